What follows belongs to an exercise in optimizing a design on an open flow for small area; a production flow would make more cautious choices. Function was checked by simulation only, so behaviour that the tests miss may differ from the original. Runs are listed by start time; runs that overlapped did not see each other's results, and the first one shown may already differ from the original design. The series may have gaps, and a smaller design here may also do less where the tests do not look.

==> design.v <==
module hamming_window #(
    parameter DATA_WIDTH = 16,
    parameter WINDOW_SIZE = 1024
)(
    input wire clk,
    input wire rst_n,
    input wire [DATA_WIDTH-1:0] data_in,
    input wire data_valid,
    output wire [DATA_WIDTH-1:0] data_out,
    output wire data_out_valid
);
reg [DATA_WIDTH-1:0] window_coeff [0:WINDOW_SIZE-1];
reg [$clog2(WINDOW_SIZE)-1:0] window_index;
reg [DATA_WIDTH*2-1:0] multiplied_result;
reg result_valid;
initial begin
    $readmemh("hamming_coeff.hex", window_coeff);
end
always @(posedge clk or negedge rst_n) begin
    if (!rst_n) begin
        window_index <= 0;
        multiplied_result <= 0;
        result_valid <= 0;
    end else if (data_valid) begin
        multiplied_result <= data_in * window_coeff[window_index];
        result_valid <= 1;
        if (window_index == WINDOW_SIZE - 1) begin
            window_index <= 0;
        end else begin
            window_index <= window_index + 1;
        end
    end else begin
        result_valid <= 0;
    end
end
assign data_out = multiplied_result[DATA_WIDTH*2-1:DATA_WIDTH];
assign data_out_valid = result_valid;
endmodule
==> hamming_coeff.hex <==
0a3d
0a3d
0a3e
0a3f
0a41
0a44
0a47
0a4b
0a4f
0a54
0a59
0a5f
0a66
0a6d
0a75
0a7d
0a86
0a8f
0a99
0aa3
0aae
0aba
0ac6
0ad3
0ae0
0aee
0afd
0b0c
0b1b
0b2b
0b3c
0b4d
0b5f
0b71
0b84
0b98
0bac
0bc0
0bd6
0beb
0c01
0c18
0c30
0c47
0c60
0c79
0c92
0cad
0cc7
0ce2
0cfe
0d1a
0d37
0d54
0d72
0d91
0db0
0dcf
0def
0e10
0e31
0e52
0e75
0e97
0eba
0ede
0f02
0f27
0f4c
0f72
0f99
0fbf
0fe7
100f
1037
1060
1089
10b3
10de
1109
1134
1160
118c
11b9
11e7
1215
1243
1272
12a1
12d1
1302
1332
1364
1396
13c8
13fb
142e
1462
1496
14ca
1500
1535
156b
15a2
15d9
1610
1648
1680
16b9
16f2
172c
1766
17a1
17dc
1817
1853
188f
18cc
1909
1947
1985
19c3
1a02
1a41
1a81
1ac1
1b02
1b42
1b84
1bc5
1c08
1c4a
1c8d
1cd0
1d14
1d58
1d9c
1de1
1e27
1e6c
1eb2
1ef8
1f3f
1f86
1fce
2015
205e
20a6
20ef
2138
2182
21cc
2216
2260
22ab
22f7
2342
238e
23da
2427
2474
24c1
250e
255c
25aa
25f9
2647
2696
26e6
2735
2785
27d5
2826
2877
28c8
2919
296a
29bc
2a0e
2a61
2ab3
2b06
2b59
2bad
2c00
2c54
2ca8
2cfd
2d51
2da6
2dfb
2e50
2ea6
2efb
2f51
2fa7
2ffe
3054
30ab
3102
3159
31b0
3208
325f
32b7
330f
3367
33c0
3418
3471
34ca
3523
357c
35d5
362f
3688
36e2
373c
3796
37f0
384b
38a5
3900
395a
39b5
3a10
3a6b
3ac6
3b21
3b7c
3bd8
3c33
3c8f
3cea
3d46
3da2
3dfe
3e5a
3eb6
3f12
3f6e
3fca
4026
4083
40df
413b
4198
41f4
4250
42ad
4309
4366
43c3
441f
447c
44d8
4535
4591
45ee
464b
46a7
4704
4760
47bd
4819
4876
48d2
492e
498b
49e7
4a43
4a9f
4afc
4b58
4bb4
4c10
4c6b
4cc7
4d23
4d7f
4dda
4e36
4e91
4eed
4f48
4fa3
4ffe
5059
50b4
510e
5169
51c4
521e
5278
52d2
532c
5386
53e0
5439
5493
54ec
5545
559e
55f7
564f
56a8
5700
5758
57b0
5808
585f
58b7
590e
5965
59bc
5a13
5a69
5abf
5b15
5b6b
5bc0
5c16
5c6b
5cc0
5d15
5d69
5dbd
5e11
5e65
5eb8
5f0c
5f5f
5fb1
6004
6056
60a8
60fa
614b
619c
61ed
623e
628e
62de
632e
637d
63cc
641b
646a
64b8
6506
6554
65a1
65ee
663b
6687
66d3
671f
676a
67b5
6800
684b
6895
68de
6928
6971
69ba
6a02
6a4a
6a91
6ad9
6b20
6b66
6bac
6bf2
6c37
6c7c
6cc1
6d05
6d49
6d8d
6dd0
6e13
6e55
6e97
6ed8
6f19
6f5a
6f9a
6fda
701a
7059
7097
70d6
7113
7151
718e
71ca
7206
7242
727d
72b8
72f2
732c
7366
739f
73d7
740f
7447
747e
74b5
74eb
7521
7556
758b
75c0
75f4
7627
765a
768d
76bf
76f0
7721
7752
7782
77b2
77e1
7810
783e
786b
7899
78c5
78f1
791d
7948
7973
799d
79c7
79f0
7a19
7a41
7a68
7a8f
7ab6
7adc
7b02
7b27
7b4b
7b6f
7b93
7bb6
7bd8
7bfa
7c1b
7c3c
7c5c
7c7c
7c9b
7cba
7cd8
7cf6
7d13
7d2f
7d4b
7d67
7d82
7d9c
7db6
7dcf
7de8
7e00
7e18
7e2f
7e45
7e5b
7e70
7e85
7e9a
7ead
7ec1
7ed3
7ee5
7ef7
7f08
7f18
7f28
7f37
7f46
7f54
7f62
7f6f
7f7b
7f87
7f93
7f9d
7fa8
7fb1
7fba
7fc3
7fcb
7fd2
7fd9
7fdf
7fe5
7fea
7fef
7ff2
7ff6
7ff9
7ffb
7ffd
7ffe
7ffe
7ffe
7ffe
7ffd
7ffb
7ff9
7ff6
7ff2
7fef
7fea
7fe5
7fdf
7fd9
7fd2
7fcb
7fc3
7fba
7fb1
7fa8
7f9d
7f93
7f87
7f7b
7f6f
7f62
7f54
7f46
7f37
7f28
7f18
7f08
7ef7
7ee5
7ed3
7ec1
7ead
7e9a
7e85
7e70
7e5b
7e45
7e2f
7e18
7e00
7de8
7dcf
7db6
7d9c
7d82
7d67
7d4b
7d2f
7d13
7cf6
7cd8
7cba
7c9b
7c7c
7c5c
7c3c
7c1b
7bfa
7bd8
7bb6
7b93
7b6f
7b4b
7b27
7b02
7adc
7ab6
7a8f
7a68
7a41
7a19
79f0
79c7
799d
7973
7948
791d
78f1
78c5
7899
786b
783e
7810
77e1
77b2
7782
7752
7721
76f0
76bf
768d
765a
7627
75f4
75c0
758b
7556
7521
74eb
74b5
747e
7447
740f
73d7
739f
7366
732c
72f2
72b8
727d
7242
7206
71ca
718e
7151
7114
70d6
7097
7059
701a
6fda
6f9a
6f5a
6f19
6ed8
6e97
6e55
6e13
6dd0
6d8d
6d49
6d05
6cc1
6c7d
6c37
6bf2
6bac
6b66
6b20
6ad9
6a92
6a4a
6a02
69ba
6971
6928
68df
6895
684b
6800
67b6
676a
671f
66d3
6687
663b
65ee
65a1
6554
6506
64b8
646a
641b
63cd
637d
632e
62de
628e
623e
61ed
619c
614b
60fa
60a8
6056
6004
5fb1
5f5f
5f0c
5eb8
5e65
5e11
5dbd
5d69
5d15
5cc0
5c6b
5c16
5bc1
5b6b
5b15
5abf
5a69
5a13
59bc
5965
590e
58b7
5860
5808
57b0
5758
5700
56a8
564f
55f7
559e
5545
54ec
5493
5439
53e0
5386
532c
52d2
5278
521e
51c4
5169
510f
50b4
5059
4ffe
4fa3
4f48
4eed
4e91
4e36
4dda
4d7f
4d23
4cc7
4c6c
4c10
4bb4
4b58
4afc
4a9f
4a43
49e7
498b
492e
48d2
4876
4819
47bd
4760
4704
46a7
464b
45ee
4591
4535
44d8
447c
441f
43c3
4366
430a
42ad
4251
41f4
4198
413b
40df
4083
4026
3fca
3f6e
3f12
3eb6
3e5a
3dfe
3da2
3d46
3cea
3c8f
3c33
3bd8
3b7c
3b21
3ac6
3a6b
3a10
39b5
395a
3900
38a5
384b
37f0
3796
373c
36e2
3689
362f
35d5
357c
3523
34ca
3471
3418
33c0
3367
330f
32b7
325f
3208
31b0
3159
3102
30ab
3054
2ffe
2fa7
2f51
2efb
2ea6
2e50
2dfb
2da6
2d51
2cfd
2ca8
2c54
2c00
2bad
2b59
2b06
2ab3
2a61
2a0e
29bc
296a
2919
28c8
2877
2826
27d5
2785
2735
26e6
2696
2647
25f9
25aa
255c
250e
24c1
2474
2427
23da
238e
2342
22f7
22ab
2260
2216
21cc
2182
2138
20ef
20a6
205e
2015
1fce
1f86
1f3f
1ef8
1eb2
1e6c
1e27
1de1
1d9d
1d58
1d14
1cd0
1c8d
1c4a
1c08
1bc6
1b84
1b43
1b02
1ac1
1a81
1a41
1a02
19c3
1985
1947
1909
18cc
188f
1853
1817
17dc
17a1
1766
172c
16f2
16b9
1680
1648
1610
15d9
15a2
156b
1535
1500
14cb
1496
1462
142e
13fb
13c8
1396
1364
1333
1302
12d1
12a1
1272
1243
1215
11e7
11b9
118c
1160
1134
1109
10de
10b3
1089
1060
1037
100f
0fe7
0fbf
0f99
0f72
0f4c
0f27
0f02
0ede
0eba
0e97
0e75
0e52
0e31
0e10
0def
0dcf
0db0
0d91
0d72
0d54
0d37
0d1a
0cfe
0ce2
0cc7
0cad
0c92
0c79
0c60
0c47
0c30
0c18
0c01
0beb
0bd6
0bc0
0bac
0b98
0b84
0b71
0b5f
0b4d
0b3c
0b2b
0b1b
0b0c
0afd
0aee
0ae0
0ad3
0ac6
0aba
0aae
0aa3
0a99
0a8f
0a86
0a7d
0a75
0a6d
0a66
0a5f
0a59
0a54
0a4f
0a4b
0a47
0a44
0a41
0a3f
0a3e
0a3d
0a3d
==> run.sh <==
#!/bin/bash
# synth_recipe.tcl (not shown) runs the flow's synth.tcl, then flattens the netlist and writes it again
# the make line also repeats each setting of config.mk as NAME=value (left out here)
make -C /OpenROAD-flow-scripts/flow DESIGN_CONFIG=/design/flow/config.mk WORK_HOME=/design/flow/orfs CLKGATE_MAP_FILE= SYNTH_SCRIPT=/design/flow/synth_recipe.tcl finish
==> config.mk <==
export PLATFORM = sky130hd
export DESIGN_NAME = hamming_window
export DESIGN_NICKNAME = hamming_window
export VERILOG_FILES = /design/flow/design.v
export SDC_FILE = /design/flow/constraint.sdc
export NUM_CORES = 4
export LEC_CHECK = 0
export CAP_MARGIN = 20
export CORE_MARGIN = 2
export CORE_UTILIZATION = 25
export PLACE_DENSITY = 0.5
export SLEW_MARGIN = 20
export SYNTH_MEMORY_MAX_BITS = 32768
==> constraint.sdc <==
create_clock -name core_clock -period 10.0 [get_ports {clk}]
set_input_delay 2.0000 -clock core_clock [delete_from_list [all_inputs] [get_ports {clk}]]
set_output_delay 2.0000 -clock core_clock [all_outputs]
set_load 0.01 [all_outputs]
==> flow_metrics.tcl, run 1 <==
set metrics [dict create \
    status "no timing/DRC/antenna violations" \
    die_w_um 292.9 \
    cp.required_ns 10.15 \
    ff_latch_area_um2 695.7 \
    clk_pin_slew_worst_paths_ns 0.08 \
    fin_crit_sh_pct 97.60 \
    synth_edf_count 0 \
    max_stage_delay_ns 0.82 \
    routabilityCongestion 1.121 \
    drtAntennaViolNets 0 \
    hpwl_um 123200 \
    grt_use_total_pct 36.50 \
    grt_overflow_total 0 \
    ys_ff_latch 27 \
    synthFlopType "dfrtp_1" \
    synth_cells 3068 \
    rsz0062_at_grt "false" \
    die_area_um2 85800 \
    cts_root_buf "clkbuf_16" \
    initial_core_util_pct 25.33 \
    hold_class "flip-flop to flip-flop" \
    drive_above_1_share_pct 13.37 \
    async_flop_share_pct 100.0 \
    worstPathArrival_ns 9.91 \
    grt_max_degree 109 \
    finalCriticalPeriod_ns 9.760 \
    crit_type "flip-flop to flip-flop" \
    cts_tree "yes" \
    wl_um 161000 \
    via_per_inst 6.592 \
    dr.first_iter.drc_count 5078 \
    vias 27810 \
    maxSlewViolCount 0 \
    ys_types 92 \
    max_freq_mhz 102.5 \
    die_h_um 292.9 \
    core_um2 82370 \
    cts_buffer_depth 2 \
    ioPinCount 36 \
    postCtsSetupBuffers 0 \
    worstMarginPinSlew_ns 1.277 \
    final_common_cell "nand2_1" \
    critPathMostFrequentCell "fa_1" \
    synth_warnings 1 \
    nFillCells 9113 \
    port_buffers 35 \
    seq_area_frac_synth_pct 3.238 \
    drt_pass1_iterations 8 \
    grt_pass1_wl_um 220700 \
    crit_fanout 29 \
    grt_pass1_vias 26570 \
    finalNetCount 3484 \
    cts.sinks 27 \
    layout_common_cells "nand2_1, buf_4, inv_1, a21oi_1, nor2_1" \
    slowest_stage "and2_1" \
    setup_viol 0 \
    holdWs_ns 0.5258 \
    row_count 105 \
    hold_buffers 0 \
    crit_path_start_kind "flip-flop" \
    syn_area_per_cell_um2 6.802 \
    fin_util_pct 29.41 \
    cts_made_buffers 3 \
    cap_violations 0 \
    route.detailed.drc 0 \
    area_growth_pct 16.09 \
    critPathCaptureType "flip-flop" \
    antenna_found_initial 13 \
    setup_tns_ns 0 \
    netlist_area_um2 20870 \
    clock_latency_ns 0.28 \
    hold_viol_final 0 \
    relSlewSlack_pct 14.62 \
    htreeDepth 1 \
    clock_skew_ns 0.006249 \
    multiInputGateArea_um2 17890 \
    wl_per_cell_um 38.16 \
]
[registers in the layout (all words and copies together) (netlist names)]
| name | flops |
|---|---|
| result_valid | 1 |
| multiplied_result | 16 |
| window_index | 10 |
[metal layers]
| layer | GRT usage (%) | vias to the layer above | part of all wire (%) |
|---|---|---|---|
| li1 | - | 11100 | - |
| met5 | 0 | - | 0.093 |
| met1 | 48.93 | 13540 | 41 |
| met2 | 47.87 | 2450 | 37 |
| met3 | 15.03 | 712 | 14 |
| met4 | 22.19 | 14 | 7.7 |
[worst max-delay path: cells and delay by family, from the launching register on]
family | cells | cell delay [ns]
buf+inv | 8 | 1.26
compound gates | 9 | 2.04
simple gates | 7 | 1.70
flops | 1 | 0.34
xor+xnor | 1 | 0.29
fa+ha+maj | 8 | 3.92
[cell families after synthesis]
kind of cell	count (synthesis)	share of synthesized area [%]
AND/OR/NAND/NOR	1093	25.07
AO/OA/AOI/OAI	1011	32.49
buffers and inverters	579	11.29
adder cells (fa/ha/maj)	323	25.84
flip-flops	27	3.238
multiplexers	20	1.439
XOR/XNOR	15	0.6296
[worst paths after layout]
check | to | depth (start not counted) | startpoint | slack, ns
min in group asynchronous | multiplied_result[19] | 2 | rst_n | 2.12
max in group asynchronous | window_index[2] | 2 | rst_n | 7.51
setup reg to reg | multiplied_result[17] | 33 | window_index[0] | 0.24
hold reg to reg | multiplied_result[19] | 2 | multiplied_result[19] | 0.53
setup / recovery | multiplied_result[17] | 33 | window_index[0] | 0.24
hold / removal | multiplied_result[19] | 2 | multiplied_result[19] | 0.53
[final cells by class]
| class | instances | area share, % |
|---|---|---|
| Tap cell | 1070 | 5.526 |
| Clock inverter | 1 | 0.03099 |
| Antenna cell | 8 | 0.08264 |
| Timing Repair Buffer | 380 | 13.17 |
| Sequential cell | 27 | 2.872 |
| Inverter | 268 | 4.158 |
| Multi-Input combinational cell | 2462 | 73.85 |
| Clock buffer | 3 | 0.3099 |
[repair_timing]
action                                  4_1_cts  5_1_grt
resized for setup                             0        7
hold endpoints to repair                      0        0
endpoints found under the setup margin        0       13
[cell usage after synthesis (15+ instances only)]
master / count / area, µm²
a2111oi_0: 15 / 131.4
a211oi_1: 54 / 405.4
a21o_1: 36 / 270.3
a21oi_1: 234 / 1171
a221oi_1: 25 / 219.0
a311oi_1: 32 / 280.3
a31oi_1: 60 / 375.4
and2_1: 144 / 900.9
buf_1: 31 / 116.4
buf_2: 104 / 520.5
clkbuf_1: 167 / 626.9
dfrtp_1: 27 / 675.7
fa_1: 180 / 3603
ha_1: 143 / 1789
inv_1: 267 / 1002
nand2_1: 344 / 1291
nand2b_1: 45 / 281.5
nand3_1: 103 / 515.5
nand4_1: 23 / 143.9
nor2_1: 234 / 878.3
nor2b_1: 31 / 193.9
nor3_1: 88 / 440.4
o2111ai_1: 19 / 166.4
o211ai_1: 61 / 457.9
o21ai_0: 209 / 1046
o221ai_1: 27 / 236.5
o22ai_1: 31 / 193.9
o311ai_0: 36 / 315.3
o31ai_1: 22 / 165.2
[metrics by stage]
| stage | setup slack [ns] | instance area [µm²] | cells |
|---|---|---|---|
| floorplan | 0.6669 | 20870 | 3068 |
| global placement | 0.2443 | 24090 | 4207 |
| detailed placement | 0.3360 | 24090 | 4207 |
| CTS | 0.2249 | 24170 | 4211 |
| global route | 0.04763 | 24210 | 4211 |
| finish | 0.2398 | 24230 | 4219 |
Power of run 1 is left out: the tool's default activity adds up to more than one toggle a clock period on the data nets, which glitch-free logic cannot reach.
==> run 2: changes to the inputs <==
==> design.v (replaced) <==
module hamming_window #(
    parameter DATA_WIDTH = 16,
    parameter WINDOW_SIZE = 1024
)(
    input wire clk,
    input wire rst_n,
    input wire [DATA_WIDTH-1:0] data_in,
    input wire data_valid,
    output wire [DATA_WIDTH-1:0] data_out,
    output wire data_out_valid
);
reg [9:0]  window_index;
reg [14:0] coeff;
reg [7:0]  slope;
reg [14:0] result_hi;
reg        result_valid;
function [2:0] dd_rom(input [9:0] a);
    case (a)
    10'd0: dd_rom = 3'b001;
    10'd2: dd_rom = 3'b001;
    10'd3: dd_rom = 3'b001;
    10'd5: dd_rom = 3'b001;
    10'd7: dd_rom = 3'b001;
    10'd9: dd_rom = 3'b001;
    10'd10: dd_rom = 3'b001;
    10'd12: dd_rom = 3'b001;
    10'd14: dd_rom = 3'b001;
    10'd16: dd_rom = 3'b001;
    10'd18: dd_rom = 3'b001;
    10'd19: dd_rom = 3'b001;
    10'd21: dd_rom = 3'b001;
    10'd23: dd_rom = 3'b001;
    10'd24: dd_rom = 3'b001;
    10'd27: dd_rom = 3'b001;
    10'd28: dd_rom = 3'b001;
    10'd30: dd_rom = 3'b001;
    10'd32: dd_rom = 3'b001;
    10'd33: dd_rom = 3'b001;
    10'd36: dd_rom = 3'b010;
    10'd37: dd_rom = 3'b111;
    10'd38: dd_rom = 3'b001;
    10'd39: dd_rom = 3'b001;
    10'd40: dd_rom = 3'b001;
    10'd41: dd_rom = 3'b111;
    10'd42: dd_rom = 3'b010;
    10'd45: dd_rom = 3'b010;
    10'd46: dd_rom = 3'b111;
    10'd47: dd_rom = 3'b001;
    10'd48: dd_rom = 3'b001;
    10'd50: dd_rom = 3'b001;
    10'd52: dd_rom = 3'b001;
    10'd53: dd_rom = 3'b001;
    10'd56: dd_rom = 3'b001;
    10'd57: dd_rom = 3'b001;
    10'd60: dd_rom = 3'b010;
    10'd61: dd_rom = 3'b111;
    10'd62: dd_rom = 3'b001;
    10'd63: dd_rom = 3'b001;
    10'd65: dd_rom = 3'b001;
    10'd67: dd_rom = 3'b001;
    10'd68: dd_rom = 3'b001;
    10'd69: dd_rom = 3'b111;
    10'd70: dd_rom = 3'b010;
    10'd73: dd_rom = 3'b001;
    10'd75: dd_rom = 3'b001;
    10'd76: dd_rom = 3'b001;
    10'd79: dd_rom = 3'b001;
    10'd81: dd_rom = 3'b001;
    10'd82: dd_rom = 3'b001;
    10'd85: dd_rom = 3'b001;
    10'd87: dd_rom = 3'b001;
    10'd88: dd_rom = 3'b001;
    10'd89: dd_rom = 3'b111;
    10'd90: dd_rom = 3'b010;
    10'd93: dd_rom = 3'b001;
    10'd95: dd_rom = 3'b001;
    10'd98: dd_rom = 3'b010;
    10'd99: dd_rom = 3'b111;
    10'd100: dd_rom = 3'b001;
    10'd101: dd_rom = 3'b001;
    10'd104: dd_rom = 3'b001;
    10'd106: dd_rom = 3'b001;
    10'd108: dd_rom = 3'b001;
    10'd110: dd_rom = 3'b001;
    10'd113: dd_rom = 3'b001;
    10'd115: dd_rom = 3'b001;
    10'd117: dd_rom = 3'b001;
    10'd120: dd_rom = 3'b001;
    10'd122: dd_rom = 3'b001;
    10'd124: dd_rom = 3'b001;
    10'd125: dd_rom = 3'b111;
    10'd126: dd_rom = 3'b010;
    10'd127: dd_rom = 3'b111;
    10'd128: dd_rom = 3'b010;
    10'd129: dd_rom = 3'b111;
    10'd130: dd_rom = 3'b001;
    10'd132: dd_rom = 3'b001;
    10'd135: dd_rom = 3'b001;
    10'd136: dd_rom = 3'b001;
    10'd137: dd_rom = 3'b111;
    10'd138: dd_rom = 3'b001;
    10'd140: dd_rom = 3'b001;
    10'd142: dd_rom = 3'b001;
    10'd143: dd_rom = 3'b111;
    10'd144: dd_rom = 3'b010;
    10'd145: dd_rom = 3'b111;
    10'd146: dd_rom = 3'b001;
    10'd148: dd_rom = 3'b001;
    10'd152: dd_rom = 3'b001;
    10'd153: dd_rom = 3'b001;
    10'd154: dd_rom = 3'b111;
    10'd155: dd_rom = 3'b001;
    10'd157: dd_rom = 3'b001;
    10'd161: dd_rom = 3'b001;
    10'd163: dd_rom = 3'b001;
    10'd164: dd_rom = 3'b111;
    10'd165: dd_rom = 3'b001;
    10'd166: dd_rom = 3'b001;
    10'd167: dd_rom = 3'b111;
    10'd168: dd_rom = 3'b001;
    10'd170: dd_rom = 3'b001;
    10'd175: dd_rom = 3'b001;
    10'd177: dd_rom = 3'b001;
    10'd178: dd_rom = 3'b111;
    10'd179: dd_rom = 3'b001;
    10'd181: dd_rom = 3'b001;
    10'd182: dd_rom = 3'b111;
    10'd183: dd_rom = 3'b001;
    10'd185: dd_rom = 3'b001;
    10'd186: dd_rom = 3'b111;
    10'd187: dd_rom = 3'b001;
    10'd190: dd_rom = 3'b001;
    10'd191: dd_rom = 3'b111;
    10'd192: dd_rom = 3'b001;
    10'd194: dd_rom = 3'b001;
    10'd195: dd_rom = 3'b111;
    10'd196: dd_rom = 3'b001;
    10'd200: dd_rom = 3'b001;
    10'd201: dd_rom = 3'b111;
    10'd202: dd_rom = 3'b001;
    10'd205: dd_rom = 3'b001;
    10'd206: dd_rom = 3'b111;
    10'd207: dd_rom = 3'b001;
    10'd212: dd_rom = 3'b001;
    10'd213: dd_rom = 3'b111;
    10'd214: dd_rom = 3'b001;
    10'd218: dd_rom = 3'b001;
    10'd219: dd_rom = 3'b111;
    10'd220: dd_rom = 3'b001;
    10'd221: dd_rom = 3'b111;
    10'd222: dd_rom = 3'b001;
    10'd228: dd_rom = 3'b001;
    10'd229: dd_rom = 3'b111;
    10'd230: dd_rom = 3'b001;
    10'd231: dd_rom = 3'b111;
    10'd232: dd_rom = 3'b001;
    10'd241: dd_rom = 3'b001;
    10'd242: dd_rom = 3'b111;
    10'd244: dd_rom = 3'b001;
    10'd245: dd_rom = 3'b111;
    10'd247: dd_rom = 3'b001;
    10'd248: dd_rom = 3'b111;
    10'd249: dd_rom = 3'b001;
    10'd251: dd_rom = 3'b111;
    10'd252: dd_rom = 3'b001;
    10'd253: dd_rom = 3'b111;
    10'd254: dd_rom = 3'b001;
    10'd255: dd_rom = 3'b111;
    10'd256: dd_rom = 3'b001;
    10'd258: dd_rom = 3'b111;
    10'd259: dd_rom = 3'b001;
    10'd260: dd_rom = 3'b111;
    10'd261: dd_rom = 3'b001;
    10'd262: dd_rom = 3'b111;
    10'd263: dd_rom = 3'b001;
    10'd264: dd_rom = 3'b111;
    10'd266: dd_rom = 3'b001;
    10'd267: dd_rom = 3'b111;
    10'd270: dd_rom = 3'b001;
    10'd271: dd_rom = 3'b111;
    10'd274: dd_rom = 3'b111;
    10'd275: dd_rom = 3'b001;
    10'd278: dd_rom = 3'b111;
    10'd279: dd_rom = 3'b001;
    10'd280: dd_rom = 3'b111;
    10'd281: dd_rom = 3'b001;
    10'd282: dd_rom = 3'b111;
    10'd287: dd_rom = 3'b111;
    10'd288: dd_rom = 3'b001;
    10'd290: dd_rom = 3'b111;
    10'd296: dd_rom = 3'b111;
    10'd297: dd_rom = 3'b001;
    10'd298: dd_rom = 3'b111;
    10'd302: dd_rom = 3'b111;
    10'd303: dd_rom = 3'b001;
    10'd304: dd_rom = 3'b111;
    10'd308: dd_rom = 3'b111;
    10'd309: dd_rom = 3'b001;
    10'd310: dd_rom = 3'b111;
    10'd314: dd_rom = 3'b111;
    10'd318: dd_rom = 3'b111;
    10'd319: dd_rom = 3'b001;
    10'd320: dd_rom = 3'b111;
    10'd323: dd_rom = 3'b111;
    10'd327: dd_rom = 3'b111;
    10'd328: dd_rom = 3'b001;
    10'd329: dd_rom = 3'b111;
    10'd330: dd_rom = 3'b111;
    10'd331: dd_rom = 3'b001;
    10'd332: dd_rom = 3'b111;
    10'd335: dd_rom = 3'b111;
    10'd339: dd_rom = 3'b111;
    10'd342: dd_rom = 3'b111;
    10'd346: dd_rom = 3'b111;
    10'd349: dd_rom = 3'b111;
    10'd352: dd_rom = 3'b111;
    10'd355: dd_rom = 3'b111;
    10'd359: dd_rom = 3'b111;
    10'd360: dd_rom = 3'b111;
    10'd361: dd_rom = 3'b001;
    10'd362: dd_rom = 3'b111;
    10'd364: dd_rom = 3'b111;
    10'd366: dd_rom = 3'b111;
    10'd367: dd_rom = 3'b001;
    10'd368: dd_rom = 3'b111;
    10'd369: dd_rom = 3'b111;
    10'd372: dd_rom = 3'b111;
    10'd375: dd_rom = 3'b111;
    10'd378: dd_rom = 3'b111;
    10'd380: dd_rom = 3'b111;
    10'd382: dd_rom = 3'b111;
    10'd385: dd_rom = 3'b111;
    10'd388: dd_rom = 3'b111;
    10'd389: dd_rom = 3'b111;
    10'd390: dd_rom = 3'b001;
    10'd391: dd_rom = 3'b110;
    10'd392: dd_rom = 3'b001;
    10'd393: dd_rom = 3'b111;
    10'd394: dd_rom = 3'b111;
    10'd397: dd_rom = 3'b111;
    10'd399: dd_rom = 3'b111;
    10'd402: dd_rom = 3'b111;
    10'd403: dd_rom = 3'b111;
    10'd406: dd_rom = 3'b111;
    10'd408: dd_rom = 3'b111;
    10'd410: dd_rom = 3'b111;
    10'd413: dd_rom = 3'b111;
    10'd414: dd_rom = 3'b111;
    10'd417: dd_rom = 3'b111;
    10'd418: dd_rom = 3'b111;
    10'd421: dd_rom = 3'b111;
    10'd423: dd_rom = 3'b111;
    10'd425: dd_rom = 3'b111;
    10'd426: dd_rom = 3'b111;
    10'd427: dd_rom = 3'b001;
    10'd428: dd_rom = 3'b110;
    10'd431: dd_rom = 3'b111;
    10'd433: dd_rom = 3'b111;
    10'd435: dd_rom = 3'b111;
    10'd437: dd_rom = 3'b111;
    10'd438: dd_rom = 3'b111;
    10'd441: dd_rom = 3'b111;
    10'd443: dd_rom = 3'b111;
    10'd444: dd_rom = 3'b111;
    10'd447: dd_rom = 3'b111;
    10'd448: dd_rom = 3'b111;
    10'd450: dd_rom = 3'b111;
    10'd452: dd_rom = 3'b111;
    10'd454: dd_rom = 3'b111;
    10'd456: dd_rom = 3'b111;
    10'd458: dd_rom = 3'b111;
    10'd459: dd_rom = 3'b111;
    10'd462: dd_rom = 3'b111;
    10'd463: dd_rom = 3'b111;
    10'd465: dd_rom = 3'b111;
    10'd467: dd_rom = 3'b111;
    10'd469: dd_rom = 3'b111;
    10'd470: dd_rom = 3'b111;
    10'd472: dd_rom = 3'b111;
    10'd475: dd_rom = 3'b110;
    10'd476: dd_rom = 3'b001;
    10'd477: dd_rom = 3'b110;
    10'd480: dd_rom = 3'b111;
    10'd481: dd_rom = 3'b111;
    10'd483: dd_rom = 3'b111;
    10'd485: dd_rom = 3'b111;
    10'd487: dd_rom = 3'b111;
    10'd488: dd_rom = 3'b111;
    10'd491: dd_rom = 3'b110;
    10'd492: dd_rom = 3'b001;
    10'd493: dd_rom = 3'b110;
    10'd496: dd_rom = 3'b111;
    10'd497: dd_rom = 3'b111;
    10'd499: dd_rom = 3'b111;
    10'd501: dd_rom = 3'b111;
    10'd503: dd_rom = 3'b110;
    10'd504: dd_rom = 3'b001;
    10'd505: dd_rom = 3'b111;
    10'd506: dd_rom = 3'b111;
    10'd508: dd_rom = 3'b111;
    10'd509: dd_rom = 3'b111;
    10'd512: dd_rom = 3'b111;
    10'd513: dd_rom = 3'b111;
    10'd515: dd_rom = 3'b111;
    10'd516: dd_rom = 3'b111;
    10'd517: dd_rom = 3'b001;
    10'd518: dd_rom = 3'b110;
    10'd520: dd_rom = 3'b111;
    10'd522: dd_rom = 3'b111;
    10'd524: dd_rom = 3'b111;
    10'd525: dd_rom = 3'b111;
    10'd528: dd_rom = 3'b110;
    10'd529: dd_rom = 3'b001;
    10'd530: dd_rom = 3'b110;
    10'd533: dd_rom = 3'b111;
    10'd534: dd_rom = 3'b111;
    10'd536: dd_rom = 3'b111;
    10'd538: dd_rom = 3'b111;
    10'd540: dd_rom = 3'b111;
    10'd541: dd_rom = 3'b111;
    10'd544: dd_rom = 3'b110;
    10'd545: dd_rom = 3'b001;
    10'd546: dd_rom = 3'b110;
    10'd549: dd_rom = 3'b111;
    10'd551: dd_rom = 3'b111;
    10'd552: dd_rom = 3'b111;
    10'd554: dd_rom = 3'b111;
    10'd556: dd_rom = 3'b111;
    10'd558: dd_rom = 3'b111;
    10'd559: dd_rom = 3'b111;
    10'd562: dd_rom = 3'b111;
    10'd563: dd_rom = 3'b111;
    10'd565: dd_rom = 3'b111;
    10'd567: dd_rom = 3'b111;
    10'd569: dd_rom = 3'b111;
    10'd571: dd_rom = 3'b111;
    10'd573: dd_rom = 3'b111;
    10'd574: dd_rom = 3'b111;
    10'd577: dd_rom = 3'b111;
    10'd578: dd_rom = 3'b111;
    10'd580: dd_rom = 3'b111;
    10'd583: dd_rom = 3'b111;
    10'd584: dd_rom = 3'b111;
    10'd586: dd_rom = 3'b111;
    10'd588: dd_rom = 3'b111;
    10'd590: dd_rom = 3'b111;
    10'd593: dd_rom = 3'b110;
    10'd594: dd_rom = 3'b001;
    10'd595: dd_rom = 3'b111;
    10'd596: dd_rom = 3'b111;
    10'd598: dd_rom = 3'b111;
    10'd600: dd_rom = 3'b111;
    10'd603: dd_rom = 3'b111;
    10'd604: dd_rom = 3'b111;
    10'd607: dd_rom = 3'b111;
    10'd608: dd_rom = 3'b111;
    10'd611: dd_rom = 3'b111;
    10'd613: dd_rom = 3'b111;
    10'd615: dd_rom = 3'b111;
    10'd618: dd_rom = 3'b111;
    10'd619: dd_rom = 3'b111;
    10'd622: dd_rom = 3'b111;
    10'd624: dd_rom = 3'b111;
    10'd627: dd_rom = 3'b111;
    10'd629: dd_rom = 3'b111;
    10'd630: dd_rom = 3'b111;
    10'd631: dd_rom = 3'b001;
    10'd632: dd_rom = 3'b111;
    10'd633: dd_rom = 3'b111;
    10'd636: dd_rom = 3'b111;
    10'd639: dd_rom = 3'b111;
    10'd641: dd_rom = 3'b111;
    10'd643: dd_rom = 3'b111;
    10'd647: dd_rom = 3'b110;
    10'd648: dd_rom = 3'b001;
    10'd649: dd_rom = 3'b111;
    10'd652: dd_rom = 3'b111;
    10'd654: dd_rom = 3'b111;
    10'd657: dd_rom = 3'b111;
    10'd660: dd_rom = 3'b111;
    10'd662: dd_rom = 3'b111;
    10'd663: dd_rom = 3'b001;
    10'd664: dd_rom = 3'b110;
    10'd665: dd_rom = 3'b001;
    10'd666: dd_rom = 3'b111;
    10'd669: dd_rom = 3'b111;
    10'd672: dd_rom = 3'b111;
    10'd675: dd_rom = 3'b111;
    10'd676: dd_rom = 3'b001;
    10'd677: dd_rom = 3'b110;
    10'd678: dd_rom = 3'b001;
    10'd679: dd_rom = 3'b111;
    10'd682: dd_rom = 3'b111;
    10'd686: dd_rom = 3'b111;
    10'd689: dd_rom = 3'b111;
    10'd690: dd_rom = 3'b001;
    10'd691: dd_rom = 3'b111;
    10'd692: dd_rom = 3'b111;
    10'd693: dd_rom = 3'b001;
    10'd694: dd_rom = 3'b111;
    10'd698: dd_rom = 3'b111;
    10'd702: dd_rom = 3'b111;
    10'd707: dd_rom = 3'b111;
    10'd712: dd_rom = 3'b111;
    10'd717: dd_rom = 3'b111;
    10'd718: dd_rom = 3'b001;
    10'd719: dd_rom = 3'b111;
    10'd723: dd_rom = 3'b111;
    10'd724: dd_rom = 3'b001;
    10'd725: dd_rom = 3'b111;
    10'd731: dd_rom = 3'b111;
    10'd732: dd_rom = 3'b001;
    10'd733: dd_rom = 3'b111;
    10'd739: dd_rom = 3'b111;
    10'd740: dd_rom = 3'b001;
    10'd741: dd_rom = 3'b111;
    10'd742: dd_rom = 3'b001;
    10'd743: dd_rom = 3'b111;
    10'd745: dd_rom = 3'b001;
    10'd746: dd_rom = 3'b111;
    10'd750: dd_rom = 3'b111;
    10'd751: dd_rom = 3'b001;
    10'd754: dd_rom = 3'b111;
    10'd755: dd_rom = 3'b001;
    10'd757: dd_rom = 3'b111;
    10'd758: dd_rom = 3'b001;
    10'd759: dd_rom = 3'b111;
    10'd760: dd_rom = 3'b001;
    10'd761: dd_rom = 3'b111;
    10'd762: dd_rom = 3'b001;
    10'd763: dd_rom = 3'b111;
    10'd765: dd_rom = 3'b001;
    10'd766: dd_rom = 3'b111;
    10'd767: dd_rom = 3'b001;
    10'd768: dd_rom = 3'b111;
    10'd769: dd_rom = 3'b001;
    10'd770: dd_rom = 3'b111;
    10'd771: dd_rom = 3'b001;
    10'd772: dd_rom = 3'b111;
    10'd773: dd_rom = 3'b001;
    10'd774: dd_rom = 3'b111;
    10'd775: dd_rom = 3'b001;
    10'd776: dd_rom = 3'b111;
    10'd777: dd_rom = 3'b001;
    10'd779: dd_rom = 3'b111;
    10'd780: dd_rom = 3'b001;
    10'd789: dd_rom = 3'b001;
    10'd790: dd_rom = 3'b111;
    10'd791: dd_rom = 3'b001;
    10'd792: dd_rom = 3'b111;
    10'd793: dd_rom = 3'b001;
    10'd799: dd_rom = 3'b001;
    10'd800: dd_rom = 3'b111;
    10'd801: dd_rom = 3'b001;
    10'd802: dd_rom = 3'b111;
    10'd803: dd_rom = 3'b001;
    10'd806: dd_rom = 3'b001;
    10'd807: dd_rom = 3'b111;
    10'd809: dd_rom = 3'b001;
    10'd814: dd_rom = 3'b001;
    10'd815: dd_rom = 3'b111;
    10'd816: dd_rom = 3'b001;
    10'd819: dd_rom = 3'b001;
    10'd820: dd_rom = 3'b111;
    10'd821: dd_rom = 3'b001;
    10'd825: dd_rom = 3'b001;
    10'd826: dd_rom = 3'b111;
    10'd827: dd_rom = 3'b001;
    10'd829: dd_rom = 3'b001;
    10'd830: dd_rom = 3'b111;
    10'd831: dd_rom = 3'b001;
    10'd834: dd_rom = 3'b001;
    10'd835: dd_rom = 3'b111;
    10'd836: dd_rom = 3'b001;
    10'd838: dd_rom = 3'b001;
    10'd839: dd_rom = 3'b111;
    10'd840: dd_rom = 3'b001;
    10'd842: dd_rom = 3'b001;
    10'd843: dd_rom = 3'b111;
    10'd844: dd_rom = 3'b001;
    10'd846: dd_rom = 3'b001;
    10'd851: dd_rom = 3'b001;
    10'd853: dd_rom = 3'b001;
    10'd854: dd_rom = 3'b111;
    10'd855: dd_rom = 3'b001;
    10'd856: dd_rom = 3'b001;
    10'd857: dd_rom = 3'b111;
    10'd858: dd_rom = 3'b001;
    10'd860: dd_rom = 3'b001;
    10'd864: dd_rom = 3'b001;
    10'd866: dd_rom = 3'b001;
    10'd867: dd_rom = 3'b111;
    10'd868: dd_rom = 3'b001;
    10'd869: dd_rom = 3'b001;
    10'd873: dd_rom = 3'b001;
    10'd875: dd_rom = 3'b001;
    10'd876: dd_rom = 3'b111;
    10'd877: dd_rom = 3'b010;
    10'd878: dd_rom = 3'b111;
    10'd879: dd_rom = 3'b001;
    10'd881: dd_rom = 3'b001;
    10'd883: dd_rom = 3'b001;
    10'd884: dd_rom = 3'b111;
    10'd885: dd_rom = 3'b010;
    10'd886: dd_rom = 3'b111;
    10'd887: dd_rom = 3'b001;
    10'd889: dd_rom = 3'b001;
    10'd891: dd_rom = 3'b001;
    10'd894: dd_rom = 3'b001;
    10'd897: dd_rom = 3'b001;
    10'd899: dd_rom = 3'b001;
    10'd901: dd_rom = 3'b001;
    10'd904: dd_rom = 3'b001;
    10'd906: dd_rom = 3'b001;
    10'd908: dd_rom = 3'b001;
    10'd911: dd_rom = 3'b001;
    10'd913: dd_rom = 3'b001;
    10'd915: dd_rom = 3'b001;
    10'd917: dd_rom = 3'b001;
    10'd920: dd_rom = 3'b001;
    10'd921: dd_rom = 3'b001;
    10'd924: dd_rom = 3'b001;
    10'd926: dd_rom = 3'b001;
    10'd928: dd_rom = 3'b001;
    10'd930: dd_rom = 3'b001;
    10'd933: dd_rom = 3'b001;
    10'd934: dd_rom = 3'b001;
    10'd936: dd_rom = 3'b001;
    10'd939: dd_rom = 3'b001;
    10'd940: dd_rom = 3'b001;
    10'd942: dd_rom = 3'b001;
    10'd945: dd_rom = 3'b001;
    10'd946: dd_rom = 3'b001;
    10'd948: dd_rom = 3'b001;
    10'd951: dd_rom = 3'b010;
    10'd952: dd_rom = 3'b111;
    10'd953: dd_rom = 3'b001;
    10'd954: dd_rom = 3'b001;
    10'd956: dd_rom = 3'b001;
    10'd958: dd_rom = 3'b001;
    10'd959: dd_rom = 3'b001;
    10'd960: dd_rom = 3'b111;
    10'd961: dd_rom = 3'b010;
    10'd964: dd_rom = 3'b001;
    10'd965: dd_rom = 3'b001;
    10'd968: dd_rom = 3'b001;
    10'd969: dd_rom = 3'b001;
    10'd971: dd_rom = 3'b001;
    10'd973: dd_rom = 3'b001;
    10'd974: dd_rom = 3'b001;
    10'd975: dd_rom = 3'b111;
    10'd976: dd_rom = 3'b010;
    10'd979: dd_rom = 3'b010;
    10'd980: dd_rom = 3'b111;
    10'd981: dd_rom = 3'b001;
    10'd982: dd_rom = 3'b001;
    10'd983: dd_rom = 3'b001;
    10'd984: dd_rom = 3'b111;
    10'd985: dd_rom = 3'b010;
    10'd988: dd_rom = 3'b001;
    10'd989: dd_rom = 3'b001;
    10'd991: dd_rom = 3'b001;
    10'd993: dd_rom = 3'b001;
    10'd994: dd_rom = 3'b001;
    10'd997: dd_rom = 3'b001;
    10'd998: dd_rom = 3'b001;
    10'd1000: dd_rom = 3'b001;
    10'd1002: dd_rom = 3'b001;
    10'd1003: dd_rom = 3'b001;
    10'd1005: dd_rom = 3'b001;
    10'd1007: dd_rom = 3'b001;
    10'd1009: dd_rom = 3'b001;
    10'd1011: dd_rom = 3'b001;
    10'd1012: dd_rom = 3'b001;
    10'd1014: dd_rom = 3'b001;
    10'd1016: dd_rom = 3'b001;
    10'd1018: dd_rom = 3'b001;
    10'd1019: dd_rom = 3'b001;
    10'd1021: dd_rom = 3'b001;
    default: dd_rom = 3'b000;
    endcase
endfunction
wire [2:0] dd = dd_rom(window_index);
wire [14:0] prod_hi;
wire pp1 = ~(data_in[0] & coeff[0]);
wire pp2 = ~(data_in[0] & coeff[1]);
wire pp3 = ~(data_in[0] & coeff[2]);
wire pp4 = ~(data_in[0] & coeff[3]);
wire pp5 = ~(data_in[0] & coeff[4]);
wire pp6 = ~(data_in[0] & coeff[5]);
wire pp7 = ~(data_in[0] & coeff[6]);
wire pp8 = ~(data_in[0] & coeff[7]);
wire pp9 = ~(data_in[0] & coeff[8]);
wire pp10 = ~(data_in[0] & coeff[9]);
wire pp11 = ~(data_in[0] & coeff[10]);
wire pp12 = ~(data_in[0] & coeff[11]);
wire pp13 = ~(data_in[0] & coeff[12]);
wire pp14 = ~(data_in[0] & coeff[13]);
wire pp15 = ~(data_in[0] & coeff[14]);
wire pp16 = ~(data_in[1] & coeff[0]);
wire pp17 = ~(data_in[1] & coeff[1]);
wire pp18 = ~(data_in[1] & coeff[2]);
wire pp19 = ~(data_in[1] & coeff[3]);
wire pp20 = ~(data_in[1] & coeff[4]);
wire pp21 = ~(data_in[1] & coeff[5]);
wire pp22 = ~(data_in[1] & coeff[6]);
wire pp23 = ~(data_in[1] & coeff[7]);
wire pp24 = ~(data_in[1] & coeff[8]);
wire pp25 = ~(data_in[1] & coeff[9]);
wire pp26 = ~(data_in[1] & coeff[10]);
wire pp27 = ~(data_in[1] & coeff[11]);
wire pp28 = ~(data_in[1] & coeff[12]);
wire pp29 = ~(data_in[1] & coeff[13]);
wire pp30 = ~(data_in[1] & coeff[14]);
wire pp31 = ~(data_in[2] & coeff[0]);
wire pp32 = ~(data_in[2] & coeff[1]);
wire pp33 = ~(data_in[2] & coeff[2]);
wire pp34 = ~(data_in[2] & coeff[3]);
wire pp35 = ~(data_in[2] & coeff[4]);
wire pp36 = ~(data_in[2] & coeff[5]);
wire pp37 = ~(data_in[2] & coeff[6]);
wire pp38 = ~(data_in[2] & coeff[7]);
wire pp39 = ~(data_in[2] & coeff[8]);
wire pp40 = ~(data_in[2] & coeff[9]);
wire pp41 = ~(data_in[2] & coeff[10]);
wire pp42 = ~(data_in[2] & coeff[11]);
wire pp43 = ~(data_in[2] & coeff[12]);
wire pp44 = ~(data_in[2] & coeff[13]);
wire pp45 = ~(data_in[2] & coeff[14]);
wire pp46 = ~(data_in[3] & coeff[0]);
wire pp47 = ~(data_in[3] & coeff[1]);
wire pp48 = ~(data_in[3] & coeff[2]);
wire pp49 = ~(data_in[3] & coeff[3]);
wire pp50 = ~(data_in[3] & coeff[4]);
wire pp51 = ~(data_in[3] & coeff[5]);
wire pp52 = ~(data_in[3] & coeff[6]);
wire pp53 = ~(data_in[3] & coeff[7]);
wire pp54 = ~(data_in[3] & coeff[8]);
wire pp55 = ~(data_in[3] & coeff[9]);
wire pp56 = ~(data_in[3] & coeff[10]);
wire pp57 = ~(data_in[3] & coeff[11]);
wire pp58 = ~(data_in[3] & coeff[12]);
wire pp59 = ~(data_in[3] & coeff[13]);
wire pp60 = ~(data_in[3] & coeff[14]);
wire pp61 = ~(data_in[4] & coeff[0]);
wire pp62 = ~(data_in[4] & coeff[1]);
wire pp63 = ~(data_in[4] & coeff[2]);
wire pp64 = ~(data_in[4] & coeff[3]);
wire pp65 = ~(data_in[4] & coeff[4]);
wire pp66 = ~(data_in[4] & coeff[5]);
wire pp67 = ~(data_in[4] & coeff[6]);
wire pp68 = ~(data_in[4] & coeff[7]);
wire pp69 = ~(data_in[4] & coeff[8]);
wire pp70 = ~(data_in[4] & coeff[9]);
wire pp71 = ~(data_in[4] & coeff[10]);
wire pp72 = ~(data_in[4] & coeff[11]);
wire pp73 = ~(data_in[4] & coeff[12]);
wire pp74 = ~(data_in[4] & coeff[13]);
wire pp75 = ~(data_in[4] & coeff[14]);
wire pp76 = ~(data_in[5] & coeff[0]);
wire pp77 = ~(data_in[5] & coeff[1]);
wire pp78 = ~(data_in[5] & coeff[2]);
wire pp79 = ~(data_in[5] & coeff[3]);
wire pp80 = ~(data_in[5] & coeff[4]);
wire pp81 = ~(data_in[5] & coeff[5]);
wire pp82 = ~(data_in[5] & coeff[6]);
wire pp83 = ~(data_in[5] & coeff[7]);
wire pp84 = ~(data_in[5] & coeff[8]);
wire pp85 = ~(data_in[5] & coeff[9]);
wire pp86 = ~(data_in[5] & coeff[10]);
wire pp87 = ~(data_in[5] & coeff[11]);
wire pp88 = ~(data_in[5] & coeff[12]);
wire pp89 = ~(data_in[5] & coeff[13]);
wire pp90 = ~(data_in[5] & coeff[14]);
wire pp91 = ~(data_in[6] & coeff[0]);
wire pp92 = ~(data_in[6] & coeff[1]);
wire pp93 = ~(data_in[6] & coeff[2]);
wire pp94 = ~(data_in[6] & coeff[3]);
wire pp95 = ~(data_in[6] & coeff[4]);
wire pp96 = ~(data_in[6] & coeff[5]);
wire pp97 = ~(data_in[6] & coeff[6]);
wire pp98 = ~(data_in[6] & coeff[7]);
wire pp99 = ~(data_in[6] & coeff[8]);
wire pp100 = ~(data_in[6] & coeff[9]);
wire pp101 = ~(data_in[6] & coeff[10]);
wire pp102 = ~(data_in[6] & coeff[11]);
wire pp103 = ~(data_in[6] & coeff[12]);
wire pp104 = ~(data_in[6] & coeff[13]);
wire pp105 = ~(data_in[6] & coeff[14]);
wire pp106 = ~(data_in[7] & coeff[0]);
wire pp107 = ~(data_in[7] & coeff[1]);
wire pp108 = ~(data_in[7] & coeff[2]);
wire pp109 = ~(data_in[7] & coeff[3]);
wire pp110 = ~(data_in[7] & coeff[4]);
wire pp111 = ~(data_in[7] & coeff[5]);
wire pp112 = ~(data_in[7] & coeff[6]);
wire pp113 = ~(data_in[7] & coeff[7]);
wire pp114 = ~(data_in[7] & coeff[8]);
wire pp115 = ~(data_in[7] & coeff[9]);
wire pp116 = ~(data_in[7] & coeff[10]);
wire pp117 = ~(data_in[7] & coeff[11]);
wire pp118 = ~(data_in[7] & coeff[12]);
wire pp119 = ~(data_in[7] & coeff[13]);
wire pp120 = ~(data_in[7] & coeff[14]);
wire pp121 = ~(data_in[8] & coeff[0]);
wire pp122 = ~(data_in[8] & coeff[1]);
wire pp123 = ~(data_in[8] & coeff[2]);
wire pp124 = ~(data_in[8] & coeff[3]);
wire pp125 = ~(data_in[8] & coeff[4]);
wire pp126 = ~(data_in[8] & coeff[5]);
wire pp127 = ~(data_in[8] & coeff[6]);
wire pp128 = ~(data_in[8] & coeff[7]);
wire pp129 = ~(data_in[8] & coeff[8]);
wire pp130 = ~(data_in[8] & coeff[9]);
wire pp131 = ~(data_in[8] & coeff[10]);
wire pp132 = ~(data_in[8] & coeff[11]);
wire pp133 = ~(data_in[8] & coeff[12]);
wire pp134 = ~(data_in[8] & coeff[13]);
wire pp135 = ~(data_in[8] & coeff[14]);
wire pp136 = ~(data_in[9] & coeff[0]);
wire pp137 = ~(data_in[9] & coeff[1]);
wire pp138 = ~(data_in[9] & coeff[2]);
wire pp139 = ~(data_in[9] & coeff[3]);
wire pp140 = ~(data_in[9] & coeff[4]);
wire pp141 = ~(data_in[9] & coeff[5]);
wire pp142 = ~(data_in[9] & coeff[6]);
wire pp143 = ~(data_in[9] & coeff[7]);
wire pp144 = ~(data_in[9] & coeff[8]);
wire pp145 = ~(data_in[9] & coeff[9]);
wire pp146 = ~(data_in[9] & coeff[10]);
wire pp147 = ~(data_in[9] & coeff[11]);
wire pp148 = ~(data_in[9] & coeff[12]);
wire pp149 = ~(data_in[9] & coeff[13]);
wire pp150 = ~(data_in[9] & coeff[14]);
wire pp151 = ~(data_in[10] & coeff[0]);
wire pp152 = ~(data_in[10] & coeff[1]);
wire pp153 = ~(data_in[10] & coeff[2]);
wire pp154 = ~(data_in[10] & coeff[3]);
wire pp155 = ~(data_in[10] & coeff[4]);
wire pp156 = ~(data_in[10] & coeff[5]);
wire pp157 = ~(data_in[10] & coeff[6]);
wire pp158 = ~(data_in[10] & coeff[7]);
wire pp159 = ~(data_in[10] & coeff[8]);
wire pp160 = ~(data_in[10] & coeff[9]);
wire pp161 = ~(data_in[10] & coeff[10]);
wire pp162 = ~(data_in[10] & coeff[11]);
wire pp163 = ~(data_in[10] & coeff[12]);
wire pp164 = ~(data_in[10] & coeff[13]);
wire pp165 = ~(data_in[10] & coeff[14]);
wire pp166 = ~(data_in[11] & coeff[0]);
wire pp167 = ~(data_in[11] & coeff[1]);
wire pp168 = ~(data_in[11] & coeff[2]);
wire pp169 = ~(data_in[11] & coeff[3]);
wire pp170 = ~(data_in[11] & coeff[4]);
wire pp171 = ~(data_in[11] & coeff[5]);
wire pp172 = ~(data_in[11] & coeff[6]);
wire pp173 = ~(data_in[11] & coeff[7]);
wire pp174 = ~(data_in[11] & coeff[8]);
wire pp175 = ~(data_in[11] & coeff[9]);
wire pp176 = ~(data_in[11] & coeff[10]);
wire pp177 = ~(data_in[11] & coeff[11]);
wire pp178 = ~(data_in[11] & coeff[12]);
wire pp179 = ~(data_in[11] & coeff[13]);
wire pp180 = ~(data_in[11] & coeff[14]);
wire pp181 = ~(data_in[12] & coeff[0]);
wire pp182 = ~(data_in[12] & coeff[1]);
wire pp183 = ~(data_in[12] & coeff[2]);
wire pp184 = ~(data_in[12] & coeff[3]);
wire pp185 = ~(data_in[12] & coeff[4]);
wire pp186 = ~(data_in[12] & coeff[5]);
wire pp187 = ~(data_in[12] & coeff[6]);
wire pp188 = ~(data_in[12] & coeff[7]);
wire pp189 = ~(data_in[12] & coeff[8]);
wire pp190 = ~(data_in[12] & coeff[9]);
wire pp191 = ~(data_in[12] & coeff[10]);
wire pp192 = ~(data_in[12] & coeff[11]);
wire pp193 = ~(data_in[12] & coeff[12]);
wire pp194 = ~(data_in[12] & coeff[13]);
wire pp195 = ~(data_in[12] & coeff[14]);
wire pp196 = ~(data_in[13] & coeff[0]);
wire pp197 = ~(data_in[13] & coeff[1]);
wire pp198 = ~(data_in[13] & coeff[2]);
wire pp199 = ~(data_in[13] & coeff[3]);
wire pp200 = ~(data_in[13] & coeff[4]);
wire pp201 = ~(data_in[13] & coeff[5]);
wire pp202 = ~(data_in[13] & coeff[6]);
wire pp203 = ~(data_in[13] & coeff[7]);
wire pp204 = ~(data_in[13] & coeff[8]);
wire pp205 = ~(data_in[13] & coeff[9]);
wire pp206 = ~(data_in[13] & coeff[10]);
wire pp207 = ~(data_in[13] & coeff[11]);
wire pp208 = ~(data_in[13] & coeff[12]);
wire pp209 = ~(data_in[13] & coeff[13]);
wire pp210 = ~(data_in[13] & coeff[14]);
wire pp211 = ~(data_in[14] & coeff[0]);
wire pp212 = ~(data_in[14] & coeff[1]);
wire pp213 = ~(data_in[14] & coeff[2]);
wire pp214 = ~(data_in[14] & coeff[3]);
wire pp215 = ~(data_in[14] & coeff[4]);
wire pp216 = ~(data_in[14] & coeff[5]);
wire pp217 = ~(data_in[14] & coeff[6]);
wire pp218 = ~(data_in[14] & coeff[7]);
wire pp219 = ~(data_in[14] & coeff[8]);
wire pp220 = ~(data_in[14] & coeff[9]);
wire pp221 = ~(data_in[14] & coeff[10]);
wire pp222 = ~(data_in[14] & coeff[11]);
wire pp223 = ~(data_in[14] & coeff[12]);
wire pp224 = ~(data_in[14] & coeff[13]);
wire pp225 = ~(data_in[14] & coeff[14]);
wire pp226 = ~(data_in[15] & coeff[0]);
wire pp227 = ~(data_in[15] & coeff[1]);
wire pp228 = ~(data_in[15] & coeff[2]);
wire pp229 = ~(data_in[15] & coeff[3]);
wire pp230 = ~(data_in[15] & coeff[4]);
wire pp231 = ~(data_in[15] & coeff[5]);
wire pp232 = ~(data_in[15] & coeff[6]);
wire pp233 = ~(data_in[15] & coeff[7]);
wire pp234 = ~(data_in[15] & coeff[8]);
wire pp235 = ~(data_in[15] & coeff[9]);
wire pp236 = ~(data_in[15] & coeff[10]);
wire pp237 = ~(data_in[15] & coeff[11]);
wire pp238 = ~(data_in[15] & coeff[12]);
wire pp239 = ~(data_in[15] & coeff[13]);
wire pp240 = ~(data_in[15] & coeff[14]);
wire s241, c242;
mul_ha_n us241 (.a(pp14), .b(pp28), .s(s241), .co(c242));
wire s243, c244;
mul_fa us243 (.a(pp15), .b(pp29), .c(pp43), .s(s243), .co(c244));
wire s245, c246;
mul_ha_n us245 (.a(pp57), .b(pp71), .s(s245), .co(c246));
wire s247, c248;
mul_fa us247 (.a(pp30), .b(pp44), .c(pp58), .s(s247), .co(c248));
wire s249, c250;
mul_fa us249 (.a(pp72), .b(pp86), .c(pp100), .s(s249), .co(c250));
wire s251, c252;
mul_fa us251 (.a(pp45), .b(pp59), .c(pp73), .s(s251), .co(c252));
wire s253, c254;
mul_ha_n us253 (.a(pp87), .b(pp101), .s(s253), .co(c254));
wire s255, c256;
mul_fa us255 (.a(pp60), .b(pp74), .c(pp88), .s(s255), .co(c256));
wire s257, c258;
mul_ha_n us257 (.a(pp10), .b(pp24), .s(s257), .co(c258));
wire s259, c260;
mul_fa us259 (.a(pp11), .b(pp25), .c(pp39), .s(s259), .co(c260));
wire s261, c262;
mul_ha_n us261 (.a(pp53), .b(pp67), .s(s261), .co(c262));
wire s263, c264;
mul_fa us263 (.a(pp12), .b(pp26), .c(pp40), .s(s263), .co(c264));
wire s265, c266;
mul_fa us265 (.a(pp54), .b(pp68), .c(pp82), .s(s265), .co(c266));
wire s267, c268;
mul_ha_n us267 (.a(pp96), .b(pp110), .s(s267), .co(c268));
wire s269, c270;
mul_fa us269 (.a(pp13), .b(pp27), .c(pp41), .s(s269), .co(c270));
wire s271, c272;
mul_fa us271 (.a(pp55), .b(pp69), .c(pp83), .s(s271), .co(c272));
wire s273, c274;
mul_fa us273 (.a(pp97), .b(pp111), .c(pp125), .s(s273), .co(c274));
wire s275, c276;
mul_ha_n us275 (.a(pp139), .b(pp153), .s(s275), .co(c276));
wire s277, c278;
mul_fa us277 (.a(s241), .b(pp42), .c(pp56), .s(s277), .co(c278));
wire s279, c280;
mul_fa us279 (.a(pp70), .b(pp84), .c(pp98), .s(s279), .co(c280));
wire s281, c282;
mul_fa us281 (.a(pp112), .b(pp126), .c(pp140), .s(s281), .co(c282));
wire s283, c284;
mul_fa us283 (.a(pp154), .b(pp168), .c(pp182), .s(s283), .co(c284));
wire s285, c286;
mul_fa us285 (.a(c242), .b(s243), .c(s245), .s(s285), .co(c286));
wire s287, c288;
mul_fa us287 (.a(pp85), .b(pp99), .c(pp113), .s(s287), .co(c288));
wire s289, c290;
mul_fa us289 (.a(pp127), .b(pp141), .c(pp155), .s(s289), .co(c290));
wire s291, c292;
mul_fa us291 (.a(pp169), .b(pp183), .c(pp197), .s(s291), .co(c292));
wire s293, c294;
mul_fa us293 (.a(c244), .b(c246), .c(s247), .s(s293), .co(c294));
wire s295, c296;
mul_fa us295 (.a(s249), .b(pp114), .c(pp128), .s(s295), .co(c296));
wire s297, c298;
mul_fa us297 (.a(pp142), .b(pp156), .c(pp170), .s(s297), .co(c298));
wire s299, c300;
mul_fa us299 (.a(pp184), .b(pp198), .c(pp212), .s(s299), .co(c300));
wire s301, c302;
mul_fa us301 (.a(c248), .b(c250), .c(s251), .s(s301), .co(c302));
wire s303, c304;
mul_fa us303 (.a(s253), .b(pp115), .c(pp129), .s(s303), .co(c304));
wire s305, c306;
mul_fa us305 (.a(pp143), .b(pp157), .c(pp171), .s(s305), .co(c306));
wire s307, c308;
mul_fa us307 (.a(pp185), .b(pp199), .c(pp213), .s(s307), .co(c308));
wire s309, c310;
mul_fa us309 (.a(c252), .b(c254), .c(s255), .s(s309), .co(c310));
wire s311, c312;
mul_fa us311 (.a(pp102), .b(pp116), .c(pp130), .s(s311), .co(c312));
wire s313, c314;
mul_fa us313 (.a(pp144), .b(pp158), .c(pp172), .s(s313), .co(c314));
wire s315, c316;
mul_fa us315 (.a(pp186), .b(pp200), .c(pp214), .s(s315), .co(c316));
wire s317, c318;
mul_fa us317 (.a(c256), .b(pp75), .c(pp89), .s(s317), .co(c318));
wire s319, c320;
mul_fa us319 (.a(pp103), .b(pp117), .c(pp131), .s(s319), .co(c320));
wire s321, c322;
mul_fa us321 (.a(pp145), .b(pp159), .c(pp173), .s(s321), .co(c322));
wire s323, c324;
mul_fa us323 (.a(pp187), .b(pp201), .c(pp215), .s(s323), .co(c324));
wire s325, c326;
mul_fa us325 (.a(pp90), .b(pp104), .c(pp118), .s(s325), .co(c326));
wire s327, c328;
mul_fa us327 (.a(pp132), .b(pp146), .c(pp160), .s(s327), .co(c328));
wire s329, c330;
mul_fa us329 (.a(pp174), .b(pp188), .c(pp202), .s(s329), .co(c330));
wire s331, c332;
mul_fa us331 (.a(pp105), .b(pp119), .c(pp133), .s(s331), .co(c332));
wire s333, c334;
mul_fa us333 (.a(pp147), .b(pp161), .c(pp175), .s(s333), .co(c334));
wire s335, c336;
mul_fa us335 (.a(pp120), .b(pp134), .c(pp148), .s(s335), .co(c336));
wire s337, c338;
mul_ha_n us337 (.a(pp7), .b(pp21), .s(s337), .co(c338));
wire s339, c340;
mul_fa us339 (.a(pp8), .b(pp22), .c(pp36), .s(s339), .co(c340));
wire s341, c342;
mul_ha_n us341 (.a(pp50), .b(pp64), .s(s341), .co(c342));
wire s343, c344;
mul_fa us343 (.a(pp9), .b(pp23), .c(pp37), .s(s343), .co(c344));
wire s345, c346;
mul_fa us345 (.a(pp51), .b(pp65), .c(pp79), .s(s345), .co(c346));
wire s347, c348;
mul_ha_n us347 (.a(pp93), .b(pp107), .s(s347), .co(c348));
wire s349, c350;
mul_fa us349 (.a(s257), .b(pp38), .c(pp52), .s(s349), .co(c350));
wire s351, c352;
mul_fa us351 (.a(pp66), .b(pp80), .c(pp94), .s(s351), .co(c352));
wire s353, c354;
mul_fa us353 (.a(pp108), .b(pp122), .c(pp136), .s(s353), .co(c354));
wire s355, c356;
mul_fa us355 (.a(c258), .b(s259), .c(s261), .s(s355), .co(c356));
wire s357, c358;
mul_fa us357 (.a(pp81), .b(pp95), .c(pp109), .s(s357), .co(c358));
wire s359, c360;
mul_fa us359 (.a(pp123), .b(pp137), .c(pp151), .s(s359), .co(c360));
wire s361, c362;
mul_fa us361 (.a(c260), .b(c262), .c(s263), .s(s361), .co(c362));
wire s363, c364;
mul_fa us363 (.a(s265), .b(s267), .c(pp124), .s(s363), .co(c364));
wire s365, c366;
mul_fa us365 (.a(pp138), .b(pp152), .c(pp166), .s(s365), .co(c366));
wire s367, c368;
mul_fa us367 (.a(c264), .b(c266), .c(c268), .s(s367), .co(c368));
wire s369, c370;
mul_fa us369 (.a(s269), .b(s271), .c(s273), .s(s369), .co(c370));
wire s371, c372;
mul_fa us371 (.a(s275), .b(pp167), .c(pp181), .s(s371), .co(c372));
wire s373, c374;
mul_fa us373 (.a(c270), .b(c272), .c(c274), .s(s373), .co(c374));
wire s375, c376;
mul_fa us375 (.a(c276), .b(s277), .c(s279), .s(s375), .co(c376));
wire s377, c378;
mul_fa us377 (.a(s281), .b(s283), .c(pp196), .s(s377), .co(c378));
wire s379, c380;
mul_fa us379 (.a(c278), .b(c280), .c(c282), .s(s379), .co(c380));
wire s381, c382;
mul_fa us381 (.a(c284), .b(s285), .c(s287), .s(s381), .co(c382));
wire s383, c384;
mul_fa us383 (.a(s289), .b(s291), .c(pp211), .s(s383), .co(c384));
wire s385, c386;
mul_fa us385 (.a(c286), .b(c288), .c(c290), .s(s385), .co(c386));
wire s387, c388;
mul_fa us387 (.a(c292), .b(s293), .c(s295), .s(s387), .co(c388));
wire s389, c390;
mul_fa us389 (.a(s297), .b(s299), .c(pp226), .s(s389), .co(c390));
wire s391, c392;
mul_fa us391 (.a(c294), .b(c296), .c(c298), .s(s391), .co(c392));
wire s393, c394;
mul_fa us393 (.a(c300), .b(s301), .c(s303), .s(s393), .co(c394));
wire s395, c396;
mul_fa us395 (.a(s305), .b(s307), .c(pp227), .s(s395), .co(c396));
wire s397, c398;
mul_fa us397 (.a(c302), .b(c304), .c(c306), .s(s397), .co(c398));
wire s399, c400;
mul_fa us399 (.a(c308), .b(s309), .c(s311), .s(s399), .co(c400));
wire s401, c402;
mul_fa us401 (.a(s313), .b(s315), .c(pp228), .s(s401), .co(c402));
wire s403, c404;
mul_fa us403 (.a(c310), .b(c312), .c(c314), .s(s403), .co(c404));
wire s405, c406;
mul_fa us405 (.a(c316), .b(s317), .c(s319), .s(s405), .co(c406));
wire s407, c408;
mul_fa us407 (.a(s321), .b(s323), .c(pp229), .s(s407), .co(c408));
wire s409, c410;
mul_fa us409 (.a(c318), .b(c320), .c(c322), .s(s409), .co(c410));
wire s411, c412;
mul_fa us411 (.a(c324), .b(s325), .c(s327), .s(s411), .co(c412));
wire s413, c414;
mul_fa us413 (.a(s329), .b(pp216), .c(pp230), .s(s413), .co(c414));
wire s415, c416;
mul_fa us415 (.a(c326), .b(c328), .c(c330), .s(s415), .co(c416));
wire s417, c418;
mul_fa us417 (.a(s331), .b(s333), .c(pp189), .s(s417), .co(c418));
wire s419, c420;
mul_fa us419 (.a(pp203), .b(pp217), .c(pp231), .s(s419), .co(c420));
wire s421, c422;
mul_fa us421 (.a(c332), .b(c334), .c(s335), .s(s421), .co(c422));
wire s423, c424;
mul_fa us423 (.a(pp162), .b(pp176), .c(pp190), .s(s423), .co(c424));
wire s425, c426;
mul_fa us425 (.a(pp204), .b(pp218), .c(pp232), .s(s425), .co(c426));
wire s427, c428;
mul_fa us427 (.a(c336), .b(pp135), .c(pp149), .s(s427), .co(c428));
wire s429, c430;
mul_fa us429 (.a(pp163), .b(pp177), .c(pp191), .s(s429), .co(c430));
wire s431, c432;
mul_fa us431 (.a(pp205), .b(pp219), .c(pp233), .s(s431), .co(c432));
wire s433, c434;
mul_fa us433 (.a(pp150), .b(pp164), .c(pp178), .s(s433), .co(c434));
wire s435, c436;
mul_fa us435 (.a(pp192), .b(pp206), .c(pp220), .s(s435), .co(c436));
wire s437, c438;
mul_fa us437 (.a(pp165), .b(pp179), .c(pp193), .s(s437), .co(c438));
wire s439, c440;
mul_ha_n us439 (.a(pp5), .b(pp19), .s(s439), .co(c440));
wire s441, c442;
mul_fa us441 (.a(pp6), .b(pp20), .c(pp34), .s(s441), .co(c442));
wire s443, c444;
mul_ha_n us443 (.a(pp48), .b(pp62), .s(s443), .co(c444));
wire s445, c446;
mul_fa us445 (.a(s337), .b(pp35), .c(pp49), .s(s445), .co(c446));
wire s447, c448;
mul_fa us447 (.a(pp63), .b(pp77), .c(pp91), .s(s447), .co(c448));
wire s449, c450;
mul_fa us449 (.a(c338), .b(s339), .c(s341), .s(s449), .co(c450));
wire s451, c452;
mul_fa us451 (.a(pp78), .b(pp92), .c(pp106), .s(s451), .co(c452));
wire s453, c454;
mul_fa us453 (.a(c340), .b(c342), .c(s343), .s(s453), .co(c454));
wire s455, c456;
mul_fa us455 (.a(s345), .b(s347), .c(pp121), .s(s455), .co(c456));
wire s457, c458;
mul_fa us457 (.a(c344), .b(c346), .c(c348), .s(s457), .co(c458));
wire s459, c460;
mul_fa us459 (.a(s349), .b(s351), .c(s353), .s(s459), .co(c460));
wire s461, c462;
mul_fa us461 (.a(c350), .b(c352), .c(c354), .s(s461), .co(c462));
wire s463, c464;
mul_fa us463 (.a(s355), .b(s357), .c(s359), .s(s463), .co(c464));
wire s465, c466;
mul_fa us465 (.a(c356), .b(c358), .c(c360), .s(s465), .co(c466));
wire s467, c468;
mul_fa us467 (.a(s361), .b(s363), .c(s365), .s(s467), .co(c468));
wire s469, c470;
mul_fa us469 (.a(c362), .b(c364), .c(c366), .s(s469), .co(c470));
wire s471, c472;
mul_fa us471 (.a(s367), .b(s369), .c(s371), .s(s471), .co(c472));
wire s473, c474;
mul_fa us473 (.a(c368), .b(c370), .c(c372), .s(s473), .co(c474));
wire s475, c476;
mul_fa us475 (.a(s373), .b(s375), .c(s377), .s(s475), .co(c476));
wire s477, c478;
mul_fa us477 (.a(c374), .b(c376), .c(c378), .s(s477), .co(c478));
wire s479, c480;
mul_fa us479 (.a(s379), .b(s381), .c(s383), .s(s479), .co(c480));
wire s481, c482;
mul_fa us481 (.a(c380), .b(c382), .c(c384), .s(s481), .co(c482));
wire s483, c484;
mul_fa us483 (.a(s385), .b(s387), .c(s389), .s(s483), .co(c484));
wire s485, c486;
mul_fa us485 (.a(c386), .b(c388), .c(c390), .s(s485), .co(c486));
wire s487, c488;
mul_fa us487 (.a(s391), .b(s393), .c(s395), .s(s487), .co(c488));
wire s489, c490;
mul_fa us489 (.a(c392), .b(c394), .c(c396), .s(s489), .co(c490));
wire s491, c492;
mul_fa us491 (.a(s397), .b(s399), .c(s401), .s(s491), .co(c492));
wire s493, c494;
mul_fa us493 (.a(c398), .b(c400), .c(c402), .s(s493), .co(c494));
wire s495, c496;
mul_fa us495 (.a(s403), .b(s405), .c(s407), .s(s495), .co(c496));
wire s497, c498;
mul_fa us497 (.a(c404), .b(c406), .c(c408), .s(s497), .co(c498));
wire s499, c500;
mul_fa us499 (.a(s409), .b(s411), .c(s413), .s(s499), .co(c500));
wire s501, c502;
mul_fa us501 (.a(c410), .b(c412), .c(c414), .s(s501), .co(c502));
wire s503, c504;
mul_fa us503 (.a(s415), .b(s417), .c(s419), .s(s503), .co(c504));
wire s505, c506;
mul_fa us505 (.a(c416), .b(c418), .c(c420), .s(s505), .co(c506));
wire s507, c508;
mul_fa us507 (.a(s421), .b(s423), .c(s425), .s(s507), .co(c508));
wire s509, c510;
mul_fa us509 (.a(c422), .b(c424), .c(c426), .s(s509), .co(c510));
wire s511, c512;
mul_fa us511 (.a(s427), .b(s429), .c(s431), .s(s511), .co(c512));
wire s513, c514;
mul_fa us513 (.a(c428), .b(c430), .c(c432), .s(s513), .co(c514));
wire s515, c516;
mul_fa us515 (.a(s433), .b(s435), .c(pp234), .s(s515), .co(c516));
wire s517, c518;
mul_fa us517 (.a(c434), .b(c436), .c(s437), .s(s517), .co(c518));
wire s519, c520;
mul_fa us519 (.a(pp207), .b(pp221), .c(pp235), .s(s519), .co(c520));
wire s521, c522;
mul_fa us521 (.a(c438), .b(pp180), .c(pp194), .s(s521), .co(c522));
wire s523, c524;
mul_fa us523 (.a(pp208), .b(pp222), .c(pp236), .s(s523), .co(c524));
wire s525, c526;
mul_fa us525 (.a(pp195), .b(pp209), .c(pp223), .s(s525), .co(c526));
wire s527, c528;
mul_ha_n us527 (.a(pp4), .b(pp18), .s(s527), .co(c528));
wire s529, c530;
mul_fa us529 (.a(s439), .b(pp33), .c(pp47), .s(s529), .co(c530));
wire s531, c532;
mul_fa us531 (.a(c440), .b(s441), .c(s443), .s(s531), .co(c532));
wire s533, c534;
mul_fa us533 (.a(c442), .b(c444), .c(s445), .s(s533), .co(c534));
wire s535, c536;
mul_fa us535 (.a(c446), .b(c448), .c(s449), .s(s535), .co(c536));
wire s537, c538;
mul_fa us537 (.a(c450), .b(c452), .c(s453), .s(s537), .co(c538));
wire s539, c540;
mul_fa us539 (.a(c454), .b(c456), .c(s457), .s(s539), .co(c540));
wire s541, c542;
mul_fa us541 (.a(c458), .b(c460), .c(s461), .s(s541), .co(c542));
wire s543, c544;
mul_fa us543 (.a(c462), .b(c464), .c(s465), .s(s543), .co(c544));
wire s545, c546;
mul_fa us545 (.a(c466), .b(c468), .c(s469), .s(s545), .co(c546));
wire s547, c548;
mul_fa us547 (.a(c470), .b(c472), .c(s473), .s(s547), .co(c548));
wire s549, c550;
mul_fa us549 (.a(c474), .b(c476), .c(s477), .s(s549), .co(c550));
wire s551, c552;
mul_fa us551 (.a(c478), .b(c480), .c(s481), .s(s551), .co(c552));
wire s553, c554;
mul_fa us553 (.a(c482), .b(c484), .c(s485), .s(s553), .co(c554));
wire s555, c556;
mul_fa us555 (.a(c486), .b(c488), .c(s489), .s(s555), .co(c556));
wire s557, c558;
mul_fa us557 (.a(c490), .b(c492), .c(s493), .s(s557), .co(c558));
wire s559, c560;
mul_fa us559 (.a(c494), .b(c496), .c(s497), .s(s559), .co(c560));
wire s561, c562;
mul_fa us561 (.a(c498), .b(c500), .c(s501), .s(s561), .co(c562));
wire s563, c564;
mul_fa us563 (.a(c502), .b(c504), .c(s505), .s(s563), .co(c564));
wire s565, c566;
mul_fa us565 (.a(c506), .b(c508), .c(s509), .s(s565), .co(c566));
wire s567, c568;
mul_fa us567 (.a(c510), .b(c512), .c(s513), .s(s567), .co(c568));
wire s569, c570;
mul_fa us569 (.a(c514), .b(c516), .c(s517), .s(s569), .co(c570));
wire s571, c572;
mul_fa us571 (.a(c518), .b(c520), .c(s521), .s(s571), .co(c572));
wire s573, c574;
mul_fa us573 (.a(c522), .b(c524), .c(s525), .s(s573), .co(c574));
wire s575, c576;
mul_fa us575 (.a(c526), .b(pp210), .c(pp224), .s(s575), .co(c576));
wire s577, c578;
mul_ha_n us577 (.a(pp3), .b(pp17), .s(s577), .co(c578));
wire s579, c580;
mul_fa us579 (.a(s527), .b(pp32), .c(pp46), .s(s579), .co(c580));
wire s581, c582;
mul_fa us581 (.a(c528), .b(s529), .c(pp61), .s(s581), .co(c582));
wire s583, c584;
mul_fa us583 (.a(c530), .b(s531), .c(pp76), .s(s583), .co(c584));
wire s585, c586;
mul_fa us585 (.a(c532), .b(s533), .c(s447), .s(s585), .co(c586));
wire s587, c588;
mul_fa us587 (.a(c534), .b(s535), .c(s451), .s(s587), .co(c588));
wire s589, c590;
mul_fa us589 (.a(c536), .b(s537), .c(s455), .s(s589), .co(c590));
wire s591, c592;
mul_fa us591 (.a(c538), .b(s539), .c(s459), .s(s591), .co(c592));
wire s593, c594;
mul_fa us593 (.a(c540), .b(s541), .c(s463), .s(s593), .co(c594));
wire s595, c596;
mul_fa us595 (.a(c542), .b(s543), .c(s467), .s(s595), .co(c596));
wire s597, c598;
mul_fa us597 (.a(c544), .b(s545), .c(s471), .s(s597), .co(c598));
wire s599, c600;
mul_fa us599 (.a(c546), .b(s547), .c(s475), .s(s599), .co(c600));
wire s601, c602;
mul_fa us601 (.a(c548), .b(s549), .c(s479), .s(s601), .co(c602));
wire s603, c604;
mul_fa us603 (.a(c550), .b(s551), .c(s483), .s(s603), .co(c604));
wire s605, c606;
mul_fa us605 (.a(c552), .b(s553), .c(s487), .s(s605), .co(c606));
wire s607, c608;
mul_fa us607 (.a(c554), .b(s555), .c(s491), .s(s607), .co(c608));
wire s609, c610;
mul_fa us609 (.a(c556), .b(s557), .c(s495), .s(s609), .co(c610));
wire s611, c612;
mul_fa us611 (.a(c558), .b(s559), .c(s499), .s(s611), .co(c612));
wire s613, c614;
mul_fa us613 (.a(c560), .b(s561), .c(s503), .s(s613), .co(c614));
wire s615, c616;
mul_fa us615 (.a(c562), .b(s563), .c(s507), .s(s615), .co(c616));
wire s617, c618;
mul_fa us617 (.a(c564), .b(s565), .c(s511), .s(s617), .co(c618));
wire s619, c620;
mul_fa us619 (.a(c566), .b(s567), .c(s515), .s(s619), .co(c620));
wire s621, c622;
mul_fa us621 (.a(c568), .b(s569), .c(s519), .s(s621), .co(c622));
wire s623, c624;
mul_fa us623 (.a(c570), .b(s571), .c(s523), .s(s623), .co(c624));
wire s625, c626;
mul_fa us625 (.a(c572), .b(s573), .c(pp237), .s(s625), .co(c626));
wire s627, c628;
mul_fa us627 (.a(c574), .b(s575), .c(pp238), .s(s627), .co(c628));
wire s629, c630;
mul_fa us629 (.a(c576), .b(pp225), .c(pp239), .s(s629), .co(c630));
wire c631 = pp2 | pp16;
wire c632 = (s577 & pp31) | (s577 & c631) | (pp31 & c631);
wire c633 = (c578 & s579) | (c578 & c632) | (s579 & c632);
wire c634 = (c580 & s581) | (c580 & c633) | (s581 & c633);
wire c635 = (c582 & s583) | (c582 & c634) | (s583 & c634);
wire c636 = (c584 & s585) | (c584 & c635) | (s585 & c635);
wire c637 = (c586 & s587) | (c586 & c636) | (s587 & c636);
wire c638 = (c588 & s589) | (c588 & c637) | (s589 & c637);
wire c639 = (c590 & s591) | (c590 & c638) | (s591 & c638);
wire c640 = (c592 & s593) | (c592 & c639) | (s593 & c639);
wire c641 = (c594 & s595) | (c594 & c640) | (s595 & c640);
wire c642 = (c596 & s597) | (c596 & c641) | (s597 & c641);
wire c643 = (c598 & s599) | (c598 & c642) | (s599 & c642);
wire c644 = (c600 & s601) | (c600 & c643) | (s601 & c643);
wire c645 = (c602 & s603) | (c602 & c644) | (s603 & c644);
wire s646, c647;
mul_fa us646 (.a(c604), .b(s605), .c(c645), .s(s646), .co(c647));
wire s648, c649;
mul_fa us648 (.a(c606), .b(s607), .c(c647), .s(s648), .co(c649));
wire s650, c651;
mul_fa us650 (.a(c608), .b(s609), .c(c649), .s(s650), .co(c651));
wire s652, c653;
mul_fa us652 (.a(c610), .b(s611), .c(c651), .s(s652), .co(c653));
wire s654, c655;
mul_fa us654 (.a(c612), .b(s613), .c(c653), .s(s654), .co(c655));
wire s656, c657;
mul_fa us656 (.a(c614), .b(s615), .c(c655), .s(s656), .co(c657));
wire s658, c659;
mul_fa us658 (.a(c616), .b(s617), .c(c657), .s(s658), .co(c659));
wire s660, c661;
mul_fa us660 (.a(c618), .b(s619), .c(c659), .s(s660), .co(c661));
wire s662, c663;
mul_fa us662 (.a(c620), .b(s621), .c(c661), .s(s662), .co(c663));
wire s664, c665;
mul_fa us664 (.a(c622), .b(s623), .c(c663), .s(s664), .co(c665));
wire s666, c667;
mul_fa us666 (.a(c624), .b(s625), .c(c665), .s(s666), .co(c667));
wire s668, c669;
mul_fa us668 (.a(c626), .b(s627), .c(c667), .s(s668), .co(c669));
wire s670, c671;
mul_fa us670 (.a(c628), .b(s629), .c(c669), .s(s670), .co(c671));
wire s672, c673;
mul_fa us672 (.a(c630), .b(pp240), .c(c671), .s(s672), .co(c673));
assign prod_hi = ~{c673, s672, s670, s668, s666, s664, s662, s660, s658, s656, s654, s652, s650, s648, s646};
always @(posedge clk or negedge rst_n) begin
    if (!rst_n) begin
        window_index <= 10'd0;
        coeff        <= 15'd2621;
        slope        <= 8'd0;
        result_valid <= 1'b0;
    end else begin
        result_valid <= data_valid;
        if (data_valid) begin
            window_index <= window_index + 10'd1;
            coeff        <= coeff + {{7{slope[7]}}, slope};
            slope        <= slope + {{5{dd[2]}}, dd};
        end
    end
end
always @(posedge clk) begin
    result_hi <= prod_hi;
end
assign data_out = {1'b0, result_hi};
assign data_out_valid = result_valid;
endmodule
module mul_fa(input wire a, input wire b, input wire c, output wire s, output wire co);
assign s = a ^ b ^ c;
assign co = (a & b) | (a & c) | (b & c);
endmodule
module mul_ha_n(input wire a, input wire b, output wire s, output wire co);
assign s = ~(a ^ b);
assign co = a | b;
endmodule
--- a/config.mk
+++ b/config.mk
@@ -6,8 +6,11 @@
 export NUM_CORES = 4
 export LEC_CHECK = 0
+export ABC_AREA = 1
 export CAP_MARGIN = 20
 export CORE_MARGIN = 2
-export CORE_UTILIZATION = 25
-export PLACE_DENSITY = 0.5
+export CORE_UTILIZATION = 60
+export PLACE_DENSITY = 0.7
 export SLEW_MARGIN = 20
+export SYNTH_HIERARCHICAL = 1
 export SYNTH_MEMORY_MAX_BITS = 32768
+export SYNTH_MINIMUM_KEEP_SIZE = 0
removed: hamming_coeff.hex
==> flow_metrics.tcl, run 2 <==
set metrics [dict create \
    status "finished with violations" \
    failed_checks "setup timing" \
    relSlewSlack_pct 39.42 \
    reg2reg_to "result_hi[13]" \
    cts.sinks 49 \
    setup_viol 1 \
    cts_made_buffers 5 \
    crit_cells 23 \
    cts_buffer_depth 2 \
    synth_top_cell_by_area "fa_1" \
    maxSlewViolCount 0 \
    slowest_stage "fa_2" \
    cap_violations 0 \
    via_per_inst 6.157 \
    hold_class "flip-flop to flip-flop" \
    port_buffers 34 \
    die_w_um 139.2 \
    wl_um 33980 \
    cp.required_ns 10.20 \
    layout_common_cells "nand2_1, fa_1, inv_1, nand3_1, ha_1" \
    vias 10290 \
    cts_tree "yes" \
    worstRegToRegCells 26 \
    critPathCaptureType "flip-flop" \
    rr_startpoint "coeff[13]" \
    drtAntennaViolNets 0 \
    area_growth_pct 7.657 \
    netlist_top_cells_count "nand2_1, fa_1, inv_1" \
    synthMostInstantiatedCell "nand2_1" \
    route.detailed.drc 0 \
    worstPathArrival_ns 10.34 \
    critPathMostFrequentCell "fa_2" \
    max_stage_delay_ns 0.54 \
    setup_tns_ns -0.1342 \
    finalCriticalPeriod_ns 10.13 \
    max_freq_mhz 98.68 \
    drt_pass1_iterations 6 \
    crit_chain "clkdlybuf4s50_1 > buf_4 > nand2_1 > fa_1 > fa_1 > fa_1 > fa_1 > fa_1 > fa_2 > fa_2 > fa_2 > fa_2 > fa_2 > fa_2 > fa_2 > fa_2 > fa_2 > fa_2 > fa_2 > fa_2 > fa_2 > fa_2 > inv_2" \
    ys_ff_latch 49 \
    worstMarginPinSlew_ns 0.9058 \
    crit_type "primary input to flip-flop" \
    grt_pass1_vias 10380 \
    ff_latch_area_um2 1160 \
    reg_top3 "coeff: 15 flops, result_hi: 15 flops, window_index: 10 flops" \
    rsz0062_at_grt "true" \
    synth_top_area_share_pct 35.97 \
    reg2reg_slack_ns 0.78 \
    die_h_um 139.2 \
    clk_pin_slew_worst_paths_ns 0.07 \
    critPathBufInv 3 \
    synth_warnings 7 \
    nFillCells 1595 \
    htreeDepth 2 \
    crit_fanout 14 \
    finalNetCount 1722 \
    grt_use_total_pct 35.55 \
    netlist_area_um2 10960 \
    hpwl_um 25670 \
    ioPinCount 36 \
    cp_top_family "adder cells" \
    fin_ws_ns -0.1342 \
    drive_above_1_share_pct 9.425 \
    hold_end "slope[3]" \
    multiInputGateArea_um2 8821 \
    whs_path_depth 2 \
    fin_crit_sh_pct 101.3 \
    grt_overflow_total 0 \
    core_um2 17960 \
    wl_per_cell_um 20.32 \
    synthTopCellsByArea "fa_1, nand2_1, ha_1" \
    n_antenna_cell 0 \
    synth_edf_count 0 \
    syn_area_per_cell_um2 7.662 \
    seq_area_frac_synth_pct 10.58 \
    grt_max_degree 36 \
    die_area_um2 19370 \
    hold_viol_final 0 \
    clock_latency_ns 0.30 \
    final_common_cell "nand2_1" \
    synthFlopType "dfrtp_1" \
    async_flop_share_pct 69.39 \
    row_count 49 \
    grt_pass1_wl_um 54320 \
    cts_root_buf "clkbuf_16" \
    clock_skew_ns 0.01023 \
    ys_types 52 \
    crit_path_start_kind "primary input" \
    synth_cells 1431 \
    initial_core_util_pct 61.04 \
    dr.first_iter.drc_count 1231 \
    hold_buffers 0 \
    antenna_found_initial 0 \
    routabilityCongestion 1.063 \
    worstHoldStart "slope[3]" \
]
## run 2: cell families (layout without fill, tap and decap cells)
group                      count (synthesis)  after routing  synth area share [%]
adders and majority gates                261            261                 43.27
xor gates and xnor gates                  16             16                 1.278
buffers and inverters                    256            268                 9.757
and+or+nand+nor                          667            667                 25.25
other                                      1              1               0.03420
AOI/OAI and AO/OA                        181            181                 9.825
DFF                                       49             49                 10.58
## run 2: tightest hold or removal path, delay by kind of cell (launching register included)
family	cells	cell delay, ns
flops	1	0.38
compound gates	1	0.06
simple gates	1	0.06
## run 2: how the worst max path moves through the flow
stage,start,to,slack (ns)
2_1_floorplan,data_in[2],result_hi[13],-0.04
3_3_place_gp,data_in[0],result_hi[13],-0.79
3_5_place_dp,data_in[0],result_hi[13],-0.87
4_1_cts,data_in[4],result_hi[13],-0.23
5_1_grt,data_in[2],result_hi[13],-0.34
6_report,data_in[13],result_hi[13],-0.13
## run 2: repair_timing
action                     CTS  global route
pin swaps                   10             3
gates resized for setup     35            27
gates cloned                 0             0
buffers inserted             1             1
setup endpoints to repair    3             3
## run 2: modules after synthesis, one instance, submodules excluded
module | area, µm² | times used | cells inside | flip-flops and latches
hamming_window | 6675 | 1 | 1166 | 49
mul_fa | 20.02 | 195 | 1 | 0
mul_ha_n | 27.53 | 14 | 5 | 0
## run 2: per-layer routing
layer,vias up,part of all wire [%],GRT usage [%]
met5,-,0,0
met1,4913,38,48.38
met2,731,46,57.87
li1,4518,-,-
met4,0,3.5,11.11
met3,132,12,7.182
## run 2: final cells by class
class / count / area share, %
multi-input combinational: 1126 / 74.73
inverter: 178 / 5.745
clock buffer: 5 / 1.060
clock inverter: 3 / 0.2438
sequential: 49 / 9.826
timing repair buffer: 82 / 5.968
tap: 229 / 2.427
## run 2: stage by stage
| step | hold slack, ns | setup slack [ns] | utilization (%) | std cells | instance area [µm²] |
|---|---|---|---|---|---|
| 6_report | 0.5290 | -0.1342 | 65.71 | 1672 | 11800 |
| 5_1_grt | 0.5707 | -0.3387 | 65.71 | 1672 | 11800 |
| 4_1_cts | 0.5358 | -0.2318 | 65.50 | 1671 | 11770 |
| 3_5_place_dp | 0.5176 | -0.8706 | 64.57 | 1662 | 11600 |
| 3_3_place_gp | 0.5101 | -0.7895 | 64.57 | 1662 | 11600 |
| 2_1_floorplan | 0.4739 | -0.04364 | - | 1431 | 11030 |
Power of run 2 is left out for the same reason.
==> run 3: changes to the inputs <==
==> design.v (replaced) <==
module hamming_window #(
    parameter DATA_WIDTH = 16,
    parameter WINDOW_SIZE = 1024
)(
    input wire clk,
    input wire rst_n,
    input wire [DATA_WIDTH-1:0] data_in,
    input wire data_valid,
    output wire [DATA_WIDTH-1:0] data_out,
    output wire data_out_valid
);
reg [9:0]  window_index;
reg [14:0] coeff;
reg [7:0]  slope;
reg [14:0] result_hi;
reg        result_valid;
function [2:0] dd_rom(input [9:0] a);
    case (a)
    10'd0: dd_rom = 3'b001;
    10'd2: dd_rom = 3'b001;
    10'd3: dd_rom = 3'b001;
    10'd5: dd_rom = 3'b001;
    10'd7: dd_rom = 3'b001;
    10'd9: dd_rom = 3'b001;
    10'd10: dd_rom = 3'b001;
    10'd12: dd_rom = 3'b001;
    10'd14: dd_rom = 3'b001;
    10'd16: dd_rom = 3'b001;
    10'd18: dd_rom = 3'b001;
    10'd19: dd_rom = 3'b001;
    10'd21: dd_rom = 3'b001;
    10'd23: dd_rom = 3'b001;
    10'd24: dd_rom = 3'b001;
    10'd27: dd_rom = 3'b001;
    10'd28: dd_rom = 3'b001;
    10'd30: dd_rom = 3'b001;
    10'd32: dd_rom = 3'b001;
    10'd33: dd_rom = 3'b001;
    10'd36: dd_rom = 3'b010;
    10'd37: dd_rom = 3'b111;
    10'd38: dd_rom = 3'b001;
    10'd39: dd_rom = 3'b001;
    10'd40: dd_rom = 3'b001;
    10'd41: dd_rom = 3'b111;
    10'd42: dd_rom = 3'b010;
    10'd45: dd_rom = 3'b010;
    10'd46: dd_rom = 3'b111;
    10'd47: dd_rom = 3'b001;
    10'd48: dd_rom = 3'b001;
    10'd50: dd_rom = 3'b001;
    10'd52: dd_rom = 3'b001;
    10'd53: dd_rom = 3'b001;
    10'd56: dd_rom = 3'b001;
    10'd57: dd_rom = 3'b001;
    10'd60: dd_rom = 3'b010;
    10'd61: dd_rom = 3'b111;
    10'd62: dd_rom = 3'b001;
    10'd63: dd_rom = 3'b001;
    10'd65: dd_rom = 3'b001;
    10'd67: dd_rom = 3'b001;
    10'd68: dd_rom = 3'b001;
    10'd69: dd_rom = 3'b111;
    10'd70: dd_rom = 3'b010;
    10'd73: dd_rom = 3'b001;
    10'd75: dd_rom = 3'b001;
    10'd76: dd_rom = 3'b001;
    10'd79: dd_rom = 3'b001;
    10'd81: dd_rom = 3'b001;
    10'd82: dd_rom = 3'b001;
    10'd85: dd_rom = 3'b001;
    10'd87: dd_rom = 3'b001;
    10'd88: dd_rom = 3'b001;
    10'd89: dd_rom = 3'b111;
    10'd90: dd_rom = 3'b010;
    10'd93: dd_rom = 3'b001;
    10'd95: dd_rom = 3'b001;
    10'd98: dd_rom = 3'b010;
    10'd99: dd_rom = 3'b111;
    10'd100: dd_rom = 3'b001;
    10'd101: dd_rom = 3'b001;
    10'd104: dd_rom = 3'b001;
    10'd106: dd_rom = 3'b001;
    10'd108: dd_rom = 3'b001;
    10'd110: dd_rom = 3'b001;
    10'd113: dd_rom = 3'b001;
    10'd115: dd_rom = 3'b001;
    10'd117: dd_rom = 3'b001;
    10'd120: dd_rom = 3'b001;
    10'd122: dd_rom = 3'b001;
    10'd124: dd_rom = 3'b001;
    10'd125: dd_rom = 3'b111;
    10'd126: dd_rom = 3'b010;
    10'd127: dd_rom = 3'b111;
    10'd128: dd_rom = 3'b010;
    10'd129: dd_rom = 3'b111;
    10'd130: dd_rom = 3'b001;
    10'd132: dd_rom = 3'b001;
    10'd135: dd_rom = 3'b001;
    10'd136: dd_rom = 3'b001;
    10'd137: dd_rom = 3'b111;
    10'd138: dd_rom = 3'b001;
    10'd140: dd_rom = 3'b001;
    10'd142: dd_rom = 3'b001;
    10'd143: dd_rom = 3'b111;
    10'd144: dd_rom = 3'b010;
    10'd145: dd_rom = 3'b111;
    10'd146: dd_rom = 3'b001;
    10'd148: dd_rom = 3'b001;
    10'd152: dd_rom = 3'b001;
    10'd153: dd_rom = 3'b001;
    10'd154: dd_rom = 3'b111;
    10'd155: dd_rom = 3'b001;
    10'd157: dd_rom = 3'b001;
    10'd161: dd_rom = 3'b001;
    10'd163: dd_rom = 3'b001;
    10'd164: dd_rom = 3'b111;
    10'd165: dd_rom = 3'b001;
    10'd166: dd_rom = 3'b001;
    10'd167: dd_rom = 3'b111;
    10'd168: dd_rom = 3'b001;
    10'd170: dd_rom = 3'b001;
    10'd175: dd_rom = 3'b001;
    10'd177: dd_rom = 3'b001;
    10'd178: dd_rom = 3'b111;
    10'd179: dd_rom = 3'b001;
    10'd181: dd_rom = 3'b001;
    10'd182: dd_rom = 3'b111;
    10'd183: dd_rom = 3'b001;
    10'd185: dd_rom = 3'b001;
    10'd186: dd_rom = 3'b111;
    10'd187: dd_rom = 3'b001;
    10'd190: dd_rom = 3'b001;
    10'd191: dd_rom = 3'b111;
    10'd192: dd_rom = 3'b001;
    10'd194: dd_rom = 3'b001;
    10'd195: dd_rom = 3'b111;
    10'd196: dd_rom = 3'b001;
    10'd200: dd_rom = 3'b001;
    10'd201: dd_rom = 3'b111;
    10'd202: dd_rom = 3'b001;
    10'd205: dd_rom = 3'b001;
    10'd206: dd_rom = 3'b111;
    10'd207: dd_rom = 3'b001;
    10'd212: dd_rom = 3'b001;
    10'd213: dd_rom = 3'b111;
    10'd214: dd_rom = 3'b001;
    10'd218: dd_rom = 3'b001;
    10'd219: dd_rom = 3'b111;
    10'd220: dd_rom = 3'b001;
    10'd221: dd_rom = 3'b111;
    10'd222: dd_rom = 3'b001;
    10'd228: dd_rom = 3'b001;
    10'd229: dd_rom = 3'b111;
    10'd230: dd_rom = 3'b001;
    10'd231: dd_rom = 3'b111;
    10'd232: dd_rom = 3'b001;
    10'd241: dd_rom = 3'b001;
    10'd242: dd_rom = 3'b111;
    10'd244: dd_rom = 3'b001;
    10'd245: dd_rom = 3'b111;
    10'd247: dd_rom = 3'b001;
    10'd248: dd_rom = 3'b111;
    10'd249: dd_rom = 3'b001;
    10'd251: dd_rom = 3'b111;
    10'd252: dd_rom = 3'b001;
    10'd253: dd_rom = 3'b111;
    10'd254: dd_rom = 3'b001;
    10'd255: dd_rom = 3'b111;
    10'd256: dd_rom = 3'b001;
    10'd258: dd_rom = 3'b111;
    10'd259: dd_rom = 3'b001;
    10'd260: dd_rom = 3'b111;
    10'd261: dd_rom = 3'b001;
    10'd262: dd_rom = 3'b111;
    10'd263: dd_rom = 3'b001;
    10'd264: dd_rom = 3'b111;
    10'd266: dd_rom = 3'b001;
    10'd267: dd_rom = 3'b111;
    10'd270: dd_rom = 3'b001;
    10'd271: dd_rom = 3'b111;
    10'd274: dd_rom = 3'b111;
    10'd275: dd_rom = 3'b001;
    10'd278: dd_rom = 3'b111;
    10'd279: dd_rom = 3'b001;
    10'd280: dd_rom = 3'b111;
    10'd281: dd_rom = 3'b001;
    10'd282: dd_rom = 3'b111;
    10'd287: dd_rom = 3'b111;
    10'd288: dd_rom = 3'b001;
    10'd290: dd_rom = 3'b111;
    10'd296: dd_rom = 3'b111;
    10'd297: dd_rom = 3'b001;
    10'd298: dd_rom = 3'b111;
    10'd302: dd_rom = 3'b111;
    10'd303: dd_rom = 3'b001;
    10'd304: dd_rom = 3'b111;
    10'd308: dd_rom = 3'b111;
    10'd309: dd_rom = 3'b001;
    10'd310: dd_rom = 3'b111;
    10'd314: dd_rom = 3'b111;
    10'd318: dd_rom = 3'b111;
    10'd319: dd_rom = 3'b001;
    10'd320: dd_rom = 3'b111;
    10'd323: dd_rom = 3'b111;
    10'd327: dd_rom = 3'b111;
    10'd328: dd_rom = 3'b001;
    10'd329: dd_rom = 3'b111;
    10'd330: dd_rom = 3'b111;
    10'd331: dd_rom = 3'b001;
    10'd332: dd_rom = 3'b111;
    10'd335: dd_rom = 3'b111;
    10'd339: dd_rom = 3'b111;
    10'd342: dd_rom = 3'b111;
    10'd346: dd_rom = 3'b111;
    10'd349: dd_rom = 3'b111;
    10'd352: dd_rom = 3'b111;
    10'd355: dd_rom = 3'b111;
    10'd359: dd_rom = 3'b111;
    10'd360: dd_rom = 3'b111;
    10'd361: dd_rom = 3'b001;
    10'd362: dd_rom = 3'b111;
    10'd364: dd_rom = 3'b111;
    10'd366: dd_rom = 3'b111;
    10'd367: dd_rom = 3'b001;
    10'd368: dd_rom = 3'b111;
    10'd369: dd_rom = 3'b111;
    10'd372: dd_rom = 3'b111;
    10'd375: dd_rom = 3'b111;
    10'd378: dd_rom = 3'b111;
    10'd380: dd_rom = 3'b111;
    10'd382: dd_rom = 3'b111;
    10'd385: dd_rom = 3'b111;
    10'd388: dd_rom = 3'b111;
    10'd389: dd_rom = 3'b111;
    10'd390: dd_rom = 3'b001;
    10'd391: dd_rom = 3'b110;
    10'd392: dd_rom = 3'b001;
    10'd393: dd_rom = 3'b111;
    10'd394: dd_rom = 3'b111;
    10'd397: dd_rom = 3'b111;
    10'd399: dd_rom = 3'b111;
    10'd402: dd_rom = 3'b111;
    10'd403: dd_rom = 3'b111;
    10'd406: dd_rom = 3'b111;
    10'd408: dd_rom = 3'b111;
    10'd410: dd_rom = 3'b111;
    10'd413: dd_rom = 3'b111;
    10'd414: dd_rom = 3'b111;
    10'd417: dd_rom = 3'b111;
    10'd418: dd_rom = 3'b111;
    10'd421: dd_rom = 3'b111;
    10'd423: dd_rom = 3'b111;
    10'd425: dd_rom = 3'b111;
    10'd426: dd_rom = 3'b111;
    10'd427: dd_rom = 3'b001;
    10'd428: dd_rom = 3'b110;
    10'd431: dd_rom = 3'b111;
    10'd433: dd_rom = 3'b111;
    10'd435: dd_rom = 3'b111;
    10'd437: dd_rom = 3'b111;
    10'd438: dd_rom = 3'b111;
    10'd441: dd_rom = 3'b111;
    10'd443: dd_rom = 3'b111;
    10'd444: dd_rom = 3'b111;
    10'd447: dd_rom = 3'b111;
    10'd448: dd_rom = 3'b111;
    10'd450: dd_rom = 3'b111;
    10'd452: dd_rom = 3'b111;
    10'd454: dd_rom = 3'b111;
    10'd456: dd_rom = 3'b111;
    10'd458: dd_rom = 3'b111;
    10'd459: dd_rom = 3'b111;
    10'd462: dd_rom = 3'b111;
    10'd463: dd_rom = 3'b111;
    10'd465: dd_rom = 3'b111;
    10'd467: dd_rom = 3'b111;
    10'd469: dd_rom = 3'b111;
    10'd470: dd_rom = 3'b111;
    10'd472: dd_rom = 3'b111;
    10'd475: dd_rom = 3'b110;
    10'd476: dd_rom = 3'b001;
    10'd477: dd_rom = 3'b110;
    10'd480: dd_rom = 3'b111;
    10'd481: dd_rom = 3'b111;
    10'd483: dd_rom = 3'b111;
    10'd485: dd_rom = 3'b111;
    10'd487: dd_rom = 3'b111;
    10'd488: dd_rom = 3'b111;
    10'd491: dd_rom = 3'b110;
    10'd492: dd_rom = 3'b001;
    10'd493: dd_rom = 3'b110;
    10'd496: dd_rom = 3'b111;
    10'd497: dd_rom = 3'b111;
    10'd499: dd_rom = 3'b111;
    10'd501: dd_rom = 3'b111;
    10'd503: dd_rom = 3'b110;
    10'd504: dd_rom = 3'b001;
    10'd505: dd_rom = 3'b111;
    10'd506: dd_rom = 3'b111;
    10'd508: dd_rom = 3'b111;
    10'd509: dd_rom = 3'b111;
    10'd512: dd_rom = 3'b111;
    10'd513: dd_rom = 3'b111;
    10'd515: dd_rom = 3'b111;
    10'd516: dd_rom = 3'b111;
    10'd517: dd_rom = 3'b001;
    10'd518: dd_rom = 3'b110;
    10'd520: dd_rom = 3'b111;
    10'd522: dd_rom = 3'b111;
    10'd524: dd_rom = 3'b111;
    10'd525: dd_rom = 3'b111;
    10'd528: dd_rom = 3'b110;
    10'd529: dd_rom = 3'b001;
    10'd530: dd_rom = 3'b110;
    10'd533: dd_rom = 3'b111;
    10'd534: dd_rom = 3'b111;
    10'd536: dd_rom = 3'b111;
    10'd538: dd_rom = 3'b111;
    10'd540: dd_rom = 3'b111;
    10'd541: dd_rom = 3'b111;
    10'd544: dd_rom = 3'b110;
    10'd545: dd_rom = 3'b001;
    10'd546: dd_rom = 3'b110;
    10'd549: dd_rom = 3'b111;
    10'd551: dd_rom = 3'b111;
    10'd552: dd_rom = 3'b111;
    10'd554: dd_rom = 3'b111;
    10'd556: dd_rom = 3'b111;
    10'd558: dd_rom = 3'b111;
    10'd559: dd_rom = 3'b111;
    10'd562: dd_rom = 3'b111;
    10'd563: dd_rom = 3'b111;
    10'd565: dd_rom = 3'b111;
    10'd567: dd_rom = 3'b111;
    10'd569: dd_rom = 3'b111;
    10'd571: dd_rom = 3'b111;
    10'd573: dd_rom = 3'b111;
    10'd574: dd_rom = 3'b111;
    10'd577: dd_rom = 3'b111;
    10'd578: dd_rom = 3'b111;
    10'd580: dd_rom = 3'b111;
    10'd583: dd_rom = 3'b111;
    10'd584: dd_rom = 3'b111;
    10'd586: dd_rom = 3'b111;
    10'd588: dd_rom = 3'b111;
    10'd590: dd_rom = 3'b111;
    10'd593: dd_rom = 3'b110;
    10'd594: dd_rom = 3'b001;
    10'd595: dd_rom = 3'b111;
    10'd596: dd_rom = 3'b111;
    10'd598: dd_rom = 3'b111;
    10'd600: dd_rom = 3'b111;
    10'd603: dd_rom = 3'b111;
    10'd604: dd_rom = 3'b111;
    10'd607: dd_rom = 3'b111;
    10'd608: dd_rom = 3'b111;
    10'd611: dd_rom = 3'b111;
    10'd613: dd_rom = 3'b111;
    10'd615: dd_rom = 3'b111;
    10'd618: dd_rom = 3'b111;
    10'd619: dd_rom = 3'b111;
    10'd622: dd_rom = 3'b111;
    10'd624: dd_rom = 3'b111;
    10'd627: dd_rom = 3'b111;
    10'd629: dd_rom = 3'b111;
    10'd630: dd_rom = 3'b111;
    10'd631: dd_rom = 3'b001;
    10'd632: dd_rom = 3'b111;
    10'd633: dd_rom = 3'b111;
    10'd636: dd_rom = 3'b111;
    10'd639: dd_rom = 3'b111;
    10'd641: dd_rom = 3'b111;
    10'd643: dd_rom = 3'b111;
    10'd647: dd_rom = 3'b110;
    10'd648: dd_rom = 3'b001;
    10'd649: dd_rom = 3'b111;
    10'd652: dd_rom = 3'b111;
    10'd654: dd_rom = 3'b111;
    10'd657: dd_rom = 3'b111;
    10'd660: dd_rom = 3'b111;
    10'd662: dd_rom = 3'b111;
    10'd663: dd_rom = 3'b001;
    10'd664: dd_rom = 3'b110;
    10'd665: dd_rom = 3'b001;
    10'd666: dd_rom = 3'b111;
    10'd669: dd_rom = 3'b111;
    10'd672: dd_rom = 3'b111;
    10'd675: dd_rom = 3'b111;
    10'd676: dd_rom = 3'b001;
    10'd677: dd_rom = 3'b110;
    10'd678: dd_rom = 3'b001;
    10'd679: dd_rom = 3'b111;
    10'd682: dd_rom = 3'b111;
    10'd686: dd_rom = 3'b111;
    10'd689: dd_rom = 3'b111;
    10'd690: dd_rom = 3'b001;
    10'd691: dd_rom = 3'b111;
    10'd692: dd_rom = 3'b111;
    10'd693: dd_rom = 3'b001;
    10'd694: dd_rom = 3'b111;
    10'd698: dd_rom = 3'b111;
    10'd702: dd_rom = 3'b111;
    10'd707: dd_rom = 3'b111;
    10'd712: dd_rom = 3'b111;
    10'd717: dd_rom = 3'b111;
    10'd718: dd_rom = 3'b001;
    10'd719: dd_rom = 3'b111;
    10'd723: dd_rom = 3'b111;
    10'd724: dd_rom = 3'b001;
    10'd725: dd_rom = 3'b111;
    10'd731: dd_rom = 3'b111;
    10'd732: dd_rom = 3'b001;
    10'd733: dd_rom = 3'b111;
    10'd739: dd_rom = 3'b111;
    10'd740: dd_rom = 3'b001;
    10'd741: dd_rom = 3'b111;
    10'd742: dd_rom = 3'b001;
    10'd743: dd_rom = 3'b111;
    10'd745: dd_rom = 3'b001;
    10'd746: dd_rom = 3'b111;
    10'd750: dd_rom = 3'b111;
    10'd751: dd_rom = 3'b001;
    10'd754: dd_rom = 3'b111;
    10'd755: dd_rom = 3'b001;
    10'd757: dd_rom = 3'b111;
    10'd758: dd_rom = 3'b001;
    10'd759: dd_rom = 3'b111;
    10'd760: dd_rom = 3'b001;
    10'd761: dd_rom = 3'b111;
    10'd762: dd_rom = 3'b001;
    10'd763: dd_rom = 3'b111;
    10'd765: dd_rom = 3'b001;
    10'd766: dd_rom = 3'b111;
    10'd767: dd_rom = 3'b001;
    10'd768: dd_rom = 3'b111;
    10'd769: dd_rom = 3'b001;
    10'd770: dd_rom = 3'b111;
    10'd771: dd_rom = 3'b001;
    10'd772: dd_rom = 3'b111;
    10'd773: dd_rom = 3'b001;
    10'd774: dd_rom = 3'b111;
    10'd775: dd_rom = 3'b001;
    10'd776: dd_rom = 3'b111;
    10'd777: dd_rom = 3'b001;
    10'd779: dd_rom = 3'b111;
    10'd780: dd_rom = 3'b001;
    10'd789: dd_rom = 3'b001;
    10'd790: dd_rom = 3'b111;
    10'd791: dd_rom = 3'b001;
    10'd792: dd_rom = 3'b111;
    10'd793: dd_rom = 3'b001;
    10'd799: dd_rom = 3'b001;
    10'd800: dd_rom = 3'b111;
    10'd801: dd_rom = 3'b001;
    10'd802: dd_rom = 3'b111;
    10'd803: dd_rom = 3'b001;
    10'd806: dd_rom = 3'b001;
    10'd807: dd_rom = 3'b111;
    10'd809: dd_rom = 3'b001;
    10'd814: dd_rom = 3'b001;
    10'd815: dd_rom = 3'b111;
    10'd816: dd_rom = 3'b001;
    10'd819: dd_rom = 3'b001;
    10'd820: dd_rom = 3'b111;
    10'd821: dd_rom = 3'b001;
    10'd825: dd_rom = 3'b001;
    10'd826: dd_rom = 3'b111;
    10'd827: dd_rom = 3'b001;
    10'd829: dd_rom = 3'b001;
    10'd830: dd_rom = 3'b111;
    10'd831: dd_rom = 3'b001;
    10'd834: dd_rom = 3'b001;
    10'd835: dd_rom = 3'b111;
    10'd836: dd_rom = 3'b001;
    10'd838: dd_rom = 3'b001;
    10'd839: dd_rom = 3'b111;
    10'd840: dd_rom = 3'b001;
    10'd842: dd_rom = 3'b001;
    10'd843: dd_rom = 3'b111;
    10'd844: dd_rom = 3'b001;
    10'd846: dd_rom = 3'b001;
    10'd851: dd_rom = 3'b001;
    10'd853: dd_rom = 3'b001;
    10'd854: dd_rom = 3'b111;
    10'd855: dd_rom = 3'b001;
    10'd856: dd_rom = 3'b001;
    10'd857: dd_rom = 3'b111;
    10'd858: dd_rom = 3'b001;
    10'd860: dd_rom = 3'b001;
    10'd864: dd_rom = 3'b001;
    10'd866: dd_rom = 3'b001;
    10'd867: dd_rom = 3'b111;
    10'd868: dd_rom = 3'b001;
    10'd869: dd_rom = 3'b001;
    10'd873: dd_rom = 3'b001;
    10'd875: dd_rom = 3'b001;
    10'd876: dd_rom = 3'b111;
    10'd877: dd_rom = 3'b010;
    10'd878: dd_rom = 3'b111;
    10'd879: dd_rom = 3'b001;
    10'd881: dd_rom = 3'b001;
    10'd883: dd_rom = 3'b001;
    10'd884: dd_rom = 3'b111;
    10'd885: dd_rom = 3'b010;
    10'd886: dd_rom = 3'b111;
    10'd887: dd_rom = 3'b001;
    10'd889: dd_rom = 3'b001;
    10'd891: dd_rom = 3'b001;
    10'd894: dd_rom = 3'b001;
    10'd897: dd_rom = 3'b001;
    10'd899: dd_rom = 3'b001;
    10'd901: dd_rom = 3'b001;
    10'd904: dd_rom = 3'b001;
    10'd906: dd_rom = 3'b001;
    10'd908: dd_rom = 3'b001;
    10'd911: dd_rom = 3'b001;
    10'd913: dd_rom = 3'b001;
    10'd915: dd_rom = 3'b001;
    10'd917: dd_rom = 3'b001;
    10'd920: dd_rom = 3'b001;
    10'd921: dd_rom = 3'b001;
    10'd924: dd_rom = 3'b001;
    10'd926: dd_rom = 3'b001;
    10'd928: dd_rom = 3'b001;
    10'd930: dd_rom = 3'b001;
    10'd933: dd_rom = 3'b001;
    10'd934: dd_rom = 3'b001;
    10'd936: dd_rom = 3'b001;
    10'd939: dd_rom = 3'b001;
    10'd940: dd_rom = 3'b001;
    10'd942: dd_rom = 3'b001;
    10'd945: dd_rom = 3'b001;
    10'd946: dd_rom = 3'b001;
    10'd948: dd_rom = 3'b001;
    10'd951: dd_rom = 3'b010;
    10'd952: dd_rom = 3'b111;
    10'd953: dd_rom = 3'b001;
    10'd954: dd_rom = 3'b001;
    10'd956: dd_rom = 3'b001;
    10'd958: dd_rom = 3'b001;
    10'd959: dd_rom = 3'b001;
    10'd960: dd_rom = 3'b111;
    10'd961: dd_rom = 3'b010;
    10'd964: dd_rom = 3'b001;
    10'd965: dd_rom = 3'b001;
    10'd968: dd_rom = 3'b001;
    10'd969: dd_rom = 3'b001;
    10'd971: dd_rom = 3'b001;
    10'd973: dd_rom = 3'b001;
    10'd974: dd_rom = 3'b001;
    10'd975: dd_rom = 3'b111;
    10'd976: dd_rom = 3'b010;
    10'd979: dd_rom = 3'b010;
    10'd980: dd_rom = 3'b111;
    10'd981: dd_rom = 3'b001;
    10'd982: dd_rom = 3'b001;
    10'd983: dd_rom = 3'b001;
    10'd984: dd_rom = 3'b111;
    10'd985: dd_rom = 3'b010;
    10'd988: dd_rom = 3'b001;
    10'd989: dd_rom = 3'b001;
    10'd991: dd_rom = 3'b001;
    10'd993: dd_rom = 3'b001;
    10'd994: dd_rom = 3'b001;
    10'd997: dd_rom = 3'b001;
    10'd998: dd_rom = 3'b001;
    10'd1000: dd_rom = 3'b001;
    10'd1002: dd_rom = 3'b001;
    10'd1003: dd_rom = 3'b001;
    10'd1005: dd_rom = 3'b001;
    10'd1007: dd_rom = 3'b001;
    10'd1009: dd_rom = 3'b001;
    10'd1011: dd_rom = 3'b001;
    10'd1012: dd_rom = 3'b001;
    10'd1014: dd_rom = 3'b001;
    10'd1016: dd_rom = 3'b001;
    10'd1018: dd_rom = 3'b001;
    10'd1019: dd_rom = 3'b001;
    10'd1021: dd_rom = 3'b001;
    default: dd_rom = 3'b000;
    endcase
endfunction
wire [2:0] dd = dd_rom(window_index);
wire [14:0] prod_hi;
wire [15:0] data_in_n;
wire y1;
inv_m uy1 (.a(data_in[0]), .y(y1));
assign data_in_n[0] = y1;
wire y2;
inv_m uy2 (.a(data_in[1]), .y(y2));
assign data_in_n[1] = y2;
wire y3;
inv_m uy3 (.a(data_in[2]), .y(y3));
assign data_in_n[2] = y3;
wire y4;
inv_m uy4 (.a(data_in[3]), .y(y4));
assign data_in_n[3] = y4;
wire y5;
inv_m uy5 (.a(data_in[4]), .y(y5));
assign data_in_n[4] = y5;
wire y6;
inv_m uy6 (.a(data_in[5]), .y(y6));
assign data_in_n[5] = y6;
wire y7;
inv_m uy7 (.a(data_in[6]), .y(y7));
assign data_in_n[6] = y7;
wire y8;
inv_m uy8 (.a(data_in[7]), .y(y8));
assign data_in_n[7] = y8;
wire y9;
inv_m uy9 (.a(data_in[8]), .y(y9));
assign data_in_n[8] = y9;
wire y10;
inv_m uy10 (.a(data_in[9]), .y(y10));
assign data_in_n[9] = y10;
wire y11;
inv_m uy11 (.a(data_in[10]), .y(y11));
assign data_in_n[10] = y11;
wire y12;
inv_m uy12 (.a(data_in[11]), .y(y12));
assign data_in_n[11] = y12;
wire y13;
inv_m uy13 (.a(data_in[12]), .y(y13));
assign data_in_n[12] = y13;
wire y14;
inv_m uy14 (.a(data_in[13]), .y(y14));
assign data_in_n[13] = y14;
wire y15;
inv_m uy15 (.a(data_in[14]), .y(y15));
assign data_in_n[14] = y15;
wire y16;
inv_m uy16 (.a(data_in[15]), .y(y16));
assign data_in_n[15] = y16;
wire one_n17, two_n18, neg19, nneg20;
booth_enc uone_n17 (.b2(coeff[1]), .b1(coeff[0]), .b0(1'b0), .one_n(one_n17), .two_n(two_n18), .neg(neg19), .nneg(nneg20));
wire y21;
nor2m uy21 (.a(one_n17), .b(data_in_n[0]), .y(y21));
wire s22;
xor2m us22 (.a(y21), .b(neg19), .s(s22));
wire y23;
oai22m uy23 (.a(one_n17), .b(data_in_n[1]), .c(two_n18), .d(data_in_n[0]), .y(y23));
wire s24;
xor2m us24 (.a(y23), .b(neg19), .s(s24));
wire y25;
oai22m uy25 (.a(one_n17), .b(data_in_n[2]), .c(two_n18), .d(data_in_n[1]), .y(y25));
wire s26;
xor2m us26 (.a(y25), .b(neg19), .s(s26));
wire y27;
oai22m uy27 (.a(one_n17), .b(data_in_n[3]), .c(two_n18), .d(data_in_n[2]), .y(y27));
wire s28;
xor2m us28 (.a(y27), .b(neg19), .s(s28));
wire y29;
oai22m uy29 (.a(one_n17), .b(data_in_n[4]), .c(two_n18), .d(data_in_n[3]), .y(y29));
wire s30;
xor2m us30 (.a(y29), .b(neg19), .s(s30));
wire y31;
oai22m uy31 (.a(one_n17), .b(data_in_n[5]), .c(two_n18), .d(data_in_n[4]), .y(y31));
wire s32;
xor2m us32 (.a(y31), .b(neg19), .s(s32));
wire y33;
oai22m uy33 (.a(one_n17), .b(data_in_n[6]), .c(two_n18), .d(data_in_n[5]), .y(y33));
wire s34;
xor2m us34 (.a(y33), .b(neg19), .s(s34));
wire y35;
oai22m uy35 (.a(one_n17), .b(data_in_n[7]), .c(two_n18), .d(data_in_n[6]), .y(y35));
wire s36;
xor2m us36 (.a(y35), .b(neg19), .s(s36));
wire y37;
oai22m uy37 (.a(one_n17), .b(data_in_n[8]), .c(two_n18), .d(data_in_n[7]), .y(y37));
wire s38;
xor2m us38 (.a(y37), .b(neg19), .s(s38));
wire y39;
oai22m uy39 (.a(one_n17), .b(data_in_n[9]), .c(two_n18), .d(data_in_n[8]), .y(y39));
wire s40;
xor2m us40 (.a(y39), .b(neg19), .s(s40));
wire y41;
oai22m uy41 (.a(one_n17), .b(data_in_n[10]), .c(two_n18), .d(data_in_n[9]), .y(y41));
wire s42;
xor2m us42 (.a(y41), .b(neg19), .s(s42));
wire y43;
oai22m uy43 (.a(one_n17), .b(data_in_n[11]), .c(two_n18), .d(data_in_n[10]), .y(y43));
wire s44;
xor2m us44 (.a(y43), .b(neg19), .s(s44));
wire y45;
oai22m uy45 (.a(one_n17), .b(data_in_n[12]), .c(two_n18), .d(data_in_n[11]), .y(y45));
wire s46;
xor2m us46 (.a(y45), .b(neg19), .s(s46));
wire y47;
oai22m uy47 (.a(one_n17), .b(data_in_n[13]), .c(two_n18), .d(data_in_n[12]), .y(y47));
wire s48;
xor2m us48 (.a(y47), .b(neg19), .s(s48));
wire y49;
oai22m uy49 (.a(one_n17), .b(data_in_n[14]), .c(two_n18), .d(data_in_n[13]), .y(y49));
wire s50;
xor2m us50 (.a(y49), .b(neg19), .s(s50));
wire y51;
oai22m uy51 (.a(one_n17), .b(data_in_n[15]), .c(two_n18), .d(data_in_n[14]), .y(y51));
wire s52;
xor2m us52 (.a(y51), .b(neg19), .s(s52));
wire y53;
nor2m uy53 (.a(two_n18), .b(data_in_n[15]), .y(y53));
wire s54;
xor2m us54 (.a(y53), .b(neg19), .s(s54));
wire one_n55, two_n56, neg57, nneg58;
booth_enc uone_n55 (.b2(coeff[3]), .b1(coeff[2]), .b0(coeff[1]), .one_n(one_n55), .two_n(two_n56), .neg(neg57), .nneg(nneg58));
wire y59;
nor2m uy59 (.a(one_n55), .b(data_in_n[0]), .y(y59));
wire s60;
xor2m us60 (.a(y59), .b(neg57), .s(s60));
wire y61;
oai22m uy61 (.a(one_n55), .b(data_in_n[1]), .c(two_n56), .d(data_in_n[0]), .y(y61));
wire s62;
xor2m us62 (.a(y61), .b(neg57), .s(s62));
wire y63;
oai22m uy63 (.a(one_n55), .b(data_in_n[2]), .c(two_n56), .d(data_in_n[1]), .y(y63));
wire s64;
xor2m us64 (.a(y63), .b(neg57), .s(s64));
wire y65;
oai22m uy65 (.a(one_n55), .b(data_in_n[3]), .c(two_n56), .d(data_in_n[2]), .y(y65));
wire s66;
xor2m us66 (.a(y65), .b(neg57), .s(s66));
wire y67;
oai22m uy67 (.a(one_n55), .b(data_in_n[4]), .c(two_n56), .d(data_in_n[3]), .y(y67));
wire s68;
xor2m us68 (.a(y67), .b(neg57), .s(s68));
wire y69;
oai22m uy69 (.a(one_n55), .b(data_in_n[5]), .c(two_n56), .d(data_in_n[4]), .y(y69));
wire s70;
xor2m us70 (.a(y69), .b(neg57), .s(s70));
wire y71;
oai22m uy71 (.a(one_n55), .b(data_in_n[6]), .c(two_n56), .d(data_in_n[5]), .y(y71));
wire s72;
xor2m us72 (.a(y71), .b(neg57), .s(s72));
wire y73;
oai22m uy73 (.a(one_n55), .b(data_in_n[7]), .c(two_n56), .d(data_in_n[6]), .y(y73));
wire s74;
xor2m us74 (.a(y73), .b(neg57), .s(s74));
wire y75;
oai22m uy75 (.a(one_n55), .b(data_in_n[8]), .c(two_n56), .d(data_in_n[7]), .y(y75));
wire s76;
xor2m us76 (.a(y75), .b(neg57), .s(s76));
wire y77;
oai22m uy77 (.a(one_n55), .b(data_in_n[9]), .c(two_n56), .d(data_in_n[8]), .y(y77));
wire s78;
xor2m us78 (.a(y77), .b(neg57), .s(s78));
wire y79;
oai22m uy79 (.a(one_n55), .b(data_in_n[10]), .c(two_n56), .d(data_in_n[9]), .y(y79));
wire s80;
xor2m us80 (.a(y79), .b(neg57), .s(s80));
wire y81;
oai22m uy81 (.a(one_n55), .b(data_in_n[11]), .c(two_n56), .d(data_in_n[10]), .y(y81));
wire s82;
xor2m us82 (.a(y81), .b(neg57), .s(s82));
wire y83;
oai22m uy83 (.a(one_n55), .b(data_in_n[12]), .c(two_n56), .d(data_in_n[11]), .y(y83));
wire s84;
xor2m us84 (.a(y83), .b(neg57), .s(s84));
wire y85;
oai22m uy85 (.a(one_n55), .b(data_in_n[13]), .c(two_n56), .d(data_in_n[12]), .y(y85));
wire s86;
xor2m us86 (.a(y85), .b(neg57), .s(s86));
wire y87;
oai22m uy87 (.a(one_n55), .b(data_in_n[14]), .c(two_n56), .d(data_in_n[13]), .y(y87));
wire s88;
xor2m us88 (.a(y87), .b(neg57), .s(s88));
wire y89;
oai22m uy89 (.a(one_n55), .b(data_in_n[15]), .c(two_n56), .d(data_in_n[14]), .y(y89));
wire s90;
xor2m us90 (.a(y89), .b(neg57), .s(s90));
wire y91;
nor2m uy91 (.a(two_n56), .b(data_in_n[15]), .y(y91));
wire s92;
xor2m us92 (.a(y91), .b(neg57), .s(s92));
wire one_n93, two_n94, neg95, nneg96;
booth_enc uone_n93 (.b2(coeff[5]), .b1(coeff[4]), .b0(coeff[3]), .one_n(one_n93), .two_n(two_n94), .neg(neg95), .nneg(nneg96));
wire y97;
nor2m uy97 (.a(one_n93), .b(data_in_n[0]), .y(y97));
wire s98;
xor2m us98 (.a(y97), .b(neg95), .s(s98));
wire y99;
oai22m uy99 (.a(one_n93), .b(data_in_n[1]), .c(two_n94), .d(data_in_n[0]), .y(y99));
wire s100;
xor2m us100 (.a(y99), .b(neg95), .s(s100));
wire y101;
oai22m uy101 (.a(one_n93), .b(data_in_n[2]), .c(two_n94), .d(data_in_n[1]), .y(y101));
wire s102;
xor2m us102 (.a(y101), .b(neg95), .s(s102));
wire y103;
oai22m uy103 (.a(one_n93), .b(data_in_n[3]), .c(two_n94), .d(data_in_n[2]), .y(y103));
wire s104;
xor2m us104 (.a(y103), .b(neg95), .s(s104));
wire y105;
oai22m uy105 (.a(one_n93), .b(data_in_n[4]), .c(two_n94), .d(data_in_n[3]), .y(y105));
wire s106;
xor2m us106 (.a(y105), .b(neg95), .s(s106));
wire y107;
oai22m uy107 (.a(one_n93), .b(data_in_n[5]), .c(two_n94), .d(data_in_n[4]), .y(y107));
wire s108;
xor2m us108 (.a(y107), .b(neg95), .s(s108));
wire y109;
oai22m uy109 (.a(one_n93), .b(data_in_n[6]), .c(two_n94), .d(data_in_n[5]), .y(y109));
wire s110;
xor2m us110 (.a(y109), .b(neg95), .s(s110));
wire y111;
oai22m uy111 (.a(one_n93), .b(data_in_n[7]), .c(two_n94), .d(data_in_n[6]), .y(y111));
wire s112;
xor2m us112 (.a(y111), .b(neg95), .s(s112));
wire y113;
oai22m uy113 (.a(one_n93), .b(data_in_n[8]), .c(two_n94), .d(data_in_n[7]), .y(y113));
wire s114;
xor2m us114 (.a(y113), .b(neg95), .s(s114));
wire y115;
oai22m uy115 (.a(one_n93), .b(data_in_n[9]), .c(two_n94), .d(data_in_n[8]), .y(y115));
wire s116;
xor2m us116 (.a(y115), .b(neg95), .s(s116));
wire y117;
oai22m uy117 (.a(one_n93), .b(data_in_n[10]), .c(two_n94), .d(data_in_n[9]), .y(y117));
wire s118;
xor2m us118 (.a(y117), .b(neg95), .s(s118));
wire y119;
oai22m uy119 (.a(one_n93), .b(data_in_n[11]), .c(two_n94), .d(data_in_n[10]), .y(y119));
wire s120;
xor2m us120 (.a(y119), .b(neg95), .s(s120));
wire y121;
oai22m uy121 (.a(one_n93), .b(data_in_n[12]), .c(two_n94), .d(data_in_n[11]), .y(y121));
wire s122;
xor2m us122 (.a(y121), .b(neg95), .s(s122));
wire y123;
oai22m uy123 (.a(one_n93), .b(data_in_n[13]), .c(two_n94), .d(data_in_n[12]), .y(y123));
wire s124;
xor2m us124 (.a(y123), .b(neg95), .s(s124));
wire y125;
oai22m uy125 (.a(one_n93), .b(data_in_n[14]), .c(two_n94), .d(data_in_n[13]), .y(y125));
wire s126;
xor2m us126 (.a(y125), .b(neg95), .s(s126));
wire y127;
oai22m uy127 (.a(one_n93), .b(data_in_n[15]), .c(two_n94), .d(data_in_n[14]), .y(y127));
wire s128;
xor2m us128 (.a(y127), .b(neg95), .s(s128));
wire y129;
nor2m uy129 (.a(two_n94), .b(data_in_n[15]), .y(y129));
wire s130;
xor2m us130 (.a(y129), .b(neg95), .s(s130));
wire one_n131, two_n132, neg133, nneg134;
booth_enc uone_n131 (.b2(coeff[7]), .b1(coeff[6]), .b0(coeff[5]), .one_n(one_n131), .two_n(two_n132), .neg(neg133), .nneg(nneg134));
wire y135;
nor2m uy135 (.a(one_n131), .b(data_in_n[0]), .y(y135));
wire s136;
xor2m us136 (.a(y135), .b(neg133), .s(s136));
wire y137;
oai22m uy137 (.a(one_n131), .b(data_in_n[1]), .c(two_n132), .d(data_in_n[0]), .y(y137));
wire s138;
xor2m us138 (.a(y137), .b(neg133), .s(s138));
wire y139;
oai22m uy139 (.a(one_n131), .b(data_in_n[2]), .c(two_n132), .d(data_in_n[1]), .y(y139));
wire s140;
xor2m us140 (.a(y139), .b(neg133), .s(s140));
wire y141;
oai22m uy141 (.a(one_n131), .b(data_in_n[3]), .c(two_n132), .d(data_in_n[2]), .y(y141));
wire s142;
xor2m us142 (.a(y141), .b(neg133), .s(s142));
wire y143;
oai22m uy143 (.a(one_n131), .b(data_in_n[4]), .c(two_n132), .d(data_in_n[3]), .y(y143));
wire s144;
xor2m us144 (.a(y143), .b(neg133), .s(s144));
wire y145;
oai22m uy145 (.a(one_n131), .b(data_in_n[5]), .c(two_n132), .d(data_in_n[4]), .y(y145));
wire s146;
xor2m us146 (.a(y145), .b(neg133), .s(s146));
wire y147;
oai22m uy147 (.a(one_n131), .b(data_in_n[6]), .c(two_n132), .d(data_in_n[5]), .y(y147));
wire s148;
xor2m us148 (.a(y147), .b(neg133), .s(s148));
wire y149;
oai22m uy149 (.a(one_n131), .b(data_in_n[7]), .c(two_n132), .d(data_in_n[6]), .y(y149));
wire s150;
xor2m us150 (.a(y149), .b(neg133), .s(s150));
wire y151;
oai22m uy151 (.a(one_n131), .b(data_in_n[8]), .c(two_n132), .d(data_in_n[7]), .y(y151));
wire s152;
xor2m us152 (.a(y151), .b(neg133), .s(s152));
wire y153;
oai22m uy153 (.a(one_n131), .b(data_in_n[9]), .c(two_n132), .d(data_in_n[8]), .y(y153));
wire s154;
xor2m us154 (.a(y153), .b(neg133), .s(s154));
wire y155;
oai22m uy155 (.a(one_n131), .b(data_in_n[10]), .c(two_n132), .d(data_in_n[9]), .y(y155));
wire s156;
xor2m us156 (.a(y155), .b(neg133), .s(s156));
wire y157;
oai22m uy157 (.a(one_n131), .b(data_in_n[11]), .c(two_n132), .d(data_in_n[10]), .y(y157));
wire s158;
xor2m us158 (.a(y157), .b(neg133), .s(s158));
wire y159;
oai22m uy159 (.a(one_n131), .b(data_in_n[12]), .c(two_n132), .d(data_in_n[11]), .y(y159));
wire s160;
xor2m us160 (.a(y159), .b(neg133), .s(s160));
wire y161;
oai22m uy161 (.a(one_n131), .b(data_in_n[13]), .c(two_n132), .d(data_in_n[12]), .y(y161));
wire s162;
xor2m us162 (.a(y161), .b(neg133), .s(s162));
wire y163;
oai22m uy163 (.a(one_n131), .b(data_in_n[14]), .c(two_n132), .d(data_in_n[13]), .y(y163));
wire s164;
xor2m us164 (.a(y163), .b(neg133), .s(s164));
wire y165;
oai22m uy165 (.a(one_n131), .b(data_in_n[15]), .c(two_n132), .d(data_in_n[14]), .y(y165));
wire s166;
xor2m us166 (.a(y165), .b(neg133), .s(s166));
wire y167;
nor2m uy167 (.a(two_n132), .b(data_in_n[15]), .y(y167));
wire s168;
xor2m us168 (.a(y167), .b(neg133), .s(s168));
wire one_n169, two_n170, neg171, nneg172;
booth_enc uone_n169 (.b2(coeff[9]), .b1(coeff[8]), .b0(coeff[7]), .one_n(one_n169), .two_n(two_n170), .neg(neg171), .nneg(nneg172));
wire y173;
nor2m uy173 (.a(one_n169), .b(data_in_n[0]), .y(y173));
wire s174;
xor2m us174 (.a(y173), .b(neg171), .s(s174));
wire y175;
oai22m uy175 (.a(one_n169), .b(data_in_n[1]), .c(two_n170), .d(data_in_n[0]), .y(y175));
wire s176;
xor2m us176 (.a(y175), .b(neg171), .s(s176));
wire y177;
oai22m uy177 (.a(one_n169), .b(data_in_n[2]), .c(two_n170), .d(data_in_n[1]), .y(y177));
wire s178;
xor2m us178 (.a(y177), .b(neg171), .s(s178));
wire y179;
oai22m uy179 (.a(one_n169), .b(data_in_n[3]), .c(two_n170), .d(data_in_n[2]), .y(y179));
wire s180;
xor2m us180 (.a(y179), .b(neg171), .s(s180));
wire y181;
oai22m uy181 (.a(one_n169), .b(data_in_n[4]), .c(two_n170), .d(data_in_n[3]), .y(y181));
wire s182;
xor2m us182 (.a(y181), .b(neg171), .s(s182));
wire y183;
oai22m uy183 (.a(one_n169), .b(data_in_n[5]), .c(two_n170), .d(data_in_n[4]), .y(y183));
wire s184;
xor2m us184 (.a(y183), .b(neg171), .s(s184));
wire y185;
oai22m uy185 (.a(one_n169), .b(data_in_n[6]), .c(two_n170), .d(data_in_n[5]), .y(y185));
wire s186;
xor2m us186 (.a(y185), .b(neg171), .s(s186));
wire y187;
oai22m uy187 (.a(one_n169), .b(data_in_n[7]), .c(two_n170), .d(data_in_n[6]), .y(y187));
wire s188;
xor2m us188 (.a(y187), .b(neg171), .s(s188));
wire y189;
oai22m uy189 (.a(one_n169), .b(data_in_n[8]), .c(two_n170), .d(data_in_n[7]), .y(y189));
wire s190;
xor2m us190 (.a(y189), .b(neg171), .s(s190));
wire y191;
oai22m uy191 (.a(one_n169), .b(data_in_n[9]), .c(two_n170), .d(data_in_n[8]), .y(y191));
wire s192;
xor2m us192 (.a(y191), .b(neg171), .s(s192));
wire y193;
oai22m uy193 (.a(one_n169), .b(data_in_n[10]), .c(two_n170), .d(data_in_n[9]), .y(y193));
wire s194;
xor2m us194 (.a(y193), .b(neg171), .s(s194));
wire y195;
oai22m uy195 (.a(one_n169), .b(data_in_n[11]), .c(two_n170), .d(data_in_n[10]), .y(y195));
wire s196;
xor2m us196 (.a(y195), .b(neg171), .s(s196));
wire y197;
oai22m uy197 (.a(one_n169), .b(data_in_n[12]), .c(two_n170), .d(data_in_n[11]), .y(y197));
wire s198;
xor2m us198 (.a(y197), .b(neg171), .s(s198));
wire y199;
oai22m uy199 (.a(one_n169), .b(data_in_n[13]), .c(two_n170), .d(data_in_n[12]), .y(y199));
wire s200;
xor2m us200 (.a(y199), .b(neg171), .s(s200));
wire y201;
oai22m uy201 (.a(one_n169), .b(data_in_n[14]), .c(two_n170), .d(data_in_n[13]), .y(y201));
wire s202;
xor2m us202 (.a(y201), .b(neg171), .s(s202));
wire y203;
oai22m uy203 (.a(one_n169), .b(data_in_n[15]), .c(two_n170), .d(data_in_n[14]), .y(y203));
wire s204;
xor2m us204 (.a(y203), .b(neg171), .s(s204));
wire y205;
nor2m uy205 (.a(two_n170), .b(data_in_n[15]), .y(y205));
wire s206;
xor2m us206 (.a(y205), .b(neg171), .s(s206));
wire one_n207, two_n208, neg209, nneg210;
booth_enc uone_n207 (.b2(coeff[11]), .b1(coeff[10]), .b0(coeff[9]), .one_n(one_n207), .two_n(two_n208), .neg(neg209), .nneg(nneg210));
wire y211;
nor2m uy211 (.a(one_n207), .b(data_in_n[0]), .y(y211));
wire s212;
xor2m us212 (.a(y211), .b(neg209), .s(s212));
wire y213;
oai22m uy213 (.a(one_n207), .b(data_in_n[1]), .c(two_n208), .d(data_in_n[0]), .y(y213));
wire s214;
xor2m us214 (.a(y213), .b(neg209), .s(s214));
wire y215;
oai22m uy215 (.a(one_n207), .b(data_in_n[2]), .c(two_n208), .d(data_in_n[1]), .y(y215));
wire s216;
xor2m us216 (.a(y215), .b(neg209), .s(s216));
wire y217;
oai22m uy217 (.a(one_n207), .b(data_in_n[3]), .c(two_n208), .d(data_in_n[2]), .y(y217));
wire s218;
xor2m us218 (.a(y217), .b(neg209), .s(s218));
wire y219;
oai22m uy219 (.a(one_n207), .b(data_in_n[4]), .c(two_n208), .d(data_in_n[3]), .y(y219));
wire s220;
xor2m us220 (.a(y219), .b(neg209), .s(s220));
wire y221;
oai22m uy221 (.a(one_n207), .b(data_in_n[5]), .c(two_n208), .d(data_in_n[4]), .y(y221));
wire s222;
xor2m us222 (.a(y221), .b(neg209), .s(s222));
wire y223;
oai22m uy223 (.a(one_n207), .b(data_in_n[6]), .c(two_n208), .d(data_in_n[5]), .y(y223));
wire s224;
xor2m us224 (.a(y223), .b(neg209), .s(s224));
wire y225;
oai22m uy225 (.a(one_n207), .b(data_in_n[7]), .c(two_n208), .d(data_in_n[6]), .y(y225));
wire s226;
xor2m us226 (.a(y225), .b(neg209), .s(s226));
wire y227;
oai22m uy227 (.a(one_n207), .b(data_in_n[8]), .c(two_n208), .d(data_in_n[7]), .y(y227));
wire s228;
xor2m us228 (.a(y227), .b(neg209), .s(s228));
wire y229;
oai22m uy229 (.a(one_n207), .b(data_in_n[9]), .c(two_n208), .d(data_in_n[8]), .y(y229));
wire s230;
xor2m us230 (.a(y229), .b(neg209), .s(s230));
wire y231;
oai22m uy231 (.a(one_n207), .b(data_in_n[10]), .c(two_n208), .d(data_in_n[9]), .y(y231));
wire s232;
xor2m us232 (.a(y231), .b(neg209), .s(s232));
wire y233;
oai22m uy233 (.a(one_n207), .b(data_in_n[11]), .c(two_n208), .d(data_in_n[10]), .y(y233));
wire s234;
xor2m us234 (.a(y233), .b(neg209), .s(s234));
wire y235;
oai22m uy235 (.a(one_n207), .b(data_in_n[12]), .c(two_n208), .d(data_in_n[11]), .y(y235));
wire s236;
xor2m us236 (.a(y235), .b(neg209), .s(s236));
wire y237;
oai22m uy237 (.a(one_n207), .b(data_in_n[13]), .c(two_n208), .d(data_in_n[12]), .y(y237));
wire s238;
xor2m us238 (.a(y237), .b(neg209), .s(s238));
wire y239;
oai22m uy239 (.a(one_n207), .b(data_in_n[14]), .c(two_n208), .d(data_in_n[13]), .y(y239));
wire s240;
xor2m us240 (.a(y239), .b(neg209), .s(s240));
wire y241;
oai22m uy241 (.a(one_n207), .b(data_in_n[15]), .c(two_n208), .d(data_in_n[14]), .y(y241));
wire s242;
xor2m us242 (.a(y241), .b(neg209), .s(s242));
wire y243;
nor2m uy243 (.a(two_n208), .b(data_in_n[15]), .y(y243));
wire s244;
xor2m us244 (.a(y243), .b(neg209), .s(s244));
wire one_n245, two_n246, neg247, nneg248;
booth_enc uone_n245 (.b2(coeff[13]), .b1(coeff[12]), .b0(coeff[11]), .one_n(one_n245), .two_n(two_n246), .neg(neg247), .nneg(nneg248));
wire y249;
nor2m uy249 (.a(one_n245), .b(data_in_n[0]), .y(y249));
wire s250;
xor2m us250 (.a(y249), .b(neg247), .s(s250));
wire y251;
oai22m uy251 (.a(one_n245), .b(data_in_n[1]), .c(two_n246), .d(data_in_n[0]), .y(y251));
wire s252;
xor2m us252 (.a(y251), .b(neg247), .s(s252));
wire y253;
oai22m uy253 (.a(one_n245), .b(data_in_n[2]), .c(two_n246), .d(data_in_n[1]), .y(y253));
wire s254;
xor2m us254 (.a(y253), .b(neg247), .s(s254));
wire y255;
oai22m uy255 (.a(one_n245), .b(data_in_n[3]), .c(two_n246), .d(data_in_n[2]), .y(y255));
wire s256;
xor2m us256 (.a(y255), .b(neg247), .s(s256));
wire y257;
oai22m uy257 (.a(one_n245), .b(data_in_n[4]), .c(two_n246), .d(data_in_n[3]), .y(y257));
wire s258;
xor2m us258 (.a(y257), .b(neg247), .s(s258));
wire y259;
oai22m uy259 (.a(one_n245), .b(data_in_n[5]), .c(two_n246), .d(data_in_n[4]), .y(y259));
wire s260;
xor2m us260 (.a(y259), .b(neg247), .s(s260));
wire y261;
oai22m uy261 (.a(one_n245), .b(data_in_n[6]), .c(two_n246), .d(data_in_n[5]), .y(y261));
wire s262;
xor2m us262 (.a(y261), .b(neg247), .s(s262));
wire y263;
oai22m uy263 (.a(one_n245), .b(data_in_n[7]), .c(two_n246), .d(data_in_n[6]), .y(y263));
wire s264;
xor2m us264 (.a(y263), .b(neg247), .s(s264));
wire y265;
oai22m uy265 (.a(one_n245), .b(data_in_n[8]), .c(two_n246), .d(data_in_n[7]), .y(y265));
wire s266;
xor2m us266 (.a(y265), .b(neg247), .s(s266));
wire y267;
oai22m uy267 (.a(one_n245), .b(data_in_n[9]), .c(two_n246), .d(data_in_n[8]), .y(y267));
wire s268;
xor2m us268 (.a(y267), .b(neg247), .s(s268));
wire y269;
oai22m uy269 (.a(one_n245), .b(data_in_n[10]), .c(two_n246), .d(data_in_n[9]), .y(y269));
wire s270;
xor2m us270 (.a(y269), .b(neg247), .s(s270));
wire y271;
oai22m uy271 (.a(one_n245), .b(data_in_n[11]), .c(two_n246), .d(data_in_n[10]), .y(y271));
wire s272;
xor2m us272 (.a(y271), .b(neg247), .s(s272));
wire y273;
oai22m uy273 (.a(one_n245), .b(data_in_n[12]), .c(two_n246), .d(data_in_n[11]), .y(y273));
wire s274;
xor2m us274 (.a(y273), .b(neg247), .s(s274));
wire y275;
oai22m uy275 (.a(one_n245), .b(data_in_n[13]), .c(two_n246), .d(data_in_n[12]), .y(y275));
wire s276;
xor2m us276 (.a(y275), .b(neg247), .s(s276));
wire y277;
oai22m uy277 (.a(one_n245), .b(data_in_n[14]), .c(two_n246), .d(data_in_n[13]), .y(y277));
wire s278;
xor2m us278 (.a(y277), .b(neg247), .s(s278));
wire y279;
oai22m uy279 (.a(one_n245), .b(data_in_n[15]), .c(two_n246), .d(data_in_n[14]), .y(y279));
wire s280;
xor2m us280 (.a(y279), .b(neg247), .s(s280));
wire y281;
nor2m uy281 (.a(two_n246), .b(data_in_n[15]), .y(y281));
wire s282;
xor2m us282 (.a(y281), .b(neg247), .s(s282));
wire one_n283, two_n284, neg285, nneg286;
booth_enc uone_n283 (.b2(1'b0), .b1(coeff[14]), .b0(coeff[13]), .one_n(one_n283), .two_n(two_n284), .neg(neg285), .nneg(nneg286));
wire y287;
nor2m uy287 (.a(one_n283), .b(data_in_n[0]), .y(y287));
wire y288;
oai22m uy288 (.a(one_n283), .b(data_in_n[1]), .c(two_n284), .d(data_in_n[0]), .y(y288));
wire y289;
oai22m uy289 (.a(one_n283), .b(data_in_n[2]), .c(two_n284), .d(data_in_n[1]), .y(y289));
wire y290;
oai22m uy290 (.a(one_n283), .b(data_in_n[3]), .c(two_n284), .d(data_in_n[2]), .y(y290));
wire y291;
oai22m uy291 (.a(one_n283), .b(data_in_n[4]), .c(two_n284), .d(data_in_n[3]), .y(y291));
wire y292;
oai22m uy292 (.a(one_n283), .b(data_in_n[5]), .c(two_n284), .d(data_in_n[4]), .y(y292));
wire y293;
oai22m uy293 (.a(one_n283), .b(data_in_n[6]), .c(two_n284), .d(data_in_n[5]), .y(y293));
wire y294;
oai22m uy294 (.a(one_n283), .b(data_in_n[7]), .c(two_n284), .d(data_in_n[6]), .y(y294));
wire y295;
oai22m uy295 (.a(one_n283), .b(data_in_n[8]), .c(two_n284), .d(data_in_n[7]), .y(y295));
wire y296;
oai22m uy296 (.a(one_n283), .b(data_in_n[9]), .c(two_n284), .d(data_in_n[8]), .y(y296));
wire y297;
oai22m uy297 (.a(one_n283), .b(data_in_n[10]), .c(two_n284), .d(data_in_n[9]), .y(y297));
wire y298;
oai22m uy298 (.a(one_n283), .b(data_in_n[11]), .c(two_n284), .d(data_in_n[10]), .y(y298));
wire y299;
oai22m uy299 (.a(one_n283), .b(data_in_n[12]), .c(two_n284), .d(data_in_n[11]), .y(y299));
wire y300;
oai22m uy300 (.a(one_n283), .b(data_in_n[13]), .c(two_n284), .d(data_in_n[12]), .y(y300));
wire y301;
oai22m uy301 (.a(one_n283), .b(data_in_n[14]), .c(two_n284), .d(data_in_n[13]), .y(y301));
wire y302;
oai22m uy302 (.a(one_n283), .b(data_in_n[15]), .c(two_n284), .d(data_in_n[14]), .y(y302));
wire y303;
nor2m uy303 (.a(two_n284), .b(data_in_n[15]), .y(y303));
wire s304, co305;
ha_m us304 (.a(neg209), .b(s42), .s(s304), .co(co305));
wire s306, co307;
ha_m us306 (.a(s44), .b(s78), .s(s306), .co(co307));
wire s308, co309;
mul_fa us308 (.a(neg247), .b(s46), .c(s80), .s(s308), .co(co309));
wire s310, co311;
ha_m us310 (.a(s114), .b(s148), .s(s310), .co(co311));
wire s312, co313;
mul_fa us312 (.a(s48), .b(s82), .c(s116), .s(s312), .co(co313));
wire s314, co315;
ha_m us314 (.a(s150), .b(s184), .s(s314), .co(co315));
wire s316, co317;
mul_fa us316 (.a(s50), .b(s84), .c(s118), .s(s316), .co(co317));
wire s318, co319;
mul_fa us318 (.a(s152), .b(s186), .c(s220), .s(s318), .co(co319));
wire s320, co321;
mul_fa us320 (.a(s52), .b(s86), .c(s120), .s(s320), .co(co321));
wire s322, co323;
mul_fa us322 (.a(s154), .b(s188), .c(s222), .s(s322), .co(co323));
wire s324, co325;
mul_fa us324 (.a(s54), .b(s88), .c(s122), .s(s324), .co(co325));
wire s326, co327;
mul_fa us326 (.a(s156), .b(s190), .c(s224), .s(s326), .co(co327));
wire s328, co329;
mul_fa us328 (.a(1'b1), .b(nneg20), .c(s90), .s(s328), .co(co329));
wire s330, co331;
mul_fa us330 (.a(s124), .b(s158), .c(s192), .s(s330), .co(co331));
wire s332, co333;
ha_m us332 (.a(s226), .b(s260), .s(s332), .co(co333));
wire s334, co335;
mul_fa us334 (.a(1'b1), .b(s92), .c(s126), .s(s334), .co(co335));
wire s336, co337;
mul_fa us336 (.a(s160), .b(s194), .c(s228), .s(s336), .co(co337));
wire s338, co339;
ha_m us338 (.a(s262), .b(y291), .s(s338), .co(co339));
wire s340, co341;
mul_fa us340 (.a(nneg58), .b(s128), .c(s162), .s(s340), .co(co341));
wire s342, co343;
mul_fa us342 (.a(s196), .b(s230), .c(s264), .s(s342), .co(co343));
wire s344, co345;
mul_fa us344 (.a(1'b1), .b(s130), .c(s164), .s(s344), .co(co345));
wire s346, co347;
ha_m us346 (.a(s198), .b(s232), .s(s346), .co(co347));
wire s348, co349;
mul_fa us348 (.a(nneg96), .b(s166), .c(s200), .s(s348), .co(co349));
wire y350;
inv_m uy350 (.a(s168), .y(y350));
wire s351, co352;
ha_m us351 (.a(neg133), .b(s34), .s(s351), .co(co352));
wire s353, co354;
ha_m us353 (.a(s36), .b(s70), .s(s353), .co(co354));
wire s355, co356;
mul_fa us355 (.a(neg171), .b(s38), .c(s72), .s(s355), .co(co356));
wire s357, co358;
ha_m us357 (.a(s106), .b(s140), .s(s357), .co(co358));
wire s359, co360;
mul_fa us359 (.a(s40), .b(s74), .c(s108), .s(s359), .co(co360));
wire s361, co362;
ha_m us361 (.a(s142), .b(s176), .s(s361), .co(co362));
wire s363, co364;
mul_fa us363 (.a(s76), .b(s110), .c(s144), .s(s363), .co(co364));
wire s365, co366;
mul_fa us365 (.a(s178), .b(s212), .c(s304), .s(s365), .co(co366));
wire s367, co368;
mul_fa us367 (.a(s112), .b(s146), .c(s180), .s(s367), .co(co368));
wire s369, co370;
mul_fa us369 (.a(s214), .b(co305), .c(s306), .s(s369), .co(co370));
wire s371, co372;
mul_fa us371 (.a(s182), .b(s216), .c(s250), .s(s371), .co(co372));
wire s373, co374;
mul_fa us373 (.a(co307), .b(s310), .c(s308), .s(s373), .co(co374));
wire s375, co376;
mul_fa us375 (.a(s218), .b(s252), .c(co311), .s(s375), .co(co376));
wire s377, co378;
mul_fa us377 (.a(s314), .b(co309), .c(s312), .s(s377), .co(co378));
wire s379, co380;
mul_fa us379 (.a(s254), .b(y287), .c(co315), .s(s379), .co(co380));
wire s381, co382;
mul_fa us381 (.a(co313), .b(s316), .c(s318), .s(s381), .co(co382));
wire s383, co384;
mul_fa us383 (.a(s256), .b(y288), .c(co317), .s(s383), .co(co384));
wire s385, co386;
mul_fa us385 (.a(co319), .b(s320), .c(s322), .s(s385), .co(co386));
wire s387, co388;
mul_fa us387 (.a(s258), .b(y289), .c(co321), .s(s387), .co(co388));
wire s389, co390;
mul_fa us389 (.a(co323), .b(s324), .c(s326), .s(s389), .co(co390));
wire s391, co392;
mul_fa us391 (.a(y290), .b(s332), .c(co325), .s(s391), .co(co392));
wire s393, co394;
mul_fa us393 (.a(co327), .b(s328), .c(s330), .s(s393), .co(co394));
wire s395, co396;
mul_fa us395 (.a(co333), .b(s338), .c(co329), .s(s395), .co(co396));
wire s397, co398;
mul_fa us397 (.a(co331), .b(s334), .c(s336), .s(s397), .co(co398));
wire s399, co400;
mul_fa us399 (.a(y292), .b(co339), .c(co335), .s(s399), .co(co400));
wire s401, co402;
mul_fa us401 (.a(co337), .b(s340), .c(s342), .s(s401), .co(co402));
wire s403, co404;
mul_fa us403 (.a(s266), .b(y293), .c(s346), .s(s403), .co(co404));
wire s405, co406;
mul_fa us405 (.a(co341), .b(co343), .c(s344), .s(s405), .co(co406));
wire s407, co408;
mul_fa us407 (.a(s234), .b(s268), .c(y294), .s(s407), .co(co408));
wire s409, co410;
mul_fa us409 (.a(co347), .b(co345), .c(s348), .s(s409), .co(co410));
wire s411, co412;
mul_fa us411 (.a(s202), .b(s236), .c(s270), .s(s411), .co(co412));
wire s413, co414;
mul_fa us413 (.a(y295), .b(y350), .c(co349), .s(s413), .co(co414));
wire s415, co416;
mul_fa us415 (.a(nneg134), .b(s168), .c(s204), .s(s415), .co(co416));
wire s417, co418;
mul_fa us417 (.a(s238), .b(s272), .c(y296), .s(s417), .co(co418));
wire s419, co420;
mul_fa us419 (.a(1'b1), .b(s206), .c(s240), .s(s419), .co(co420));
wire s421, co422;
ha_m us421 (.a(s274), .b(y297), .s(s421), .co(co422));
wire s423, co424;
mul_fa us423 (.a(nneg172), .b(s242), .c(s276), .s(s423), .co(co424));
wire y425;
inv_m uy425 (.a(s244), .y(y425));
wire s426, co427;
ha_m us426 (.a(neg95), .b(s30), .s(s426), .co(co427));
wire s428, co429;
ha_m us428 (.a(s32), .b(s66), .s(s428), .co(co429));
wire s430, co431;
mul_fa us430 (.a(s68), .b(s102), .c(s136), .s(s430), .co(co431));
wire s432, co433;
mul_fa us432 (.a(s104), .b(s138), .c(co352), .s(s432), .co(co433));
wire s434, co435;
mul_fa us434 (.a(s174), .b(co354), .c(s357), .s(s434), .co(co435));
wire s436, co437;
mul_fa us436 (.a(co358), .b(s361), .c(co356), .s(s436), .co(co437));
wire s438, co439;
mul_fa us438 (.a(co362), .b(co360), .c(s363), .s(s438), .co(co439));
wire s440, co441;
mul_fa us440 (.a(co364), .b(s367), .c(co366), .s(s440), .co(co441));
wire s442, co443;
mul_fa us442 (.a(co368), .b(s371), .c(co370), .s(s442), .co(co443));
wire s444, co445;
mul_fa us444 (.a(co372), .b(s375), .c(co374), .s(s444), .co(co445));
wire s446, co447;
mul_fa us446 (.a(co376), .b(s379), .c(co378), .s(s446), .co(co447));
wire s448, co449;
mul_fa us448 (.a(co380), .b(s383), .c(co382), .s(s448), .co(co449));
wire s450, co451;
mul_fa us450 (.a(co384), .b(s387), .c(co386), .s(s450), .co(co451));
wire s452, co453;
mul_fa us452 (.a(co388), .b(s391), .c(co390), .s(s452), .co(co453));
wire s454, co455;
mul_fa us454 (.a(co392), .b(s395), .c(co394), .s(s454), .co(co455));
wire s456, co457;
mul_fa us456 (.a(co396), .b(s399), .c(co398), .s(s456), .co(co457));
wire s458, co459;
mul_fa us458 (.a(s403), .b(co400), .c(co402), .s(s458), .co(co459));
wire s460, co461;
mul_fa us460 (.a(s407), .b(co404), .c(co406), .s(s460), .co(co461));
wire s462, co463;
mul_fa us462 (.a(co408), .b(s411), .c(s413), .s(s462), .co(co463));
wire s464, co465;
mul_fa us464 (.a(co412), .b(s415), .c(s417), .s(s464), .co(co465));
wire s466, co467;
mul_fa us466 (.a(s421), .b(co416), .c(co418), .s(s466), .co(co467));
wire s468, co469;
mul_fa us468 (.a(y298), .b(co422), .c(co420), .s(s468), .co(co469));
wire s470, co471;
mul_fa us470 (.a(s278), .b(y299), .c(y425), .s(s470), .co(co471));
wire s472, co473;
mul_fa us472 (.a(nneg210), .b(s244), .c(s280), .s(s472), .co(co473));
wire y474;
inv_m uy474 (.a(s282), .y(y474));
wire s475, co476;
ha_m us475 (.a(neg57), .b(s26), .s(s475), .co(co476));
wire s477, co478;
ha_m us477 (.a(s28), .b(s62), .s(s477), .co(co478));
wire s479, co480;
mul_fa us479 (.a(s64), .b(s98), .c(s426), .s(s479), .co(co480));
wire s481, co482;
mul_fa us481 (.a(s100), .b(co427), .c(s428), .s(s481), .co(co482));
wire s483, co484;
mul_fa us483 (.a(co429), .b(s351), .c(s430), .s(s483), .co(co484));
wire s485, co486;
mul_fa us485 (.a(s353), .b(co431), .c(s432), .s(s485), .co(co486));
wire s487, co488;
mul_fa us487 (.a(s355), .b(co433), .c(s434), .s(s487), .co(co488));
wire s489, co490;
mul_fa us489 (.a(s359), .b(co435), .c(s436), .s(s489), .co(co490));
wire s491, co492;
mul_fa us491 (.a(s365), .b(co437), .c(s438), .s(s491), .co(co492));
wire s493, co494;
mul_fa us493 (.a(s369), .b(co439), .c(s440), .s(s493), .co(co494));
wire s495, co496;
mul_fa us495 (.a(s373), .b(co441), .c(s442), .s(s495), .co(co496));
wire s497, co498;
mul_fa us497 (.a(s377), .b(co443), .c(s444), .s(s497), .co(co498));
wire s499, co500;
mul_fa us499 (.a(s381), .b(co445), .c(s446), .s(s499), .co(co500));
wire s501, co502;
mul_fa us501 (.a(s385), .b(co447), .c(s448), .s(s501), .co(co502));
wire s503, co504;
mul_fa us503 (.a(s389), .b(co449), .c(s450), .s(s503), .co(co504));
wire s505, co506;
mul_fa us505 (.a(s393), .b(co451), .c(s452), .s(s505), .co(co506));
wire s507, co508;
mul_fa us507 (.a(s397), .b(co453), .c(s454), .s(s507), .co(co508));
wire s509, co510;
mul_fa us509 (.a(s401), .b(co455), .c(s456), .s(s509), .co(co510));
wire s511, co512;
mul_fa us511 (.a(s405), .b(co457), .c(s458), .s(s511), .co(co512));
wire s513, co514;
mul_fa us513 (.a(s409), .b(co459), .c(s460), .s(s513), .co(co514));
wire s515, co516;
mul_fa us515 (.a(co410), .b(s462), .c(co461), .s(s515), .co(co516));
wire s517, co518;
mul_fa us517 (.a(co414), .b(s464), .c(co463), .s(s517), .co(co518));
wire s519, co520;
mul_fa us519 (.a(s419), .b(co465), .c(s466), .s(s519), .co(co520));
wire s521, co522;
mul_fa us521 (.a(s423), .b(co467), .c(s468), .s(s521), .co(co522));
wire s523, co524;
mul_fa us523 (.a(co424), .b(s470), .c(co469), .s(s523), .co(co524));
wire s525, co526;
mul_fa us525 (.a(y300), .b(co471), .c(s472), .s(s525), .co(co526));
wire s527, co528;
mul_fa us527 (.a(y301), .b(y474), .c(co473), .s(s527), .co(co528));
wire s529, co530;
mul_fa us529 (.a(nneg248), .b(s282), .c(y302), .s(s529), .co(co530));
wire y531;
inv_m uy531 (.a(y303), .y(y531));
wire co532;
carry2 uco532 (.a(neg19), .b(s22), .co(co532));
wire co533;
and2m uco533 (.a(co532), .b(s24), .co(co533));
wire g534, p535;
gp_t ug534 (.a(s60), .b(s475), .g(g534), .p(p535));
wire cn536;
chain_aoi ucn536 (.g(g534), .p(p535), .c(co533), .cn(cn536));
wire gn537, pn538;
gp_n ugn537 (.a(co476), .b(s477), .gn(gn537), .pn(pn538));
wire c539;
chain_oai uc539 (.gn(gn537), .pn(pn538), .cn(cn536), .c(c539));
wire g540, p541;
gp_t ug540 (.a(co478), .b(s479), .g(g540), .p(p541));
wire cn542;
chain_aoi ucn542 (.g(g540), .p(p541), .c(c539), .cn(cn542));
wire gn543, pn544;
gp_n ugn543 (.a(co480), .b(s481), .gn(gn543), .pn(pn544));
wire c545;
chain_oai uc545 (.gn(gn543), .pn(pn544), .cn(cn542), .c(c545));
wire g546, p547;
gp_t ug546 (.a(co482), .b(s483), .g(g546), .p(p547));
wire cn548;
chain_aoi ucn548 (.g(g546), .p(p547), .c(c545), .cn(cn548));
wire gn549, pn550;
gp_n ugn549 (.a(co484), .b(s485), .gn(gn549), .pn(pn550));
wire c551;
chain_oai uc551 (.gn(gn549), .pn(pn550), .cn(cn548), .c(c551));
wire g552, p553;
gp_t ug552 (.a(co486), .b(s487), .g(g552), .p(p553));
wire cn554;
chain_aoi ucn554 (.g(g552), .p(p553), .c(c551), .cn(cn554));
wire gn555, pn556;
gp_n ugn555 (.a(co488), .b(s489), .gn(gn555), .pn(pn556));
wire c557;
chain_oai uc557 (.gn(gn555), .pn(pn556), .cn(cn554), .c(c557));
wire g558, p559;
gp_t ug558 (.a(co490), .b(s491), .g(g558), .p(p559));
wire cn560;
chain_aoi ucn560 (.g(g558), .p(p559), .c(c557), .cn(cn560));
wire gn561, pn562;
gp_n ugn561 (.a(co492), .b(s493), .gn(gn561), .pn(pn562));
wire c563;
chain_oai uc563 (.gn(gn561), .pn(pn562), .cn(cn560), .c(c563));
wire g564, p565;
gp_t ug564 (.a(co494), .b(s495), .g(g564), .p(p565));
wire cn566;
chain_aoi ucn566 (.g(g564), .p(p565), .c(c563), .cn(cn566));
wire gn567, pn568;
gp_n ugn567 (.a(co496), .b(s497), .gn(gn567), .pn(pn568));
wire c569;
chain_oai uc569 (.gn(gn567), .pn(pn568), .cn(cn566), .c(c569));
wire g570, p571;
gp_t ug570 (.a(co498), .b(s499), .g(g570), .p(p571));
wire cn572;
chain_aoi ucn572 (.g(g570), .p(p571), .c(c569), .cn(cn572));
wire gn573, pn574;
gp_n ugn573 (.a(co500), .b(s501), .gn(gn573), .pn(pn574));
wire c575;
chain_oai uc575 (.gn(gn573), .pn(pn574), .cn(cn572), .c(c575));
wire s576, co577;
ha_m us576 (.a(co502), .b(s503), .s(s576), .co(co577));
wire s578;
xor2m us578 (.a(s576), .b(c575), .s(s578));
wire cn579;
chain_aoi ucn579 (.g(co577), .p(s576), .c(c575), .cn(cn579));
wire gn580, pn581;
gp_n ugn580 (.a(co504), .b(s505), .gn(gn580), .pn(pn581));
wire s582;
xor2m us582 (.a(co504), .b(s505), .s(s582));
wire s583;
xnor2m us583 (.a(s582), .b(cn579), .s(s583));
wire c584;
chain_oai uc584 (.gn(gn580), .pn(pn581), .cn(cn579), .c(c584));
wire s585, co586;
ha_m us585 (.a(co506), .b(s507), .s(s585), .co(co586));
wire s587;
xor2m us587 (.a(s585), .b(c584), .s(s587));
wire cn588;
chain_aoi ucn588 (.g(co586), .p(s585), .c(c584), .cn(cn588));
wire gn589, pn590;
gp_n ugn589 (.a(co508), .b(s509), .gn(gn589), .pn(pn590));
wire s591;
xor2m us591 (.a(co508), .b(s509), .s(s591));
wire s592;
xnor2m us592 (.a(s591), .b(cn588), .s(s592));
wire c593;
chain_oai uc593 (.gn(gn589), .pn(pn590), .cn(cn588), .c(c593));
wire s594, co595;
ha_m us594 (.a(co510), .b(s511), .s(s594), .co(co595));
wire s596;
xor2m us596 (.a(s594), .b(c593), .s(s596));
wire cn597;
chain_aoi ucn597 (.g(co595), .p(s594), .c(c593), .cn(cn597));
wire gn598, pn599;
gp_n ugn598 (.a(co512), .b(s513), .gn(gn598), .pn(pn599));
wire s600;
xor2m us600 (.a(co512), .b(s513), .s(s600));
wire s601;
xnor2m us601 (.a(s600), .b(cn597), .s(s601));
wire c602;
chain_oai uc602 (.gn(gn598), .pn(pn599), .cn(cn597), .c(c602));
wire s603, co604;
ha_m us603 (.a(co514), .b(s515), .s(s603), .co(co604));
wire s605;
xor2m us605 (.a(s603), .b(c602), .s(s605));
wire cn606;
chain_aoi ucn606 (.g(co604), .p(s603), .c(c602), .cn(cn606));
wire gn607, pn608;
gp_n ugn607 (.a(co516), .b(s517), .gn(gn607), .pn(pn608));
wire s609;
xor2m us609 (.a(co516), .b(s517), .s(s609));
wire s610;
xnor2m us610 (.a(s609), .b(cn606), .s(s610));
wire c611;
chain_oai uc611 (.gn(gn607), .pn(pn608), .cn(cn606), .c(c611));
wire s612, co613;
ha_m us612 (.a(s519), .b(co518), .s(s612), .co(co613));
wire s614;
xor2m us614 (.a(s612), .b(c611), .s(s614));
wire cn615;
chain_aoi ucn615 (.g(co613), .p(s612), .c(c611), .cn(cn615));
wire gn616, pn617;
gp_n ugn616 (.a(co520), .b(s521), .gn(gn616), .pn(pn617));
wire s618;
xor2m us618 (.a(co520), .b(s521), .s(s618));
wire s619;
xnor2m us619 (.a(s618), .b(cn615), .s(s619));
wire c620;
chain_oai uc620 (.gn(gn616), .pn(pn617), .cn(cn615), .c(c620));
wire s621, co622;
ha_m us621 (.a(co522), .b(s523), .s(s621), .co(co622));
wire s623;
xor2m us623 (.a(s621), .b(c620), .s(s623));
wire cn624;
chain_aoi ucn624 (.g(co622), .p(s621), .c(c620), .cn(cn624));
wire gn625, pn626;
gp_n ugn625 (.a(s525), .b(co524), .gn(gn625), .pn(pn626));
wire s627;
xor2m us627 (.a(s525), .b(co524), .s(s627));
wire s628;
xnor2m us628 (.a(s627), .b(cn624), .s(s628));
wire c629;
chain_oai uc629 (.gn(gn625), .pn(pn626), .cn(cn624), .c(c629));
wire s630, co631;
ha_m us630 (.a(s527), .b(co526), .s(s630), .co(co631));
wire s632;
xor2m us632 (.a(s630), .b(c629), .s(s632));
wire cn633;
chain_aoi ucn633 (.g(co631), .p(s630), .c(c629), .cn(cn633));
wire gn634, pn635;
gp_n ugn634 (.a(s529), .b(co528), .gn(gn634), .pn(pn635));
wire s636;
xor2m us636 (.a(s529), .b(co528), .s(s636));
wire s637;
xnor2m us637 (.a(s636), .b(cn633), .s(s637));
wire c638;
chain_oai uc638 (.gn(gn634), .pn(pn635), .cn(cn633), .c(c638));
wire s639, co640;
ha_m us639 (.a(y531), .b(co530), .s(s639), .co(co640));
wire s641;
xor2m us641 (.a(s639), .b(c638), .s(s641));
assign prod_hi = {s641, s637, s632, s628, s623, s619, s614, s610, s605, s601, s596, s592, s587, s583, s578};
always @(posedge clk or negedge rst_n) begin
    if (!rst_n) begin
        window_index <= 10'd0;
        coeff        <= 15'd2621;
        slope        <= 8'd0;
        result_valid <= 1'b0;
    end else begin
        result_valid <= data_valid;
        if (data_valid) begin
            window_index <= window_index + 10'd1;
            coeff        <= coeff + {{7{slope[7]}}, slope};
            slope        <= slope + {{5{dd[2]}}, dd};
        end
    end
end
always @(posedge clk) begin
    result_hi <= prod_hi;
end
assign data_out = {1'b0, result_hi};
assign data_out_valid = result_valid;
endmodule
module booth_enc(input wire b2, input wire b1, input wire b0,
                 output wire one_n, output wire two_n, output wire neg, output wire nneg);
assign one_n = ~(b1 ^ b0);
assign two_n = ~((b2 & ~b1 & ~b0) | (~b2 & b1 & b0));
assign neg  = b2 & ~(b1 & b0);
assign nneg = ~neg;
endmodule
module oai22m(input wire a, input wire b, input wire c, input wire d, output wire y);
assign y = ~((a | b) & (c | d));
endmodule
module nor2m(input wire a, input wire b, output wire y);
assign y = ~(a | b);
endmodule
module nand2m(input wire a, input wire b, output wire y);
assign y = ~(a & b);
endmodule
module aoi22m(input wire a, input wire b, input wire c, input wire d, output wire y);
assign y = ~((a & b) | (c & d));
endmodule
module booth_sel(input wire one, input wire two, input wire neg, input wire xa, input wire xb,
                 output wire p);
assign p = ((one & xa) | (two & xb)) ^ neg;
endmodule
module booth_sel_pos(input wire one, input wire two, input wire xa, input wire xb, output wire p);
assign p = (one & xa) | (two & xb);
endmodule
module mul_fa(input wire a, input wire b, input wire c, output wire s, output wire co);
assign s  = a ^ b ^ c;
assign co = (a & b) | (a & c) | (b & c);
endmodule
module add_1(input wire a, input wire b, output wire s, output wire co);
assign s  = ~(a ^ b);
assign co = a | b;
endmodule
module ha_m(input wire a, input wire b, output wire s, output wire co);
assign s  = a ^ b;
assign co = a & b;
endmodule
module carry2(input wire a, input wire b, output wire co);
assign co = a & b;
endmodule
module carry3(input wire a, input wire b, input wire c, output wire co);
assign co = (a & b) | (a & c) | (b & c);
endmodule
module gp_m(input wire a, input wire b, output wire g, output wire x);
assign g = a & b;
assign x = a ^ b;
endmodule
module chain_m(input wire g, input wire p, input wire c, output wire co);
assign co = g | (p & c);
endmodule
module gp_t(input wire a, input wire b, output wire g, output wire p);
assign g = a & b;
assign p = a | b;
endmodule
module gp_n(input wire a, input wire b, output wire gn, output wire pn);
assign gn = ~(a & b);
assign pn = ~(a | b);
endmodule
module chain_aoi(input wire g, input wire p, input wire c, output wire cn);
assign cn = ~(g | (p & c));
endmodule
module chain_oai(input wire gn, input wire pn, input wire cn, output wire c);
assign c = ~(gn & (pn | cn));
endmodule
module xnor2m(input wire a, input wire b, output wire s);
assign s = ~(a ^ b);
endmodule
module and2m(input wire a, input wire b, output wire co);
assign co = a & b;
endmodule
module nor2bm(input wire a, input wire b, output wire co);
assign co = a | ~b;
endmodule
module inv_m(input wire a, output wire y);
assign y = ~a;
endmodule
module xor2m(input wire a, input wire b, output wire s);
assign s = a ^ b;
endmodule
module xor3m(input wire a, input wire b, input wire c, output wire s);
assign s = a ^ b ^ c;
endmodule
--- a/config.mk
+++ b/config.mk
@@ -6,9 +6,8 @@
 export NUM_CORES = 4
 export LEC_CHECK = 0
-export ABC_AREA = 1
 export CAP_MARGIN = 20
 export CORE_MARGIN = 2
-export CORE_UTILIZATION = 60
-export PLACE_DENSITY = 0.7
+export CORE_UTILIZATION = 65
+export PLACE_DENSITY = 0.75
 export SLEW_MARGIN = 20
 export SYNTH_HIERARCHICAL = 1
==> flow_metrics.tcl, run 3 <==
set metrics [dict create \
    status "no timing/DRC/antenna violations" \
    holdWs_ns 0.5770 \
    finalNetCount 1426 \
    layout_common_cells "xor2_1, o22ai_1, fa_1, nor2_1, ha_1" \
    antenna_found_initial 0 \
    syn_area_per_cell_um2 8.709 \
    n_antenna_cell 0 \
    cp.required_ns 10.23 \
    critPathMostFrequentCell "o21ai_1" \
    grt_pass1_wl_um 52300 \
    core_um2 16000 \
    worstMarginPinSlew_ns 1.159 \
    initial_core_util_pct 66.89 \
    die_h_um 132.3 \
    fin_crit_sh_pct 80.84 \
    hold_viol_final 0 \
    drive_above_1_share_pct 8.367 \
    setup_tns_ns 0 \
    grt_use_total_pct 36.86 \
    grt_pass1_vias 9767 \
    via_per_inst 7.006 \
    clk_pin_slew_worst_paths_ns 0.08 \
    area_growth_pct 5.436 \
    cts_tree "yes" \
    hold_class "flip-flop to flip-flop" \
    maxSlewViolCount 0 \
    postCtsSetupBuffers 0 \
    row_count 46 \
    finalCriticalPeriod_ns 8.084 \
    reg_top3 "coeff: 15 flops, result_hi: 15 flops, window_index: 10 flops" \
    crit_fanout 16 \
    setup_viol 0 \
    vias 10140 \
    netlist_area_um2 10700 \
    worstPathArrival_ns 8.32 \
    cts_root_buf "clkbuf_16" \
    die_area_um2 17510 \
    drtAntennaViolNets 0 \
    wl_per_cell_um 22.43 \
    rsz0062_at_grt "false" \
    fin_ws_ns 1.916 \
    grt_overflow_total 0 \
    crit_type "primary input to flip-flop" \
    route.detailed.drc 0 \
    grt_max_degree 82 \
    max_freq_mhz 123.7 \
    ioPinCount 36 \
    pre_cts_ws_ns 1.642 \
    drt_pass1_iterations 8 \
    cts_made_buffers 5 \
    relSlewSlack_pct 22.71 \
    dr.first_iter.drc_count 1535 \
    port_buffers 34 \
    routabilityCongestion 1.083 \
    nFillCells 1332 \
    max_stage_delay_ns 0.54 \
    slowest_stage "fa_1" \
    hold_buffers 0 \
    clock_latency_ns 0.31 \
    wl_um 32460 \
    htreeDepth 2 \
    cts_buffer_depth 2 \
    clock_skew_ns 0.004438 \
    final_common_cell "xor2_1" \
    synth_warnings 7 \
    cap_violations 0 \
    critPathCaptureType "flip-flop" \
    crit_path_start_kind "primary input" \
    cts.sinks 49 \
    synth_cells 1229 \
    hpwl_um 22590 \
    post_cts_resize_count 0 \
    die_w_um 132.3 \
]
==> run 3: critical path, delay by kind of cell <==
kind / cells / cell delay [ns]
AO/OA/AOI/OAI: 18 / 3.05
XOR/XNOR: 2 / 0.38
adder cells (fa/ha/maj): 4 / 1.95
buffers and inverters: 2 / 0.88
AND/OR/NAND/NOR: 1 / 0.05
==> run 3: metrics by stage <==
stage / instance area [µm²] / cells / util, %
final: 11280 / 1447 / 70.53
after global routing: 11280 / 1447 / 70.53
after CTS: 11280 / 1447 / 70.52
after detailed placement: 11120 / 1439 / 69.53
after global placement: 11120 / 1439 / 69.53
after floorplan: 10730 / 1237 / -
==> run 3: final timing paths <==
kind                       cells after the start               to  slack [ns]        start
max in group asynchronous                      1  window_index[3]        7.71        rst_n
min in group asynchronous                      1         slope[3]        1.75        rst_n
min                                            1         slope[0]        0.58     slope[0]
min reg2reg                                    1         slope[0]        0.58     slope[0]
max reg2reg                                   30    result_hi[14]        3.09     coeff[6]
max                                           27    result_hi[14]        1.92  data_in[11]
==> run 3: metal layers <==
metal	part of all wire, %	track usage (%)	routed length, µm
met5	0	0	0
met4	5.1	16.55	1653
met3	11	6.151	3604
met1	39	49.89	12540
met2	45	58.20	14660
==> run 3: layout make-up <==
type | count | area [µm²] | share of cell area [%]
Clock buffer | 5 | 125.1 | 1.109
Clock inverter | 3 | 33.78 | 0.2994
Inverter | 55 | 206.4 | 1.829
Multi-Input combinational cell | 1076 | 9082 | 80.49
Sequential cell | 49 | 1164 | 10.31
Tap cell | 216 | 270.3 | 2.395
Timing Repair Buffer | 43 | 402.9 | 3.570
Power of run 3 is left out for the same reason.
==> run 4: changes to the inputs <==
--- a/design.v
+++ b/design.v
@@ -15,571 +15,4 @@
 reg [14:0] result_hi;
 reg        result_valid;
-function [2:0] dd_rom(input [9:0] a);
-    case (a)
-    10'd0: dd_rom = 3'b001;
-    10'd2: dd_rom = 3'b001;
-    10'd3: dd_rom = 3'b001;
-    10'd5: dd_rom = 3'b001;
-    10'd7: dd_rom = 3'b001;
-    10'd9: dd_rom = 3'b001;
-    10'd10: dd_rom = 3'b001;
-    10'd12: dd_rom = 3'b001;
-    10'd14: dd_rom = 3'b001;
-    10'd16: dd_rom = 3'b001;
-    10'd18: dd_rom = 3'b001;
-    10'd19: dd_rom = 3'b001;
-    10'd21: dd_rom = 3'b001;
-    10'd23: dd_rom = 3'b001;
-    10'd24: dd_rom = 3'b001;
-    10'd27: dd_rom = 3'b001;
-    10'd28: dd_rom = 3'b001;
-    10'd30: dd_rom = 3'b001;
-    10'd32: dd_rom = 3'b001;
-    10'd33: dd_rom = 3'b001;
-    10'd36: dd_rom = 3'b010;
-    10'd37: dd_rom = 3'b111;
-    10'd38: dd_rom = 3'b001;
-    10'd39: dd_rom = 3'b001;
-    10'd40: dd_rom = 3'b001;
-    10'd41: dd_rom = 3'b111;
-    10'd42: dd_rom = 3'b010;
-    10'd45: dd_rom = 3'b010;
-    10'd46: dd_rom = 3'b111;
-    10'd47: dd_rom = 3'b001;
-    10'd48: dd_rom = 3'b001;
-    10'd50: dd_rom = 3'b001;
-    10'd52: dd_rom = 3'b001;
-    10'd53: dd_rom = 3'b001;
-    10'd56: dd_rom = 3'b001;
-    10'd57: dd_rom = 3'b001;
-    10'd60: dd_rom = 3'b010;
-    10'd61: dd_rom = 3'b111;
-    10'd62: dd_rom = 3'b001;
-    10'd63: dd_rom = 3'b001;
-    10'd65: dd_rom = 3'b001;
-    10'd67: dd_rom = 3'b001;
-    10'd68: dd_rom = 3'b001;
-    10'd69: dd_rom = 3'b111;
-    10'd70: dd_rom = 3'b010;
-    10'd73: dd_rom = 3'b001;
-    10'd75: dd_rom = 3'b001;
-    10'd76: dd_rom = 3'b001;
-    10'd79: dd_rom = 3'b001;
-    10'd81: dd_rom = 3'b001;
-    10'd82: dd_rom = 3'b001;
-    10'd85: dd_rom = 3'b001;
-    10'd87: dd_rom = 3'b001;
-    10'd88: dd_rom = 3'b001;
-    10'd89: dd_rom = 3'b111;
-    10'd90: dd_rom = 3'b010;
-    10'd93: dd_rom = 3'b001;
-    10'd95: dd_rom = 3'b001;
-    10'd98: dd_rom = 3'b010;
-    10'd99: dd_rom = 3'b111;
-    10'd100: dd_rom = 3'b001;
-    10'd101: dd_rom = 3'b001;
-    10'd104: dd_rom = 3'b001;
-    10'd106: dd_rom = 3'b001;
-    10'd108: dd_rom = 3'b001;
-    10'd110: dd_rom = 3'b001;
-    10'd113: dd_rom = 3'b001;
-    10'd115: dd_rom = 3'b001;
-    10'd117: dd_rom = 3'b001;
-    10'd120: dd_rom = 3'b001;
-    10'd122: dd_rom = 3'b001;
-    10'd124: dd_rom = 3'b001;
-    10'd125: dd_rom = 3'b111;
-    10'd126: dd_rom = 3'b010;
-    10'd127: dd_rom = 3'b111;
-    10'd128: dd_rom = 3'b010;
-    10'd129: dd_rom = 3'b111;
-    10'd130: dd_rom = 3'b001;
-    10'd132: dd_rom = 3'b001;
-    10'd135: dd_rom = 3'b001;
-    10'd136: dd_rom = 3'b001;
-    10'd137: dd_rom = 3'b111;
-    10'd138: dd_rom = 3'b001;
-    10'd140: dd_rom = 3'b001;
-    10'd142: dd_rom = 3'b001;
-    10'd143: dd_rom = 3'b111;
-    10'd144: dd_rom = 3'b010;
-    10'd145: dd_rom = 3'b111;
-    10'd146: dd_rom = 3'b001;
-    10'd148: dd_rom = 3'b001;
-    10'd152: dd_rom = 3'b001;
-    10'd153: dd_rom = 3'b001;
-    10'd154: dd_rom = 3'b111;
-    10'd155: dd_rom = 3'b001;
-    10'd157: dd_rom = 3'b001;
-    10'd161: dd_rom = 3'b001;
-    10'd163: dd_rom = 3'b001;
-    10'd164: dd_rom = 3'b111;
-    10'd165: dd_rom = 3'b001;
-    10'd166: dd_rom = 3'b001;
-    10'd167: dd_rom = 3'b111;
-    10'd168: dd_rom = 3'b001;
-    10'd170: dd_rom = 3'b001;
-    10'd175: dd_rom = 3'b001;
-    10'd177: dd_rom = 3'b001;
-    10'd178: dd_rom = 3'b111;
-    10'd179: dd_rom = 3'b001;
-    10'd181: dd_rom = 3'b001;
-    10'd182: dd_rom = 3'b111;
-    10'd183: dd_rom = 3'b001;
-    10'd185: dd_rom = 3'b001;
-    10'd186: dd_rom = 3'b111;
-    10'd187: dd_rom = 3'b001;
-    10'd190: dd_rom = 3'b001;
-    10'd191: dd_rom = 3'b111;
-    10'd192: dd_rom = 3'b001;
-    10'd194: dd_rom = 3'b001;
-    10'd195: dd_rom = 3'b111;
-    10'd196: dd_rom = 3'b001;
-    10'd200: dd_rom = 3'b001;
-    10'd201: dd_rom = 3'b111;
-    10'd202: dd_rom = 3'b001;
-    10'd205: dd_rom = 3'b001;
-    10'd206: dd_rom = 3'b111;
-    10'd207: dd_rom = 3'b001;
-    10'd212: dd_rom = 3'b001;
-    10'd213: dd_rom = 3'b111;
-    10'd214: dd_rom = 3'b001;
-    10'd218: dd_rom = 3'b001;
-    10'd219: dd_rom = 3'b111;
-    10'd220: dd_rom = 3'b001;
-    10'd221: dd_rom = 3'b111;
-    10'd222: dd_rom = 3'b001;
-    10'd228: dd_rom = 3'b001;
-    10'd229: dd_rom = 3'b111;
-    10'd230: dd_rom = 3'b001;
-    10'd231: dd_rom = 3'b111;
-    10'd232: dd_rom = 3'b001;
-    10'd241: dd_rom = 3'b001;
-    10'd242: dd_rom = 3'b111;
-    10'd244: dd_rom = 3'b001;
-    10'd245: dd_rom = 3'b111;
-    10'd247: dd_rom = 3'b001;
-    10'd248: dd_rom = 3'b111;
-    10'd249: dd_rom = 3'b001;
-    10'd251: dd_rom = 3'b111;
-    10'd252: dd_rom = 3'b001;
-    10'd253: dd_rom = 3'b111;
-    10'd254: dd_rom = 3'b001;
-    10'd255: dd_rom = 3'b111;
-    10'd256: dd_rom = 3'b001;
-    10'd258: dd_rom = 3'b111;
-    10'd259: dd_rom = 3'b001;
-    10'd260: dd_rom = 3'b111;
-    10'd261: dd_rom = 3'b001;
-    10'd262: dd_rom = 3'b111;
-    10'd263: dd_rom = 3'b001;
-    10'd264: dd_rom = 3'b111;
-    10'd266: dd_rom = 3'b001;
-    10'd267: dd_rom = 3'b111;
-    10'd270: dd_rom = 3'b001;
-    10'd271: dd_rom = 3'b111;
-    10'd274: dd_rom = 3'b111;
-    10'd275: dd_rom = 3'b001;
-    10'd278: dd_rom = 3'b111;
-    10'd279: dd_rom = 3'b001;
-    10'd280: dd_rom = 3'b111;
-    10'd281: dd_rom = 3'b001;
-    10'd282: dd_rom = 3'b111;
-    10'd287: dd_rom = 3'b111;
-    10'd288: dd_rom = 3'b001;
-    10'd290: dd_rom = 3'b111;
-    10'd296: dd_rom = 3'b111;
-    10'd297: dd_rom = 3'b001;
-    10'd298: dd_rom = 3'b111;
-    10'd302: dd_rom = 3'b111;
-    10'd303: dd_rom = 3'b001;
-    10'd304: dd_rom = 3'b111;
-    10'd308: dd_rom = 3'b111;
-    10'd309: dd_rom = 3'b001;
-    10'd310: dd_rom = 3'b111;
-    10'd314: dd_rom = 3'b111;
-    10'd318: dd_rom = 3'b111;
-    10'd319: dd_rom = 3'b001;
-    10'd320: dd_rom = 3'b111;
-    10'd323: dd_rom = 3'b111;
-    10'd327: dd_rom = 3'b111;
-    10'd328: dd_rom = 3'b001;
-    10'd329: dd_rom = 3'b111;
-    10'd330: dd_rom = 3'b111;
-    10'd331: dd_rom = 3'b001;
-    10'd332: dd_rom = 3'b111;
-    10'd335: dd_rom = 3'b111;
-    10'd339: dd_rom = 3'b111;
-    10'd342: dd_rom = 3'b111;
-    10'd346: dd_rom = 3'b111;
-    10'd349: dd_rom = 3'b111;
-    10'd352: dd_rom = 3'b111;
-    10'd355: dd_rom = 3'b111;
-    10'd359: dd_rom = 3'b111;
-    10'd360: dd_rom = 3'b111;
-    10'd361: dd_rom = 3'b001;
-    10'd362: dd_rom = 3'b111;
-    10'd364: dd_rom = 3'b111;
-    10'd366: dd_rom = 3'b111;
-    10'd367: dd_rom = 3'b001;
-    10'd368: dd_rom = 3'b111;
-    10'd369: dd_rom = 3'b111;
-    10'd372: dd_rom = 3'b111;
-    10'd375: dd_rom = 3'b111;
-    10'd378: dd_rom = 3'b111;
-    10'd380: dd_rom = 3'b111;
-    10'd382: dd_rom = 3'b111;
-    10'd385: dd_rom = 3'b111;
-    10'd388: dd_rom = 3'b111;
-    10'd389: dd_rom = 3'b111;
-    10'd390: dd_rom = 3'b001;
-    10'd391: dd_rom = 3'b110;
-    10'd392: dd_rom = 3'b001;
-    10'd393: dd_rom = 3'b111;
-    10'd394: dd_rom = 3'b111;
-    10'd397: dd_rom = 3'b111;
-    10'd399: dd_rom = 3'b111;
-    10'd402: dd_rom = 3'b111;
-    10'd403: dd_rom = 3'b111;
-    10'd406: dd_rom = 3'b111;
-    10'd408: dd_rom = 3'b111;
-    10'd410: dd_rom = 3'b111;
-    10'd413: dd_rom = 3'b111;
-    10'd414: dd_rom = 3'b111;
-    10'd417: dd_rom = 3'b111;
-    10'd418: dd_rom = 3'b111;
-    10'd421: dd_rom = 3'b111;
-    10'd423: dd_rom = 3'b111;
-    10'd425: dd_rom = 3'b111;
-    10'd426: dd_rom = 3'b111;
-    10'd427: dd_rom = 3'b001;
-    10'd428: dd_rom = 3'b110;
-    10'd431: dd_rom = 3'b111;
-    10'd433: dd_rom = 3'b111;
-    10'd435: dd_rom = 3'b111;
-    10'd437: dd_rom = 3'b111;
-    10'd438: dd_rom = 3'b111;
-    10'd441: dd_rom = 3'b111;
-    10'd443: dd_rom = 3'b111;
-    10'd444: dd_rom = 3'b111;
-    10'd447: dd_rom = 3'b111;
-    10'd448: dd_rom = 3'b111;
-    10'd450: dd_rom = 3'b111;
-    10'd452: dd_rom = 3'b111;
-    10'd454: dd_rom = 3'b111;
-    10'd456: dd_rom = 3'b111;
-    10'd458: dd_rom = 3'b111;
-    10'd459: dd_rom = 3'b111;
-    10'd462: dd_rom = 3'b111;
-    10'd463: dd_rom = 3'b111;
-    10'd465: dd_rom = 3'b111;
-    10'd467: dd_rom = 3'b111;
-    10'd469: dd_rom = 3'b111;
-    10'd470: dd_rom = 3'b111;
-    10'd472: dd_rom = 3'b111;
-    10'd475: dd_rom = 3'b110;
-    10'd476: dd_rom = 3'b001;
-    10'd477: dd_rom = 3'b110;
-    10'd480: dd_rom = 3'b111;
-    10'd481: dd_rom = 3'b111;
-    10'd483: dd_rom = 3'b111;
-    10'd485: dd_rom = 3'b111;
-    10'd487: dd_rom = 3'b111;
-    10'd488: dd_rom = 3'b111;
-    10'd491: dd_rom = 3'b110;
-    10'd492: dd_rom = 3'b001;
-    10'd493: dd_rom = 3'b110;
-    10'd496: dd_rom = 3'b111;
-    10'd497: dd_rom = 3'b111;
-    10'd499: dd_rom = 3'b111;
-    10'd501: dd_rom = 3'b111;
-    10'd503: dd_rom = 3'b110;
-    10'd504: dd_rom = 3'b001;
-    10'd505: dd_rom = 3'b111;
-    10'd506: dd_rom = 3'b111;
-    10'd508: dd_rom = 3'b111;
-    10'd509: dd_rom = 3'b111;
-    10'd512: dd_rom = 3'b111;
-    10'd513: dd_rom = 3'b111;
-    10'd515: dd_rom = 3'b111;
-    10'd516: dd_rom = 3'b111;
-    10'd517: dd_rom = 3'b001;
-    10'd518: dd_rom = 3'b110;
-    10'd520: dd_rom = 3'b111;
-    10'd522: dd_rom = 3'b111;
-    10'd524: dd_rom = 3'b111;
-    10'd525: dd_rom = 3'b111;
-    10'd528: dd_rom = 3'b110;
-    10'd529: dd_rom = 3'b001;
-    10'd530: dd_rom = 3'b110;
-    10'd533: dd_rom = 3'b111;
-    10'd534: dd_rom = 3'b111;
-    10'd536: dd_rom = 3'b111;
-    10'd538: dd_rom = 3'b111;
-    10'd540: dd_rom = 3'b111;
-    10'd541: dd_rom = 3'b111;
-    10'd544: dd_rom = 3'b110;
-    10'd545: dd_rom = 3'b001;
-    10'd546: dd_rom = 3'b110;
-    10'd549: dd_rom = 3'b111;
-    10'd551: dd_rom = 3'b111;
-    10'd552: dd_rom = 3'b111;
-    10'd554: dd_rom = 3'b111;
-    10'd556: dd_rom = 3'b111;
-    10'd558: dd_rom = 3'b111;
-    10'd559: dd_rom = 3'b111;
-    10'd562: dd_rom = 3'b111;
-    10'd563: dd_rom = 3'b111;
-    10'd565: dd_rom = 3'b111;
-    10'd567: dd_rom = 3'b111;
-    10'd569: dd_rom = 3'b111;
-    10'd571: dd_rom = 3'b111;
-    10'd573: dd_rom = 3'b111;
-    10'd574: dd_rom = 3'b111;
-    10'd577: dd_rom = 3'b111;
-    10'd578: dd_rom = 3'b111;
-    10'd580: dd_rom = 3'b111;
-    10'd583: dd_rom = 3'b111;
-    10'd584: dd_rom = 3'b111;
-    10'd586: dd_rom = 3'b111;
-    10'd588: dd_rom = 3'b111;
-    10'd590: dd_rom = 3'b111;
-    10'd593: dd_rom = 3'b110;
-    10'd594: dd_rom = 3'b001;
-    10'd595: dd_rom = 3'b111;
-    10'd596: dd_rom = 3'b111;
-    10'd598: dd_rom = 3'b111;
-    10'd600: dd_rom = 3'b111;
-    10'd603: dd_rom = 3'b111;
-    10'd604: dd_rom = 3'b111;
-    10'd607: dd_rom = 3'b111;
-    10'd608: dd_rom = 3'b111;
-    10'd611: dd_rom = 3'b111;
-    10'd613: dd_rom = 3'b111;
-    10'd615: dd_rom = 3'b111;
-    10'd618: dd_rom = 3'b111;
-    10'd619: dd_rom = 3'b111;
-    10'd622: dd_rom = 3'b111;
-    10'd624: dd_rom = 3'b111;
-    10'd627: dd_rom = 3'b111;
-    10'd629: dd_rom = 3'b111;
-    10'd630: dd_rom = 3'b111;
-    10'd631: dd_rom = 3'b001;
-    10'd632: dd_rom = 3'b111;
-    10'd633: dd_rom = 3'b111;
-    10'd636: dd_rom = 3'b111;
-    10'd639: dd_rom = 3'b111;
-    10'd641: dd_rom = 3'b111;
-    10'd643: dd_rom = 3'b111;
-    10'd647: dd_rom = 3'b110;
-    10'd648: dd_rom = 3'b001;
-    10'd649: dd_rom = 3'b111;
-    10'd652: dd_rom = 3'b111;
-    10'd654: dd_rom = 3'b111;
-    10'd657: dd_rom = 3'b111;
-    10'd660: dd_rom = 3'b111;
-    10'd662: dd_rom = 3'b111;
-    10'd663: dd_rom = 3'b001;
-    10'd664: dd_rom = 3'b110;
-    10'd665: dd_rom = 3'b001;
-    10'd666: dd_rom = 3'b111;
-    10'd669: dd_rom = 3'b111;
-    10'd672: dd_rom = 3'b111;
-    10'd675: dd_rom = 3'b111;
-    10'd676: dd_rom = 3'b001;
-    10'd677: dd_rom = 3'b110;
-    10'd678: dd_rom = 3'b001;
-    10'd679: dd_rom = 3'b111;
-    10'd682: dd_rom = 3'b111;
-    10'd686: dd_rom = 3'b111;
-    10'd689: dd_rom = 3'b111;
-    10'd690: dd_rom = 3'b001;
-    10'd691: dd_rom = 3'b111;
-    10'd692: dd_rom = 3'b111;
-    10'd693: dd_rom = 3'b001;
-    10'd694: dd_rom = 3'b111;
-    10'd698: dd_rom = 3'b111;
-    10'd702: dd_rom = 3'b111;
-    10'd707: dd_rom = 3'b111;
-    10'd712: dd_rom = 3'b111;
-    10'd717: dd_rom = 3'b111;
-    10'd718: dd_rom = 3'b001;
-    10'd719: dd_rom = 3'b111;
-    10'd723: dd_rom = 3'b111;
-    10'd724: dd_rom = 3'b001;
-    10'd725: dd_rom = 3'b111;
-    10'd731: dd_rom = 3'b111;
-    10'd732: dd_rom = 3'b001;
-    10'd733: dd_rom = 3'b111;
-    10'd739: dd_rom = 3'b111;
-    10'd740: dd_rom = 3'b001;
-    10'd741: dd_rom = 3'b111;
-    10'd742: dd_rom = 3'b001;
-    10'd743: dd_rom = 3'b111;
-    10'd745: dd_rom = 3'b001;
-    10'd746: dd_rom = 3'b111;
-    10'd750: dd_rom = 3'b111;
-    10'd751: dd_rom = 3'b001;
-    10'd754: dd_rom = 3'b111;
-    10'd755: dd_rom = 3'b001;
-    10'd757: dd_rom = 3'b111;
-    10'd758: dd_rom = 3'b001;
-    10'd759: dd_rom = 3'b111;
-    10'd760: dd_rom = 3'b001;
-    10'd761: dd_rom = 3'b111;
-    10'd762: dd_rom = 3'b001;
-    10'd763: dd_rom = 3'b111;
-    10'd765: dd_rom = 3'b001;
-    10'd766: dd_rom = 3'b111;
-    10'd767: dd_rom = 3'b001;
-    10'd768: dd_rom = 3'b111;
-    10'd769: dd_rom = 3'b001;
-    10'd770: dd_rom = 3'b111;
-    10'd771: dd_rom = 3'b001;
-    10'd772: dd_rom = 3'b111;
-    10'd773: dd_rom = 3'b001;
-    10'd774: dd_rom = 3'b111;
-    10'd775: dd_rom = 3'b001;
-    10'd776: dd_rom = 3'b111;
-    10'd777: dd_rom = 3'b001;
-    10'd779: dd_rom = 3'b111;
-    10'd780: dd_rom = 3'b001;
-    10'd789: dd_rom = 3'b001;
-    10'd790: dd_rom = 3'b111;
-    10'd791: dd_rom = 3'b001;
-    10'd792: dd_rom = 3'b111;
-    10'd793: dd_rom = 3'b001;
-    10'd799: dd_rom = 3'b001;
-    10'd800: dd_rom = 3'b111;
-    10'd801: dd_rom = 3'b001;
-    10'd802: dd_rom = 3'b111;
-    10'd803: dd_rom = 3'b001;
-    10'd806: dd_rom = 3'b001;
-    10'd807: dd_rom = 3'b111;
-    10'd809: dd_rom = 3'b001;
-    10'd814: dd_rom = 3'b001;
-    10'd815: dd_rom = 3'b111;
-    10'd816: dd_rom = 3'b001;
-    10'd819: dd_rom = 3'b001;
-    10'd820: dd_rom = 3'b111;
-    10'd821: dd_rom = 3'b001;
-    10'd825: dd_rom = 3'b001;
-    10'd826: dd_rom = 3'b111;
-    10'd827: dd_rom = 3'b001;
-    10'd829: dd_rom = 3'b001;
-    10'd830: dd_rom = 3'b111;
-    10'd831: dd_rom = 3'b001;
-    10'd834: dd_rom = 3'b001;
-    10'd835: dd_rom = 3'b111;
-    10'd836: dd_rom = 3'b001;
-    10'd838: dd_rom = 3'b001;
-    10'd839: dd_rom = 3'b111;
-    10'd840: dd_rom = 3'b001;
-    10'd842: dd_rom = 3'b001;
-    10'd843: dd_rom = 3'b111;
-    10'd844: dd_rom = 3'b001;
-    10'd846: dd_rom = 3'b001;
-    10'd851: dd_rom = 3'b001;
-    10'd853: dd_rom = 3'b001;
-    10'd854: dd_rom = 3'b111;
-    10'd855: dd_rom = 3'b001;
-    10'd856: dd_rom = 3'b001;
-    10'd857: dd_rom = 3'b111;
-    10'd858: dd_rom = 3'b001;
-    10'd860: dd_rom = 3'b001;
-    10'd864: dd_rom = 3'b001;
-    10'd866: dd_rom = 3'b001;
-    10'd867: dd_rom = 3'b111;
-    10'd868: dd_rom = 3'b001;
-    10'd869: dd_rom = 3'b001;
-    10'd873: dd_rom = 3'b001;
-    10'd875: dd_rom = 3'b001;
-    10'd876: dd_rom = 3'b111;
-    10'd877: dd_rom = 3'b010;
-    10'd878: dd_rom = 3'b111;
-    10'd879: dd_rom = 3'b001;
-    10'd881: dd_rom = 3'b001;
-    10'd883: dd_rom = 3'b001;
-    10'd884: dd_rom = 3'b111;
-    10'd885: dd_rom = 3'b010;
-    10'd886: dd_rom = 3'b111;
-    10'd887: dd_rom = 3'b001;
-    10'd889: dd_rom = 3'b001;
-    10'd891: dd_rom = 3'b001;
-    10'd894: dd_rom = 3'b001;
-    10'd897: dd_rom = 3'b001;
-    10'd899: dd_rom = 3'b001;
-    10'd901: dd_rom = 3'b001;
-    10'd904: dd_rom = 3'b001;
-    10'd906: dd_rom = 3'b001;
-    10'd908: dd_rom = 3'b001;
-    10'd911: dd_rom = 3'b001;
-    10'd913: dd_rom = 3'b001;
-    10'd915: dd_rom = 3'b001;
-    10'd917: dd_rom = 3'b001;
-    10'd920: dd_rom = 3'b001;
-    10'd921: dd_rom = 3'b001;
-    10'd924: dd_rom = 3'b001;
-    10'd926: dd_rom = 3'b001;
-    10'd928: dd_rom = 3'b001;
-    10'd930: dd_rom = 3'b001;
-    10'd933: dd_rom = 3'b001;
-    10'd934: dd_rom = 3'b001;
-    10'd936: dd_rom = 3'b001;
-    10'd939: dd_rom = 3'b001;
-    10'd940: dd_rom = 3'b001;
-    10'd942: dd_rom = 3'b001;
-    10'd945: dd_rom = 3'b001;
-    10'd946: dd_rom = 3'b001;
-    10'd948: dd_rom = 3'b001;
-    10'd951: dd_rom = 3'b010;
-    10'd952: dd_rom = 3'b111;
-    10'd953: dd_rom = 3'b001;
-    10'd954: dd_rom = 3'b001;
-    10'd956: dd_rom = 3'b001;
-    10'd958: dd_rom = 3'b001;
-    10'd959: dd_rom = 3'b001;
-    10'd960: dd_rom = 3'b111;
-    10'd961: dd_rom = 3'b010;
-    10'd964: dd_rom = 3'b001;
-    10'd965: dd_rom = 3'b001;
-    10'd968: dd_rom = 3'b001;
-    10'd969: dd_rom = 3'b001;
-    10'd971: dd_rom = 3'b001;
-    10'd973: dd_rom = 3'b001;
-    10'd974: dd_rom = 3'b001;
-    10'd975: dd_rom = 3'b111;
-    10'd976: dd_rom = 3'b010;
-    10'd979: dd_rom = 3'b010;
-    10'd980: dd_rom = 3'b111;
-    10'd981: dd_rom = 3'b001;
-    10'd982: dd_rom = 3'b001;
-    10'd983: dd_rom = 3'b001;
-    10'd984: dd_rom = 3'b111;
-    10'd985: dd_rom = 3'b010;
-    10'd988: dd_rom = 3'b001;
-    10'd989: dd_rom = 3'b001;
-    10'd991: dd_rom = 3'b001;
-    10'd993: dd_rom = 3'b001;
-    10'd994: dd_rom = 3'b001;
-    10'd997: dd_rom = 3'b001;
-    10'd998: dd_rom = 3'b001;
-    10'd1000: dd_rom = 3'b001;
-    10'd1002: dd_rom = 3'b001;
-    10'd1003: dd_rom = 3'b001;
-    10'd1005: dd_rom = 3'b001;
-    10'd1007: dd_rom = 3'b001;
-    10'd1009: dd_rom = 3'b001;
-    10'd1011: dd_rom = 3'b001;
-    10'd1012: dd_rom = 3'b001;
-    10'd1014: dd_rom = 3'b001;
-    10'd1016: dd_rom = 3'b001;
-    10'd1018: dd_rom = 3'b001;
-    10'd1019: dd_rom = 3'b001;
-    10'd1021: dd_rom = 3'b001;
-    default: dd_rom = 3'b000;
-    endcase
-endfunction
-wire [2:0] dd = dd_rom(window_index);
 wire [14:0] prod_hi;
 wire [15:0] data_in_n;
@@ -1553,7 +986,126 @@
 xor2m us641 (.a(s639), .b(c638), .s(s641));
 assign prod_hi = {s641, s637, s632, s628, s623, s619, s614, s610, s605, s601, s596, s592, s587, s583, s578};
+wire s642, co643;
+ha_m us642 (.a(window_index[0]), .b(data_valid), .s(s642), .co(co643));
+wire s644, co645;
+ha_m us644 (.a(window_index[1]), .b(co643), .s(s644), .co(co645));
+wire s646, co647;
+ha_m us646 (.a(window_index[2]), .b(co645), .s(s646), .co(co647));
+wire s648, co649;
+ha_m us648 (.a(window_index[3]), .b(co647), .s(s648), .co(co649));
+wire s650, co651;
+ha_m us650 (.a(window_index[4]), .b(co649), .s(s650), .co(co651));
+wire s652, co653;
+ha_m us652 (.a(window_index[5]), .b(co651), .s(s652), .co(co653));
+wire s654, co655;
+ha_m us654 (.a(window_index[6]), .b(co653), .s(s654), .co(co655));
+wire s656, co657;
+ha_m us656 (.a(window_index[7]), .b(co655), .s(s656), .co(co657));
+wire s658, co659;
+ha_m us658 (.a(window_index[8]), .b(co657), .s(s658), .co(co659));
+wire s660;
+xor2m us660 (.a(window_index[9]), .b(co659), .s(s660));
+wire s661;
+xor2m us661 (.a(window_index[0]), .b(window_index[9]), .s(s661));
+wire s662;
+xor2m us662 (.a(window_index[1]), .b(window_index[9]), .s(s662));
+wire s663;
+xor2m us663 (.a(window_index[2]), .b(window_index[9]), .s(s663));
+wire s664;
+xor2m us664 (.a(window_index[3]), .b(window_index[9]), .s(s664));
+wire s665;
+xor2m us665 (.a(window_index[4]), .b(window_index[9]), .s(s665));
+wire s666;
+xor2m us666 (.a(window_index[5]), .b(window_index[9]), .s(s666));
+wire s667;
+xor2m us667 (.a(window_index[6]), .b(window_index[9]), .s(s667));
+wire s668;
+xor2m us668 (.a(window_index[7]), .b(window_index[9]), .s(s668));
+wire s669;
+xor2m us669 (.a(window_index[8]), .b(window_index[9]), .s(s669));
+wire [8:0] mirror_index = {s669, s668, s667, s666, s665, s664, s663, s662, s661};
+wire [2:0] dd_sym, dd_fix;
+rom_dd u_rom_dd (.m(mirror_index), .dd(dd_sym));
+rom_fix u_rom_fix (.j(window_index), .c(dd_fix));
+wire s670, co671;
+ha_m us670 (.a(dd_sym[0]), .b(dd_fix[0]), .s(s670), .co(co671));
+wire s672, co673;
+mul_fa us672 (.a(dd_sym[1]), .b(dd_fix[1]), .c(co671), .s(s672), .co(co673));
+wire s674;
+xor3m us674 (.a(dd_sym[2]), .b(dd_fix[2]), .c(co673), .s(s674));
+wire co675;
+and2m uco675 (.a(s670), .b(data_valid), .co(co675));
+wire co676;
+and2m uco676 (.a(s672), .b(data_valid), .co(co676));
+wire co677;
+and2m uco677 (.a(s674), .b(data_valid), .co(co677));
+wire s678, co679;
+ha_m us678 (.a(slope[0]), .b(co675), .s(s678), .co(co679));
+wire s680, co681;
+mul_fa us680 (.a(slope[1]), .b(co676), .c(co679), .s(s680), .co(co681));
+wire s682, co683;
+mul_fa us682 (.a(slope[2]), .b(co677), .c(co681), .s(s682), .co(co683));
+wire s684, co685;
+mul_fa us684 (.a(slope[3]), .b(co677), .c(co683), .s(s684), .co(co685));
+wire s686, co687;
+mul_fa us686 (.a(slope[4]), .b(co677), .c(co685), .s(s686), .co(co687));
+wire s688, co689;
+mul_fa us688 (.a(slope[5]), .b(co677), .c(co687), .s(s688), .co(co689));
+wire s690, co691;
+mul_fa us690 (.a(slope[6]), .b(co677), .c(co689), .s(s690), .co(co691));
+wire s692;
+xor3m us692 (.a(slope[7]), .b(co677), .c(co691), .s(s692));
+wire co693;
+and2m uco693 (.a(slope[0]), .b(data_valid), .co(co693));
+wire co694;
+and2m uco694 (.a(slope[1]), .b(data_valid), .co(co694));
+wire co695;
+and2m uco695 (.a(slope[2]), .b(data_valid), .co(co695));
+wire co696;
+and2m uco696 (.a(slope[3]), .b(data_valid), .co(co696));
+wire co697;
+and2m uco697 (.a(slope[4]), .b(data_valid), .co(co697));
+wire co698;
+and2m uco698 (.a(slope[5]), .b(data_valid), .co(co698));
+wire co699;
+and2m uco699 (.a(slope[6]), .b(data_valid), .co(co699));
+wire co700;
+and2m uco700 (.a(slope[7]), .b(data_valid), .co(co700));
+wire s701, co702;
+ha_m us701 (.a(coeff[0]), .b(co693), .s(s701), .co(co702));
+wire s703, co704;
+mul_fa us703 (.a(coeff[1]), .b(co694), .c(co702), .s(s703), .co(co704));
+wire s705, co706;
+mul_fa us705 (.a(coeff[2]), .b(co695), .c(co704), .s(s705), .co(co706));
+wire s707, co708;
+mul_fa us707 (.a(coeff[3]), .b(co696), .c(co706), .s(s707), .co(co708));
+wire s709, co710;
+mul_fa us709 (.a(coeff[4]), .b(co697), .c(co708), .s(s709), .co(co710));
+wire s711, co712;
+mul_fa us711 (.a(coeff[5]), .b(co698), .c(co710), .s(s711), .co(co712));
+wire s713, co714;
+mul_fa us713 (.a(coeff[6]), .b(co699), .c(co712), .s(s713), .co(co714));
+wire s715, co716;
+mul_fa us715 (.a(coeff[7]), .b(co700), .c(co714), .s(s715), .co(co716));
+wire s717, co718;
+mul_fa us717 (.a(coeff[8]), .b(co700), .c(co716), .s(s717), .co(co718));
+wire s719, co720;
+mul_fa us719 (.a(coeff[9]), .b(co700), .c(co718), .s(s719), .co(co720));
+wire s721, co722;
+mul_fa us721 (.a(coeff[10]), .b(co700), .c(co720), .s(s721), .co(co722));
+wire s723, co724;
+mul_fa us723 (.a(coeff[11]), .b(co700), .c(co722), .s(s723), .co(co724));
+wire s725, co726;
+mul_fa us725 (.a(coeff[12]), .b(co700), .c(co724), .s(s725), .co(co726));
+wire s727, co728;
+mul_fa us727 (.a(coeff[13]), .b(co700), .c(co726), .s(s727), .co(co728));
+wire s729;
+xor3m us729 (.a(coeff[14]), .b(co700), .c(co728), .s(s729));
+wire [9:0] window_index_next = {s660, s658, s656, s654, s652, s650, s648, s646, s644, s642};
+wire [7:0] slope_next = {s692, s690, s688, s686, s684, s682, s680, s678};
+wire [14:0] coeff_next = {s729, s727, s725, s723, s721, s719, s717, s715, s713, s711, s709, s707, s705, s703, s701};
 always @(posedge clk or negedge rst_n) begin
     if (!rst_n) begin
-        window_index <= 10'd0;
+        window_index <= 10'd1;
         coeff        <= 15'd2621;
         slope        <= 8'd0;
@@ -1561,9 +1113,7 @@
     end else begin
         result_valid <= data_valid;
-        if (data_valid) begin
-            window_index <= window_index + 10'd1;
-            coeff        <= coeff + {{7{slope[7]}}, slope};
-            slope        <= slope + {{5{dd[2]}}, dd};
-        end
+        window_index <= window_index_next;
+        coeff        <= coeff_next;
+        slope        <= slope_next;
     end
 end
@@ -1657,2 +1207,595 @@
 assign s = a ^ b ^ c;
 endmodule
+module rom_dd(m, dd);
+  input [8:0] m;
+  wire [8:0] m;
+  output [2:0] dd;
+  wire [2:0] dd;
+  wire _000_;
+  wire _001_;
+  wire _002_;
+  wire _003_;
+  wire _004_;
+  wire _005_;
+  wire _006_;
+  wire _007_;
+  wire _008_;
+  wire _009_;
+  wire _010_;
+  wire _011_;
+  wire _012_;
+  wire _013_;
+  wire _014_;
+  wire _015_;
+  wire _016_;
+  wire _017_;
+  wire _018_;
+  wire _019_;
+  wire _020_;
+  wire _021_;
+  wire _022_;
+  wire _023_;
+  wire _024_;
+  wire _025_;
+  wire _026_;
+  wire _027_;
+  wire _028_;
+  wire _029_;
+  wire _030_;
+  wire _031_;
+  wire _032_;
+  wire _033_;
+  wire _034_;
+  wire _035_;
+  wire _036_;
+  wire _037_;
+  wire _038_;
+  wire _039_;
+  wire _040_;
+  wire _041_;
+  wire _042_;
+  wire _043_;
+  wire _044_;
+  wire _045_;
+  wire _046_;
+  wire _047_;
+  wire _048_;
+  wire _049_;
+  wire _050_;
+  wire _051_;
+  wire _052_;
+  wire _053_;
+  wire _054_;
+  wire _055_;
+  wire _056_;
+  wire _057_;
+  wire _058_;
+  wire _059_;
+  wire _060_;
+  wire _061_;
+  wire _062_;
+  wire _063_;
+  wire _064_;
+  wire _065_;
+  wire _066_;
+  wire _067_;
+  wire _068_;
+  wire _069_;
+  wire _070_;
+  wire _071_;
+  wire _072_;
+  wire _073_;
+  wire _074_;
+  wire _075_;
+  wire _076_;
+  wire _077_;
+  wire _078_;
+  wire _079_;
+  wire _080_;
+  wire _081_;
+  wire _082_;
+  wire _083_;
+  wire _084_;
+  wire _085_;
+  wire _086_;
+  wire _087_;
+  wire _088_;
+  wire _089_;
+  wire _090_;
+  wire _091_;
+  wire _092_;
+  wire _093_;
+  wire _094_;
+  wire _095_;
+  wire _096_;
+  wire _097_;
+  wire _098_;
+  wire _099_;
+  wire _100_;
+  wire _101_;
+  wire _102_;
+  wire _103_;
+  wire _104_;
+  wire _105_;
+  wire _106_;
+  wire _107_;
+  wire _108_;
+  wire _109_;
+  wire _110_;
+  wire _111_;
+  wire _112_;
+  wire _113_;
+  wire _114_;
+  wire _115_;
+  wire _116_;
+  wire _117_;
+  wire _118_;
+  wire _119_;
+  wire _120_;
+  wire _121_;
+  wire _122_;
+  wire _123_;
+  wire _124_;
+  wire _125_;
+  wire _126_;
+  wire _127_;
+  wire _128_;
+  wire _129_;
+  wire _130_;
+  wire _131_;
+  wire _132_;
+  wire _133_;
+  wire _134_;
+  wire _135_;
+  wire _136_;
+  wire _137_;
+  wire _138_;
+  wire _139_;
+  wire _140_;
+  wire _141_;
+  wire _142_;
+  wire _143_;
+  wire _144_;
+  wire _145_;
+  wire _146_;
+  wire _147_;
+  wire _148_;
+  wire _149_;
+  wire _150_;
+  wire _151_;
+  wire _152_;
+  wire _153_;
+  wire _154_;
+  wire _155_;
+  wire _156_;
+  wire _157_;
+  wire _158_;
+  wire _159_;
+  wire _160_;
+  wire _161_;
+  wire _162_;
+  wire _163_;
+  wire _164_;
+  wire _165_;
+  wire _166_;
+  wire _167_;
+  wire _168_;
+  wire _169_;
+  wire _170_;
+  wire _171_;
+  wire _172_;
+  wire _173_;
+  wire _174_;
+  wire _175_;
+  wire _176_;
+  wire _177_;
+  wire _178_;
+  wire _179_;
+  wire _180_;
+  wire _181_;
+  wire _182_;
+  wire _183_;
+  wire _184_;
+  wire _185_;
+  wire _186_;
+  wire _187_;
+  wire _188_;
+  wire _189_;
+  wire _190_;
+  wire _191_;
+  wire _192_;
+  wire _193_;
+  wire [8:0] n_0 ;
+  k_inv _194_ (.A(m[4]), .Y(_030_));
+  k_nor2 _195_ (.A(m[0]), .B(_030_), .Y(_041_));
+  k_inv _196_ (.A(m[0]), .Y(_051_));
+  k_nor2 _197_ (.A(m[4]), .B(_051_), .Y(_062_));
+  k_nor2 _198_ (.A(m[4]), .B(m[1]), .Y(_073_));
+  k_nor2 _199_ (.A(m[5]), .B(_030_), .Y(_084_));
+  k_inv _200_ (.A(m[2]), .Y(_095_));
+  k_nor2 _201_ (.A(m[3]), .B(_095_), .Y(_106_));
+  k_o21ai _202_ (.A1(_073_), .A2(_084_), .B1(_106_), .Y(_115_));
+  k_nor2 _203_ (.A(m[3]), .B(m[1]), .Y(_116_));
+  k_nand2 _204_ (.A(_116_), .B(m[4]), .Y(_117_));
+  k_inv _205_ (.A(_117_), .Y(_118_));
+  k_inv _206_ (.A(m[3]), .Y(_119_));
+  k_nor2 _207_ (.A(_095_), .B(_119_), .Y(_120_));
+  k_nor2 _208_ (.A(m[1]), .B(m[0]), .Y(_121_));
+  k_inv _209_ (.A(_121_), .Y(_122_));
+  k_o311a _210_ (.A1(m[5]), .A2(_073_), .A3(_041_), .B1(_120_), .C1(_122_), .X(_123_));
+  k_inv _211_ (.A(m[5]), .Y(_124_));
+  k_nor2 _212_ (.A(m[0]), .B(_124_), .Y(_125_));
+  k_inv _213_ (.A(_125_), .Y(_126_));
+  k_o21ai _214_ (.A1(_118_), .A2(_123_), .B1(_126_), .Y(_127_));
+  k_nor2 _215_ (.A(m[1]), .B(_124_), .Y(_128_));
+  k_inv _216_ (.A(_128_), .Y(_129_));
+  k_nor2 _217_ (.A(m[0]), .B(_129_), .Y(_130_));
+  k_inv _218_ (.A(m[1]), .Y(_131_));
+  k_nor2 _219_ (.A(_131_), .B(_051_), .Y(_132_));
+  k_nor2 _220_ (.A(_119_), .B(_030_), .Y(_133_));
+  k_nor2 _221_ (.A(m[5]), .B(m[0]), .Y(_134_));
+  k_nor2 _222_ (.A(_119_), .B(_134_), .Y(_135_));
+  k_inv _223_ (.A(_135_), .Y(_136_));
+  k_nor2 _224_ (.A(_128_), .B(_136_), .Y(_137_));
+  k_nor2 _225_ (.A(_133_), .B(_137_), .Y(_138_));
+  k_nor2 _226_ (.A(_030_), .B(_131_), .Y(_139_));
+  k_inv _227_ (.A(_139_), .Y(_140_));
+  k_nor2 _228_ (.A(m[1]), .B(_051_), .Y(_141_));
+  k_nor2 _229_ (.A(m[3]), .B(_141_), .Y(_142_));
+  k_o21ai _230_ (.A1(_126_), .A2(_140_), .B1(_142_), .Y(_143_));
+  k_o311ai _231_ (.A1(_130_), .A2(_132_), .A3(_138_), .B1(_095_), .C1(_143_), .Y(_144_));
+  k_o311ai _232_ (.A1(_041_), .A2(_062_), .A3(_115_), .B1(_127_), .C1(_144_), .Y(_145_));
+  k_nor2 _233_ (.A(m[5]), .B(_051_), .Y(_146_));
+  k_nand2 _234_ (.A(_118_), .B(_146_), .Y(_147_));
+  k_a31oi _235_ (.A1(_145_), .A2(m[6]), .A3(_147_), .B1(m[7]), .Y(_148_));
+  k_nor2 _236_ (.A(_073_), .B(_139_), .Y(_149_));
+  k_a311oi _237_ (.A1(_030_), .A2(m[2]), .A3(m[5]), .B1(m[3]), .C1(_051_), .Y(_150_));
+  k_o311ai _238_ (.A1(m[2]), .A2(_084_), .A3(_149_), .B1(_147_), .C1(_150_), .Y(_151_));
+  k_inv _239_ (.A(_120_), .Y(_152_));
+  k_nor2 _240_ (.A(m[2]), .B(m[3]), .Y(_153_));
+  k_inv _241_ (.A(_153_), .Y(_154_));
+  k_nand2 _242_ (.A(_152_), .B(_154_), .Y(_155_));
+  k_nor2 _243_ (.A(_122_), .B(_133_), .Y(_156_));
+  k_o21ai _244_ (.A1(m[3]), .A2(m[4]), .B1(m[5]), .Y(_157_));
+  k_nand3 _245_ (.A(_155_), .B(_156_), .C(_157_), .Y(_158_));
+  k_nor2 _246_ (.A(_073_), .B(_084_), .Y(_159_));
+  k_o22ai _247_ (.A1(_124_), .A2(_131_), .B1(m[2]), .B2(_159_), .Y(_160_));
+  k_nor2 _248_ (.A(_119_), .B(_051_), .Y(_161_));
+  k_nand2 _249_ (.A(_160_), .B(_161_), .Y(_162_));
+  k_nand3 _250_ (.A(_151_), .B(_158_), .C(_162_), .Y(_163_));
+  k_inv _251_ (.A(m[6]), .Y(_164_));
+  k_nand2 _252_ (.A(_163_), .B(_164_), .Y(_165_));
+  k_nor2 _253_ (.A(m[4]), .B(_119_), .Y(_166_));
+  k_inv _254_ (.A(_166_), .Y(_167_));
+  k_nor2 _255_ (.A(_131_), .B(_167_), .Y(_168_));
+  k_inv _256_ (.A(_168_), .Y(_169_));
+  k_nand3 _257_ (.A(_169_), .B(m[3]), .C(_124_), .Y(_170_));
+  k_nand2 _258_ (.A(_139_), .B(_120_), .Y(_171_));
+  k_nand2 _259_ (.A(_170_), .B(_171_), .Y(_172_));
+  k_nor2 _260_ (.A(_095_), .B(_051_), .Y(_173_));
+  k_nor2 _261_ (.A(m[4]), .B(_095_), .Y(_174_));
+  k_nand2 _262_ (.A(_030_), .B(m[5]), .Y(_175_));
+  k_o21ai _263_ (.A1(_174_), .A2(_120_), .B1(_175_), .Y(_176_));
+  k_o21ai _264_ (.A1(_116_), .A2(_168_), .B1(m[5]), .Y(_177_));
+  k_nand2 _265_ (.A(_170_), .B(_177_), .Y(_178_));
+  k_nand2 _266_ (.A(_178_), .B(_095_), .Y(_179_));
+  k_o21ai _267_ (.A1(_172_), .A2(_176_), .B1(_179_), .Y(_180_));
+  k_inv _268_ (.A(_133_), .Y(_181_));
+  k_nor2 _269_ (.A(m[2]), .B(m[1]), .Y(_182_));
+  k_nand2 _270_ (.A(_181_), .B(_182_), .Y(_183_));
+  k_nor2 _271_ (.A(_124_), .B(_051_), .Y(_184_));
+  k_o21ai _272_ (.A1(m[2]), .A2(m[1]), .B1(_133_), .Y(_185_));
+  k_nand3 _273_ (.A(_183_), .B(_184_), .C(_185_), .Y(_186_));
+  k_nor2 _274_ (.A(_041_), .B(_062_), .Y(_187_));
+  k_inv _275_ (.A(_173_), .Y(_188_));
+  k_nor2 _276_ (.A(m[5]), .B(_131_), .Y(_189_));
+  k_nand3 _277_ (.A(_187_), .B(_188_), .C(_189_), .Y(_190_));
+  k_nand4 _278_ (.A(_186_), .B(m[6]), .C(_147_), .D(_190_), .Y(_191_));
+  k_a221o _279_ (.A1(_172_), .A2(_173_), .B1(_180_), .B2(_051_), .C1(_191_), .X(_192_));
+  k_nor2 _280_ (.A(m[0]), .B(_131_), .Y(_193_));
+  k_inv _281_ (.A(_193_), .Y(_000_));
+  k_nor2 _282_ (.A(m[3]), .B(m[0]), .Y(_001_));
+  k_inv _283_ (.A(_001_), .Y(_002_));
+  k_nor2 _284_ (.A(m[2]), .B(_030_), .Y(_003_));
+  k_a32oi _285_ (.A1(_000_), .A2(_002_), .A3(_003_), .B1(_119_), .B2(_073_), .Y(_004_));
+  k_o221a _286_ (.A1(_051_), .A2(_117_), .B1(_146_), .B2(_004_), .C1(_164_), .X(_005_));
+  k_nand2 _287_ (.A(_095_), .B(_051_), .Y(_006_));
+  k_nand2 _288_ (.A(_188_), .B(_006_), .Y(_007_));
+  k_nand2 _289_ (.A(_007_), .B(_131_), .Y(_008_));
+  k_nor2 _290_ (.A(_073_), .B(_062_), .Y(_009_));
+  k_inv _291_ (.A(_009_), .Y(_010_));
+  k_nand2 _292_ (.A(_095_), .B(m[1]), .Y(_011_));
+  k_nand3 _293_ (.A(_008_), .B(_010_), .C(_011_), .Y(_012_));
+  k_nor2 _294_ (.A(_128_), .B(_189_), .Y(_013_));
+  k_o21ai _295_ (.A1(_119_), .A2(_051_), .B1(_189_), .Y(_014_));
+  k_o21ai _296_ (.A1(_014_), .A2(_187_), .B1(_152_), .Y(_015_));
+  k_o21ai _297_ (.A1(_152_), .A2(_013_), .B1(_015_), .Y(_016_));
+  k_inv _298_ (.A(m[7]), .Y(_017_));
+  k_a31oi _299_ (.A1(_005_), .A2(_012_), .A3(_016_), .B1(_017_), .Y(_018_));
+  k_inv _300_ (.A(m[8]), .Y(_019_));
+  k_a221o _301_ (.A1(_148_), .A2(_165_), .B1(_192_), .B2(_018_), .C1(_019_), .X(_020_));
+  k_nor2 _302_ (.A(m[5]), .B(_132_), .Y(_021_));
+  k_nor2 _303_ (.A(_149_), .B(_186_), .Y(_022_));
+  k_nor2 _304_ (.A(_051_), .B(_181_), .Y(_023_));
+  k_inv _305_ (.A(_023_), .Y(_024_));
+  k_o21ai _306_ (.A1(_011_), .A2(_024_), .B1(_164_), .Y(_025_));
+  k_a221o _307_ (.A1(_153_), .A2(_021_), .B1(_022_), .B2(_119_), .C1(_025_), .X(_026_));
+  k_or3 _308_ (.A(_152_), .B(_187_), .C(_123_), .X(_027_));
+  k_a31oi _309_ (.A1(_193_), .A2(m[2]), .A3(m[4]), .B1(_164_), .Y(_028_));
+  k_nor2 _310_ (.A(_095_), .B(_124_), .Y(_029_));
+  k_o31a _311_ (.A1(_073_), .A2(_139_), .A3(_029_), .B1(_001_), .X(_031_));
+  k_inv _312_ (.A(_003_), .Y(_032_));
+  k_nand3 _313_ (.A(_031_), .B(_032_), .C(_013_), .Y(_033_));
+  k_nand4 _314_ (.A(_183_), .B(_184_), .C(_185_), .D(_003_), .Y(_034_));
+  k_nand4 _315_ (.A(_027_), .B(_028_), .C(_033_), .D(_034_), .Y(_035_));
+  k_nand2 _316_ (.A(_026_), .B(_035_), .Y(_036_));
+  k_o311ai _317_ (.A1(_167_), .A2(_013_), .A3(_006_), .B1(m[7]), .C1(_036_), .Y(_037_));
+  k_o22ai _318_ (.A1(_051_), .A2(_011_), .B1(_095_), .B2(_122_), .Y(_038_));
+  k_inv _319_ (.A(_038_), .Y(_039_));
+  k_o311ai _320_ (.A1(m[3]), .A2(m[4]), .A3(_039_), .B1(m[6]), .C1(_171_), .Y(_040_));
+  k_o21ai _321_ (.A1(m[3]), .A2(m[4]), .B1(_032_), .Y(_042_));
+  k_nand3 _322_ (.A(_042_), .B(_154_), .C(_189_), .Y(_043_));
+  k_inv _323_ (.A(_141_), .Y(_044_));
+  k_o21ai _324_ (.A1(_166_), .A2(_044_), .B1(_000_), .Y(_045_));
+  k_o21ai _325_ (.A1(_120_), .A2(_174_), .B1(_045_), .Y(_046_));
+  k_nand3 _326_ (.A(_046_), .B(_164_), .C(_169_), .Y(_047_));
+  k_a31oi _327_ (.A1(_040_), .A2(m[5]), .A3(_047_), .B1(m[7]), .Y(_048_));
+  k_o21ai _328_ (.A1(_040_), .A2(_043_), .B1(_048_), .Y(_049_));
+  k_nand3 _329_ (.A(_037_), .B(_019_), .C(_049_), .Y(_050_));
+  k_nand2 _330_ (.A(_020_), .B(_050_), .Y(dd[1]));
+  k_nand2 _331_ (.A(_156_), .B(_124_), .Y(_052_));
+  k_nor2 _332_ (.A(_030_), .B(_189_), .Y(_053_));
+  k_nor2 _333_ (.A(_062_), .B(_135_), .Y(_054_));
+  k_a22o _334_ (.A1(_161_), .A2(_053_), .B1(_054_), .B2(_189_), .X(_055_));
+  k_nand2 _335_ (.A(_055_), .B(_095_), .Y(_056_));
+  k_a31oi _336_ (.A1(m[5]), .A2(_140_), .A3(_161_), .B1(_031_), .Y(_057_));
+  k_a32oi _337_ (.A1(_126_), .A2(m[2]), .A3(_073_), .B1(_042_), .B2(_134_), .Y(_058_));
+  k_nand4 _338_ (.A(_056_), .B(_057_), .C(_028_), .D(_058_), .Y(_059_));
+  k_o21ai _339_ (.A1(_132_), .A2(_059_), .B1(m[6]), .Y(_060_));
+  k_inv _340_ (.A(_053_), .Y(_061_));
+  k_nor2 _341_ (.A(_131_), .B(_084_), .Y(_063_));
+  k_a32oi _342_ (.A1(_061_), .A2(_095_), .A3(m[0]), .B1(_063_), .B2(_161_), .Y(_064_));
+  k_o21ai _343_ (.A1(_121_), .A2(_021_), .B1(m[4]), .Y(_065_));
+  k_nand3 _344_ (.A(_065_), .B(_175_), .C(_106_), .Y(_066_));
+  k_nand3 _345_ (.A(_179_), .B(_064_), .C(_066_), .Y(_067_));
+  k_nand2 _346_ (.A(_060_), .B(_067_), .Y(_068_));
+  k_nand2 _347_ (.A(_192_), .B(_054_), .Y(_069_));
+  k_o21ai _348_ (.A1(m[5]), .A2(_044_), .B1(_126_), .Y(_070_));
+  k_nand2 _349_ (.A(_070_), .B(m[2]), .Y(_071_));
+  k_a221o _350_ (.A1(_122_), .A2(_053_), .B1(_071_), .B2(_010_), .C1(_119_), .X(_072_));
+  k_nor2 _351_ (.A(_131_), .B(_003_), .Y(_074_));
+  k_o21ai _352_ (.A1(_106_), .A2(_074_), .B1(_184_), .Y(_075_));
+  k_o21ai _353_ (.A1(_184_), .A2(_155_), .B1(_164_), .Y(_076_));
+  k_nand4 _354_ (.A(_069_), .B(_072_), .C(_075_), .D(_076_), .Y(_077_));
+  k_nand2 _355_ (.A(_039_), .B(_010_), .Y(_078_));
+  k_a31oi _356_ (.A1(_005_), .A2(_078_), .A3(_016_), .B1(_017_), .Y(_079_));
+  k_a32oi _357_ (.A1(_052_), .A2(_148_), .A3(_068_), .B1(_077_), .B2(_079_), .Y(_080_));
+  k_nand2 _358_ (.A(_163_), .B(_153_), .Y(_081_));
+  k_nor2 _359_ (.A(_119_), .B(_003_), .Y(_082_));
+  k_o21ai _360_ (.A1(_174_), .A2(_193_), .B1(_082_), .Y(_083_));
+  k_nand2 _361_ (.A(_081_), .B(_083_), .Y(_085_));
+  k_nand2 _362_ (.A(_085_), .B(m[5]), .Y(_086_));
+  k_nor2 _363_ (.A(m[5]), .B(_095_), .Y(_087_));
+  k_o21ai _364_ (.A1(_142_), .A2(_023_), .B1(_087_), .Y(_088_));
+  k_nor2 _365_ (.A(_001_), .B(_166_), .Y(_089_));
+  k_inv _366_ (.A(_174_), .Y(_090_));
+  k_o22ai _367_ (.A1(_119_), .A2(_090_), .B1(_124_), .B2(_044_), .Y(_091_));
+  k_a32oi _368_ (.A1(_136_), .A2(_182_), .A3(_089_), .B1(_091_), .B2(_187_), .Y(_092_));
+  k_a31oi _369_ (.A1(_086_), .A2(_088_), .A3(_092_), .B1(m[6]), .Y(_093_));
+  k_nor2 _370_ (.A(m[0]), .B(_061_), .Y(_094_));
+  k_a32oi _371_ (.A1(_170_), .A2(_177_), .A3(_094_), .B1(_124_), .B2(_062_), .Y(_096_));
+  k_nor2 _372_ (.A(m[2]), .B(_096_), .Y(_097_));
+  k_o21ai _373_ (.A1(m[2]), .A2(_128_), .B1(_090_), .Y(_098_));
+  k_nand2 _374_ (.A(_190_), .B(_098_), .Y(_099_));
+  k_nand2 _375_ (.A(_063_), .B(_175_), .Y(_100_));
+  k_nor2 _376_ (.A(_166_), .B(_188_), .Y(_101_));
+  k_a221o _377_ (.A1(m[3]), .A2(_099_), .B1(_100_), .B2(_101_), .C1(_035_), .X(_102_));
+  k_o21ai _378_ (.A1(_097_), .A2(_102_), .B1(m[7]), .Y(_103_));
+  k_nand3 _379_ (.A(_038_), .B(m[5]), .C(_140_), .Y(_104_));
+  k_nand2 _380_ (.A(_149_), .B(m[5]), .Y(_105_));
+  k_o21ai _381_ (.A1(m[5]), .A2(_044_), .B1(_095_), .Y(_107_));
+  k_o22ai _382_ (.A1(_125_), .A2(_011_), .B1(m[0]), .B2(_129_), .Y(_108_));
+  k_a32o _383_ (.A1(_107_), .A2(_166_), .A3(_188_), .B1(_133_), .B2(_108_), .X(_109_));
+  k_a31oi _384_ (.A1(_119_), .A2(_007_), .A3(_105_), .B1(_109_), .Y(_110_));
+  k_o311ai _385_ (.A1(_152_), .A2(_132_), .A3(_013_), .B1(_104_), .C1(_110_), .Y(_111_));
+  k_nand2 _386_ (.A(_111_), .B(_164_), .Y(_112_));
+  k_a31oi _387_ (.A1(_112_), .A2(_017_), .A3(_059_), .B1(m[8]), .Y(_113_));
+  k_o21ai _388_ (.A1(_093_), .A2(_103_), .B1(_113_), .Y(_114_));
+  k_o21a _389_ (.A1(_019_), .A2(_080_), .B1(_114_), .X(dd[0]));
+  k_and2 _390_ (.A(dd[1]), .B(_114_), .X(dd[2]));
+  assign n_0  = 9'hxxx;
+endmodule
+module rom_fix(j, c);
+  input [9:0] j;
+  wire [9:0] j;
+  output [2:0] c;
+  wire [2:0] c;
+  wire _000_;
+  wire _001_;
+  wire _002_;
+  wire _003_;
+  wire _004_;
+  wire _005_;
+  wire _006_;
+  wire _007_;
+  wire _008_;
+  wire _009_;
+  wire _010_;
+  wire _011_;
+  wire _012_;
+  wire _013_;
+  wire _014_;
+  wire _015_;
+  wire _016_;
+  wire _017_;
+  wire _018_;
+  wire _019_;
+  wire _020_;
+  wire _021_;
+  wire _022_;
+  wire _023_;
+  wire _024_;
+  wire _025_;
+  wire _026_;
+  wire _027_;
+  wire _028_;
+  wire _029_;
+  wire _030_;
+  wire _031_;
+  wire _032_;
+  wire _033_;
+  wire _034_;
+  wire _035_;
+  wire _036_;
+  wire _037_;
+  wire _038_;
+  wire _039_;
+  wire _040_;
+  wire _041_;
+  wire _042_;
+  wire _043_;
+  wire _044_;
+  wire _045_;
+  wire _046_;
+  wire _047_;
+  wire _048_;
+  wire _049_;
+  wire _050_;
+  wire _051_;
+  wire _052_;
+  wire _053_;
+  wire _054_;
+  wire _055_;
+  wire _056_;
+  wire _057_;
+  wire _058_;
+  wire _059_;
+  wire [9:0] n_0 ;
+  k_inv _060_ (.A(j[5]), .Y(_000_));
+  k_inv _061_ (.A(j[8]), .Y(_001_));
+  k_nor2 _062_ (.A(j[7]), .B(_001_), .Y(_002_));
+  k_nand2 _063_ (.A(_001_), .B(j[7]), .Y(_003_));
+  k_nand2 _064_ (.A(_003_), .B(_000_), .Y(_004_));
+  k_o21ai _065_ (.A1(_000_), .A2(_002_), .B1(_004_), .Y(_005_));
+  k_inv _066_ (.A(j[1]), .Y(_006_));
+  k_inv _067_ (.A(j[2]), .Y(_007_));
+  k_nor2 _068_ (.A(_006_), .B(_007_), .Y(_008_));
+  k_inv _069_ (.A(_008_), .Y(_009_));
+  k_a31oi _070_ (.A1(_005_), .A2(_006_), .A3(j[2]), .B1(j[3]), .Y(_010_));
+  k_o21ai _071_ (.A1(_005_), .A2(_009_), .B1(_010_), .Y(_011_));
+  k_o21ai _072_ (.A1(j[1]), .A2(j[2]), .B1(j[3]), .Y(_012_));
+  k_nand2 _073_ (.A(_011_), .B(_012_), .Y(_013_));
+  k_nor2 _074_ (.A(_005_), .B(_013_), .Y(_014_));
+  k_inv _075_ (.A(j[4]), .Y(_015_));
+  k_inv _076_ (.A(j[6]), .Y(_016_));
+  k_nor2 _077_ (.A(j[6]), .B(_008_), .Y(_017_));
+  k_and3 _078_ (.A(_017_), .B(j[7]), .C(j[8]), .X(_018_));
+  k_inv _079_ (.A(j[3]), .Y(_019_));
+  k_o21ai _080_ (.A1(j[1]), .A2(j[2]), .B1(_000_), .Y(_020_));
+  k_nand2 _081_ (.A(_020_), .B(_015_), .Y(_021_));
+  k_o21ai _082_ (.A1(_019_), .A2(_015_), .B1(_021_), .Y(_022_));
+  k_nand2 _083_ (.A(_020_), .B(j[3]), .Y(_023_));
+  k_nand3 _084_ (.A(_018_), .B(_022_), .C(_023_), .Y(_024_));
+  k_a31oi _085_ (.A1(_006_), .A2(_007_), .A3(j[5]), .B1(_024_), .Y(_025_));
+  k_a31oi _086_ (.A1(_014_), .A2(_015_), .A3(_016_), .B1(_025_), .Y(_026_));
+  k_nand2 _087_ (.A(_026_), .B(_006_), .Y(_027_));
+  k_inv _088_ (.A(j[9]), .Y(_028_));
+  k_nor2 _089_ (.A(j[0]), .B(_028_), .Y(_029_));
+  k_nor2 _090_ (.A(_015_), .B(_016_), .Y(_030_));
+  k_inv _091_ (.A(_030_), .Y(_031_));
+  k_o21ai _092_ (.A1(_031_), .A2(_005_), .B1(j[3]), .Y(_032_));
+  k_o21ai _093_ (.A1(j[4]), .A2(j[6]), .B1(j[7]), .Y(_033_));
+  k_nand3 _094_ (.A(_033_), .B(j[5]), .C(_001_), .Y(_034_));
+  k_nor2 _095_ (.A(j[7]), .B(_030_), .Y(_035_));
+  k_o21ai _096_ (.A1(_034_), .A2(_035_), .B1(_019_), .Y(_036_));
+  k_nand3 _097_ (.A(_032_), .B(j[2]), .C(_036_), .Y(_037_));
+  k_nand2 _098_ (.A(_037_), .B(j[1]), .Y(_038_));
+  k_nand3 _099_ (.A(_027_), .B(_029_), .C(_038_), .Y(_039_));
+  k_nand2 _100_ (.A(_031_), .B(j[5]), .Y(_040_));
+  k_o21ai _101_ (.A1(j[4]), .A2(j[6]), .B1(_000_), .Y(_041_));
+  k_nand3 _102_ (.A(_040_), .B(_002_), .C(_041_), .Y(_042_));
+  k_nor2 _103_ (.A(j[3]), .B(_006_), .Y(_043_));
+  k_o21ai _104_ (.A1(_019_), .A2(_015_), .B1(_016_), .Y(_044_));
+  k_nand2 _105_ (.A(_044_), .B(_000_), .Y(_045_));
+  k_o21ai _106_ (.A1(_006_), .A2(_021_), .B1(_045_), .Y(_046_));
+  k_nand2 _107_ (.A(_046_), .B(j[2]), .Y(_047_));
+  k_o21ai _108_ (.A1(_012_), .A2(_017_), .B1(_041_), .Y(_048_));
+  k_a311oi _109_ (.A1(j[1]), .A2(_019_), .A3(_007_), .B1(_003_), .C1(_030_), .Y(_049_));
+  k_nand3 _110_ (.A(_047_), .B(_048_), .C(_049_), .Y(_050_));
+  k_o22ai _111_ (.A1(j[3]), .A2(_042_), .B1(_043_), .B2(_050_), .Y(_051_));
+  k_nand2 _112_ (.A(_023_), .B(_007_), .Y(_052_));
+  k_nand2 _113_ (.A(_006_), .B(j[5]), .Y(_053_));
+  k_and2 _114_ (.A(j[0]), .B(j[9]), .X(_054_));
+  k_nand4 _115_ (.A(_051_), .B(_052_), .C(_053_), .D(_054_), .Y(_055_));
+  k_nand2 _116_ (.A(_039_), .B(_055_), .Y(c[2]));
+  k_o21ai _117_ (.A1(_042_), .A2(_013_), .B1(_050_), .Y(_056_));
+  k_nor2 _118_ (.A(_009_), .B(_042_), .Y(_057_));
+  k_o21ai _119_ (.A1(_037_), .A2(_057_), .B1(_026_), .Y(_058_));
+  k_a22o _120_ (.A1(_029_), .A2(_056_), .B1(_058_), .B2(_054_), .X(c[0]));
+  k_nand2 _121_ (.A(_057_), .B(_032_), .Y(_059_));
+  k_o311ai _122_ (.A1(_028_), .A2(_014_), .A3(_059_), .B1(_055_), .C1(_039_), .Y(c[1]));
+  assign n_0  = 10'hxxx;
+endmodule
+module k_a221o(input wire A1, input wire A2, input wire B1, input wire B2, input wire C1, output wire X);
+assign X = (B1&B2) | (A1&A2) | (C1);
+endmodule
+module k_a22o(input wire A1, input wire A2, input wire B1, input wire B2, output wire X);
+assign X = (B1&B2) | (A1&A2);
+endmodule
+module k_a311oi(input wire A1, input wire A2, input wire A3, input wire B1, input wire C1, output wire Y);
+assign Y = (~A1&~B1&~C1) | (~A2&~B1&~C1) | (~A3&~B1&~C1);
+endmodule
+module k_a31oi(input wire A1, input wire A2, input wire A3, input wire B1, output wire Y);
+assign Y = (~A1&~B1) | (~A2&~B1) | (~A3&~B1);
+endmodule
+module k_a32o(input wire A1, input wire A2, input wire A3, input wire B1, input wire B2, output wire X);
+assign X = (A1&A2&A3) | (B1&B2);
+endmodule
+module k_a32oi(input wire A1, input wire A2, input wire A3, input wire B1, input wire B2, output wire Y);
+assign Y = (~A1&~B1) | (~A1&~B2) | (~A2&~B1) | (~A3&~B1) | (~A2&~B2) | (~A3&~B2);
+endmodule
+module k_and2(input wire A, input wire B, output wire X);
+assign X = (A&B);
+endmodule
+module k_and3(input wire A, input wire B, input wire C, output wire X);
+assign X = (A&B&C);
+endmodule
+module k_inv(input wire A, output wire Y);
+assign Y = (~A);
+endmodule
+module k_nand2(input wire A, input wire B, output wire Y);
+assign Y = (~A) | (~B);
+endmodule
+module k_nand3(input wire A, input wire B, input wire C, output wire Y);
+assign Y = (~A) | (~B) | (~C);
+endmodule
+module k_nand4(input wire A, input wire B, input wire C, input wire D, output wire Y);
+assign Y = (~A) | (~B) | (~C) | (~D);
+endmodule
+module k_nor2(input wire A, input wire B, output wire Y);
+assign Y = (~A&~B);
+endmodule
+module k_o21a(input wire A1, input wire A2, input wire B1, output wire X);
+assign X = (A1&B1) | (A2&B1);
+endmodule
+module k_o21ai(input wire A1, input wire A2, input wire B1, output wire Y);
+assign Y = (~A1&~A2) | (~B1);
+endmodule
+module k_o221a(input wire A1, input wire A2, input wire B1, input wire B2, input wire C1, output wire X);
+assign X = (A1&B1&C1) | (A2&B1&C1) | (A1&B2&C1) | (A2&B2&C1);
+endmodule
+module k_o22ai(input wire A1, input wire A2, input wire B1, input wire B2, output wire Y);
+assign Y = (~B1&~B2) | (~A1&~A2);
+endmodule
+module k_o311a(input wire A1, input wire A2, input wire A3, input wire B1, input wire C1, output wire X);
+assign X = (A1&B1&C1) | (A2&B1&C1) | (A3&B1&C1);
+endmodule
+module k_o311ai(input wire A1, input wire A2, input wire A3, input wire B1, input wire C1, output wire Y);
+assign Y = (~A1&~A2&~A3) | (~B1) | (~C1);
+endmodule
+module k_o31a(input wire A1, input wire A2, input wire A3, input wire B1, output wire X);
+assign X = (A1&B1) | (A2&B1) | (A3&B1);
+endmodule
+module k_or3(input wire A, input wire B, input wire C, output wire X);
+assign X = (A) | (B) | (C);
+endmodule
==> flow_metrics.tcl, run 4 <==
set metrics [dict create \
    drive_above_1_share_pct 6.797 \
    port_buffers 34 \
    reg2reg_slack_ns 2.93 \
    clk_pin_slew_worst_paths_ns 0.08 \
    initial_core_util_pct 66.54 \
    hpwl_um 17530 \
    worstMarginPinSlew_ns 1.131 \
    die_w_um 117.7 \
    crit_end "result_hi[14]" \
    cp.required_ns 10.24 \
    drtAntennaViolNets 0 \
    layout.cells.non_filler 1143 \
    grt_use_met3_pct 5.184 \
    crit_fanout 16 \
    drt_pass1_iterations 9 \
    layout_common_cells "xor2_1, o22ai_1, fa_1, nor2_1, inv_1" \
    max_stage_delay_ns 0.50 \
    synth_cells 911 \
    top_usage_layer "met2" \
    antenna_found_initial 0 \
    via_per_inst 6.814 \
    finalNetCount 1149 \
    netlist_area_um2 8397 \
    cts_tree "yes" \
    critPathCaptureType "flip-flop" \
    critPathBufInv 2 \
    syn_area_per_cell_um2 9.217 \
    cts_buffer_depth 2 \
    synth_warnings 7 \
    setup_tns_ns 0 \
    grt_pass1_wl_um 40420 \
    slowest_stage "inv_1" \
    worstPathArrival_ns 8.56 \
    routabilityCongestion 0.9725 \
    worstRegToRegCells 31 \
    clock_skew_ns 0.006319 \
    cts_root_buf "clkbuf_16" \
    rsz0062_at_grt "false" \
    core_um2 12620 \
    ioPinCount 36 \
    wl_per_cell_um 21.37 \
    reg_top3 "coeff: 15 flops, result_hi: 15 flops, window_index: 10 flops" \
    grt_use_total_pct 36.18 \
    crit_cells 31 \
    grt_overflow_total 0 \
    hold_buffers 0 \
    rr_startpoint "coeff[5]" \
    die_area_um2 13840 \
    grt_pass1_vias 8156 \
    hold_class "flip-flop to flip-flop" \
    row_count 41 \
    clock_latency_ns 0.30 \
    cap_violations 0 \
    maxSlewViolCount 0 \
    route.detailed.drc 0 \
    status "no timing/DRC/antenna violations" \
    fin_crit_sh_pct 83.29 \
    grt_max_degree 35 \
    vias 7788 \
    post_cts_resize_count 0 \
    htreeDepth 2 \
    grt_util_met2_pct 58.72 \
    postCtsSetupBuffers 0 \
    relSlewSlack_pct 24.60 \
    wl_um 24420 \
    area_growth_pct 9.805 \
    dr.first_iter.drc_count 1246 \
    setup_viol 0 \
    reg2reg_to "result_hi[14]" \
    crit_path_start_kind "primary input" \
    cts.sinks 49 \
    use_met1_pct 48.43 \
    crit_type "primary input to flip-flop" \
    cp_top_family "compound AO/OA/AOI/OAI gates" \
    max_freq_mhz 120.1 \
    final_common_cell "xor2_1" \
    finalCriticalPeriod_ns 8.329 \
    cts_made_buffers 5 \
    placed_cells 1135 \
    critPathLaunch "data_in[4]" \
    n_antenna_cell 0 \
    hold_viol_final 0 \
    die_h_um 117.7 \
]
==> run 4: how the worst min path moves through the flow <==
stage	start	endpoint	slack (ns)	depth (start not counted)
global route	slope[0]	slope[0]	0.54	1
floorplan	slope[0]	slope[0]	0.47	1
finish	slope[0]	slope[0]	0.54	1
CTS	slope[0]	slope[0]	0.55	1
detailed placement	slope[0]	slope[0]	0.53	1
global placement	slope[0]	slope[0]	0.50	1
==> run 4: per-layer routing <==
layer  vias up  share of wire (%)  wire, µm
li1       3304                  -         -
met1      3685                 37      8936
met2       639                 47     11580
met3       160                 11      2653
met4         0                5.1      1254
met5         -                  0         0
==> run 4: stage by stage <==
stage,hold slack (ns),utilization [%],worst slack (ns),instance area [µm²]
3_5_place_dp,0.5306,71.83,1.387,9065
3_3_place_gp,0.5033,71.83,1.763,9065
5_1_grt,0.5436,73.06,1.196,9220
4_1_cts,0.5471,73.05,1.669,9219
6_report,0.5421,73.06,1.671,9220
2_1_floorplan,0.4708,-,2.478,8427
==> run 4: worst register-to-register path: cells and delay by family (launching register included) <==
kind | cells | cell delay, ns
and+or+nand+nor | 2 | 0.23
DFF | 1 | 0.61
AOI/OAI and AO/OA | 24 | 4.50
xor gates and xnor gates | 2 | 0.34
adders and majority gates | 3 | 1.31
==> run 4: final cells by class <==
cell class	count	area, µm²
multi-input cells	794	6985
fillers	892	3400
flip-flops and latches	49	1161
repair buffers	45	422.9
inverters	75	281.5
well taps	172	215.2
clock buffers	5	125.1
clock inverters	3	28.78
Power of run 4 is left out for the same reason.
--- run 5: outline of the changes from run 4 ---
design.v: 1801 -> 1696 lines; modules unchanged: 33
  hamming_window: edited, 1125 -> 1009 lines, shown in part
  aoi222m: new, 4 lines
  oa22m: new, 3 lines
  oa21m: new, 3 lines
  aoi221m: new, 3 lines
  aoi21m: new, 3 lines
  mux2im: new, 3 lines
  or2m: new, 3 lines
  rom_dd: edited, 399 -> 401 lines
  rom_fix: edited, 131 -> 137 lines
  k_a2111o: new, 3 lines
  k_a211o: new, 3 lines
  k_a21o: new, 3 lines
  k_nand2b: new, 3 lines
  k_o2111a: new, 3 lines
  k_o211a: new, 3 lines
  k_o41a: new, 3 lines
  k_xnor2: new, 3 lines
  removed: booth_enc, aoi22m, booth_sel, booth_sel_pos, add_1, carry3, gp_m, chain_m, nor2bm, k_a22o, k_o21a, k_o221a
==> module hamming_window, changes in run 5, first 44 of 1833 lines <==
@@ -65,1044 +65,928 @@
 inv_m uy16 (.a(data_in[15]), .y(y16));
 assign data_in_n[15] = y16;
-wire one_n17, two_n18, neg19, nneg20;
-booth_enc uone_n17 (.b2(coeff[1]), .b1(coeff[0]), .b0(1'b0), .one_n(one_n17), .two_n(two_n18), .neg(neg19), .nneg(nneg20));
+wire y17;
+inv_m uy17 (.a(coeff[0]), .y(y17));
+wire co18;
+and2m uco18 (.a(coeff[1]), .b(coeff[0]), .co(co18));
+wire y19;
+inv_m uy19 (.a(coeff[1]), .y(y19));
+wire y20;
+nor2m uy20 (.a(coeff[1]), .b(y17), .y(y20));
 wire y21;
-nor2m uy21 (.a(one_n17), .b(data_in_n[0]), .y(y21));
+nor2m uy21 (.a(y19), .b(y17), .y(y21));
 wire s22;
-xor2m us22 (.a(y21), .b(neg19), .s(s22));
+xnor2m us22 (.a(coeff[1]), .b(coeff[0]), .s(s22));
 wire y23;
-oai22m uy23 (.a(one_n17), .b(data_in_n[1]), .c(two_n18), .d(data_in_n[0]), .y(y23));
-wire s24;
-xor2m us24 (.a(y23), .b(neg19), .s(s24));
+nor2m uy23 (.a(coeff[0]), .b(s22), .y(y23));
+wire y24;
+mux2im uy24 (.s(coeff[0]), .a0(s22), .a1(coeff[1]), .y(y24));
 wire y25;
-oai22m uy25 (.a(one_n17), .b(data_in_n[2]), .c(two_n18), .d(data_in_n[1]), .y(y25));
-wire s26;
-xor2m us26 (.a(y25), .b(neg19), .s(s26));
+inv_m uy25 (.a(y24), .y(y25));
+wire y26;
+aoi221m uy26 (.a1(y20), .a2(data_in_n[0]), .b1(y21), .b2(data_in[0]), .c(y23), .y(y26));
 wire y27;
-oai22m uy27 (.a(one_n17), .b(data_in_n[3]), .c(two_n18), .d(data_in_n[2]), .y(y27));
-wire s28;
-xor2m us28 (.a(y27), .b(neg19), .s(s28));
+aoi222m uy27 (.a1(y20), .a2(data_in_n[1]), .b1(y21), .b2(data_in[1]), .c1(y23), .c2(data_in_n[0]), .y(y27));
+wire y28;
+aoi222m uy28 (.a1(y20), .a2(data_in_n[2]), .b1(y21), .b2(data_in[2]), .c1(y23), .c2(data_in_n[1]), .y(y28));
 wire y29;
-oai22m uy29 (.a(one_n17), .b(data_in_n[4]), .c(two_n18), .d(data_in_n[3]), .y(y29));
-wire s30;
-xor2m us30 (.a(y29), .b(neg19), .s(s30));
==> module aoi222m as of run 5 <==
module aoi222m(input wire a1, input wire a2, input wire b1, input wire b2, input wire c1, input wire c2,
               output wire y);
assign y = ~((a1 & a2) | (b1 & b2) | (c1 & c2));
endmodule
==> module oa22m as of run 5 <==
module oa22m(input wire a, input wire b, input wire c, input wire d, output wire y);
assign y = (a | b) & (c | d);
endmodule
==> module oa21m as of run 5 <==
module oa21m(input wire a, input wire b, input wire c, output wire y);
assign y = (a | b) & c;
endmodule
==> module aoi221m as of run 5 <==
module aoi221m(input wire a1, input wire a2, input wire b1, input wire b2, input wire c, output wire y);
assign y = ~((a1 & a2) | (b1 & b2) | c);
endmodule
==> module aoi21m as of run 5 <==
module aoi21m(input wire a1, input wire a2, input wire b, output wire y);
assign y = ~((a1 & a2) | b);
endmodule
==> module mux2im as of run 5 <==
module mux2im(input wire s, input wire a0, input wire a1, output wire y);
assign y = ~(s ? a1 : a0);
endmodule
==> module or2m as of run 5 <==
module or2m(input wire a, input wire b, output wire y);
assign y = a | b;
endmodule
==> module rom_dd as of run 5 <==
module rom_dd(m, dd);
  input [8:0] m;
  wire [8:0] m;
  output [2:0] dd;
  wire [2:0] dd;
  wire _000_;
  wire _001_;
  wire _002_;
  wire _003_;
  wire _004_;
  wire _005_;
  wire _006_;
  wire _007_;
  wire _008_;
  wire _009_;
  wire _010_;
  wire _011_;
  wire _012_;
  wire _013_;
  wire _014_;
  wire _015_;
  wire _016_;
  wire _017_;
  wire _018_;
  wire _019_;
  wire _020_;
  wire _021_;
  wire _022_;
  wire _023_;
  wire _024_;
  wire _025_;
  wire _026_;
  wire _027_;
  wire _028_;
  wire _029_;
  wire _030_;
  wire _031_;
  wire _032_;
  wire _033_;
  wire _034_;
  wire _035_;
  wire _036_;
  wire _037_;
  wire _038_;
  wire _039_;
  wire _040_;
  wire _041_;
  wire _042_;
  wire _043_;
  wire _044_;
  wire _045_;
  wire _046_;
  wire _047_;
  wire _048_;
  wire _049_;
  wire _050_;
  wire _051_;
  wire _052_;
  wire _053_;
  wire _054_;
  wire _055_;
  wire _056_;
  wire _057_;
  wire _058_;
  wire _059_;
  wire _060_;
  wire _061_;
  wire _062_;
  wire _063_;
  wire _064_;
  wire _065_;
  wire _066_;
  wire _067_;
  wire _068_;
  wire _069_;
  wire _070_;
  wire _071_;
  wire _072_;
  wire _073_;
  wire _074_;
  wire _075_;
  wire _076_;
  wire _077_;
  wire _078_;
  wire _079_;
  wire _080_;
  wire _081_;
  wire _082_;
  wire _083_;
  wire _084_;
  wire _085_;
  wire _086_;
  wire _087_;
  wire _088_;
  wire _089_;
  wire _090_;
  wire _091_;
  wire _092_;
  wire _093_;
  wire _094_;
  wire _095_;
  wire _096_;
  wire _097_;
  wire _098_;
  wire _099_;
  wire _100_;
  wire _101_;
  wire _102_;
  wire _103_;
  wire _104_;
  wire _105_;
  wire _106_;
  wire _107_;
  wire _108_;
  wire _109_;
  wire _110_;
  wire _111_;
  wire _112_;
  wire _113_;
  wire _114_;
  wire _115_;
  wire _116_;
  wire _117_;
  wire _118_;
  wire _119_;
  wire _120_;
  wire _121_;
  wire _122_;
  wire _123_;
  wire _124_;
  wire _125_;
  wire _126_;
  wire _127_;
  wire _128_;
  wire _129_;
  wire _130_;
  wire _131_;
  wire _132_;
  wire _133_;
  wire _134_;
  wire _135_;
  wire _136_;
  wire _137_;
  wire _138_;
  wire _139_;
  wire _140_;
  wire _141_;
  wire _142_;
  wire _143_;
  wire _144_;
  wire _145_;
  wire _146_;
  wire _147_;
  wire _148_;
  wire _149_;
  wire _150_;
  wire _151_;
  wire _152_;
  wire _153_;
  wire _154_;
  wire _155_;
  wire _156_;
  wire _157_;
  wire _158_;
  wire _159_;
  wire _160_;
  wire _161_;
  wire _162_;
  wire _163_;
  wire _164_;
  wire _165_;
  wire _166_;
  wire _167_;
  wire _168_;
  wire _169_;
  wire _170_;
  wire _171_;
  wire _172_;
  wire _173_;
  wire _174_;
  wire _175_;
  wire _176_;
  wire _177_;
  wire _178_;
  wire _179_;
  wire _180_;
  wire _181_;
  wire _182_;
  wire _183_;
  wire _184_;
  wire _185_;
  wire _186_;
  wire _187_;
  wire _188_;
  wire _189_;
  wire _190_;
  wire _191_;
  wire _192_;
  wire _193_;
  wire _194_;
  wire [8:0] n_0 ;
  k_inv _195_ (.A(m[4]), .Y(_030_));
  k_nor2 _196_ (.A(m[1]), .B(m[0]), .Y(_041_));
  k_inv _197_ (.A(m[1]), .Y(_052_));
  k_inv _198_ (.A(m[0]), .Y(_063_));
  k_nor2 _199_ (.A(_052_), .B(_063_), .Y(_073_));
  k_nor2 _200_ (.A(_041_), .B(_073_), .Y(_084_));
  k_nor2 _201_ (.A(m[2]), .B(m[1]), .Y(_095_));
  k_inv _202_ (.A(_095_), .Y(_106_));
  k_nand2 _203_ (.A(_084_), .B(_106_), .Y(_116_));
  k_nor2 _204_ (.A(m[1]), .B(_063_), .Y(_117_));
  k_inv _205_ (.A(_117_), .Y(_118_));
  k_nor2 _206_ (.A(m[3]), .B(m[0]), .Y(_119_));
  k_nor2 _207_ (.A(m[2]), .B(_119_), .Y(_120_));
  k_nand2 _208_ (.A(_118_), .B(_120_), .Y(_121_));
  k_inv _209_ (.A(m[3]), .Y(_122_));
  k_nor2 _210_ (.A(m[4]), .B(m[5]), .Y(_123_));
  k_nand2 _211_ (.A(_063_), .B(m[3]), .Y(_124_));
  k_inv _212_ (.A(m[5]), .Y(_125_));
  k_nor2 _213_ (.A(_125_), .B(_052_), .Y(_126_));
  k_nor2 _214_ (.A(_125_), .B(_063_), .Y(_127_));
  k_inv _215_ (.A(_127_), .Y(_128_));
  k_o21ai _216_ (.A1(_124_), .A2(_126_), .B1(_128_), .Y(_129_));
  k_a32oi _217_ (.A1(_122_), .A2(m[0]), .A3(_123_), .B1(_129_), .B2(m[4]), .Y(_130_));
  k_nor2 _218_ (.A(_030_), .B(_126_), .Y(_131_));
  k_inv _219_ (.A(_131_), .Y(_132_));
  k_nand2 _220_ (.A(_084_), .B(_122_), .Y(_133_));
  k_inv _221_ (.A(m[6]), .Y(_134_));
  k_nor2 _222_ (.A(m[1]), .B(_125_), .Y(_135_));
  k_nor2 _223_ (.A(m[3]), .B(m[4]), .Y(_136_));
  k_nand2 _224_ (.A(_135_), .B(_136_), .Y(_137_));
  k_nor2 _225_ (.A(m[5]), .B(m[1]), .Y(_138_));
  k_nor2 _226_ (.A(_138_), .B(_126_), .Y(_139_));
  k_inv _227_ (.A(_139_), .Y(_140_));
  k_inv _228_ (.A(m[2]), .Y(_141_));
  k_nor2 _229_ (.A(_141_), .B(_122_), .Y(_142_));
  k_nand2 _230_ (.A(_140_), .B(_142_), .Y(_143_));
  k_o2111a _231_ (.A1(_132_), .A2(_133_), .B1(_134_), .C1(_137_), .D1(_143_), .X(_144_));
  k_o21ai _232_ (.A1(m[2]), .A2(_130_), .B1(_144_), .Y(_145_));
  k_a31oi _233_ (.A1(_030_), .A2(_116_), .A3(_121_), .B1(_145_), .Y(_146_));
  k_nand2 _234_ (.A(_118_), .B(_141_), .Y(_147_));
  k_nor2 _235_ (.A(_030_), .B(_138_), .Y(_148_));
  k_nor2 _236_ (.A(_030_), .B(_125_), .Y(_149_));
  k_nor2 _237_ (.A(_123_), .B(_149_), .Y(_150_));
  k_nor2 _238_ (.A(m[0]), .B(_141_), .Y(_151_));
  k_nor2 _239_ (.A(_095_), .B(_151_), .Y(_152_));
  k_a32oi _240_ (.A1(_116_), .A2(_147_), .A3(_148_), .B1(_150_), .B2(_152_), .Y(_153_));
  k_nor2 _241_ (.A(_122_), .B(_153_), .Y(_154_));
  k_nor2 _242_ (.A(m[2]), .B(m[3]), .Y(_155_));
  k_nand2 _243_ (.A(_125_), .B(_063_), .Y(_156_));
  k_nand2 _244_ (.A(_125_), .B(m[4]), .Y(_157_));
  k_o21ai _245_ (.A1(m[1]), .A2(m[0]), .B1(_157_), .Y(_158_));
  k_nor2 _246_ (.A(m[2]), .B(m[5]), .Y(_159_));
  k_inv _247_ (.A(_159_), .Y(_160_));
  k_o21ai _248_ (.A1(_124_), .A2(_160_), .B1(m[6]), .Y(_161_));
  k_a31oi _249_ (.A1(_155_), .A2(_156_), .A3(_158_), .B1(_161_), .Y(_162_));
  k_inv _250_ (.A(_138_), .Y(_163_));
  k_o21ai _251_ (.A1(_030_), .A2(_163_), .B1(_128_), .Y(_164_));
  k_inv _252_ (.A(_164_), .Y(_165_));
  k_nor2 _253_ (.A(_155_), .B(_142_), .Y(_166_));
  k_nor2 _254_ (.A(m[2]), .B(_122_), .Y(_167_));
  k_inv _255_ (.A(_167_), .Y(_168_));
  k_o21ai _256_ (.A1(m[1]), .A2(_166_), .B1(_168_), .Y(_169_));
  k_a221o _257_ (.A1(_118_), .A2(_131_), .B1(_165_), .B2(_156_), .C1(_169_), .X(_170_));
  k_o311ai _258_ (.A1(m[4]), .A2(_118_), .A3(_143_), .B1(_162_), .C1(_170_), .Y(_171_));
  k_nor2 _259_ (.A(_154_), .B(_171_), .Y(_172_));
  k_nand2 _260_ (.A(m[7]), .B(m[8]), .Y(_173_));
  k_nor2 _261_ (.A(m[4]), .B(_125_), .Y(_174_));
  k_nand2 _262_ (.A(_166_), .B(m[0]), .Y(_175_));
  k_o21ai _263_ (.A1(_174_), .A2(_175_), .B1(_120_), .Y(_176_));
  k_o22ai _264_ (.A1(m[0]), .A2(_136_), .B1(_151_), .B2(_142_), .Y(_177_));
  k_nand2 _265_ (.A(_176_), .B(_177_), .Y(_178_));
  k_nand2 _266_ (.A(_178_), .B(_052_), .Y(_179_));
  k_nor2 _267_ (.A(m[5]), .B(m[6]), .Y(_180_));
  k_inv _268_ (.A(_180_), .Y(_181_));
  k_inv _269_ (.A(_135_), .Y(_182_));
  k_nand4 _270_ (.A(_169_), .B(_030_), .C(_181_), .D(_182_), .Y(_183_));
  k_nor2 _271_ (.A(m[0]), .B(_052_), .Y(_184_));
  k_nand2 _272_ (.A(_175_), .B(m[4]), .Y(_185_));
  k_nand2 _273_ (.A(_030_), .B(m[2]), .Y(_186_));
  k_inv _274_ (.A(_119_), .Y(_187_));
  k_nor2 _275_ (.A(m[1]), .B(_187_), .Y(_188_));
  k_a31oi _276_ (.A1(_185_), .A2(m[1]), .A3(_186_), .B1(_188_), .Y(_189_));
  k_o22ai _277_ (.A1(m[6]), .A2(_184_), .B1(_155_), .B2(_189_), .Y(_190_));
  k_nor2 _278_ (.A(m[4]), .B(m[1]), .Y(_191_));
  k_nor2 _279_ (.A(_030_), .B(_052_), .Y(_192_));
  k_nor2 _280_ (.A(_191_), .B(_192_), .Y(_193_));
  k_inv _281_ (.A(_193_), .Y(_194_));
  k_nand2 _282_ (.A(_194_), .B(_106_), .Y(_000_));
  k_o21ai _283_ (.A1(_175_), .A2(_000_), .B1(_134_), .Y(_001_));
  k_a31oi _284_ (.A1(m[4]), .A2(_184_), .A3(_129_), .B1(_001_), .Y(_002_));
  k_and3 _285_ (.A(_122_), .B(_125_), .C(m[0]), .X(_003_));
  k_nor2 _286_ (.A(m[4]), .B(_124_), .Y(_004_));
  k_o21ai _287_ (.A1(_003_), .A2(_004_), .B1(m[2]), .Y(_005_));
  k_nand2 _288_ (.A(_002_), .B(_005_), .Y(_006_));
  k_inv _289_ (.A(_084_), .Y(_007_));
  k_nor2 _290_ (.A(_030_), .B(_007_), .Y(_008_));
  k_nor2 _291_ (.A(m[5]), .B(_008_), .Y(_009_));
  k_nand2 _292_ (.A(_151_), .B(m[6]), .Y(_010_));
  k_o21ai _293_ (.A1(_157_), .A2(_010_), .B1(_128_), .Y(_011_));
  k_nor2 _294_ (.A(_122_), .B(_052_), .Y(_012_));
  k_nand2 _295_ (.A(_011_), .B(_012_), .Y(_013_));
  k_inv _296_ (.A(m[7]), .Y(_014_));
  k_nand3 _297_ (.A(_013_), .B(_014_), .C(m[8]), .Y(_015_));
  k_inv _298_ (.A(_149_), .Y(_016_));
  k_nand2 _299_ (.A(_118_), .B(m[3]), .Y(_017_));
  k_nand4 _300_ (.A(_133_), .B(_141_), .C(_016_), .D(_017_), .Y(_018_));
  k_nor2 _301_ (.A(m[3]), .B(_063_), .Y(_019_));
  k_nand3 _302_ (.A(_147_), .B(_149_), .C(_019_), .Y(_020_));
  k_nand2 _303_ (.A(m[5]), .B(m[6]), .Y(_021_));
  k_inv _304_ (.A(_179_), .Y(_022_));
  k_inv _305_ (.A(_174_), .Y(_023_));
  k_o21ai _306_ (.A1(_187_), .A2(_135_), .B1(_023_), .Y(_024_));
  k_o211a _307_ (.A1(_073_), .A2(_023_), .B1(_141_), .C1(_024_), .X(_025_));
  k_a31oi _308_ (.A1(m[2]), .A2(_052_), .A3(m[0]), .B1(_025_), .Y(_026_));
  k_o21ai _309_ (.A1(_030_), .A2(_026_), .B1(m[6]), .Y(_027_));
  k_nor2 _310_ (.A(_022_), .B(_027_), .Y(_028_));
  k_a31oi _311_ (.A1(_018_), .A2(_020_), .A3(_021_), .B1(_028_), .Y(_029_));
  k_a311oi _312_ (.A1(_190_), .A2(_006_), .A3(_009_), .B1(_015_), .C1(_029_), .Y(_031_));
  k_o21ai _313_ (.A1(_179_), .A2(_183_), .B1(_031_), .Y(_032_));
  k_o31a _314_ (.A1(_146_), .A2(_172_), .A3(_173_), .B1(_032_), .X(_033_));
  k_or3 _315_ (.A(_141_), .B(_004_), .C(_188_), .X(_034_));
  k_nor2 _316_ (.A(_180_), .B(_034_), .Y(_035_));
  k_a211o _317_ (.A1(_134_), .A2(_034_), .B1(_035_), .C1(_154_), .X(_036_));
  k_o21ai _318_ (.A1(_122_), .A2(_052_), .B1(_123_), .Y(_037_));
  k_a2111o _319_ (.A1(_149_), .A2(_141_), .B1(_134_), .C1(_123_), .D1(_151_), .X(_038_));
  k_nand4 _320_ (.A(_036_), .B(_001_), .C(_037_), .D(_038_), .Y(_039_));
  k_nand3 _321_ (.A(_138_), .B(_122_), .C(m[6]), .Y(_040_));
  k_o21ai _322_ (.A1(_168_), .A2(_140_), .B1(_040_), .Y(_042_));
  k_nand3 _323_ (.A(_042_), .B(_030_), .C(_063_), .Y(_043_));
  k_nor2 _324_ (.A(_180_), .B(_073_), .Y(_044_));
  k_inv _325_ (.A(_044_), .Y(_045_));
  k_nand2 _326_ (.A(_016_), .B(_073_), .Y(_046_));
  k_a31oi _327_ (.A1(_045_), .A2(_155_), .A3(_046_), .B1(_014_), .Y(_047_));
  k_nor2 _328_ (.A(_122_), .B(_030_), .Y(_048_));
  k_o21ai _329_ (.A1(_117_), .A2(_193_), .B1(m[6]), .Y(_049_));
  k_nand2 _330_ (.A(_049_), .B(m[5]), .Y(_050_));
  k_nand2 _331_ (.A(_050_), .B(m[2]), .Y(_051_));
  k_o21ai _332_ (.A1(_136_), .A2(_048_), .B1(_051_), .Y(_053_));
  k_nand4 _333_ (.A(_123_), .B(_122_), .C(m[1]), .D(m[6]), .Y(_054_));
  k_nor2 _334_ (.A(_041_), .B(_132_), .Y(_055_));
  k_nand2 _335_ (.A(_055_), .B(_181_), .Y(_056_));
  k_o21ai _336_ (.A1(_052_), .A2(m[0]), .B1(_174_), .Y(_057_));
  k_nand2 _337_ (.A(_056_), .B(_057_), .Y(_058_));
  k_nand2 _338_ (.A(_007_), .B(_134_), .Y(_059_));
  k_a32oi _339_ (.A1(_058_), .A2(m[1]), .A3(m[6]), .B1(m[2]), .B2(_059_), .Y(_060_));
  k_a21o _340_ (.A1(_053_), .A2(_054_), .B1(_060_), .X(_061_));
  k_a31oi _341_ (.A1(_012_), .A2(_134_), .A3(_174_), .B1(m[7]), .Y(_062_));
  k_a32o _342_ (.A1(_039_), .A2(_043_), .A3(_047_), .B1(_061_), .B2(_062_), .X(_064_));
  k_inv _343_ (.A(m[8]), .Y(_065_));
  k_nand2 _344_ (.A(_064_), .B(_065_), .Y(_066_));
  k_and2 _345_ (.A(_033_), .B(_066_), .X(dd[1]));
  k_nor2 _346_ (.A(m[4]), .B(_003_), .Y(_067_));
  k_nand3 _347_ (.A(_182_), .B(_141_), .C(m[0]), .Y(_068_));
  k_nand2 _348_ (.A(_163_), .B(_063_), .Y(_069_));
  k_a31oi _349_ (.A1(_067_), .A2(_068_), .A3(_069_), .B1(_145_), .Y(_070_));
  k_o21ai _350_ (.A1(_095_), .A2(_023_), .B1(_132_), .Y(_071_));
  k_a31oi _351_ (.A1(m[3]), .A2(_118_), .A3(_071_), .B1(_171_), .Y(_072_));
  k_nor2 _352_ (.A(m[6]), .B(_150_), .Y(_074_));
  k_nor2 _353_ (.A(_052_), .B(_074_), .Y(_075_));
  k_nand3 _354_ (.A(_071_), .B(m[3]), .C(_118_), .Y(_076_));
  k_o21ai _355_ (.A1(_141_), .A2(_019_), .B1(_076_), .Y(_077_));
  k_nand2 _356_ (.A(_077_), .B(_135_), .Y(_078_));
  k_a31oi _357_ (.A1(_176_), .A2(_030_), .A3(_095_), .B1(_025_), .Y(_079_));
  k_nand2 _358_ (.A(_078_), .B(_079_), .Y(_080_));
  k_nand2 _359_ (.A(_048_), .B(_180_), .Y(_081_));
  k_o21ai _360_ (.A1(m[4]), .A2(_118_), .B1(_081_), .Y(_082_));
  k_a32oi _361_ (.A1(_007_), .A2(_134_), .A3(_123_), .B1(_141_), .B2(_082_), .Y(_083_));
  k_o311a _362_ (.A1(_187_), .A2(_075_), .A3(_080_), .B1(_183_), .C1(_083_), .X(_085_));
  k_nand2 _363_ (.A(_031_), .B(_085_), .Y(_086_));
  k_nor2 _364_ (.A(m[1]), .B(_186_), .Y(_087_));
  k_and3 _365_ (.A(_181_), .B(m[3]), .C(_030_), .X(_088_));
  k_o21ai _366_ (.A1(_126_), .A2(_087_), .B1(_088_), .Y(_089_));
  k_o311ai _367_ (.A1(_163_), .A2(_168_), .A3(_074_), .B1(_054_), .C1(_089_), .Y(_090_));
  k_o21ai _368_ (.A1(m[2]), .A2(_063_), .B1(_090_), .Y(_091_));
  k_nand2 _369_ (.A(_160_), .B(m[6]), .Y(_092_));
  k_nand3 _370_ (.A(_055_), .B(_044_), .C(_092_), .Y(_093_));
  k_nand2 _371_ (.A(_044_), .B(_092_), .Y(_094_));
  k_and3 _372_ (.A(_178_), .B(_052_), .C(_094_), .X(_096_));
  k_o21ai _373_ (.A1(_058_), .A2(_096_), .B1(_155_), .Y(_097_));
  k_o2111a _374_ (.A1(_189_), .A2(_021_), .B1(_091_), .C1(_093_), .D1(_097_), .X(_098_));
  k_nor2 _375_ (.A(_141_), .B(_164_), .Y(_099_));
  k_nor2 _376_ (.A(_159_), .B(_087_), .Y(_100_));
  k_o21ai _377_ (.A1(_100_), .A2(_000_), .B1(m[0]), .Y(_101_));
  k_o311ai _378_ (.A1(_194_), .A2(_159_), .A3(_099_), .B1(_122_), .C1(_101_), .Y(_102_));
  k_nand2 _379_ (.A(_184_), .B(_159_), .Y(_103_));
  k_o21ai _380_ (.A1(_192_), .A2(_128_), .B1(m[2]), .Y(_104_));
  k_o21ai _381_ (.A1(_030_), .A2(_007_), .B1(_163_), .Y(_105_));
  k_a32oi _382_ (.A1(m[3]), .A2(_164_), .A3(_104_), .B1(_105_), .B2(_099_), .Y(_107_));
  k_a31oi _383_ (.A1(_102_), .A2(_103_), .A3(_107_), .B1(_134_), .Y(_108_));
  k_o22ai _384_ (.A1(m[3]), .A2(_052_), .B1(_180_), .B2(_184_), .Y(_109_));
  k_nor2 _385_ (.A(_109_), .B(_036_), .Y(_110_));
  k_and2 _386_ (.A(_036_), .B(_109_), .X(_111_));
  k_o21ai _387_ (.A1(_006_), .A2(_080_), .B1(_014_), .Y(_112_));
  k_o41a _388_ (.A1(_141_), .A2(_014_), .A3(_110_), .A4(_111_), .B1(_112_), .X(_113_));
  k_o22ai _389_ (.A1(_014_), .A2(_098_), .B1(_108_), .B2(_113_), .Y(_114_));
  k_nand2 _390_ (.A(_114_), .B(_065_), .Y(_115_));
  k_o311a _391_ (.A1(_173_), .A2(_070_), .A3(_072_), .B1(_086_), .C1(_115_), .X(dd[0]));
  k_and3 _392_ (.A(_115_), .B(_033_), .C(_066_), .X(dd[2]));
  assign n_0  = 9'hxxx;
endmodule
==> module rom_fix as of run 5 <==
module rom_fix(j, c);
  input [9:0] j;
  wire [9:0] j;
  output [2:0] c;
  wire [2:0] c;
  wire _000_;
  wire _001_;
  wire _002_;
  wire _003_;
  wire _004_;
  wire _005_;
  wire _006_;
  wire _007_;
  wire _008_;
  wire _009_;
  wire _010_;
  wire _011_;
  wire _012_;
  wire _013_;
  wire _014_;
  wire _015_;
  wire _016_;
  wire _017_;
  wire _018_;
  wire _019_;
  wire _020_;
  wire _021_;
  wire _022_;
  wire _023_;
  wire _024_;
  wire _025_;
  wire _026_;
  wire _027_;
  wire _028_;
  wire _029_;
  wire _030_;
  wire _031_;
  wire _032_;
  wire _033_;
  wire _034_;
  wire _035_;
  wire _036_;
  wire _037_;
  wire _038_;
  wire _039_;
  wire _040_;
  wire _041_;
  wire _042_;
  wire _043_;
  wire _044_;
  wire _045_;
  wire _046_;
  wire _047_;
  wire _048_;
  wire _049_;
  wire _050_;
  wire _051_;
  wire _052_;
  wire _053_;
  wire _054_;
  wire _055_;
  wire _056_;
  wire _057_;
  wire _058_;
  wire _059_;
  wire _060_;
  wire _061_;
  wire _062_;
  wire [9:0] n_0 ;
  k_nor2 _063_ (.A(j[4]), .B(j[6]), .Y(_000_));
  k_inv _064_ (.A(j[7]), .Y(_001_));
  k_nor2 _065_ (.A(j[3]), .B(_001_), .Y(_002_));
  k_nor2 _066_ (.A(j[1]), .B(j[2]), .Y(_003_));
  k_inv _067_ (.A(j[5]), .Y(_004_));
  k_nand2 _068_ (.A(_002_), .B(_000_), .Y(_005_));
  k_nor2 _069_ (.A(j[5]), .B(_000_), .Y(_006_));
  k_nor2 _070_ (.A(j[6]), .B(_001_), .Y(_007_));
  k_nand3 _071_ (.A(_006_), .B(j[3]), .C(_007_), .Y(_008_));
  k_o21ai _072_ (.A1(_004_), .A2(_005_), .B1(_008_), .Y(_009_));
  k_a31oi _073_ (.A1(_000_), .A2(_002_), .A3(_003_), .B1(_009_), .Y(_010_));
  k_inv _074_ (.A(j[1]), .Y(_011_));
  k_inv _075_ (.A(j[2]), .Y(_012_));
  k_nor2 _076_ (.A(_011_), .B(_012_), .Y(_013_));
  k_o21ai _077_ (.A1(_003_), .A2(_013_), .B1(_009_), .Y(_014_));
  k_nand3 _078_ (.A(_014_), .B(j[9]), .C(j[8]), .Y(_015_));
  k_nand3 _079_ (.A(_001_), .B(j[9]), .C(j[8]), .Y(_016_));
  k_inv _080_ (.A(j[8]), .Y(_017_));
  k_nand3 _081_ (.A(_017_), .B(j[7]), .C(j[9]), .Y(_018_));
  k_inv _082_ (.A(_018_), .Y(_019_));
  k_nand2 _083_ (.A(_019_), .B(_004_), .Y(_020_));
  k_o21ai _084_ (.A1(_004_), .A2(_016_), .B1(_020_), .Y(_021_));
  k_xnor2 _085_ (.A(j[3]), .B(j[2]), .Y(_022_));
  k_nor2 _086_ (.A(_003_), .B(_013_), .Y(_023_));
  k_nor2 _087_ (.A(_022_), .B(_023_), .Y(_024_));
  k_nand3 _088_ (.A(_021_), .B(_024_), .C(_000_), .Y(_025_));
  k_o21ai _089_ (.A1(_010_), .A2(_015_), .B1(_025_), .Y(_026_));
  k_nand3 _090_ (.A(_017_), .B(j[5]), .C(j[9]), .Y(_027_));
  k_nand2b _091_ (.A_N(j[3]), .B(j[2]), .Y(_028_));
  k_nand3 _092_ (.A(_021_), .B(j[3]), .C(j[2]), .Y(_029_));
  k_o21ai _093_ (.A1(_027_), .A2(_028_), .B1(_029_), .Y(_030_));
  k_nand2 _094_ (.A(j[4]), .B(j[6]), .Y(_031_));
  k_o21ai _095_ (.A1(_031_), .A2(_002_), .B1(_005_), .Y(_032_));
  k_nand2 _096_ (.A(_030_), .B(_032_), .Y(_033_));
  k_nand2 _097_ (.A(_033_), .B(j[1]), .Y(_034_));
  k_o21ai _098_ (.A1(j[1]), .A2(_026_), .B1(_034_), .Y(_035_));
  k_inv _099_ (.A(j[0]), .Y(_036_));
  k_and2 _100_ (.A(_035_), .B(_036_), .X(_037_));
  k_nand3 _101_ (.A(_013_), .B(j[4]), .C(j[6]), .Y(_038_));
  k_o21ai _102_ (.A1(j[5]), .A2(_028_), .B1(_038_), .Y(_039_));
  k_nor2 _103_ (.A(_016_), .B(_006_), .Y(_040_));
  k_o21ai _104_ (.A1(j[5]), .A2(_022_), .B1(j[1]), .Y(_041_));
  k_nor2 _105_ (.A(j[5]), .B(_022_), .Y(_042_));
  k_nand2 _106_ (.A(_042_), .B(_011_), .Y(_043_));
  k_o21ai _107_ (.A1(j[4]), .A2(_004_), .B1(_013_), .Y(_044_));
  k_nand2 _108_ (.A(_011_), .B(_004_), .Y(_045_));
  k_nand3 _109_ (.A(_023_), .B(j[6]), .C(_045_), .Y(_046_));
  k_o21ai _110_ (.A1(_006_), .A2(_044_), .B1(_046_), .Y(_047_));
  k_nand2 _111_ (.A(_047_), .B(j[3]), .Y(_048_));
  k_nand2 _112_ (.A(_042_), .B(j[4]), .Y(_049_));
  k_nand2 _113_ (.A(_006_), .B(_003_), .Y(_050_));
  k_nand3 _114_ (.A(_048_), .B(_049_), .C(_050_), .Y(_051_));
  k_nand3 _115_ (.A(_051_), .B(_019_), .C(_031_), .Y(_052_));
  k_a21o _116_ (.A1(_041_), .A2(_043_), .B1(_052_), .X(_053_));
  k_nand2 _117_ (.A(_053_), .B(j[0]), .Y(_054_));
  k_a31oi _118_ (.A1(_035_), .A2(_039_), .A3(_040_), .B1(_054_), .Y(_055_));
  k_nor2 _119_ (.A(_037_), .B(_055_), .Y(c[2]));
  k_nand2 _120_ (.A(_039_), .B(_040_), .Y(_056_));
  k_a31oi _121_ (.A1(_032_), .A2(_030_), .A3(_056_), .B1(_026_), .Y(_057_));
  k_nand3 _122_ (.A(_024_), .B(j[4]), .C(j[6]), .Y(_058_));
  k_nand2 _123_ (.A(_058_), .B(_043_), .Y(_059_));
  k_nand2 _124_ (.A(_059_), .B(_040_), .Y(_060_));
  k_nand2 _125_ (.A(_052_), .B(_060_), .Y(_061_));
  k_nand2 _126_ (.A(_061_), .B(_036_), .Y(_062_));
  k_o21ai _127_ (.A1(_036_), .A2(_057_), .B1(_062_), .Y(c[0]));
  k_o22ai _128_ (.A1(_056_), .A2(_059_), .B1(_037_), .B2(_055_), .Y(c[1]));
  assign n_0  = 10'hxxx;
endmodule
==> module k_a2111o as of run 5 <==
module k_a2111o(input wire A1, input wire A2, input wire B1, input wire C1, input wire D1, output wire X);
assign X = (A1&A2) | (B1) | (C1) | (D1);
endmodule
==> module k_a211o as of run 5 <==
module k_a211o(input wire A1, input wire A2, input wire B1, input wire C1, output wire X);
assign X = (A1&A2) | (B1) | (C1);
endmodule
==> module k_a21o as of run 5 <==
module k_a21o(input wire A1, input wire A2, input wire B1, output wire X);
assign X = (A1&A2) | (B1);
endmodule
==> module k_nand2b as of run 5 <==
module k_nand2b(input wire A_N, input wire B, output wire Y);
assign Y = (A_N) | (~B);
endmodule
==> module k_o2111a as of run 5 <==
module k_o2111a(input wire A1, input wire A2, input wire B1, input wire C1, input wire D1, output wire X);
assign X = (A1&B1&C1&D1) | (A2&B1&C1&D1);
endmodule
==> module k_o211a as of run 5 <==
module k_o211a(input wire A1, input wire A2, input wire B1, input wire C1, output wire X);
assign X = (A1&B1&C1) | (A2&B1&C1);
endmodule
==> module k_o41a as of run 5 <==
module k_o41a(input wire A1, input wire A2, input wire A3, input wire A4, input wire B1, output wire X);
assign X = (A1&B1) | (A2&B1) | (A3&B1) | (A4&B1);
endmodule
==> module k_xnor2 as of run 5 <==
module k_xnor2(input wire A, input wire B, output wire Y);
assign Y = (~A&~B) | (A&B);
endmodule
--- a/config.mk
+++ b/config.mk
@@ -8,6 +8,6 @@
 export CAP_MARGIN = 20
 export CORE_MARGIN = 2
-export CORE_UTILIZATION = 65
-export PLACE_DENSITY = 0.75
+export CORE_UTILIZATION = 60
+export PLACE_DENSITY = 0.7
 export SLEW_MARGIN = 20
 export SYNTH_HIERARCHICAL = 1
==> flow_metrics.tcl, run 5 <==
set metrics [dict create \
    drt_pass1_iterations 33 \
    cp.required_ns 10.22 \
    row_count 41 \
    setup_viol 0 \
    core_um2 12670 \
    drive_above_1_share_pct 9.194 \
    vias 7798 \
    via_per_inst 7.406 \
    die_area_um2 13940 \
    grt_overflow_total 0 \
    clock_skew_ns 0.01030 \
    htreeDepth 2 \
    hpwl_um 18590 \
    clk_pin_slew_worst_paths_ns 0.07 \
    synthFlopType "dfrtp_1" \
    crit_path_start_kind "primary input" \
    grt_use_total_pct 36.27 \
    finalNetCount 1047 \
    grt_max_degree 35 \
    clock_latency_ns 0.30 \
    ys_types 42 \
    wl_um 25120 \
    netlist_top_cells_count "fa_1, a222oi_1, nor2_1" \
    wl_per_cell_um 23.85 \
    route.detailed.drc 0 \
    pre_cts_ws_ns 1.229 \
    postCtsSetupBuffers 0 \
    rr_startpoint "coeff[1]" \
    status "no timing/DRC/antenna violations" \
    final_common_cell "fa_1" \
    async_flop_share_pct 69.39 \
    worstMarginPinSlew_ns 0.7334 \
    layout_common_cells "fa_1, a222oi_1, nor2_1, inv_1, nand2_1" \
    cts.sinks 49 \
    fin_util_pct 68.95 \
    reg_top3 "coeff: 15 flops, result_hi: 15 flops, window_index: 10 flops" \
    netlist_area_um2 7805 \
    ioPinCount 36 \
    synthTopCellsByArea "fa_1, a222oi_1, dfrtp_1" \
    cts_made_buffers 5 \
    hold_viol_final 0 \
    cts_tree "yes" \
    multiInputGateArea_um2 6347 \
    grt_pass1_vias 7621 \
    relSlewSlack_pct 50.99 \
    synthMostInstantiatedCell "fa_1" \
    fin_ws_ns 1.316 \
    worstPathArrival_ns 8.90 \
    ff_latch_area_um2 1161 \
    die_h_um 118.1 \
    max_freq_mhz 115.2 \
    holdWs_ns 0.5056 \
    crit_fanout 16 \
    setup_tns_ns 0 \
    area_growth_pct 11.94 \
    cts_buffer_depth 2 \
    rsz0062_at_grt "false" \
    synth_edf_count 0 \
    seq_area_frac_synth_pct 14.88 \
    maxSlewViolCount 0 \
    hold_class "flip-flop to flip-flop" \
    finalCriticalPeriod_ns 8.684 \
    port_buffers 34 \
    cts_root_buf "clkbuf_16" \
    syn_area_per_cell_um2 9.636 \
    synth_top_area_share_pct 29.75 \
    synth_warnings 7 \
    dr.first_iter.drc_count 2404 \
    initial_core_util_pct 61.60 \
    hold_buffers 0 \
    nFillCells 970 \
    synth_top_cell_by_area "fa_1" \
    fin_crit_sh_pct 86.84 \
    synth_cells 810 \
    routabilityCongestion 0.9818 \
    critPathLaunch "data_in[13]" \
    cap_violations 0 \
    n_antenna_cell 0 \
    crit_type "primary input to flip-flop" \
    critPathCaptureType "flip-flop" \
    drtAntennaViolNets 0 \
    post_cts_resize_count 0 \
    antenna_found_initial 0 \
    grt_pass1_wl_um 40560 \
    worstHoldStart "slope[0]" \
    die_w_um 118.1 \
    ys_ff_latch 49 \
]
-- run 5: kinds of logic (layout without fill, tap and decap cells) --
kind of cell	after synthesis	count (layout)	synth area share, %
compound gates	250	250	26.66
xor+xnor	50	50	6.188
fa+ha+maj	148	148	34.88
buf+inv	78	149	3.799
flops	49	49	14.88
mux	7	7	0.8978
other cells	1	1	0.04805
simple gates	227	227	12.65
-- run 5: area by class of cell --
class / count / share of cell area [%]
tap: 172 / 2.463
multi-input combinational: 683 / 72.65
clock inverter: 3 / 0.3867
clock buffer: 5 / 1.432
timing repair buffer: 64 / 6.473
sequential: 49 / 13.29
inverter: 77 / 3.308
-- run 5: routing by layer --
metal	wire, µm	global-route usage [%]
met4	1424	14.16
met2	11070	54.03
met1	9116	50.53
met5	0	1.838
met3	3513	9.787
-- run 5: critical path, stage by stage --
cell	delay, ns
clkdlybuf4s50_1	0.72
inv_1	0.38
a222oi_1	0.61
fa_1	0.50
fa_1	0.42
fa_1	0.49
fa_1	0.52
and2_2	0.15
a21oi_2	0.04
o21ai_1	0.34
a21oi_2	0.12
o21ai_1	0.25
a21oi_2	0.11
o21ai_1	0.25
a21oi_2	0.11
o21ai_1	0.28
a21oi_2	0.12
o21ai_1	0.27
a21oi_2	0.11
o21ai_1	0.27
a21oi_2	0.11
o21ai_1	0.27
a21oi_2	0.12
o21ai_1	0.18
xor2_1	0.16
-- run 5: final timing paths --
check	to	cells after the start	slack, ns
worst max-delay path	result_hi[14]	25	1.32
worst min-delay path	slope[0]	1	0.51
worst max register to register	result_hi[14]	33	1.99
worst min register to register	slope[0]	1	0.51
max in group asynchronous	window_index[0]	2	7.57
min in group asynchronous	coeff[8]	2	2.10
-- run 5: Yosys stat by module, one instance, submodules excluded, excerpt --
module    flip-flops and latches  cells inside  times used  cell area, µm²
inv_m                          0             1          43           3.754
k_and3                         0             1           4           6.256
k_nand2b                       0             1           1           6.256
k_o211a                        0             1           1           10.01
mux2im                         0             1           7           10.01
oa21m                          0             1           6           7.507
xnor2m                         0             1          21           8.758
-- run 5: through the flow --
stage,instances,area (µm²)
after CTS,1053,8737
final,1053,8737
after detailed placement,1045,8578
after global routing,1053,8737
after floorplan,810,7805
after global placement,1045,8578
Power of run 5 is left out for the same reason.
--- run 6: outline of the changes from run 5 ---
design.v: 1696 -> 1900 lines; modules unchanged: 44
  hamming_window: edited, 1009 -> 1205 lines, shown in part
  rom_dd: edited, 401 -> 415 lines
  k_a31o: new, 3 lines
  k_o21a: new, 3 lines
  k_o221a: new, 3 lines
  removed: k_a2111o, k_a311oi, k_o211a, k_o41a, k_or3
==> module hamming_window, changes in run 6, first 48 of 1871 lines <==
@@ -65,928 +65,1124 @@
 inv_m uy16 (.a(data_in[15]), .y(y16));
 assign data_in_n[15] = y16;
-wire y17;
-inv_m uy17 (.a(coeff[0]), .y(y17));
-wire co18;
-and2m uco18 (.a(coeff[1]), .b(coeff[0]), .co(co18));
+wire s17;
+xnor2m us17 (.a(coeff[0]), .b(1'b0), .s(s17));
+wire s18;
+xor2m us18 (.a(coeff[1]), .b(coeff[0]), .s(s18));
 wire y19;
-inv_m uy19 (.a(coeff[1]), .y(y19));
+nand2m uy19 (.a(s17), .b(s18), .y(y19));
 wire y20;
-nor2m uy20 (.a(coeff[1]), .b(y17), .y(y20));
+nand2m uy20 (.a(coeff[0]), .b(1'b0), .y(y20));
 wire y21;
-nor2m uy21 (.a(y19), .b(y17), .y(y21));
-wire s22;
-xnor2m us22 (.a(coeff[1]), .b(coeff[0]), .s(s22));
+nand2m uy21 (.a(coeff[1]), .b(y20), .y(y21));
+wire y22;
+inv_m uy22 (.a(y21), .y(y22));
 wire y23;
-nor2m uy23 (.a(coeff[0]), .b(s22), .y(y23));
-wire y24;
-mux2im uy24 (.s(coeff[0]), .a0(s22), .a1(coeff[1]), .y(y24));
+nor2m uy23 (.a(s17), .b(data_in_n[0]), .y(y23));
+wire s24;
+xor2m us24 (.a(y23), .b(y22), .s(s24));
 wire y25;
-inv_m uy25 (.a(y24), .y(y25));
-wire y26;
-aoi221m uy26 (.a1(y20), .a2(data_in_n[0]), .b1(y21), .b2(data_in[0]), .c(y23), .y(y26));
+oai22m uy25 (.a(s17), .b(data_in_n[1]), .c(y19), .d(data_in_n[0]), .y(y25));
+wire s26;
+xor2m us26 (.a(y25), .b(y22), .s(s26));
 wire y27;
-aoi222m uy27 (.a1(y20), .a2(data_in_n[1]), .b1(y21), .b2(data_in[1]), .c1(y23), .c2(data_in_n[0]), .y(y27));
-wire y28;
-aoi222m uy28 (.a1(y20), .a2(data_in_n[2]), .b1(y21), .b2(data_in[2]), .c1(y23), .c2(data_in_n[1]), .y(y28));
+oai22m uy27 (.a(s17), .b(data_in_n[2]), .c(y19), .d(data_in_n[1]), .y(y27));
+wire s28;
+xor2m us28 (.a(y27), .b(y22), .s(s28));
 wire y29;
-aoi222m uy29 (.a1(y20), .a2(data_in_n[3]), .b1(y21), .b2(data_in[3]), .c1(y23), .c2(data_in_n[2]), .y(y29));
-wire y30;
==> module rom_dd as of run 6 <==
module rom_dd(m, dd);
  input [8:0] m;
  wire [8:0] m;
  output [2:0] dd;
  wire [2:0] dd;
  wire _000_;
  wire _001_;
  wire _002_;
  wire _003_;
  wire _004_;
  wire _005_;
  wire _006_;
  wire _007_;
  wire _008_;
  wire _009_;
  wire _010_;
  wire _011_;
  wire _012_;
  wire _013_;
  wire _014_;
  wire _015_;
  wire _016_;
  wire _017_;
  wire _018_;
  wire _019_;
  wire _020_;
  wire _021_;
  wire _022_;
  wire _023_;
  wire _024_;
  wire _025_;
  wire _026_;
  wire _027_;
  wire _028_;
  wire _029_;
  wire _030_;
  wire _031_;
  wire _032_;
  wire _033_;
  wire _034_;
  wire _035_;
  wire _036_;
  wire _037_;
  wire _038_;
  wire _039_;
  wire _040_;
  wire _041_;
  wire _042_;
  wire _043_;
  wire _044_;
  wire _045_;
  wire _046_;
  wire _047_;
  wire _048_;
  wire _049_;
  wire _050_;
  wire _051_;
  wire _052_;
  wire _053_;
  wire _054_;
  wire _055_;
  wire _056_;
  wire _057_;
  wire _058_;
  wire _059_;
  wire _060_;
  wire _061_;
  wire _062_;
  wire _063_;
  wire _064_;
  wire _065_;
  wire _066_;
  wire _067_;
  wire _068_;
  wire _069_;
  wire _070_;
  wire _071_;
  wire _072_;
  wire _073_;
  wire _074_;
  wire _075_;
  wire _076_;
  wire _077_;
  wire _078_;
  wire _079_;
  wire _080_;
  wire _081_;
  wire _082_;
  wire _083_;
  wire _084_;
  wire _085_;
  wire _086_;
  wire _087_;
  wire _088_;
  wire _089_;
  wire _090_;
  wire _091_;
  wire _092_;
  wire _093_;
  wire _094_;
  wire _095_;
  wire _096_;
  wire _097_;
  wire _098_;
  wire _099_;
  wire _100_;
  wire _101_;
  wire _102_;
  wire _103_;
  wire _104_;
  wire _105_;
  wire _106_;
  wire _107_;
  wire _108_;
  wire _109_;
  wire _110_;
  wire _111_;
  wire _112_;
  wire _113_;
  wire _114_;
  wire _115_;
  wire _116_;
  wire _117_;
  wire _118_;
  wire _119_;
  wire _120_;
  wire _121_;
  wire _122_;
  wire _123_;
  wire _124_;
  wire _125_;
  wire _126_;
  wire _127_;
  wire _128_;
  wire _129_;
  wire _130_;
  wire _131_;
  wire _132_;
  wire _133_;
  wire _134_;
  wire _135_;
  wire _136_;
  wire _137_;
  wire _138_;
  wire _139_;
  wire _140_;
  wire _141_;
  wire _142_;
  wire _143_;
  wire _144_;
  wire _145_;
  wire _146_;
  wire _147_;
  wire _148_;
  wire _149_;
  wire _150_;
  wire _151_;
  wire _152_;
  wire _153_;
  wire _154_;
  wire _155_;
  wire _156_;
  wire _157_;
  wire _158_;
  wire _159_;
  wire _160_;
  wire _161_;
  wire _162_;
  wire _163_;
  wire _164_;
  wire _165_;
  wire _166_;
  wire _167_;
  wire _168_;
  wire _169_;
  wire _170_;
  wire _171_;
  wire _172_;
  wire _173_;
  wire _174_;
  wire _175_;
  wire _176_;
  wire _177_;
  wire _178_;
  wire _179_;
  wire _180_;
  wire _181_;
  wire _182_;
  wire _183_;
  wire _184_;
  wire _185_;
  wire _186_;
  wire _187_;
  wire _188_;
  wire _189_;
  wire _190_;
  wire _191_;
  wire _192_;
  wire _193_;
  wire _194_;
  wire _195_;
  wire _196_;
  wire _197_;
  wire _198_;
  wire _199_;
  wire _200_;
  wire _201_;
  wire [8:0] n_0 ;
  k_nand2 _202_ (.A(m[7]), .B(m[8]), .Y(_030_));
  k_inv _203_ (.A(m[3]), .Y(_041_));
  k_nor2 _204_ (.A(m[4]), .B(_041_), .Y(_052_));
  k_inv _205_ (.A(m[2]), .Y(_063_));
  k_nor2 _206_ (.A(m[0]), .B(_063_), .Y(_074_));
  k_inv _207_ (.A(m[5]), .Y(_085_));
  k_nor2 _208_ (.A(m[1]), .B(_085_), .Y(_096_));
  k_inv _209_ (.A(m[1]), .Y(_106_));
  k_nor2 _210_ (.A(m[5]), .B(_106_), .Y(_117_));
  k_nor2 _211_ (.A(_096_), .B(_117_), .Y(_124_));
  k_inv _212_ (.A(_124_), .Y(_125_));
  k_nor2 _213_ (.A(m[4]), .B(m[5]), .Y(_126_));
  k_inv _214_ (.A(m[4]), .Y(_127_));
  k_nor2 _215_ (.A(_127_), .B(_085_), .Y(_128_));
  k_nor2 _216_ (.A(_126_), .B(_128_), .Y(_129_));
  k_nand2 _217_ (.A(_125_), .B(_129_), .Y(_130_));
  k_inv _218_ (.A(m[0]), .Y(_131_));
  k_nor2 _219_ (.A(m[2]), .B(_131_), .Y(_132_));
  k_nor2 _220_ (.A(_132_), .B(_074_), .Y(_133_));
  k_nor2 _221_ (.A(_041_), .B(_085_), .Y(_134_));
  k_nor2 _222_ (.A(m[1]), .B(_127_), .Y(_135_));
  k_nand2 _223_ (.A(_134_), .B(_135_), .Y(_136_));
  k_nor2 _224_ (.A(m[3]), .B(m[1]), .Y(_137_));
  k_o21ai _225_ (.A1(_127_), .A2(m[5]), .B1(_124_), .Y(_138_));
  k_nor2 _226_ (.A(m[2]), .B(_138_), .Y(_139_));
  k_o21ai _227_ (.A1(_137_), .A2(_052_), .B1(_139_), .Y(_140_));
  k_nor2 _228_ (.A(_063_), .B(_041_), .Y(_141_));
  k_inv _229_ (.A(_141_), .Y(_142_));
  k_nor2 _230_ (.A(_131_), .B(_142_), .Y(_143_));
  k_nand2 _231_ (.A(_143_), .B(_129_), .Y(_144_));
  k_o221a _232_ (.A1(_133_), .A2(_136_), .B1(_085_), .B2(_140_), .C1(_144_), .X(_145_));
  k_o21ai _233_ (.A1(_137_), .A2(_052_), .B1(_131_), .Y(_146_));
  k_nor2 _234_ (.A(m[5]), .B(m[6]), .Y(_147_));
  k_inv _235_ (.A(_147_), .Y(_148_));
  k_nand3 _236_ (.A(_146_), .B(m[2]), .C(_148_), .Y(_149_));
  k_nand2 _237_ (.A(_146_), .B(m[2]), .Y(_150_));
  k_inv _238_ (.A(m[6]), .Y(_151_));
  k_nand2 _239_ (.A(_150_), .B(_151_), .Y(_152_));
  k_nand3 _240_ (.A(_145_), .B(_149_), .C(_152_), .Y(_153_));
  k_o21ai _241_ (.A1(_127_), .A2(_106_), .B1(m[5]), .Y(_154_));
  k_a31oi _242_ (.A1(_132_), .A2(_041_), .A3(m[5]), .B1(_151_), .Y(_155_));
  k_inv _243_ (.A(_155_), .Y(_156_));
  k_o21ai _244_ (.A1(m[1]), .A2(m[0]), .B1(_156_), .Y(_157_));
  k_o21ai _245_ (.A1(_130_), .A2(_153_), .B1(_157_), .Y(_158_));
  k_a31o _246_ (.A1(_130_), .A2(_153_), .A3(_154_), .B1(_158_), .X(_159_));
  k_nor2 _247_ (.A(m[0]), .B(_106_), .Y(_160_));
  k_nand2 _248_ (.A(_160_), .B(m[4]), .Y(_161_));
  k_nor2 _249_ (.A(m[3]), .B(_106_), .Y(_162_));
  k_nand4 _250_ (.A(_159_), .B(_155_), .C(_161_), .D(_162_), .Y(_163_));
  k_nor2 _251_ (.A(m[3]), .B(_127_), .Y(_164_));
  k_inv _252_ (.A(_132_), .Y(_165_));
  k_nor2 _253_ (.A(_164_), .B(_165_), .Y(_166_));
  k_nor2 _254_ (.A(m[5]), .B(_127_), .Y(_167_));
  k_nor2 _255_ (.A(m[0]), .B(_041_), .Y(_168_));
  k_nand2 _256_ (.A(_168_), .B(m[4]), .Y(_169_));
  k_o21ai _257_ (.A1(m[3]), .A2(_131_), .B1(m[2]), .Y(_170_));
  k_nand2 _258_ (.A(_169_), .B(_170_), .Y(_171_));
  k_nand2 _259_ (.A(_171_), .B(_096_), .Y(_172_));
  k_inv _260_ (.A(_172_), .Y(_173_));
  k_o21ai _261_ (.A1(_167_), .A2(_173_), .B1(_168_), .Y(_174_));
  k_inv _262_ (.A(_174_), .Y(_175_));
  k_nor2 _263_ (.A(_127_), .B(_106_), .Y(_176_));
  k_o21ai _264_ (.A1(_166_), .A2(_175_), .B1(_176_), .Y(_177_));
  k_inv _265_ (.A(_137_), .Y(_178_));
  k_nor2 _266_ (.A(m[4]), .B(_131_), .Y(_179_));
  k_nor2 _267_ (.A(m[2]), .B(_041_), .Y(_180_));
  k_inv _268_ (.A(_180_), .Y(_181_));
  k_nor2 _269_ (.A(m[4]), .B(m[1]), .Y(_182_));
  k_and3 _270_ (.A(_165_), .B(_181_), .C(_182_), .X(_183_));
  k_o21ai _271_ (.A1(_168_), .A2(_170_), .B1(_183_), .Y(_184_));
  k_nand3 _272_ (.A(_133_), .B(_041_), .C(_154_), .Y(_185_));
  k_nand3 _273_ (.A(_184_), .B(_172_), .C(_185_), .Y(_186_));
  k_a31oi _274_ (.A1(_139_), .A2(_178_), .A3(_179_), .B1(_186_), .Y(_187_));
  k_nand2 _275_ (.A(_177_), .B(_187_), .Y(_188_));
  k_a221o _276_ (.A1(_052_), .A2(_074_), .B1(_163_), .B2(m[6]), .C1(_188_), .X(_189_));
  k_nand2 _277_ (.A(_132_), .B(_106_), .Y(_190_));
  k_nor2 _278_ (.A(m[3]), .B(_085_), .Y(_191_));
  k_nor2 _279_ (.A(_160_), .B(_074_), .Y(_192_));
  k_nand2 _280_ (.A(_127_), .B(m[1]), .Y(_193_));
  k_nor2 _281_ (.A(m[2]), .B(m[0]), .Y(_194_));
  k_nand3 _282_ (.A(_193_), .B(_085_), .C(_194_), .Y(_195_));
  k_o21ai _283_ (.A1(_041_), .A2(_195_), .B1(m[6]), .Y(_196_));
  k_a31oi _284_ (.A1(_190_), .A2(_191_), .A3(_192_), .B1(_196_), .Y(_197_));
  k_nand2 _285_ (.A(_189_), .B(_197_), .Y(_198_));
  k_inv _286_ (.A(_198_), .Y(_199_));
  k_nand3 _287_ (.A(_154_), .B(m[2]), .C(_041_), .Y(_200_));
  k_o21ai _288_ (.A1(m[5]), .A2(_106_), .B1(_200_), .Y(_201_));
  k_nand3 _289_ (.A(_201_), .B(_127_), .C(_131_), .Y(_000_));
  k_inv _290_ (.A(_160_), .Y(_001_));
  k_inv _291_ (.A(_135_), .Y(_002_));
  k_nand3 _292_ (.A(_001_), .B(_002_), .C(_085_), .Y(_003_));
  k_o21ai _293_ (.A1(m[3]), .A2(_131_), .B1(_003_), .Y(_004_));
  k_inv _294_ (.A(_162_), .Y(_005_));
  k_nand3 _295_ (.A(_004_), .B(_167_), .C(_005_), .Y(_006_));
  k_o311a _296_ (.A1(_131_), .A2(_142_), .A3(_138_), .B1(_000_), .C1(_006_), .X(_007_));
  k_nor2 _297_ (.A(m[2]), .B(m[3]), .Y(_008_));
  k_inv _298_ (.A(_128_), .Y(_009_));
  k_o21ai _299_ (.A1(_131_), .A2(_009_), .B1(_174_), .Y(_010_));
  k_nand2 _300_ (.A(_010_), .B(_063_), .Y(_011_));
  k_nor2 _301_ (.A(m[1]), .B(_131_), .Y(_012_));
  k_inv _302_ (.A(_012_), .Y(_013_));
  k_nand2 _303_ (.A(_130_), .B(_013_), .Y(_014_));
  k_o21ai _304_ (.A1(_142_), .A2(_125_), .B1(_151_), .Y(_015_));
  k_a31oi _305_ (.A1(_014_), .A2(_041_), .A3(_003_), .B1(_015_), .Y(_016_));
  k_nand2 _306_ (.A(_011_), .B(_016_), .Y(_017_));
  k_a31oi _307_ (.A1(_126_), .A2(_001_), .A3(_008_), .B1(_017_), .Y(_018_));
  k_nand3 _308_ (.A(_013_), .B(_001_), .C(m[2]), .Y(_019_));
  k_nand2 _309_ (.A(_019_), .B(_190_), .Y(_020_));
  k_nand2 _310_ (.A(_020_), .B(_127_), .Y(_021_));
  k_a32o _311_ (.A1(_199_), .A2(_145_), .A3(_007_), .B1(_018_), .B2(_021_), .X(_022_));
  k_inv _312_ (.A(m[7]), .Y(_023_));
  k_inv _313_ (.A(m[8]), .Y(_024_));
  k_inv _314_ (.A(_134_), .Y(_025_));
  k_nor2 _315_ (.A(_193_), .B(_025_), .Y(_026_));
  k_inv _316_ (.A(_164_), .Y(_027_));
  k_nand2b _317_ (.A_N(_052_), .B(_027_), .Y(_028_));
  k_nor2 _318_ (.A(_106_), .B(_131_), .Y(_029_));
  k_inv _319_ (.A(_029_), .Y(_031_));
  k_a32oi _320_ (.A1(_031_), .A2(m[2]), .A3(m[5]), .B1(m[1]), .B2(m[6]), .Y(_032_));
  k_nor2 _321_ (.A(_028_), .B(_032_), .Y(_033_));
  k_o21ai _322_ (.A1(_026_), .A2(_033_), .B1(_159_), .Y(_034_));
  k_nand2 _323_ (.A(_127_), .B(_131_), .Y(_035_));
  k_nor2 _324_ (.A(m[1]), .B(_151_), .Y(_036_));
  k_a32oi _325_ (.A1(_041_), .A2(_085_), .A3(_036_), .B1(_125_), .B2(_180_), .Y(_037_));
  k_nand2 _326_ (.A(_009_), .B(_029_), .Y(_038_));
  k_nand2 _327_ (.A(_031_), .B(_148_), .Y(_039_));
  k_nand3 _328_ (.A(_038_), .B(_039_), .C(_008_), .Y(_040_));
  k_nor2 _329_ (.A(m[8]), .B(_023_), .Y(_042_));
  k_nand2 _330_ (.A(_127_), .B(m[6]), .Y(_043_));
  k_nand3 _331_ (.A(_009_), .B(_194_), .C(_043_), .Y(_044_));
  k_o21ai _332_ (.A1(_131_), .A2(_009_), .B1(_044_), .Y(_045_));
  k_nor2 _333_ (.A(_008_), .B(_045_), .Y(_046_));
  k_nand2 _334_ (.A(_183_), .B(_025_), .Y(_047_));
  k_o31a _335_ (.A1(m[2]), .A2(m[3]), .A3(_035_), .B1(_195_), .X(_048_));
  k_a221o _336_ (.A1(_151_), .A2(_002_), .B1(_047_), .B2(_048_), .C1(_137_), .X(_049_));
  k_and3 _337_ (.A(_063_), .B(_106_), .C(m[6]), .X(_050_));
  k_nand3 _338_ (.A(_048_), .B(_164_), .C(_050_), .Y(_051_));
  k_nor2 _339_ (.A(m[2]), .B(m[1]), .Y(_053_));
  k_o22ai _340_ (.A1(m[3]), .A2(_053_), .B1(_160_), .B2(_181_), .Y(_054_));
  k_o21ai _341_ (.A1(_106_), .A2(_151_), .B1(m[3]), .Y(_055_));
  k_nand2 _342_ (.A(_166_), .B(_055_), .Y(_056_));
  k_o21ai _343_ (.A1(m[4]), .A2(_054_), .B1(_056_), .Y(_057_));
  k_nand2 _344_ (.A(_057_), .B(m[5]), .Y(_058_));
  k_nand3 _345_ (.A(_049_), .B(_051_), .C(_058_), .Y(_059_));
  k_inv _346_ (.A(_059_), .Y(_060_));
  k_o311a _347_ (.A1(_013_), .A2(_155_), .A3(_046_), .B1(_060_), .C1(_163_), .X(_061_));
  k_nor2 _348_ (.A(_131_), .B(_052_), .Y(_062_));
  k_nand2 _349_ (.A(_188_), .B(_062_), .Y(_064_));
  k_nand2 _350_ (.A(_064_), .B(_151_), .Y(_065_));
  k_nand3 _351_ (.A(_062_), .B(m[2]), .C(m[6]), .Y(_066_));
  k_nand4 _352_ (.A(_061_), .B(_153_), .C(_065_), .D(_066_), .Y(_067_));
  k_o2111a _353_ (.A1(_035_), .A2(_037_), .B1(_040_), .C1(_042_), .D1(_067_), .X(_068_));
  k_a31oi _354_ (.A1(_023_), .A2(_024_), .A3(_034_), .B1(_068_), .Y(_069_));
  k_o21ai _355_ (.A1(_030_), .A2(_022_), .B1(_069_), .Y(_070_));
  k_a31oi _356_ (.A1(_127_), .A2(_085_), .A3(_162_), .B1(_022_), .Y(_071_));
  k_a211o _357_ (.A1(_027_), .A2(_022_), .B1(_131_), .C1(_071_), .X(_072_));
  k_nand2 _358_ (.A(_085_), .B(m[0]), .Y(_073_));
  k_inv _359_ (.A(_017_), .Y(_075_));
  k_nor2 _360_ (.A(_057_), .B(_075_), .Y(_076_));
  k_nor2 _361_ (.A(_073_), .B(_076_), .Y(_077_));
  k_o21ai _362_ (.A1(_147_), .A2(_160_), .B1(_005_), .Y(_078_));
  k_nor2 _363_ (.A(_078_), .B(_153_), .Y(_079_));
  k_nand2 _364_ (.A(_153_), .B(_078_), .Y(_080_));
  k_nand2 _365_ (.A(_080_), .B(m[2]), .Y(_081_));
  k_nor2 _366_ (.A(_079_), .B(_081_), .Y(_082_));
  k_nor2 _367_ (.A(_085_), .B(_198_), .Y(_083_));
  k_a21o _368_ (.A1(_009_), .A2(_036_), .B1(_188_), .X(_084_));
  k_o21ai _369_ (.A1(_128_), .A2(_059_), .B1(_074_), .Y(_086_));
  k_o311ai _370_ (.A1(_077_), .A2(_082_), .A3(_083_), .B1(_084_), .C1(_086_), .Y(_087_));
  k_nand3 _371_ (.A(_013_), .B(m[3]), .C(_126_), .Y(_088_));
  k_nand2 _372_ (.A(_029_), .B(_134_), .Y(_089_));
  k_nand3 _373_ (.A(_089_), .B(_023_), .C(m[8]), .Y(_090_));
  k_a31oi _374_ (.A1(_045_), .A2(_041_), .A3(_106_), .B1(_090_), .Y(_091_));
  k_nand3 _375_ (.A(_018_), .B(_132_), .C(_088_), .Y(_092_));
  k_o311a _376_ (.A1(m[2]), .A2(_088_), .A3(_018_), .B1(_091_), .C1(_092_), .X(_093_));
  k_nand3 _377_ (.A(_072_), .B(_087_), .C(_093_), .Y(_094_));
  k_inv _378_ (.A(_094_), .Y(_095_));
  k_nor2 _379_ (.A(_070_), .B(_095_), .Y(dd[1]));
  k_nand2 _380_ (.A(m[2]), .B(m[4]), .Y(_097_));
  k_nand3 _381_ (.A(_035_), .B(_085_), .C(_097_), .Y(_098_));
  k_nand2 _382_ (.A(_200_), .B(_098_), .Y(_099_));
  k_nand2 _383_ (.A(_016_), .B(_099_), .Y(_100_));
  k_nand3 _384_ (.A(_036_), .B(m[3]), .C(_126_), .Y(_101_));
  k_nand3 _385_ (.A(_191_), .B(_053_), .C(_043_), .Y(_102_));
  k_and3 _386_ (.A(_140_), .B(_101_), .C(_102_), .X(_103_));
  k_a221o _387_ (.A1(m[2]), .A2(_154_), .B1(m[5]), .B2(_131_), .C1(_004_), .X(_104_));
  k_nand2 _388_ (.A(_074_), .B(_191_), .Y(_105_));
  k_nand3 _389_ (.A(_181_), .B(m[4]), .C(_160_), .Y(_107_));
  k_nand4 _390_ (.A(_104_), .B(_047_), .C(_105_), .D(_107_), .Y(_108_));
  k_nand2 _391_ (.A(_108_), .B(m[6]), .Y(_109_));
  k_a31oi _392_ (.A1(_189_), .A2(_024_), .A3(_109_), .B1(_042_), .Y(_110_));
  k_nand2 _393_ (.A(_068_), .B(_082_), .Y(_111_));
  k_a31oi _394_ (.A1(_050_), .A2(m[0]), .A3(_167_), .B1(_023_), .Y(_112_));
  k_and3 _395_ (.A(_111_), .B(_061_), .C(_112_), .X(_113_));
  k_nor2 _396_ (.A(_026_), .B(_175_), .Y(_114_));
  k_a31oi _397_ (.A1(_199_), .A2(_007_), .A3(_114_), .B1(_030_), .Y(_115_));
  k_nand2 _398_ (.A(_131_), .B(m[5]), .Y(_116_));
  k_nand3 _399_ (.A(_073_), .B(_116_), .C(_182_), .Y(_118_));
  k_nand2 _400_ (.A(_041_), .B(_085_), .Y(_119_));
  k_nand3 _401_ (.A(_179_), .B(_119_), .C(m[2]), .Y(_120_));
  k_nand3 _402_ (.A(_018_), .B(_118_), .C(_120_), .Y(_121_));
  k_nand2 _403_ (.A(_115_), .B(_121_), .Y(_122_));
  k_o21ai _404_ (.A1(_110_), .A2(_113_), .B1(_122_), .Y(_123_));
  k_a31oi _405_ (.A1(_095_), .A2(_100_), .A3(_103_), .B1(_123_), .Y(dd[0]));
  k_o21a _406_ (.A1(_113_), .A2(_110_), .B1(dd[1]), .X(dd[2]));
  assign n_0  = 9'hxxx;
endmodule
==> module k_a31o as of run 6 <==
module k_a31o(input wire A1, input wire A2, input wire A3, input wire B1, output wire X);
assign X = (A1&A2&A3) | (B1);
endmodule
==> module k_o21a as of run 6 <==
module k_o21a(input wire A1, input wire A2, input wire B1, output wire X);
assign X = (A1&B1) | (A2&B1);
endmodule
==> module k_o221a as of run 6 <==
module k_o221a(input wire A1, input wire A2, input wire B1, input wire B2, input wire C1, output wire X);
assign X = (A1&B1&C1) | (A2&B1&C1) | (A1&B2&C1) | (A2&B2&C1);
endmodule
--- a/config.mk
+++ b/config.mk
@@ -8,6 +8,6 @@
 export CAP_MARGIN = 20
 export CORE_MARGIN = 2
-export CORE_UTILIZATION = 60
-export PLACE_DENSITY = 0.7
+export CORE_UTILIZATION = 65
+export PLACE_DENSITY = 0.75
 export SLEW_MARGIN = 20
 export SYNTH_HIERARCHICAL = 1
==> flow_metrics.tcl, run 6 <==
set metrics [dict create \
    netlist_top_cells_count "xor2_1, o22ai_1, fa_1" \
    relSlewSlack_pct 29.95 \
    hold_class "flip-flop to flip-flop" \
    dr.first_iter.drc_count 1065 \
    synthMostInstantiatedCell "xor2_1" \
    finalCriticalPeriod_ns 8.395 \
    crit_type "primary input to flip-flop" \
    reg2reg_slack_ns 1.89 \
    ys_ff_latch 49 \
    post_cts_resize_count 0 \
    drive_above_1_share_pct 5.749 \
    reg_top3 "coeff: 15 flops, result_hi: 15 flops, window_index: 10 flops" \
    critPathBufInv 2 \
    top_usage_layer "met2" \
    synth_edf_count 0 \
    crit_fanout 16 \
    grt_pass1_wl_um 39300 \
    reg2reg_to "slope[7]" \
    pre_cts_ws_ns 1.429 \
    netlist_area_um2 8195 \
    fin_ws_ns 1.605 \
    core_um2 12470 \
    cts_made_buffers 5 \
    cts_root_buf "clkbuf_16" \
    grt_use_met3_pct 5.241 \
    n_antenna_cell 0 \
    grt_overflow_total 0 \
    finalNetCount 1140 \
    worstMarginPinSlew_ns 1.050 \
    seq_area_frac_synth_pct 14.17 \
    area_growth_pct 10.44 \
    drt_pass1_iterations 7 \
    synth_cells 912 \
    initial_core_util_pct 65.74 \
    ioPinCount 36 \
    worstRegToRegCells 30 \
    synth_top_area_share_pct 28.34 \
    worstHoldStart "slope[0]" \
    cp.required_ns 10.23 \
    clock_skew_ns 0.01139 \
    status "no timing/DRC/antenna violations" \
    wl_per_cell_um 21.04 \
    ys_types 36 \
    crit_path_start_kind "primary input" \
    routabilityCongestion 0.9529 \
    worstPathArrival_ns 8.63 \
    die_w_um 116.3 \
    critPathCaptureType "flip-flop" \
    nFillCells 898 \
    clock_latency_ns 0.30 \
    postCtsSetupBuffers 0 \
    layout_common_cells "xor2_1, o22ai_1, fa_1, nand2_1, nor2_1" \
    wl_um 24110 \
    fin_crit_sh_pct 83.95 \
    grt_max_degree 35 \
    cap_violations 0 \
    max_stage_delay_ns 0.51 \
    die_area_um2 13520 \
    synthFlopType "dfrtp_1" \
    async_flop_share_pct 69.39 \
    hold_buffers 0 \
    critPathMostFrequentCell "o21ai_1" \
    max_freq_mhz 119.1 \
    row_count 41 \
    rr_startpoint "window_index[9]" \
    route.detailed.drc 0 \
    cts.sinks 49 \
    synthTopCellsByArea "fa_1, xor2_1, o22ai_1" \
    setup_tns_ns 0 \
    vias 7712 \
    final_common_cell "xor2_1" \
    clk_pin_slew_worst_paths_ns 0.07 \
    grt_util_met2_pct 60.31 \
    cp_top_family "compound AO/OA/AOI/OAI gates" \
    rsz0062_at_grt "false" \
    via_per_inst 6.729 \
    antenna_found_initial 0 \
    hpwl_um 17770 \
    hold_viol_final 0 \
    port_buffers 34 \
    die_h_um 116.3 \
    synth_warnings 7 \
    htreeDepth 2 \
    hold_end "slope[0]" \
    grt_pass1_vias 7804 \
    cts_tree "yes" \
    use_met1_pct 51.26 \
    grt_use_total_pct 37.37 \
    whs_path_depth 1 \
    synth_top_cell_by_area "fa_1" \
    setup_viol 0 \
    cts_buffer_depth 2 \
    syn_area_per_cell_um2 8.986 \
    maxSlewViolCount 0 \
    slowest_stage "fa_1" \
    drtAntennaViolNets 0 \
]
run 6: worst register-to-register path, delay by kind of cell (launching register included):
family | cells | cell delay, ns
adder cells (fa/ha/maj) | 8 | 3.02
AO/OA/AOI/OAI | 8 | 1.99
flip-flops | 1 | 0.75
AND/OR/NAND/NOR | 8 | 1.24
XOR/XNOR | 2 | 0.31
buffers and inverters | 4 | 0.67
run 6: area by class of cell:
type	count	area (µm²)	area share (%)
Clock buffer	5	125.1	1.382
Clock inverter	3	28.78	0.3179
Inverter	68	255.2	2.820
Multi-Input combinational cell	797	6790	75.02
Sequential cell	49	1161	12.83
Tap cell	172	215.2	2.378
Timing Repair Buffer	52	475.5	5.253
run 6: per-module statistics from Yosys, one instance, submodules excluded, excerpt:
module | times used | flops+latches | cell area (µm²)
chain_aoi | 14 | 0 | 8.758
chain_oai | 14 | 0 | 5.005
k_inv | 37 | 0 | 3.754
k_nand2 | 57 | 0 | 3.754
k_o21ai | 35 | 0 | 5.005
k_xnor2 | 1 | 0 | 8.758
run 6: worst max-delay path by stage:
stage / startpoint / to / slack [ns] / depth (start not counted)
3_5_place_dp: data_in[6] / result_hi[14] / 1.43 / 32
5_1_grt: data_in[3] / result_hi[14] / 1.29 / 34
3_3_place_gp: data_valid / coeff[14] / 1.72 / 17
6_report: data_in[7] / result_hi[14] / 1.61 / 30
2_1_floorplan: data_valid / coeff[14] / 2.48 / 16
4_1_cts: data_in[6] / result_hi[14] / 1.71 / 32
run 6: logic make-up (layout without fill, tap and decap cells):
family	count (synthesis)	count (layout)	share of synthesized area, %
AND/OR/NAND/NOR	256	256	13.54
AO/OA/AOI/OAI	218	218	16.99
XOR/XNOR	171	171	18.82
adder cells (fa/ha/maj)	148	148	33.22
buffers and inverters	69	128	3.206
flip-flops	49	49	14.17
other	1	4	0.04576
run 6: stage by stage:
step | instances | instance area (µm²) | hold WS (ns) | utilization (%)
floorplan | 915 | 8207 | 0.4708 | -
global placement | 1138 | 8897 | 0.4865 | 71.37
detailed placement | 1138 | 8897 | 0.4975 | 71.37
CTS | 1146 | 9051 | 0.5144 | 72.61
global route | 1146 | 9051 | 0.5234 | 72.61
finish | 1146 | 9051 | 0.5088 | 72.61
run 6: per-layer routing:
metal	share of wire (%)	up-vias
met2	47	623
met3	11	125
li1	-	3276
met1	37	3688
met5	0	-
met4	4.6	0
Power of run 6 is left out for the same reason.
==> run 7: changes to the inputs <==
==> flow/run.sh (new file) <==
#!/bin/bash
# Layout flow: the standard layout (standard.sh: standard synthesis, floorplan,
# placement, CTS, routing, finish) with one change: the buffers that ORFS puts on
# every input and output port are the smallest buffer, sky130_fd_sc_hd__buf_1,
# instead of ORFS's default choice.  Each tool's full output stays in the ORFS
# log folder (orfs/logs/...); make's own output goes to flow_make.log.
set -euo pipefail
export BUFFER_PORTS_ARGS="-buffer_cell sky130_fd_sc_hd__buf_1"
bash standard.sh finish > flow_make.log 2>&1
==> standard.sh (new file) <==
#!/bin/bash
# synth_recipe.tcl (not shown) runs the flow's synth.tcl, then flattens the netlist and writes it again
# the make line also repeats each setting of config.mk as NAME=value (left out here)
make -C /OpenROAD-flow-scripts/flow DESIGN_CONFIG=/design/flow/config.mk WORK_HOME=/design/flow/orfs CLKGATE_MAP_FILE= SYNTH_SCRIPT=/design/flow/synth_recipe.tcl "${@:-finish}"
removed: run.sh
==> flow_metrics.tcl, run 7 <==
set metrics [dict create \
    wl_per_cell_um 20.90 \
    seq_area_frac_synth_pct 14.17 \
    area_growth_pct 7.954 \
    finalCriticalPeriod_ns 7.947 \
    crit_type "primary input to flip-flop" \
    fin_crit_sh_pct 79.47 \
    cts_tree "yes" \
    clk_pin_slew_worst_paths_ns 0.07 \
    port_buffers 34 \
    crit_fanout 16 \
    cts.sinks 49 \
    reg2reg_to "slope[7]" \
    post_cts_resize_count 0 \
    netlist_area_um2 8195 \
    route.detailed.drc 0 \
    worstMarginPinSlew_ns 1.034 \
    die_w_um 116.3 \
    cp.required_ns 10.23 \
    layout_common_cells "xor2_1, o22ai_1, fa_1, nand2_1, nor2_1" \
    antenna_found_initial 0 \
    synth_top_cell_by_area "fa_1" \
    htreeDepth 2 \
    die_area_um2 13520 \
    clock_skew_ns 0.007750 \
    grt_use_total_pct 37.10 \
    cts_made_buffers 5 \
    rsz0062_at_grt "false" \
    setup_tns_ns 0 \
    hold_buffers 0 \
    critPathBufInv 2 \
    grt_pass1_vias 7996 \
    die_h_um 116.3 \
    synth_cells 912 \
    hold_viol_final 0 \
    initial_core_util_pct 65.74 \
    drt_pass1_iterations 6 \
    routabilityCongestion 0.9988 \
    grt_max_degree 35 \
    grt_overflow_total 0 \
    final_common_cell "xor2_1" \
    synthMostInstantiatedCell "xor2_1" \
    synth_edf_count 0 \
    postCtsSetupBuffers 0 \
    hpwl_um 17440 \
    max_freq_mhz 125.8 \
    slowest_stage "fa_1" \
    cp_top_family "compound AO/OA/AOI/OAI gates" \
    synthFlopType "dfrtp_1" \
    vias 7530 \
    dr.first_iter.drc_count 1044 \
    ys_ff_latch 49 \
    ioPinCount 36 \
    synth_warnings 7 \
    row_count 41 \
    ff_latch_area_um2 1161 \
    hold_class "flip-flop to flip-flop" \
    critPathMostFrequentCell "o21ai_1" \
    rr_startpoint "window_index[9]" \
    async_flop_share_pct 69.39 \
    reg_top3 "coeff: 15 flops, result_hi: 15 flops, window_index: 10 flops" \
    cap_violations 0 \
    crit_end "result_hi[14]" \
    critPathLaunch "data_in[10]" \
    ys_types 36 \
    drive_above_1_share_pct 5.949 \
    maxSlewViolCount 0 \
    drtAntennaViolNets 0 \
    reg2reg_slack_ns 2.13 \
    worstPathArrival_ns 8.18 \
    setup_viol 0 \
    via_per_inst 6.565 \
    n_antenna_cell 0 \
    critPathCaptureType "flip-flop" \
    max_stage_delay_ns 0.53 \
    netlist_top_cells_count "xor2_1, o22ai_1, fa_1" \
    syn_area_per_cell_um2 8.986 \
    nFillCells 946 \
    core_um2 12470 \
    crit_path_start_kind "primary input" \
    grt_pass1_wl_um 39130 \
    status "no timing/DRC/antenna violations" \
    synthTopCellsByArea "fa_1, xor2_1, o22ai_1" \
    cts_root_buf "clkbuf_16" \
    finalNetCount 1141 \
    worstRegToRegCells 30 \
    crit_cells 29 \
    multiInputGateArea_um2 6790 \
    synth_top_area_share_pct 28.34 \
    relSlewSlack_pct 31.01 \
    wl_um 23980 \
    cts_buffer_depth 2 \
    clock_latency_ns 0.30 \
]
## run 7: cell counts after synthesis
Identical to the previous run, type by type.
## run 7: layer usage
metal | vias to the layer above | part of all wire, % | track usage (%)
met3 | 110 | 9.6 | 5.449
met4 | 0 | 3.3 | 14.76
met1 | 3635 | 39 | 50.33
met5 | - | 0 | 0
li1 | 3274 | - | -
met2 | 511 | 48 | 60.62
## run 7: how the worst min path moves through the flow
stage | from | cells past startpoint | end
2_1_floorplan | slope[0] | 1 | slope[0]
3_3_place_gp | slope[0] | 1 | slope[0]
3_5_place_dp | slope[0] | 1 | slope[0]
4_1_cts | slope[0] | 1 | slope[0]
5_1_grt | slope[0] | 1 | slope[0]
6_report | slope[0] | 1 | slope[0]
## run 7: modules after synthesis, one instance, submodules excluded, excerpt
module	cell area, µm²	cells	flops+latches
k_o2111a	11.26	1	0
k_and3	6.256	1	0
chain_aoi	8.758	1	0
and2m	6.256	1	0
k_o21a	7.507	1	0
k_xnor2	8.758	1	0
k_a211o	8.758	1	0
nor2m	3.754	1	0
k_o22ai	6.256	1	0
k_inv	3.754	1	0
k_a31oi	6.256	1	0
k_o311ai	8.758	1	0
k_nand2b	6.256	1	0
## run 7: through the flow
stage               std cells  worst slack, ns  cell area, µm²  hold slack [ns]  util (%)
floorplan                 915            2.478            8207           0.4708         -
global route             1147            1.607            8847           0.5445     70.97
finish                   1147            2.053            8847           0.5113     70.97
global placement         1139            2.061            8693           0.4826     69.74
CTS                      1147            2.135            8847           0.5124     70.97
detailed placement       1139            1.835            8693           0.4959     69.74
## run 7: logic make-up (layout without fill, tap and decap cells)
group	after synthesis	in the layout	share of synthesized area, %
and+or+nand+nor	256	256	13.54
AOI/OAI and AO/OA	218	218	16.99
xor gates and xnor gates	171	171	18.82
adders and majority gates	148	148	33.22
buffers and inverters	69	129	3.206
DFF	49	49	14.17
other	1	4	0.04576
## run 7: area by class of cell
| type | instances | area share [%] |
|---|---|---|
| clock buffer | 5 | 1.414 |
| clock inverter | 3 | 0.3253 |
| inverter | 68 | 2.885 |
| multi-input combinational | 797 | 76.75 |
| sequential | 49 | 13.12 |
| tap | 172 | 2.432 |
| timing repair buffer | 53 | 3.069 |
Power of run 7 is left out for the same reason.
==> run 8: changes to the inputs <==
--- a/design.v
+++ b/design.v
@@ -964,225 +964,211 @@
 chain_oai uc587 (.gn(gn585), .pn(pn586), .cn(cn584), .c(c587));
 wire s588, co589;
-ha_m us588 (.a(co515), .b(s516), .s(s588), .co(co589));
-wire s590;
-xor2m us590 (.a(s588), .b(c587), .s(s590));
-wire cn591;
-chain_aoi ucn591 (.g(co589), .p(s588), .c(c587), .cn(cn591));
-wire gn592, pn593;
-gp_n ugn592 (.a(co517), .b(s518), .gn(gn592), .pn(pn593));
+mul_fa us588 (.a(co515), .b(s516), .c(c587), .s(s588), .co(co589));
+wire s590, co591;
+mul_fa us590 (.a(co517), .b(s518), .c(co589), .s(s590), .co(co591));
+wire s592, co593;
+ha_m us592 (.a(co519), .b(s520), .s(s592), .co(co593));
 wire s594;
-xor2m us594 (.a(co517), .b(s518), .s(s594));
-wire s595;
-xnor2m us595 (.a(s594), .b(cn591), .s(s595));
-wire c596;
-chain_oai uc596 (.gn(gn592), .pn(pn593), .cn(cn591), .c(c596));
+xor2m us594 (.a(s592), .b(co591), .s(s594));
+wire cn595;
+chain_aoi ucn595 (.g(co593), .p(s592), .c(co591), .cn(cn595));
+wire y596;
+inv_m uy596 (.a(cn595), .y(y596));
 wire s597, co598;
-ha_m us597 (.a(co519), .b(s520), .s(s597), .co(co598));
-wire s599;
-xor2m us599 (.a(s597), .b(c596), .s(s599));
-wire cn600;
-chain_aoi ucn600 (.g(co598), .p(s597), .c(c596), .cn(cn600));
-wire gn601, pn602;
-gp_n ugn601 (.a(co521), .b(s522), .gn(gn601), .pn(pn602));
-wire s603;
-xor2m us603 (.a(co521), .b(s522), .s(s603));
-wire s604;
-xnor2m us604 (.a(s603), .b(cn600), .s(s604));
-wire c605;
-chain_oai uc605 (.gn(gn601), .pn(pn602), .cn(cn600), .c(c605));
-wire s606, co607;
-ha_m us606 (.a(co523), .b(s524), .s(s606), .co(co607));
-wire s608;
-xor2m us608 (.a(s606), .b(c605), .s(s608));
-wire cn609;
-chain_aoi ucn609 (.g(co607), .p(s606), .c(c605), .cn(cn609));
-wire gn610, pn611;
-gp_n ugn610 (.a(co525), .b(s526), .gn(gn610), .pn(pn611));
-wire s612;
-xor2m us612 (.a(co525), .b(s526), .s(s612));
-wire s613;
-xnor2m us613 (.a(s612), .b(cn609), .s(s613));
-wire c614;
-chain_oai uc614 (.gn(gn610), .pn(pn611), .cn(cn609), .c(c614));
-wire s615, co616;
-ha_m us615 (.a(co527), .b(s528), .s(s615), .co(co616));
-wire s617;
-xor2m us617 (.a(s615), .b(c614), .s(s617));
-wire cn618;
-chain_aoi ucn618 (.g(co616), .p(s615), .c(c614), .cn(cn618));
-wire gn619, pn620;
-gp_n ugn619 (.a(co529), .b(s530), .gn(gn619), .pn(pn620));
-wire s621;
-xor2m us621 (.a(co529), .b(s530), .s(s621));
-wire s622;
-xnor2m us622 (.a(s621), .b(cn618), .s(s622));
-wire c623;
-chain_oai uc623 (.gn(gn619), .pn(pn620), .cn(cn618), .c(c623));
-wire s624, co625;
-ha_m us624 (.a(s532), .b(co531), .s(s624), .co(co625));
-wire s626;
-xor2m us626 (.a(s624), .b(c623), .s(s626));
-wire cn627;
-chain_aoi ucn627 (.g(co625), .p(s624), .c(c623), .cn(cn627));
-wire gn628, pn629;
-gp_n ugn628 (.a(co533), .b(s534), .gn(gn628), .pn(pn629));
-wire s630;
-xor2m us630 (.a(co533), .b(s534), .s(s630));
-wire s631;
-xnor2m us631 (.a(s630), .b(cn627), .s(s631));
-wire c632;
-chain_oai uc632 (.gn(gn628), .pn(pn629), .cn(cn627), .c(c632));
-wire s633, co634;
-ha_m us633 (.a(co535), .b(s536), .s(s633), .co(co634));
-wire s635;
-xor2m us635 (.a(s633), .b(c632), .s(s635));
-wire cn636;
-chain_aoi ucn636 (.g(co634), .p(s633), .c(c632), .cn(cn636));
-wire gn637, pn638;
-gp_n ugn637 (.a(s538), .b(co537), .gn(gn637), .pn(pn638));
-wire s639;
-xor2m us639 (.a(s538), .b(co537), .s(s639));
-wire s640;
-xnor2m us640 (.a(s639), .b(cn636), .s(s640));
-wire c641;
-chain_oai uc641 (.gn(gn637), .pn(pn638), .cn(cn636), .c(c641));
-wire s642, co643;
-ha_m us642 (.a(s540), .b(co539), .s(s642), .co(co643));
-wire s644;
-xor2m us644 (.a(s642), .b(c641), .s(s644));
-wire cn645;
-chain_aoi ucn645 (.g(co643), .p(s642), .c(c641), .cn(cn645));
-wire gn646, pn647;
-gp_n ugn646 (.a(s542), .b(co541), .gn(gn646), .pn(pn647));
-wire s648;
-xor2m us648 (.a(s542), .b(co541), .s(s648));
-wire s649;
-xnor2m us649 (.a(s648), .b(cn645), .s(s649));
-wire c650;
-chain_oai uc650 (.gn(gn646), .pn(pn647), .cn(cn645), .c(c650));
+mul_fa us597 (.a(co521), .b(s522), .c(y596), .s(s597), .co(co598));
+wire s599, co600;
+ha_m us599 (.a(co523), .b(s524), .s(s599), .co(co600));
+wire s601;
+xor2m us601 (.a(s599), .b(co598), .s(s601));
+wire cn602;
+chain_aoi ucn602 (.g(co600), .p(s599), .c(co598), .cn(cn602));
+wire gn603, pn604;
+gp_n ugn603 (.a(co525), .b(s526), .gn(gn603), .pn(pn604));
+wire s605;
+xor2m us605 (.a(co525), .b(s526), .s(s605));
+wire s606;
+xnor2m us606 (.a(s605), .b(cn602), .s(s606));
+wire c607;
+chain_oai uc607 (.gn(gn603), .pn(pn604), .cn(cn602), .c(c607));
+wire s608, co609;
+ha_m us608 (.a(co527), .b(s528), .s(s608), .co(co609));
+wire s610;
+xor2m us610 (.a(s608), .b(c607), .s(s610));
+wire cn611;
+chain_aoi ucn611 (.g(co609), .p(s608), .c(c607), .cn(cn611));
+wire gn612, pn613;
+gp_n ugn612 (.a(co529), .b(s530), .gn(gn612), .pn(pn613));
+wire s614;
+xor2m us614 (.a(co529), .b(s530), .s(s614));
+wire s615;
+xnor2m us615 (.a(s614), .b(cn611), .s(s615));
+wire c616;
+chain_oai uc616 (.gn(gn612), .pn(pn613), .cn(cn611), .c(c616));
+wire s617, co618;
+ha_m us617 (.a(s532), .b(co531), .s(s617), .co(co618));
+wire s619;
+xor2m us619 (.a(s617), .b(c616), .s(s619));
+wire cn620;
+chain_aoi ucn620 (.g(co618), .p(s617), .c(c616), .cn(cn620));
+wire gn621, pn622;
+gp_n ugn621 (.a(co533), .b(s534), .gn(gn621), .pn(pn622));
+wire s623;
+xor2m us623 (.a(co533), .b(s534), .s(s623));
+wire s624;
+xnor2m us624 (.a(s623), .b(cn620), .s(s624));
+wire c625;
+chain_oai uc625 (.gn(gn621), .pn(pn622), .cn(cn620), .c(c625));
+wire s626, co627;
+ha_m us626 (.a(co535), .b(s536), .s(s626), .co(co627));
+wire s628;
+xor2m us628 (.a(s626), .b(c625), .s(s628));
+wire cn629;
+chain_aoi ucn629 (.g(co627), .p(s626), .c(c625), .cn(cn629));
+wire gn630, pn631;
+gp_n ugn630 (.a(s538), .b(co537), .gn(gn630), .pn(pn631));
+wire s632;
+xor2m us632 (.a(s538), .b(co537), .s(s632));
+wire s633;
+xnor2m us633 (.a(s632), .b(cn629), .s(s633));
+wire c634;
+chain_oai uc634 (.gn(gn630), .pn(pn631), .cn(cn629), .c(c634));
+wire s635, co636;
+ha_m us635 (.a(s540), .b(co539), .s(s635), .co(co636));
+wire s637;
+xor2m us637 (.a(s635), .b(c634), .s(s637));
+wire cn638;
+chain_aoi ucn638 (.g(co636), .p(s635), .c(c634), .cn(cn638));
+wire gn639, pn640;
+gp_n ugn639 (.a(s542), .b(co541), .gn(gn639), .pn(pn640));
+wire s641;
+xor2m us641 (.a(s542), .b(co541), .s(s641));
+wire s642;
+xnor2m us642 (.a(s641), .b(cn638), .s(s642));
+wire c643;
+chain_oai uc643 (.gn(gn639), .pn(pn640), .cn(cn638), .c(c643));
+wire s644, co645;
+ha_m us644 (.a(y327), .b(co543), .s(s644), .co(co645));
+wire s646;
+xor2m us646 (.a(s644), .b(c643), .s(s646));
+assign prod_hi = {s646, s642, s637, s633, s628, s624, s619, s615, s610, s606, s601, s597, s594, s590, s588};
+wire s647, co648;
+ha_m us647 (.a(window_index[0]), .b(data_valid), .s(s647), .co(co648));
+wire s649, co650;
+ha_m us649 (.a(window_index[1]), .b(co648), .s(s649), .co(co650));
 wire s651, co652;
-ha_m us651 (.a(y327), .b(co543), .s(s651), .co(co652));
-wire s653;
-xor2m us653 (.a(s651), .b(c650), .s(s653));
-assign prod_hi = {s653, s649, s644, s640, s635, s631, s626, s622, s617, s613, s608, s604, s599, s595, s590};
-wire s654, co655;
-ha_m us654 (.a(window_index[0]), .b(data_valid), .s(s654), .co(co655));
-wire s656, co657;
-ha_m us656 (.a(window_index[1]), .b(co655), .s(s656), .co(co657));
-wire s658, co659;
-ha_m us658 (.a(window_index[2]), .b(co657), .s(s658), .co(co659));
-wire s660, co661;
-ha_m us660 (.a(window_index[3]), .b(co659), .s(s660), .co(co661));
-wire s662, co663;
-ha_m us662 (.a(window_index[4]), .b(co661), .s(s662), .co(co663));
-wire s664, co665;
-ha_m us664 (.a(window_index[5]), .b(co663), .s(s664), .co(co665));
-wire s666, co667;
-ha_m us666 (.a(window_index[6]), .b(co665), .s(s666), .co(co667));
-wire s668, co669;
-ha_m us668 (.a(window_index[7]), .b(co667), .s(s668), .co(co669));
-wire s670, co671;
-ha_m us670 (.a(window_index[8]), .b(co669), .s(s670), .co(co671));
+ha_m us651 (.a(window_index[2]), .b(co650), .s(s651), .co(co652));
+wire s653, co654;
+ha_m us653 (.a(window_index[3]), .b(co652), .s(s653), .co(co654));
+wire s655, co656;
+ha_m us655 (.a(window_index[4]), .b(co654), .s(s655), .co(co656));
+wire s657, co658;
+ha_m us657 (.a(window_index[5]), .b(co656), .s(s657), .co(co658));
+wire s659, co660;
+ha_m us659 (.a(window_index[6]), .b(co658), .s(s659), .co(co660));
+wire s661, co662;
+ha_m us661 (.a(window_index[7]), .b(co660), .s(s661), .co(co662));
+wire s663, co664;
+ha_m us663 (.a(window_index[8]), .b(co662), .s(s663), .co(co664));
+wire s665;
+xor2m us665 (.a(window_index[9]), .b(co664), .s(s665));
+wire s666;
+xor2m us666 (.a(window_index[0]), .b(window_index[9]), .s(s666));
+wire s667;
+xor2m us667 (.a(window_index[1]), .b(window_index[9]), .s(s667));
+wire s668;
+xor2m us668 (.a(window_index[2]), .b(window_index[9]), .s(s668));
+wire s669;
+xor2m us669 (.a(window_index[3]), .b(window_index[9]), .s(s669));
+wire s670;
+xor2m us670 (.a(window_index[4]), .b(window_index[9]), .s(s670));
+wire s671;
+xor2m us671 (.a(window_index[5]), .b(window_index[9]), .s(s671));
 wire s672;
-xor2m us672 (.a(window_index[9]), .b(co671), .s(s672));
+xor2m us672 (.a(window_index[6]), .b(window_index[9]), .s(s672));
 wire s673;
-xor2m us673 (.a(window_index[0]), .b(window_index[9]), .s(s673));
+xor2m us673 (.a(window_index[7]), .b(window_index[9]), .s(s673));
 wire s674;
-xor2m us674 (.a(window_index[1]), .b(window_index[9]), .s(s674));
-wire s675;
-xor2m us675 (.a(window_index[2]), .b(window_index[9]), .s(s675));
-wire s676;
-xor2m us676 (.a(window_index[3]), .b(window_index[9]), .s(s676));
-wire s677;
-xor2m us677 (.a(window_index[4]), .b(window_index[9]), .s(s677));
-wire s678;
-xor2m us678 (.a(window_index[5]), .b(window_index[9]), .s(s678));
-wire s679;
-xor2m us679 (.a(window_index[6]), .b(window_index[9]), .s(s679));
-wire s680;
-xor2m us680 (.a(window_index[7]), .b(window_index[9]), .s(s680));
-wire s681;
-xor2m us681 (.a(window_index[8]), .b(window_index[9]), .s(s681));
-wire [8:0] mirror_index = {s681, s680, s679, s678, s677, s676, s675, s674, s673};
+xor2m us674 (.a(window_index[8]), .b(window_index[9]), .s(s674));
+wire [8:0] mirror_index = {s674, s673, s672, s671, s670, s669, s668, s667, s666};
 wire [2:0] dd_sym, dd_fix;
 rom_dd u_rom_dd (.m(mirror_index), .dd(dd_sym));
 rom_fix u_rom_fix (.j(window_index), .c(dd_fix));
-wire s682, co683;
-ha_m us682 (.a(dd_sym[0]), .b(dd_fix[0]), .s(s682), .co(co683));
-wire s684, co685;
-mul_fa us684 (.a(dd_sym[1]), .b(dd_fix[1]), .c(co683), .s(s684), .co(co685));
-wire s686;
-xor3m us686 (.a(dd_sym[2]), .b(dd_fix[2]), .c(co685), .s(s686));
-wire co687;
-and2m uco687 (.a(s682), .b(data_valid), .co(co687));
-wire co688;
-and2m uco688 (.a(s684), .b(data_valid), .co(co688));
-wire co689;
-and2m uco689 (.a(s686), .b(data_valid), .co(co689));
-wire s690, co691;
-ha_m us690 (.a(slope[0]), .b(co687), .s(s690), .co(co691));
-wire s692, co693;
-mul_fa us692 (.a(slope[1]), .b(co688), .c(co691), .s(s692), .co(co693));
-wire s694, co695;
-mul_fa us694 (.a(slope[2]), .b(co689), .c(co693), .s(s694), .co(co695));
-wire s696, co697;
-mul_fa us696 (.a(slope[3]), .b(co689), .c(co695), .s(s696), .co(co697));
-wire s698, co699;
-mul_fa us698 (.a(slope[4]), .b(co689), .c(co697), .s(s698), .co(co699));
-wire s700, co701;
-mul_fa us700 (.a(slope[5]), .b(co689), .c(co699), .s(s700), .co(co701));
-wire s702, co703;
-mul_fa us702 (.a(slope[6]), .b(co689), .c(co701), .s(s702), .co(co703));
-wire s704;
-xor3m us704 (.a(slope[7]), .b(co689), .c(co703), .s(s704));
+wire s675, co676;
+ha_m us675 (.a(dd_sym[0]), .b(dd_fix[0]), .s(s675), .co(co676));
+wire s677, co678;
+mul_fa us677 (.a(dd_sym[1]), .b(dd_fix[1]), .c(co676), .s(s677), .co(co678));
+wire s679;
+xor3m us679 (.a(dd_sym[2]), .b(dd_fix[2]), .c(co678), .s(s679));
+wire co680;
+and2m uco680 (.a(s675), .b(data_valid), .co(co680));
+wire co681;
+and2m uco681 (.a(s677), .b(data_valid), .co(co681));
+wire co682;
+and2m uco682 (.a(s679), .b(data_valid), .co(co682));
+wire s683, co684;
+ha_m us683 (.a(slope[0]), .b(co680), .s(s683), .co(co684));
+wire s685, co686;
+mul_fa us685 (.a(slope[1]), .b(co681), .c(co684), .s(s685), .co(co686));
+wire s687, co688;
+mul_fa us687 (.a(slope[2]), .b(co682), .c(co686), .s(s687), .co(co688));
+wire s689, co690;
+mul_fa us689 (.a(slope[3]), .b(co682), .c(co688), .s(s689), .co(co690));
+wire s691, co692;
+mul_fa us691 (.a(slope[4]), .b(co682), .c(co690), .s(s691), .co(co692));
+wire s693, co694;
+mul_fa us693 (.a(slope[5]), .b(co682), .c(co692), .s(s693), .co(co694));
+wire s695, co696;
+mul_fa us695 (.a(slope[6]), .b(co682), .c(co694), .s(s695), .co(co696));
+wire s697;
+xor3m us697 (.a(slope[7]), .b(co682), .c(co696), .s(s697));
+wire co698;
+and2m uco698 (.a(slope[0]), .b(data_valid), .co(co698));
+wire co699;
+and2m uco699 (.a(slope[1]), .b(data_valid), .co(co699));
+wire co700;
+and2m uco700 (.a(slope[2]), .b(data_valid), .co(co700));
+wire co701;
+and2m uco701 (.a(slope[3]), .b(data_valid), .co(co701));
+wire co702;
+and2m uco702 (.a(slope[4]), .b(data_valid), .co(co702));
+wire co703;
+and2m uco703 (.a(slope[5]), .b(data_valid), .co(co703));
+wire co704;
+and2m uco704 (.a(slope[6]), .b(data_valid), .co(co704));
 wire co705;
-and2m uco705 (.a(slope[0]), .b(data_valid), .co(co705));
-wire co706;
-and2m uco706 (.a(slope[1]), .b(data_valid), .co(co706));
-wire co707;
-and2m uco707 (.a(slope[2]), .b(data_valid), .co(co707));
-wire co708;
-and2m uco708 (.a(slope[3]), .b(data_valid), .co(co708));
-wire co709;
-and2m uco709 (.a(slope[4]), .b(data_valid), .co(co709));
-wire co710;
-and2m uco710 (.a(slope[5]), .b(data_valid), .co(co710));
-wire co711;
-and2m uco711 (.a(slope[6]), .b(data_valid), .co(co711));
-wire co712;
-and2m uco712 (.a(slope[7]), .b(data_valid), .co(co712));
-wire s713, co714;
-ha_m us713 (.a(coeff[0]), .b(co705), .s(s713), .co(co714));
-wire s715, co716;
-mul_fa us715 (.a(coeff[1]), .b(co706), .c(co714), .s(s715), .co(co716));
-wire s717, co718;
-mul_fa us717 (.a(coeff[2]), .b(co707), .c(co716), .s(s717), .co(co718));
-wire s719, co720;
-mul_fa us719 (.a(coeff[3]), .b(co708), .c(co718), .s(s719), .co(co720));
-wire s721, co722;
-mul_fa us721 (.a(coeff[4]), .b(co709), .c(co720), .s(s721), .co(co722));
-wire s723, co724;
-mul_fa us723 (.a(coeff[5]), .b(co710), .c(co722), .s(s723), .co(co724));
-wire s725, co726;
-mul_fa us725 (.a(coeff[6]), .b(co711), .c(co724), .s(s725), .co(co726));
-wire s727, co728;
-mul_fa us727 (.a(coeff[7]), .b(co712), .c(co726), .s(s727), .co(co728));
-wire s729, co730;
-mul_fa us729 (.a(coeff[8]), .b(co712), .c(co728), .s(s729), .co(co730));
-wire s731, co732;
-mul_fa us731 (.a(coeff[9]), .b(co712), .c(co730), .s(s731), .co(co732));
-wire s733, co734;
-mul_fa us733 (.a(coeff[10]), .b(co712), .c(co732), .s(s733), .co(co734));
-wire s735, co736;
-mul_fa us735 (.a(coeff[11]), .b(co712), .c(co734), .s(s735), .co(co736));
-wire s737, co738;
-mul_fa us737 (.a(coeff[12]), .b(co712), .c(co736), .s(s737), .co(co738));
-wire s739, co740;
-mul_fa us739 (.a(coeff[13]), .b(co712), .c(co738), .s(s739), .co(co740));
-wire s741;
-xor3m us741 (.a(coeff[14]), .b(co712), .c(co740), .s(s741));
-wire [9:0] window_index_next = {s672, s670, s668, s666, s664, s662, s660, s658, s656, s654};
-wire [7:0] slope_next = {s704, s702, s700, s698, s696, s694, s692, s690};
-wire [14:0] coeff_next = {s741, s739, s737, s735, s733, s731, s729, s727, s725, s723, s721, s719, s717, s715, s713};
+and2m uco705 (.a(slope[7]), .b(data_valid), .co(co705));
+wire s706, co707;
+ha_m us706 (.a(coeff[0]), .b(co698), .s(s706), .co(co707));
+wire s708, co709;
+mul_fa us708 (.a(coeff[1]), .b(co699), .c(co707), .s(s708), .co(co709));
+wire s710, co711;
+mul_fa us710 (.a(coeff[2]), .b(co700), .c(co709), .s(s710), .co(co711));
+wire s712, co713;
+mul_fa us712 (.a(coeff[3]), .b(co701), .c(co711), .s(s712), .co(co713));
+wire s714, co715;
+mul_fa us714 (.a(coeff[4]), .b(co702), .c(co713), .s(s714), .co(co715));
+wire s716, co717;
+mul_fa us716 (.a(coeff[5]), .b(co703), .c(co715), .s(s716), .co(co717));
+wire s718, co719;
+mul_fa us718 (.a(coeff[6]), .b(co704), .c(co717), .s(s718), .co(co719));
+wire s720, co721;
+mul_fa us720 (.a(coeff[7]), .b(co705), .c(co719), .s(s720), .co(co721));
+wire s722, co723;
+mul_fa us722 (.a(coeff[8]), .b(co705), .c(co721), .s(s722), .co(co723));
+wire s724, co725;
+mul_fa us724 (.a(coeff[9]), .b(co705), .c(co723), .s(s724), .co(co725));
+wire s726, co727;
+mul_fa us726 (.a(coeff[10]), .b(co705), .c(co725), .s(s726), .co(co727));
+wire s728, co729;
+mul_fa us728 (.a(coeff[11]), .b(co705), .c(co727), .s(s728), .co(co729));
+wire s730, co731;
+mul_fa us730 (.a(coeff[12]), .b(co705), .c(co729), .s(s730), .co(co731));
+wire s732, co733;
+mul_fa us732 (.a(coeff[13]), .b(co705), .c(co731), .s(s732), .co(co733));
+wire s734;
+xor3m us734 (.a(coeff[14]), .b(co705), .c(co733), .s(s734));
+wire [9:0] window_index_next = {s665, s663, s661, s659, s657, s655, s653, s651, s649, s647};
+wire [7:0] slope_next = {s697, s695, s693, s691, s689, s687, s685, s683};
+wire [14:0] coeff_next = {s734, s732, s730, s728, s726, s724, s722, s720, s718, s716, s714, s712, s710, s708, s706};
 always @(posedge clk or negedge rst_n) begin
     if (!rst_n) begin
==> flow_metrics.tcl, run 8 <==
set metrics [dict create \
    status "no timing/DRC/antenna violations" \
    cp.required_ns 10.20 \
    ff_latch_area_um2 1161 \
    max_stage_delay_ns 0.53 \
    crit_fanout 16 \
    wl_um 23710 \
    clock_latency_ns 0.31 \
    wl_per_cell_um 20.94 \
    clock_skew_ns 0.01411 \
    route.detailed.drc 0 \
    holdWs_ns 0.5013 \
    setup_viol 0 \
    slowest_stage "fa_1" \
    critPathMostFrequentCell "a21oi_2" \
    seq_area_frac_synth_pct 14.21 \
    drt_pass1_iterations 7 \
    finalCriticalPeriod_ns 8.414 \
    rsz0062_at_grt "false" \
    via_per_inst 6.781 \
    postCtsSetupBuffers 0 \
    row_count 40 \
    critPathCaptureType "flip-flop" \
    synthTopCellsByArea "fa_1, xor2_1, o22ai_1" \
    htreeDepth 2 \
    cts_made_buffers 5 \
    crit_path_start_kind "primary input" \
    reg2reg_to "slope[7]" \
    crit_type "primary input to flip-flop" \
    hold_end "slope[0]" \
    maxSlewViolCount 0 \
    whs_path_depth 1 \
    dr.first_iter.drc_count 1034 \
    relSlewSlack_pct 28.68 \
    grt_pass1_vias 8065 \
    synthFlopType "dfrtp_1" \
    die_h_um 116.1 \
    fin_crit_sh_pct 84.14 \
    vias 7676 \
    die_w_um 116.1 \
    routabilityCongestion 1.026 \
    cts_buffer_depth 2 \
    final_common_cell "xor2_1" \
    ys_ff_latch 49 \
    grt_overflow_total 0 \
    worstMarginPinSlew_ns 1.069 \
    finalNetCount 1132 \
    worstPathArrival_ns 8.62 \
    n_antenna_cell 0 \
    reg2reg_slack_ns 2.05 \
    setup_tns_ns 0 \
    netlist_area_um2 8169 \
    hold_class "flip-flop to flip-flop" \
    die_area_um2 13480 \
    post_cts_resize_count 0 \
    max_freq_mhz 118.9 \
    ys_types 36 \
    cts_tree "yes" \
    synth_cells 903 \
    core_um2 12160 \
    worstRegToRegCells 31 \
    placed_cells 1124 \
    synth_top_cell_by_area "fa_1" \
    initial_core_util_pct 67.17 \
    hpwl_um 17130 \
    synth_warnings 7 \
    rr_startpoint "window_index[9]" \
    reg_top3 "coeff: 15 flops, result_hi: 15 flops, window_index: 10 flops" \
    layout.cells.non_filler 1132 \
    nFillCells 884 \
    ioPinCount 36 \
    layout_common_cells "xor2_1, o22ai_1, fa_1, nand2_1, nor2_1" \
    cap_violations 0 \
    synth_top_area_share_pct 29.16 \
    grt_use_total_pct 37.30 \
    hold_buffers 0 \
    grt_max_degree 35 \
    port_buffers 34 \
    hold_viol_final 0 \
    synthMostInstantiatedCell "xor2_1" \
    drive_above_1_share_pct 5.602 \
    cts.sinks 49 \
    drtAntennaViolNets 0 \
    worstHoldStart "slope[0]" \
    netlist_top_cells_count "xor2_1, o22ai_1, fa_1" \
    cts_root_buf "clkbuf_16" \
    syn_area_per_cell_um2 9.047 \
    clk_pin_slew_worst_paths_ns 0.08 \
    area_growth_pct 7.643 \
    grt_pass1_wl_um 39130 \
    synth_edf_count 0 \
    multiInputGateArea_um2 6753 \
    antenna_found_initial 0 \
    async_flop_share_pct 69.39 \
]
[run 8: cell types whose count changed in the layout (fill, tap and decap cells not counted)]
cell | previous run | this run
a21oi_2 | 14 | 13
buf_4 | 19 | 17
inv_1 | 68 | 69
nor2_1 | 88 | 86
ha_1 | 32 | 31
o21ai_1 | 49 | 47
fa_1 | 116 | 119
xor2_2 | 1 | 0
nand2_1 | 93 | 91
xor2_1 | 151 | 149
xnor2_1 | 16 | 14
[run 8: Yosys stat by module (local to each module, per instance), excerpt]
module | cells | times used | flops+latches | cell area (µm²)
k_o2111a | 1 | 1 | 0 | 11.26
k_nor2 | 1 | 58 | 0 | 3.754
gp_n | 2 | 12 | 0 | 7.507
k_o21ai | 1 | 35 | 0 | 5.005
and2m | 1 | 12 | 0 | 6.256
k_a221o | 1 | 3 | 0 | 10.01
k_a21o | 1 | 2 | 0 | 7.507
k_nand2b | 1 | 2 | 0 | 6.256
k_a32o | 1 | 1 | 0 | 10.01
chain_oai | 1 | 12 | 0 | 5.005
oai22m | 1 | 120 | 0 | 6.256
xnor2m | 1 | 13 | 0 | 8.758
k_o221a | 1 | 1 | 0 | 11.26
inv_m | 1 | 32 | 0 | 3.754
k_o22ai | 1 | 2 | 0 | 6.256
k_nand3 | 1 | 38 | 0 | 5.005
[run 8: critical path, delay by kind of cell]
kind / cells / cell delay [ns]
buf+inv: 3 / 0.64
compound gates: 18 / 2.60
xor+xnor: 2 / 0.37
fa+ha+maj: 6 / 2.75
simple gates: 1 / 0.26
[run 8: final cells by class]
type / instances / share of cell area [%]
multi-input cells: 787 / 76.79
flip-flops and latches: 49 / 13.20
inverters: 69 / 2.945
repair buffers: 51 / 2.917
well taps: 168 / 2.390
clock buffers: 5 / 1.423
clock inverters: 3 / 0.3273
[run 8: through the flow]
step / setup slack [ns] / area (µm²) / util, %
after floorplan: 2.175 / 8180 / -
after global placement: 1.615 / 8640 / 71.04
after detailed placement: 1.325 / 8640 / 71.04
after CTS: 1.656 / 8793 / 72.30
after global routing: 1.280 / 8793 / 72.30
final: 1.586 / 8793 / 72.30
[run 8: kinds of logic (layout without fill, tap and decap cells)]
kind of cell / count (synthesis) / after routing / synth area share [%]
fa+ha+maj: 150 / 150 / 33.91
simple gates: 252 / 252 / 13.40
buf+inv: 70 / 128 / 3.262
xor+xnor: 166 / 166 / 18.35
flops: 49 / 49 / 14.21
other cells: 1 / 4 / 0.04590
compound gates: 215 / 215 / 16.82
[run 8: worst max-delay path by stage]
stage / start / endpoint / slack (ns)
finish: data_in[5] / result_hi[14] / 1.59
global route: data_in[4] / result_hi[14] / 1.28
CTS: data_in[5] / result_hi[14] / 1.66
detailed placement: data_in[5] / result_hi[14] / 1.33
global placement: data_in[6] / result_hi[14] / 1.62
floorplan: data_in[13] / result_hi[14] / 2.17
[run 8: metal layers]
layer | track usage (%) | vias up | wire (µm)
met5 | 0 | - | 0
met4 | 20.16 | 0 | 1312
met3 | 7.421 | 161 | 2904
met2 | 57.86 | 642 | 10800
met1 | 50.05 | 3634 | 8690
li1 | - | 3239 | -
Power of run 8 is left out for the same reason.
==> run 9: changes to the inputs <==
--- a/config.mk
+++ b/config.mk
@@ -9,4 +9,5 @@
 export CORE_MARGIN = 2
 export CORE_UTILIZATION = 65
+export CTS_BUF_LIST = sky130_fd_sc_hd__clkbuf_8
 export PLACE_DENSITY = 0.75
 export SLEW_MARGIN = 20
==> flow_metrics.tcl, run 9 <==
set metrics [dict create \
    status "no timing/DRC/antenna violations" \
    routabilityCongestion 1.026 \
    cts.sinks 49 \
    cap_violations 0 \
    grt_max_degree 35 \
    wl_um 23450 \
    synth_cells 903 \
    hpwl_um 17130 \
    drive_above_1_share_pct 5.602 \
    final_common_cell "xor2_1" \
    finalNetCount 1132 \
    clk_pin_slew_worst_paths_ns 0.12 \
    post_cts_resize_count 0 \
    finalCriticalPeriod_ns 8.386 \
    yosys.area_share.simple_pct 13.40 \
    hold_class "flip-flop to flip-flop" \
    reg_top3 "coeff: 15 flops, result_hi: 15 flops, window_index: 10 flops" \
    core_um2 12160 \
    grt_use_met3_pct 7.369 \
    worstMarginPinSlew_ns 1.073 \
    ys_types 36 \
    die_h_um 116.1 \
    synth_top_family_by_area "adder cells" \
    netlist_area_um2 8169 \
    synth_warnings 7 \
    via_per_inst 6.785 \
    crit_path_start_kind "primary input" \
    route.detailed.drc 0 \
    layout.cells.non_filler 1132 \
    synthAdderAreaFrac_pct 33.91 \
    postCtsSetupBuffers 0 \
    antenna_found_initial 0 \
    synth_mux_area_share_pct 0 \
    critPathMostFrequentCell "a21oi_2" \
    async_flop_share_pct 69.39 \
    die_area_um2 13480 \
    grt_util_met2_pct 57.43 \
    worstPathArrival_ns 8.62 \
    cts_root_buf "clkbuf_8" \
    crit_fanout 16 \
    slowest_stage "fa_1" \
    clock_latency_ns 0.33 \
    ioPinCount 36 \
    vias 7681 \
    max_stage_delay_ns 0.53 \
    n_antenna_cell 0 \
    initial_core_util_pct 67.17 \
    layout_common_cells "xor2_1, o22ai_1, fa_1, nand2_1, nor2_1" \
    grt_pass1_wl_um 38660 \
    dr.first_iter.drc_count 870 \
    synthTopCellsByArea "fa_1, xor2_1, o22ai_1" \
    syn_area_per_cell_um2 9.047 \
    cts_tree "yes" \
    holdWs_ns 0.5634 \
    maxSlewViolCount 0 \
    hold_buffers 0 \
    area_growth_pct 6.954 \
    critPathCaptureType "flip-flop" \
    synthMostInstantiatedCell "xor2_1" \
    synthFlopType "dfrtp_1" \
    ys_ff_latch 49 \
    netlist_top_cells_count "xor2_1, o22ai_1, fa_1" \
    use_met1_pct 48.78 \
    synth_edf_count 0 \
    placed_cells 1124 \
    synth_top_cell_by_area "fa_1" \
    crit_type "primary input to flip-flop" \
    cp.required_ns 10.23 \
    grt_pass1_vias 8105 \
    grt_overflow_total 0 \
    htreeDepth 2 \
    cts_made_buffers 5 \
    drt_pass1_iterations 7 \
    setup_tns_ns 0 \
    drtAntennaViolNets 0 \
    synth_compound_area_share_pct 16.82 \
    yosys.area_share.xor_xnor_pct 18.35 \
    rsz0062_at_grt "false" \
    relSlewSlack_pct 28.38 \
    wl_per_cell_um 20.71 \
    synth_top_area_share_pct 29.16 \
    grt_use_total_pct 36.70 \
    seq_area_frac_synth_pct 14.21 \
    die_w_um 116.1 \
    fin_crit_sh_pct 83.86 \
    cts_buffer_depth 2 \
    port_buffers 34 \
    top_usage_layer "met2" \
    max_freq_mhz 119.2 \
    row_count 40 \
    hold_viol_final 0 \
    setup_viol 0 \
    clock_skew_ns 0.01814 \
]
## run 9: cell count changes in the layout (fill, tap and decap cells not counted)
cell       before  now
clkbuf_16       5    0
clkbuf_8        0    5
## run 9: per-stage QoR
step	instance area (µm²)	setup WS, ns	util (%)
after floorplan	8180	2.175	-
after CTS	8737	1.671	71.84
after global placement	8640	1.615	71.04
after global routing	8737	1.335	71.84
after detailed placement	8640	1.325	71.04
final	8737	1.614	71.84
## run 9: Yosys stat by module (local to each module, per instance), excerpt
module	cells inside	area, µm²	times used	flops+latches
xor3m	1	23.77	3	0
k_o221a	1	11.26	1	0
xor2m	1	8.758	149	0
k_and2	1	6.256	1	0
k_o22ai	1	6.256	2	0
k_nor2	1	3.754	58	0
## run 9: final timing paths
kind                            startpoint            end  slack, ns  depth (start not counted)
max                             data_in[6]  result_hi[14]       1.61                         30
min                               slope[0]       slope[0]       0.56                          1
max reg2reg                window_index[9]       slope[7]       2.06                         30
min reg2reg                       slope[0]       slope[0]       0.56                          1
max in group asynchronous            rst_n       coeff[1]       7.72                          1
min in group asynchronous            rst_n       coeff[8]       1.75                          1
## run 9: per-layer routing
layer | share of wire [%] | vias to the layer above
li1 | - | 3245
met1 | 36 | 3648
met2 | 46 | 649
met3 | 13 | 139
met4 | 5.0 | 0
met5 | 0 | -
## run 9: cell families after synthesis
kind of cell | after synthesis
AO/OA/AOI/OAI | 215
XOR/XNOR | 166
adder cells (fa/ha/maj) | 150
buffers and inverters | 70
flip-flops | 49
other | 1
AND/OR/NAND/NOR | 252
## run 9: cell type report
cell class                      instances  area [µm²]
Clock buffer                            5       68.82
Clock inverter                          3       28.78
Inverter                               69       259.0
Timing Repair Buffer                   51       256.5
Sequential cell                        49        1161
Fill cell                             889        3425
Tap cell                              168       210.2
Multi-Input combinational cell        787        6753
## run 9: worst max-delay path: cells and delay by family
kind | cells | cell delay, ns
buffers and inverters | 3 | 0.62
AOI/OAI and AO/OA | 18 | 2.62
xor gates and xnor gates | 2 | 0.37
and+or+nand+nor | 1 | 0.25
adders and majority gates | 6 | 2.74
Power of run 9 is left out for the same reason.
==> run 10: changes to the inputs <==
==> design.v: back to that of run 5 <==
--- a/config.mk
+++ b/config.mk
@@ -8,7 +8,7 @@
 export CAP_MARGIN = 20
 export CORE_MARGIN = 2
-export CORE_UTILIZATION = 65
+export CORE_UTILIZATION = 60
 export CTS_BUF_LIST = sky130_fd_sc_hd__clkbuf_8
-export PLACE_DENSITY = 0.75
+export PLACE_DENSITY = 0.7
 export SLEW_MARGIN = 20
 export SYNTH_HIERARCHICAL = 1
==> flow_metrics.tcl, run 10 <==
set metrics [dict create \
    synthMostInstantiatedCell "fa_1" \
    reg_top3 "coeff: 15 flops, result_hi: 15 flops, window_index: 10 flops" \
    grt_pass1_wl_um 39520 \
    crit_type "primary input to flip-flop" \
    hpwl_um 17790 \
    drtAntennaViolNets 0 \
    die_area_um2 13940 \
    htreeDepth 2 \
    antenna_found_initial 0 \
    synthTopCellsByArea "fa_1, a222oi_1, dfrtp_1" \
    row_count 41 \
    setup_viol 0 \
    pre_cts_ws_ns 1.570 \
    rsz0062_at_grt "false" \
    hold_buffers 0 \
    ioPinCount 36 \
    grt_pass1_vias 7628 \
    post_cts_resize_count 0 \
    placed_cells 1044 \
    status "no timing/DRC/antenna violations" \
    core_um2 12670 \
    hold_class "flip-flop to flip-flop" \
    crit_fanout 16 \
    ys_ff_latch 49 \
    critPathCaptureType "flip-flop" \
    fin_crit_sh_pct 82.60 \
    dr.first_iter.drc_count 2614 \
    syn_area_per_cell_um2 9.636 \
    cts_root_buf "clkbuf_8" \
    final_common_cell "fa_1" \
    initial_core_util_pct 61.60 \
    seq_area_frac_synth_pct 14.88 \
    clock_latency_ns 0.32 \
    cts_made_buffers 5 \
    max_stage_delay_ns 0.52 \
    n_antenna_cell 0 \
    slowest_stage "a222oi_1" \
    synth_edf_count 0 \
    layout.cells.non_filler 1052 \
    ys_types 42 \
    worstPathArrival_ns 8.51 \
    worstMarginPinSlew_ns 0.7825 \
    cp_top_family "compound AO/OA/AOI/OAI gates" \
    port_buffers 34 \
    routabilityCongestion 1.016 \
    crit_path_start_kind "primary input" \
    via_per_inst 7.397 \
    area_growth_pct 8.352 \
    maxSlewViolCount 0 \
    netlist_area_um2 7805 \
    cts_tree "yes" \
    synth_top_cell_by_area "fa_1" \
    finalNetCount 1046 \
    fin_ws_ns 1.740 \
    grt_overflow_total 0 \
    setup_tns_ns 0 \
    wl_per_cell_um 22.95 \
    synth_cells 810 \
    cp.required_ns 10.25 \
    wl_um 24140 \
    synthFlopType "dfrtp_1" \
    async_flop_share_pct 69.39 \
    postCtsSetupBuffers 0 \
    ff_latch_area_um2 1161 \
    clk_pin_slew_worst_paths_ns 0.10 \
    critPathMostFrequentCell "o21ai_1" \
    cts_buffer_depth 2 \
    cap_violations 0 \
    multiInputGateArea_um2 6347 \
    max_freq_mhz 121.1 \
    drive_above_1_share_pct 9.205 \
    relSlewSlack_pct 47.83 \
    netlist_top_cells_count "fa_1, a222oi_1, nor2_1" \
    clock_skew_ns 0.006753 \
    route.detailed.drc 0 \
    nFillCells 1021 \
    die_w_um 118.1 \
    vias 7782 \
    drt_pass1_iterations 20 \
    die_h_um 118.1 \
    finalCriticalPeriod_ns 8.260 \
    synth_top_area_share_pct 29.75 \
    synth_warnings 7 \
    cts.sinks 49 \
    critPathBufInv 2 \
    grt_max_degree 35 \
    layout_common_cells "fa_1, a222oi_1, nor2_1, inv_1, nand2_1" \
    hold_viol_final 0 \
    grt_use_total_pct 35.18 \
]
[run 10: changes by cell type after synthesis, sizes merged, moves of 7 or more]
cell | previous run | this run
a21oi | 13 | 21
a221oi | 0 | 7
a222oi | 0 | 105
inv | 69 | 77
mux2i | 0 | 7
nand2 | 91 | 68
nand3 | 38 | 19
nor2 | 86 | 99
o21ai | 47 | 54
o22ai | 122 | 20
xnor2 | 14 | 22
xor2 | 149 | 25
[run 10: final timing paths]
path / start / end / slack, ns / depth (start not counted)
max: data_in[10] / result_hi[14] / 1.74 / 28
min reg2reg: slope[0] / slope[0] / 0.51 / 1
min in group asynchronous: rst_n / coeff[8] / 1.73 / 1
max reg2reg: coeff[1] / result_hi[14] / 2.01 / 33
min: slope[0] / slope[0] / 0.51 / 1
max in group asynchronous: rst_n / window_index[6] / 7.77 / 1
[run 10: cell type report]
type                    count  share of cell area [%]
clock buffers               5                  0.8137
clock inverters             3                  0.3403
inverters                  77                   3.418
multi-input cells         683                   75.06
flip-flops and latches     49                   13.73
well taps                 172                   2.545
repair buffers             63                   4.098
[run 10: layer usage]
| layer | part of all wire (%) | track usage (%) | wire length [µm] | vias to the layer above |
|---|---|---|---|---|
| met4 | 4.7 | 12.80 | 1144 | 0 |
| met2 | 44 | 52.98 | 10650 | 713 |
| met5 | 0 | 0.3676 | 0 | - |
| met3 | 14 | 9.060 | 3356 | 140 |
| met1 | 37 | 49.30 | 8996 | 3700 |
| li1 | - | - | - | 3229 |
[run 10: kinds of logic after synthesis]
kind of cell / count (synthesis) / synth area share (%)
compound gates: 250 / 26.66
xor+xnor: 50 / 6.188
fa+ha+maj: 148 / 34.88
buf+inv: 78 / 3.799
flops: 49 / 14.88
mux: 7 / 0.8978
other cells: 1 / 0.04805
simple gates: 227 / 12.65
[run 10: modules after synthesis (local to each module, per instance), a selection]
module | times used | cell area (µm²) | flip-flops and latches
k_a21o | 2 | 7.507 | 0
xor2m | 25 | 8.758 | 0
k_nand2b | 1 | 6.256 | 0
k_and2 | 3 | 6.256 | 0
k_a221o | 1 | 10.01 | 0
gp_t | 7 | 13.76 | 0
chain_oai | 14 | 5.005 | 0
k_o41a | 1 | 11.26 | 0
k_a31oi | 15 | 6.256 | 0
chain_aoi | 14 | 8.758 | 0
k_or3 | 1 | 6.256 | 0
k_inv | 34 | 3.754 | 0
mul_fa | 116 | 20.02 | 0
k_o311a | 2 | 10.01 | 0
aoi221m | 7 | 15.01 | 0
nor2m | 23 | 3.754 | 0
[run 10: stage by stage]
step                utilization, %  area, µm²  hold slack, ns
global route                 66.74       8457          0.5568
global placement             65.97       8359          0.4820
detailed placement           65.97       8359          0.4888
floorplan                        -       7805          0.4708
finish                       66.74       8457          0.5093
CTS                          66.74       8457          0.5131
Power of run 10 is left out for the same reason.
==> run 11: changes to the inputs <==
--- a/config.mk
+++ b/config.mk
@@ -8,7 +8,7 @@
 export CAP_MARGIN = 20
 export CORE_MARGIN = 2
-export CORE_UTILIZATION = 60
+export CORE_UTILIZATION = 50
 export CTS_BUF_LIST = sky130_fd_sc_hd__clkbuf_8
-export PLACE_DENSITY = 0.7
+export PLACE_DENSITY = 0.55
 export SLEW_MARGIN = 20
 export SYNTH_HIERARCHICAL = 1
==> flow_metrics.tcl, run 11 <==
set metrics [dict create \
    vias 7492 \
    port_buffers 34 \
    final_common_cell "fa_1" \
    wl_per_cell_um 22.52 \
    crit_path_start_kind "primary input" \
    status "no timing/DRC/antenna violations" \
    cp.required_ns 10.25 \
    postCtsSetupBuffers 0 \
    grt_use_total_pct 29.99 \
    wl_um 24030 \
    initial_core_util_pct 51.34 \
    post_cts_resize_count 0 \
    die_area_um2 16630 \
    die_h_um 128.9 \
    hold_buffers 0 \
    cap_violations 0 \
    placed_cells 1059 \
    drtAntennaViolNets 0 \
    die_w_um 128.9 \
    worstHoldStart "slope[0]" \
    maxSlewViolCount 0 \
    layout.cells.non_filler 1067 \
    synth_compound_area_share_pct 26.66 \
    cts_made_buffers 5 \
    ys_ff_latch 49 \
    grt_pass1_vias 7394 \
    reg_top3 "coeff: 15 flops, result_hi: 15 flops, window_index: 10 flops" \
    synth_cells 810 \
    yosys.area_share.simple_pct 12.65 \
    grt_use_met3_pct 6.154 \
    synth_warnings 7 \
    yosys.area_share.xor_xnor_pct 6.188 \
    ioPinCount 36 \
    rsz0062_at_grt "false" \
    dr.first_iter.drc_count 1789 \
    rr_startpoint "coeff[1]" \
    finalCriticalPeriod_ns 8.260 \
    synthMostInstantiatedCell "fa_1" \
    grt_pass1_wl_um 39200 \
    synthAdderAreaFrac_pct 34.88 \
    finalNetCount 1045 \
    synth_edf_count 0 \
    reg2reg_slack_ns 2.12 \
    clock_skew_ns 0.01850 \
    hpwl_um 18080 \
    routabilityCongestion 0.9595 \
    hold_class "flip-flop to flip-flop" \
    synth_top_cell_by_area "fa_1" \
    setup_tns_ns 0 \
    max_stage_delay_ns 0.51 \
    ys_types 42 \
    grt_util_met2_pct 45.19 \
    cts_buffer_depth 2 \
    grt_overflow_total 0 \
    antenna_found_initial 0 \
    syn_area_per_cell_um2 9.636 \
    clk_pin_slew_worst_paths_ns 0.11 \
    htreeDepth 2 \
    via_per_inst 7.022 \
    drt_pass1_iterations 19 \
    worstPathArrival_ns 8.51 \
    seq_area_frac_synth_pct 14.88 \
    cts.sinks 49 \
    async_flop_share_pct 69.39 \
    synthFlopType "dfrtp_1" \
    route.detailed.drc 0 \
    hold_viol_final 0 \
    netlist_area_um2 7805 \
    row_count 45 \
    area_growth_pct 8.512 \
    drive_above_1_share_pct 9.101 \
    n_antenna_cell 0 \
    synth_top_family_by_area "adder cells" \
    synth_top_area_share_pct 29.75 \
    synthTopCellsByArea "fa_1, a222oi_1, dfrtp_1" \
    top_usage_layer "met2" \
    core_um2 15200 \
    grt_max_degree 35 \
    crit_type "primary input to flip-flop" \
    netlist_top_cells_count "fa_1, a222oi_1, nor2_1" \
    critPathCaptureType "flip-flop" \
    worstMarginPinSlew_ns 0.7927 \
    slowest_stage "inv_1" \
    setup_viol 0 \
    use_met1_pct 43.85 \
    cts_tree "yes" \
    clock_latency_ns 0.31 \
    critPathLaunch "data_in[0]" \
    fin_crit_sh_pct 82.60 \
    layout_common_cells "fa_1, a222oi_1, nor2_1, inv_1, nand2_1" \
    relSlewSlack_pct 47.15 \
    max_freq_mhz 121.1 \
    crit_fanout 16 \
    synth_mux_area_share_pct 0.8977 \
    cts_root_buf "clkbuf_8" \
]
## run 11: cell counts after synthesis
No cell type changed its count.
## run 11: logic make-up after synthesis
logic type                 Yosys count
AOI/OAI and AO/OA                  250
and+or+nand+nor                    227
adders and majority gates          148
buffers and inverters               78
xor gates and xnor gates            50
DFF                                 49
muxes                                7
other                                1
## run 11: per-module statistics from Yosys (local to each module, per instance), excerpt
module / flops+latches / area [µm²]
k_o31a: 0 / 8.758
and2m: 0 / 6.256
carry2: 0 / 6.256
aoi222m: 0 / 10.01
k_xnor2: 0 / 8.758
k_o311a: 0 / 10.01
k_o211a: 0 / 10.01
k_o22ai: 0 / 6.256
k_a2111o: 0 / 11.26
k_and3: 0 / 6.256
k_nand3: 0 / 5.005
## run 11: worst paths after layout
path	endpoint	depth (start not counted)
setup reg to reg	result_hi[14]	33
hold / removal	slope[0]	1
max in group asynchronous	coeff[6]	1
hold reg to reg	slope[0]	1
setup / recovery	result_hi[14]	31
min in group asynchronous	coeff[8]	1
## run 11: layer usage
metal	vias to the layer above	share of wire (%)
li1	3233	-
met4	0	3.0
met2	555	45
met1	3631	41
met3	73	11
met5	-	0
## run 11: area by class of cell
cell class              count  area (µm²)
clock buffers               5       68.82
clock inverters             3       28.78
fillers                  1363        6733
inverters                  77       289.0
multi-input cells         683        6347
flip-flops and latches     49        1161
well taps                 188       235.2
repair buffers             62       339.1
## run 11: critical path, delay by kind of cell
kind | cells | cell delay (ns)
compound gates | 25 | 4.23
fa+ha+maj | 2 | 0.99
buf+inv | 2 | 0.98
xor+xnor | 1 | 0.16
simple gates | 1 | 0.15
## run 11: stage by stage
stage | setup slack [ns] | util [%] | area, µm² | hold slack [ns]
finish | 1.740 | 55.71 | 8469 | 0.5364
global route | 1.167 | 55.71 | 8469 | 0.5693
CTS | 1.758 | 55.71 | 8469 | 0.5328
detailed placement | 1.462 | 55.07 | 8372 | 0.5091
global placement | 1.708 | 55.07 | 8372 | 0.4862
floorplan | 2.478 | - | 7805 | 0.4708
Power of run 11 is left out for the same reason.

[static timing again, ports no longer ideal]
How much do the figures lean on ideal ports? The routed layouts below were timed once more, with nothing changed but the port constraints.
Step 1: set_driving_cell puts a clkbuf_16 on clk and a buf_2 on each other input, an assumption about the parent block.
Step 2 also shifts input and output timing later by t, the mid clock arrival at the registers, as if the neighbouring blocks saw the same clock.
Slacks: ideal ports / drivers / drivers and shift; pairs: ideal ports / drivers.
run	t (ns)	slack for setup (ns)	hold slack, ns	worst setup path at the end	slew at the worst register clock pin (ns)
run 1	0.331	0.240 / 0.240 / 0.240	0.526 / 0.526 / 0.526	register to register	0.08 / 0.08
run 2	0.334	-0.134 / -0.132 / -0.466	0.529 / 0.529 / 0.529	input to register	0.08 / 0.08
run 3	0.342	1.916 / 1.925 / 1.584	0.577 / 0.577 / 0.577	input to register	0.08 / 0.08
run 4	0.335	1.671 / 1.690 / 1.355	0.542 / 0.542 / 0.542	input to register	0.08 / 0.08
run 5	0.335	1.316 / 1.327 / 0.992	0.506 / 0.506 / 0.506	input to register	0.08 / 0.08
run 6	0.332	1.605 / 1.619 / 1.287	0.509 / 0.509 / 0.509	input to register	0.09 / 0.09
run 7	0.333	2.053 / 2.069 / 1.736	0.511 / 0.511 / 0.511	input to register	0.08 / 0.08
run 8	0.339	1.586 / 1.605 / 1.266	0.501 / 0.501 / 0.501	input to register	0.08 / 0.08
run 9	0.351	1.614 / 1.626 / 1.276	0.563 / 0.563 / 0.563	input to register	0.12 / 0.12
run 10	0.352	1.740 / 1.746 / 1.393	0.509 / 0.509 / 0.509	input to register	0.11 / 0.11
run 11	0.339	1.740 / 1.748 / 1.409	0.536 / 0.536 / 0.536	input to register	0.11 / 0.11
The setup slack of run 10, which loses most, moves by +0.006 ns with the drivers and by -0.347 ns with both steps.
